This design comes from an exercise in tuning for small area and a short achievable clock period on the open sky130 flow, not from production work. At most, simulation tests tie the RTL to the original design; equivalence was not proved. The runs stand in the order in which they began. Some may have run side by side, so a run need not build on the results above it, and the first need not be the original design. Not every run is shown, and edits may drop behaviour that the tests do not exercise. For runs 4, 5, 13, 15 to 18, 22, 23, 26 and 38, only the layout was checked, not whether the RTL still works.

==> flow/run.sh <==
#!/bin/bash
# synth_recipe.tcl (not shown) runs the flow's synth.tcl, then flattens the netlist and writes it again
# the make line also repeats each setting of config.mk as NAME=value (left out here)
make -C /OpenROAD-flow-scripts/flow DESIGN_CONFIG=/design/flow/config.mk WORK_HOME=/design/flow/orfs CLKGATE_MAP_FILE= SYNTH_SCRIPT=/design/flow/synth_recipe.tcl finish
==> flow/config.mk <==
export PLATFORM = sky130hd
export DESIGN_NAME = bitcruncher_dp
export DESIGN_NICKNAME = bitcruncher_dp
export VERILOG_FILES = /design/flow/design.v
export SDC_FILE = /design/flow/constraint.sdc
export NUM_CORES = 4
export LEC_CHECK = 0
export CAP_MARGIN = 20
export CORE_MARGIN = 2
export CORE_UTILIZATION = 40
export SLEW_MARGIN = 20
==> flow/constraint.sdc <==
create_clock -name core_clock -period 40.0 [get_ports {clk}]
set_input_delay 8.0000 -clock core_clock [delete_from_list [all_inputs] [get_ports {clk}]]
set_output_delay 8.0000 -clock core_clock [all_outputs]
set_load 0.01 [all_outputs]
==> flow/design.v <==
`timescale 1ns / 1ps
module ALU_ACC(
    input         clk,
    input         rst_n,
    input         C8,     
    input         C9,     
    input         C13,    
    input         C15,    
    input         C16,    
    input         C17,    
    input         C18,    
    input         C19,    
    input         C20,    
    input         C21,    
    input  [15:0] BR_out,
    output [15:0] ALU_out,
    output reg [3:0] ALUflags  
    );
    reg [15:0] ACC;
    assign ALU_out = ACC;
    wire signed [15:0] sACC = ACC;
    wire signed [15:0] sBR  = BR_out;
    wire signed [31:0] prod = sACC * sBR;
    wire [16:0] sum  = {1'b0, ACC} + {1'b0, BR_out};
    wire [16:0] diff = {1'b0, ACC} - {1'b0, BR_out};
    wire [15:0] quot = (BR_out == 16'b0) ? 16'hFFFF : ACC / BR_out;
    reg  [15:0] res;
    always @(*) begin
        if (C17)      res = ACC >> 1;
        else if (C18) res = ACC << 1;
        else if (C19) res = ACC & BR_out;
        else if (C20) res = ACC | BR_out;
        else          res = ~ACC;
    end
    always @(posedge clk or negedge rst_n) begin
        if (!rst_n) begin
            ACC      <= 16'b0;
            ALUflags <= 4'b0;
        end
        else begin
            if (C8) begin
                ACC      <= 16'b0;
                ALUflags <= {1'b1, 3'b0};
            end
            else if (C9) begin
                ACC <= sum[15:0];
                ALUflags[3] <= (sum[15:0] == 16'b0);
                ALUflags[2] <= sum[16];
                ALUflags[1] <= (ACC[15] == BR_out[15]) && (sum[15] != ACC[15]);
                ALUflags[0] <= sum[15];
            end
            else if (C13) begin
                ACC <= diff[15:0];
                ALUflags[3] <= (diff[15:0] == 16'b0);
                ALUflags[2] <= (ACC < BR_out);
                ALUflags[1] <= (ACC[15] != BR_out[15]) && (diff[15] != ACC[15]);
                ALUflags[0] <= diff[15];
            end
            else if (C15) begin
                ACC <= prod[15:0];
                ALUflags[3] <= (prod[15:0] == 16'b0);
                ALUflags[2] <= 1'b0;
                ALUflags[1] <= (prod[31:16] != {16{prod[15]}});
                ALUflags[0] <= prod[15];
            end
            else if (C16) begin
                ACC <= quot;
                ALUflags[3] <= (quot == 16'b0);
                ALUflags[2] <= 1'b0;
                ALUflags[1] <= 1'b0;
                ALUflags[0] <= quot[15];
            end
            else if (C17 | C18 | C19 | C20 | C21) begin
                ACC <= res;
                ALUflags[3] <= (res == 16'b0);
                ALUflags[2] <= 1'b0;
                ALUflags[1] <= 1'b0;
                ALUflags[0] <= res[15];
            end
        end
    end
endmodule
`timescale 1ns / 1ps
    module BR(
    input clk,
    input rst_n,
    input C7,
    input [15:0] MBR_out,
    output [15:0] BR_out
    );
    reg [15:0] BRr;
    assign BR_out = BRr;
    always@(posedge clk or negedge rst_n) begin
        if(!rst_n) begin
            BRr <= 16'b0;
        end
        else begin
            if(C7) begin
                BRr <= MBR_out;  
            end
            else begin
                BRr <= BRr;
            end
        end
    end
endmodule
`timescale 1ns / 1ps
module IR(
    input clk,
    input rst_n,
    input C4,
    input [15:0] MBR_out,
    output [7:0] IR_out
    );
    reg [7:0] IRr;
    assign IR_out = IRr;
    always@(posedge clk or negedge rst_n) begin
        if(!rst_n) begin
            IRr <= 8'b0;
        end
        else begin
            if(C4) begin
                IRr <= MBR_out[15:8];
            end
            else begin
                IRr <= IRr;
            end
        end
    end
endmodule
`timescale 1ns / 1ps
module MAR(
    input clk,
    input rst_n,
    input C5,
    input C10,
    input [15:0] MBR_out,
    input [7:0] PC_out,
    output [7:0] MAR_out_memory
    );
    reg [7:0] MARr;
    assign MAR_out_memory = MARr;
    always@(posedge clk or negedge rst_n) begin
        if(!rst_n) begin
            MARr <= 8'b0;
        end
        else begin
            if(C5) begin
                MARr <= MBR_out[7:0];
            end
            else if(C10) begin
                MARr <= PC_out;
            end
            else begin
                MARr <= MARr;
            end
        end
    end
endmodule
`timescale 1ns / 1ps
module MBR(
    input clk,
    input rst_n,
    input C3,
    input C11,
    input C12,
    input [15:0] ALU_out,
    input [15:0] MBR_in_memory,
    output [15:0] MBR_out,
    output reg [15:0] MBR_out_memory
    );
    reg [15:0] MBRr;
    assign MBR_out = MBRr;
    always@(posedge clk or negedge rst_n) begin
        if(!rst_n) begin
            MBRr <= 16'b0;
        end
        else begin
            if(C3) begin
                MBRr <= MBR_in_memory;
            end
            else if(C12) begin
                MBRr <= ALU_out;
            end
            else begin
                MBRr <= MBRr;
            end
            if(C11) begin
                MBR_out_memory <= MBRr;
            end
        end
    end
endmodule
`timescale 1ns / 1ps
module PC(
    input clk,
    input rst_n,
    input C6,
    input C14,
    input [15:0] MBR_out,
    output [7:0] PC_out
    );
    reg [7:0] PCr;
    assign PC_out = PCr;
    always@(posedge clk or negedge rst_n) begin
        if(!rst_n) begin
            PCr <= 8'b0;
        end
        else begin
            if(C14) begin
                PCr <= MBR_out[15:8];  
            end
            else if(C6) begin
                PCr <= PCr + 1'b1;  
            end
            else begin
                PCr <= PCr;
            end
        end
    end
endmodule
`timescale 1ns / 1ps
module bitcruncher_dp(
    input         clk,
    input         rst_n,
    input  [21:0] ctrl,             
    input  [15:0] MBR_in_memory,
    output [7:0]  MAR_out_memory,
    output [15:0] MBR_out_memory,
    output [7:0]  IR_out,
    output [3:0]  ALUflags
    );
    wire [21:0] Control_Signals = ctrl;
    wire [15:0] MBR_out;
    wire [15:0] BR_out;
    wire [15:0] ALU_out;
    wire [7:0]  PC_out;
    MAR u_MAR(
    .clk     ( clk     ),
    .rst_n   ( rst_n   ),
    .C5      ( Control_Signals[5]  ),
    .C10     ( Control_Signals[10] ),
    .MBR_out ( MBR_out ),
    .PC_out  ( PC_out  ),
    .MAR_out_memory ( MAR_out_memory )
    );
    MBR u_MBR(
    .clk           ( clk           ),
    .rst_n         ( rst_n         ),
    .C3            ( Control_Signals[3]  ),
    .C11           ( Control_Signals[11] ),
    .C12           ( Control_Signals[12] ),
    .ALU_out       ( ALU_out       ),
    .MBR_in_memory ( MBR_in_memory ),
    .MBR_out       ( MBR_out       ),
    .MBR_out_memory ( MBR_out_memory )
    );
    ALU_ACC u_ALU_ACC(
    .clk     ( clk     ),
    .rst_n   ( rst_n   ),
    .C8      ( Control_Signals[8]  ),
    .C9      ( Control_Signals[9]  ),
    .C13     ( Control_Signals[13] ),
    .C15     ( Control_Signals[15] ),
    .C16     ( Control_Signals[16] ),
    .C17     ( Control_Signals[17] ),
    .C18     ( Control_Signals[18] ),
    .C19     ( Control_Signals[19] ),
    .C20     ( Control_Signals[20] ),
    .C21     ( Control_Signals[21] ),
    .BR_out  ( BR_out  ),
    .ALU_out ( ALU_out ),
    .ALUflags ( ALUflags )
    );
    PC u_PC(
    .clk     ( clk     ),
    .rst_n   ( rst_n   ),
    .C6      ( Control_Signals[6]  ),
    .C14     ( Control_Signals[14] ),
    .MBR_out ( MBR_out ),
    .PC_out  ( PC_out  )
    );
    IR u_IR(
    .clk     ( clk     ),
    .rst_n   ( rst_n   ),
    .C4      ( Control_Signals[4] ),
    .MBR_out ( MBR_out ),
    .IR_out  ( IR_out  )
    );
    BR u_BR(
    .clk     ( clk     ),
    .rst_n   ( rst_n   ),
    .C7      ( Control_Signals[7] ),
    .MBR_out ( MBR_out ),
    .BR_out  ( BR_out  )
    );
endmodule
==> summary.md, run 1 <==
For this run, the top clock speed supported by timing is 0.02886 GHz. For the number of buffers created by CTS, the log shows 9. The layout has 5701 filler cells.

By startpoint and endpoint, the worst setup path is classified as reg -> reg. The count of maximum capacitance violations was 0; the first-pass detailed-route iteration total was 5. TritonCTS built the clock tree. The worst setup path is captured at a register.

In the final routed layout, each cell accounts on average for 22.35 µm. The run gives 125100 µm as the wire length of the first global-routing pass. Count of pins over their slew limit: 0.

At the pin with the least slew margin, the transition time is 1.230 ns. Row count: 87. Along the worst path, the maximum fanout reaches 24.

Relative to the synthesized area, the layout overhead comes to 8.239%. Headroom to the max-slew limit came out at 17.23%. After global routing the overflow that remains totals 0.

The run gives 0.02713 ns as the clock tree skew after final layout. The horizontal die dimension was 243.9 µm; the area of the placeable core was 56600 µm². Counting I/O delays and the setup requirement, the final critical path takes 34.65 ns. The via count of the first global-routing pass was 21390.

The initial antenna violation count is 1, and the mean instance size in the synthesized netlist is 8.077 µm². The number of enable-type register cells in the synthesized netlist was 16; the largest net degree at the start of global routing was 42. The CTS sink count came out at 91. For the worst-skew pair, the clock arrives at the later sink with an insertion delay of 0.37 ns. After synthesis the cells add up to 23020 µm².

Across the whole layout, storage elements account for 2357 µm². The count of input and output buffers was 72; the clock transition at the registers of the reported paths was 0.07 ns. Global router's overall resource usage: 27.20%. For the effective utilization at floorplan, the log shows 40.67%. The tools report the global placer's final weighted congestion as 0.9906.

In this run, post-CTS repair resized a total of 0 instances. The element type at the critical path start is a register. The number of nets handed over by synthesis was 3425. The tools report the count of endpoints failing hold in the final timing report as 0. For the count of yosys warnings during synthesis, the log shows 6. The logic depth of the worst register-to-register path is 122. In the layout the commonest cells are sky130_fd_sc_hd__inv_1, sky130_fd_sc_hd__nor2_1, sky130_fd_sc_hd__nand2_1, sky130_fd_sc_hd__ha_1, sky130_fd_sc_hd__fa_1.

The final standard cell count with taps included and fillers excluded is 3613. Measured along the y axis, the die boundary spans 243.9 µm. The final worst-path setup slack is 5.352 ns, and the count of antenna diodes in the layout is 0.

The final layout contains 3427 nets. The post-detailed-placement half-perimeter wirelength is 62910 µm. After detailed routing, the number of remaining DRC violations is 0.

Timing analysis after detailed placement gives a worst setup slack of 6.249 ns. Sequential elements use 10.24% of the synthesized area. The peak per-stage delay on the critical path was 1.05 ns; the fraction of registers with async set or reset after synthesis was 82.42%. Setup repair after global routing left no endpoint under its margin. The run gives 2 as the maximum number of buffers from clock root to sink. The routed layout has 21090 vias. For the worst setup path, the data arrival time is 34.94 ns. Setup violations remaining at the end of the flow were counted as 0. Once placement completed, the tool counted placed cells totaling 3597. The post-route netlist has 4.935% of its cells at a drive strength greater than 1.

The clock root buffer master is sky130_fd_sc_hd__clkbuf_16. The worst hold path cell count came out at 1. Floorplan die area: 59490 µm².

The flow ran to the end and the layout has no timing, DRC or antenna violations. Most used flip-flop cell after synthesis: sky130_fd_sc_hd__dfrtp_1. The clock tree synthesis step divided the H-tree into 3 levels.

Standard cell with the maximum stage delay on the critical path: sky130_fd_sc_hd__nor4_1. The number of violations reported at the end of detailed-routing iteration 0 came out at 1828. The number of distinct library cell variants in the gate-level netlist after synthesis was 92. The tools report the number of nets with antenna violations after routing as 0. The total detailed-routing wirelength is 80750 µm. Synthesis inferred 91 register bits.

By instance count, the cell type seen most on the critical path is sky130_fd_sc_hd__ha_1. Of the available clock period, the critical path in the final layout requires 86.62%. The instance count of the mapped netlist was 2850.

The most common cell after layout, fill and taps aside is sky130_fd_sc_hd__inv_1. The run gives 0 as the number of hold buffers added after CTS. For the number of top-level pins, the log shows 76. Dividing the detail-routed via count by the number of cells gives 5.837. The run gives 0 as the setup fix buffers added after clock tree synthesis. The post-route setup TNS was 0 ns. On the final layout, the worst hold slack is 0.5035 ns. In the final layout, the multi-input gates occupy 18710 µm².

For the worst setup path, the data required time is 40.29 ns. Class of the most critical hold timing path: reg -> reg.
## per-layer routing
layer / vias up / part of all wire (%) / track usage [%]
met4: 2 / 4.0 / 9.631
met3: 163 / 6.3 / 3.536
li1: 9695 / - / -
met5: - / 0.017 / 0
met1: 10440 / 43 / 35.93
met2: 794 / 47 / 45.61
## state kept, by name, indices dropped and copies added (netlist names)
| name | cells |
|---|---|
| u_ALU_ACC.ACC | 15 |
| u_ALU_ACC.ALUflags | 4 |
| u_BR.BRr | 16 |
| u_IR.IRr | 8 |
| u_MAR.MARr | 8 |
| u_MBR.MBR_out_memory | 16 |
| u_MBR.MBRr | 16 |
| u_PC.PCr | 8 |
## area by class of cell
class / instances / share of cell area [%]
inverter: 387 / 5.830
multi-input combinational: 2237 / 75.10
sequential: 91 / 9.460
clock buffer: 10 / 0.9189
clock inverter: 6 / 0.3816
timing repair buffer: 126 / 4.509
tap: 756 / 3.796
## worst paths after layout
check,start,to,slack (ns)
worst min-delay path,u_IR.IRr[3],u_IR.IRr[3],0.50
worst min register to register,u_IR.IRr[3],u_IR.IRr[3],0.50
max in group asynchronous,rst_n,u_ALU_ACC.ACC[10],31.41
worst max register to register,u_ALU_ACC.ACC[3],u_ALU_ACC.ALUflags[3],5.35
worst max-delay path,u_ALU_ACC.ACC[3],u_ALU_ACC.ALUflags[3],5.35
min in group asynchronous,rst_n,u_PC.PCr[6],7.61
## metrics by stage
| stage | util, % | cell area [µm²] |
|---|---|---|
| floorplan | - | 23020 |
| global placement | 43.45 | 24590 |
| detailed placement | 43.45 | 24590 |
| CTS | 44.02 | 24920 |
| global route | 44.02 | 24920 |
| finish | 44.02 | 24920 |
## worst max-delay path: cells and delay by family, from the launching register on
family          cells  cell delay, ns
mux                 6            2.53
flops               1            0.36
compound gates     68           18.58
buf+inv             2            0.49
simple gates       31            8.08
fa+ha+maj          15            4.46
## cell usage after synthesis, types with 9 or more instances
library cell	number	area [µm²]
sky130_fd_sc_hd__nor3b_1	9	67.56
sky130_fd_sc_hd__o22ai_1	11	68.82
sky130_fd_sc_hd__a211oi_1	27	202.7
sky130_fd_sc_hd__o211ai_1	19	142.6
sky130_fd_sc_hd__dfrtp_1	75	1877
sky130_fd_sc_hd__a21boi_0	10	75.07
sky130_fd_sc_hd__edfxtp_1	16	480.5
sky130_fd_sc_hd__or2_2	13	81.33
sky130_fd_sc_hd__o221ai_1	15	131.4
sky130_fd_sc_hd__fa_1	264	5285
sky130_fd_sc_hd__a31oi_1	24	150.1
sky130_fd_sc_hd__nand3_1	37	185.2
sky130_fd_sc_hd__mux2_2	28	315.3
sky130_fd_sc_hd__nand4_1	17	106.4
sky130_fd_sc_hd__and3_1	10	62.56
sky130_fd_sc_hd__ha_1	271	3391
sky130_fd_sc_hd__clkbuf_1	123	461.7
sky130_fd_sc_hd__xnor2_1	81	709.4
sky130_fd_sc_hd__inv_1	377	1415
sky130_fd_sc_hd__a21o_1	48	360.4
sky130_fd_sc_hd__nor2_1	306	1149
sky130_fd_sc_hd__mux2i_1	58	580.6
sky130_fd_sc_hd__a21oi_1	127	635.6
sky130_fd_sc_hd__nand2_1	280	1051
sky130_fd_sc_hd__and2_1	10	62.56
sky130_fd_sc_hd__o31ai_1	17	127.6
sky130_fd_sc_hd__o21a_1	47	352.8
sky130_fd_sc_hd__nor4_1	24	150.1
sky130_fd_sc_hd__or3_1	21	131.4
sky130_fd_sc_hd__nor2b_1	18	112.6
sky130_fd_sc_hd__xor2_1	34	297.8
sky130_fd_sc_hd__nor3_1	79	395.4
sky130_fd_sc_hd__nand2b_1	17	106.4
sky130_fd_sc_hd__clkinv_1	9	33.78
sky130_fd_sc_hd__o21ai_0	166	830.8
## logic make-up (layout without fill, tap and decap cells)
kind of cell | count (synthesis) | count (layout) | synth area share [%]
flip-flops | 91 | 91 | 10.24
AND/OR/NAND/NOR | 868 | 868 | 16.96
multiplexers | 86 | 86 | 3.892
buffers and inverters | 522 | 529 | 8.549
AO/OA/AOI/OAI | 633 | 633 | 18.29
adder cells (fa/ha/maj) | 535 | 535 | 37.69
XOR/XNOR | 115 | 115 | 4.375
Power of run 1 is left out: the tool's default activity adds up to more than one toggle a clock period on the data nets, which glitch-free logic cannot reach.
==> run 2: changes to the inputs <==
--- a/flow/design.v
+++ b/flow/design.v
@@ -18,68 +18,181 @@
     );
     reg [15:0] ACC;
     assign ALU_out = ACC;
-    wire signed [15:0] sACC = ACC;
-    wire signed [15:0] sBR  = BR_out;
-    wire signed [31:0] prod = sACC * sBR;
     wire [16:0] sum  = {1'b0, ACC} + {1'b0, BR_out};
     wire [16:0] diff = {1'b0, ACC} - {1'b0, BR_out};
-    wire [15:0] quot = (BR_out == 16'b0) ? 16'hFFFF : ACC / BR_out;
-    reg  [15:0] res;
-    always @(*) begin
-        if (C17)      res = ACC >> 1;
-        else if (C18) res = ACC << 1;
-        else if (C19) res = ACC & BR_out;
-        else if (C20) res = ACC | BR_out;
-        else          res = ~ACC;
-    end
+    wire add_of = (ACC[15] == BR_out[15]) && (sum[15] != ACC[15]);
+    wire sub_of = (ACC[15] != BR_out[15]) && (diff[15] != ACC[15]);
+    wire [15:0] prod;
+    wire        mul_of;
+    mul16 u_mul(.a(ACC), .b(BR_out), .p(prod), .of(mul_of));
+    wire [15:0] quot;
+    div16 u_div(.a(ACC), .d(BR_out), .q(quot));
+    wire quot_z = diff[16];
+    wire [15:0] shr = {1'b0, ACC[15:1]};
+    wire [15:0] shl = {ACC[14:0], 1'b0};
+    wire [15:0] band = ACC & BR_out;
+    wire [15:0] bor  = ACC | BR_out;
+    wire [15:0] bnot = ~ACC;
+    wire n8  = ~C8;
+    wire s9  = n8 & C9;
+    wire n9  = n8 & ~C9;
+    wire s13 = n9 & C13;
+    wire n13 = n9 & ~C13;
+    wire s15 = n13 & C15;
+    wire n15 = n13 & ~C15;
+    wire s16 = n15 & C16;
+    wire n16 = n15 & ~C16;
+    wire s17 = n16 & C17;
+    wire n17 = n16 & ~C17;
+    wire s18 = n17 & C18;
+    wire n18 = n17 & ~C18;
+    wire s19 = n18 & C19;
+    wire n19 = n18 & ~C19;
+    wire s20 = n19 & C20;
+    wire n20 = n19 & ~C20;
+    wire s21 = n20 & C21;
+    wire hold = n20 & ~C21;
+    wire [15:0] acc_n =
+          ({16{hold}} & ACC)
+        | ({16{s9}}   & sum[15:0])
+        | ({16{s13}}  & diff[15:0])
+        | ({16{s15}}  & prod)
+        | ({16{s16}}  & quot)
+        | ({16{s17}}  & shr)
+        | ({16{s18}}  & shl)
+        | ({16{s19}}  & band)
+        | ({16{s20}}  & bor)
+        | ({16{s21}}  & bnot);
+    wire zf_n = (hold & ALUflags[3]) | C8
+        | (s9  & ~|sum[15:0])
+        | (s13 & ~|diff[15:0])
+        | (s15 & ~|prod)
+        | (s16 & quot_z)
+        | (s17 & ~|ACC[15:1])
+        | (s18 & ~|ACC[14:0])
+        | (s19 & ~|band)
+        | (s20 & ~|bor)
+        | (s21 & &ACC);
+    wire cf_n = (hold & ALUflags[2]) | (s9 & sum[16]) | (s13 & diff[16]);
+    wire of_n = (hold & ALUflags[1]) | (s9 & add_of) | (s13 & sub_of) | (s15 & mul_of);
+    wire sf_n = (hold & ALUflags[0])
+        | (s9  & sum[15])
+        | (s13 & diff[15])
+        | (s15 & prod[15])
+        | (s16 & quot[15])
+        | (s18 & ACC[14])
+        | (s19 & band[15])
+        | (s20 & bor[15])
+        | (s21 & ~ACC[15]);
     always @(posedge clk or negedge rst_n) begin
         if (!rst_n) begin
             ACC      <= 16'b0;
             ALUflags <= 4'b0;
         end
         else begin
-            if (C8) begin
-                ACC      <= 16'b0;
-                ALUflags <= {1'b1, 3'b0};
-            end
-            else if (C9) begin
-                ACC <= sum[15:0];
-                ALUflags[3] <= (sum[15:0] == 16'b0);
-                ALUflags[2] <= sum[16];
-                ALUflags[1] <= (ACC[15] == BR_out[15]) && (sum[15] != ACC[15]);
-                ALUflags[0] <= sum[15];
-            end
-            else if (C13) begin
-                ACC <= diff[15:0];
-                ALUflags[3] <= (diff[15:0] == 16'b0);
-                ALUflags[2] <= (ACC < BR_out);
-                ALUflags[1] <= (ACC[15] != BR_out[15]) && (diff[15] != ACC[15]);
-                ALUflags[0] <= diff[15];
-            end
-            else if (C15) begin
-                ACC <= prod[15:0];
-                ALUflags[3] <= (prod[15:0] == 16'b0);
-                ALUflags[2] <= 1'b0;
-                ALUflags[1] <= (prod[31:16] != {16{prod[15]}});
-                ALUflags[0] <= prod[15];
-            end
-            else if (C16) begin
-                ACC <= quot;
-                ALUflags[3] <= (quot == 16'b0);
-                ALUflags[2] <= 1'b0;
-                ALUflags[1] <= 1'b0;
-                ALUflags[0] <= quot[15];
-            end
-            else if (C17 | C18 | C19 | C20 | C21) begin
-                ACC <= res;
-                ALUflags[3] <= (res == 16'b0);
-                ALUflags[2] <= 1'b0;
-                ALUflags[1] <= 1'b0;
-                ALUflags[0] <= res[15];
-            end
+            ACC      <= acc_n;
+            ALUflags <= {zf_n, cf_n, of_n, sf_n};
         end
     end
 endmodule
+module mul16(input [15:0] a, input [15:0] b, output [15:0] p, output of);
+  wire [16:0] l = {a[15], a} * {b[15], b};
+  assign p = l[15:0];
+  wire [15:1] ta, tb;
+  genvar k;
+  generate for (k = 1; k <= 15; k = k + 1) begin : th
+    assign ta[k] = |(a[15:k-1] ^ {(17-k){a[15]}});
+    assign tb[k] = |(b[15:k-1] ^ {(17-k){b[15]}});
+  end endgenerate
+  wire big = (ta[2]&tb[15]) | (ta[3]&tb[14]) | (ta[4]&tb[13]) | (ta[5]&tb[12]) | (ta[6]&tb[11]) |
+             (ta[7]&tb[10]) | (ta[8]&tb[9]) | (ta[9]&tb[8]) | (ta[10]&tb[7]) | (ta[11]&tb[6]) |
+             (ta[12]&tb[5]) | (ta[13]&tb[4]) | (ta[14]&tb[3]) | (ta[15]&tb[2]);
+  assign of = big | (l[16] ^ l[15]);
+endmodule
+module div16(input [15:0] a, input [15:0] d, output [15:0] q);
+  wire [19:0] m1 = {4'd0, d};
+  wire [19:0] m2 = {m1[18:0], 1'b0};
+  wire [19:0] m3 = m2 + m1;
+  wire [1:0] c0 = a[15:14];
+  wire [2:0] df0_1 = {1'b0, c0} - {1'b0, m1[1:0]};
+  wire ge0_1 = (~|m1[19:2]) & ~df0_1[2];
+  wire [2:0] df0_2 = {1'b0, c0} - {1'b0, m2[1:0]};
+  wire ge0_2 = (~|m2[19:2]) & ~df0_2[2];
+  wire [2:0] df0_3 = {1'b0, c0} - {1'b0, m3[1:0]};
+  wire ge0_3 = (~|m3[19:2]) & ~df0_3[2];
+  wire [1:0] r0 = ({2{~ge0_1}} & c0[1:0]) | ({2{(ge0_1 & ~ge0_2)}} & df0_1[1:0]) | ({2{(ge0_2 & ~ge0_3)}} & df0_2[1:0]) | ({2{ge0_3}} & df0_3[1:0]);
+  assign q[14] = (ge0_1 & ~ge0_2) | ge0_3;
+  assign q[15] = (ge0_2 & ~ge0_3) | ge0_3;
+  wire [3:0] c1 = {r0[1:0], a[13:12]};
+  wire [4:0] df1_1 = {1'b0, c1} - {1'b0, m1[3:0]};
+  wire ge1_1 = (~|m1[19:4]) & ~df1_1[4];
+  wire [4:0] df1_2 = {1'b0, c1} - {1'b0, m2[3:0]};
+  wire ge1_2 = (~|m2[19:4]) & ~df1_2[4];
+  wire [4:0] df1_3 = {1'b0, c1} - {1'b0, m3[3:0]};
+  wire ge1_3 = (~|m3[19:4]) & ~df1_3[4];
+  wire [3:0] r1 = ({4{~ge1_1}} & c1[3:0]) | ({4{(ge1_1 & ~ge1_2)}} & df1_1[3:0]) | ({4{(ge1_2 & ~ge1_3)}} & df1_2[3:0]) | ({4{ge1_3}} & df1_3[3:0]);
+  assign q[12] = (ge1_1 & ~ge1_2) | ge1_3;
+  assign q[13] = (ge1_2 & ~ge1_3) | ge1_3;
+  wire [5:0] c2 = {r1[3:0], a[11:10]};
+  wire [6:0] df2_1 = {1'b0, c2} - {1'b0, m1[5:0]};
+  wire ge2_1 = (~|m1[19:6]) & ~df2_1[6];
+  wire [6:0] df2_2 = {1'b0, c2} - {1'b0, m2[5:0]};
+  wire ge2_2 = (~|m2[19:6]) & ~df2_2[6];
+  wire [6:0] df2_3 = {1'b0, c2} - {1'b0, m3[5:0]};
+  wire ge2_3 = (~|m3[19:6]) & ~df2_3[6];
+  wire [5:0] r2 = ({6{~ge2_1}} & c2[5:0]) | ({6{(ge2_1 & ~ge2_2)}} & df2_1[5:0]) | ({6{(ge2_2 & ~ge2_3)}} & df2_2[5:0]) | ({6{ge2_3}} & df2_3[5:0]);
+  assign q[10] = (ge2_1 & ~ge2_2) | ge2_3;
+  assign q[11] = (ge2_2 & ~ge2_3) | ge2_3;
+  wire [7:0] c3 = {r2[5:0], a[9:8]};
+  wire [8:0] df3_1 = {1'b0, c3} - {1'b0, m1[7:0]};
+  wire ge3_1 = (~|m1[19:8]) & ~df3_1[8];
+  wire [8:0] df3_2 = {1'b0, c3} - {1'b0, m2[7:0]};
+  wire ge3_2 = (~|m2[19:8]) & ~df3_2[8];
+  wire [8:0] df3_3 = {1'b0, c3} - {1'b0, m3[7:0]};
+  wire ge3_3 = (~|m3[19:8]) & ~df3_3[8];
+  wire [7:0] r3 = ({8{~ge3_1}} & c3[7:0]) | ({8{(ge3_1 & ~ge3_2)}} & df3_1[7:0]) | ({8{(ge3_2 & ~ge3_3)}} & df3_2[7:0]) | ({8{ge3_3}} & df3_3[7:0]);
+  assign q[8] = (ge3_1 & ~ge3_2) | ge3_3;
+  assign q[9] = (ge3_2 & ~ge3_3) | ge3_3;
+  wire [9:0] c4 = {r3[7:0], a[7:6]};
+  wire [10:0] df4_1 = {1'b0, c4} - {1'b0, m1[9:0]};
+  wire ge4_1 = (~|m1[19:10]) & ~df4_1[10];
+  wire [10:0] df4_2 = {1'b0, c4} - {1'b0, m2[9:0]};
+  wire ge4_2 = (~|m2[19:10]) & ~df4_2[10];
+  wire [10:0] df4_3 = {1'b0, c4} - {1'b0, m3[9:0]};
+  wire ge4_3 = (~|m3[19:10]) & ~df4_3[10];
+  wire [9:0] r4 = ({10{~ge4_1}} & c4[9:0]) | ({10{(ge4_1 & ~ge4_2)}} & df4_1[9:0]) | ({10{(ge4_2 & ~ge4_3)}} & df4_2[9:0]) | ({10{ge4_3}} & df4_3[9:0]);
+  assign q[6] = (ge4_1 & ~ge4_2) | ge4_3;
+  assign q[7] = (ge4_2 & ~ge4_3) | ge4_3;
+  wire [11:0] c5 = {r4[9:0], a[5:4]};
+  wire [12:0] df5_1 = {1'b0, c5} - {1'b0, m1[11:0]};
+  wire ge5_1 = (~|m1[19:12]) & ~df5_1[12];
+  wire [12:0] df5_2 = {1'b0, c5} - {1'b0, m2[11:0]};
+  wire ge5_2 = (~|m2[19:12]) & ~df5_2[12];
+  wire [12:0] df5_3 = {1'b0, c5} - {1'b0, m3[11:0]};
+  wire ge5_3 = (~|m3[19:12]) & ~df5_3[12];
+  wire [11:0] r5 = ({12{~ge5_1}} & c5[11:0]) | ({12{(ge5_1 & ~ge5_2)}} & df5_1[11:0]) | ({12{(ge5_2 & ~ge5_3)}} & df5_2[11:0]) | ({12{ge5_3}} & df5_3[11:0]);
+  assign q[4] = (ge5_1 & ~ge5_2) | ge5_3;
+  assign q[5] = (ge5_2 & ~ge5_3) | ge5_3;
+  wire [13:0] c6 = {r5[11:0], a[3:2]};
+  wire [14:0] df6_1 = {1'b0, c6} - {1'b0, m1[13:0]};
+  wire ge6_1 = (~|m1[19:14]) & ~df6_1[14];
+  wire [14:0] df6_2 = {1'b0, c6} - {1'b0, m2[13:0]};
+  wire ge6_2 = (~|m2[19:14]) & ~df6_2[14];
+  wire [14:0] df6_3 = {1'b0, c6} - {1'b0, m3[13:0]};
+  wire ge6_3 = (~|m3[19:14]) & ~df6_3[14];
+  wire [13:0] r6 = ({14{~ge6_1}} & c6[13:0]) | ({14{(ge6_1 & ~ge6_2)}} & df6_1[13:0]) | ({14{(ge6_2 & ~ge6_3)}} & df6_2[13:0]) | ({14{ge6_3}} & df6_3[13:0]);
+  assign q[2] = (ge6_1 & ~ge6_2) | ge6_3;
+  assign q[3] = (ge6_2 & ~ge6_3) | ge6_3;
+  wire [15:0] c7 = {r6[13:0], a[1:0]};
+  wire [16:0] df7_1 = {1'b0, c7} - {1'b0, m1[15:0]};
+  wire ge7_1 = (~|m1[19:16]) & ~df7_1[16];
+  wire [16:0] df7_2 = {1'b0, c7} - {1'b0, m2[15:0]};
+  wire ge7_2 = (~|m2[19:16]) & ~df7_2[16];
+  wire [16:0] df7_3 = {1'b0, c7} - {1'b0, m3[15:0]};
+  wire ge7_3 = (~|m3[19:16]) & ~df7_3[16];
+  assign q[0] = (ge7_1 & ~ge7_2) | ge7_3;
+  assign q[1] = (ge7_2 & ~ge7_3) | ge7_3;
+endmodule
 `timescale 1ns / 1ps
     module BR(
     input clk,
==> summary.md, run 2 <==
The maximum number of buffers from clock root to sink was 2 (unchanged). Class of the most critical hold timing path: reg -> reg. The number of violations reported at the end of detailed-routing iteration 0 is 2040 (+12%), and the floorplan die area is 55380 µm² (-6.9%). The wire length of the first global-routing pass was 124200 µm (-0.78%); the insertion delay to the later sink of the worst-skew pair was 0.36 ns (about the same). The data arrival time at the worst-slack endpoint came out at 24.43 ns (-10.51 ns). The top cell types in the final layout, fill and taps aside, are sky130_fd_sc_hd__ha_1, sky130_fd_sc_hd__inv_1, sky130_fd_sc_hd__nand2_1, sky130_fd_sc_hd__nor2_1, sky130_fd_sc_hd__o21ai_0. The tools report the critical path required time as 40.22 ns (-0.07 ns). The effective utilization at floorplan is 40.57% (-0.099 points), and the count of input and output buffers is 72 (unchanged). The share of cell area taken by muxes after synthesis works out to 1.929% (-2.0 points). For the maximum frequency from static timing analysis, the log shows 0.04130 GHz (+43%). By count the netlist is led by sky130_fd_sc_hd__ha_1, sky130_fd_sc_hd__inv_1, sky130_fd_sc_hd__nand2_1, sky130_fd_sc_hd__nor2_1, sky130_fd_sc_hd__o21ai_0. The detailed-route wire length per cell is 24.05 µm (+7.6%). The clock period minus worst slack is 24.22 ns (-10.43 ns). The count of buffer and inverter cells on the critical path works out to 7 (+5). Residual DRC count: 0 (unchanged). The mean instance size in the synthesized netlist is 7.999 µm² (-0.97%), and the number of buffers created by CTS is 9 (unchanged). The fraction of the mapped netlist area in compound gates came out at 22.52% (+4.2 points). Tracing the worst setup path back leads to its startpoint at u_BR.BRr[2]. The height of the die was 235.3 µm (-3.5%); the via count of the first global-routing pass was 20500 (-4.1%). The area share of and/or/nand/nor cells after synthesis is 18.38% (+1.4 points), and the maximum fanout encountered on the critical timing path is 18 (-25%). For the instance count of the mapped netlist, the log shows 2676 (-6.1%). The launch instance of the worst min-delay path was u_IR.IRr[3]. The tools report the largest net degree at the start of global routing as 78 (+86%). Peak per-stage delay on the critical path: 1.00 ns (-0.05 ns). Clock transition at the registers of the reported paths: 0.09 ns (+0.02 ns).

The number of nets with antenna violations after routing is 0 (unchanged). The run gives 0 (unchanged) as the count of endpoints failing hold in the final timing report. The number of hold buffers added after CTS is 0 (unchanged). The post-synthesis sequential area ratio is 11.13% (+0.89 points), and the setup fix buffers added after clock tree synthesis is 0 (unchanged). The worst setup path is launched from a register. Area share of the largest cell type after synthesis: 20.98% (-2.0 points). The logs give 26.93% (+9.7 points) for the worst slew margin relative to its limit and 28.92% (+1.7 points) for the global router's overall resource usage. The count of pins over their slew limit came out at 0 (unchanged). The logs give 0 (unchanged) for the number of setup violations in the final report and 3192 (-6.8%) for the number of nets produced by synthesis.

The horizontal die dimension is 235.3 µm (-3.5%). The class of the most critical setup path is reg -> reg. The row count was 84 (-3.4%); the clock tree skew after final layout was 0.01219 ns (-0.01494 ns). Clock tree synthesis selected as its root buffer the cell sky130_fd_sc_hd__clkbuf_16. The final global-route overflow total was 0 (unchanged); the instance count after placement with tap cells included was 3397 (-5.6%).

By area, the combinational part of the netlist is dominated by adder cells. By area the synthesized netlist is led by sky130_fd_sc_hd__ha_1, sky130_fd_sc_hd__fa_1, sky130_fd_sc_hd__dfrtp_1. For the first-pass detailed-route iteration total, the log shows 8 (+3). The most used flip-flop cell after synthesis is sky130_fd_sc_hd__dfrtp_1. Global placer's final weighted congestion: 0.9862 (-0.44%). The standard cell with the maximum stage delay on the critical path is sky130_fd_sc_hd__o311ai_0. The initial antenna violation count is 3 (+2). The number of top-level pins was 76 (unchanged); the post-cts gate resize count was 0 (unchanged). The total detailed-routing wirelength is 82150 µm (+1.7%). The most common cell after layout, fill and taps aside was sky130_fd_sc_hd__ha_1. The layout-stage area growth over the synthesis result was 9.154%.

The CTS sink count is 92 (+1.1%). Setup repair after global routing left no endpoint under its margin. The largest total area in the synthesized netlist belongs to sky130_fd_sc_hd__ha_1. The final critical-path share of the clock period is 60.54% (-26 points). The worst setup path is captured at a register.

The logs give 21140 (+0.22%) for the total number of vias and 62570 µm (-0.54%) for the post-detailed-placement half-perimeter wirelength. The fraction of layout instances using a drive strength above 1 was 4.624% (-0.31 points). The number of distinct library cell variants in the gate-level netlist after synthesis was 95 (+3.3%).

The run gives 0 ns (unchanged) as the post-route setup TNS. Adder and majority gate portion of the synthesized area: 31.93% (-5.8 points). On the critical path the largest part of the delay comes from compound AO/OA/AOI/OAI gates. The count of yosys warnings during synthesis was 6 (unchanged); the flip-flop and latch count after synthesis was 92 (+1.1%). The most common cell in the netlist is sky130_fd_sc_hd__ha_1. The area of the placeable core was 52760 µm² (-6.8%); the transition time at the pin with the least slew margin was 1.095 ns (-0.1353 ns). The number of vias per cell after detailed routing is 6.187 (+6.0%). The number of enable-type register cells in the synthesized netlist is 16 (unchanged), and the number of nets in the final layout is 3236 (-5.6%). The cell repeated most along the worst path is sky130_fd_sc_hd__o21ai_0. The synthesized-area fraction occupied by xor and xnor cells was 8.061% (+3.7 points); the smallest hold slack was 0.5126 ns (+0.009057 ns).

The flow ran to the end and the layout has no timing, DRC or antenna violations. TritonCTS built the clock tree. The tools report the final standard cell count with taps included and fillers excluded as 3416 (-5.5%). The summed instance area of the synthesized netlist came out at 21410 µm² (-7.0%). The run gives 0 (unchanged) as the count of maximum capacitance violations. The origin of the critical flop-to-flop path is u_BR.BRr[2]. The H-tree depth was 3 (unchanged); the fraction of registers with async set or reset after synthesis was 82.61% (+0.19 points).
run 2: cells by family (layout without fill, tap and decap cells):
kind of cell	Yosys count	in the layout
other	0	3
muxes	40	40
buffers and inverters	339	388
and+or+nand+nor	811	811
AOI/OAI and AO/OA	721	721
xor gates and xnor gates	197	197
DFF	92	92
adders and majority gates	476	476
run 2: worst paths after layout:
path                       slack, ns  depth (start not counted)               end
min in group asynchronous       7.69                          1      u_BR.BRr[10]
min reg2reg                     0.51                          1       u_IR.IRr[3]
max reg2reg                    15.79                         85  u_ALU_ACC.ACC[0]
max in group asynchronous      31.82                          1       u_BR.BRr[3]
max                            15.79                         85  u_ALU_ACC.ACC[0]
min                             0.51                          1       u_IR.IRr[3]
run 2: through the flow:
step | worst slack, ns | cell area, µm² | utilization, %
2_1_floorplan | 20.75 | 21410 | -
3_3_place_gp | 16.72 | 23040 | 43.66
3_5_place_dp | 16.45 | 23040 | 43.67
4_1_cts | 16.28 | 23350 | 44.26
5_1_grt | 14.21 | 23360 | 44.27
6_report | 15.79 | 23360 | 44.28
run 2: area by class of cell:
cell class | count | area [µm²]
Fill cell | 5271 | 29400
Clock buffer | 9 | 225.2
Clock inverter | 7 | 86.33
Sequential cell | 92 | 2382
Antenna cell | 3 | 7.507
Tap cell | 688 | 860.8
Inverter | 244 | 915.9
Multi-Input combinational cell | 2245 | 17740
Timing Repair Buffer | 128 | 1142
run 2: per-layer routing:
| layer | wire, µm | vias to the layer above | track usage (%) |
|---|---|---|---|
| li1 | - | 9680 | - |
| met1 | 34540 | 10220 | 37.70 |
| met2 | 37130 | 999 | 47.45 |
| met3 | 6777 | 233 | 4.749 |
| met4 | 3714 | 0 | 12.14 |
| met5 | 0 | - | 0 |
run 2: worst register-to-register path, delay by kind of cell, from the launching register on:
| kind | cells | cell delay (ns) |
|---|---|---|
| AO/OA/AOI/OAI | 52 | 14.38 |
| AND/OR/NAND/NOR | 17 | 4.10 |
| adder cells (fa/ha/maj) | 8 | 2.68 |
| buffers and inverters | 7 | 2.12 |
| XOR/XNOR | 1 | 0.46 |
| flip-flops | 1 | 0.33 |
Power of run 2 is not shown: the default activity estimate is doubtful for this run.
==> run 3: changes to the inputs <==
--- a/flow/config.mk
+++ b/flow/config.mk
@@ -7,5 +7,5 @@
 export LEC_CHECK = 0
 export CAP_MARGIN = 20
 export CORE_MARGIN = 2
-export CORE_UTILIZATION = 40
+export CORE_UTILIZATION = 65
 export SLEW_MARGIN = 20
==> summary.md, run 3 <==
The count of buffer and inverter cells on the critical path is 6 (-1), and the number of nets in the final layout is 3227 (-0.28%). The largest net degree at the start of global routing was 76 (-2.6%). The number of nets produced by synthesis came out at 3192 (unchanged).

The logs give 45.94% (+17 points) for the global router's overall resource usage and 0 (unchanged) for the number of nets with antenna violations after routing. Initial antenna violation count: 3 (unchanged). The cell family contributing the most delay on the critical path is compound AO/OA/AOI/OAI gates. The count of yosys warnings during synthesis came out at 6 (unchanged). The critical path is of the reg -> reg type. The maximum fanout encountered on the critical timing path came out at 16 (-2). The cell repeated most along the worst path was sky130_fd_sc_hd__o21ai_0. The footprint of the multi-input gates was 17740 µm² (about the same). The most common cell in the netlist is sky130_fd_sc_hd__ha_1. Among all stages on the critical path, the largest delay is contributed by sky130_fd_sc_hd__a21oi_1. The storage element area came out at 2382 µm² (unchanged).

TritonCTS built the clock tree. The post-route setup TNS was 0 ns (unchanged). Count of input and output buffers: 72 (unchanged).

Most common cell after layout, fill and taps aside: sky130_fd_sc_hd__ha_1. For the maximum number of buffers from clock root to sink, the log shows 2 (unchanged). The first-pass detailed-route iteration total was 9 (+1); the total number of vias was 21850 (+3.4%).

The flip-flop and latch count after synthesis works out to 92 (unchanged). For the summed instance area of the synthesized netlist, the log shows 21410 µm² (unchanged). The tools report the number of top-level pins as 76 (unchanged). The cell type with the highest aggregate area in the netlist was sky130_fd_sc_hd__ha_1. Count of maximum capacitance violations: 0 (unchanged). The logs give 0 (unchanged) for the count of endpoints failing hold in the final timing report and 2676 (unchanged) for the instance count of the mapped netlist. In the layout the commonest cells are sky130_fd_sc_hd__ha_1, sky130_fd_sc_hd__inv_1, sky130_fd_sc_hd__nand2_1, sky130_fd_sc_hd__nor2_1, sky130_fd_sc_hd__o21ai_0.

The tools report the worst slew margin relative to its limit as 23.60% (-3.3 points). The CTS sink count was 92 (unchanged). Maximum frequency from static timing analysis: 0.04020 GHz (-2.7%). Post-detailed-placement half-perimeter wirelength: 58780 µm (-6.1%). The horizontal die dimension was 185.5 µm (-21%); the number of setup violations in the final report was 0 (unchanged). STA classifies the critical path startpoint as a register.

The residual DRC count was 0 (unchanged); the clock transition at the registers of the reported paths was 0.07 ns (-0.02 ns). By count the netlist is led by sky130_fd_sc_hd__ha_1, sky130_fd_sc_hd__inv_1, sky130_fd_sc_hd__nand2_1, sky130_fd_sc_hd__nor2_1, sky130_fd_sc_hd__o21ai_0. The area share of the largest cell type after synthesis is 20.98% (unchanged). The run finished with no timing, DRC or antenna violations. Setup repair after global routing left no endpoint under its margin. The tools report the row count as 66 (-21%). The logs give 25.09 ns (+0.66 ns) for the data arrival time at the worst-slack endpoint and 32450 µm² (-38%) for the area of the placeable core.

The run gives 34400 µm² (-38%) as the floorplan die area. The transition time at the pin with the least slew margin is 1.134 ns (+0.03908 ns), and the peak per-stage delay on the critical path is 0.86 ns (-0.14 ns). H-tree depth: 3 (unchanged). The clock period minus worst slack came out at 24.88 ns (+0.6635 ns). The number of vias per cell after detailed routing came out at 6.911 (+12%).

The run gives 79220 µm (-3.6%) as the total detailed-routing wirelength. The via count of the first global-routing pass was 21050 (+2.7%). The detailed-route wire length per cell is 25.06 µm (+4.2%). Clock root buffer master: sky130_fd_sc_hd__clkbuf_16. The effective utilization at floorplan is 65.96% (+25 points), and the number of hold buffers added after CTS is 0 (unchanged).

The fraction of registers with async set or reset after synthesis was 82.61% (unchanged); the fraction of layout instances using a drive strength above 1 was 4.234% (-0.39 points). The number of distinct library cell variants in the gate-level netlist after synthesis is 95 (unchanged), and the number of violations reported at the end of detailed-routing iteration 0 is 2701 (+32%). The count of pins over their slew limit came out at 0 (unchanged).

In the synthesized netlist the dominant register cell turns out to be sky130_fd_sc_hd__dfrtp_1. The global placer's final weighted congestion is 1.025 (+3.9%), and the mean instance size in the synthesized netlist is 7.999 µm² (unchanged). The post-synthesis sequential area ratio was 11.13% (unchanged); the wire length of the first global-routing pass was 119900 µm (-3.4%).

Yosys attributes the largest share of cell area to sky130_fd_sc_hd__ha_1, sky130_fd_sc_hd__fa_1, sky130_fd_sc_hd__dfrtp_1. The path class of the tightest hold or removal check is reg -> reg. Setup fix buffers added after clock tree synthesis: 0 (unchanged). The final-layout fill cell count was 2655 (-50%); the critical path required time was 40.22 ns (about the same).

Post-cts gate resize count: 0 (unchanged). Relative to the synthesized area, the layout overhead comes to 7.312%. Final critical-path share of the clock period: 62.20% (+1.7 points). The height of the die is 185.5 µm (-21%).

The tools report the endpoint type of the worst setup path as a register. The logs give 0 (unchanged) for the final global-route overflow total and 0.36 ns (about the same) for the insertion delay to the later sink of the worst-skew pair. The number of buffers created by CTS was 9 (unchanged).

The number of enable-type register cells in the synthesized netlist was 16 (unchanged). The tools report the clock tree skew after final layout as 0.006541 ns (-0.005647 ns).
run 3: per-stage QoR:
stage | cells | area, µm² | setup WS, ns | hold slack, ns | utilization, %
finish | 3161 | 22970 | 15.12 | 0.5134 | 70.78
global route | 3158 | 22960 | 14.07 | 0.5248 | 70.76
CTS | 3157 | 22960 | 16.09 | 0.5145 | 70.74
detailed placement | 3141 | 22650 | 16.22 | 0.5009 | 69.80
global placement | 3141 | 22650 | 16.80 | 0.4914 | 69.80
floorplan | 2676 | 21410 | 20.75 | 0.4673 | -
run 3: area by class of cell:
type                            count  share of cell area, %
Multi-Input combinational cell   2245                  77.23
Sequential cell                    92                  10.37
Timing Repair Buffer              119                  4.652
Inverter                          244                  3.987
Tap cell                          442                  2.408
Clock buffer                       11                  1.106
Clock inverter                      5                 0.2179
Antenna cell                        3                0.03268
run 3: kinds of logic (layout without fill, tap and decap cells):
| logic type | count (synthesis) | in the layout | synth area share (%) |
|---|---|---|---|
| adder cells (fa/ha/maj) | 476 | 476 | 31.93 |
| buffers and inverters | 339 | 379 | 6.056 |
| flip-flops | 92 | 92 | 11.13 |
| AND/OR/NAND/NOR | 811 | 811 | 18.38 |
| other | 0 | 3 | 0 |
| multiplexers | 40 | 40 | 1.929 |
| AO/OA/AOI/OAI | 721 | 721 | 22.52 |
| XOR/XNOR | 197 | 197 | 8.061 |
run 3: worst paths after layout:
check	startpoint	to	depth (start not counted)	slack (ns)
max	u_BR.BRr[5]	u_ALU_ACC.ACC[0]	86	15.12
min	u_IR.IRr[0]	u_IR.IRr[0]	1	0.51
max reg2reg	u_BR.BRr[5]	u_ALU_ACC.ACC[0]	86	15.12
min reg2reg	u_IR.IRr[0]	u_IR.IRr[0]	1	0.51
max in group asynchronous	rst_n	u_ALU_ACC.ACC[15]	2	31.41
min in group asynchronous	rst_n	u_MAR.MARr[2]	1	7.42
run 3: worst register-to-register path: cells and delay by family (launching register included):
family          cells  cell delay (ns)
compound gates     53            14.45
simple gates       18             4.51
fa+ha+maj           8             2.75
buf+inv             6             1.52
flops               1             0.81
xor+xnor            1             0.62
run 3: metal layers:
| layer | GRT usage, % | vias up | share of wire (%) |
|---|---|---|---|
| li1 | - | 9641 | - |
| met1 | 56.54 | 10300 | 37 |
| met2 | 69.33 | 1481 | 42 |
| met3 | 11.11 | 423 | 12 |
| met4 | 35.37 | 2 | 8.8 |
| met5 | 0 | - | 0.014 |
Power of run 3 is not shown: the default activity estimate is doubtful for this run.
==> run 4: too many edits to list; what changed since run 3 <==
flow/design.v: 410 -> 1007 lines; modules unchanged: 8
  div16: edited, 84 -> 681 lines, shown in part
==> module div16 as of run 4, first 37 of 681 lines <==
module div16(input [15:0] a, input [15:0] d, output [15:0] q);
  wire [19:0] m1 = {4'd0, d};
  wire [19:0] m2 = {m1[18:0], 1'b0};
  wire [19:0] m3 = m2 + m1;
  wire [19:0] nm1 = ~m1, nm2 = ~m2, nm3 = ~m3;
  wire [15:0] c0q;
  wire [1:0] c0c0 = a[15:14];
  wire [1:0] c0s0k1_g = c0c0 & nm1[1:0];
  wire [1:0] c0s0k1_t = c0c0 | nm1[1:0];
  wire c0s0k1_G0_1 = c0s0k1_g[1] | (c0s0k1_t[1] & c0s0k1_t[0]);
  wire c0s0k1_co = c0s0k1_G0_1;
  wire [1:0] c0s0k1_x = c0c0 ^ nm1[1:0];
  wire [1:0] c0s0k1_df = c0s0k1_x ^ {c0s0k1_t[0], 1'b1};
  wire c0ge0_1 = (~|m1[19:2]) & c0s0k1_co;
  wire [1:0] c0s0k2_g = c0c0 & nm2[1:0];
  wire [1:0] c0s0k2_t = c0c0 | nm2[1:0];
  wire c0s0k2_G0_1 = c0s0k2_g[1] | (c0s0k2_t[1] & c0s0k2_t[0]);
  wire c0s0k2_co = c0s0k2_G0_1;
  wire [1:0] c0s0k2_x = c0c0 ^ nm2[1:0];
  wire [1:0] c0s0k2_df = c0s0k2_x ^ {c0s0k2_t[0], 1'b1};
  wire c0ge0_2 = (~|m2[19:2]) & c0s0k2_co;
  wire [1:0] c0s0k3_g = c0c0 & nm3[1:0];
  wire [1:0] c0s0k3_t = c0c0 | nm3[1:0];
  wire c0s0k3_G0_1 = c0s0k3_g[1] | (c0s0k3_t[1] & c0s0k3_t[0]);
  wire c0s0k3_co = c0s0k3_G0_1;
  wire [1:0] c0s0k3_x = c0c0 ^ nm3[1:0];
  wire [1:0] c0s0k3_df = c0s0k3_x ^ {c0s0k3_t[0], 1'b1};
  wire c0ge0_3 = (~|m3[19:2]) & c0s0k3_co;
  wire [1:0] c0r0 = ({2{~c0ge0_1}} & c0c0[1:0]) | ({2{(c0ge0_1 & ~c0ge0_2)}} & c0s0k1_df[1:0]) | ({2{(c0ge0_2 & ~c0ge0_3)}} & c0s0k2_df[1:0]) | ({2{c0ge0_3}} & c0s0k3_df[1:0]);
  assign c0q[14] = (c0ge0_1 & ~c0ge0_2) | c0ge0_3;
  assign c0q[15] = (c0ge0_2 & ~c0ge0_3) | c0ge0_3;
  wire [3:0] c0c1 = {c0r0, a[13:12]};
  wire [3:0] c0s1k1_g = c0c1 & nm1[3:0];
  wire [3:0] c0s1k1_t = c0c1 | nm1[3:0];
  wire c0s1k1_G0_1 = c0s1k1_g[1] | (c0s1k1_t[1] & c0s1k1_t[0]);
  wire c0s1k1_G0_3 = c0s1k1_g[3] | (c0s1k1_t[3] & c0s1k1_g[2]);
  wire c0s1k1_T0_3 = c0s1k1_t[3] & c0s1k1_t[2];
--- a/flow/config.mk
+++ b/flow/config.mk
@@ -7,5 +7,5 @@
 export LEC_CHECK = 0
 export CAP_MARGIN = 20
 export CORE_MARGIN = 2
-export CORE_UTILIZATION = 65
+export CORE_UTILIZATION = 40
 export SLEW_MARGIN = 20
==> summary.md, run 4 <==
The data arrival time at the worst-slack endpoint came out at 23.53 ns (-1.56 ns). The wire length of the first global-routing pass came out at 131900 µm (+10%). The tools report the area of the placeable core as 55420 µm² (+71%). The tools report the endpoint type of the worst setup path as a register. Most common cell in the netlist: sky130_fd_sc_hd__ha_1.

The flow ran to the end and the layout has no timing, DRC or antenna violations. The transition time at the pin with the least slew margin was 1.169 ns (+0.03527 ns). The run gives 3 (unchanged) as the H-tree depth. The footprint of the multi-input gates was 18530 µm² (+4.5%). The logs give 0 (unchanged) for the final global-route overflow total and 22520 µm² (+5.2%) for the summed instance area of the synthesized netlist. By count the netlist is led by sky130_fd_sc_hd__ha_1, sky130_fd_sc_hd__inv_1, sky130_fd_sc_hd__nor2_1, sky130_fd_sc_hd__nand2_1, sky130_fd_sc_hd__a21oi_1. Number of enable-type register cells in the synthesized netlist: 16 (unchanged). In this run the worst hold path is classified as reg -> reg.

Height of the die: 241.3 µm (+30%). For the count of maximum capacitance violations, the log shows 0 (unchanged). The number of nets in the final layout is 3347 (+3.7%), and the storage element area is 2382 µm² (unchanged). The instance count of the mapped netlist was 2772 (+3.6%). The peak per-stage delay on the critical path came out at 0.92 ns (+0.06 ns). The run gives 0.36 ns (about the same) as the insertion delay to the later sink of the worst-skew pair. Yosys attributes the largest share of cell area to sky130_fd_sc_hd__ha_1, sky130_fd_sc_hd__fa_1, sky130_fd_sc_hd__dfrtp_1. The instance count after placement with tap cells included was 3545 (+13%); the CTS sink count was 92 (unchanged). The detailed-route wire length per cell was 24.58 µm (-1.9%); the critical path required time was 40.23 ns (about the same). The most common cell after layout, fill and taps aside was sky130_fd_sc_hd__ha_1. Cell repeated most along the worst path: sky130_fd_sc_hd__nor2_1.

The clock period minus worst slack was 23.30 ns (-1.576 ns); the number of vias per cell after detailed routing was 6.191 (-10%). The run gives 3311 (+3.7%) as the number of nets produced by synthesis. The count of yosys warnings during synthesis was 6 (unchanged); the count of antenna diodes in the layout was 0 (-3). The run gives 58210 µm² (+69%) as the floorplan die area. Compared with the post-synthesis result, the final layout area differs by 8.647%. The post-synthesis sequential area ratio is 10.58% (-0.55 points), and the fraction of registers with async set or reset after synthesis is 82.61% (unchanged).

The final critical-path share of the clock period was 58.26% (-3.9 points). The count of input and output buffers is 72 (unchanged). In the synthesized netlist the dominant register cell turns out to be sky130_fd_sc_hd__dfrtp_1. The tools report the number of hold buffers added after CTS as 0 (unchanged). The setup fix buffers added after clock tree synthesis was 0 (unchanged); the final standard cell count with taps included and fillers excluded was 3561 (+13%). The tools report the via count of the first global-routing pass as 21750 (+3.4%).

The residual DRC count was 0 (unchanged). The fraction of layout instances using a drive strength above 1 was 6.363% (+2.1 points); the clock transition at the registers of the reported paths was 0.07 ns (about the same). For the global placer's final weighted congestion, the log shows 1.001 (-2.3%).

The flip-flop and latch count after synthesis came out at 92 (unchanged). The final-layout fill cell count is 5502 (+110%), and the row count is 86 (+30%). The tools report the count of endpoints failing hold in the final timing report as 0 (unchanged). The cell type with the highest aggregate area in the netlist is sky130_fd_sc_hd__ha_1. The fraction of the core area covered by cells at the end of the flow is 44.15% (-27 points). In the layout the commonest cells are sky130_fd_sc_hd__ha_1, sky130_fd_sc_hd__inv_1, sky130_fd_sc_hd__nor2_1, sky130_fd_sc_hd__nand2_1, sky130_fd_sc_hd__a21oi_1.

The logs give 78 (+2.6%) for the largest net degree at the start of global routing and 0 (unchanged) for the number of setup violations in the final report. The initial antenna violation count is 0 (-3), and the first-pass detailed-route iteration total is 7 (-2). TritonCTS built the clock tree. The clock tree skew after final layout is 0.01526 ns (+0.008718 ns). The worst setup path is launched from a register.

Mean instance size in the synthesized netlist: 8.123 µm² (+1.5%). The standard cell with the maximum stage delay on the critical path was sky130_fd_sc_hd__clkinv_1. The post-route setup TNS was 0 ns (unchanged).

The count of pins over their slew limit is 0 (unchanged), and the number of top-level pins is 76 (unchanged). The tools report the number of buffers created by CTS as 9 (unchanged). By startpoint and endpoint, the worst setup path is classified as reg -> reg. The maximum fanout encountered on the critical timing path came out at 18 (+2).

The number of distinct library cell variants in the gate-level netlist after synthesis was 124 (+31%); the number of violations reported at the end of detailed-routing iteration 0 was 2331 (-14%). The run gives 0 (unchanged) as the post-cts gate resize count. The post-detailed-placement half-perimeter wirelength is 65010 µm (+11%), and the total number of vias is 22050 (+0.91%). The tools report the maximum frequency from static timing analysis as 0.04291 GHz (+6.8%). The horizontal die dimension is 241.3 µm (+30%).

Clock root buffer master: sky130_fd_sc_hd__clkbuf_16. For the maximum number of buffers from clock root to sink, the log shows 2 (unchanged). The area share of the largest cell type after synthesis is 20.84% (-0.15 points). The effective utilization at floorplan came out at 40.63% (-25 points). Setup repair after global routing left no endpoint under its margin. The logs give 29.80% (-16 points) for the global router's overall resource usage and 87520 µm (+10%) for the total detailed-routing wirelength. The tools report the worst slew margin relative to its limit as 21.45% (-2.2 points). The run gives 0 (unchanged) as the number of nets with antenna violations after routing.
-- run 4: kinds of logic after synthesis --
group | after synthesis | synth area share, %
fa+ha+maj | 508 | 32.27
compound gates | 717 | 23.29
mux | 37 | 1.695
simple gates | 793 | 16.66
xor+xnor | 214 | 8.324
flops | 92 | 10.58
buf+inv | 411 | 7.179
-- run 4: final cells by class --
type / instances / share of cell area, %
multi-input cells: 2269 / 75.75
well taps: 748 / 3.826
repair buffers: 131 / 4.762
flip-flops and latches: 92 / 9.738
inverters: 305 / 4.680
clock inverters: 5 / 0.1688
clock buffers: 11 / 1.079
-- run 4: metrics by stage --
stage	hold WS, ns	setup slack [ns]	instance area, µm²
2_1_floorplan	0.4673	22.24	22520
3_3_place_gp	0.4911	17.44	24150
3_5_place_dp	0.4939	17.27	24150
4_1_cts	0.5102	17.19	24460
5_1_grt	0.5413	15.28	24460
6_report	0.5061	16.70	24460
-- run 4: path summary, 6_finish.rpt --
check / end / cells after the start / slack [ns] / from
max in group asynchronous: u_ALU_ACC.ALUflags[3] / 1 / 31.79 / rst_n
worst max-delay path: u_ALU_ACC.ACC[0] / 86 / 16.70 / u_BR.BRr[2]
worst min register to register: u_IR.IRr[1] / 1 / 0.51 / u_IR.IRr[1]
min in group asynchronous: u_MAR.MARr[4] / 1 / 7.69 / rst_n
worst max register to register: u_ALU_ACC.ACC[0] / 86 / 16.70 / u_BR.BRr[2]
worst min-delay path: u_IR.IRr[1] / 1 / 0.51 / u_IR.IRr[1]
-- run 4: per-layer routing --
metal  wire (µm)  track usage [%]
met1       36490            39.80
met2       38900            47.95
met3        7474            3.772
met4        4655            13.67
met5           0                0
-- run 4: worst max-delay path, delay by kind of cell (launching register included) --
| family | cells | cell delay [ns] |
|---|---|---|
| flip-flops | 1 | 0.79 |
| buffers and inverters | 9 | 2.55 |
| AND/OR/NAND/NOR | 33 | 7.84 |
| AO/OA/AOI/OAI | 37 | 9.51 |
| adder cells (fa/ha/maj) | 7 | 2.39 |
Power of run 4 is not shown: the default activity estimate is doubtful for this run.
==> run 5: too many edits to list; what changed since run 4 <==
flow/design.v: 1007 -> 1398 lines; modules unchanged: 8
  div16: edited, 681 -> 1072 lines, shown in part
==> module div16 as of run 5, first 41 of 1072 lines <==
module div16(input [15:0] a, input [15:0] d, output [15:0] q);
  wire [19:0] m1 = {4'd0, d};
  wire [19:0] m2 = {m1[18:0], 1'b0};
  wire [19:0] m3 = m2 + m1;
  wire [19:0] m4 = {m2[18:0], 1'b0};
  wire [19:0] m5 = m4 + m1;
  wire [19:0] m6 = {m3[18:0], 1'b0};
  wire [19:0] m7 = m6 + m1;
  wire [19:0] nm1 = ~m1, nm2 = ~m2, nm3 = ~m3, nm4 = ~m4, nm5 = ~m5, nm6 = ~m6, nm7 = ~m7;
  wire [0:0] c0 = a[15:15];
  wire [0:0] s0k1_g = c0 & nm1[0:0];
  wire [0:0] s0k1_t = c0 | nm1[0:0];
  wire s0k1_co = s0k1_t[0];
  wire [0:0] s0k1_x = c0 ^ nm1[0:0];
  wire [0:0] s0k1_df = s0k1_x ^ {1'b1};
  wire ge0_1 = (~|m1[19:1]) & s0k1_co;
  wire [0:0] r0 = ({1{~ge0_1}} & c0[0:0]) | ({1{ge0_1}} & s0k1_df[0:0]);
  assign q[15] = ge0_1;
  wire [3:0] c1 = {r0[0:0], a[14:12]};
  wire [3:0] s1k1_g = c1 & nm1[3:0];
  wire [3:0] s1k1_t = c1 | nm1[3:0];
  wire s1k1_G0_1 = s1k1_g[1] | (s1k1_t[1] & s1k1_t[0]);
  wire s1k1_G0_3 = s1k1_g[3] | (s1k1_t[3] & s1k1_g[2]);
  wire s1k1_T0_3 = s1k1_t[3] & s1k1_t[2];
  wire s1k1_G1_2 = s1k1_g[2] | (s1k1_t[2] & s1k1_G0_1);
  wire s1k1_G1_3 = s1k1_G0_3 | (s1k1_T0_3 & s1k1_G0_1);
  wire s1k1_co = s1k1_G1_3;
  wire [3:0] s1k1_x = c1 ^ nm1[3:0];
  wire [3:0] s1k1_df = s1k1_x ^ {s1k1_G1_2, s1k1_G0_1, s1k1_t[0], 1'b1};
  wire ge1_1 = (~|m1[19:4]) & s1k1_co;
  wire [3:0] s1k2_g = c1 & nm2[3:0];
  wire [3:0] s1k2_t = c1 | nm2[3:0];
  wire s1k2_G0_1 = s1k2_g[1] | (s1k2_t[1] & s1k2_t[0]);
  wire s1k2_G0_3 = s1k2_g[3] | (s1k2_t[3] & s1k2_g[2]);
  wire s1k2_T0_3 = s1k2_t[3] & s1k2_t[2];
  wire s1k2_G1_2 = s1k2_g[2] | (s1k2_t[2] & s1k2_G0_1);
  wire s1k2_G1_3 = s1k2_G0_3 | (s1k2_T0_3 & s1k2_G0_1);
  wire s1k2_co = s1k2_G1_3;
  wire [3:0] s1k2_x = c1 ^ nm2[3:0];
  wire [3:0] s1k2_df = s1k2_x ^ {s1k2_G1_2, s1k2_G0_1, s1k2_t[0], 1'b1};
  wire ge1_2 = (~|m2[19:4]) & s1k2_co;
==> summary.md, run 5 <==
The CTS sink count came out at 92 (unchanged). The horizontal die dimension came out at 268.5 µm (+11%). The count of input and output buffers works out to 72 (unchanged). Layout-stage area growth over the synthesis result: 9.093%. Leaving out fill and tap cells, the most frequent cell in the layout is sky130_fd_sc_hd__ha_1. The final critical-path share of the clock period came out at 49.69% (-8.6 points). Sorting the synthesized cells by how often they occur yields sky130_fd_sc_hd__ha_1, sky130_fd_sc_hd__nor2_1, sky130_fd_sc_hd__inv_1, sky130_fd_sc_hd__nand2_1, sky130_fd_sc_hd__a21oi_1. The most crowded layer after global routing was met2. After synthesis, the cell types taking the most area are sky130_fd_sc_hd__ha_1, sky130_fd_sc_hd__fa_1, sky130_fd_sc_hd__dfrtp_1. The class of the most critical hold timing path was reg -> reg.

TritonCTS built the clock tree. Height of the die: 268.5 µm (+11%). The area share of the largest cell type after synthesis was 23.07% (+2.2 points). The run finished with no timing, DRC or antenna violations. The cell repeated most along the worst path was sky130_fd_sc_hd__nor2_1. For the number of hold buffers added after CTS, the log shows 0 (unchanged). The number of nets in the final layout is 4260 (+27%), and the setup fix buffers added after clock tree synthesis is 0 (unchanged). Insertion delay to the later sink of the worst-skew pair: 0.38 ns (+0.02 ns).

The endpoint type of the worst setup path was a register. The run gives 89520 µm (+38%) as the post-detailed-placement half-perimeter wirelength. The maximum number of buffers from clock root to sink came out at 2 (unchanged). The detailed-route wire length per cell is 26.09 µm (+6.2%), and the worst slew margin relative to its limit is 24.48% (+3.0 points). The number of enable-type register cells in the synthesized netlist is 16 (unchanged).

The wire length of the first global-routing pass is 173000 µm (+31%), and the flip-flop and latch count after synthesis is 92 (unchanged). Setup repair after global routing left no endpoint under its margin. The final global-route overflow total is 0 (unchanged), and the global placer's final weighted congestion is 1.029 (+2.8%). The via count of the first global-routing pass is 26200 (+20%), and the met2 track demand over resource is 49.67% (+1.7 points).

The tools report the element type at the critical path start as a register. For the post-synthesis sequential area ratio, the log shows 8.512% (-2.1 points). The peak per-stage delay on the critical path is 0.87 ns (-0.05 ns).

The tools report the total number of vias as 27870 (+26%). For this design, the slowest cell found on the critical path is sky130_fd_sc_hd__dfrtp_1. The number of buffers created by CTS is 9 (unchanged), and the clock transition at the registers of the reported paths is 0.09 ns (+0.02 ns).

The number of vias per cell after detailed routing works out to 6.199 (+0.13%). The floorplan die area was 72100 µm² (+24%). The most used flip-flop cell after synthesis is sky130_fd_sc_hd__dfrtp_1. The worst setup path is of the reg -> reg kind. The H-tree depth was 3 (unchanged); the row count was 96 (+12%). In this run the clock root is driven by a sky130_fd_sc_hd__clkbuf_16.

The global router's overall resource usage was 32.06% (+2.3 points). The cell type with the highest aggregate area in the netlist was sky130_fd_sc_hd__ha_1. The run gives 0 (unchanged) as the count of pins over their slew limit.

The tools report the global routing usage on met3 as 5.991% (+2.2 points). The post-route setup TNS was 0 ns (unchanged); the total detailed-routing wirelength was 117300 µm (+34%). The run gives 0 (unchanged) as the number of nets with antenna violations after routing.

For the initial antenna violation count, the log shows 3 (+3). The summed instance area of the synthesized netlist is 27990 µm² (+24%), and the count of endpoints failing hold in the final timing report is 0 (unchanged). The residual DRC count is 0 (unchanged).

The post-cts gate resize count is 0 (unchanged). The effective utilization at floorplan was 40.59% (about the same); the largest net degree at the start of global routing was 65 (-17%). The number of distinct library cell variants in the gate-level netlist after synthesis was 120 (-3.2%). The met1 track demand over resource in global routing was 44.38% (+4.6 points); the mean instance size in the synthesized netlist was 8.008 µm² (-1.4%). The most common cell in the netlist was sky130_fd_sc_hd__ha_1. The fraction of registers with async set or reset after synthesis is 82.61% (unchanged). Instance count of the mapped netlist: 3495 (+26%). For the maximum frequency from static timing analysis, the log shows 0.05031 GHz (+17%). The data arrival time at the worst-slack endpoint was 20.10 ns (-3.43 ns). The fraction of layout instances using a drive strength above 1 came out at 6.792% (+0.43 points). The transition time at the pin with the least slew margin came out at 1.127 ns (-0.04260 ns). The final-layout fill cell count is 7041 (+28%).

The tools report the number of setup violations in the final report as 0 (unchanged). The number of violations reported at the end of detailed-routing iteration 0 is 3362 (+44%). The first-pass detailed-route iteration total was 8 (+1); the area of the placeable core was 68950 µm² (+24%). Number of top-level pins: 76 (unchanged). The run gives 40.22 ns (about the same) as the critical path required time. The count of yosys warnings during synthesis is 6 (unchanged), and the clock period minus worst slack is 19.88 ns (-3.426 ns). The maximum fanout encountered on the critical timing path is 12 (-6), and the number of nets produced by synthesis is 4197 (+27%).

The run gives 0 (unchanged) as the count of maximum capacitance violations. The clock tree skew after final layout is 0.02629 ns (+0.01103 ns). The top cell types in the final layout, fill and taps aside, are sky130_fd_sc_hd__ha_1, sky130_fd_sc_hd__nor2_1, sky130_fd_sc_hd__inv_1, sky130_fd_sc_hd__nand2_1, sky130_fd_sc_hd__a21oi_1.
run 5: worst paths after layout:
| path | start | to | slack, ns | cells past startpoint |
|---|---|---|---|---|
| min in group asynchronous | rst_n | u_IR.IRr[0] | 7.47 | 1 |
| max | u_BR.BRr[6] | u_ALU_ACC.ACC[0] | 20.12 | 60 |
| max reg2reg | u_BR.BRr[6] | u_ALU_ACC.ACC[0] | 20.12 | 60 |
| min reg2reg | u_ALU_ACC.ALUflags[0] | u_ALU_ACC.ALUflags[0] | 0.49 | 1 |
| min | u_ALU_ACC.ALUflags[0] | u_ALU_ACC.ALUflags[0] | 0.49 | 1 |
| max in group asynchronous | rst_n | u_BR.BRr[1] | 31.28 | 2 |
run 5: critical path: cells and delay by family, from the launching register on:
kind / cells / cell delay (ns)
buffers and inverters: 5 / 2.09
adder cells (fa/ha/maj): 5 / 1.94
AO/OA/AOI/OAI: 27 / 6.97
flip-flops: 1 / 0.87
AND/OR/NAND/NOR: 23 / 7.80
run 5: per-layer routing:
metal,vias to the layer above,wire length (µm)
met4,4,5048
met2,1512,50470
li1,12590,-
met3,281,11700
met1,13480,50050
met5,-,23
run 5: metrics by stage:
step | instances | util (%) | cell area (µm²) | hold WS (ns) | setup slack [ns]
after floorplan | 3495 | - | 27990 | 0.4673 | 24.36
after global placement | 4477 | 43.79 | 30190 | 0.4687 | 20.65
after detailed placement | 4477 | 43.79 | 30190 | 0.4729 | 20.41
after CTS | 4493 | 44.27 | 30520 | 0.4931 | 20.36
after global routing | 4494 | 44.28 | 30530 | 0.5040 | 19.42
final | 4495 | 44.28 | 30530 | 0.4894 | 20.12
run 5: cell families after synthesis:
kind of cell | count (synthesis) | synth area share, %
muxes | 40 | 1.480
adders and majority gates | 680 | 34.17
buffers and inverters | 470 | 6.442
AOI/OAI and AO/OA | 897 | 23.15
DFF | 92 | 8.512
xor gates and xnor gates | 252 | 7.886
and+or+nand+nor | 1064 | 18.36
run 5: final cells by class:
class | instances | area, µm² | area share [%]
well taps | 931 | 1165 | 3.815
inverters | 346 | 1299 | 4.254
multi-input cells | 2933 | 23850 | 78.11
flip-flops and latches | 92 | 2385 | 7.811
diodes | 1 | 2.502 | 0.008196
clock buffers | 9 | 225.2 | 0.7376
clock inverters | 7 | 107.6 | 0.3524
repair buffers | 176 | 1499 | 4.909
Power of run 5 is not shown: the default activity estimate is doubtful for this run.
==> run 6: too many edits to list; what changed since run 5 <==
flow/design.v: 1398 -> 986 lines; modules unchanged: 7
  ALU_ACC: edited, 96 -> 75 lines
  div16: edited, 1072 -> 681 lines, shown in part
==> module ALU_ACC as of run 6 <==
module ALU_ACC(
    input         clk,
    input         rst_n,
    input         C8,     
    input         C9,     
    input         C13,    
    input         C15,    
    input         C16,    
    input         C17,    
    input         C18,    
    input         C19,    
    input         C20,    
    input         C21,    
    input  [15:0] BR_out,
    output [15:0] ALU_out,
    output reg [3:0] ALUflags  
    );
    reg [15:0] ACC;
    assign ALU_out = ACC;
    wire n8  = ~C8;
    wire s9  = n8 & C9;
    wire n9  = n8 & ~C9;
    wire s13 = n9 & C13;
    wire n13 = n9 & ~C13;
    wire s15 = n13 & C15;
    wire n15 = n13 & ~C15;
    wire s16 = n15 & C16;
    wire n16 = n15 & ~C16;
    wire s17 = n16 & C17;
    wire n17 = n16 & ~C17;
    wire s18 = n17 & C18;
    wire n18 = n17 & ~C18;
    wire s19 = n18 & C19;
    wire n19 = n18 & ~C19;
    wire s20 = n19 & C20;
    wire n20 = n19 & ~C20;
    wire s21 = n20 & C21;
    wire hold = n20 & ~C21;
    wire sas = s9 | s13;
    wire        sub = ~C9;
    wire [15:0] bx  = BR_out ^ {16{sub}};
    wire [16:0] as  = {1'b0, ACC} + {1'b0, bx} + {16'd0, sub};
    wire as_cf = as[16] ^ sub;                  
    wire as_of = (ACC[15] == bx[15]) && (as[15] != ACC[15]);
    wire [15:0] prod;
    wire        mul_of;
    mul16 u_mul(.a(ACC), .b(BR_out), .p(prod), .of(mul_of));
    wire [15:0] quot;
    div16 u_div(.a(ACC), .d(BR_out), .q(quot));
    wire quot_z = as_cf;
    wire [15:0] acc_nd =
          ({16{hold}} & ACC)
        | ({16{sas}}  & as[15:0])
        | ({16{s15}}  & prod)
        | ({16{s17}}  & {1'b0, ACC[15:1]})
        | ({16{s18}}  & {ACC[14:0], 1'b0})
        | ({16{s19}}  & (ACC & BR_out))
        | ({16{s20}}  & (ACC | BR_out))
        | ({16{s21}}  & ~ACC);
    wire [15:0] acc_n = acc_nd | ({16{s16}} & quot);
    wire zf_n = hold ? ALUflags[3] : (s16 ? quot_z : ~|acc_nd);
    wire cf_n = hold ? ALUflags[2] : (sas & as_cf);
    wire of_n = hold ? ALUflags[1] : ((sas & as_of) | (s15 & mul_of));
    wire sf_n = hold ? ALUflags[0] : acc_n[15];
    always @(posedge clk or negedge rst_n) begin
        if (!rst_n) begin
            ACC      <= 16'b0;
            ALUflags <= 4'b0;
        end
        else begin
            ACC      <= acc_n;
            ALUflags <= {zf_n, cf_n, of_n, sf_n};
        end
    end
endmodule
==> module div16 as of run 6, first 37 of 681 lines <==
module div16(input [15:0] a, input [15:0] d, output [15:0] q);
  wire [19:0] m1 = {4'd0, d};
  wire [19:0] m2 = {m1[18:0], 1'b0};
  wire [19:0] m3 = m2 + m1;
  wire [19:0] nm1 = ~m1, nm2 = ~m2, nm3 = ~m3;
  wire [15:0] c0q;
  wire [1:0] c0c0 = a[15:14];
  wire [1:0] c0s0k1_g = c0c0 & nm1[1:0];
  wire [1:0] c0s0k1_t = c0c0 | nm1[1:0];
  wire c0s0k1_G0_1 = c0s0k1_g[1] | (c0s0k1_t[1] & c0s0k1_t[0]);
  wire c0s0k1_co = c0s0k1_G0_1;
  wire [1:0] c0s0k1_x = c0c0 ^ nm1[1:0];
  wire [1:0] c0s0k1_df = c0s0k1_x ^ {c0s0k1_t[0], 1'b1};
  wire c0ge0_1 = (~|m1[19:2]) & c0s0k1_co;
  wire [1:0] c0s0k2_g = c0c0 & nm2[1:0];
  wire [1:0] c0s0k2_t = c0c0 | nm2[1:0];
  wire c0s0k2_G0_1 = c0s0k2_g[1] | (c0s0k2_t[1] & c0s0k2_t[0]);
  wire c0s0k2_co = c0s0k2_G0_1;
  wire [1:0] c0s0k2_x = c0c0 ^ nm2[1:0];
  wire [1:0] c0s0k2_df = c0s0k2_x ^ {c0s0k2_t[0], 1'b1};
  wire c0ge0_2 = (~|m2[19:2]) & c0s0k2_co;
  wire [1:0] c0s0k3_g = c0c0 & nm3[1:0];
  wire [1:0] c0s0k3_t = c0c0 | nm3[1:0];
  wire c0s0k3_G0_1 = c0s0k3_g[1] | (c0s0k3_t[1] & c0s0k3_t[0]);
  wire c0s0k3_co = c0s0k3_G0_1;
  wire [1:0] c0s0k3_x = c0c0 ^ nm3[1:0];
  wire [1:0] c0s0k3_df = c0s0k3_x ^ {c0s0k3_t[0], 1'b1};
  wire c0ge0_3 = (d <= 16'd1) & c0s0k3_co;
  wire [1:0] c0r0 = ({2{~c0ge0_1}} & c0c0[1:0]) | ({2{(c0ge0_1 & ~c0ge0_2)}} & c0s0k1_df[1:0]) | ({2{(c0ge0_2 & ~c0ge0_3)}} & c0s0k2_df[1:0]) | ({2{c0ge0_3}} & c0s0k3_df[1:0]);
  assign c0q[14] = (c0ge0_1 & ~c0ge0_2) | c0ge0_3;
  assign c0q[15] = (c0ge0_2 & ~c0ge0_3) | c0ge0_3;
  wire [3:0] c0c1 = {c0r0, a[13:12]};
  wire [3:0] c0s1k1_g = c0c1 & nm1[3:0];
  wire [3:0] c0s1k1_t = c0c1 | nm1[3:0];
  wire c0s1k1_G0_1 = c0s1k1_g[1] | (c0s1k1_t[1] & c0s1k1_t[0]);
  wire c0s1k1_G0_3 = c0s1k1_g[3] | (c0s1k1_t[3] & c0s1k1_g[2]);
  wire c0s1k1_T0_3 = c0s1k1_t[3] & c0s1k1_t[2];
removed: flow/run.sh
==> flow/flow/run.sh (new file) <==
#!/bin/bash
# The standard layout, with the standard synthesis, but with timing repair
# aiming for 18 ns of setup slack instead of 0 (the clock period and the
# constraints are the design's own). Each step's output goes to its own log.
set -euo pipefail
bash standard.sh synth > synth.log 2>&1
bash standard.sh SETUP_SLACK_MARGIN=18 finish > layout.log 2>&1
==> flow/standard.sh (new file) <==
#!/bin/bash
# synth_recipe.tcl (not shown) runs the flow's synth.tcl, then flattens the netlist and writes it again
# the make line also repeats each setting of config.mk as NAME=value (left out here)
make -C /OpenROAD-flow-scripts/flow DESIGN_CONFIG=/design/flow/config.mk WORK_HOME=/design/flow/orfs CLKGATE_MAP_FILE= SYNTH_SCRIPT=/design/flow/synth_recipe.tcl "${@:-finish}"
==> summary.md, run 6 <==
Final global-route overflow total: 0 (unchanged). For the via count of the first global-routing pass, the log shows 20800 (-21%). The CTS sink count is 92 (unchanged), and the global router's overall resource usage is 28.56% (-3.5 points).

The number of top-level pins is 76 (unchanged). The logic depth of the worst register-to-register path works out to 76 (+27%). The effective utilization at floorplan was 40.52% (-0.074 points); the number of enable-type register cells in the synthesized netlist was 16 (unchanged).

The H-tree depth was 3 (unchanged); the count of endpoints failing hold in the final timing report was 0 (unchanged). Clock period minus worst slack: 20.76 ns (+0.8835 ns). Leaving out fill and tap cells, the most frequent cell in the layout is sky130_fd_sc_hd__ha_1. The number of nets with antenna violations after routing was 0 (unchanged); the fraction of layout instances using a drive strength above 1 was 6.511% (-0.28 points). For the fraction of the core area covered by cells at the end of the flow, the log shows 44.29% (about the same). The fraction of registers with async set or reset after synthesis is 82.61% (unchanged), and the worst slew margin relative to its limit is 25.58% (+1.1 points). The synthesized-area fraction occupied by xor and xnor cells is 8.074% (+0.19 points).

The critical path ends at u_ALU_ACC.ACC[0]. Number of nets in the final layout: 3266 (-23%). Origin of the critical flop-to-flop path: u_BR.BRr[10].

The path length in cells of the critical path is 76 (+27%). STA classifies the critical path startpoint as a register. The peak per-stage delay on the critical path came out at 0.69 ns (-0.18 ns).

Ranked by instance count, the synthesized netlist is headed by sky130_fd_sc_hd__ha_1, sky130_fd_sc_hd__inv_1, sky130_fd_sc_hd__nand2_1, sky130_fd_sc_hd__nor2_1, sky130_fd_sc_hd__a21oi_1. The flip-flop and latch count after synthesis came out at 92 (unchanged). The worst register-to-register path ends at u_ALU_ACC.ACC[0]. The tools report the area of the placeable core as 53810 µm² (-22%).

For the global placer's final weighted congestion, the log shows 0.9628 (-6.4%). Transition time at the pin with the least slew margin: 1.112 ns (-0.01444 ns). For the data arrival time at the worst-slack endpoint, the log shows 20.98 ns (+0.88 ns).

The post-synthesis sequential area ratio is 10.93% (+2.4 points). The setup path with the least slack is of type reg -> reg. Relative to the synthesized area, the layout overhead comes to 9.307%. The mean instance size in the synthesized netlist was 8.088 µm² (+1.0%). The register-to-register setup slack was 19.24 ns (-0.88 ns). The critical path starts at u_BR.BRr[10].

The detailed-route wire length per cell is 23.48 µm (-10%). The number of distinct library cell variants in the gate-level netlist after synthesis was 120 (unchanged). Count of yosys warnings during synthesis: 6 (unchanged).

The number of setup violations in the final report is 0 (unchanged), and the count of buffer and inverter cells on the critical path is 9 (+4). The adder and majority gate portion of the synthesized area works out to 32.25% (-1.9 points). The share of cell area taken by muxes after synthesis works out to 1.853% (+0.37 points). The setup fix buffers added after clock tree synthesis was 0 (unchanged). Clock root buffer master: sky130_fd_sc_hd__clkbuf_16. The logs give 56390 µm² (-22%) for the floorplan die area and 124500 µm (-28%) for the wire length of the first global-routing pass.

For the post-detailed-placement half-perimeter wirelength, the log shows 60500 µm (-32%). The total detailed-routing wirelength was 80920 µm (-31%). sky130_fd_sc_hd__ha_1 takes more of the synthesized area than any other cell. The area share of and/or/nand/nor cells after synthesis works out to 17.34% (-1.0 points). The row count was 85 (-11%). Among all cell types in the netlist, the one instantiated most often is sky130_fd_sc_hd__ha_1.

The tools report the summed instance area of the synthesized netlist as 21800 µm² (-22%). The fraction of the mapped netlist area in compound gates came out at 22.03% (-1.1 points). The flow ran to the end and the layout has no timing, DRC or antenna violations.

The maximum fanout encountered on the critical timing path is 21 (+9), and the count of maximum capacitance violations is 0 (unchanged). Most used flip-flop cell after synthesis: sky130_fd_sc_hd__dfrtp_1. The first-pass detailed-route iteration total was 6 (-2); the final critical-path share of the clock period was 51.90% (+2.2 points).

The largest net degree at the start of global routing is 78 (+20%), and the number of nets produced by synthesis is 3218 (-23%). Family with the most delay on the worst path: compound AO/OA/AOI/OAI gates. Main combinational cell family by area after synthesis: adder cells. The count of input and output buffers works out to 72 (unchanged). The clock tree skew after final layout is 0.01611 ns (-0.01017 ns).

Horizontal die dimension: 237.5 µm (-12%). The residual DRC count is 0 (unchanged). TritonCTS built the clock tree.

The run gives 2022 (-40%) as the number of violations reported at the end of detailed-routing iteration 0. Number of vias per cell after detailed routing: 6.104 (-1.5%). The number of buffers created by CTS was 9 (unchanged); the area share of the largest cell type after synthesis was 20.49% (-2.6 points). Setup repair after global routing left no endpoint under its margin. The height of the die was 237.5 µm (-12%). The path class of the tightest hold or removal check is reg -> reg. Leaving out fill and tap cells, the most frequent cells in the layout are sky130_fd_sc_hd__ha_1, sky130_fd_sc_hd__inv_1, sky130_fd_sc_hd__nand2_1, sky130_fd_sc_hd__nor2_1, sky130_fd_sc_hd__a21oi_1.

The tools report the instance count of the mapped netlist as 2696 (-23%). The worst setup path is captured at a register. The initial antenna violation count is 1 (-2). The maximum frequency from static timing analysis came out at 0.04817 GHz (-4.3%). The standard cell with the maximum stage delay on the critical path was sky130_fd_sc_hd__a221oi_1. The post-route setup TNS is 0 ns (unchanged).

The insertion delay to the later sink of the worst-skew pair is 0.37 ns (about the same), and the critical path required time is 40.23 ns (about the same). The logs give 0 (unchanged) for the count of pins over their slew limit and 21040 (-24%) for the total number of vias. By area the synthesized netlist is led by sky130_fd_sc_hd__ha_1, sky130_fd_sc_hd__fa_1, sky130_fd_sc_hd__dfrtp_1. The clock transition at the registers of the reported paths is 0.09 ns (about the same), and the maximum number of buffers from clock root to sink is 2 (unchanged).
-- run 6: cell count changes after synthesis, moves of 21 or more --
| cell | delta |
|---|---|
| sky130_fd_sc_hd__ha_1 | -159 |
| sky130_fd_sc_hd__nor2_1 | -131 |
| sky130_fd_sc_hd__nand2_1 | -36 |
| sky130_fd_sc_hd__xor2_1 | -33 |
| sky130_fd_sc_hd__a21oi_1 | -28 |
| sky130_fd_sc_hd__clkbuf_1 | -22 |
| sky130_fd_sc_hd__nand3_1 | -22 |
| sky130_fd_sc_hd__nor3_1 | -22 |
| sky130_fd_sc_hd__fa_1 | -21 |
-- run 6: final cells by class --
| class | instances | area, µm² |
|---|---|---|
| Sequential cell | 92 | 2384 |
| Clock inverter | 7 | 80.08 |
| Clock buffer | 9 | 225.2 |
| Tap cell | 696 | 870.8 |
| Inverter | 324 | 1220 |
| Timing Repair Buffer | 138 | 1212 |
| Fill cell | 5413 | 29980 |
| Antenna cell | 2 | 5.005 |
| Multi-Input combinational cell | 2179 | 17840 |
-- run 6: kinds of logic after synthesis --
logic type	after synthesis
compound gates	673
xor+xnor	201
fa+ha+maj	488
buf+inv	425
flops	92
mux	38
simple gates	779
-- run 6: stage by stage --
| step | worst slack [ns] | hold WS [ns] | cell area (µm²) | instances |
|---|---|---|---|---|
| final | 19.24 | 0.5149 | 23830 | 3447 |
| after global routing | 18.07 | 0.5354 | 23830 | 3445 |
| after CTS | 18.68 | 0.5145 | 23770 | 3444 |
| after detailed placement | 18.76 | 0.4969 | 23470 | 3428 |
| after global placement | 18.88 | 0.4920 | 23470 | 3428 |
| after floorplan | 22.77 | 0.4673 | 21800 | 2696 |
-- run 6: layer usage --
layer | track usage [%] | wire length (µm) | part of all wire (%) | vias up
met5 | 0 | 0 | 0 | -
met1 | 38.85 | 34400 | 43 | 10370
li1 | - | - | - | 9519
met3 | 3.345 | 6629 | 8.2 | 170
met2 | 46.84 | 36990 | 46 | 977
met4 | 9.968 | 2905 | 3.6 | 0
-- run 6: worst min path at each step --
| stage | end | slack (ns) | cells past startpoint | start |
|---|---|---|---|---|
| 3_3_place_gp | u_IR.IRr[1] | 0.49 | 1 | u_IR.IRr[1] |
| 5_1_grt | u_IR.IRr[3] | 0.54 | 1 | u_IR.IRr[3] |
| 4_1_cts | u_IR.IRr[3] | 0.51 | 1 | u_IR.IRr[3] |
| 3_5_place_dp | u_IR.IRr[3] | 0.50 | 1 | u_IR.IRr[3] |
| 6_report | u_IR.IRr[7] | 0.51 | 1 | u_IR.IRr[7] |
| 2_1_floorplan | u_MBR.MBR_out_memory[6] | 0.47 | 0 | u_MBR.MBRr[6] |
-- run 6: worst register-to-register path, delay by kind of cell, from the launching register on --
family / cells / cell delay (ns)
and+or+nand+nor: 29 / 7.89
DFF: 1 / 0.33
adders and majority gates: 7 / 1.98
AOI/OAI and AO/OA: 31 / 8.09
buffers and inverters: 9 / 2.32
-- run 6: timing repair --
action	in CTS	in global routing
setup endpoints to repair	0	2
gates resized for setup	0	7
endpoints found under the hold margin	0	0
hold buffers	0	0
Power of run 6 is left out: the tool's default activity adds up to more than one toggle a clock period on the data nets, which glitch-free logic cannot reach.
==> run 7: changes to the inputs <==
==> flow/run.sh (new file) <==
#!/bin/bash
# synth_recipe.tcl (not shown) runs the flow's synth.tcl, then flattens the netlist and writes it again
# the make line also repeats each setting of config.mk as NAME=value (left out here)
make -C /OpenROAD-flow-scripts/flow DESIGN_CONFIG=/design/flow/config.mk WORK_HOME=/design/flow/orfs CLKGATE_MAP_FILE= SYNTH_SCRIPT=/design/flow/synth_recipe.tcl finish
removed: flow/flow/run.sh
removed: flow/standard.sh
==> summary.md, run 7 <==
The tools report the count of endpoints failing hold in the final timing report as 0 (unchanged). The flow ran to the end and the layout has no timing, DRC or antenna violations. The area share of and/or/nand/nor cells after synthesis was 17.34% (unchanged); the fraction of registers with async set or reset after synthesis was 82.61% (unchanged).

The final critical-path share of the clock period was 54.45% (+2.6 points); the post-detailed-placement half-perimeter wirelength was 60500 µm (unchanged). The fraction of layout instances using a drive strength above 1 came out at 6.330% (-0.18 points). sky130_fd_sc_hd__ha_1 is the most common cell in the netlist.

The launch instance of the worst min-delay path was u_IR.IRr[7]. The number of vias per cell after detailed routing came out at 6.084 (-0.33%). The maximum frequency from static timing analysis is 0.04591 GHz (-4.7%). Most used flip-flop cell after synthesis: sky130_fd_sc_hd__dfrtp_1. The run gives 0.37 ns (about the same) as the insertion delay to the later sink of the worst-skew pair. The logs give 6 (unchanged) for the first-pass detailed-route iteration total and 76 (unchanged) for the number of top-level pins.

Ranked by total cell area, the synthesized netlist is headed by sky130_fd_sc_hd__ha_1, sky130_fd_sc_hd__fa_1, sky130_fd_sc_hd__dfrtp_1. The total number of vias was 20960 (-0.38%); the synthesized-area fraction occupied by xor and xnor cells was 8.074% (unchanged). The run gives 2696 (unchanged) as the instance count of the mapped netlist. The clock period minus worst slack was 21.78 ns (+1.022 ns); the final global-route overflow total was 0 (unchanged). For the critical path required time, the log shows 40.29 ns (+0.06 ns). The clock root buffer master is sky130_fd_sc_hd__clkbuf_16. The run gives 53810 µm² (unchanged) as the area of the placeable core. Leaving out fill and tap cells, the most frequent cells in the layout are sky130_fd_sc_hd__ha_1, sky130_fd_sc_hd__inv_1, sky130_fd_sc_hd__nand2_1, sky130_fd_sc_hd__nor2_1, sky130_fd_sc_hd__a21oi_1.

Counting instances in the post-synthesis netlist gives the leading cell types as sky130_fd_sc_hd__ha_1, sky130_fd_sc_hd__inv_1, sky130_fd_sc_hd__nand2_1, sky130_fd_sc_hd__nor2_1, sky130_fd_sc_hd__a21oi_1. Post-synthesis sequential area ratio: 10.93% (unchanged). The final worst-path setup slack was 18.22 ns (-1.022 ns). The register-to-register setup slack is 18.22 ns (-1.02 ns), and the number of enable-type register cells in the synthesized netlist is 16 (unchanged). The run gives 0 (unchanged) as the post-cts gate resize count. Worst slew margin relative to its limit: 26.54% (+0.96 points). The global router's overall resource usage was 28.56% (unchanged); the number of hold buffers added after CTS was 0 (unchanged). The clock tree skew after final layout came out at 0.01900 ns (+0.002885 ns). The row count was 85 (unchanged); the adder and majority gate portion of the synthesized area was 32.25% (unchanged). The class of the most critical setup path was reg -> reg. For the initial antenna violation count, the log shows 1 (unchanged). The effective utilization at floorplan was 40.52% (unchanged); the maximum number of buffers from clock root to sink was 2 (unchanged). TritonCTS built the clock tree. The peak per-stage delay on the critical path was 0.88 ns (+0.19 ns).

For the count of yosys warnings during synthesis, the log shows 6 (unchanged). The element type at the critical path start was a register. Count of maximum capacitance violations: 0 (unchanged). The endpoint identified for the worst register-to-register timing path is u_ALU_ACC.ACC[0]. The number of setup violations in the final report was 0 (unchanged); the mean instance size in the synthesized netlist was 8.088 µm² (unchanged).

Among the stages of the critical path, the cell type that occurs most often is sky130_fd_sc_hd__inv_1. The transition time at the pin with the least slew margin was 1.098 ns (-0.01439 ns). The tools report the global placer's final weighted congestion as 0.9628 (unchanged). The path with the worst hold slack has its endpoint at u_IR.IRr[7]. Setup repair after global routing left no endpoint under its margin. For the residual DRC count, the log shows 0 (unchanged). The layout-stage area growth over the synthesis result was 9.112%. Number of distinct library cell variants in the gate-level netlist after synthesis: 120 (unchanged). The share of cell area taken by muxes after synthesis came out at 1.853% (unchanged). The logs give 3 (unchanged) for the H-tree depth and 0.5149 ns (-0.00001800 ns) for the smallest hold slack. The maximum fanout encountered on the critical timing path was 21 (unchanged); the post-route setup TNS was 0 ns (unchanged).

The height of the die is 237.5 µm (unchanged). Wire length of the first global-routing pass: 124500 µm (unchanged). The largest net degree at the start of global routing came out at 78 (unchanged).

Of all cell types, the one taking the most synthesized area is sky130_fd_sc_hd__ha_1. The count of pins over their slew limit came out at 0 (unchanged). Worst hold path cell count: 1 (unchanged). The detailed-route wire length per cell is 23.51 µm (+0.14%). The path class of the tightest hold or removal check is reg -> reg.

The logs give 56390 µm² (unchanged) for the floorplan die area and 5414 (+0.018%) for the final-layout fill cell count. Fraction of the mapped netlist area in compound gates: 22.03% (unchanged). The clock transition at the registers of the reported paths was 0.09 ns (about the same). Leaving out fill and tap cells, the most frequent cell in the layout is sky130_fd_sc_hd__ha_1. The endpoint type of the worst setup path was a register.

The number of nets in the final layout came out at 3266 (unchanged). By area, the combinational part of the netlist is dominated by adder cells. The slowest stage of the critical path belongs to the cell sky130_fd_sc_hd__clkinv_1. The fraction of the core area covered by cells at the end of the flow is 44.21% (-0.079 points), and the area share of the largest cell type after synthesis is 20.49% (unchanged).

The CTS sink count came out at 92 (unchanged). The count of input and output buffers was 72 (unchanged). The setup fix buffers added after clock tree synthesis was 0 (unchanged); the horizontal die dimension was 237.5 µm (unchanged). The count of antenna diodes in the layout was 0 (-2). The worst register-to-register path begins at u_BR.BRr[10].

The flip-flop and latch count after synthesis is 92 (unchanged). For the summed instance area of the synthesized netlist, the log shows 21800 µm² (unchanged). The logs give 3218 (unchanged) for the number of nets produced by synthesis and 0 (unchanged) for the number of nets with antenna violations after routing. The tools report the number of violations reported at the end of detailed-routing iteration 0 as 2196 (+8.6%). The logic depth of the worst register-to-register path is 74 (-2.6%), and the total detailed-routing wirelength is 80990 µm (about the same). The number of buffers created by CTS is 9 (unchanged), and the via count of the first global-routing pass is 20800 (unchanged).

The worst setup slack before clock tree synthesis was 18.76 ns (unchanged); the data arrival time at the worst-slack endpoint was 22.07 ns (+1.09 ns).
## run 7: worst max path at each step
stage,startpoint,to,cells after the start
after floorplan,u_BR.BRr[1],u_ALU_ACC.ACC[0],78
after global placement,u_BR.BRr[10],u_ALU_ACC.ACC[0],74
after detailed placement,u_BR.BRr[10],u_ALU_ACC.ACC[0],74
after CTS,u_BR.BRr[10],u_ALU_ACC.ACC[0],74
after global routing,u_BR.BRr[10],u_ALU_ACC.ACC[0],74
final,u_BR.BRr[10],u_ALU_ACC.ACC[0],74
## run 7: layout make-up
| type | count | area, µm² | area share (%) |
|---|---|---|---|
| tap | 696 | 870.8 | 3.660 |
| multi-input combinational | 2179 | 17800 | 74.84 |
| clock buffer | 9 | 225.2 | 0.9466 |
| inverter | 324 | 1216 | 5.112 |
| sequential | 92 | 2382 | 10.01 |
| timing repair buffer | 138 | 1212 | 5.096 |
| clock inverter | 7 | 80.08 | 0.3366 |
## run 7: per-layer routing
layer / track usage [%] / up-vias / share of wire (%)
li1: - / 9512 / -
met1: 38.85 / 10280 / 43
met2: 46.84 / 975 / 45
met3: 3.345 / 188 / 7.9
met4: 9.968 / 0 / 3.9
met5: 0 / - / 0
## run 7: critical path, delay by kind of cell, from the launching register on
family                   cells  cell delay (ns)
buffers and inverters       10             2.76
flip-flops                   1             0.33
adder cells (fa/ha/maj)      7             2.20
AO/OA/AOI/OAI               31             8.98
AND/OR/NAND/NOR             26             7.39
## run 7: cells by family after synthesis
kind of cell	count (synthesis)
xor gates and xnor gates	201
buffers and inverters	425
DFF	92
adders and majority gates	488
and+or+nand+nor	779
muxes	38
AOI/OAI and AO/OA	673
## run 7: metrics by stage
| stage | std cells | instance area (µm²) |
|---|---|---|
| floorplan | 2696 | 21800 |
| global placement | 3428 | 23470 |
| detailed placement | 3428 | 23470 |
| CTS | 3444 | 23770 |
| global route | 3445 | 23790 |
| finish | 3445 | 23790 |
Power of run 7 is left out for the same reason.
==> run 8: changes to the inputs <==
==> flow/flow/run.sh (new file) <==
#!/bin/bash
# The standard layout, with the standard synthesis, but with timing repair
# aiming for 24 ns of setup slack instead of 0 (the clock period and the
# constraints are the design's own). Each step's output goes to its own log.
set -euo pipefail
bash standard.sh synth > synth.log 2>&1
bash standard.sh SETUP_SLACK_MARGIN=24 finish > layout.log 2>&1
==> flow/standard.sh (new file) <==
#!/bin/bash
# synth_recipe.tcl (not shown) runs the flow's synth.tcl, then flattens the netlist and writes it again
# the make line also repeats each setting of config.mk as NAME=value (left out here)
make -C /OpenROAD-flow-scripts/flow DESIGN_CONFIG=/design/flow/config.mk WORK_HOME=/design/flow/orfs CLKGATE_MAP_FILE= SYNTH_SCRIPT=/design/flow/synth_recipe.tcl "${@:-finish}"
removed: flow/run.sh
==> summary.md, run 8 <==
The run finished with no timing, DRC or antenna violations. The mean instance size in the synthesized netlist was 8.088 µm² (unchanged). The initial antenna violation count is 1 (unchanged), and the insertion delay to the later sink of the worst-skew pair is 0.38 ns (about the same). CTS placed an instance of sky130_fd_sc_hd__clkbuf_16 at the clock tree root. The number of hold buffers added after CTS is 0 (unchanged). The met2 track demand over resource came out at 48.79% (+1.9 points).

The detailed-route wire length per cell is 23.89 µm (+1.6%), and the number of nets with antenna violations after routing is 0 (unchanged). The logs give 0 (unchanged) for the final global-route overflow total and 2201 (+0.23%) for the number of violations reported at the end of detailed-routing iteration 0. The post-synthesis sequential area ratio was 10.93% (unchanged).

The run gives 40.52% (unchanged) as the effective utilization at floorplan. The count of endpoints failing hold in the final timing report is 0 (unchanged). The number of buffers created by CTS is 9 (unchanged). The run gives 3 (unchanged) as the H-tree depth. The post-detailed-placement half-perimeter wirelength is 60810 µm (+0.53%). The global router's overall resource usage is 29.77% (+1.2 points). Leaving out fill and tap cells, the most frequent cells in the layout are sky130_fd_sc_hd__ha_1, sky130_fd_sc_hd__inv_1, sky130_fd_sc_hd__buf_4, sky130_fd_sc_hd__nand2_1, sky130_fd_sc_hd__nor2_1. The global routing stage identified its most utilized layer as met2. The run gives 0.9633 (about the same) as the global placer's final weighted congestion.

The fraction of registers with async set or reset after synthesis was 82.61% (unchanged). The layout-stage area growth over the synthesis result works out to 25.76%. Sorting the synthesized cells by how often they occur yields sky130_fd_sc_hd__ha_1, sky130_fd_sc_hd__inv_1, sky130_fd_sc_hd__nand2_1, sky130_fd_sc_hd__nor2_1, sky130_fd_sc_hd__a21oi_1.

The total number of vias is 22340 (+6.6%). The count of pins over their slew limit is 0 (unchanged). Horizontal die dimension: 237.5 µm (unchanged). For the global routing usage on met3, the log shows 4.599% (+1.3 points). The most common cell after layout, fill and taps aside was sky130_fd_sc_hd__ha_1. The count of maximum capacitance violations was 0 (unchanged). TritonCTS built the clock tree.

The run gives 0.06281 GHz (+37%) as the maximum frequency from static timing analysis. The cell type with the highest aggregate area in the netlist is sky130_fd_sc_hd__ha_1. The worst hold path belongs to the class reg -> reg. The number of nets produced by synthesis is 3218 (unchanged). The worst setup path is captured at a register. The area share of the largest cell type after synthesis is 20.49% (unchanged), and the height of the die is 237.5 µm (unchanged). The fraction of layout instances using a drive strength above 1 was 22.16% (+16 points); the maximum number of buffers from clock root to sink was 2 (unchanged). Yosys attributes the largest share of cell area to sky130_fd_sc_hd__ha_1, sky130_fd_sc_hd__fa_1, sky130_fd_sc_hd__dfrtp_1.

For the largest net degree at the start of global routing, the log shows 78 (unchanged). The instance count after placement with tap cells included is 3424 (-0.12%). The peak per-stage delay on the critical path came out at 0.55 ns (-0.33 ns). The number of vias per cell after detailed routing was 6.109 (+0.41%).

The worst setup path is launched from a register. The maximum fanout encountered on the critical timing path works out to 7 (-67%). The worst slew margin relative to its limit is 29.30% (+2.8 points), and the first-pass detailed-route iteration total is 9 (+3).

The number of distinct library cell variants in the gate-level netlist after synthesis came out at 120 (unchanged). The number of nets in the final layout was 3477 (+6.5%); the count of input and output buffers was 72 (unchanged). For the critical path required time, the log shows 40.29 ns (about the same). The final critical-path share of the clock period works out to 39.80% (-15 points). The standard cell with the maximum stage delay on the critical path was sky130_fd_sc_hd__or4_4. The total detailed-routing wirelength was 87360 µm (+7.9%). The setup path with the least slack is of type reg -> reg. For the met1 track demand over resource in global routing, the log shows 38.76% (-0.085 points).

The clock transition at the registers of the reported paths was 0.08 ns (about the same); the number of setup violations in the final report was 0 (unchanged). Residual DRC count: 0 (unchanged). Setup repair after global routing could not meet its margin everywhere. The number of enable-type register cells in the synthesized netlist was 16 (unchanged).

For the CTS sink count, the log shows 92 (unchanged). The clock period minus worst slack is 15.92 ns (-5.862 ns), and the post-route setup TNS is 0 ns (unchanged). The most used flip-flop cell after synthesis was sky130_fd_sc_hd__dfrtp_1.

The clock tree skew after final layout was 0.01665 ns (-0.002353 ns); the area of the placeable core was 53810 µm² (unchanged). The transition time at the pin with the least slew margin works out to 1.057 ns (-0.04129 ns). For the wire length of the first global-routing pass, the log shows 129700 µm (+4.2%). The count of antenna diodes in the layout was 0 (unchanged).

The floorplan die area was 56390 µm² (unchanged); the final standard cell count with taps included and fillers excluded was 3656 (+6.1%). The logs give 6 (unchanged) for the count of yosys warnings during synthesis and 21800 µm² (unchanged) for the summed instance area of the synthesized netlist. The smallest hold slack came out at 0.5139 ns (-0.001027 ns).

The tools report the number of top-level pins as 76 (unchanged). The run gives 5024 (-7.2%) as the final-layout fill cell count. The logs give 16.21 ns (-5.86 ns) for the data arrival time at the worst-slack endpoint and 85 (unchanged) for the row count. Flip-flop and latch count after synthesis: 92 (unchanged). sky130_fd_sc_hd__ha_1 is the most common cell in the netlist. The logs give 21690 (+4.3%) for the via count of the first global-routing pass and 2696 (unchanged) for the instance count of the mapped netlist.
-- run 8: cell counts after synthesis --
Identical to the previous run, type by type.
-- run 8: worst paths after layout --
| path | start | to | slack (ns) | cells after the start |
|---|---|---|---|---|
| min | u_IR.IRr[0] | u_IR.IRr[0] | 0.51 | 1 |
| min reg2reg | u_IR.IRr[0] | u_IR.IRr[0] | 0.51 | 1 |
| max reg2reg | u_BR.BRr[12] | u_ALU_ACC.ACC[0] | 24.08 | 77 |
| min in group asynchronous | rst_n | u_IR.IRr[0] | 7.68 | 1 |
| max | u_BR.BRr[12] | u_ALU_ACC.ACC[0] | 24.08 | 77 |
| max in group asynchronous | rst_n | u_BR.BRr[12] | 31.73 | 1 |
-- run 8: kinds of logic (layout without fill, tap and decap cells) --
| logic type | count (synthesis) | count (layout) | share of synthesized area (%) |
|---|---|---|---|
| buffers and inverters | 425 | 687 | 7.529 |
| DFF | 92 | 92 | 10.93 |
| and+or+nand+nor | 779 | 779 | 17.34 |
| muxes | 38 | 38 | 1.853 |
| AOI/OAI and AO/OA | 673 | 675 | 22.03 |
| xor gates and xnor gates | 201 | 201 | 8.074 |
| adders and majority gates | 488 | 488 | 32.25 |
-- run 8: cell type report --
class                   count  area [µm²]  share of cell area [%]
clock buffers               9       225.2                  0.8213
clock inverters             7       86.33                  0.3148
inverters                 324        1285                   4.686
multi-input cells        2181       19500                   71.11
flip-flops and latches     92        2397                   8.742
well taps                 696       870.8                   3.176
repair buffers            347        3057                   11.15
-- run 8: stage by stage --
| step | setup WS, ns | utilization (%) | instance area, µm² |
|---|---|---|---|
| after floorplan | 24.07 | - | 21860 |
| after global placement | 19.49 | 43.62 | 23470 |
| after detailed placement | 19.11 | 43.62 | 23470 |
| after CTS | 24.00 | 47.92 | 25790 |
| after global routing | 23.44 | 50.96 | 27420 |
| final | 24.08 | 50.96 | 27420 |
-- run 8: repair_timing --
action,4_1_cts,5_1_grt
setup endpoints to repair,4,2
setup buffers,107,104
gates resized for setup,265,175
gates cloned,1,4
pin swaps,71,117
-- run 8: layer usage --
| layer | wire length, µm | share of wire [%] | up-vias |
|---|---|---|---|
| li1 | - | - | 9940 |
| met1 | 34690 | 40 | 10910 |
| met2 | 39630 | 45 | 1190 |
| met3 | 8029 | 9.2 | 297 |
| met4 | 5009 | 5.7 | 0 |
| met5 | 0 | 0 | - |
-- run 8: critical path: cells and delay by family, from the launching register on --
kind	cells	cell delay, ns
AOI/OAI and AO/OA	30	6.16
adders and majority gates	8	1.75
buffers and inverters	9	0.95
DFF	1	0.52
and+or+nand+nor	30	6.45
Power of run 8 is left out for the same reason.
==> run 9: changes to the inputs <==
==> flow/flow/run.sh (replaced) <==
#!/bin/bash
# The standard layout, with the standard synthesis, but with timing repair
# aiming for 21 ns of setup slack instead of 0 (the clock period and the
# constraints are the design's own). Each step's output goes to its own log.
set -euo pipefail
bash standard.sh synth > synth.log 2>&1
bash standard.sh SETUP_SLACK_MARGIN=21 finish > layout.log 2>&1
==> summary.md, run 9 <==
The fraction of layout instances using a drive strength above 1 works out to 9.591% (-13 points). The worst slew margin relative to its limit is 27.16% (-2.1 points), and the residual DRC count is 0 (unchanged). Relative to the synthesized area, the layout overhead comes to 12.13%. Class of the most critical hold timing path: reg -> reg. The most used flip-flop cell after synthesis is sky130_fd_sc_hd__dfrtp_1. The instance count of the mapped netlist is 2696 (unchanged), and the count of antenna diodes in the layout is 0 (unchanged). The logs give 2 (unchanged) for the maximum number of buffers from clock root to sink and 85 (unchanged) for the row count. The worst hold path cell count works out to 1 (unchanged).

Global router's overall resource usage: 28.65% (-1.1 points). Setup repair after global routing left no endpoint under its margin. The via count of the first global-routing pass is 20890 (-3.7%), and the fraction of the core area covered by cells at the end of the flow is 45.43% (-5.5 points). The tools report the total number of vias as 21110 (-5.5%). The class of the most critical setup path was reg -> reg. The number of buffers created by CTS was 9 (unchanged). The library cell used most frequently in the layout, excluding fill and tap cells, is sky130_fd_sc_hd__ha_1. The summed instance area of the synthesized netlist was 21800 µm² (unchanged). The flow ran to the end and the layout has no timing, DRC or antenna violations. The run gives 0 (unchanged) as the count of pins over their slew limit.

The standard cell with the maximum stage delay on the critical path is sky130_fd_sc_hd__or4_1. The count of input and output buffers is 72 (unchanged), and the number of nets in the final layout is 3301 (-5.1%). The effective utilization at floorplan is 40.52% (unchanged), and the logic depth of the worst register-to-register path is 80 (+3.9%). The smallest hold slack was 0.5149 ns (+0.0009790 ns).

The tools report the number of distinct library cell variants in the gate-level netlist after synthesis as 120 (unchanged). The run gives 92 (unchanged) as the CTS sink count. The number of violations reported at the end of detailed-routing iteration 0 was 2043 (-7.2%); the first-pass detailed-route iteration total was 5 (-4). The mean instance size in the synthesized netlist was 8.088 µm² (unchanged); the number of nets produced by synthesis was 3218 (unchanged). For the data arrival time at the worst-slack endpoint, the log shows 18.41 ns (+2.20 ns).

The number of vias per cell after detailed routing was 6.067 (-0.69%); the number of enable-type register cells in the synthesized netlist was 16 (unchanged). The maximum frequency from static timing analysis was 0.05519 GHz (-12%). Post-synthesis sequential area ratio: 10.93% (unchanged). The count of yosys warnings during synthesis is 6 (unchanged), and the area share of the largest cell type after synthesis is 20.49% (unchanged). Sorting the synthesized cells by how often they occur yields sky130_fd_sc_hd__ha_1, sky130_fd_sc_hd__inv_1, sky130_fd_sc_hd__nand2_1, sky130_fd_sc_hd__nor2_1, sky130_fd_sc_hd__a21oi_1. The total detailed-routing wirelength came out at 81840 µm (-6.3%). The number of hold buffers added after CTS was 0 (unchanged).

In the post-synthesis netlist, the biggest area contributors are sky130_fd_sc_hd__ha_1, sky130_fd_sc_hd__fa_1, sky130_fd_sc_hd__dfrtp_1. The logs give 0 (unchanged) for the count of endpoints failing hold in the final timing report and 124800 µm (-3.7%) for the wire length of the first global-routing pass. Final worst-path setup slack: 21.88 ns (-2.198 ns).

The endpoint type of the worst setup path is a register. The clock transition at the registers of the reported paths was 0.08 ns (about the same). The fraction of registers with async set or reset after synthesis is 82.61% (unchanged), and the critical path required time is 40.29 ns (about the same). The detailed-route wire length per cell is 23.52 µm (-1.6%), and the peak per-stage delay on the critical path is 0.58 ns (+0.03 ns).

The transition time at the pin with the least slew margin works out to 1.089 ns (+0.03203 ns). The height of the die came out at 237.5 µm (unchanged). sky130_fd_sc_hd__ha_1 is the most common cell in the netlist. Number of nets with antenna violations after routing: 0 (unchanged).

The run gives 56390 µm² (unchanged) as the floorplan die area. The logs give 0 (unchanged) for the final global-route overflow total and 53810 µm² (unchanged) for the area of the placeable core. The tools report the H-tree depth as 3 (unchanged). For the insertion delay to the later sink of the worst-skew pair, the log shows 0.37 ns (about the same). The tools report the count of maximum capacitance violations as 0 (unchanged).

In this run the clock root is driven by a sky130_fd_sc_hd__clkbuf_16. The maximum fanout encountered on the critical timing path works out to 14 (+7). For the initial antenna violation count, the log shows 1 (unchanged).

sky130_fd_sc_hd__ha_1 takes more of the synthesized area than any other cell. The final critical-path share of the clock period was 45.30% (+5.5 points). The flip-flop and latch count after synthesis works out to 92 (unchanged). The top cell types in the final layout, fill and taps aside, are sky130_fd_sc_hd__ha_1, sky130_fd_sc_hd__inv_1, sky130_fd_sc_hd__nand2_1, sky130_fd_sc_hd__nor2_1, sky130_fd_sc_hd__a21oi_1. The run gives 0.01511 ns (-0.001537 ns) as the clock tree skew after final layout. The post-detailed-placement half-perimeter wirelength is 60500 µm (-0.52%). The post-route setup TNS is 0 ns (unchanged). The clock period minus worst slack is 18.12 ns (+2.198 ns), and the number of setup violations in the final report is 0 (unchanged). The run gives 78 (unchanged) as the largest net degree at the start of global routing. TritonCTS built the clock tree. The global placer's final weighted congestion is 0.9628 (about the same). The worst setup path is launched from a register. Horizontal die dimension: 237.5 µm (unchanged). For the worst setup slack before clock tree synthesis, the log shows 18.76 ns (-0.3501 ns).

The number of top-level pins is 76 (unchanged).
[run 9: final timing paths]
check | from | to | slack [ns]
max | u_BR.BRr[11] | u_ALU_ACC.ACC[0] | 21.88
min | u_IR.IRr[7] | u_IR.IRr[7] | 0.51
max reg2reg | u_BR.BRr[11] | u_ALU_ACC.ACC[0] | 21.88
min reg2reg | u_IR.IRr[7] | u_IR.IRr[7] | 0.51
max in group asynchronous | rst_n | u_BR.BRr[13] | 31.74
min in group asynchronous | rst_n | u_PC.PCr[0] | 7.69
[run 9: stage by stage]
step	area [µm²]	instances
2_1_floorplan	21800	2696
3_3_place_gp	23470	3428
3_5_place_dp	23470	3428
4_1_cts	23980	3453
5_1_grt	24450	3480
6_report	24450	3480
[run 9: what timing repair did]
item / 4_1_cts / 5_1_grt
cloned: 0 / 0
buffers inserted: 9 / 26
pin swaps: 3 / 5
endpoints found under the setup margin: 2 / 2
resized for setup: 28 / 55
[run 9: logic make-up (layout without fill, tap and decap cells)]
kind of cell / after synthesis / after routing / share of synthesized area, %
flops: 92 / 92 / 10.93
simple gates: 779 / 779 / 17.34
compound gates: 673 / 673 / 22.03
fa+ha+maj: 488 / 488 / 32.25
xor+xnor: 201 / 201 / 8.074
mux: 38 / 38 / 1.853
buf+inv: 425 / 513 / 7.529
[run 9: layout make-up]
cell class                 count  area (µm²)
tap                          696       870.8
clock inverter                 7       80.08
timing repair buffer         173        1515
fill                        5372       29360
sequential                    92        2390
inverter                     324        1230
clock buffer                   9       225.2
multi-input combinational   2179       18140
[run 9: critical path: cells and delay by family (launching register included)]
family,cells,cell delay [ns]
compound gates,32,6.81
buf+inv,11,1.83
flops,1,0.38
fa+ha+maj,8,2.07
simple gates,28,6.67
xor+xnor,1,0.20
[run 9: routing by layer]
metal | wire length [µm] | GRT usage (%)
met3 | 6719 | 3.391
met1 | 34760 | 38.89
met4 | 3436 | 10.33
met2 | 36930 | 46.89
met5 | 0 | 0
Power of run 9 is left out for the same reason.
==> run 10: changes to the inputs <==
==> flow/flow/run.sh (replaced) <==
#!/bin/bash
# The standard layout, with the standard synthesis, but with timing repair
# aiming for 27 ns of setup slack instead of 0 (the clock period and the
# constraints are the design's own). Each step's output goes to its own log.
set -euo pipefail
bash standard.sh synth > synth.log 2>&1
bash standard.sh SETUP_SLACK_MARGIN=27 finish > layout.log 2>&1
==> summary.md, run 10 <==
The run finished with no timing, DRC or antenna violations. Class of the most critical hold timing path: reg -> reg. The horizontal die dimension came out at 237.5 µm (unchanged). Endpoint of the most critical register-to-register path: u_ALU_ACC.ACC[1].

Peak per-stage delay on the critical path: 0.52 ns (-0.06 ns). The logs give 21800 µm² (unchanged) for the summed instance area of the synthesized netlist and 10.93% (unchanged) for the post-synthesis sequential area ratio. The logic depth of the worst register-to-register path is 95 (+19%), and the critical path required time is 40.17 ns (-0.12 ns).

TritonCTS built the clock tree. For the total number of vias, the log shows 22970 (+8.8%). The detailed-route wire length per cell is 24.35 µm (+3.5%). The top cell types in the final layout, fill and taps aside, are sky130_fd_sc_hd__ha_1, sky130_fd_sc_hd__buf_4, sky130_fd_sc_hd__inv_1, sky130_fd_sc_hd__nand2_1, sky130_fd_sc_hd__nor2_1. For the number of nets in the final layout, the log shows 3545 (+7.4%).

The most common cell in the synthesized netlist is sky130_fd_sc_hd__ha_1. Count of input and output buffers: 72 (unchanged). By count the netlist is led by sky130_fd_sc_hd__ha_1, sky130_fd_sc_hd__inv_1, sky130_fd_sc_hd__nand2_1, sky130_fd_sc_hd__nor2_1, sky130_fd_sc_hd__a21oi_1. The maximum frequency from static timing analysis was 0.06322 GHz (+15%); the worst hold path cell count was 1 (unchanged). CTS sink count: 92 (unchanged). The number of setup violations in the final report was 0 (unchanged); the floorplan die area was 56390 µm² (unchanged).

The row count was 85 (unchanged); the height of the die was 237.5 µm (unchanged). The first-pass detailed-route iteration total is 6 (+1). The path with the worst hold slack has its endpoint at u_IR.IRr[6]. The launch instance of the worst min-delay path was u_IR.IRr[6]. Cell type with the highest aggregate area in the netlist: sky130_fd_sc_hd__ha_1.

The number of top-level pins was 76 (unchanged). In this design, the critical path's most frequently occurring cell is sky130_fd_sc_hd__buf_6. The data arrival time at the worst-slack endpoint is 15.99 ns (-2.42 ns), and the post-detailed-placement half-perimeter wirelength is 60970 µm (+0.78%).

The run gives 6 (unchanged) as the count of yosys warnings during synthesis. By area, the combinational part of the netlist is dominated by adder cells. Ranked by total cell area, the synthesized netlist is headed by sky130_fd_sc_hd__ha_1, sky130_fd_sc_hd__fa_1, sky130_fd_sc_hd__dfrtp_1. The count of pins over their slew limit was 0 (unchanged); the count of maximum capacitance violations was 0 (unchanged). The endpoint type of the worst setup path was a register.

Setup repair after global routing could not meet its margin everywhere. The tools report the total detailed-routing wirelength as 90710 µm (+11%). The via count of the first global-routing pass is 23020 (+10%).

Maximum fanout encountered on the critical timing path: 7 (-7). The number of enable-type register cells in the synthesized netlist works out to 16 (unchanged). The fraction of the mapped netlist area in compound gates is 22.03% (unchanged), and the number of violations reported at the end of detailed-routing iteration 0 is 2372 (+16%). Fraction of registers with async set or reset after synthesis: 82.61% (unchanged).

The run gives 3 (unchanged) as the H-tree depth. The final critical-path share of the clock period came out at 39.55% (-5.7 points). The tools report the effective utilization at floorplan as 40.52% (unchanged).

Clock tree synthesis selected as its root buffer the cell sky130_fd_sc_hd__clkbuf_16. The transition time at the pin with the least slew margin was 1.107 ns (+0.01805 ns); the worst slew margin relative to its limit was 25.69% (-1.5 points). The count of endpoints failing hold in the final timing report is 0 (unchanged).

The class of the most critical setup path is reg -> reg. The number of nets with antenna violations after routing was 0 (unchanged); the flip-flop and latch count after synthesis was 92 (unchanged). The tools report the number of buffers created by CTS as 9 (unchanged). The clock period minus worst slack is 15.82 ns (-2.299 ns), and the register-to-register setup slack is 24.18 ns (+2.30 ns).

The area share of and/or/nand/nor cells after synthesis is 17.34% (unchanged), and the global router's overall resource usage is 31.12% (+2.5 points). The clock transition at the registers of the reported paths was 0.09 ns (about the same); the maximum number of buffers from clock root to sink was 2 (unchanged). For the instance count of the mapped netlist, the log shows 2696 (unchanged). The number of hold buffers added after CTS was 0 (unchanged); the area share of the largest cell type after synthesis was 20.49% (unchanged). The final global-route overflow total is 0 (unchanged), and the layout-stage area growth over the synthesis result is 32.23%. The worst setup path is launched from a register. The synthesized-area fraction occupied by xor and xnor cells works out to 8.074% (unchanged). Number of nets produced by synthesis: 3218 (unchanged). Number of distinct library cell variants in the gate-level netlist after synthesis: 120 (unchanged). Leaving out fill and tap cells, the most frequent cell in the layout is sky130_fd_sc_hd__ha_1. The wire length of the first global-routing pass was 135200 µm (+8.3%); the clock tree skew after final layout was 0.02078 ns (+0.005668 ns).

For the initial antenna violation count, the log shows 1 (unchanged). For this design, the slowest cell found on the critical path is sky130_fd_sc_hd__or4_4. The post-route setup TNS is 0 ns (unchanged), and the share of cell area taken by muxes after synthesis is 1.853% (unchanged). The fraction of layout instances using a drive strength above 1 was 26.65% (+17 points).

The number of vias per cell after detailed routing came out at 6.167 (+1.6%). The most used flip-flop cell after synthesis was sky130_fd_sc_hd__dfrtp_1. Global placer's final weighted congestion: 0.9520 (-1.1%). The adder and majority gate portion of the synthesized area was 32.25% (unchanged); the mean instance size in the synthesized netlist was 8.088 µm² (unchanged). The run gives 53810 µm² (unchanged) as the area of the placeable core.

The insertion delay to the later sink of the worst-skew pair was 0.38 ns (about the same); the residual DRC count was 0 (unchanged). The largest net degree at the start of global routing is 78 (unchanged). The tools report the origin of the critical flop-to-flop path as u_BR.BRr[7].
## run 10: cell counts after synthesis
No cell type changed its count.
## run 10: how the worst max path moves through the flow
| stage | start | end | cells past startpoint |
|---|---|---|---|
| finish | u_BR.BRr[7] | u_ALU_ACC.ACC[1] | 95 |
| global route | u_BR.BRr[12] | u_ALU_ACC.ACC[0] | 92 |
| CTS | u_BR.BRr[0] | u_ALU_ACC.ACC[1] | 83 |
| detailed placement | u_BR.BRr[14] | u_ALU_ACC.ACC[0] | 79 |
| global placement | u_BR.BRr[12] | u_ALU_ACC.ACC[0] | 80 |
| floorplan | u_BR.BRr[12] | u_ALU_ACC.ACC[0] | 85 |
## run 10: worst max-delay path, delay by kind of cell, from the launching register on
family	cells	cell delay, ns
adder cells (fa/ha/maj)	9	1.65
flip-flops	1	0.46
AND/OR/NAND/NOR	31	4.82
buffers and inverters	22	2.80
AO/OA/AOI/OAI	33	5.87
## run 10: area by class of cell
cell class,instances,area (µm²)
diodes,1,2.502
clock buffers,9,225.2
clock inverters,7,91.34
fillers,4843,24980
inverters,324,1349
multi-input cells,2180,20110
flip-flops and latches,92,2401
well taps,696,870.8
repair buffers,416,3785
## run 10: layer usage
layer  vias to the layer above  track usage, %  share of wire, %
li1                      10090               -                 -
met1                     11230           39.69                39
met5                         -               0                 0
met3                       342           4.378               9.1
met4                         0           14.98               5.8
met2                      1314           51.80                46
## run 10: metrics by stage
stage	util (%)	setup WS (ns)	hold WS (ns)	area [µm²]	instances
3_3_place_gp	44.04	20.69	0.4930	23700	3414
5_1_grt	53.58	23.58	0.5356	28830	3725
3_5_place_dp	44.04	20.53	0.4949	23700	3414
6_report	53.58	24.18	0.5101	28830	3725
4_1_cts	51.13	24.57	0.5139	27520	3644
2_1_floorplan	-	25.29	0.4673	22220	2696
## run 10: repair_timing
action	in CTS	in global routing
endpoints found under the setup margin	6	4
cloned	4	1
pin swaps	149	98
buffers inserted	210	79
resized for setup	374	138
## run 10: kinds of logic after synthesis
| group | count (synthesis) |
|---|---|
| buffers and inverters | 425 |
| DFF | 92 |
| adders and majority gates | 488 |
| muxes | 38 |
| xor gates and xnor gates | 201 |
| AOI/OAI and AO/OA | 673 |
| and+or+nand+nor | 779 |
Power of run 10 is left out for the same reason.
==> run 11: changes to the inputs <==
--- a/flow/design.v
+++ b/flow/design.v
@@ -75,7 +75,298 @@
     end
 endmodule
 module mul16(input [15:0] a, input [15:0] b, output [15:0] p, output of);
-  wire [16:0] l = {a[15], a} * {b[15], b};
+  wire [17:0] ax = {a[15], a[15], a};       
+  wire [16:0] bx = {b, 1'b0};               
+  wire one0 = bx[1] ^ bx[0];
+  wire two0 = (bx[2] & ~bx[1] & ~bx[0]) | (~bx[2] & bx[1] & bx[0]);
+  wire neg0 = bx[2];
+  wire [16:0] pp0;
+  assign pp0[0] = (one0 & ax[0]) ^ neg0;
+  assign pp0[1] = ((one0 & ax[1]) | (two0 & ax[0])) ^ neg0;
+  assign pp0[2] = ((one0 & ax[2]) | (two0 & ax[1])) ^ neg0;
+  assign pp0[3] = ((one0 & ax[3]) | (two0 & ax[2])) ^ neg0;
+  assign pp0[4] = ((one0 & ax[4]) | (two0 & ax[3])) ^ neg0;
+  assign pp0[5] = ((one0 & ax[5]) | (two0 & ax[4])) ^ neg0;
+  assign pp0[6] = ((one0 & ax[6]) | (two0 & ax[5])) ^ neg0;
+  assign pp0[7] = ((one0 & ax[7]) | (two0 & ax[6])) ^ neg0;
+  assign pp0[8] = ((one0 & ax[8]) | (two0 & ax[7])) ^ neg0;
+  assign pp0[9] = ((one0 & ax[9]) | (two0 & ax[8])) ^ neg0;
+  assign pp0[10] = ((one0 & ax[10]) | (two0 & ax[9])) ^ neg0;
+  assign pp0[11] = ((one0 & ax[11]) | (two0 & ax[10])) ^ neg0;
+  assign pp0[12] = ((one0 & ax[12]) | (two0 & ax[11])) ^ neg0;
+  assign pp0[13] = ((one0 & ax[13]) | (two0 & ax[12])) ^ neg0;
+  assign pp0[14] = ((one0 & ax[14]) | (two0 & ax[13])) ^ neg0;
+  assign pp0[15] = ((one0 & ax[15]) | (two0 & ax[14])) ^ neg0;
+  assign pp0[16] = ((one0 & ax[16]) | (two0 & ax[15])) ^ neg0;
+  wire one1 = bx[3] ^ bx[2];
+  wire two1 = (bx[4] & ~bx[3] & ~bx[2]) | (~bx[4] & bx[3] & bx[2]);
+  wire neg1 = bx[4];
+  wire [14:0] pp1;
+  assign pp1[0] = (one1 & ax[0]) ^ neg1;
+  assign pp1[1] = ((one1 & ax[1]) | (two1 & ax[0])) ^ neg1;
+  assign pp1[2] = ((one1 & ax[2]) | (two1 & ax[1])) ^ neg1;
+  assign pp1[3] = ((one1 & ax[3]) | (two1 & ax[2])) ^ neg1;
+  assign pp1[4] = ((one1 & ax[4]) | (two1 & ax[3])) ^ neg1;
+  assign pp1[5] = ((one1 & ax[5]) | (two1 & ax[4])) ^ neg1;
+  assign pp1[6] = ((one1 & ax[6]) | (two1 & ax[5])) ^ neg1;
+  assign pp1[7] = ((one1 & ax[7]) | (two1 & ax[6])) ^ neg1;
+  assign pp1[8] = ((one1 & ax[8]) | (two1 & ax[7])) ^ neg1;
+  assign pp1[9] = ((one1 & ax[9]) | (two1 & ax[8])) ^ neg1;
+  assign pp1[10] = ((one1 & ax[10]) | (two1 & ax[9])) ^ neg1;
+  assign pp1[11] = ((one1 & ax[11]) | (two1 & ax[10])) ^ neg1;
+  assign pp1[12] = ((one1 & ax[12]) | (two1 & ax[11])) ^ neg1;
+  assign pp1[13] = ((one1 & ax[13]) | (two1 & ax[12])) ^ neg1;
+  assign pp1[14] = ((one1 & ax[14]) | (two1 & ax[13])) ^ neg1;
+  wire one2 = bx[5] ^ bx[4];
+  wire two2 = (bx[6] & ~bx[5] & ~bx[4]) | (~bx[6] & bx[5] & bx[4]);
+  wire neg2 = bx[6];
+  wire [12:0] pp2;
+  assign pp2[0] = (one2 & ax[0]) ^ neg2;
+  assign pp2[1] = ((one2 & ax[1]) | (two2 & ax[0])) ^ neg2;
+  assign pp2[2] = ((one2 & ax[2]) | (two2 & ax[1])) ^ neg2;
+  assign pp2[3] = ((one2 & ax[3]) | (two2 & ax[2])) ^ neg2;
+  assign pp2[4] = ((one2 & ax[4]) | (two2 & ax[3])) ^ neg2;
+  assign pp2[5] = ((one2 & ax[5]) | (two2 & ax[4])) ^ neg2;
+  assign pp2[6] = ((one2 & ax[6]) | (two2 & ax[5])) ^ neg2;
+  assign pp2[7] = ((one2 & ax[7]) | (two2 & ax[6])) ^ neg2;
+  assign pp2[8] = ((one2 & ax[8]) | (two2 & ax[7])) ^ neg2;
+  assign pp2[9] = ((one2 & ax[9]) | (two2 & ax[8])) ^ neg2;
+  assign pp2[10] = ((one2 & ax[10]) | (two2 & ax[9])) ^ neg2;
+  assign pp2[11] = ((one2 & ax[11]) | (two2 & ax[10])) ^ neg2;
+  assign pp2[12] = ((one2 & ax[12]) | (two2 & ax[11])) ^ neg2;
+  wire one3 = bx[7] ^ bx[6];
+  wire two3 = (bx[8] & ~bx[7] & ~bx[6]) | (~bx[8] & bx[7] & bx[6]);
+  wire neg3 = bx[8];
+  wire [10:0] pp3;
+  assign pp3[0] = (one3 & ax[0]) ^ neg3;
+  assign pp3[1] = ((one3 & ax[1]) | (two3 & ax[0])) ^ neg3;
+  assign pp3[2] = ((one3 & ax[2]) | (two3 & ax[1])) ^ neg3;
+  assign pp3[3] = ((one3 & ax[3]) | (two3 & ax[2])) ^ neg3;
+  assign pp3[4] = ((one3 & ax[4]) | (two3 & ax[3])) ^ neg3;
+  assign pp3[5] = ((one3 & ax[5]) | (two3 & ax[4])) ^ neg3;
+  assign pp3[6] = ((one3 & ax[6]) | (two3 & ax[5])) ^ neg3;
+  assign pp3[7] = ((one3 & ax[7]) | (two3 & ax[6])) ^ neg3;
+  assign pp3[8] = ((one3 & ax[8]) | (two3 & ax[7])) ^ neg3;
+  assign pp3[9] = ((one3 & ax[9]) | (two3 & ax[8])) ^ neg3;
+  assign pp3[10] = ((one3 & ax[10]) | (two3 & ax[9])) ^ neg3;
+  wire one4 = bx[9] ^ bx[8];
+  wire two4 = (bx[10] & ~bx[9] & ~bx[8]) | (~bx[10] & bx[9] & bx[8]);
+  wire neg4 = bx[10];
+  wire [8:0] pp4;
+  assign pp4[0] = (one4 & ax[0]) ^ neg4;
+  assign pp4[1] = ((one4 & ax[1]) | (two4 & ax[0])) ^ neg4;
+  assign pp4[2] = ((one4 & ax[2]) | (two4 & ax[1])) ^ neg4;
+  assign pp4[3] = ((one4 & ax[3]) | (two4 & ax[2])) ^ neg4;
+  assign pp4[4] = ((one4 & ax[4]) | (two4 & ax[3])) ^ neg4;
+  assign pp4[5] = ((one4 & ax[5]) | (two4 & ax[4])) ^ neg4;
+  assign pp4[6] = ((one4 & ax[6]) | (two4 & ax[5])) ^ neg4;
+  assign pp4[7] = ((one4 & ax[7]) | (two4 & ax[6])) ^ neg4;
+  assign pp4[8] = ((one4 & ax[8]) | (two4 & ax[7])) ^ neg4;
+  wire one5 = bx[11] ^ bx[10];
+  wire two5 = (bx[12] & ~bx[11] & ~bx[10]) | (~bx[12] & bx[11] & bx[10]);
+  wire neg5 = bx[12];
+  wire [6:0] pp5;
+  assign pp5[0] = (one5 & ax[0]) ^ neg5;
+  assign pp5[1] = ((one5 & ax[1]) | (two5 & ax[0])) ^ neg5;
+  assign pp5[2] = ((one5 & ax[2]) | (two5 & ax[1])) ^ neg5;
+  assign pp5[3] = ((one5 & ax[3]) | (two5 & ax[2])) ^ neg5;
+  assign pp5[4] = ((one5 & ax[4]) | (two5 & ax[3])) ^ neg5;
+  assign pp5[5] = ((one5 & ax[5]) | (two5 & ax[4])) ^ neg5;
+  assign pp5[6] = ((one5 & ax[6]) | (two5 & ax[5])) ^ neg5;
+  wire one6 = bx[13] ^ bx[12];
+  wire two6 = (bx[14] & ~bx[13] & ~bx[12]) | (~bx[14] & bx[13] & bx[12]);
+  wire neg6 = bx[14];
+  wire [4:0] pp6;
+  assign pp6[0] = (one6 & ax[0]) ^ neg6;
+  assign pp6[1] = ((one6 & ax[1]) | (two6 & ax[0])) ^ neg6;
+  assign pp6[2] = ((one6 & ax[2]) | (two6 & ax[1])) ^ neg6;
+  assign pp6[3] = ((one6 & ax[3]) | (two6 & ax[2])) ^ neg6;
+  assign pp6[4] = ((one6 & ax[4]) | (two6 & ax[3])) ^ neg6;
+  wire one7 = bx[15] ^ bx[14];
+  wire two7 = (bx[16] & ~bx[15] & ~bx[14]) | (~bx[16] & bx[15] & bx[14]);
+  wire neg7 = bx[16];
+  wire [2:0] pp7;
+  assign pp7[0] = (one7 & ax[0]) ^ neg7;
+  assign pp7[1] = ((one7 & ax[1]) | (two7 & ax[0])) ^ neg7;
+  assign pp7[2] = ((one7 & ax[2]) | (two7 & ax[1])) ^ neg7;
+  wire hs1 = pp0[10] ^ pp1[8];
+  wire hc1 = pp0[10] & pp1[8];
+  wire hs2 = pp0[11] ^ pp1[9];
+  wire hc2 = pp0[11] & pp1[9];
+  wire fs3 = pp0[12] ^ pp1[10] ^ pp2[8];
+  wire fc3 = (pp0[12] & pp1[10]) | (pp0[12] & pp2[8]) | (pp1[10] & pp2[8]);
+  wire hs4 = pp3[6] ^ pp4[4];
+  wire hc4 = pp3[6] & pp4[4];
+  wire fs5 = pp0[13] ^ pp1[11] ^ pp2[9];
+  wire fc5 = (pp0[13] & pp1[11]) | (pp0[13] & pp2[9]) | (pp1[11] & pp2[9]);
+  wire hs6 = pp3[7] ^ pp4[5];
+  wire hc6 = pp3[7] & pp4[5];
+  wire fs7 = pp0[14] ^ pp1[12] ^ pp2[10];
+  wire fc7 = (pp0[14] & pp1[12]) | (pp0[14] & pp2[10]) | (pp1[12] & pp2[10]);
+  wire fs8 = pp3[8] ^ pp4[6] ^ pp5[4];
+  wire fc8 = (pp3[8] & pp4[6]) | (pp3[8] & pp5[4]) | (pp4[6] & pp5[4]);
+  wire hs9 = pp6[2] ^ pp7[0];
+  wire hc9 = pp6[2] & pp7[0];
+  wire fs10 = pp0[15] ^ pp1[13] ^ pp2[11];
+  wire fc10 = (pp0[15] & pp1[13]) | (pp0[15] & pp2[11]) | (pp1[13] & pp2[11]);
+  wire fs11 = pp3[9] ^ pp4[7] ^ pp5[5];
+  wire fc11 = (pp3[9] & pp4[7]) | (pp3[9] & pp5[5]) | (pp4[7] & pp5[5]);
+  wire hs12 = pp6[3] ^ pp7[1];
+  wire hc12 = pp6[3] & pp7[1];
+  wire fs13 = pp0[16] ^ pp1[14] ^ pp2[12];
+  wire fc13 = (pp0[16] & pp1[14]) | (pp0[16] & pp2[12]) | (pp1[14] & pp2[12]);
+  wire fs14 = pp3[10] ^ pp4[8] ^ pp5[6];
+  wire fc14 = (pp3[10] & pp4[8]) | (pp3[10] & pp5[6]) | (pp4[8] & pp5[6]);
+  wire hs15 = pp6[4] ^ pp7[2];
+  wire hc15 = pp6[4] & pp7[2];
+  wire hs16 = pp0[6] ^ pp1[4];
+  wire hc16 = pp0[6] & pp1[4];
+  wire hs17 = pp0[7] ^ pp1[5];
+  wire hc17 = pp0[7] & pp1[5];
+  wire fs18 = pp0[8] ^ pp1[6] ^ pp2[4];
+  wire fc18 = (pp0[8] & pp1[6]) | (pp0[8] & pp2[4]) | (pp1[6] & pp2[4]);
+  wire hs19 = pp3[2] ^ pp4[0];
+  wire hc19 = pp3[2] & pp4[0];
+  wire fs20 = pp0[9] ^ pp1[7] ^ pp2[5];
+  wire fc20 = (pp0[9] & pp1[7]) | (pp0[9] & pp2[5]) | (pp1[7] & pp2[5]);
+  wire hs21 = pp3[3] ^ pp4[1];
+  wire hc21 = pp3[3] & pp4[1];
+  wire fs22 = pp2[6] ^ pp3[4] ^ pp4[2];
+  wire fc22 = (pp2[6] & pp3[4]) | (pp2[6] & pp4[2]) | (pp3[4] & pp4[2]);
+  wire fs23 = pp5[0] ^ neg5 ^ hs1;
+  wire fc23 = (pp5[0] & neg5) | (pp5[0] & hs1) | (neg5 & hs1);
+  wire fs24 = pp2[7] ^ pp3[5] ^ pp4[3];
+  wire fc24 = (pp2[7] & pp3[5]) | (pp2[7] & pp4[3]) | (pp3[5] & pp4[3]);
+  wire fs25 = pp5[1] ^ hc1 ^ hs2;
+  wire fc25 = (pp5[1] & hc1) | (pp5[1] & hs2) | (hc1 & hs2);
+  wire fs26 = pp5[2] ^ pp6[0] ^ neg6;
+  wire fc26 = (pp5[2] & pp6[0]) | (pp5[2] & neg6) | (pp6[0] & neg6);
+  wire fs27 = hc2 ^ fs3 ^ hs4;
+  wire fc27 = (hc2 & fs3) | (hc2 & hs4) | (fs3 & hs4);
+  wire fs28 = pp5[3] ^ pp6[1] ^ fc3;
+  wire fc28 = (pp5[3] & pp6[1]) | (pp5[3] & fc3) | (pp6[1] & fc3);
+  wire fs29 = hc4 ^ fs5 ^ hs6;
+  wire fc29 = (hc4 & fs5) | (hc4 & hs6) | (fs5 & hs6);
+  wire fs30 = neg7 ^ fc5 ^ hc6;
+  wire fc30 = (neg7 & fc5) | (neg7 & hc6) | (fc5 & hc6);
+  wire fs31 = fs7 ^ fs8 ^ hs9;
+  wire fc31 = (fs7 & fs8) | (fs7 & hs9) | (fs8 & hs9);
+  wire fs32 = fc7 ^ fc8 ^ hc9;
+  wire fc32 = (fc7 & fc8) | (fc7 & hc9) | (fc8 & hc9);
+  wire fs33 = fs10 ^ fs11 ^ hs12;
+  wire fc33 = (fs10 & fs11) | (fs10 & hs12) | (fs11 & hs12);
+  wire fs34 = fc10 ^ fc11 ^ hc12;
+  wire fc34 = (fc10 & fc11) | (fc10 & hc12) | (fc11 & hc12);
+  wire fs35 = fs13 ^ fs14 ^ hs15;
+  wire fc35 = (fs13 & fs14) | (fs13 & hs15) | (fs14 & hs15);
+  wire hs36 = pp0[4] ^ pp1[2];
+  wire hc36 = pp0[4] & pp1[2];
+  wire hs37 = pp0[5] ^ pp1[3];
+  wire hc37 = pp0[5] & pp1[3];
+  wire fs38 = pp2[2] ^ pp3[0] ^ neg3;
+  wire fc38 = (pp2[2] & pp3[0]) | (pp2[2] & neg3) | (pp3[0] & neg3);
+  wire fs39 = pp2[3] ^ pp3[1] ^ hc16;
+  wire fc39 = (pp2[3] & pp3[1]) | (pp2[3] & hc16) | (pp3[1] & hc16);
+  wire fs40 = neg4 ^ hc17 ^ fs18;
+  wire fc40 = (neg4 & hc17) | (neg4 & fs18) | (hc17 & fs18);
+  wire fs41 = fc18 ^ hc19 ^ fs20;
+  wire fc41 = (fc18 & hc19) | (fc18 & fs20) | (hc19 & fs20);
+  wire fs42 = fc20 ^ hc21 ^ fs22;
+  wire fc42 = (fc20 & hc21) | (fc20 & fs22) | (hc21 & fs22);
+  wire fs43 = fc22 ^ fc23 ^ fs24;
+  wire fc43 = (fc22 & fc23) | (fc22 & fs24) | (fc23 & fs24);
+  wire fs44 = fc24 ^ fc25 ^ fs26;
+  wire fc44 = (fc24 & fc25) | (fc24 & fs26) | (fc25 & fs26);
+  wire fs45 = fc26 ^ fc27 ^ fs28;
+  wire fc45 = (fc26 & fc27) | (fc26 & fs28) | (fc27 & fs28);
+  wire fs46 = fc28 ^ fc29 ^ fs30;
+  wire fc46 = (fc28 & fc29) | (fc28 & fs30) | (fc29 & fs30);
+  wire fs47 = fc30 ^ fc31 ^ fs32;
+  wire fc47 = (fc30 & fc31) | (fc30 & fs32) | (fc31 & fs32);
+  wire fs48 = fc32 ^ fc33 ^ fs34;
+  wire fc48 = (fc32 & fc33) | (fc32 & fs34) | (fc33 & fs34);
+  wire hs49 = pp0[2] ^ pp1[0];
+  wire hc49 = pp0[2] & pp1[0];
+  wire hs50 = pp0[3] ^ pp1[1];
+  wire hc50 = pp0[3] & pp1[1];
+  wire fs51 = pp2[0] ^ neg2 ^ hs36;
+  wire fc51 = (pp2[0] & neg2) | (pp2[0] & hs36) | (neg2 & hs36);
+  wire fs52 = pp2[1] ^ hc36 ^ hs37;
+  wire fc52 = (pp2[1] & hc36) | (pp2[1] & hs37) | (hc36 & hs37);
+  wire fs53 = hs16 ^ hc37 ^ fs38;
+  wire fc53 = (hs16 & hc37) | (hs16 & fs38) | (hc37 & fs38);
+  wire fs54 = hs17 ^ fc38 ^ fs39;
+  wire fc54 = (hs17 & fc38) | (hs17 & fs39) | (fc38 & fs39);
+  wire fs55 = hs19 ^ fc39 ^ fs40;
+  wire fc55 = (hs19 & fc39) | (hs19 & fs40) | (fc39 & fs40);
+  wire fs56 = hs21 ^ fc40 ^ fs41;
+  wire fc56 = (hs21 & fc40) | (hs21 & fs41) | (fc40 & fs41);
+  wire fs57 = fs23 ^ fc41 ^ fs42;
+  wire fc57 = (fs23 & fc41) | (fs23 & fs42) | (fc41 & fs42);
+  wire fs58 = fs25 ^ fc42 ^ fs43;
+  wire fc58 = (fs25 & fc42) | (fs25 & fs43) | (fc42 & fs43);
+  wire fs59 = fs27 ^ fc43 ^ fs44;
+  wire fc59 = (fs27 & fc43) | (fs27 & fs44) | (fc43 & fs44);
+  wire fs60 = fs29 ^ fc44 ^ fs45;
+  wire fc60 = (fs29 & fc44) | (fs29 & fs45) | (fc44 & fs45);
+  wire fs61 = fs31 ^ fc45 ^ fs46;
+  wire fc61 = (fs31 & fc45) | (fs31 & fs46) | (fc45 & fs46);
+  wire fs62 = fs33 ^ fc46 ^ fs47;
+  wire fc62 = (fs33 & fc46) | (fs33 & fs47) | (fc46 & fs47);
+  wire fs63 = fs35 ^ fc47 ^ fs48;
+  wire fc63 = (fs35 & fc47) | (fs35 & fs48) | (fc47 & fs48);
+  wire [16:0] l;
+  wire hs64 = pp0[0] ^ neg0;
+  wire hc64 = pp0[0] & neg0;
+  assign l[0] = hs64;
+  wire hs65 = pp0[1] ^ hc64;
+  wire hc65 = pp0[1] & hc64;
+  assign l[1] = hs65;
+  wire fs66 = neg1 ^ hs49 ^ hc65;
+  wire fc66 = (neg1 & hs49) | (neg1 & hc65) | (hs49 & hc65);
+  assign l[2] = fs66;
+  wire fs67 = hc49 ^ hs50 ^ fc66;
+  wire fc67 = (hc49 & hs50) | (hc49 & fc66) | (hs50 & fc66);
+  assign l[3] = fs67;
+  wire fs68 = hc50 ^ fs51 ^ fc67;
+  wire fc68 = (hc50 & fs51) | (hc50 & fc67) | (fs51 & fc67);
+  assign l[4] = fs68;
+  wire fs69 = fc51 ^ fs52 ^ fc68;
+  wire fc69 = (fc51 & fs52) | (fc51 & fc68) | (fs52 & fc68);
+  assign l[5] = fs69;
+  wire fs70 = fc52 ^ fs53 ^ fc69;
+  wire fc70 = (fc52 & fs53) | (fc52 & fc69) | (fs53 & fc69);
+  assign l[6] = fs70;
+  wire fs71 = fc53 ^ fs54 ^ fc70;
+  wire fc71 = (fc53 & fs54) | (fc53 & fc70) | (fs54 & fc70);
+  assign l[7] = fs71;
+  wire fs72 = fc54 ^ fs55 ^ fc71;
+  wire fc72 = (fc54 & fs55) | (fc54 & fc71) | (fs55 & fc71);
+  assign l[8] = fs72;
+  wire fs73 = fc55 ^ fs56 ^ fc72;
+  wire fc73 = (fc55 & fs56) | (fc55 & fc72) | (fs56 & fc72);
+  assign l[9] = fs73;
+  wire fs74 = fc56 ^ fs57 ^ fc73;
+  wire fc74 = (fc56 & fs57) | (fc56 & fc73) | (fs57 & fc73);
+  assign l[10] = fs74;
+  wire fs75 = fc57 ^ fs58 ^ fc74;
+  wire fc75 = (fc57 & fs58) | (fc57 & fc74) | (fs58 & fc74);
+  assign l[11] = fs75;
+  wire fs76 = fc58 ^ fs59 ^ fc75;
+  wire fc76 = (fc58 & fs59) | (fc58 & fc75) | (fs59 & fc75);
+  assign l[12] = fs76;
+  wire fs77 = fc59 ^ fs60 ^ fc76;
+  wire fc77 = (fc59 & fs60) | (fc59 & fc76) | (fs60 & fc76);
+  assign l[13] = fs77;
+  wire fs78 = fc60 ^ fs61 ^ fc77;
+  wire fc78 = (fc60 & fs61) | (fc60 & fc77) | (fs61 & fc77);
+  assign l[14] = fs78;
+  wire fs79 = fc61 ^ fs62 ^ fc78;
+  wire fc79 = (fc61 & fs62) | (fc61 & fc78) | (fs62 & fc78);
+  assign l[15] = fs79;
+  wire fs80 = fc62 ^ fs63 ^ fc79;
+  wire fc80 = (fc62 & fs63) | (fc62 & fc79) | (fs63 & fc79);
+  assign l[16] = fs80;
   assign p = l[15:0];
   wire [15:1] ta, tb;
   genvar k;
==> flow/flow/run.sh (replaced) <==
#!/bin/bash
# The standard layout, with the standard synthesis, but with timing repair
# aiming for 24 ns of setup slack instead of 0 (the clock period and the
# constraints are the design's own). Each step's output goes to its own log.
set -euo pipefail
bash standard.sh synth > synth.log 2>&1
bash standard.sh SETUP_SLACK_MARGIN=24 finish > layout.log 2>&1
==> summary.md, run 11 <==
The flow ran to the end and the layout has no timing, DRC or antenna violations. The height of the die was 231.6 µm (-2.5%); the detailed-route wire length per cell was 24.85 µm (+2.0%). TritonCTS built the clock tree. For the H-tree depth, the log shows 3 (unchanged). The floorplan die area is 53630 µm² (-4.9%).

The most common cell after layout, fill and taps aside was sky130_fd_sc_hd__ha_1. The tools report the largest net degree at the start of global routing as 60 (-23%). For the total number of vias, the log shows 21670 (-5.6%). Worst slew margin relative to its limit: 17.47% (-8.2 points). The tools report the number of buffers created by CTS as 9 (unchanged). The clock tree skew after final layout is 0.03540 ns (+0.01462 ns). The number of vias per cell after detailed routing is 6.291 (+2.0%), and the global router's overall resource usage is 30.00% (-1.1 points). The register-to-register setup slack came out at 24.34 ns (+0.16 ns). The worst setup path is captured at a register. Compared with the post-synthesis result, the final layout area differs by 25.62%. The clock transition at the registers of the reported paths came out at 0.08 ns (about the same). The tightest min-delay check is of the reg -> reg type. The tools report the insertion delay to the later sink of the worst-skew pair as 0.38 ns (about the same). The mean instance size in the synthesized netlist is 8.182 µm² (+1.2%). The post-synthesis sequential area ratio was 11.50% (+0.57 points). The worst setup path is launched from a register. The area share of the largest cell type after synthesis came out at 18.84% (-1.6 points). The final critical-path share of the clock period is 39.14% (-0.41 points). The number of hold buffers added after CTS was 0 (unchanged). The post-detailed-placement half-perimeter wirelength is 59220 µm (-2.9%), and the number of enable-type register cells in the synthesized netlist is 16 (unchanged). The area share of and/or/nand/nor cells after synthesis is 14.81% (-2.5 points), and the fraction of the mapped netlist area in compound gates is 26.40% (+4.4 points). The logs give 3 (+2) for the initial antenna violation count and 0 (unchanged) for the residual DRC count. The share of cell area taken by muxes after synthesis works out to 2.700% (+0.85 points). The cell type with the highest aggregate area in the netlist is sky130_fd_sc_hd__ha_1.

The total detailed-routing wirelength came out at 85600 µm (-5.6%). The clock period minus worst slack was 15.66 ns (-0.1625 ns). The run gives 22240 µm² (-6.1%) as the post-detailed-placement cell area. The run gives 26030 µm² (-9.7%) as the summed area of non-filler cells in the final layout. The run gives 0 ns (unchanged) as the post-route setup TNS. The count of endpoints failing hold in the final timing report came out at 0 (unchanged). The logs give 0.9534 (+0.15%) for the global placer's final weighted congestion and 0 (unchanged) for the count of maximum capacitance violations. For the first-pass detailed-route iteration total, the log shows 7 (+1). Sorting the synthesized cells by how often they occur yields sky130_fd_sc_hd__ha_1, sky130_fd_sc_hd__inv_1, sky130_fd_sc_hd__xnor2_1, sky130_fd_sc_hd__nand2_1, sky130_fd_sc_hd__a21oi_1. The row count is 83 (-2.4%). The number of setup violations in the final report is 0 (unchanged).

For the number of distinct library cell variants in the gate-level netlist after synthesis, the log shows 120 (unchanged). Flip-flop and latch count after synthesis: 92 (unchanged). In the post-synthesis netlist, the cell with the most instances is sky130_fd_sc_hd__ha_1.

The data arrival time at the worst-slack endpoint is 15.78 ns (-0.21 ns), and the maximum number of buffers from clock root to sink is 2 (unchanged). After synthesis, the largest family of logic cells by area is adder cells. The maximum frequency from static timing analysis is 0.06387 GHz (+1.0%), and the critical path required time is 40.13 ns (-0.04 ns).

The CTS sink count was 92 (unchanged); the fraction of layout instances using a drive strength above 1 was 22.11% (-4.5 points). The count of pins over their slew limit was 0 (unchanged); the wire length of the first global-routing pass was 124300 µm (-8.1%). The transition time at the pin with the least slew margin was 1.235 ns (+0.1283 ns); the synthesized-area fraction occupied by xor and xnor cells was 10.48% (+2.4 points). The number of violations reported at the end of detailed-routing iteration 0 was 2388 (+0.67%); the fraction of registers with async set or reset after synthesis was 82.61% (unchanged). Among all flip-flop cells after synthesis, the most frequent one is sky130_fd_sc_hd__dfrtp_1. The summed instance area of the synthesized netlist is 20720 µm² (-5.0%), and the peak per-stage delay on the critical path is 0.56 ns (+0.04 ns).

Final global-route overflow total: 0 (unchanged). The count of input and output buffers is 72 (unchanged). The run gives 3189 (-10%) as the number of nets in the final layout.

For the area of the placeable core, the log shows 51300 µm² (-4.7%). The most numerous cell type found on the critical path is sky130_fd_sc_hd__nor2_1. The number of nets with antenna violations after routing was 0 (unchanged); the number of nets produced by synthesis was 2967 (-7.8%).

The run gives 20760 (-9.8%) as the via count of the first global-routing pass. The library cells used most frequently in the layout, excluding fill and tap cells, are sky130_fd_sc_hd__ha_1, sky130_fd_sc_hd__buf_4, sky130_fd_sc_hd__inv_1, sky130_fd_sc_hd__xnor2_1, sky130_fd_sc_hd__nand2_1. The logs give 2532 (-6.1%) for the instance count of the mapped netlist and 6 (unchanged) for the count of yosys warnings during synthesis. Number of top-level pins: 76 (unchanged). The horizontal die dimension is 231.6 µm (-2.5%).

The tree is rooted in a sky130_fd_sc_hd__clkbuf_16. The adder and majority gate portion of the synthesized area works out to 27.30% (-5.0 points). The maximum fanout encountered on the critical timing path came out at 25 (+18). Sorting the synthesized cells by area gives the leading types as sky130_fd_sc_hd__ha_1, sky130_fd_sc_hd__dfrtp_1, sky130_fd_sc_hd__xnor2_1. The standard cell with the maximum stage delay on the critical path is sky130_fd_sc_hd__or4_4.

For the effective utilization at floorplan, the log shows 40.38% (-0.14 points). The class of the most critical setup path is reg -> reg. The fraction of the core area covered by cells at the end of the flow was 50.73% (-2.8 points). Setup repair after global routing left no endpoint under its margin.
==> run 11: changes by cell type in the layout (fill, tap and decap cells not counted), sizes merged, moves of 45 or more <==
cell and delta:
nor2 -76, buf -91, inv -73, xnor2 +53
ha -45, a22oi +71, nand2 -53
==> run 11: timing repair <==
action,4_1_cts,5_1_grt
setup endpoints to repair,4,2
pin swaps,35,121
gates resized for setup,182,241
buffers inserted,64,128
gates cloned,2,3
==> run 11: path summary, 6_finish.rpt <==
check / start / end / cells past startpoint
setup / recovery: u_BR.BRr[5] / u_ALU_ACC.ACC[1] / 77
hold / removal: u_ALU_ACC.ALUflags[3] / u_ALU_ACC.ALUflags[3] / 2
setup reg to reg: u_BR.BRr[5] / u_ALU_ACC.ACC[1] / 77
hold reg to reg: u_ALU_ACC.ALUflags[3] / u_ALU_ACC.ALUflags[3] / 2
max in group asynchronous: rst_n / u_BR.BRr[3] / 2
min in group asynchronous: rst_n / u_ALU_ACC.ACC[4] / 1
==> run 11: cell type report <==
class                   count  area (µm²)
inverters                 245        1015
clock inverters             7       81.33
multi-input cells        2081       18530
diodes                      6       15.01
fillers                  4849       25280
flip-flops and latches     92        2390
well taps                 680       850.8
repair buffers            325        2923
clock buffers               9       225.2
==> run 11: cells by family after synthesis <==
family,Yosys count
fa+ha+maj,404
buf+inv,360
xor+xnor,248
compound gates,756
simple gates,619
flops,92
mux,53
==> run 11: per-stage QoR <==
stage	hold WS, ns	cells	setup slack, ns
after floorplan	0.4673	2532	24.07
after global placement	0.4673	3225	19.94
after detailed placement	0.4707	3225	20.00
after CTS	0.4940	3307	24.01
after global routing	0.5383	3439	23.81
final	0.5008	3445	24.34
==> run 11: per-layer routing <==
| metal | GRT usage, % | part of all wire [%] | vias to the layer above |
|---|---|---|---|
| met3 | 4.441 | 9.6 | 289 |
| met2 | 49.20 | 46 | 1177 |
| li1 | - | - | 9623 |
| met4 | 13.28 | 4.9 | 2 |
| met5 | 0 | 0.015 | - |
| met1 | 39.04 | 40 | 10580 |
==> run 11: critical path, delay by kind of cell (launching register included) <==
family | cells | cell delay, ns
AOI/OAI and AO/OA | 29 | 6.05
adders and majority gates | 8 | 1.84
buffers and inverters | 13 | 1.78
DFF | 1 | 0.48
muxes | 1 | 0.13
and+or+nand+nor | 26 | 5.07
Power of run 11 is left out for the same reason.
==> run 12: changes to the inputs <==
==> flow/flow/run.sh (replaced) <==
#!/bin/bash
# The standard layout, with the standard synthesis, but with timing repair
# aiming for 22 ns of setup slack instead of 0 (the clock period and the
# constraints are the design's own). Each step's output goes to its own log.
set -euo pipefail
bash standard.sh synth > synth.log 2>&1
bash standard.sh SETUP_SLACK_MARGIN=22 finish > layout.log 2>&1
==> summary.md, run 12 <==
The run finished with no timing, DRC or antenna violations. The clock tree skew after final layout was 0.02873 ns (-0.006666 ns). Class of the most critical hold timing path: reg -> reg. The library cell used most frequently in the layout, excluding fill and tap cells, is sky130_fd_sc_hd__ha_1. Family with the most delay on the worst path: compound AO/OA/AOI/OAI gates. The most used flip-flop cell after synthesis is sky130_fd_sc_hd__dfrtp_1. The count of endpoints failing hold in the final timing report was 0 (unchanged); the instance count of the mapped netlist was 2532 (unchanged).

In the layout the commonest cells are sky130_fd_sc_hd__ha_1, sky130_fd_sc_hd__inv_1, sky130_fd_sc_hd__xnor2_1, sky130_fd_sc_hd__nand2_1, sky130_fd_sc_hd__a21oi_1. The area share of the largest cell type after synthesis came out at 18.84% (unchanged). The number of nets in the final layout was 3033 (-4.9%); the area of the placeable core was 51300 µm² (unchanged). The count of pins over their slew limit is 0 (unchanged), and the clock period minus worst slack is 17.33 ns (+1.670 ns). Element type at the critical path start: a register. The commonest cells after synthesis are sky130_fd_sc_hd__ha_1, sky130_fd_sc_hd__inv_1, sky130_fd_sc_hd__xnor2_1, sky130_fd_sc_hd__nand2_1, sky130_fd_sc_hd__a21oi_1. The tools report the post-route setup TNS as 0 ns (unchanged). The data arrival time at the worst-slack endpoint is 17.52 ns (+1.74 ns), and the detailed-route wire length per cell is 24.94 µm (+0.38%). TritonCTS built the clock tree. The tools report the initial antenna violation count as 0 (-3). Final global-route overflow total: 0 (unchanged). The total detailed-routing wirelength is 81910 µm (-4.3%), and the layout-stage area growth over the synthesis result is 12.42%.

Maximum number of buffers from clock root to sink: 2 (unchanged). The run gives 76 (unchanged) as the number of top-level pins. sky130_fd_sc_hd__ha_1 is the most common cell in the netlist. The logic depth of the worst register-to-register path was 69 (-10%); the height of the die was 231.6 µm (unchanged).

The insertion delay to the later sink of the worst-skew pair was 0.37 ns (about the same); the global placer's final weighted congestion was 0.9451 (-0.87%). The run gives 0 (unchanged) as the number of nets with antenna violations after routing. The worst slew margin relative to its limit was 25.82% (+8.3 points). The count of yosys warnings during synthesis is 6 (unchanged), and the number of setup violations in the final report is 0 (unchanged). The effective utilization at floorplan is 40.38% (unchanged), and the post-detailed-placement half-perimeter wirelength is 59470 µm (+0.42%). For the summed instance area of the synthesized netlist, the log shows 20720 µm² (unchanged). The clock root buffer master was sky130_fd_sc_hd__clkbuf_16. The via count of the first global-routing pass is 20350 (-2.0%). The run gives 2385 µm² (-0.21%) as the storage element area. The fraction of registers with async set or reset after synthesis was 82.61% (unchanged); the number of buffers created by CTS was 9 (unchanged). Floorplan die area: 53630 µm² (unchanged). The number of hold buffers added after CTS is 0 (unchanged), and the number of nets produced by synthesis is 2967 (unchanged). The transition time at the pin with the least slew margin is 1.110 ns (-0.1249 ns).

The number of violations reported at the end of detailed-routing iteration 0 was 2426 (+1.6%). For the critical path required time, the log shows 40.19 ns (+0.06 ns). STA classifies the critical path endpoint as a register. The H-tree depth is 3 (unchanged), and the wire length of the first global-routing pass is 123600 µm (-0.59%). The peak per-stage delay on the critical path was 0.60 ns (+0.04 ns). The number of distinct library cell variants in the gate-level netlist after synthesis is 120 (unchanged), and the mean instance size in the synthesized netlist is 8.182 µm² (unchanged). In the post-synthesis netlist, the biggest area contributors are sky130_fd_sc_hd__ha_1, sky130_fd_sc_hd__dfrtp_1, sky130_fd_sc_hd__xnor2_1. The final critical-path share of the clock period is 43.32% (+4.2 points), and the CTS sink count is 92 (unchanged).

The horizontal die dimension works out to 231.6 µm (unchanged). The footprint of the multi-input gates is 17350 µm² (-6.3%), and the worst hold path cell count is 2 (unchanged). The first-pass detailed-route iteration total is 6 (-1). The flip-flop and latch count after synthesis was 92 (unchanged); the clock transition at the registers of the reported paths was 0.07 ns (about the same). The fraction of layout instances using a drive strength above 1 works out to 10.83% (-11 points).

The count of input and output buffers is 72 (unchanged). The number of vias per cell after detailed routing works out to 6.335 (+0.69%). By startpoint and endpoint, the worst setup path is classified as reg -> reg. Path length in cells of the critical path: 69 (-10%). The tools report the global router's overall resource usage as 29.93% (-0.075 points). Largest net degree at the start of global routing: 60 (unchanged). The biggest area contributor in the post-synthesis netlist is sky130_fd_sc_hd__ha_1. Count of buffer and inverter cells on the critical path: 11 (-2).

Setup repair after global routing left no endpoint under its margin. The post-synthesis sequential area ratio came out at 11.50% (unchanged). The residual DRC count was 0 (unchanged); the total number of vias was 20800 (-4.0%).

For the count of maximum capacitance violations, the log shows 0 (unchanged). The final-layout fill cell count was 5142 (+6.0%). The row count was 83 (unchanged). The maximum fanout encountered on the critical timing path was 17 (-32%); the maximum frequency from static timing analysis was 0.05771 GHz (-9.6%). The slowest stage of the critical path is the sky130_fd_sc_hd__or4_1 cell. The number of enable-type register cells in the synthesized netlist was 16 (unchanged).
-- run 12: cell counts after synthesis --
Identical to the previous run, type by type.
-- run 12: path summary, 6_finish.rpt --
kind | from | end | slack [ns]
setup / recovery | u_BR.BRr[10] | u_ALU_ACC.ACC[1] | 22.67
hold / removal | u_ALU_ACC.ALUflags[3] | u_ALU_ACC.ALUflags[3] | 0.49
setup reg to reg | u_BR.BRr[10] | u_ALU_ACC.ACC[1] | 22.67
hold reg to reg | u_ALU_ACC.ALUflags[3] | u_ALU_ACC.ALUflags[3] | 0.49
max in group asynchronous | rst_n | u_BR.BRr[3] | 31.23
min in group asynchronous | rst_n | u_ALU_ACC.ACC[7] | 7.55
-- run 12: per-stage QoR --
| step | hold slack, ns | cell area (µm²) | setup WS (ns) | instances | util, % |
|---|---|---|---|---|---|
| final | 0.4913 | 23290 | 22.67 | 3284 | 45.40 |
| after floorplan | 0.4673 | 20720 | 23.08 | 2532 | - |
| after global placement | 0.4686 | 22250 | 19.59 | 3228 | 43.36 |
| after detailed placement | 0.4736 | 22250 | 19.43 | 3228 | 43.36 |
| after global routing | 0.5085 | 23290 | 22.00 | 3283 | 45.40 |
| after CTS | 0.4890 | 22830 | 22.02 | 3260 | 44.49 |
-- run 12: timing repair --
| item | CTS | global route |
|---|---|---|
| pin swaps | 5 | 10 |
| endpoints found under the setup margin | 4 | 3 |
| setup buffers | 16 | 22 |
| gates cloned | 0 | 1 |
| endpoints found under the hold margin | 0 | 0 |
| gates resized for setup | 40 | 71 |
-- run 12: cell families (layout without fill, tap and decap cells) --
kind of cell    Yosys count  count (layout)  synth area share [%]
compound gates          756             756                 26.40
buf+inv                 360             430                 6.806
xor+xnor                248             248                 10.48
fa+ha+maj               404             404                 27.30
mux                      53              53                 2.700
other cells               0               1                     0
flops                    92              92                 11.50
simple gates            619             620                 14.81
-- run 12: per-layer routing --
| layer | track usage [%] | up-vias | part of all wire, % |
|---|---|---|---|
| li1 | - | 9295 | - |
| met1 | 39.41 | 10220 | 41 |
| met2 | 48.63 | 1056 | 45 |
| met3 | 4.183 | 232 | 8.7 |
| met4 | 13.32 | 0 | 4.5 |
| met5 | 0 | - | 0 |
-- run 12: layout make-up --
type,instances,area share [%]
clock buffer,10,0.9831
clock inverter,6,0.2041
inverter,245,4.072
timing repair buffer,169,6.334
sequential,92,10.24
multi-input combinational,2081,74.50
antenna,1,0.01074
tap,680,3.653
-- run 12: tightest hold or removal path, cell delays in order, from the launching register on --
cell and delay (ns):
sky130_fd_sc_hd__dfrtp_1 0.35, sky130_fd_sc_hd__nand2_1 0.05, sky130_fd_sc_hd__o21ai_0 0.06
Power of run 12 is left out for the same reason.
==> run 13: too many edits to list; what changed since run 12 <==
flow/design.v: 1277 -> 1670 lines; modules unchanged: 8
  div16: edited, 681 -> 1074 lines, shown in part
==> module div16, changes in run 13, first 38 of 1425 lines <==
@@ -2,34 +2,22 @@
   wire [19:0] m1 = {4'd0, d};
   wire [19:0] m2 = {m1[18:0], 1'b0};
   wire [19:0] m3 = m2 + m1;
-  wire [19:0] nm1 = ~m1, nm2 = ~m2, nm3 = ~m3;
+  wire [19:0] m4 = {m2[18:0], 1'b0};
+  wire [19:0] m5 = m4 + m1;
+  wire [19:0] m6 = {m3[18:0], 1'b0};
+  wire [19:0] m7 = m6 + m1;
+  wire [19:0] nm1 = ~m1, nm2 = ~m2, nm3 = ~m3, nm4 = ~m4, nm5 = ~m5, nm6 = ~m6, nm7 = ~m7;
   wire [15:0] c0q;
-  wire [1:0] c0c0 = a[15:14];
-  wire [1:0] c0s0k1_g = c0c0 & nm1[1:0];
-  wire [1:0] c0s0k1_t = c0c0 | nm1[1:0];
-  wire c0s0k1_G0_1 = c0s0k1_g[1] | (c0s0k1_t[1] & c0s0k1_t[0]);
-  wire c0s0k1_co = c0s0k1_G0_1;
-  wire [1:0] c0s0k1_x = c0c0 ^ nm1[1:0];
-  wire [1:0] c0s0k1_df = c0s0k1_x ^ {c0s0k1_t[0], 1'b1};
-  wire c0ge0_1 = (~|m1[19:2]) & c0s0k1_co;
-  wire [1:0] c0s0k2_g = c0c0 & nm2[1:0];
-  wire [1:0] c0s0k2_t = c0c0 | nm2[1:0];
-  wire c0s0k2_G0_1 = c0s0k2_g[1] | (c0s0k2_t[1] & c0s0k2_t[0]);
-  wire c0s0k2_co = c0s0k2_G0_1;
-  wire [1:0] c0s0k2_x = c0c0 ^ nm2[1:0];
-  wire [1:0] c0s0k2_df = c0s0k2_x ^ {c0s0k2_t[0], 1'b1};
-  wire c0ge0_2 = (~|m2[19:2]) & c0s0k2_co;
-  wire [1:0] c0s0k3_g = c0c0 & nm3[1:0];
-  wire [1:0] c0s0k3_t = c0c0 | nm3[1:0];
-  wire c0s0k3_G0_1 = c0s0k3_g[1] | (c0s0k3_t[1] & c0s0k3_t[0]);
-  wire c0s0k3_co = c0s0k3_G0_1;
-  wire [1:0] c0s0k3_x = c0c0 ^ nm3[1:0];
-  wire [1:0] c0s0k3_df = c0s0k3_x ^ {c0s0k3_t[0], 1'b1};
-  wire c0ge0_3 = (d <= 16'd1) & c0s0k3_co;
-  wire [1:0] c0r0 = ({2{~c0ge0_1}} & c0c0[1:0]) | ({2{(c0ge0_1 & ~c0ge0_2)}} & c0s0k1_df[1:0]) | ({2{(c0ge0_2 & ~c0ge0_3)}} & c0s0k2_df[1:0]) | ({2{c0ge0_3}} & c0s0k3_df[1:0]);
-  assign c0q[14] = (c0ge0_1 & ~c0ge0_2) | c0ge0_3;
-  assign c0q[15] = (c0ge0_2 & ~c0ge0_3) | c0ge0_3;
-  wire [3:0] c0c1 = {c0r0, a[13:12]};
+  wire [0:0] c0c0 = a[15:15];
==> flow/flow/run.sh (replaced) <==
#!/bin/bash
# The standard layout, with the standard synthesis, but with timing repair
# aiming for 26 ns of setup slack instead of 0 (the clock period and the
# constraints are the design's own). Each step's output goes to its own log.
set -euo pipefail
bash standard.sh synth > synth.log 2>&1
bash standard.sh SETUP_SLACK_MARGIN=26 finish > layout.log 2>&1
==> summary.md, run 13 <==
The flow ran to the end and the layout has no timing, DRC or antenna violations. For the instance count of the mapped netlist, the log shows 3161 (+25%). The number of enable-type register cells in the synthesized netlist is 16 (unchanged), and the post-synthesis sequential area ratio is 9.215% (-2.3 points). The run gives 26.37 ns (+3.69 ns) as the register-to-register setup slack. Number of setup violations in the final report: 0 (unchanged).

The initial antenna violation count was 6 (+6); the logic depth of the worst register-to-register path was 61 (-12%). The height of the die is 258.2 µm (+12%). The number of nets with antenna violations after routing is 0 (unchanged). The horizontal die dimension works out to 258.2 µm (+12%). The tools report the global router's overall resource usage as 31.17% (+1.2 points). The run gives 0 (unchanged) as the residual DRC count. The largest net degree at the start of global routing was 61 (+1.7%). The final-layout fill cell count is 6466 (+26%). The tools report the via count of the first global-routing pass as 24400 (+20%). The standard cell with the maximum stage delay on the critical path was sky130_fd_sc_hd__or4_4. The critical path required time is 40.24 ns (+0.05 ns). The footprint of the multi-input gates was 22410 µm² (+29%). The endpoint of the most critical register-to-register path was u_ALU_ACC.ACC[1]. The number of hold buffers added after CTS was 0 (unchanged); the row count was 93 (+12%). The count of maximum capacitance violations is 0 (unchanged), and the maximum fanout encountered on the critical timing path is 18 (+1).

For the number of buffers created by CTS, the log shows 9 (unchanged). The element type at the critical path start is a register. The cell repeated most along the worst path was sky130_fd_sc_hd__nor2_1. The fraction of layout instances using a drive strength above 1 was 13.38% (+2.5 points).

The synthesized design spends more area on one cell type than any other, namely sky130_fd_sc_hd__ha_1. The detailed-route wire length per cell was 25.71 µm (+3.1%). The fraction of registers with async set or reset after synthesis came out at 82.61% (unchanged). Ranked by total cell area, the synthesized netlist is headed by sky130_fd_sc_hd__ha_1, sky130_fd_sc_hd__fa_1, sky130_fd_sc_hd__dfrtp_1. The tools report the number of top-level pins as 76 (unchanged).

H-tree depth: 3 (unchanged). The mean instance size in the synthesized netlist is 8.178 µm² (about the same). The number of nets in the final layout is 3913 (+29%). The post-route setup TNS is 0 ns (unchanged). The final critical-path share of the clock period works out to 34.08% (-9.2 points).

The worst hold path cell count works out to 2 (unchanged). Endpoint type of the worst setup path: a register. In the layout the commonest cells are sky130_fd_sc_hd__ha_1, sky130_fd_sc_hd__inv_1, sky130_fd_sc_hd__nor2_1, sky130_fd_sc_hd__xnor2_1, sky130_fd_sc_hd__a21oi_1.

The class of the most critical setup path was reg -> reg. The floorplan die area is 66680 µm² (+24%). The most used flip-flop cell after synthesis is sky130_fd_sc_hd__dfrtp_1.

The clock period minus worst slack works out to 13.63 ns (-3.693 ns). The insertion delay to the later sink of the worst-skew pair is 0.37 ns (about the same), and the number of nets produced by synthesis is 3761 (+27%). The area share of the largest cell type after synthesis was 21.83% (+3.0 points). The clock tree skew after final layout was 0.01120 ns (-0.01753 ns). The storage element area came out at 2391 µm² (+0.26%). The library cell used most frequently in the layout, excluding fill and tap cells, is sky130_fd_sc_hd__ha_1. The path with the worst hold slack has its endpoint at u_ALU_ACC.ALUflags[3]. The count of endpoints failing hold in the final timing report was 0 (unchanged). The final global-route overflow total was 0 (unchanged); the data arrival time at the worst-slack endpoint was 13.88 ns (-3.64 ns). Setup repair after global routing left no endpoint under its margin. Compared with the post-synthesis result, the final layout area differs by 14.77%.

For the wire length of the first global-routing pass, the log shows 157700 µm (+28%). The number of vias per cell after detailed routing is 6.251 (-1.3%), and the peak per-stage delay on the critical path is 0.58 ns (-0.02 ns). The number of distinct library cell variants in the gate-level netlist after synthesis came out at 127 (+5.8%). The run gives 40.25% (-0.14 points) as the effective utilization at floorplan. The maximum frequency from static timing analysis was 0.07335 GHz (+27%); the total detailed-routing wirelength was 107300 µm (+31%). The flip-flop and latch count after synthesis was 92 (unchanged). The count of input and output buffers works out to 72 (unchanged).

The CTS sink count came out at 92 (unchanged). The number of violations reported at the end of detailed-routing iteration 0 came out at 3008 (+24%). The tools report the area of the placeable core as 64230 µm² (+25%).

The count of pins over their slew limit came out at 0 (unchanged). The count of yosys warnings during synthesis is 6 (unchanged), and the maximum number of buffers from clock root to sink is 2 (unchanged). The total number of vias is 26100 (+25%), and the clock transition at the registers of the reported paths is 0.07 ns (about the same). The tools report the clock root buffer master as sky130_fd_sc_hd__clkbuf_16. The most common cell in the netlist was sky130_fd_sc_hd__ha_1.

The tools report the origin of the critical flop-to-flop path as u_BR.BRr[6]. TritonCTS built the clock tree. The worst hold path belongs to the class reg -> reg.

For the post-detailed-placement half-perimeter wirelength, the log shows 78570 µm (+32%). The run gives 1.010 (+6.8%) as the global placer's final weighted congestion. For the worst slew margin relative to its limit, the log shows 13.65% (-12 points). The launch instance of the worst min-delay path was u_ALU_ACC.ALUflags[3]. In the synthesized netlist, the cells that appear most often are sky130_fd_sc_hd__ha_1, sky130_fd_sc_hd__inv_1, sky130_fd_sc_hd__nor2_1, sky130_fd_sc_hd__a21oi_1, sky130_fd_sc_hd__xnor2_1. The transition time at the pin with the least slew margin was 1.277 ns (+0.1674 ns). Summed instance area of the synthesized netlist: 25850 µm² (+25%).

The first-pass detailed-route iteration total came out at 7 (+1).
## run 13: area by class of cell
class                           instances  share of cell area [%]
Antenna cell                            2                 0.01687
Clock inverter                          7                  0.2109
Timing Repair Buffer                  275                   7.950
Timing Repair inverter                  1                 0.01687
Sequential cell                        92                   8.059
Inverter                              283                   3.833
Tap cell                              855                   3.606
Clock buffer                            9                  0.7591
Multi-Input combinational cell       2651                   75.55
## run 13: cell families (layout without fill, tap and decap cells)
family	Yosys count	in the layout	share of synthesized area, %
buffers and inverters	418	575	6.428
XOR/XNOR	300	300	10.19
AND/OR/NAND/NOR	770	770	14.81
adder cells (fa/ha/maj)	579	579	31.03
other	0	2	0
flip-flops	92	92	9.215
AO/OA/AOI/OAI	952	952	26.31
multiplexers	50	50	2.023
## run 13: critical path: cells and delay by family (launching register included)
kind                       cells  cell delay [ns]
buffers and inverters         11             2.08
adders and majority gates      7             1.62
and+or+nand+nor               21             4.36
DFF                            1             0.37
AOI/OAI and AO/OA             22             5.04
## run 13: per-stage QoR
step / utilization [%] / hold slack (ns) / cell area, µm² / instances / worst slack [ns]
detailed placement: 43.42 / 0.4827 / 27890 / 4059 / 22.77
global placement: 43.42 / 0.4739 / 27890 / 4059 / 22.84
finish: 46.19 / 0.4877 / 29670 / 4175 / 26.37
floorplan: - / 0.4673 / 25880 / 3161 / 26.01
CTS: 44.86 / 0.4983 / 28820 / 4108 / 26.00
global route: 46.18 / 0.5317 / 29660 / 4173 / 25.94
## run 13: routing by layer
layer	GRT usage [%]	up-vias	wire (µm)	part of all wire (%)
met3	5.468	297	11280	11
met1	41.58	12630	43530	41
li1	-	11700	-	-
met2	49.40	1468	47600	44
met5	0	-	47	0.044
met4	13.55	8	4864	4.5
## run 13: how the worst max path moves through the flow
stage | depth (start not counted) | end | slack (ns) | from
after floorplan | 55 | u_ALU_ACC.ACC[0] | 26.01 | u_BR.BRr[2]
after global placement | 45 | u_ALU_ACC.ACC[1] | 22.84 | u_BR.BRr[1]
after detailed placement | 45 | u_ALU_ACC.ACC[1] | 22.77 | u_BR.BRr[1]
after CTS | 57 | u_ALU_ACC.ACC[1] | 26.00 | u_BR.BRr[2]
after global routing | 59 | u_ALU_ACC.ACC[1] | 25.94 | u_BR.BRr[6]
final | 61 | u_ALU_ACC.ACC[1] | 26.37 | u_BR.BRr[6]
## run 13: timing repair
item,in CTS,in global routing
pin swaps,9,20
buffers inserted,33,63
endpoints found under the setup margin,6,3
gates resized for setup,87,83
gates cloned,0,2
endpoints found under the hold margin,0,0
Power of run 13 is left out for the same reason.
==> run 14: changes to the inputs <==
==> flow/design.v: back to that of run 11 <==
==> flow/flow/run.sh (replaced) <==
#!/bin/bash
# The standard layout, with the standard synthesis, but with timing repair
# aiming for 22 ns of setup slack instead of 0 (the clock period and the
# constraints are the design's own), then gates off the critical paths
# downsized again (power recovery). Each step's output goes to its own log.
set -euo pipefail
bash standard.sh synth > synth.log 2>&1
bash standard.sh SETUP_SLACK_MARGIN=22 RECOVER_POWER=100 finish > layout.log 2>&1
==> summary.md, run 14 <==
The height of the die works out to 231.6 µm (-10%). The logs give 0 (unchanged) for the residual DRC count and 83 (-11%) for the row count. The most used flip-flop cell after synthesis is sky130_fd_sc_hd__dfrtp_1.

The insertion delay to the later sink of the worst-skew pair is 0.37 ns (about the same), and the total number of vias is 20870 (-20%). The count of input and output buffers came out at 72 (unchanged). The endpoint of the most critical register-to-register path is u_ALU_ACC.ACC[1].

Compared with the post-synthesis result, the final layout area differs by 12.27%. The number of enable-type register cells in the synthesized netlist came out at 16 (unchanged). The post-route setup TNS is 0 ns (unchanged), and the critical path required time is 40.19 ns (-0.05 ns). The tools report the effective utilization at floorplan as 40.38% (+0.14 points). The tools report the count of pins over their slew limit as 97 (+97). The via count of the first global-routing pass is 20350 (-17%), and the instance count of the mapped netlist is 2532 (-20%).

For the final global-route overflow total, the log shows 0 (unchanged). The transition time at the pin with the least slew margin was 3.360 ns (+2.083 ns). Among the stages of the critical path, the cell type that occurs most often is sky130_fd_sc_hd__nor2_1.

For the final-layout fill cell count, the log shows 5145 (-20%). The library cells used most frequently in the layout, excluding fill and tap cells, are sky130_fd_sc_hd__ha_1, sky130_fd_sc_hd__inv_1, sky130_fd_sc_hd__xnor2_1, sky130_fd_sc_hd__nand2_1, sky130_fd_sc_hd__a21oi_1. The clock period minus worst slack was 19.11 ns (+5.472 ns). For the total detailed-routing wirelength, the log shows 82110 µm (-23%). Ranked by total cell area, the synthesized netlist is headed by sky130_fd_sc_hd__ha_1, sky130_fd_sc_hd__dfrtp_1, sky130_fd_sc_hd__xnor2_1.

The count of buffer and inverter cells on the critical path is 11 (unchanged). The root buffer cell chosen for the clock tree is sky130_fd_sc_hd__clkbuf_16. The summed instance area of the synthesized netlist came out at 20720 µm² (-20%).

The area of the placeable core is 51300 µm² (-20%). The tools report the instance count after placement with tap cells included as 3228 (-20%). For the routed metal-1 wire length, the log shows 34020 µm (-22%). The post-detailed-placement half-perimeter wirelength is 59470 µm (-24%). The logic depth of the worst register-to-register path was 72 (+18%); the register-to-register setup slack was 20.89 ns (-5.47 ns). The data arrival time at the worst-slack endpoint came out at 19.30 ns (+5.42 ns). The detailed-route wire length per cell works out to 24.99 µm (-2.8%). The CTS sink count came out at 92 (unchanged). The global placer's final weighted congestion is 0.9451 (-6.4%). The library cell used most frequently in the layout, excluding fill and tap cells, is sky130_fd_sc_hd__ha_1.

For the clock tree skew after final layout, the log shows 0.02767 ns (+0.01647 ns). The logs give 123600 µm (-22%) for the wire length of the first global-routing pass and 3 (unchanged) for the H-tree depth. The setup path with the least slack is of type reg -> reg. Setup repair after global routing left no endpoint under its margin.

The logs give 60 (-1.6%) for the largest net degree at the start of global routing and 37470 µm (-21%) for the wire length on met2. Maximum fanout encountered on the critical timing path: 33 (+15). The run gives 2967 (-21%) as the number of nets produced by synthesis. The run finished, with violations left. The fraction of layout instances using a drive strength above 1 was 10.53% (-2.9 points). TritonCTS built the clock tree. The number of vias per cell after detailed routing is 6.351 (+1.6%).

The number of nets in the final layout was 3033 (-22%); the final critical-path share of the clock period was 47.76% (+14 points). For the maximum frequency from static timing analysis, the log shows 0.05234 GHz (-29%). The layout checks failed on max-capacitance violations, max-slew violations. Cell type with the highest aggregate area in the netlist: sky130_fd_sc_hd__ha_1. The number of distinct library cell variants in the gate-level netlist after synthesis was 120 (-5.5%). The tools report the origin of the critical flop-to-flop path as u_BR.BRr[1]. The worst setup path is captured at a register. The slowest stage of the critical path is the sky130_fd_sc_hd__clkbuf_1 cell. The tools report the post-synthesis sequential area ratio as 11.50% (+2.3 points). The worst setup path is launched from a register. The clock transition at the registers of the reported paths was 0.07 ns (about the same). The tools report the worst setup path startpoint as u_BR.BRr[1]. Peak per-stage delay on the critical path: 1.09 ns (+0.51 ns).

The horizontal die dimension is 231.6 µm (-10%), and the wire length on met3 is 6961 µm (-38%). Flip-flop and latch count after synthesis: 92 (unchanged). The cell family contributing the most delay on the critical path is compound AO/OA/AOI/OAI gates. The number of top-level pins was 76 (unchanged); the fraction of registers with async set or reset after synthesis was 82.61% (unchanged). The count of maximum capacitance violations was 3 (+3).

The tools report the smallest hold slack as 0.4890 ns (+0.001255 ns). The most critical setup path has its endpoint at u_ALU_ACC.ACC[1]. The mean instance size in the synthesized netlist was 8.182 µm² (about the same). The tools report the first-pass detailed-route iteration total as 8 (+1). After synthesis, the most frequently instantiated cells are sky130_fd_sc_hd__ha_1, sky130_fd_sc_hd__inv_1, sky130_fd_sc_hd__xnor2_1, sky130_fd_sc_hd__nand2_1, sky130_fd_sc_hd__a21oi_1. The area share of the largest cell type after synthesis is 18.84% (-3.0 points), and the maximum number of buffers from clock root to sink is 2 (unchanged).

The path length in cells of the critical path was 72 (+18%). For the initial antenna violation count, the log shows 1 (-5). The run gives 3286 (-21%) as the final standard cell count with taps included and fillers excluded. The logs give 29.93% (-1.2 points) for the global router's overall resource usage and 0 (unchanged) for the number of nets with antenna violations after routing.

The logs give 6 (unchanged) for the count of yosys warnings during synthesis and 0 (unchanged) for the number of setup violations in the final report. The floorplan die area was 53630 µm² (-20%); the count of endpoints failing hold in the final timing report was 0 (unchanged). The highest layer touched by signal routing is met4. Most common cell in the netlist: sky130_fd_sc_hd__ha_1. The number of buffers created by CTS came out at 9 (unchanged). The class of the most critical hold timing path was reg -> reg.

The number of violations reported at the end of detailed-routing iteration 0 is 2306 (-23%), and the worst slew margin relative to its limit is -124.0% (-140 points).
[run 14: final cells by class]
cell class              count  area [µm²]  share of cell area [%]
well taps                 680       850.8                   3.658
clock buffers              10       229.0                  0.9844
clock inverters             6       47.55                  0.2044
repair buffers            169        1456                   6.261
inverters                 245       948.4                   4.077
flip-flops and latches     92        2385                   10.25
diodes                      3       7.507                 0.03228
multi-input cells        2081       17340                   74.53
[run 14: stage by stage]
stage                     instance area (µm²)  setup slack (ns)  utilization (%)
after floorplan                         20720             23.08                -
after global placement                  22250             19.59            43.36
after detailed placement                22250             19.43            43.36
after CTS                               22830             22.02            44.49
after global routing                    23250             20.25            45.32
final                                   23260             20.89            45.34
[run 14: what timing repair did]
item | CTS | global route
hold buffers | 0 | 0
endpoints found under the setup margin | 4 | 3
pin swaps | 5 | 10
gates cloned | 0 | 1
gates resized for setup | 40 | 71
buffers inserted | 16 | 22
[run 14: cell families (layout without fill, tap and decap cells)]
logic type / count (synthesis) / in the layout / synth area share (%)
AOI/OAI and AO/OA: 756 / 756 / 26.40
and+or+nand+nor: 619 / 620 / 14.81
adders and majority gates: 404 / 404 / 27.30
other: 0 / 3 / 0
xor gates and xnor gates: 248 / 248 / 10.48
DFF: 92 / 92 / 11.50
muxes: 53 / 53 / 2.700
buffers and inverters: 360 / 430 / 6.806
[run 14: worst reg2reg max path, delay by kind of cell, from the launching register on]
family / cells / cell delay (ns)
AND/OR/NAND/NOR: 24 / 5.58
buffers and inverters: 11 / 2.76
flip-flops: 1 / 0.33
AO/OA/AOI/OAI: 26 / 7.00
adder cells (fa/ha/maj): 10 / 3.10
multiplexers: 1 / 0.20
[run 14: layer usage]
layer	vias to the layer above	GRT usage, %
met2	1058	48.63
met1	10270	39.41
met4	0	13.32
li1	9300	-
met5	-	0
met3	236	4.183
[run 14: how the worst min path moves through the flow]
stage                          startpoint                      end  cells past startpoint
floorplan                   u_MBR.MBRr[6]  u_MBR.MBR_out_memory[6]                      0
global placement    u_ALU_ACC.ALUflags[3]    u_ALU_ACC.ALUflags[3]                      2
detailed placement  u_ALU_ACC.ALUflags[3]    u_ALU_ACC.ALUflags[3]                      2
CTS                 u_ALU_ACC.ALUflags[3]    u_ALU_ACC.ALUflags[3]                      2
global route        u_ALU_ACC.ALUflags[3]    u_ALU_ACC.ALUflags[3]                      2
finish              u_ALU_ACC.ALUflags[2]    u_ALU_ACC.ALUflags[2]                      2
Power of run 14 is left out for the same reason.
==> run 15: too many edits to list; what changed since run 14 <==
flow/design.v: 1277 -> 1673 lines; modules unchanged: 8
  div16: edited, 681 -> 1077 lines, shown in part
==> module div16, changes in run 15, first 35 of 1225 lines <==
@@ -33,9 +33,11 @@
   wire [3:0] c0s1k1_g = c0c1 & nm1[3:0];
   wire [3:0] c0s1k1_t = c0c1 | nm1[3:0];
   wire c0s1k1_G0_1 = c0s1k1_g[1] | (c0s1k1_t[1] & c0s1k1_t[0]);
+  wire c0s1k1_G0_2 = c0s1k1_g[2] | (c0s1k1_t[2] & c0s1k1_g[1]);
+  wire c0s1k1_T0_2 = c0s1k1_t[2] & c0s1k1_t[1];
   wire c0s1k1_G0_3 = c0s1k1_g[3] | (c0s1k1_t[3] & c0s1k1_g[2]);
   wire c0s1k1_T0_3 = c0s1k1_t[3] & c0s1k1_t[2];
-  wire c0s1k1_G1_2 = c0s1k1_g[2] | (c0s1k1_t[2] & c0s1k1_G0_1);
+  wire c0s1k1_G1_2 = c0s1k1_G0_2 | (c0s1k1_T0_2 & c0s1k1_t[0]);
   wire c0s1k1_G1_3 = c0s1k1_G0_3 | (c0s1k1_T0_3 & c0s1k1_G0_1);
   wire c0s1k1_co = c0s1k1_G1_3;
   wire [3:0] c0s1k1_x = c0c1 ^ nm1[3:0];
@@ -44,9 +46,11 @@
   wire [3:0] c0s1k2_g = c0c1 & nm2[3:0];
   wire [3:0] c0s1k2_t = c0c1 | nm2[3:0];
   wire c0s1k2_G0_1 = c0s1k2_g[1] | (c0s1k2_t[1] & c0s1k2_t[0]);
+  wire c0s1k2_G0_2 = c0s1k2_g[2] | (c0s1k2_t[2] & c0s1k2_g[1]);
+  wire c0s1k2_T0_2 = c0s1k2_t[2] & c0s1k2_t[1];
   wire c0s1k2_G0_3 = c0s1k2_g[3] | (c0s1k2_t[3] & c0s1k2_g[2]);
   wire c0s1k2_T0_3 = c0s1k2_t[3] & c0s1k2_t[2];
-  wire c0s1k2_G1_2 = c0s1k2_g[2] | (c0s1k2_t[2] & c0s1k2_G0_1);
+  wire c0s1k2_G1_2 = c0s1k2_G0_2 | (c0s1k2_T0_2 & c0s1k2_t[0]);
   wire c0s1k2_G1_3 = c0s1k2_G0_3 | (c0s1k2_T0_3 & c0s1k2_G0_1);
   wire c0s1k2_co = c0s1k2_G1_3;
   wire [3:0] c0s1k2_x = c0c1 ^ nm2[3:0];
@@ -55,9 +59,11 @@
   wire [3:0] c0s1k3_g = c0c1 & nm3[3:0];
   wire [3:0] c0s1k3_t = c0c1 | nm3[3:0];
   wire c0s1k3_G0_1 = c0s1k3_g[1] | (c0s1k3_t[1] & c0s1k3_t[0]);
+  wire c0s1k3_G0_2 = c0s1k3_g[2] | (c0s1k3_t[2] & c0s1k3_g[1]);
+  wire c0s1k3_T0_2 = c0s1k3_t[2] & c0s1k3_t[1];
   wire c0s1k3_G0_3 = c0s1k3_g[3] | (c0s1k3_t[3] & c0s1k3_g[2]);
   wire c0s1k3_T0_3 = c0s1k3_t[3] & c0s1k3_t[2];
-  wire c0s1k3_G1_2 = c0s1k3_g[2] | (c0s1k3_t[2] & c0s1k3_G0_1);
==> flow/flow/run.sh (replaced) <==
#!/bin/bash
# The standard layout, with the standard synthesis, but with timing repair
# aiming for 22 ns of setup slack instead of 0 (the clock period and the
# constraints are the design's own). Each step's output goes to its own log.
set -euo pipefail
bash standard.sh synth > synth.log 2>&1
bash standard.sh SETUP_SLACK_MARGIN=22 finish > layout.log 2>&1
==> summary.md, run 15 <==
Leaving out fill and tap cells, the most frequent cells in the layout are sky130_fd_sc_hd__ha_1, sky130_fd_sc_hd__inv_1, sky130_fd_sc_hd__nor2_1, sky130_fd_sc_hd__xnor2_1, sky130_fd_sc_hd__a21oi_1. The mean instance size in the synthesized netlist was 8.042 µm² (-1.7%). The worst hold path begins at u_ALU_ACC.ALUflags[3].

The horizontal die dimension is 233.2 µm (+0.68%), and the number of nets produced by synthesis is 3079 (+3.8%). The endpoint type of the worst setup path is a register. The run gives 2020 (-12%) as the number of violations reported at the end of detailed-routing iteration 0. The count of yosys warnings during synthesis came out at 6 (unchanged). The tools report the number of nets with antenna violations after routing as 0 (unchanged).

The fraction of layout instances using a drive strength above 1 is 10.77% (+0.24 points), and the number of vias per cell after detailed routing is 6.157 (-3.0%). The run gives 0 ns (unchanged) as the post-route setup TNS. The most common cell in the synthesized netlist is sky130_fd_sc_hd__ha_1. Number of buffers created by CTS: 9 (unchanged). For the H-tree depth, the log shows 3 (unchanged). The tools report the global router's overall resource usage as 28.60% (-1.3 points).

The clock tree skew after final layout is 0.01114 ns (-0.01654 ns), and the global placer's final weighted congestion is 0.9537 (+0.91%). The post-synthesis sequential area ratio is 11.34% (-0.16 points). The total number of vias came out at 20880 (+0.058%). The detailed-route wire length per cell is 23.60 µm (-5.5%). Setup repair after global routing left no endpoint under its margin. The run gives 32.45% (+160 points) as the worst slew margin relative to its limit. TritonCTS built the clock tree. Worst setup path startpoint: u_BR.BRr[14]. The critical path required time was 40.23 ns (+0.04 ns); the post-detailed-placement half-perimeter wirelength was 57700 µm (-3.0%).

The floorplan die area is 54360 µm² (+1.4%), and the maximum fanout encountered on the critical timing path is 14 (-58%). The logs give 40.70% (+0.31 points) for the effective utilization at floorplan and 107 (-11%) for the number of distinct library cell variants in the gate-level netlist after synthesis. The count of input and output buffers was 72 (unchanged); the via count of the first global-routing pass was 20400 (+0.24%). The final critical-path share of the clock period was 43.31% (-4.5 points).

The worst hold path belongs to the class reg -> reg. On the critical path, the stage with the largest delay is an instance of sky130_fd_sc_hd__dfrtp_1. The number of enable-type register cells in the synthesized netlist is 16 (unchanged).

The class of the most critical setup path was reg -> reg. Summed instance area of the synthesized netlist: 21010 µm² (+1.4%). The largest net degree at the start of global routing is 61 (+1.7%).

Clock root buffer master: sky130_fd_sc_hd__clkbuf_16. The run gives 2392 µm² (+0.31%) as the storage element area. The height of the die is 233.2 µm (+0.68%). The wire length of the first global-routing pass was 120000 µm (-2.9%); the area share of the largest cell type after synthesis was 21.38% (+2.5 points). Final-layout fill cell count: 5008 (-2.7%). The maximum number of buffers from clock root to sink came out at 2 (unchanged). The commonest cells after synthesis are sky130_fd_sc_hd__ha_1, sky130_fd_sc_hd__inv_1, sky130_fd_sc_hd__nor2_1, sky130_fd_sc_hd__a21oi_1, sky130_fd_sc_hd__xnor2_1. The clock transition at the registers of the reported paths is 0.08 ns (about the same), and the data arrival time at the worst-slack endpoint is 17.55 ns (-1.75 ns). The tools report the CTS sink count as 92 (unchanged). The smallest hold slack was 0.4950 ns (+0.005987 ns). The run gives 0.37 ns (about the same) as the insertion delay to the later sink of the worst-skew pair. Clock period minus worst slack: 17.33 ns (-1.780 ns). The initial antenna violation count came out at 0 (-1). The fraction of registers with async set or reset after synthesis came out at 82.61% (unchanged).

Sorting the synthesized cells by area gives the leading types as sky130_fd_sc_hd__ha_1, sky130_fd_sc_hd__dfrtp_1, sky130_fd_sc_hd__xnor2_1. The maximum frequency from static timing analysis was 0.05772 GHz (+10%). The transition time at the pin with the least slew margin is 1.013 ns (-2.347 ns), and the number of nets in the final layout is 3173 (+4.6%). Final global-route overflow total: 0 (unchanged). The cell repeated most along the worst path was sky130_fd_sc_hd__inv_1. The count of maximum capacitance violations came out at 0 (-3). The tools report the total detailed-routing wirelength as 80040 µm (-2.5%). The synthesized design spends more area on one cell type than any other, namely sky130_fd_sc_hd__ha_1. The residual DRC count was 0 (unchanged); the area of the placeable core was 51610 µm² (+0.61%). Number of top-level pins: 76 (unchanged). The first-pass detailed-route iteration total is 6 (-2), and the number of setup violations in the final report is 0 (unchanged). Instance count of the mapped netlist: 2612 (+3.2%). The tools report the element type at the critical path start as a register.

The count of pins over their slew limit is 0 (-100%). The flow ran to the end and the layout has no timing, DRC or antenna violations. The worst register-to-register path begins at u_BR.BRr[14]. For the footprint of the multi-input gates, the log shows 17820 µm² (+2.8%).

The flip-flop and latch count after synthesis was 92 (unchanged); the row count was 83 (unchanged). The peak per-stage delay on the critical path is 0.62 ns (-0.47 ns). For this run, the leading register cell type out of synthesis is sky130_fd_sc_hd__dfrtp_1. Leaving out fill and tap cells, the most frequent cell in the layout is sky130_fd_sc_hd__ha_1.

The tools report the count of endpoints failing hold in the final timing report as 0 (unchanged). The tools report the count of antenna diodes in the layout as 0 (-3). The layout-stage area growth over the synthesis result came out at 14.30%.
## run 15: changes by cell type in the layout (fill, tap and decap cells not counted), moves of 10 or more
| cell | before | now |
|---|---|---|
| sky130_fd_sc_hd__o21bai_1 | 40 | 57 |
| sky130_fd_sc_hd__a22oi_1 | 84 | 73 |
| sky130_fd_sc_hd__buf_4 | 90 | 114 |
| sky130_fd_sc_hd__clkdlybuf4s50_1 | 28 | 71 |
| sky130_fd_sc_hd__a21oi_1 | 160 | 184 |
| sky130_fd_sc_hd__nor2_1 | 137 | 208 |
| sky130_fd_sc_hd__dlygate4sd3_1 | 43 | 0 |
| sky130_fd_sc_hd__nand2_1 | 179 | 166 |
| sky130_fd_sc_hd__xor2_1 | 57 | 69 |
| sky130_fd_sc_hd__fa_1 | 83 | 68 |
| sky130_fd_sc_hd__o21ai_0 | 118 | 134 |
| sky130_fd_sc_hd__ha_1 | 309 | 354 |
| sky130_fd_sc_hd__a31oi_1 | 21 | 11 |
## run 15: layout make-up
class	count	area share [%]
multi-input combinational	2167	74.21
sequential	92	9.965
timing repair buffer	192	7.051
inverter	244	3.888
tap	680	3.544
clock buffer	10	1.042
clock inverter	6	0.3023
## run 15: per-stage QoR
step / worst slack [ns] / util [%] / std cells / cell area (µm²)
after global routing: 21.85 / 46.52 / 3391 / 24010
after CTS: 22.02 / 45.22 / 3348 / 23340
after floorplan: 22.76 / - / 2612 / 21010
final: 22.68 / 46.52 / 3391 / 24010
after detailed placement: 17.75 / 43.70 / 3310 / 22550
after global placement: 17.87 / 43.70 / 3310 / 22550
## run 15: timing repair
action / in CTS / in global routing
cloned: 0 / 1
setup buffers: 22 / 42
resized for setup: 62 / 68
pin swaps: 10 / 18
setup endpoints to repair: 4 / 2
hold buffers: 0 / 0
## run 15: cell families (layout without fill, tap and decap cells)
group	after synthesis	in the layout	share of synthesized area [%]
compound gates	777	777	25.89
xor+xnor	260	260	10.84
fa+ha+maj	439	439	28.45
buf+inv	353	452	6.511
flops	92	92	11.34
mux	49	49	2.448
simple gates	642	642	14.52
## run 15: path summary, 6_finish.rpt
check	end	slack, ns	cells after the start
worst max-delay path	u_ALU_ACC.ACC[0]	22.68	78
worst min-delay path	u_ALU_ACC.ALUflags[3]	0.49	2
worst max register to register	u_ALU_ACC.ACC[0]	22.68	78
worst min register to register	u_ALU_ACC.ALUflags[3]	0.49	2
max in group asynchronous	u_BR.BRr[1]	31.35	2
min in group asynchronous	u_PC.PCr[1]	7.48	1
## run 15: layer usage
layer | up-vias | part of all wire, % | global-route usage, %
met5 | - | 0 | 0
met4 | 0 | 4.3 | 11.82
met3 | 207 | 8.5 | 3.406
met2 | 1018 | 45 | 46.49
met1 | 10110 | 42 | 38.29
li1 | 9546 | - | -
## run 15: critical path, delay by kind of cell (launching register included)
family          cells  cell delay, ns
flops               1            0.62
fa+ha+maj          10            2.83
compound gates     33            8.26
simple gates       23            3.46
buf+inv            12            1.93
Power of run 15 is left out for the same reason.
==> run 16: changes to the inputs <==
==> flow/design.v: back to that of run 13 <==
==> flow/flow/run.sh (replaced) <==
#!/bin/bash
# The standard layout, with the standard synthesis, but with timing repair
# aiming for 28 ns of setup slack instead of 0 (the clock period and the
# constraints are the design's own). Each step's output goes to its own log.
set -euo pipefail
bash standard.sh synth > synth.log 2>&1
bash standard.sh SETUP_SLACK_MARGIN=28 finish > layout.log 2>&1
==> summary.md, run 16 <==
Most used flip-flop cell after synthesis: sky130_fd_sc_hd__dfrtp_1. The maximum number of buffers from clock root to sink came out at 2 (unchanged). The tools report the count of pins over their slew limit as 0 (unchanged).

Ranked by instance count, the synthesized netlist is headed by sky130_fd_sc_hd__ha_1, sky130_fd_sc_hd__inv_1, sky130_fd_sc_hd__nor2_1, sky130_fd_sc_hd__a21oi_1, sky130_fd_sc_hd__xnor2_1. The detailed-route wire length per cell is 26.24 µm (+11%). The logs give 7 (+1) for the first-pass detailed-route iteration total and 3761 (+22%) for the number of nets produced by synthesis.

Peak per-stage delay on the critical path: 0.58 ns (-0.04 ns). The number of distinct library cell variants in the gate-level netlist after synthesis is 127 (+19%). The total number of vias came out at 27580 (+32%). The clock transition at the registers of the reported paths was 0.08 ns (about the same); the flip-flop and latch count after synthesis was 92 (unchanged).

For the met2 track demand over resource, the log shows 51.48% (+5.0 points). The run gives 0 (unchanged) as the final global-route overflow total. The maximum frequency from static timing analysis is 0.08091 GHz (+40%). Wire length of the first global-routing pass: 168600 µm (+41%). The final critical-path share of the clock period was 30.90% (-12 points); the met1 track demand over resource in global routing was 42.59% (+4.3 points). The standard cell with the maximum stage delay on the critical path was sky130_fd_sc_hd__fa_2. The post-synthesis sequential area ratio is 9.215% (-2.1 points), and the synthesized-area fraction occupied by xor and xnor cells is 10.19% (-0.65 points). The run gives 40.29 ns (+0.06 ns) as the critical path required time.

Main combinational cell family by area after synthesis: adder cells. The height of the die is 258.2 µm (+11%), and the clock period minus worst slack is 12.36 ns (-4.965 ns). The library cells used most frequently in the layout, excluding fill and tap cells, are sky130_fd_sc_hd__ha_1, sky130_fd_sc_hd__buf_4, sky130_fd_sc_hd__inv_1, sky130_fd_sc_hd__xnor2_1, sky130_fd_sc_hd__nand2_1.

The run gives 40.25% (-0.45 points) as the effective utilization at floorplan. The mean instance size in the synthesized netlist works out to 8.178 µm² (+1.7%). The root buffer cell chosen for the clock tree is sky130_fd_sc_hd__clkbuf_16. The tools report the worst slew margin relative to its limit as 7.938% (-25 points).

The register-to-register setup slack is 27.64 ns (+4.96 ns). The most crowded layer after global routing was met2. The layout-stage area growth over the synthesis result is 27.19%, and the via count of the first global-routing pass is 26570 (+30%). The number of violations reported at the end of detailed-routing iteration 0 was 3165 (+57%); the area share of the largest cell type after synthesis was 21.83% (+0.44 points). The global placer's final weighted congestion was 1.008 (+5.7%). The run gives 2402 µm² (+0.42%) as the storage element area.

For the clock tree skew after final layout, the log shows 0.01069 ns (-0.0004424 ns). The total detailed-routing wirelength was 114800 µm (+43%). The fraction of layout instances using a drive strength above 1 is 24.62% (+14 points). By startpoint and endpoint, the worst setup path is classified as reg -> reg. The area share of and/or/nand/nor cells after synthesis was 14.81% (+0.29 points); the residual DRC count was 0 (unchanged). Global router's overall resource usage: 33.19% (+4.6 points). TritonCTS built the clock tree. The count of endpoints failing hold in the final timing report was 0 (unchanged); the logic depth of the worst register-to-register path was 56 (-28%). The run gives 78360 µm (+36%) as the post-detailed-placement half-perimeter wirelength. Global routing usage on met3: 6.847% (+3.4 points).

The tightest min-delay check is of the reg -> reg type. The H-tree depth was 3 (unchanged). The transition time at the pin with the least slew margin is 1.368 ns (+0.3551 ns), and the worst hold path cell count is 2 (unchanged).

The count of maximum capacitance violations was 0 (unchanged); the summed instance area of the synthesized netlist was 25850 µm² (+23%). In this design, the critical path's most frequently occurring cell is sky130_fd_sc_hd__buf_4. The footprint of the multi-input gates came out at 23720 µm² (+33%). Setup repair after global routing could not meet its margin everywhere. The data arrival time at the worst-slack endpoint is 12.65 ns (-4.90 ns). The tools report the number of buffers created by CTS as 9 (unchanged). The most common cell in the netlist is sky130_fd_sc_hd__ha_1. The run finished with no timing, DRC or antenna violations. For the count of yosys warnings during synthesis, the log shows 6 (unchanged). The fraction of registers with async set or reset after synthesis came out at 82.61% (unchanged). Cell type with the highest aggregate area in the netlist: sky130_fd_sc_hd__ha_1.

The initial antenna violation count was 7 (+7); the CTS sink count was 92 (unchanged). Number of nets in the final layout: 4112 (+30%). The number of setup violations in the final report was 0 (unchanged). Number of nets with antenna violations after routing: 0 (unchanged).

The row count is 93 (+12%). STA classifies the critical path startpoint as a register. The insertion delay to the later sink of the worst-skew pair is 0.36 ns (about the same).

STA classifies the critical path endpoint as a register. Number of enable-type register cells in the synthesized netlist: 16 (unchanged). Most common cell after layout, fill and taps aside: sky130_fd_sc_hd__ha_1. The tools report the post-route setup TNS as 0 ns (unchanged).

In the post-synthesis netlist, the biggest area contributors are sky130_fd_sc_hd__ha_1, sky130_fd_sc_hd__fa_1, sky130_fd_sc_hd__dfrtp_1. The number of vias per cell after detailed routing is 6.308 (+2.4%). For the number of top-level pins, the log shows 76 (unchanged). The adder and majority gate portion of the synthesized area was 31.03% (+2.6 points). Final-layout fill cell count: 6059 (+21%). For the instance count of the mapped netlist, the log shows 3161 (+21%). The share of cell area taken by muxes after synthesis works out to 2.023% (-0.43 points).

The horizontal die dimension works out to 258.2 µm (+11%). The area of the placeable core was 64230 µm² (+24%); the maximum fanout encountered on the critical timing path was 7 (-7). The count of input and output buffers is 72 (unchanged). Fraction of the mapped netlist area in compound gates: 26.31% (+0.42 points). Largest net degree at the start of global routing: 55 (-9.8%). For the floorplan die area, the log shows 66680 µm² (+23%).
[run 16: cell types whose count changed in the layout (fill, tap and decap cells not counted), sizes merged, moves of 18 or more]
cell and delta:
a211oi +21, a21oi +30, buf +276, clkinvlp +24, fa +41, ha +92, inv +18, nand2 +41
nor3 +23, o22ai +19, xnor2 +26
[run 16: logic make-up (layout without fill, tap and decap cells)]
family | count (synthesis) | after routing
other | 0 | 1
buffers and inverters | 418 | 772
AOI/OAI and AO/OA | 952 | 952
and+or+nand+nor | 770 | 772
DFF | 92 | 92
xor gates and xnor gates | 300 | 300
muxes | 50 | 50
adders and majority gates | 579 | 579
[run 16: path summary, 6_finish.rpt]
check / from / endpoint
min in group asynchronous: rst_n / u_MAR.MARr[0]
hold reg to reg: u_ALU_ACC.ALUflags[3] / u_ALU_ACC.ALUflags[3]
setup reg to reg: u_BR.BRr[1] / u_ALU_ACC.ACC[0]
setup / recovery: u_BR.BRr[1] / u_ALU_ACC.ACC[0]
max in group asynchronous: rst_n / u_BR.BRr[14]
hold / removal: u_ALU_ACC.ALUflags[3] / u_ALU_ACC.ALUflags[3]
[run 16: worst max-delay path: cells and delay by family (launching register included)]
family,cells,cell delay (ns)
AND/OR/NAND/NOR,11,2.41
buffers and inverters,17,2.64
adder cells (fa/ha/maj),10,2.81
AO/OA/AOI/OAI,17,3.66
flip-flops,1,0.51
XOR/XNOR,1,0.20
[run 16: final cells by class]
cell class,count,area share (%)
sequential,92,7.306
clock buffer,9,0.6850
tap,855,3.254
multi-input combinational,2653,72.15
inverter,283,3.615
clock inverter,7,0.2093
timing repair buffer,473,12.78
antenna,1,0.007611
[run 16: stage by stage]
stage                     hold WS, ns  area (µm²)  worst slack (ns)  utilization [%]  std cells
after floorplan                0.4673       26170             27.39                -       3161
after global placement         0.4671       28040             23.65            43.65       4046
after detailed placement       0.4818       28040             23.55            43.65       4046
after CTS                      0.4978       31440             28.00            48.95       4287
after global routing           0.5274       32880             27.37            51.19       4372
final                          0.4928       32880             27.64            51.19       4373
[run 16: routing by layer]
layer	wire length (µm)	share of wire [%]
met1	44430	39
met2	49430	43
met3	12650	11
met4	8220	7.2
met5	30	0.026
[run 16: timing repair]
item	4_1_cts	5_1_grt
resized for setup	304	171
gates cloned	6	3
setup endpoints to repair	7	5
pin swaps	95	105
buffers inserted	219	82
hold buffers	0	0
Power of run 16 is left out for the same reason.
## Run 17: large edit since run 16, in outline
flow/design.v: 1670 -> 1428 lines; modules unchanged: 8
  div16: edited, 1074 -> 832 lines, shown in part
==> module div16 as of run 17, first 38 of 832 lines <==
module div16(input [15:0] a, input [15:0] d, output [15:0] q);
  wire [19:0] m1 = {4'd0, d};
  wire [19:0] m2 = {m1[18:0], 1'b0};
  wire [19:0] m3 = m2 + m1;
  wire [19:0] m4 = {m2[18:0], 1'b0};
  wire [19:0] m5 = m4 + m1;
  wire [19:0] m6 = {m3[18:0], 1'b0};
  wire [19:0] m7 = m6 + m1;
  wire [19:0] nm1 = ~m1, nm2 = ~m2, nm3 = ~m3, nm4 = ~m4, nm5 = ~m5, nm6 = ~m6, nm7 = ~m7;
  wire [15:0] c0q;
  wire [0:0] c0c0 = a[15:15];
  wire [0:0] c0s0k1_g = c0c0 & nm1[0:0];
  wire [0:0] c0s0k1_t = c0c0 | nm1[0:0];
  wire c0s0k1_co = c0s0k1_t[0];
  wire [0:0] c0s0k1_x = c0c0 ^ nm1[0:0];
  wire [0:0] c0s0k1_df = c0s0k1_x ^ {1'b1};
  wire c0ge0_1 = (~|m1[19:1]) & c0s0k1_co;
  wire [0:0] c0r0 = ({1{~c0ge0_1}} & c0c0[0:0]) | ({1{c0ge0_1}} & c0s0k1_df[0:0]);
  assign c0q[15] = c0ge0_1;
  wire [3:0] c0c1 = {c0r0, a[14:12]};
  wire [3:0] c0s1k1_g = c0c1 & nm1[3:0];
  wire [3:0] c0s1k1_t = c0c1 | nm1[3:0];
  wire c0s1k1_G0_1 = c0s1k1_g[1] | (c0s1k1_t[1] & c0s1k1_t[0]);
  wire c0s1k1_G0_3 = c0s1k1_g[3] | (c0s1k1_t[3] & c0s1k1_g[2]);
  wire c0s1k1_T0_3 = c0s1k1_t[3] & c0s1k1_t[2];
  wire c0s1k1_G1_2 = c0s1k1_g[2] | (c0s1k1_t[2] & c0s1k1_G0_1);
  wire c0s1k1_G1_3 = c0s1k1_G0_3 | (c0s1k1_T0_3 & c0s1k1_G0_1);
  wire c0s1k1_co = c0s1k1_G1_3;
  wire [3:0] c0s1k1_x = c0c1 ^ nm1[3:0];
  wire [3:0] c0s1k1_df = c0s1k1_x ^ {c0s1k1_G1_2, c0s1k1_G0_1, c0s1k1_t[0], 1'b1};
  wire c0ge1_1 = (~|m1[19:4]) & c0s1k1_co;
  wire [3:0] c0s1k2_g = c0c1 & nm2[3:0];
  wire [3:0] c0s1k2_t = c0c1 | nm2[3:0];
  wire c0s1k2_G0_1 = c0s1k2_g[1] | (c0s1k2_t[1] & c0s1k2_t[0]);
  wire c0s1k2_G0_3 = c0s1k2_g[3] | (c0s1k2_t[3] & c0s1k2_g[2]);
  wire c0s1k2_T0_3 = c0s1k2_t[3] & c0s1k2_t[2];
  wire c0s1k2_G1_2 = c0s1k2_g[2] | (c0s1k2_t[2] & c0s1k2_G0_1);
  wire c0s1k2_G1_3 = c0s1k2_G0_3 | (c0s1k2_T0_3 & c0s1k2_G0_1);
==> flow/flow/run.sh (replaced) <==
#!/bin/bash
# The standard layout, with the standard synthesis, but with timing repair
# aiming for 25 ns of setup slack instead of 0 (the clock period and the
# constraints are the design's own). Each step's output goes to its own log.
set -euo pipefail
bash standard.sh synth > synth.log 2>&1
bash standard.sh SETUP_SLACK_MARGIN=25 finish > layout.log 2>&1
==> summary.md, run 17 <==
Most common cell in the netlist: sky130_fd_sc_hd__ha_1. The global placer's final weighted congestion is 0.9687 (-3.9%). For the first-pass detailed-route iteration total, the log shows 6 (-1).

The mean instance size in the synthesized netlist works out to 8.338 µm² (+2.0%). The CTS sink count came out at 92 (unchanged). The run finished with no timing, DRC or antenna violations. The logs give 0 (unchanged) for the count of endpoints failing hold in the final timing report and 3377 (-10%) for the number of nets produced by synthesis. The peak per-stage delay on the critical path was 0.58 ns (about the same); the effective utilization at floorplan was 40.66% (+0.41 points). The total detailed-routing wirelength came out at 94990 µm (-17%). In this design, the critical path's most frequently occurring cell is sky130_fd_sc_hd__ha_1. The count of antenna diodes in the layout is 0 (-1). Setup repair after global routing left no endpoint under its margin. Compared with the post-synthesis result, the final layout area differs by 16.53%. For the number of setup violations in the final report, the log shows 0 (unchanged). The largest net degree at the start of global routing was 78 (+42%). The tools report the fraction of the core area covered by cells at the end of the flow as 47.38% (-3.8 points). The commonest cells after synthesis are sky130_fd_sc_hd__ha_1, sky130_fd_sc_hd__inv_1, sky130_fd_sc_hd__xnor2_1, sky130_fd_sc_hd__nand2_1, sky130_fd_sc_hd__nor2_1.

The insertion delay to the later sink of the worst-skew pair was 0.36 ns (about the same); the fraction of the mapped netlist area in compound gates was 24.33% (-2.0 points). The clock transition at the registers of the reported paths came out at 0.08 ns (about the same). The largest total area in the synthesized netlist belongs to sky130_fd_sc_hd__ha_1.

The maximum frequency from static timing analysis came out at 0.06836 GHz (-16%). The tools report the H-tree depth as 3 (unchanged). The endpoint type of the worst setup path is a register. The logs give 14.92 ns (+2.27 ns) for the data arrival time at the worst-slack endpoint and 2 (unchanged) for the maximum number of buffers from clock root to sink. The cell sitting at the root of the clock tree is a sky130_fd_sc_hd__clkbuf_16. The number of vias per cell after detailed routing works out to 6.210 (-1.6%). The class of the most critical hold timing path was reg -> reg.

Count of input and output buffers: 72 (unchanged). The adder and majority gate portion of the synthesized area was 30.86% (-0.17 points); the number of enable-type register cells in the synthesized netlist was 16 (unchanged). Worst slew margin relative to its limit: 29.27% (+21 points). The fraction of layout instances using a drive strength above 1 was 15.24% (-9.4 points); the count of pins over their slew limit was 0 (unchanged). The most common cell after layout, fill and taps aside is sky130_fd_sc_hd__ha_1. For the count of maximum capacitance violations, the log shows 0 (unchanged). The synthesized-area fraction occupied by xor and xnor cells was 11.12% (+0.93 points); the global router's overall resource usage was 30.38% (-2.8 points). For the initial antenna violation count, the log shows 0 (-7). The tools report the instance count of the mapped netlist as 2824 (-11%). The via count of the first global-routing pass is 22690 (-15%). For the final global-route overflow total, the log shows 0 (unchanged). The critical path in this run is classified as reg -> reg. The run gives 88 (-5.4%) as the row count.

The count of yosys warnings during synthesis is 6 (unchanged), and the area share of the largest cell type after synthesis is 21.89% (+0.063 points). The maximum fanout encountered on the critical timing path came out at 30 (+23). Post-detailed-placement half-perimeter wirelength: 68770 µm (-12%). The share of cell area taken by muxes after synthesis works out to 2.184% (+0.16 points). The logs give 2524 (-20%) for the number of violations reported at the end of detailed-routing iteration 0 and 23210 (-16%) for the total number of vias. Height of the die: 246.6 µm (-4.5%). The tools report the residual DRC count as 0 (unchanged).

The tools report the post-route setup TNS as 0 ns (unchanged). The main combinational cell family by area after synthesis is adder cells. The worst setup path is launched from a register. The transition time at the pin with the least slew margin is 1.034 ns (-0.3341 ns), and the wire length of the first global-routing pass is 140700 µm (-17%). The standard cell with the maximum stage delay on the critical path is sky130_fd_sc_hd__or4_1.

For the number of nets with antenna violations after routing, the log shows 0 (unchanged). The library cells used most frequently in the layout, excluding fill and tap cells, are sky130_fd_sc_hd__ha_1, sky130_fd_sc_hd__inv_1, sky130_fd_sc_hd__xnor2_1, sky130_fd_sc_hd__nand2_1, sky130_fd_sc_hd__nor2_1. The clock period minus worst slack is 14.63 ns (+2.269 ns), and the flip-flop and latch count after synthesis is 92 (unchanged). The final critical-path share of the clock period came out at 36.57% (+5.7 points). The summed instance area of the synthesized netlist was 23550 µm² (-8.9%). The number of nets in the final layout came out at 3520 (-14%). For the number of buffers created by CTS, the log shows 9 (unchanged).

TritonCTS built the clock tree. The number of top-level pins is 76 (unchanged). By area the synthesized netlist is led by sky130_fd_sc_hd__ha_1, sky130_fd_sc_hd__fa_1, sky130_fd_sc_hd__dfrtp_1.

The fraction of registers with async set or reset after synthesis was 82.61% (unchanged). The area of the placeable core was 57920 µm² (-9.8%). The detailed-route wire length per cell came out at 25.42 µm (-3.1%).

The area share of and/or/nand/nor cells after synthesis was 14.98% (+0.17 points). The clock tree skew after final layout was 0.01193 ns (+0.001240 ns); the floorplan die area was 60830 µm² (-8.8%). The number of distinct library cell variants in the gate-level netlist after synthesis was 133 (+4.7%). The horizontal die dimension was 246.6 µm (-4.5%). The tools report the post-synthesis sequential area ratio as 10.12% (+0.90 points).

For the critical path required time, the log shows 40.29 ns (about the same). The most used flip-flop cell after synthesis is sky130_fd_sc_hd__dfrtp_1.
-- run 17: worst paths after layout --
kind	startpoint	end	slack (ns)	cells after the start
max in group asynchronous	rst_n	u_BR.BRr[1]	31.73	1
setup / recovery	u_BR.BRr[4]	u_ALU_ACC.ACC[0]	25.37	64
min in group asynchronous	rst_n	u_IR.IRr[1]	7.67	1
hold reg to reg	u_ALU_ACC.ALUflags[3]	u_ALU_ACC.ALUflags[3]	0.50	2
hold / removal	u_ALU_ACC.ALUflags[3]	u_ALU_ACC.ALUflags[3]	0.50	2
setup reg to reg	u_BR.BRr[4]	u_ALU_ACC.ACC[0]	25.37	64
-- run 17: critical path, delay by kind of cell (launching register included) --
kind / cells / cell delay [ns]
and+or+nand+nor: 24 / 5.69
AOI/OAI and AO/OA: 22 / 4.82
buffers and inverters: 10 / 1.73
adders and majority gates: 7 / 1.72
DFF: 1 / 0.39
xor gates and xnor gates: 1 / 0.14
-- run 17: per-layer routing --
layer | wire, µm | track usage [%] | vias up
li1 | - | - | 10360
met1 | 38850 | 39.82 | 11350
met2 | 42760 | 48.74 | 1200
met3 | 8042 | 4.630 | 299
met4 | 5348 | 14.58 | 0
met5 | 0 | 0 | -
-- run 17: timing repair --
item | CTS | global route
gates resized for setup | 134 | 78
setup endpoints to repair | 4 | 2
pin swaps | 24 | 30
cloned | 2 | 2
hold buffers | 0 | 0
buffers inserted | 44 | 64
-- run 17: final cells by class --
cell class                      count  area [µm²]
Clock inverter                      7       92.59
Sequential cell                    92        2392
Fill cell                        5633       30480
Tap cell                          765       957.2
Timing Repair inverter              1       5.005
Multi-Input combinational cell   2352       20540
Clock buffer                        9       225.2
Inverter                          261        1028
Timing Repair Buffer              250        2195
-- run 17: kinds of logic (layout without fill, tap and decap cells) --
kind of cell    Yosys count  in the layout
fa+ha+maj               522            522
flops                    92             92
simple gates            697            698
xor+xnor                299            299
compound gates          784            784
buf+inv                 381            528
mux                      49             49
-- run 17: through the flow --
step                area, µm²  std cells  hold WS [ns]  setup WS (ns)
floorplan               23600       2824        0.4673          25.02
global placement        25250       3609        0.4838          20.70
detailed placement      25250       3609        0.4899          20.47
CTS                     26530       3671        0.5055          25.02
global route            27440       3737        0.5354          24.94
finish                  27440       3737        0.4956          25.37
Power of run 17 is left out for the same reason.
## Run 18: large edit since run 17, in outline
flow/design.v: 1428 -> 1430 lines; modules unchanged: 8
  div16: edited, 832 -> 834 lines, shown in part
==> module div16, changes in run 18, first 38 of 939 lines <==
@@ -8,98 +8,108 @@
   wire [19:0] m7 = m6 + m1;
   wire [19:0] nm1 = ~m1, nm2 = ~m2, nm3 = ~m3, nm4 = ~m4, nm5 = ~m5, nm6 = ~m6, nm7 = ~m7;
   wire [15:0] c0q;
-  wire [0:0] c0c0 = a[15:15];
-  wire [0:0] c0s0k1_g = c0c0 & nm1[0:0];
-  wire [0:0] c0s0k1_t = c0c0 | nm1[0:0];
-  wire c0s0k1_co = c0s0k1_t[0];
-  wire [0:0] c0s0k1_x = c0c0 ^ nm1[0:0];
-  wire [0:0] c0s0k1_df = c0s0k1_x ^ {1'b1};
-  wire c0ge0_1 = (~|m1[19:1]) & c0s0k1_co;
-  wire [0:0] c0r0 = ({1{~c0ge0_1}} & c0c0[0:0]) | ({1{c0ge0_1}} & c0s0k1_df[0:0]);
-  assign c0q[15] = c0ge0_1;
-  wire [3:0] c0c1 = {c0r0, a[14:12]};
-  wire [3:0] c0s1k1_g = c0c1 & nm1[3:0];
-  wire [3:0] c0s1k1_t = c0c1 | nm1[3:0];
+  wire [2:0] c0c0 = a[15:13];
+  wire [2:0] c0s0k1_g = c0c0 & nm1[2:0];
+  wire [2:0] c0s0k1_t = c0c0 | nm1[2:0];
+  wire c0s0k1_G0_1 = c0s0k1_g[1] | (c0s0k1_t[1] & c0s0k1_t[0]);
+  wire c0s0k1_G1_2 = c0s0k1_g[2] | (c0s0k1_t[2] & c0s0k1_G0_1);
+  wire c0s0k1_co = c0s0k1_G1_2;
+  wire [2:0] c0s0k1_x = c0c0 ^ nm1[2:0];
+  wire [2:0] c0s0k1_df = c0s0k1_x ^ {c0s0k1_G0_1, c0s0k1_t[0], 1'b1};
+  wire c0ge0_1 = (~|m1[19:3]) & c0s0k1_co;
+  wire [2:0] c0s0k2_g = c0c0 & nm2[2:0];
+  wire [2:0] c0s0k2_t = c0c0 | nm2[2:0];
+  wire c0s0k2_G0_1 = c0s0k2_g[1] | (c0s0k2_t[1] & c0s0k2_t[0]);
+  wire c0s0k2_G1_2 = c0s0k2_g[2] | (c0s0k2_t[2] & c0s0k2_G0_1);
+  wire c0s0k2_co = c0s0k2_G1_2;
+  wire [2:0] c0s0k2_x = c0c0 ^ nm2[2:0];
+  wire [2:0] c0s0k2_df = c0s0k2_x ^ {c0s0k2_G0_1, c0s0k2_t[0], 1'b1};
+  wire c0ge0_2 = (~|m2[19:3]) & c0s0k2_co;
+  wire [2:0] c0s0k3_g = c0c0 & nm3[2:0];
+  wire [2:0] c0s0k3_t = c0c0 | nm3[2:0];
+  wire c0s0k3_G0_1 = c0s0k3_g[1] | (c0s0k3_t[1] & c0s0k3_t[0]);
+  wire c0s0k3_G1_2 = c0s0k3_g[2] | (c0s0k3_t[2] & c0s0k3_G0_1);
+  wire c0s0k3_co = c0s0k3_G1_2;
==> flow/flow/run.sh (replaced) <==
#!/bin/bash
# The standard layout, with the standard synthesis, but with timing repair
# aiming for 24 ns of setup slack instead of 0 (the clock period and the
# constraints are the design's own). Each step's output goes to its own log.
set -euo pipefail
bash standard.sh synth > synth.log 2>&1
bash standard.sh SETUP_SLACK_MARGIN=24 finish > layout.log 2>&1
==> summary.md, run 18 <==
The run finished with no timing, DRC or antenna violations. The layout-stage area growth over the synthesis result was 30.41%; the count of antenna diodes in the layout was 0 (unchanged). The number of nets in the final layout was 3439 (-2.3%). For the area of the placeable core, the log shows 53500 µm² (-7.6%). TritonCTS built the clock tree. The transition time at the pin with the least slew margin was 1.135 ns (+0.1011 ns). The logs give 0.06204 GHz (-9.2%) for the maximum frequency from static timing analysis and 76 (unchanged) for the number of top-level pins. The instance count of the mapped netlist is 2719 (-3.7%), and the global placer's final weighted congestion is 0.9594 (-0.96%). The clock root buffer master is sky130_fd_sc_hd__clkbuf_16. The clock transition at the registers of the reported paths works out to 0.07 ns (about the same).

The class of the most critical setup path is reg -> reg. The count of maximum capacitance violations is 0 (unchanged), and the clock period minus worst slack is 16.12 ns (+1.489 ns). The height of the die is 235.9 µm (-4.3%), and the final critical-path share of the clock period is 40.30% (+3.7 points). By area, the combinational part of the netlist is dominated by compound AO/OA/AOI/OAI gates. The most critical setup path has its startpoint at u_BR.BRr[1]. In the post-synthesis netlist, the biggest area contributors are sky130_fd_sc_hd__ha_1, sky130_fd_sc_hd__dfrtp_1, sky130_fd_sc_hd__xnor2_1. The initial antenna violation count was 1 (+1). The library cells used most frequently in the layout, excluding fill and tap cells, are sky130_fd_sc_hd__buf_4, sky130_fd_sc_hd__ha_1, sky130_fd_sc_hd__inv_1, sky130_fd_sc_hd__xnor2_1, sky130_fd_sc_hd__nand2_1. STA classifies the critical path startpoint as a register. The count of buffer and inverter cells on the critical path is 17 (+7), and the logic depth of the worst register-to-register path is 89 (+39%). The horizontal die dimension is 235.9 µm (-4.3%). The detailed-route wire length per cell was 25.35 µm (-0.29%); the fraction of the mapped netlist area in compound gates was 27.52% (+3.2 points). The peak per-stage delay on the critical path is 0.55 ns (-0.03 ns).

The share of cell area taken by muxes after synthesis is 2.890% (+0.71 points), and the first-pass detailed-route iteration total is 7 (+1). The endpoint type of the worst setup path was a register. The tools report the CTS sink count as 92 (unchanged). The synthesized-area fraction occupied by xor and xnor cells is 10.50% (-0.62 points).

The total detailed-routing wirelength was 94420 µm (-0.61%). The run gives 0 (unchanged) as the count of endpoints failing hold in the final timing report. The worst hold path belongs to the class reg -> reg. Row count: 85 (-3.4%). The post-synthesis sequential area ratio was 11.07% (+0.96 points). The cell repeated most along the worst path is sky130_fd_sc_hd__buf_4. Grouping stages by cell kind, the critical path spends the most delay in compound AO/OA/AOI/OAI gates. The residual DRC count came out at 0 (unchanged).

The maximum fanout encountered on the critical timing path is 5 (-83%). The area share of and/or/nand/nor cells after synthesis was 15.34% (+0.36 points); the number of vias per cell after detailed routing was 6.378 (+2.7%). The most used flip-flop cell after synthesis is sky130_fd_sc_hd__dfrtp_1. The tools report the critical path required time as 40.21 ns (-0.08 ns). The path length in cells of the critical path was 89 (+39%); the mean instance size in the synthesized netlist was 7.913 µm² (-5.1%).

The run gives 63060 µm (-8.3%) as the post-detailed-placement half-perimeter wirelength. The tools report the number of hold buffers added after CTS as 0 (unchanged). The adder and majority gate portion of the synthesized area is 25.70% (-5.2 points).

Standard cell with the maximum stage delay on the critical path: sky130_fd_sc_hd__fa_1. The number of setup violations in the final report was 0 (unchanged); the count of input and output buffers was 72 (unchanged). The most common cell in the synthesized netlist is sky130_fd_sc_hd__ha_1. Effective utilization at floorplan: 40.22% (-0.44 points). The launch instance of the worst min-delay path is u_ALU_ACC.ALUflags[3].

The number of buffers created by CTS came out at 9 (unchanged). The most common cell after layout, fill and taps aside is sky130_fd_sc_hd__buf_4. The via count of the first global-routing pass is 22480 (-0.92%), and the fraction of layout instances using a drive strength above 1 is 26.31% (+11 points). The tools report the summed instance area of the synthesized netlist as 21520 µm² (-8.6%). The number of nets with antenna violations after routing was 0 (unchanged).

For the maximum number of buffers from clock root to sink, the log shows 2 (unchanged). The flip-flop and latch count after synthesis was 92 (unchanged). The number of distinct library cell variants in the gate-level netlist after synthesis is 119 (-11%). Setup repair after global routing could not meet its margin everywhere. The tools report the floorplan die area as 55660 µm² (-8.5%). The post-route setup TNS was 0 ns (unchanged); the insertion delay to the later sink of the worst-skew pair was 0.37 ns (about the same). For the largest net degree at the start of global routing, the log shows 56 (-28%). The commonest cells after synthesis are sky130_fd_sc_hd__ha_1, sky130_fd_sc_hd__inv_1, sky130_fd_sc_hd__nand2_1, sky130_fd_sc_hd__xnor2_1, sky130_fd_sc_hd__a21oi_1.

The area share of the largest cell type after synthesis works out to 16.98% (-4.9 points). The number of enable-type register cells in the synthesized netlist came out at 16 (unchanged). The synthesized design spends more area on one cell type than any other, namely sky130_fd_sc_hd__ha_1. The count of pins over their slew limit is 0 (unchanged), and the number of violations reported at the end of detailed-routing iteration 0 is 2957 (+17%). The worst slew margin relative to its limit came out at 23.77% (-5.5 points). Clock tree skew after final layout: 0.01141 ns (-0.0005200 ns). For the total number of vias, the log shows 23760 (+2.4%). The count of yosys warnings during synthesis came out at 6 (unchanged). In this run the worst setup path terminates at u_ALU_ACC.ACC[2]. Wire length of the first global-routing pass: 136200 µm (-3.3%). H-tree depth: 3 (unchanged). Final global-route overflow total: 0 (unchanged). The global router's overall resource usage is 31.52% (+1.1 points), and the number of nets produced by synthesis is 3134 (-7.2%). The data arrival time at the worst-slack endpoint came out at 16.33 ns (+1.41 ns). The endpoint of the most critical register-to-register path is u_ALU_ACC.ACC[2]. The fraction of registers with async set or reset after synthesis came out at 82.61% (unchanged). Origin of the critical flop-to-flop path: u_BR.BRr[1].

The tools report the register-to-register setup slack as 23.88 ns (-1.49 ns).
run 18: changes by cell type after synthesis, sizes merged, moves of 15 or more:
cell and delta:
ha -120, o21ai +37, nor2 -31, xor2 -29, a21oi +23, and2 -19
fa -18, nand2 +15
run 18: worst min-delay path: stages (launching register included):
cell	delay, ns
sky130_fd_sc_hd__dfrtp_1	0.35
sky130_fd_sc_hd__nand2_1	0.05
sky130_fd_sc_hd__o21ai_0	0.06
run 18: logic make-up after synthesis:
| group | after synthesis |
|---|---|
| AND/OR/NAND/NOR | 673 |
| flip-flops | 92 |
| XOR/XNOR | 258 |
| adder cells (fa/ha/maj) | 396 |
| AO/OA/AOI/OAI | 855 |
| buffers and inverters | 386 |
| multiplexers | 59 |
run 18: stage by stage:
step	instances	util [%]	cell area (µm²)	hold slack (ns)	setup WS, ns
after floorplan	2719	-	21560	0.4673	24.05
after global placement	3423	43.23	23130	0.4679	19.78
after detailed placement	3423	43.23	23130	0.4854	19.68
after CTS	3573	47.19	25240	0.5058	24.02
after global routing	3725	52.45	28060	0.5266	23.39
final	3725	52.45	28060	0.4969	23.88
run 18: area by class of cell:
class,instances,area (µm²)
Fill cell,4904,25440
Multi-Input combinational cell,2242,19860
Timing Repair Buffer,425,3632
Sequential cell,92,2394
Inverter,254,1018
Tap cell,696,870.8
Clock buffer,10,239.0
Clock inverter,6,50.05
run 18: worst min-delay path by stage:
stage	cells past startpoint	to	slack, ns
finish	2	u_ALU_ACC.ALUflags[3]	0.50
global route	2	u_ALU_ACC.ALUflags[2]	0.53
CTS	2	u_ALU_ACC.ALUflags[3]	0.51
detailed placement	2	u_ALU_ACC.ALUflags[3]	0.49
global placement	2	u_ALU_ACC.ALUflags[3]	0.47
floorplan	0	u_MBR.MBR_out_memory[6]	0.47
run 18: metal layers:
metal	share of wire (%)	GRT usage [%]
met3	9.9	4.716
met5	0	0
met2	45	50.46
met1	39	41.44
met4	6.1	15.50
run 18: repair_timing:
item / CTS / global route
pin swaps: 65 / 164
cloned: 2 / 2
setup endpoints to repair: 5 / 3
resized for setup: 182 / 368
buffers inserted: 132 / 150
hold endpoints to repair: 0 / 0
Power of run 18 is left out for the same reason.
==> run 19: changes to the inputs <==
==> flow/design.v: back to that of run 11 <==
==> flow/flow/run.sh (replaced) <==
#!/bin/bash
# The standard layout, with the standard synthesis, but with timing repair
# aiming for 22 ns of setup slack instead of 0 (the clock period and the
# constraints are the design's own). Each step's output goes to its own log.
set -euo pipefail
bash standard.sh synth > synth.log 2>&1
bash standard.sh SETUP_SLACK_MARGIN=22 finish > layout.log 2>&1
--- a/flow/config.mk
+++ b/flow/config.mk
@@ -5,6 +5,7 @@
 export SDC_FILE = /design/flow/constraint.sdc
 export NUM_CORES = 4
 export LEC_CHECK = 0
+export ABC_AREA = 1
 export CAP_MARGIN = 20
 export CORE_MARGIN = 2
 export CORE_UTILIZATION = 40
==> summary.md, run 19 <==
The H-tree depth was 3 (unchanged); the count of antenna diodes in the layout was 0 (unchanged). By area the synthesized netlist is led by sky130_fd_sc_hd__ha_1, sky130_fd_sc_hd__nand2_1, sky130_fd_sc_hd__dfrtp_1. For the floorplan die area, the log shows 52390 µm² (-5.9%). Compared with the post-synthesis result, the final layout area differs by 9.240%. The smallest hold slack was 0.4930 ns (-0.003859 ns). The global router's overall resource usage was 27.78% (-3.7 points); the critical path required time was 40.21 ns (about the same).

The tools report the global placer's final weighted congestion as 0.9762 (+1.8%). The maximum fanout encountered on the critical timing path was 23 (+18); the routed metal-1 wire length was 31680 µm (-15%). The summed instance area of the synthesized netlist came out at 20230 µm² (-6.0%).

The insertion delay to the later sink of the worst-skew pair was 0.36 ns (about the same); the residual DRC count was 0 (unchanged). The wire length of the first global-routing pass is 113500 µm (-17%), and the count of maximum capacitance violations is 0 (unchanged). The cell type with the highest aggregate area in the netlist is sky130_fd_sc_hd__ha_1. The number of nets with antenna violations after routing was 0 (unchanged); the number of buffers created by CTS was 9 (unchanged). The run gives 5107 µm (-45%) as the wire length on met3.

The min-delay analysis places its worst path in the category reg -> reg. The CTS sink count is 92 (unchanged), and the via count of the first global-routing pass is 19460 (-13%). Effective utilization at floorplan: 40.41% (+0.19 points). Number of nets in the final layout: 3359 (-2.3%). The worst setup path is captured at a register.

STA classifies the critical path startpoint as a register. Maximum number of buffers from clock root to sink: 2 (unchanged). The fraction of layout instances using a drive strength above 1 is 8.330% (-18 points). Post-synthesis sequential area ratio: 11.78% (+0.70 points). The run gives 0 (unchanged) as the number of hold buffers added after CTS.

In the synthesized netlist the dominant register cell turns out to be sky130_fd_sc_hd__dfrtp_1. The height of the die was 228.9 µm (-3.0%); the count of pins over their slew limit was 0 (unchanged). The number of enable-type register cells in the synthesized netlist is 16 (unchanged).

The clock period minus worst slack is 16.20 ns (+0.08510 ns), and the peak per-stage delay on the critical path is 0.64 ns (+0.09 ns). The run finished with no timing, DRC or antenna violations. The row count was 82 (-3.5%).

The detailed-route wire length per cell works out to 20.45 µm (-19%). The total detailed-routing wirelength is 73660 µm (-22%), and the wire length on met2 is 33620 µm (-20%). The area of the placeable core was 50070 µm² (-6.4%); the clock transition at the registers of the reported paths was 0.07 ns (about the same). The commonest cells after synthesis are sky130_fd_sc_hd__nand2_1, sky130_fd_sc_hd__inv_1, sky130_fd_sc_hd__ha_1, sky130_fd_sc_hd__nor2_1, sky130_fd_sc_hd__a21oi_1. For the total number of vias, the log shows 20060 (-16%). The maximum frequency from static timing analysis was 0.06172 GHz (-0.53%).

The number of distinct library cell variants in the gate-level netlist after synthesis was 64 (-46%); the number of violations reported at the end of detailed-routing iteration 0 was 1737 (-41%). The final global-route overflow total came out at 0 (unchanged). The tools report the number of top-level pins as 76 (unchanged). The first-pass detailed-route iteration total came out at 7 (unchanged). The top routing layer in use was met4. TritonCTS built the clock tree. Flip-flop and latch count after synthesis: 92 (unchanged).

The count of yosys warnings during synthesis was 6 (unchanged); the number of setup violations in the final report was 0 (unchanged). The mean instance size in the synthesized netlist is 7.042 µm² (-11%). The top cell types in the final layout, fill and taps aside, are sky130_fd_sc_hd__nand2_1, sky130_fd_sc_hd__inv_1, sky130_fd_sc_hd__ha_1, sky130_fd_sc_hd__nor2_1, sky130_fd_sc_hd__a21oi_1. The run gives 78 (+39%) as the largest net degree at the start of global routing.

In this run the clock root is driven by a sky130_fd_sc_hd__clkbuf_16. The number of vias per cell after detailed routing is 5.571 (-13%), and the final critical-path share of the clock period is 40.51% (+0.21 points). The worst slew margin relative to its limit was 20.62% (-3.2 points); the number of nets produced by synthesis was 3308 (+5.6%).

The post-route setup TNS came out at 0 ns (unchanged). The transition time at the pin with the least slew margin came out at 1.158 ns (+0.02237 ns). The count of input and output buffers came out at 72 (unchanged). The setup path with the least slack is of type reg -> reg. The tools report the post-detailed-placement half-perimeter wirelength as 56210 µm (-11%). The most numerous cell type found on the critical path is sky130_fd_sc_hd__nand2_1. The horizontal die dimension is 228.9 µm (-3.0%).

Among all stages on the critical path, the largest delay is contributed by sky130_fd_sc_hd__a21oi_2. Leaving out fill and tap cells, the most frequent cell in the layout is sky130_fd_sc_hd__nand2_1. The fraction of registers with async set or reset after synthesis is 82.61% (unchanged), and the area share of the largest cell type after synthesis is 19.30% (+2.3 points). Data arrival time at the worst-slack endpoint: 16.41 ns (+0.08 ns).

The most common cell in the netlist is sky130_fd_sc_hd__nand2_1. Setup repair after global routing left no endpoint under its margin. The tools report the initial antenna violation count as 0 (-1). The run gives 2873 (+5.7%) as the instance count of the mapped netlist. The run gives 0 (unchanged) as the count of endpoints failing hold in the final timing report. Clock tree skew after final layout: 0.01072 ns (-0.0006900 ns).
[run 19: cell types whose count changed after synthesis, moves of 34 or more]
| cell | change |
|---|---|
| sky130_fd_sc_hd__o21ai_0 | -50 |
| sky130_fd_sc_hd__xnor2_1 | -136 |
| sky130_fd_sc_hd__nand2_2 | +49 |
| sky130_fd_sc_hd__nand4_1 | +42 |
| sky130_fd_sc_hd__nor3_1 | -41 |
| sky130_fd_sc_hd__a22oi_1 | -79 |
| sky130_fd_sc_hd__o22ai_1 | +42 |
| sky130_fd_sc_hd__clkbuf_1 | -39 |
| sky130_fd_sc_hd__nand2_1 | +331 |
| sky130_fd_sc_hd__inv_1 | +171 |
| sky130_fd_sc_hd__o21bai_1 | -34 |
| sky130_fd_sc_hd__nor2_1 | +46 |
| sky130_fd_sc_hd__xor2_1 | +87 |
| sky130_fd_sc_hd__nand3_1 | +95 |
[run 19: final timing paths]
path,cells after the start,slack (ns),to,start
max,82,23.80,u_ALU_ACC.ACC[1],u_BR.BRr[7]
min,2,0.49,u_ALU_ACC.ALUflags[0],u_ALU_ACC.ALUflags[0]
max reg2reg,82,23.80,u_ALU_ACC.ACC[1],u_BR.BRr[7]
min reg2reg,2,0.49,u_ALU_ACC.ALUflags[0],u_ALU_ACC.ALUflags[0]
max in group asynchronous,1,31.75,u_BR.BRr[3],rst_n
min in group asynchronous,1,7.66,u_IR.IRr[1],rst_n
[run 19: worst max-delay path: cells and delay by family, from the launching register on]
kind            cells  cell delay, ns
flops               1            0.32
simple gates       47            7.10
buf+inv            17            3.66
fa+ha+maj           7            1.73
compound gates     11            3.15
[run 19: layer usage]
metal | vias to the layer above | GRT usage [%]
met4 | 0 | 11.63
met1 | 9501 | 36.61
met3 | 201 | 3.505
met2 | 823 | 45.87
li1 | 9535 | -
met5 | - | 0
[run 19: per-stage QoR]
stage	worst slack, ns	instances	utilization (%)	area (µm²)
floorplan	26.78	2873	-	20230
global placement	23.92	3585	43.52	21790
finish	23.80	3601	44.14	22100
global route	22.19	3601	44.14	22100
CTS	23.72	3601	44.11	22080
detailed placement	23.80	3585	43.53	21790
[run 19: final cells by class]
type	count	area, µm²
fillers	5264	27970
multi-input cells	2246	15810
flip-flops and latches	92	2384
clock buffers	9	225.2
clock inverters	7	67.56
repair buffers	115	1045
well taps	672	840.8
inverters	460	1730
[run 19: logic make-up after synthesis]
family	after synthesis	share of synthesized area [%]
and+or+nand+nor	1134	26.09
buffers and inverters	535	10.14
AOI/OAI and AO/OA	494	14.68
adders and majority gates	395	27.51
xor gates and xnor gates	209	9.048
DFF	92	11.78
muxes	14	0.7545
[run 19: what timing repair did]
item | CTS | global route
gates resized for setup | 0 | 2
endpoints found under the setup margin | 0 | 2
setup buffers | 0 | 0
Power of run 19 is left out for the same reason.
==> run 20: changes to the inputs <==
==> flow/flow/run.sh (replaced) <==
#!/bin/bash
# The standard layout, with the standard synthesis, but with timing repair
# aiming for 28 ns of setup slack instead of 0 (the clock period and the
# constraints are the design's own). Each step's output goes to its own log.
set -euo pipefail
bash standard.sh synth > synth.log 2>&1
bash standard.sh SETUP_SLACK_MARGIN=28 finish > layout.log 2>&1
==> summary.md, run 20 <==
Number of nets in the final layout: 3587 (+6.8%). The instance count after placement with tap cells included was 3584 (-0.028%). The total detailed-routing wirelength came out at 80980 µm (+9.9%).

The run gives 25.04% (+4.4 points) as the worst slew margin relative to its limit. The flow ran to the end and the layout has no timing, DRC or antenna violations. The routed metal-1 wire length is 33060 µm (+4.4%), and the flip-flop and latch count after synthesis is 92 (unchanged). The number of distinct library cell variants in the gate-level netlist after synthesis is 64 (unchanged). Global router's overall resource usage: 29.29% (+1.5 points). Leaving out fill and tap cells, the most frequent cells in the layout are sky130_fd_sc_hd__nand2_1, sky130_fd_sc_hd__inv_1, sky130_fd_sc_hd__ha_1, sky130_fd_sc_hd__buf_4, sky130_fd_sc_hd__nor2_1.

Yosys attributes the largest share of cell area to sky130_fd_sc_hd__ha_1, sky130_fd_sc_hd__nand2_1, sky130_fd_sc_hd__dfrtp_1. The launch instance of the worst min-delay path was u_ALU_ACC.ALUflags[0]. The most critical setup path has its startpoint at u_BR.BRr[0]. The logs give 20230 µm² (unchanged) for the summed instance area of the synthesized netlist and 0 (unchanged) for the initial antenna violation count.

The layout-stage area growth over the synthesis result works out to 31.31%. Number of hold buffers added after CTS: 0 (unchanged). The tools report the wire length on met3 as 6280 µm (+23%). The class of the most critical setup path was reg -> reg. Standard cell with the maximum stage delay on the critical path: sky130_fd_sc_hd__dfrtp_1. The wire length on met2 was 37000 µm (+10%). The run gives 0 (unchanged) as the count of antenna diodes in the layout.

The run gives 11.78% (unchanged) as the post-synthesis sequential area ratio. Fraction of layout instances using a drive strength above 1: 26.83% (+18 points). The tools report the via count of the first global-routing pass as 20730 (+6.5%). The number of buffers created by CTS came out at 9 (unchanged). The run gives 0.4913 ns (-0.001691 ns) as the smallest hold slack. The horizontal die dimension is 228.9 µm (unchanged), and the final standard cell count with taps included and fillers excluded is 3829 (+6.3%).

Setup repair after global routing could not meet its margin everywhere. Area of the placeable core: 50070 µm² (unchanged). The cell that appears most often on the critical path is sky130_fd_sc_hd__nand2_2.

The library cell used most frequently in the layout, excluding fill and tap cells, is sky130_fd_sc_hd__nand2_1. The count of input and output buffers is 72 (unchanged), and the number of setup violations in the final report is 0 (unchanged). The residual DRC count came out at 0 (unchanged). The run gives 52390 µm² (unchanged) as the floorplan die area.

The summed area of non-filler cells in the final layout was 26570 µm² (+20%). The count of pins over their slew limit was 0 (unchanged); the detailed-route wire length per cell was 21.15 µm (+3.4%). Top routing layer in use: met4. The logic depth of the worst register-to-register path works out to 84 (+2.4%). The data arrival time at the worst-slack endpoint is 11.96 ns (-4.45 ns). The post-route setup TNS is 0 ns (unchanged), and the number of enable-type register cells in the synthesized netlist is 16 (unchanged).

CTS sink count: 92 (unchanged). The height of the die came out at 228.9 µm (unchanged). The peak per-stage delay on the critical path was 0.40 ns (-0.24 ns); the clock transition at the registers of the reported paths was 0.08 ns (about the same). The logs give 0 (unchanged) for the final global-route overflow total and 3308 (unchanged) for the number of nets produced by synthesis.

CTS placed an instance of sky130_fd_sc_hd__clkbuf_16 at the clock tree root. The tools report the row count as 82 (unchanged). The origin of the critical flop-to-flop path is u_BR.BRr[0].

The final-layout fill cell count is 4775 (-9.3%). The wire length of the first global-routing pass is 119900 µm (+5.6%), and the post-detailed-placement half-perimeter wirelength is 55710 µm (-0.88%). The instance count of the mapped netlist is 2873 (unchanged). The worst setup path is launched from a register. The count of endpoints failing hold in the final timing report was 0 (unchanged); the number of violations reported at the end of detailed-routing iteration 0 was 1851 (+6.6%). The number of vias per cell after detailed routing was 5.664 (+1.7%); the total number of vias was 21690 (+8.1%). The maximum frequency from static timing analysis came out at 0.08510 GHz (+38%). The count of yosys warnings during synthesis was 6 (unchanged). The first-pass detailed-route iteration total came out at 6 (-1). In the synthesized netlist, the cells that appear most often are sky130_fd_sc_hd__nand2_1, sky130_fd_sc_hd__inv_1, sky130_fd_sc_hd__ha_1, sky130_fd_sc_hd__nor2_1, sky130_fd_sc_hd__a21oi_1. The tools report the number of top-level pins as 76 (unchanged).

The critical path required time is 40.21 ns (about the same), and the worst hold path cell count is 2 (unchanged). The endpoint type of the worst setup path is a register. The count of maximum capacitance violations is 0 (unchanged), and the clock tree skew after final layout is 0.01158 ns (+0.0008544 ns). The maximum number of buffers from clock root to sink was 2 (unchanged). The clock period minus worst slack works out to 11.75 ns (-4.452 ns).

The final critical-path share of the clock period was 29.38% (-11 points). The most used flip-flop cell after synthesis is sky130_fd_sc_hd__dfrtp_1. Area share of the largest cell type after synthesis: 19.30% (unchanged). For the H-tree depth, the log shows 3 (unchanged). The transition time at the pin with the least slew margin is 1.121 ns (-0.03679 ns). The maximum fanout encountered on the critical timing path is 7 (-70%).

The post-detailed-placement cell area was 21810 µm² (about the same); the number of nets with antenna violations after routing was 0 (unchanged). The run gives 40.41% (unchanged) as the effective utilization at floorplan. TritonCTS built the clock tree. Cell type with the highest aggregate area in the netlist: sky130_fd_sc_hd__ha_1. The mean instance size in the synthesized netlist came out at 7.042 µm² (unchanged). The min-delay analysis places its worst path in the category reg -> reg. sky130_fd_sc_hd__nand2_1 is the most common cell in the netlist.

Fraction of registers with async set or reset after synthesis: 82.61% (unchanged). The tools report the insertion delay to the later sink of the worst-skew pair as 0.37 ns (about the same). The logs give 0.9754 (about the same) for the global placer's final weighted congestion and 78 (unchanged) for the largest net degree at the start of global routing.
## run 20: cell families (layout without fill, tap and decap cells)
| kind of cell | Yosys count | count (layout) | synth area share [%] |
|---|---|---|---|
| and+or+nand+nor | 1134 | 1136 | 26.09 |
| xor gates and xnor gates | 209 | 209 | 9.048 |
| AOI/OAI and AO/OA | 494 | 494 | 14.68 |
| DFF | 92 | 92 | 11.78 |
| buffers and inverters | 535 | 817 | 10.14 |
| adders and majority gates | 395 | 395 | 27.51 |
| muxes | 14 | 14 | 0.7545 |
## run 20: final cells by class
class                      count  area [µm²]  share of cell area (%)
multi-input combinational   2248       17850                   67.20
inverter                     460        1847                   6.952
clock buffer                   9       225.2                  0.8478
clock inverter                 7       93.84                  0.3532
tap                          672       840.8                   3.165
sequential                    92        2387                   8.986
timing repair buffer         341        3319                   12.50
## run 20: path summary, 6_finish.rpt
path / to / slack, ns
worst max-delay path: u_ALU_ACC.ACC[0] / 28.25
worst min-delay path: u_ALU_ACC.ALUflags[0] / 0.49
worst max register to register: u_ALU_ACC.ACC[0] / 28.25
worst min register to register: u_ALU_ACC.ALUflags[0] / 0.49
max in group asynchronous: u_ALU_ACC.ACC[14] / 31.73
min in group asynchronous: u_IR.IRr[1] / 7.64
## run 20: repair_timing
action	4_1_cts	5_1_grt
resized for setup	215	435
gates cloned	5	5
setup endpoints to repair	7	6
setup buffers	86	133
pin swaps	57	186
## run 20: worst max-delay path, delay by kind of cell, from the launching register on
| kind | cells | cell delay [ns] |
|---|---|---|
| buffers and inverters | 17 | 1.69 |
| DFF | 1 | 0.40 |
| AOI/OAI and AO/OA | 16 | 2.25 |
| adders and majority gates | 9 | 2.37 |
| xor gates and xnor gates | 2 | 0.37 |
| and+or+nand+nor | 40 | 4.49 |
## run 20: routing by layer
metal / GRT usage, % / vias up
met1: 37.62 / 10470
met5: 0 / -
li1: - / 10030
met2: 48.01 / 939
met3: 4.117 / 244
met4: 14.91 / 0
## run 20: through the flow
step,util (%),setup WS [ns]
after floorplan,-,28.02
after global placement,43.56,24.47
after detailed placement,43.56,24.30
after CTS,47.62,27.97
after global routing,53.06,27.66
final,53.06,28.25
Power of run 20 is left out for the same reason.
==> run 21: changes to the inputs <==
==> flow/flow/run.sh (replaced) <==
#!/bin/bash
# The standard layout, with the standard synthesis, but with timing repair
# aiming for 26 ns of setup slack instead of 0 (the clock period and the
# constraints are the design's own). Each step's output goes to its own log.
set -euo pipefail
bash standard.sh synth > synth.log 2>&1
bash standard.sh SETUP_SLACK_MARGIN=26 finish > layout.log 2>&1
==> summary.md, run 21 <==
The number of hold buffers added after CTS was 0 (unchanged); the count of endpoints failing hold in the final timing report was 0 (unchanged). The fraction of layout instances using a drive strength above 1 is 11.47% (-15 points). The detailed-route wire length per cell is 20.51 µm (-3.0%), and the worst slew margin relative to its limit is 22.68% (-2.4 points).

The logs give 56210 µm (+0.89%) for the post-detailed-placement half-perimeter wirelength and 2 (unchanged) for the maximum number of buffers from clock root to sink. The initial antenna violation count is 0 (unchanged), and the largest net degree at the start of global routing is 78 (unchanged). The horizontal die dimension was 228.9 µm (unchanged). The global router's overall resource usage is 27.90% (-1.4 points). The number of distinct library cell variants in the gate-level netlist after synthesis is 64 (unchanged). The logs give 74790 µm (-7.7%) for the total detailed-routing wirelength and 3404 (-5.1%) for the number of nets in the final layout. The mean instance size in the synthesized netlist is 7.042 µm² (unchanged). The worst setup path is launched from a primary input. The cell type with the highest aggregate area in the netlist is sky130_fd_sc_hd__ha_1. Final critical-path share of the clock period: 32.50% (+3.1 points).

By area the synthesized netlist is led by sky130_fd_sc_hd__ha_1, sky130_fd_sc_hd__nand2_1, sky130_fd_sc_hd__dfrtp_1. TritonCTS built the clock tree. The clock tree skew after final layout was 0.01257 ns (+0.0009928 ns); the area share of the largest cell type after synthesis was 19.30% (unchanged).

The maximum fanout encountered on the critical timing path works out to 18 (+11). The most common cell after layout, fill and taps aside was sky130_fd_sc_hd__nand2_1. The post-detailed-placement cell area came out at 21790 µm² (about the same).

Number of enable-type register cells in the synthesized netlist: 16 (unchanged). The tools report the count of yosys warnings during synthesis as 6 (unchanged). The logs give 0 (unchanged) for the count of pins over their slew limit and 113900 µm (-5.0%) for the wire length of the first global-routing pass. The run gives 5232 (+9.6%) as the final-layout fill cell count.

Standard cell with the maximum stage delay on the critical path: sky130_fd_sc_hd__nor4b_1. Among all cell types in the netlist, the one instantiated most often is sky130_fd_sc_hd__nand2_1. The worst setup path is captured at a register. The logs give 0.36 ns (about the same) for the insertion delay to the later sink of the worst-skew pair and 0 (unchanged) for the number of setup violations in the final report.

The number of vias per cell after detailed routing is 5.583 (-1.4%), and the number of nets produced by synthesis is 3308 (unchanged). The clock root buffer master was sky130_fd_sc_hd__clkbuf_16. The tools report the count of antenna diodes in the layout as 0 (unchanged).

By count the netlist is led by sky130_fd_sc_hd__nand2_1, sky130_fd_sc_hd__inv_1, sky130_fd_sc_hd__ha_1, sky130_fd_sc_hd__nor2_1, sky130_fd_sc_hd__a21oi_1. The min-delay analysis places its worst path in the category reg -> reg. Leaving out fill and tap cells, the most frequent cells in the layout are sky130_fd_sc_hd__nand2_1, sky130_fd_sc_hd__inv_1, sky130_fd_sc_hd__ha_1, sky130_fd_sc_hd__nor2_1, sky130_fd_sc_hd__a21oi_1. The flow ran to the end and the layout has no timing, DRC or antenna violations. The logs give 52390 µm² (unchanged) for the floorplan die area and 2873 (unchanged) for the instance count of the mapped netlist. The number of buffers created by CTS was 9 (unchanged); the first-pass detailed-route iteration total was 7 (+1). The run gives 50070 µm² (unchanged) as the area of the placeable core. The tools report the data arrival time at the worst-slack endpoint as 13.28 ns (+1.32 ns).

The clock transition at the registers of the reported paths works out to 0.08 ns (about the same). The logs give 76 (unchanged) for the number of top-level pins and 0 (unchanged) for the number of nets with antenna violations after routing. The tools report the post-route setup TNS as 0 ns (unchanged). The number of violations reported at the end of detailed-routing iteration 0 is 1907 (+3.0%), and the count of buffer and inverter cells on the critical path is 5 (-12). The family with the most delay on the worst path was simple AND/OR/NAND/NOR gates.

For the count of maximum capacitance violations, the log shows 0 (unchanged). The effective utilization at floorplan is 40.41% (unchanged), and the maximum frequency from static timing analysis is 0.07692 GHz (-9.6%). The H-tree depth is 3 (unchanged). Storage element area: 2386 µm² (about the same). The via count of the first global-routing pass came out at 19580 (-5.6%). The footprint of the multi-input gates was 16080 µm² (-10%). For the smallest hold slack, the log shows 0.4932 ns (+0.001903 ns). Residual DRC count: 0 (unchanged). The clock period minus worst slack is 13.00 ns (+1.250 ns), and the height of the die is 228.9 µm (unchanged). The layout-stage area growth over the synthesis result works out to 12.99%.

In the synthesized netlist the dominant register cell turns out to be sky130_fd_sc_hd__dfrtp_1. For the final global-route overflow total, the log shows 0 (unchanged). The transition time at the pin with the least slew margin was 1.128 ns (+0.006683 ns); the fraction of registers with async set or reset after synthesis was 82.61% (unchanged). Setup repair after global routing left no endpoint under its margin. The count of input and output buffers was 72 (unchanged).

The summed area of non-filler cells in the final layout is 22860 µm² (-14%), and the CTS sink count is 92 (unchanged). For the summed instance area of the synthesized netlist, the log shows 20230 µm² (unchanged). The row count is 82 (unchanged), and the global placer's final weighted congestion is 0.9762 (about the same). Post-synthesis sequential area ratio: 11.78% (unchanged).

For the total number of vias, the log shows 20360 (-6.1%). The flip-flop and latch count after synthesis was 92 (unchanged); the critical path required time was 40.28 ns (+0.07 ns). The cell that appears most often on the critical path is sky130_fd_sc_hd__nor2_1. The class of the most critical setup path is in -> reg.

The peak per-stage delay on the critical path came out at 0.75 ns (+0.35 ns).
-- run 21: layout make-up --
cell class,instances,share of cell area (%)
Inverter,460,7.734
Clock buffer,9,0.9853
Clock inverter,7,0.2956
Timing Repair Buffer,160,6.541
Sequential cell,92,10.44
Tap cell,672,3.678
Multi-Input combinational cell,2246,70.33
-- run 21: path summary, 6_finish.rpt --
path / to / cells after the start / from / slack [ns]
setup / recovery: u_ALU_ACC.ALUflags[3] / 28 / ctrl[9] / 27.00
hold / removal: u_ALU_ACC.ALUflags[0] / 2 / u_ALU_ACC.ALUflags[0] / 0.49
setup reg to reg: u_ALU_ACC.ACC[1] / 90 / u_BR.BRr[0] / 27.04
hold reg to reg: u_ALU_ACC.ALUflags[0] / 2 / u_ALU_ACC.ALUflags[0] / 0.49
max in group asynchronous: u_BR.BRr[0] / 1 / rst_n / 31.74
min in group asynchronous: u_IR.IRr[1] / 1 / rst_n / 7.65
-- run 21: repair_timing --
item | CTS | global route
cloned | 0 | 1
pin swaps | 4 | 12
endpoints found under the setup margin | 4 | 4
resized for setup | 29 | 73
buffers inserted | 14 | 30
-- run 21: tightest hold or removal path, delay by kind of cell (launching register included) --
kind | cells | cell delay, ns
flops | 1 | 0.35
simple gates | 2 | 0.11
-- run 21: cell families after synthesis --
| kind of cell | share of synthesized area, % |
|---|---|
| xor+xnor | 9.048 |
| mux | 0.7545 |
| simple gates | 26.09 |
| buf+inv | 10.14 |
| compound gates | 14.68 |
| flops | 11.78 |
| fa+ha+maj | 27.51 |
-- run 21: metal layers --
metal  GRT usage [%]  wire length (µm)  up-vias  part of all wire (%)
li1                -                 -     9645                     -
met1           36.59             31570     9656                    42
met2           46.22             34430      848                    46
met3           3.568              5377      206                   7.2
met4           11.69              3405        0                   4.6
met5               0                 0        -                     0
-- run 21: metrics by stage --
stage               worst slack [ns]  util [%]  std cells
floorplan                      26.78         -       2873
global placement               23.92     43.52       3585
detailed placement             23.80     43.53       3585
CTS                            26.01     44.58       3615
global route                   25.94     45.65       3646
finish                         27.00     45.65       3646
Power of run 21 is left out for the same reason.
## Run 22: large edit since run 21, in outline
flow/design.v: 1277 -> 1271 lines; modules unchanged: 8
  div16: edited, 681 -> 675 lines, shown in part
==> module div16, changes in run 22, first 38 of 913 lines <==
@@ -4,193 +4,114 @@
   wire [19:0] m3 = m2 + m1;
   wire [19:0] nm1 = ~m1, nm2 = ~m2, nm3 = ~m3;
   wire [15:0] c0q;
-  wire [1:0] c0c0 = a[15:14];
-  wire [1:0] c0s0k1_g = c0c0 & nm1[1:0];
-  wire [1:0] c0s0k1_t = c0c0 | nm1[1:0];
-  wire c0s0k1_G0_1 = c0s0k1_g[1] | (c0s0k1_t[1] & c0s0k1_t[0]);
-  wire c0s0k1_co = c0s0k1_G0_1;
-  wire [1:0] c0s0k1_x = c0c0 ^ nm1[1:0];
-  wire [1:0] c0s0k1_df = c0s0k1_x ^ {c0s0k1_t[0], 1'b1};
-  wire c0ge0_1 = (~|m1[19:2]) & c0s0k1_co;
-  wire [1:0] c0s0k2_g = c0c0 & nm2[1:0];
-  wire [1:0] c0s0k2_t = c0c0 | nm2[1:0];
-  wire c0s0k2_G0_1 = c0s0k2_g[1] | (c0s0k2_t[1] & c0s0k2_t[0]);
-  wire c0s0k2_co = c0s0k2_G0_1;
-  wire [1:0] c0s0k2_x = c0c0 ^ nm2[1:0];
-  wire [1:0] c0s0k2_df = c0s0k2_x ^ {c0s0k2_t[0], 1'b1};
-  wire c0ge0_2 = (~|m2[19:2]) & c0s0k2_co;
-  wire [1:0] c0s0k3_g = c0c0 & nm3[1:0];
-  wire [1:0] c0s0k3_t = c0c0 | nm3[1:0];
-  wire c0s0k3_G0_1 = c0s0k3_g[1] | (c0s0k3_t[1] & c0s0k3_t[0]);
-  wire c0s0k3_co = c0s0k3_G0_1;
-  wire [1:0] c0s0k3_x = c0c0 ^ nm3[1:0];
-  wire [1:0] c0s0k3_df = c0s0k3_x ^ {c0s0k3_t[0], 1'b1};
-  wire c0ge0_3 = (d <= 16'd1) & c0s0k3_co;
-  wire [1:0] c0r0 = ({2{~c0ge0_1}} & c0c0[1:0]) | ({2{(c0ge0_1 & ~c0ge0_2)}} & c0s0k1_df[1:0]) | ({2{(c0ge0_2 & ~c0ge0_3)}} & c0s0k2_df[1:0]) | ({2{c0ge0_3}} & c0s0k3_df[1:0]);
-  assign c0q[14] = (c0ge0_1 & ~c0ge0_2) | c0ge0_3;
-  assign c0q[15] = (c0ge0_2 & ~c0ge0_3) | c0ge0_3;
-  wire [3:0] c0c1 = {c0r0, a[13:12]};
-  wire [3:0] c0s1k1_g = c0c1 & nm1[3:0];
-  wire [3:0] c0s1k1_t = c0c1 | nm1[3:0];
+  wire [0:0] c0c0 = a[15:15];
+  wire [0:0] c0s0k1_g = c0c0 & nm1[0:0];
+  wire [0:0] c0s0k1_t = c0c0 | nm1[0:0];
+  wire c0s0k1_co = c0s0k1_t[0];
+  wire [0:0] c0s0k1_x = c0c0 ^ nm1[0:0];
+  wire [0:0] c0s0k1_df = c0s0k1_x ^ {1'b1};
==> summary.md, run 22 <==
The area share of the largest cell type after synthesis was 18.90% (-0.40 points). The instance count of the mapped netlist is 2880 (+0.24%), and the number of top-level pins is 76 (unchanged). The data arrival time at the worst-slack endpoint is 13.42 ns (+0.14 ns).

Ranked by total cell area, the synthesized netlist is headed by sky130_fd_sc_hd__ha_1, sky130_fd_sc_hd__nand2_1, sky130_fd_sc_hd__dfrtp_1. The logs give 1815 (-4.8%) for the number of violations reported at the end of detailed-routing iteration 0 and 57 (-27%) for the largest net degree at the start of global routing. The global routing usage on met3 came out at 2.567% (-1.0 points). The clock transition at the registers of the reported paths is 0.09 ns (about the same). The horizontal die dimension came out at 230.1 µm (+0.55%).

The library cells used most frequently in the layout, excluding fill and tap cells, are sky130_fd_sc_hd__nand2_1, sky130_fd_sc_hd__inv_1, sky130_fd_sc_hd__ha_1, sky130_fd_sc_hd__nor2_1, sky130_fd_sc_hd__a21oi_1. The number of setup violations in the final report was 0 (unchanged); the mean instance size in the synthesized netlist was 7.103 µm² (+0.87%). The total detailed-routing wirelength came out at 75520 µm (+0.99%). The tools report the post-detailed-placement half-perimeter wirelength as 56710 µm (+0.89%). The most used flip-flop cell after synthesis was sky130_fd_sc_hd__dfrtp_1.

The logs give 0 (unchanged) for the residual DRC count and 0.07605 GHz (-1.1%) for the maximum frequency from static timing analysis. Path length in cells of the critical path: 87 (+210%). The detailed-route wire length per cell is 20.72 µm (+1.0%). TritonCTS built the clock tree. The count of pins over their slew limit is 0 (unchanged).

The worst hold path cell count was 2 (unchanged). After global routing, the most crowded layer is met2. The setup path with the least slack is of type reg -> reg. The most common cell in the netlist is sky130_fd_sc_hd__nand2_1. For the final global-route overflow total, the log shows 0 (unchanged).

The tools report the insertion delay to the later sink of the worst-skew pair as 0.37 ns (about the same). The final-layout fill cell count is 5110 (-2.3%). Met1 track demand over resource in global routing: 37.26% (+0.67 points). The number of buffers created by CTS was 9 (unchanged); the critical path required time was 40.27 ns (about the same).

The post-route setup TNS was 0 ns (unchanged); the count of input and output buffers was 72 (unchanged). The first-pass detailed-route iteration total was 6 (-1). The root buffer cell chosen for the clock tree is sky130_fd_sc_hd__clkbuf_16. The count of maximum capacitance violations was 0 (unchanged); the number of enable-type register cells in the synthesized netlist was 16 (unchanged). The clock period minus worst slack came out at 13.15 ns (+0.1473 ns). The run gives 28.05% (+0.16 points) as the global router's overall resource usage.

The maximum fanout encountered on the critical timing path is 21 (+3), and the initial antenna violation count is 0 (unchanged). Setup repair after global routing left no endpoint under its margin. Among all stages on the critical path, the largest delay is contributed by sky130_fd_sc_hd__fa_1. For the final worst-path setup slack, the log shows 26.85 ns (-0.1473 ns).

The peak per-stage delay on the critical path was 0.37 ns (-0.38 ns); the count of endpoints failing hold in the final timing report was 0 (unchanged). The instance count after placement with tap cells included was 3595 (+0.28%). The run gives 50270 µm² (+0.41%) as the area of the placeable core. The final critical-path share of the clock period works out to 32.87% (+0.37 points). The worst slew margin relative to its limit is 17.67% (-5.0 points), and the wire length of the first global-routing pass is 115600 µm (+1.4%). The height of the die works out to 230.1 µm (+0.55%).

The tools report the effective utilization at floorplan as 40.69% (+0.28 points). The summed area of non-filler cells in the final layout was 22840 µm² (about the same). The fraction of registers with async set or reset after synthesis is 82.61% (unchanged). Grouping stages by cell kind, the critical path spends the most delay in simple AND/OR/NAND/NOR gates. The run gives 0.01771 ns (+0.005140 ns) as the clock tree skew after final layout. For the number of distinct library cell variants in the gate-level netlist after synthesis, the log shows 69 (+7.8%).

The number of nets in the final layout is 3396 (-0.24%). The logs give 52960 µm² (+1.1%) for the floorplan die area and 0 (unchanged) for the number of nets with antenna violations after routing. For the met2 track demand over resource, the log shows 46.64% (+0.42 points). The logs give 0.9779 (+0.17%) for the global placer's final weighted congestion and 3 (unchanged) for the H-tree depth.

The min-delay analysis places its worst path in the category reg -> reg. The CTS sink count was 92 (unchanged). For the total number of vias, the log shows 20400 (+0.24%).

The summed instance area of the synthesized netlist is 20460 µm² (+1.1%), and the row count is 82 (unchanged). The run gives 3308 (unchanged) as the number of nets produced by synthesis. In this design, the critical path's most frequently occurring cell is sky130_fd_sc_hd__nand2_1.

Counting instances in the post-synthesis netlist gives the leading cell types as sky130_fd_sc_hd__nand2_1, sky130_fd_sc_hd__inv_1, sky130_fd_sc_hd__ha_1, sky130_fd_sc_hd__nor2_1, sky130_fd_sc_hd__a21oi_1. The fraction of layout instances using a drive strength above 1 came out at 11.84% (+0.37 points). The tools report the post-synthesis sequential area ratio as 11.65% (-0.13 points). The count of antenna diodes in the layout is 0 (unchanged), and the count of yosys warnings during synthesis is 6 (unchanged).

The layout-stage area growth over the synthesis result was 11.68%; the worst setup slack before clock tree synthesis was 24.55 ns (+0.7557 ns). The logic depth of the worst register-to-register path works out to 87 (-3.3%). The endpoint type of the worst setup path is a register. The post-detailed-placement cell area came out at 21990 µm² (+0.92%). The flow ran to the end and the layout has no timing, DRC or antenna violations.

The maximum number of buffers from clock root to sink is 2 (unchanged), and the number of vias per cell after detailed routing is 5.598 (+0.27%). sky130_fd_sc_hd__ha_1 takes more of the synthesized area than any other cell. The final standard cell count with taps included and fillers excluded came out at 3645 (-0.027%).

The transition time at the pin with the least slew margin came out at 1.204 ns (+0.07631 ns). The via count of the first global-routing pass is 19880 (+1.5%). The most common cell after layout, fill and taps aside is sky130_fd_sc_hd__nand2_1. The flip-flop and latch count after synthesis is 92 (unchanged). The worst setup path is launched from a register. Count of buffer and inverter cells on the critical path: 18 (+13).
run 22: changes by cell type after synthesis, moves of 10 or more:
cell	before	now
sky130_fd_sc_hd__inv_1	415	429
sky130_fd_sc_hd__nor2_2	7	17
sky130_fd_sc_hd__nor2_1	204	189
sky130_fd_sc_hd__inv_2	28	12
sky130_fd_sc_hd__nand2_2	50	64
sky130_fd_sc_hd__o21ai_0	111	98
sky130_fd_sc_hd__nand3_1	145	133
sky130_fd_sc_hd__nand4_1	71	58
run 22: cells by family after synthesis:
| group | Yosys count | share of synthesized area [%] |
|---|---|---|
| DFF | 92 | 11.65 |
| AOI/OAI and AO/OA | 497 | 14.82 |
| and+or+nand+nor | 1138 | 26.63 |
| muxes | 12 | 0.6484 |
| buffers and inverters | 535 | 10.29 |
| xor gates and xnor gates | 218 | 9.334 |
| adders and majority gates | 388 | 26.63 |
run 22: area by class of cell:
type                            count  area (µm²)  area share (%)
Multi-Input combinational cell   2253       16160           70.75
Clock buffer                        9       225.2          0.9859
Timing Repair Buffer              154        1381           6.047
Sequential cell                    92        2386           10.44
Clock inverter                      7       91.34          0.3998
Inverter                          458        1758           7.695
Tap cell                          672       840.8           3.681
run 22: final timing paths:
path / end / from / slack, ns
worst max-delay path: u_ALU_ACC.ACC[0] / u_BR.BRr[4] / 26.85
worst min-delay path: u_ALU_ACC.ALUflags[0] / u_ALU_ACC.ALUflags[0] / 0.50
worst max register to register: u_ALU_ACC.ACC[0] / u_BR.BRr[4] / 26.85
worst min register to register: u_ALU_ACC.ALUflags[0] / u_ALU_ACC.ALUflags[0] / 0.50
max in group asynchronous: u_BR.BRr[7] / rst_n / 31.34
min in group asynchronous: u_ALU_ACC.ACC[0] / rst_n / 7.55
run 22: metrics by stage:
step / hold WS [ns] / util [%]
3_3_place_gp: 0.4644 / 43.74
2_1_floorplan: 0.4688 / -
5_1_grt: 0.5201 / 45.44
6_report: 0.4996 / 45.44
3_5_place_dp: 0.4834 / 43.75
4_1_cts: 0.5017 / 44.76
run 22: what timing repair did:
action                     CTS  global route
hold endpoints to repair     0             0
pin swaps                    4            11
setup endpoints to repair    4             4
resized for setup           26            45
setup buffers               10            24
hold buffers                 0             0
run 22: worst min-delay path, stage by stage, from the launching register on:
cell,delay [ns]
sky130_fd_sc_hd__dfrtp_1,0.35
sky130_fd_sc_hd__nand2_1,0.05
sky130_fd_sc_hd__nand2_1,0.06
run 22: metal layers:
metal  vias to the layer above  wire length, µm  share of wire (%)
met5                         -                0                  0
met2                       845            34880                 46
met4                         0             3032                4.0
met3                       174             5069                6.7
met1                      9762            32540                 43
li1                       9623                -                  -
Power of run 22 is left out for the same reason.
--- run 23: outline of the changes from run 22 ---
flow/design.v: 1271 -> 1276 lines; modules unchanged: 7
  ALU_ACC: edited, 75 -> 74 lines
  div16: edited, 675 -> 681 lines, shown in part
==> module ALU_ACC as of run 23 <==
module ALU_ACC(
    input         clk,
    input         rst_n,
    input         C8,     
    input         C9,     
    input         C13,    
    input         C15,    
    input         C16,    
    input         C17,    
    input         C18,    
    input         C19,    
    input         C20,    
    input         C21,    
    input  [15:0] BR_out,
    output [15:0] ALU_out,
    output reg [3:0] ALUflags  
    );
    reg [15:0] ACC;
    assign ALU_out = ACC;
    wire n8  = ~C8;
    wire s9  = n8 & C9;
    wire n9  = n8 & ~C9;
    wire s13 = n9 & C13;
    wire n13 = n9 & ~C13;
    wire s15 = n13 & C15;
    wire n15 = n13 & ~C15;
    wire s16 = n15 & C16;
    wire n16 = n15 & ~C16;
    wire s17 = n16 & C17;
    wire n17 = n16 & ~C17;
    wire s18 = n17 & C18;
    wire n18 = n17 & ~C18;
    wire s19 = n18 & C19;
    wire n19 = n18 & ~C19;
    wire s20 = n19 & C20;
    wire n20 = n19 & ~C20;
    wire s21 = n20 & C21;
    wire hold = n20 & ~C21;
    wire [16:0] sum  = {1'b0, ACC} + {1'b0, BR_out};
    wire [16:0] diff = {1'b0, ACC} - {1'b0, BR_out};
    wire add_of = (ACC[15] == BR_out[15]) && (sum[15] != ACC[15]);
    wire sub_of = (ACC[15] != BR_out[15]) && (diff[15] != ACC[15]);
    wire [15:0] prod;
    wire        mul_of;
    mul16 u_mul(.a(ACC), .b(BR_out), .p(prod), .of(mul_of));
    wire [15:0] quot;
    div16 u_div(.a(ACC), .d(BR_out), .q(quot));
    wire quot_z = diff[16];
    wire [15:0] acc_nd =
          ({16{hold}} & ACC)
        | ({16{s9}}   & sum[15:0])
        | ({16{s13}}  & diff[15:0])
        | ({16{s15}}  & prod)
        | ({16{s17}}  & {1'b0, ACC[15:1]})
        | ({16{s18}}  & {ACC[14:0], 1'b0})
        | ({16{s19}}  & (ACC & BR_out))
        | ({16{s20}}  & (ACC | BR_out))
        | ({16{s21}}  & ~ACC);
    wire [15:0] acc_n = acc_nd | ({16{s16}} & quot);
    wire zf_n = hold ? ALUflags[3] : (s16 ? quot_z : ~|acc_nd);
    wire cf_n = hold ? ALUflags[2] : ((s9 & sum[16]) | (s13 & diff[16]));
    wire of_n = hold ? ALUflags[1] : ((s9 & add_of) | (s13 & sub_of) | (s15 & mul_of));
    wire sf_n = hold ? ALUflags[0] : acc_n[15];
    always @(posedge clk or negedge rst_n) begin
        if (!rst_n) begin
            ACC      <= 16'b0;
            ALUflags <= 4'b0;
        end
        else begin
            ACC      <= acc_n;
            ALUflags <= {zf_n, cf_n, of_n, sf_n};
        end
    end
endmodule
==> module div16, changes in run 23, first 38 of 913 lines <==
@@ -4,114 +4,193 @@
   wire [19:0] m3 = m2 + m1;
   wire [19:0] nm1 = ~m1, nm2 = ~m2, nm3 = ~m3;
   wire [15:0] c0q;
-  wire [0:0] c0c0 = a[15:15];
-  wire [0:0] c0s0k1_g = c0c0 & nm1[0:0];
-  wire [0:0] c0s0k1_t = c0c0 | nm1[0:0];
-  wire c0s0k1_co = c0s0k1_t[0];
-  wire [0:0] c0s0k1_x = c0c0 ^ nm1[0:0];
-  wire [0:0] c0s0k1_df = c0s0k1_x ^ {1'b1};
-  wire c0ge0_1 = (~|m1[19:1]) & c0s0k1_co;
-  wire [0:0] c0r0 = ({1{~c0ge0_1}} & c0c0[0:0]) | ({1{c0ge0_1}} & c0s0k1_df[0:0]);
-  assign c0q[15] = c0ge0_1;
-  wire [1:0] c0c1 = {c0r0, a[14:14]};
-  wire [1:0] c0s1k1_g = c0c1 & nm1[1:0];
-  wire [1:0] c0s1k1_t = c0c1 | nm1[1:0];
+  wire [1:0] c0c0 = a[15:14];
+  wire [1:0] c0s0k1_g = c0c0 & nm1[1:0];
+  wire [1:0] c0s0k1_t = c0c0 | nm1[1:0];
+  wire c0s0k1_G0_1 = c0s0k1_g[1] | (c0s0k1_t[1] & c0s0k1_t[0]);
+  wire c0s0k1_co = c0s0k1_G0_1;
+  wire [1:0] c0s0k1_x = c0c0 ^ nm1[1:0];
+  wire [1:0] c0s0k1_df = c0s0k1_x ^ {c0s0k1_t[0], 1'b1};
+  wire c0ge0_1 = (~|m1[19:2]) & c0s0k1_co;
+  wire [1:0] c0s0k2_g = c0c0 & nm2[1:0];
+  wire [1:0] c0s0k2_t = c0c0 | nm2[1:0];
+  wire c0s0k2_G0_1 = c0s0k2_g[1] | (c0s0k2_t[1] & c0s0k2_t[0]);
+  wire c0s0k2_co = c0s0k2_G0_1;
+  wire [1:0] c0s0k2_x = c0c0 ^ nm2[1:0];
+  wire [1:0] c0s0k2_df = c0s0k2_x ^ {c0s0k2_t[0], 1'b1};
+  wire c0ge0_2 = (~|m2[19:2]) & c0s0k2_co;
+  wire [1:0] c0s0k3_g = c0c0 & nm3[1:0];
+  wire [1:0] c0s0k3_t = c0c0 | nm3[1:0];
+  wire c0s0k3_G0_1 = c0s0k3_g[1] | (c0s0k3_t[1] & c0s0k3_t[0]);
+  wire c0s0k3_co = c0s0k3_G0_1;
+  wire [1:0] c0s0k3_x = c0c0 ^ nm3[1:0];
+  wire [1:0] c0s0k3_df = c0s0k3_x ^ {c0s0k3_t[0], 1'b1};
+  wire c0ge0_3 = (d <= 16'd1) & c0s0k3_co;
==> summary.md, run 23 <==
The run finished with no timing, DRC or antenna violations. The detailed-route wire length per cell is 21.32 µm (+2.9%), and the count of yosys warnings during synthesis is 6 (unchanged). In this run the worst setup path begins at u_BR.BRr[4]. The flip-flop and latch count after synthesis is 92 (unchanged). The element type at the critical path start is a register. Via count of the first global-routing pass: 20380 (+2.5%). The residual DRC count was 0 (unchanged); the area share of the largest cell type after synthesis was 20.14% (+1.2 points).

The largest net degree at the start of global routing came out at 58 (+1.8%). Number of nets in the final layout: 3542 (+4.3%). The mean instance size in the synthesized netlist works out to 7.167 µm² (+0.91%).

The top routing layer in use is met4. The height of the die is 234.5 µm (+1.9%). The layout-stage area growth over the synthesis result was 12.26%; the count of endpoints failing hold in the final timing report was 0 (unchanged). In the layout the commonest cells are sky130_fd_sc_hd__nand2_1, sky130_fd_sc_hd__inv_1, sky130_fd_sc_hd__ha_1, sky130_fd_sc_hd__nor2_1, sky130_fd_sc_hd__a21oi_1. The maximum fanout encountered on the critical timing path was 19 (-9.5%); the instance count after placement with tap cells included was 3711 (+3.2%). H-tree depth: 3 (unchanged).

The worst hold path belongs to the class reg -> reg. The routed metal-1 wire length was 34780 µm (+6.9%). The cell repeated most along the worst path is sky130_fd_sc_hd__nand2_1. The run gives 2 (unchanged) as the maximum number of buffers from clock root to sink. The summed instance area of the synthesized netlist is 21240 µm² (+3.9%), and the total detailed-routing wirelength is 80370 µm (+6.4%). The register-to-register setup slack is 26.78 ns (-0.07 ns).

The final worst-path setup slack came out at 26.78 ns (-0.06690 ns). The logs give 92 (unchanged) for the CTS sink count and 5206 µm (+2.7%) for the wire length on met3. The number of setup violations in the final report is 0 (unchanged). The wire length of the first global-routing pass is 120800 µm (+4.6%). The number of top-level pins was 76 (unchanged).

For the row count, the log shows 84 (+2.4%). The origin of the critical flop-to-flop path was u_BR.BRr[4]. The transition time at the pin with the least slew margin was 0.9545 ns (-0.2493 ns). Setup repair after global routing left no endpoint under its margin. For the number of buffers created by CTS, the log shows 9 (unchanged).

The area share of and/or/nand/nor cells after synthesis came out at 26.65% (about the same). The peak per-stage delay on the critical path is 0.40 ns (+0.03 ns). Final critical-path share of the clock period: 33.04% (+0.17 points). The worst setup path is captured at a register. The logs give 5383 (+5.3%) for the final-layout fill cell count and 1938 (+6.8%) for the number of violations reported at the end of detailed-routing iteration 0. Among all flip-flop cells after synthesis, the most frequent one is sky130_fd_sc_hd__dfrtp_1. The global router's overall resource usage is 28.81% (+0.76 points).

The number of nets produced by synthesis was 3430 (+3.7%); the count of antenna diodes in the layout was 0 (unchanged). The cell type with the highest aggregate area in the netlist is sky130_fd_sc_hd__ha_1. The critical path is of the reg -> reg type. The wire length on met2 was 36600 µm (+4.9%). The most common cell after layout, fill and taps aside was sky130_fd_sc_hd__nand2_1. The first-pass detailed-route iteration total is 10 (+4), and the final standard cell count with taps included and fillers excluded is 3769 (+3.4%). By area, the combinational part of the netlist is dominated by adder cells.

The most common cell in the netlist was sky130_fd_sc_hd__nand2_1. The fraction of layout instances using a drive strength above 1 is 13.08% (+1.2 points), and the clock period minus worst slack is 13.22 ns (+0.06690 ns). The number of distinct library cell variants in the gate-level netlist after synthesis was 71 (+2.9%). The fraction of registers with async set or reset after synthesis is 82.61% (unchanged), and the worst slew margin relative to its limit is 36.30% (+19 points). Adder and majority gate portion of the synthesized area: 28.06% (+1.4 points).

The global placer's final weighted congestion is 1.000 (+2.3%), and the number of enable-type register cells in the synthesized netlist is 16 (unchanged). The post-detailed-placement half-perimeter wirelength is 60110 µm (+6.0%), and the fraction of the core area covered by cells at the end of the flow is 45.38% (-0.057 points). The tools report the area of the placeable core as 52550 µm² (+4.5%). Horizontal die dimension: 234.5 µm (+1.9%). Number of nets with antenna violations after routing: 0 (unchanged). The number of vias per cell after detailed routing was 5.631 (+0.60%); the maximum frequency from static timing analysis was 0.07567 GHz (-0.51%). The run gives 0 (unchanged) as the final global-route overflow total. The tools report the count of pins over their slew limit as 0 (unchanged). The worst hold path begins at u_ALU_ACC.ALUflags[0]. The floorplan die area came out at 54970 µm² (+3.8%). Initial antenna violation count: 0 (unchanged).

The fraction of the mapped netlist area in compound gates came out at 15.17% (+0.35 points). The count of input and output buffers came out at 72 (unchanged). The data arrival time at the worst-slack endpoint is 13.53 ns (+0.11 ns), and the synthesized-area fraction occupied by xor and xnor cells is 8.039% (-1.3 points).

The logs give 40.32 ns (+0.05 ns) for the critical path required time and 11.21% (-0.43 points) for the post-synthesis sequential area ratio. The tools report the total number of vias as 21220 (+4.0%). The number of hold buffers added after CTS came out at 0 (unchanged). The standard cell with the maximum stage delay on the critical path is sky130_fd_sc_hd__nor3_2. The cell sitting at the root of the clock tree is a sky130_fd_sc_hd__clkbuf_16. The post-route setup TNS was 0 ns (unchanged). TritonCTS built the clock tree.

Counting instances in the post-synthesis netlist gives the leading cell types as sky130_fd_sc_hd__nand2_1, sky130_fd_sc_hd__inv_1, sky130_fd_sc_hd__ha_1, sky130_fd_sc_hd__nor2_1, sky130_fd_sc_hd__a21oi_1. The instance count of the mapped netlist was 2964 (+2.9%); the clock transition at the registers of the reported paths was 0.08 ns (about the same). The count of maximum capacitance violations was 0 (unchanged); the share of cell area taken by muxes after synthesis was 0.6243% (-0.024 points). The effective utilization at floorplan is 40.43% (-0.26 points), and the insertion delay to the later sink of the worst-skew pair is 0.38 ns (about the same). The clock tree skew after final layout is 0.01779 ns (+0.00007980 ns), and the worst setup slack before clock tree synthesis is 24.22 ns (-0.3297 ns). In the post-synthesis netlist, the biggest area contributors are sky130_fd_sc_hd__ha_1, sky130_fd_sc_hd__nand2_1, sky130_fd_sc_hd__dfrtp_1.
## run 23: cell types whose count changed in the layout (fill, tap and decap cells not counted), sizes merged, moves of 6 or more
cell,change
ha,+33
inv,+30
xor2,-15
nand2,+14
buf,+13
clkinv,-8
xnor2,-8
o21ai,+7
nor2,+6
o31ai,+6
## run 23: cell families after synthesis
| family | Yosys count |
|---|---|
| fa+ha+maj | 426 |
| mux | 12 |
| xor+xnor | 195 |
| simple gates | 1164 |
| buf+inv | 551 |
| compound gates | 524 |
| flops | 92 |
## run 23: critical path: cells and delay by family, from the launching register on
kind,cells,cell delay (ns)
and+or+nand+nor,53,6.53
buffers and inverters,17,2.63
adders and majority gates,8,1.87
AOI/OAI and AO/OA,8,1.54
DFF,1,0.37
xor gates and xnor gates,1,0.14
## run 23: final cells by class
cell class | count | area, µm² | area share (%)
Tap cell | 688 | 860.8 | 3.609
Clock inverter | 6 | 72.57 | 0.3043
Clock buffer | 10 | 229.0 | 0.9601
Multi-Input combinational cell | 2321 | 16850 | 70.64
Inverter | 485 | 1873 | 7.854
Timing Repair Buffer | 167 | 1572 | 6.589
Sequential cell | 92 | 2395 | 10.04
## run 23: what timing repair did
| action | in CTS | in global routing |
|---|---|---|
| setup endpoints to repair | 4 | 4 |
| pin swaps | 4 | 9 |
| resized for setup | 31 | 63 |
| cloned | 0 | 1 |
| setup buffers | 12 | 29 |
## run 23: final timing paths
path	end	depth (start not counted)
max	u_ALU_ACC.ACC[0]	87
min reg2reg	u_ALU_ACC.ALUflags[0]	2
min	u_ALU_ACC.ALUflags[0]	2
max in group asynchronous	u_BR.BRr[15]	2
max reg2reg	u_ALU_ACC.ACC[0]	87
min in group asynchronous	u_ALU_ACC.ALUflags[0]	1
## run 23: per-layer routing
layer	up-vias	global-route usage [%]
met2	839	47.51
li1	9967	-
met3	208	3.464
met4	0	13.07
met5	-	0
met1	10210	37.66
## run 23: stage by stage
| step | area (µm²) | hold WS (ns) |
|---|---|---|
| after floorplan | 21240 | 0.4688 |
| after global placement | 22870 | 0.4702 |
| after detailed placement | 22880 | 0.4784 |
| after CTS | 23380 | 0.4979 |
| after global routing | 23850 | 0.5349 |
| final | 23850 | 0.4949 |
Power of run 23 is left out for the same reason.
==> run 24: changes to the inputs <==
--- a/flow/design.v
+++ b/flow/design.v
@@ -37,20 +37,21 @@
     wire n20 = n19 & ~C20;
     wire s21 = n20 & C21;
     wire hold = n20 & ~C21;
-    wire [16:0] sum  = {1'b0, ACC} + {1'b0, BR_out};
-    wire [16:0] diff = {1'b0, ACC} - {1'b0, BR_out};
-    wire add_of = (ACC[15] == BR_out[15]) && (sum[15] != ACC[15]);
-    wire sub_of = (ACC[15] != BR_out[15]) && (diff[15] != ACC[15]);
+    wire sas = s9 | s13;
+    wire        sub = ~C9;
+    wire [15:0] bx  = BR_out ^ {16{sub}};
+    wire [16:0] as  = {1'b0, ACC} + {1'b0, bx} + {16'd0, sub};
+    wire as_cf = as[16] ^ sub;                  
+    wire as_of = (ACC[15] == bx[15]) && (as[15] != ACC[15]);
     wire [15:0] prod;
     wire        mul_of;
     mul16 u_mul(.a(ACC), .b(BR_out), .p(prod), .of(mul_of));
     wire [15:0] quot;
     div16 u_div(.a(ACC), .d(BR_out), .q(quot));
-    wire quot_z = diff[16];
+    wire quot_z = as_cf;
     wire [15:0] acc_nd =
           ({16{hold}} & ACC)
-        | ({16{s9}}   & sum[15:0])
-        | ({16{s13}}  & diff[15:0])
+        | ({16{sas}}  & as[15:0])
         | ({16{s15}}  & prod)
         | ({16{s17}}  & {1'b0, ACC[15:1]})
         | ({16{s18}}  & {ACC[14:0], 1'b0})
@@ -59,8 +60,8 @@
         | ({16{s21}}  & ~ACC);
     wire [15:0] acc_n = acc_nd | ({16{s16}} & quot);
     wire zf_n = hold ? ALUflags[3] : (s16 ? quot_z : ~|acc_nd);
-    wire cf_n = hold ? ALUflags[2] : ((s9 & sum[16]) | (s13 & diff[16]));
-    wire of_n = hold ? ALUflags[1] : ((s9 & add_of) | (s13 & sub_of) | (s15 & mul_of));
+    wire cf_n = hold ? ALUflags[2] : (sas & as_cf);
+    wire of_n = hold ? ALUflags[1] : ((sas & as_of) | (s15 & mul_of));
     wire sf_n = hold ? ALUflags[0] : acc_n[15];
     always @(posedge clk or negedge rst_n) begin
         if (!rst_n) begin
--- a/flow/config.mk
+++ b/flow/config.mk
@@ -8,5 +8,5 @@
 export ABC_AREA = 1
 export CAP_MARGIN = 20
 export CORE_MARGIN = 2
-export CORE_UTILIZATION = 40
+export CORE_UTILIZATION = 55
 export SLEW_MARGIN = 20
==> summary.md, run 24 <==
The run finished with no timing, DRC or antenna violations. For the final worst-path setup slack, the log shows 26.75 ns (-0.03800 ns). The final global-route overflow total was 0 (unchanged).

For the number of buffers created by CTS, the log shows 9 (unchanged). Most common cell after layout, fill and taps aside: sky130_fd_sc_hd__nand2_1. The clock transition at the registers of the reported paths is 0.08 ns (about the same). Final standard cell count with taps included and fillers excluded: 3470 (-7.9%).

By area the synthesized netlist is led by sky130_fd_sc_hd__ha_1, sky130_fd_sc_hd__nand2_1, sky130_fd_sc_hd__dfrtp_1. The maximum number of buffers from clock root to sink was 2 (unchanged). The standard cell with the maximum stage delay on the critical path was sky130_fd_sc_hd__clkdlybuf4s50_1. The fraction of registers with async set or reset after synthesis came out at 82.61% (unchanged). The tools report the number of nets produced by synthesis as 3308 (-3.6%).

The worst slew margin relative to its limit came out at 17.06% (-19 points). The H-tree depth is 3 (unchanged). The number of vias per cell after detailed routing was 6.002 (+6.6%).

The data arrival time at the worst-slack endpoint came out at 13.54 ns (about the same). TritonCTS built the clock tree. The CTS sink count is 92 (unchanged).

The total number of vias is 20830 (-1.9%), and the effective utilization at floorplan is 55.53% (+15 points). The clock period minus worst slack is 13.25 ns (+0.03800 ns). The area share of the largest cell type after synthesis came out at 19.30% (-0.85 points). The via count of the first global-routing pass is 20310 (-0.32%).

The class of the most critical setup path is in -> reg. The tools report the worst setup slack before clock tree synthesis as 22.79 ns (-1.427 ns). For the instance count after placement with tap cells included, the log shows 3374 (-9.1%). The min-delay analysis places its worst path in the category reg -> reg. In the layout the commonest cells are sky130_fd_sc_hd__nand2_1, sky130_fd_sc_hd__inv_1, sky130_fd_sc_hd__ha_1, sky130_fd_sc_hd__nor2_1, sky130_fd_sc_hd__a21oi_1.

Counting stages on the worst path, the most repeated cell is sky130_fd_sc_hd__nor2_1. Total detailed-routing wirelength: 75840 µm (-5.6%). The run gives 0.07545 GHz (-0.29%) as the maximum frequency from static timing analysis.

Setup repair after global routing left no endpoint under its margin. Number of enable-type register cells in the synthesized netlist: 16 (unchanged). The run gives 38330 µm² (-30%) as the floorplan die area. The flip-flop and latch count after synthesis is 92 (unchanged). The detailed-route wire length per cell was 21.85 µm (+2.5%); the count of endpoints failing hold in the final timing report was 0 (unchanged). The tools report the count of antenna diodes in the layout as 0 (unchanged). The height of the die was 195.8 µm (-16%).

The post-detailed-placement half-perimeter wirelength is 55240 µm (-8.1%). The run gives 3432 (-3.1%) as the number of nets in the final layout. The transition time at the pin with the least slew margin was 1.213 ns (+0.2583 ns). The summed instance area of the synthesized netlist came out at 20230 µm² (-4.8%). The final critical-path share of the clock period is 33.13% (+0.095 points). Insertion delay to the later sink of the worst-skew pair: 0.37 ns (about the same).

The logs give 8 (-2) for the first-pass detailed-route iteration total and 0 (unchanged) for the count of pins over their slew limit. The number of distinct library cell variants in the gate-level netlist after synthesis is 64 (-9.9%), and the initial antenna violation count is 1 (+1). The commonest cells after synthesis are sky130_fd_sc_hd__nand2_1, sky130_fd_sc_hd__inv_1, sky130_fd_sc_hd__ha_1, sky130_fd_sc_hd__nor2_1, sky130_fd_sc_hd__a21oi_1. The number of nets with antenna violations after routing is 0 (unchanged). Cell type with the highest aggregate area in the netlist: sky130_fd_sc_hd__ha_1. The logs give 40.29 ns (-0.03 ns) for the critical path required time and 0 (unchanged) for the count of maximum capacitance violations. The worst hold path cell count is 2 (unchanged), and the residual DRC count is 0 (unchanged).

The fraction of the core area covered by cells at the end of the flow is 63.16% (+18 points). Mean instance size in the synthesized netlist: 7.042 µm² (-1.8%). The peak per-stage delay on the critical path works out to 0.94 ns (+0.54 ns). The count of yosys warnings during synthesis is 6 (unchanged), and the wire length of the first global-routing pass is 115900 µm (-4.1%).

In the synthesized netlist the dominant register cell turns out to be sky130_fd_sc_hd__dfrtp_1. The tools report the endpoint type of the worst setup path as a register. The logs give 11.78% (+0.56 points) for the post-synthesis sequential area ratio and 36430 µm² (-31%) for the area of the placeable core. The count of input and output buffers was 72 (unchanged); the fraction of layout instances using a drive strength above 1 was 13.02% (-0.056 points). The clock root buffer master was sky130_fd_sc_hd__clkbuf_16.

The horizontal die dimension is 195.8 µm (-16%), and the final-layout fill cell count is 3395 (-37%). The tools report the largest net degree at the start of global routing as 41 (-29%). Logic depth of the worst register-to-register path: 91 (+4.6%). The maximum fanout encountered on the critical timing path was 18 (-1). The global router's overall resource usage came out at 39.22% (+10 points).

The global placer's final weighted congestion was 0.9871 (-1.3%). By instance count, the leading cell after synthesis is sky130_fd_sc_hd__nand2_1. The row count was 70 (-17%). The element type at the critical path start is a primary input. The tools report the instance count of the mapped netlist as 2873 (-3.1%).

The number of setup violations in the final report was 0 (unchanged); the post-route setup TNS was 0 ns (unchanged). The area growth from synthesis to layout is 13.75%. The clock tree skew after final layout is 0.01516 ns (-0.002630 ns), and the number of violations reported at the end of detailed-routing iteration 0 is 2014 (+3.9%).

Number of top-level pins: 76 (unchanged).
==> run 24: cell count changes after synthesis, moves of 8 or more <==
cell	change
sky130_fd_sc_hd__ha_1	-30
sky130_fd_sc_hd__inv_1	-29
sky130_fd_sc_hd__nand2_2	-24
sky130_fd_sc_hd__nand3_1	+14
sky130_fd_sc_hd__nand2_4	-11
sky130_fd_sc_hd__nand4_1	+11
sky130_fd_sc_hd__o21ai_0	+11
sky130_fd_sc_hd__nand3_2	-9
sky130_fd_sc_hd__a21oi_1	-8
sky130_fd_sc_hd__xnor2_1	+8
==> run 24: worst paths after layout <==
path,end,from,slack [ns]
max,u_ALU_ACC.ALUflags[3],ctrl[9],26.75
max in group asynchronous,u_BR.BRr[13],rst_n,31.41
min,u_ALU_ACC.ALUflags[2],u_ALU_ACC.ALUflags[2],0.50
min in group asynchronous,u_MAR.MARr[2],rst_n,7.59
max reg2reg,u_ALU_ACC.ACC[0],u_BR.BRr[5],26.84
min reg2reg,u_ALU_ACC.ALUflags[2],u_ALU_ACC.ALUflags[2],0.50
==> run 24: cell families (layout without fill, tap and decap cells) <==
kind of cell / after synthesis / in the layout / synth area share (%)
and+or+nand+nor: 1134 / 1136 / 26.09
buffers and inverters: 535 / 662 / 10.14
AOI/OAI and AO/OA: 494 / 494 / 14.68
adders and majority gates: 395 / 395 / 27.51
xor gates and xnor gates: 209 / 209 / 9.048
DFF: 92 / 92 / 11.78
muxes: 14 / 14 / 0.7545
==> run 24: what timing repair did <==
action                                  CTS  global route
endpoints found under the setup margin    4             4
endpoints found under the hold margin     0             0
hold buffers                              0             0
resized for setup                        49           107
setup buffers                            13            65
cloned                                    0             2
pin swaps                                 4            22
==> run 24: through the flow <==
step                      hold WS (ns)  cell area [µm²]
after global routing            0.5362            23010
after detailed placement        0.4748            21480
after CTS                       0.4994            22070
after floorplan                 0.4688            20230
final                           0.4954            23010
after global placement          0.4767            21480
==> run 24: area by class of cell <==
| class | instances | area (µm²) | share of cell area, % |
|---|---|---|---|
| clock inverter | 5 | 41.29 | 0.1794 |
| clock buffer | 11 | 254.0 | 1.104 |
| timing repair buffer | 186 | 1719 | 7.471 |
| inverter | 460 | 1799 | 7.819 |
| tap | 468 | 585.6 | 2.545 |
| multi-input combinational | 2248 | 16210 | 70.45 |
| sequential | 92 | 2401 | 10.43 |
==> run 24: metal layers <==
layer / track usage (%) / wire, µm
met4: 23.06 / 5359
met2: 63.78 / 33440
met3: 5.278 / 6278
met1: 50.03 / 30740
met5: 0 / 13
==> run 24: critical path: cells and delay by family <==
| family | cells | cell delay, ns |
|---|---|---|
| buffers and inverters | 4 | 1.13 |
| AND/OR/NAND/NOR | 13 | 1.64 |
| adder cells (fa/ha/maj) | 1 | 0.29 |
| AO/OA/AOI/OAI | 8 | 1.91 |
| XOR/XNOR | 1 | 0.54 |
Power of run 24 is left out for the same reason.
==> run 25: changes to the inputs <==
==> flow/flow/run.sh (replaced) <==
#!/bin/bash
# The standard layout, with the standard synthesis, but with timing repair
# aiming for 25 ns of setup slack instead of 0 (the clock period and the
# constraints are the design's own). Each step's output goes to its own log.
set -euo pipefail
bash standard.sh synth > synth.log 2>&1
bash standard.sh SETUP_SLACK_MARGIN=25 finish > layout.log 2>&1
--- a/flow/config.mk
+++ b/flow/config.mk
@@ -8,5 +8,5 @@
 export ABC_AREA = 1
 export CAP_MARGIN = 20
 export CORE_MARGIN = 2
-export CORE_UTILIZATION = 55
+export CORE_UTILIZATION = 40
 export SLEW_MARGIN = 20
==> summary.md, run 25 <==
The tools report the via count of the first global-routing pass as 19490 (-4.0%). Fraction of registers with async set or reset after synthesis: 82.61% (unchanged). Cell repeated most along the worst path: sky130_fd_sc_hd__nand2_1.

The fraction of layout instances using a drive strength above 1 works out to 9.949% (-3.1 points). The number of distinct library cell variants in the gate-level netlist after synthesis was 64 (unchanged). The global router's overall resource usage is 27.80% (-11 points), and the CTS sink count is 92 (unchanged). The summed instance area of the synthesized netlist is 20230 µm² (unchanged). The logs give 3 (unchanged) for the H-tree depth and 0.4914 ns (-0.003988 ns) for the smallest hold slack.

Global placer's final weighted congestion: 0.9762 (-1.1%). In this run the clock root is driven by a sky130_fd_sc_hd__clkbuf_16. The top cell types in the final layout, fill and taps aside, are sky130_fd_sc_hd__nand2_1, sky130_fd_sc_hd__inv_1, sky130_fd_sc_hd__ha_1, sky130_fd_sc_hd__nor2_1, sky130_fd_sc_hd__a21oi_1. The run gives 0 (-1) as the initial antenna violation count.

The count of input and output buffers works out to 72 (unchanged). The flow ran to the end and the layout has no timing, DRC or antenna violations. The critical path required time was 40.21 ns (-0.08 ns); the number of buffers created by CTS was 9 (unchanged).

The footprint of the multi-input gates is 15930 µm² (-1.7%), and the total number of vias is 20190 (-3.1%). The number of nets with antenna violations after routing came out at 0 (unchanged). Ranked by instance count, the synthesized netlist is headed by sky130_fd_sc_hd__nand2_1, sky130_fd_sc_hd__inv_1, sky130_fd_sc_hd__ha_1, sky130_fd_sc_hd__nor2_1, sky130_fd_sc_hd__a21oi_1.

The run gives 0 (unchanged) as the residual DRC count. TritonCTS built the clock tree. The clock tree skew after final layout was 0.01076 ns (-0.004405 ns); the transition time at the pin with the least slew margin was 1.145 ns (-0.06742 ns).

The logs give 73950 µm (-2.5%) for the total detailed-routing wirelength and 52390 µm² (+37%) for the floorplan die area. Number of violations reported at the end of detailed-routing iteration 0: 1926 (-4.4%). The count of antenna diodes in the layout came out at 0 (unchanged). For the final standard cell count with taps included and fillers excluded, the log shows 3627 (+4.5%). The logs give 78 (+90%) for the largest net degree at the start of global routing and 5255 (+55%) for the final-layout fill cell count. The run gives 0.07234 GHz (-4.1%) as the maximum frequency from static timing analysis.

Count of maximum capacitance violations: 0 (unchanged). Count of pins over their slew limit: 0 (unchanged). The library cell used most frequently in the layout, excluding fill and tap cells, is sky130_fd_sc_hd__nand2_1. The area share of the largest cell type after synthesis works out to 19.30% (unchanged). After synthesis, the cell types taking the most area are sky130_fd_sc_hd__ha_1, sky130_fd_sc_hd__nand2_1, sky130_fd_sc_hd__dfrtp_1. The tools report the count of endpoints failing hold in the final timing report as 0 (unchanged).

For the post-route setup TNS, the log shows 0 ns (unchanged). The endpoint type of the worst setup path is a register. Peak per-stage delay on the critical path: 0.64 ns (-0.30 ns).

The tools report the final worst-path setup slack as 26.18 ns (-0.5699 ns). The wire length of the first global-routing pass was 113500 µm (-2.0%). The worst setup path is of the reg -> reg kind. The number of enable-type register cells in the synthesized netlist is 16 (unchanged), and the flip-flop and latch count after synthesis is 92 (unchanged). The detailed-route wire length per cell works out to 20.39 µm (-6.7%). Class of the most critical hold timing path: reg -> reg. STA classifies the critical path startpoint as a register. The row count is 82 (+17%).

Number of vias per cell after detailed routing: 5.566 (-7.3%). The worst setup slack before clock tree synthesis came out at 23.80 ns (+1.001 ns). First-pass detailed-route iteration total: 6 (-2). From synthesis to final layout, the design area changed by 11.08%. The cell type with the highest aggregate area in the netlist was sky130_fd_sc_hd__ha_1. The insertion delay to the later sink of the worst-skew pair was 0.36 ns (about the same); the final critical-path share of the clock period was 34.56% (+1.4 points). The number of nets produced by synthesis is 3308 (unchanged), and the maximum fanout encountered on the critical timing path is 21 (+3). Number of top-level pins: 76 (unchanged). The clock period minus worst slack came out at 13.82 ns (+0.5699 ns). The most used flip-flop cell after synthesis is sky130_fd_sc_hd__dfrtp_1.

The clock transition at the registers of the reported paths was 0.08 ns (about the same); the storage element area was 2385 µm² (-0.68%). The post-detailed-placement half-perimeter wirelength was 56210 µm (+1.8%); the number of setup violations in the final report was 0 (unchanged). The run gives 0 (unchanged) as the final global-route overflow total. The logs give 11.78% (unchanged) for the post-synthesis sequential area ratio and 21.46% (+4.4 points) for the worst slew margin relative to its limit. Data arrival time at the worst-slack endpoint: 14.04 ns (+0.50 ns). The tools report the instance count after placement with tap cells included as 3585 (+6.3%). The height of the die is 228.9 µm (+17%), and the horizontal die dimension is 228.9 µm (+17%). On the critical path, the stage with the largest delay is an instance of sky130_fd_sc_hd__nor3_1.

Among all cell types in the netlist, the one instantiated most often is sky130_fd_sc_hd__nand2_1. For the effective utilization at floorplan, the log shows 40.41% (-15 points). The logs give 2873 (unchanged) for the instance count of the mapped netlist and 3385 (-1.4%) for the number of nets in the final layout. The count of yosys warnings during synthesis is 6 (unchanged), and the maximum number of buffers from clock root to sink is 2 (unchanged). The area of the placeable core was 50070 µm² (+37%); the mean instance size in the synthesized netlist was 7.042 µm² (unchanged).

Setup repair after global routing left no endpoint under its margin.
-- run 25: per-stage QoR --
stage	util, %	cell area (µm²)
3_5_place_dp	43.53	21790
6_report	44.88	22470
5_1_grt	44.88	22470
3_3_place_gp	43.52	21790
4_1_cts	44.25	22160
2_1_floorplan	-	20230
-- run 25: metal layers --
| layer | GRT usage [%] | wire length, µm |
|---|---|---|
| met3 | 3.431 | 5140 |
| met5 | 0 | 0 |
| met2 | 45.94 | 33550 |
| met4 | 11.40 | 3471 |
| met1 | 36.72 | 31790 |
-- run 25: final timing paths --
kind | start | to | slack [ns] | cells past startpoint
max | u_BR.BRr[3] | u_ALU_ACC.ACC[1] | 26.18 | 82
min | u_ALU_ACC.ALUflags[0] | u_ALU_ACC.ALUflags[0] | 0.49 | 2
max reg2reg | u_BR.BRr[3] | u_ALU_ACC.ACC[1] | 26.18 | 82
min reg2reg | u_ALU_ACC.ALUflags[0] | u_ALU_ACC.ALUflags[0] | 0.49 | 2
max in group asynchronous | rst_n | u_BR.BRr[3] | 31.74 | 1
min in group asynchronous | rst_n | u_IR.IRr[1] | 7.66 | 1
-- run 25: repair_timing --
item,CTS,global route
hold buffers,0,0
resized for setup,13,31
pin swaps,0,7
setup endpoints to repair,4,4
setup buffers,1,25
-- run 25: worst max-delay path: cells and delay by family (launching register included) --
family                     cells  cell delay [ns]
DFF                            1             0.47
and+or+nand+nor               49             7.11
AOI/OAI and AO/OA              7             1.37
adders and majority gates      8             1.85
buffers and inverters         17             2.65
xor gates and xnor gates       1             0.17
-- run 25: area by class of cell --
type                       instances  area share [%]
multi-input combinational       2246           70.89
sequential                        92           10.61
inverter                         460           7.800
timing repair buffer             141           5.651
tap                              672           3.741
clock buffer                       9           1.002
clock inverter                     7          0.3007
-- run 25: cells by family after synthesis --
family | share of synthesized area (%)
mux | 0.7545
simple gates | 26.09
buf+inv | 10.14
fa+ha+maj | 27.51
flops | 11.78
compound gates | 14.68
xor+xnor | 9.048
Power of run 25 is left out for the same reason.
==> run 26: changes to the inputs <==
--- a/flow/design.v
+++ b/flow/design.v
@@ -43,23 +43,26 @@
     wire [16:0] as  = {1'b0, ACC} + {1'b0, bx} + {16'd0, sub};
     wire as_cf = as[16] ^ sub;                  
     wire as_of = (ACC[15] == bx[15]) && (as[15] != ACC[15]);
+    wire add_z = ((ACC ^ BR_out) == {ACC[14:0] | BR_out[14:0], 1'b0});
+    wire sub_z = (ACC == BR_out);
     wire [15:0] prod;
     wire        mul_of;
     mul16 u_mul(.a(ACC), .b(BR_out), .p(prod), .of(mul_of));
     wire [15:0] quot;
     div16 u_div(.a(ACC), .d(BR_out), .q(quot));
     wire quot_z = as_cf;
-    wire [15:0] acc_nd =
+    wire [15:0] acc_nl =
           ({16{hold}} & ACC)
-        | ({16{sas}}  & as[15:0])
         | ({16{s15}}  & prod)
         | ({16{s17}}  & {1'b0, ACC[15:1]})
         | ({16{s18}}  & {ACC[14:0], 1'b0})
         | ({16{s19}}  & (ACC & BR_out))
         | ({16{s20}}  & (ACC | BR_out))
         | ({16{s21}}  & ~ACC);
-    wire [15:0] acc_n = acc_nd | ({16{s16}} & quot);
-    wire zf_n = hold ? ALUflags[3] : (s16 ? quot_z : ~|acc_nd);
+    wire [15:0] acc_n = acc_nl | ({16{sas}} & as[15:0]) | ({16{s16}} & quot);
+    wire zf_n = hold ? ALUflags[3] :
+                s16  ? quot_z :
+                sas  ? (C9 ? add_z : sub_z) : ~|acc_nl;
     wire cf_n = hold ? ALUflags[2] : (sas & as_cf);
     wire of_n = hold ? ALUflags[1] : ((sas & as_of) | (s15 & mul_of));
     wire sf_n = hold ? ALUflags[0] : acc_n[15];
==> flow/flow/run.sh (replaced) <==
#!/bin/bash
# The standard layout, with the standard synthesis, but with timing repair
# aiming for 26 ns of setup slack instead of 0 (the clock period and the
# constraints are the design's own). Each step's output goes to its own log.
set -euo pipefail
bash standard.sh synth > synth.log 2>&1
bash standard.sh SETUP_SLACK_MARGIN=26 finish > layout.log 2>&1
==> summary.md, run 26 <==
Leaving out fill and tap cells, the most frequent cell in the layout is sky130_fd_sc_hd__nand2_1. The number of vias per cell after detailed routing was 5.623 (+1.0%); the count of yosys warnings during synthesis was 6 (unchanged). The CTS sink count came out at 92 (unchanged).

The run gives 20670 (+6.0%) as the via count of the first global-routing pass. The run gives 1705 (-11%) as the number of violations reported at the end of detailed-routing iteration 0. For the largest net degree at the start of global routing, the log shows 50 (-36%). The residual DRC count is 0 (unchanged). The endpoint identified for the worst register-to-register timing path is u_ALU_ACC.ACC[1].

The flip-flop and latch count after synthesis came out at 92 (unchanged). In the layout the commonest cells are sky130_fd_sc_hd__nand2_1, sky130_fd_sc_hd__inv_1, sky130_fd_sc_hd__ha_1, sky130_fd_sc_hd__nor2_1, sky130_fd_sc_hd__a21oi_1. For this run, the leading register cell type out of synthesis is sky130_fd_sc_hd__dfrtp_1. The path with the worst hold slack has its endpoint at u_ALU_ACC.ALUflags[3]. The number of hold buffers added after CTS was 0 (unchanged). The global placer's final weighted congestion is 0.9488 (-2.8%), and the summed instance area of the synthesized netlist is 21060 µm² (+4.1%). The clock period minus worst slack came out at 13.11 ns (-0.7095 ns).

The initial antenna violation count is 0 (unchanged), and the worst slew margin relative to its limit is 22.35% (+0.90 points). The height of the die was 233.5 µm (+2.0%); the count of antenna diodes in the layout was 0 (unchanged). Total detailed-routing wirelength: 79290 µm (+7.2%). The count of maximum capacitance violations came out at 0 (unchanged).

The cell type with the highest aggregate area in the netlist is sky130_fd_sc_hd__ha_1. The logic depth of the worst register-to-register path is 88 (+7.3%). The logs give 0.07625 GHz (+5.4%) for the maximum frequency from static timing analysis and 67 (+4.7%) for the number of distinct library cell variants in the gate-level netlist after synthesis. Class of the most critical setup path: reg -> reg. Count of endpoints failing hold in the final timing report: 0 (unchanged). For the first-pass detailed-route iteration total, the log shows 8 (+2). The fraction of registers with async set or reset after synthesis works out to 82.61% (unchanged). The instance count of the mapped netlist is 2934 (+2.1%). The worst hold path begins at u_ALU_ACC.ALUflags[3].

The horizontal die dimension works out to 233.5 µm (+2.0%). Global router's overall resource usage: 28.96% (+1.2 points). The storage element area came out at 2387 µm² (+0.10%).

The number of nets in the final layout came out at 3526 (+4.2%). The tools report the number of setup violations in the final report as 0 (unchanged). H-tree depth: 3 (unchanged). The class of the most critical hold timing path is reg -> reg. The effective utilization at floorplan was 40.23% (-0.17 points); the post-synthesis sequential area ratio was 11.31% (-0.46 points). The peak per-stage delay on the critical path was 0.40 ns (-0.24 ns). The worst setup path is launched from a register. The area share of the largest cell type after synthesis is 20.44% (+1.1 points). The area of the placeable core came out at 52340 µm² (+4.5%).

By count the netlist is led by sky130_fd_sc_hd__nand2_1, sky130_fd_sc_hd__inv_1, sky130_fd_sc_hd__ha_1, sky130_fd_sc_hd__nor2_1, sky130_fd_sc_hd__a21oi_1. The tree is rooted in a sky130_fd_sc_hd__clkbuf_16. The clock transition at the registers of the reported paths is 0.08 ns (about the same), and the mean instance size in the synthesized netlist is 7.178 µm² (+1.9%).

Register-to-register setup slack: 26.89 ns (+0.71 ns). The tools report the number of top-level pins as 76 (unchanged). The clock tree skew after final layout was 0.01447 ns (+0.003717 ns); the layout-stage area growth over the synthesis result was 13.53%. The fraction of the core area covered by cells at the end of the flow came out at 45.68% (+0.79 points). For the floorplan die area, the log shows 54500 µm² (+4.0%). The critical path required time is 40.26 ns (+0.05 ns), and the row count is 84 (+2.4%). Number of nets with antenna violations after routing: 0 (unchanged). Wire length of the first global-routing pass: 120700 µm (+6.3%). The maximum fanout encountered on the critical timing path is 36 (+71%), and the maximum number of buffers from clock root to sink is 2 (unchanged). The final critical-path share of the clock period was 32.78% (-1.8 points); the worst hold path cell count was 2 (unchanged). Post-route setup TNS: 0 ns (unchanged). The most common cell in the netlist was sky130_fd_sc_hd__nand2_1. The instance count after placement with tap cells included is 3660 (+2.1%). The tools report the insertion delay to the later sink of the worst-skew pair as 0.36 ns (about the same). By area the synthesized netlist is led by sky130_fd_sc_hd__ha_1, sky130_fd_sc_hd__nand2_1, sky130_fd_sc_hd__dfrtp_1. Among all stages on the critical path, the largest delay is contributed by sky130_fd_sc_hd__nor2_1. In this run the critical register-to-register path is launched from u_BR.BRr[0]. By instance count, the cell type seen most on the critical path is sky130_fd_sc_hd__nand2_1. The number of nets produced by synthesis was 3401 (+2.8%); the number of buffers created by CTS was 9 (unchanged). TritonCTS built the clock tree. The fraction of layout instances using a drive strength above 1 was 12.76% (+2.8 points). Setup repair after global routing could not meet its margin everywhere. Count of input and output buffers: 72 (unchanged). STA classifies the critical path endpoint as a register. The detailed-route wire length per cell came out at 21.13 µm (+3.6%).

The total number of vias came out at 21100 (+4.5%). The final standard cell count with taps included and fillers excluded was 3752 (+3.4%); the data arrival time at the worst-slack endpoint was 13.37 ns (-0.67 ns). The transition time at the pin with the least slew margin was 1.161 ns (+0.01538 ns).

The post-detailed-placement half-perimeter wirelength is 59130 µm (+5.2%), and the footprint of the multi-input gates is 16800 µm² (+5.5%). For the final global-route overflow total, the log shows 0 (unchanged). For the final-layout fill cell count, the log shows 5305 (+0.95%). For the smallest hold slack, the log shows 0.4894 ns (-0.001958 ns). The flow ran to the end and the layout has no timing, DRC or antenna violations.

The number of enable-type register cells in the synthesized netlist came out at 16 (unchanged). The count of pins over their slew limit was 0 (unchanged).
[run 26: cells by family after synthesis]
logic type / synth area share (%)
AOI/OAI and AO/OA: 14.60
buffers and inverters: 10.52
adders and majority gates: 28.33
DFF: 11.31
and+or+nand+nor: 25.53
muxes: 0.7249
xor gates and xnor gates: 8.983
[run 26: layout make-up]
class                   instances  area share (%)
repair buffers                189           7.159
inverters                     474           7.704
flip-flops and latches         92           9.985
multi-input cells            2293           70.27
well taps                     688           3.601
clock inverters                 7          0.3349
clock buffers                   9          0.9420
[run 26: critical path, delay by kind of cell, from the launching register on]
| kind | cells | cell delay [ns] |
|---|---|---|
| compound gates | 14 | 2.34 |
| flops | 1 | 0.37 |
| simple gates | 42 | 5.16 |
| buf+inv | 22 | 2.69 |
| fa+ha+maj | 9 | 2.25 |
| xor+xnor | 1 | 0.17 |
[run 26: per-layer routing]
metal	global-route usage [%]	wire length, µm	up-vias
li1	-	-	9910
met1	38.08	33680	10110
met2	46.94	35600	859
met3	3.748	5788	220
met4	13.81	4226	0
met5	0	0	-
[run 26: through the flow]
| step | cell area, µm² | setup slack, ns |
|---|---|---|
| finish | 23910 | 26.89 |
| global route | 23910 | 25.90 |
| CTS | 23050 | 26.01 |
| detailed placement | 22520 | 23.90 |
| global placement | 22520 | 24.07 |
| floorplan | 21060 | 27.01 |
[run 26: repair_timing]
item / in CTS / in global routing
setup buffers: 13 / 62
pin swaps: 4 / 18
endpoints found under the setup margin: 4 / 4
endpoints found under the hold margin: 0 / 0
gates resized for setup: 31 / 95
[run 26: worst max path at each step]
stage / start / cells past startpoint / to / slack (ns)
floorplan: u_BR.BRr[1] / 86 / u_ALU_ACC.ACC[0] / 27.01
global placement: u_BR.BRr[0] / 75 / u_ALU_ACC.ACC[1] / 24.07
detailed placement: u_BR.BRr[0] / 75 / u_ALU_ACC.ACC[1] / 23.90
CTS: u_BR.BRr[5] / 96 / u_ALU_ACC.ACC[1] / 26.01
global route: u_BR.BRr[14] / 94 / u_ALU_ACC.ACC[1] / 25.90
finish: u_BR.BRr[0] / 88 / u_ALU_ACC.ACC[1] / 26.89
Power of run 26 is left out for the same reason.
==> run 27: changes to the inputs <==
--- a/flow/design.v
+++ b/flow/design.v
@@ -43,26 +43,23 @@
     wire [16:0] as  = {1'b0, ACC} + {1'b0, bx} + {16'd0, sub};
     wire as_cf = as[16] ^ sub;                  
     wire as_of = (ACC[15] == bx[15]) && (as[15] != ACC[15]);
-    wire add_z = ((ACC ^ BR_out) == {ACC[14:0] | BR_out[14:0], 1'b0});
-    wire sub_z = (ACC == BR_out);
     wire [15:0] prod;
     wire        mul_of;
     mul16 u_mul(.a(ACC), .b(BR_out), .p(prod), .of(mul_of));
     wire [15:0] quot;
     div16 u_div(.a(ACC), .d(BR_out), .q(quot));
     wire quot_z = as_cf;
-    wire [15:0] acc_nl =
+    wire [15:0] acc_nd =
           ({16{hold}} & ACC)
+        | ({16{sas}}  & as[15:0])
         | ({16{s15}}  & prod)
         | ({16{s17}}  & {1'b0, ACC[15:1]})
         | ({16{s18}}  & {ACC[14:0], 1'b0})
         | ({16{s19}}  & (ACC & BR_out))
         | ({16{s20}}  & (ACC | BR_out))
         | ({16{s21}}  & ~ACC);
-    wire [15:0] acc_n = acc_nl | ({16{sas}} & as[15:0]) | ({16{s16}} & quot);
-    wire zf_n = hold ? ALUflags[3] :
-                s16  ? quot_z :
-                sas  ? (C9 ? add_z : sub_z) : ~|acc_nl;
+    wire [15:0] acc_n = acc_nd | ({16{s16}} & quot);
+    wire zf_n = hold ? ALUflags[3] : (s16 ? quot_z : ~|acc_nd);
     wire cf_n = hold ? ALUflags[2] : (sas & as_cf);
     wire of_n = hold ? ALUflags[1] : ((sas & as_of) | (s15 & mul_of));
     wire sf_n = hold ? ALUflags[0] : acc_n[15];
==> flow/flow/run.sh (replaced) <==
#!/bin/bash
# The standard layout, with the standard synthesis, but with timing repair
# aiming for 27 ns of setup slack instead of 0 (the clock period and the
# constraints are the design's own). Each step's output goes to its own log.
set -euo pipefail
bash standard.sh synth > synth.log 2>&1
bash standard.sh SETUP_SLACK_MARGIN=27 finish > layout.log 2>&1
==> summary.md, run 27 <==
Compared with the post-synthesis result, the final layout area differs by 19.20%. The area share of the largest cell type after synthesis is 19.30% (-1.1 points), and the transition time at the pin with the least slew margin is 1.263 ns (+0.1023 ns). The total number of vias was 20860 (-1.1%); the number of buffers created by CTS was 9 (unchanged). The area share of and/or/nand/nor cells after synthesis is 26.09% (+0.56 points). Class of the most critical setup path: in -> reg. The run gives 0 ns (unchanged) as the post-route setup TNS. The run finished with no timing, DRC or antenna violations.

The worst setup slack before clock tree synthesis came out at 23.68 ns (-0.2266 ns). The clock root buffer master is sky130_fd_sc_hd__clkbuf_16. The logs give 0 (unchanged) for the number of nets with antenna violations after routing and 28.03% (-0.94 points) for the global router's overall resource usage. The library cells used most frequently in the layout, excluding fill and tap cells, are sky130_fd_sc_hd__nand2_1, sky130_fd_sc_hd__inv_1, sky130_fd_sc_hd__ha_1, sky130_fd_sc_hd__nor2_1, sky130_fd_sc_hd__a21oi_1. The worst setup path is captured at a register.

TritonCTS built the clock tree. The number of enable-type register cells in the synthesized netlist is 16 (unchanged), and the maximum number of buffers from clock root to sink is 2 (unchanged). The logs give 0.08025 GHz (+5.2%) for the maximum frequency from static timing analysis and 3 (unchanged) for the H-tree depth.

Fraction of registers with async set or reset after synthesis: 82.61% (unchanged). The most common cell in the netlist is sky130_fd_sc_hd__nand2_1. The wire length of the first global-routing pass is 115000 µm (-4.7%), and the height of the die is 228.9 µm (-2.0%). Final worst-path setup slack: 27.54 ns (+0.6534 ns). The footprint of the multi-input gates came out at 16580 µm² (-1.3%). The clock transition at the registers of the reported paths is 0.08 ns (about the same). The tools report the row count as 82 (-2.4%). The maximum fanout encountered on the critical timing path was 18 (-50%); the CTS sink count was 92 (unchanged). The tools report the worst slew margin relative to its limit as 13.39% (-9.0 points).

Setup repair after global routing could not meet its margin everywhere. The fraction of the mapped netlist area in compound gates was 14.68% (+0.072 points); the synthesized-area fraction occupied by xor and xnor cells was 9.048% (+0.065 points). The logs give 1709 (+0.23%) for the number of violations reported at the end of detailed-routing iteration 0 and 52390 µm² (-3.9%) for the floorplan die area. For the count of yosys warnings during synthesis, the log shows 6 (unchanged).

The detailed-route wire length per cell came out at 20.49 µm (-3.0%). Summed over all instances, the cell type with the most area after synthesis is sky130_fd_sc_hd__ha_1. The tools report the storage element area as 2391 µm² (+0.16%).

The fraction of layout instances using a drive strength above 1 was 16.80% (+4.0 points); the number of hold buffers added after CTS was 0 (unchanged). The area of the placeable core was 50070 µm² (-4.3%); the insertion delay to the later sink of the worst-skew pair was 0.36 ns (about the same). The data arrival time at the worst-slack endpoint was 12.74 ns (-0.63 ns); the share of cell area taken by muxes after synthesis was 0.7545% (+0.030 points).

Number of vias per cell after detailed routing: 5.606 (-0.29%). The logs give 11.78% (+0.46 points) for the post-synthesis sequential area ratio and 0 (unchanged) for the number of setup violations in the final report. The first-pass detailed-route iteration total came out at 7 (-1). The mean instance size in the synthesized netlist is 7.042 µm² (-1.9%). The tools report the global placer's final weighted congestion as 0.9805 (+3.3%).

The run gives 78 (+56%) as the largest net degree at the start of global routing. The total detailed-routing wirelength came out at 76240 µm (-3.9%). Flip-flop and latch count after synthesis: 92 (unchanged). For the number of top-level pins, the log shows 76 (unchanged). Post-detailed-placement half-perimeter wirelength: 55790 µm (-5.7%). The clock period minus worst slack came out at 12.46 ns (-0.6534 ns).

The count of input and output buffers was 72 (unchanged); the clock tree skew after final layout was 0.01093 ns (-0.003549 ns). The run gives 0 (unchanged) as the count of endpoints failing hold in the final timing report. By area the synthesized netlist is led by sky130_fd_sc_hd__ha_1, sky130_fd_sc_hd__nand2_1, sky130_fd_sc_hd__dfrtp_1.

The tools report the number of nets produced by synthesis as 3308 (-2.7%). The min-delay analysis places its worst path in the category reg -> reg. The element type at the critical path start was a primary input. The horizontal die dimension is 228.9 µm (-2.0%). The effective utilization at floorplan is 40.41% (+0.17 points). The run gives 0 (unchanged) as the count of maximum capacitance violations. The number of nets in the final layout is 3479 (-1.3%), and the initial antenna violation count is 2 (+2). The final critical-path share of the clock period was 31.15% (-1.6 points).

For the count of pins over their slew limit, the log shows 0 (unchanged). The tools report the final global-route overflow total as 0 (unchanged). The library cell used most frequently in the layout, excluding fill and tap cells, is sky130_fd_sc_hd__nand2_1. The final-layout fill cell count is 5033 (-5.1%), and the number of distinct library cell variants in the gate-level netlist after synthesis is 64 (-4.5%).

Critical path required time: 40.28 ns (+0.02 ns). The tools report the residual DRC count as 0 (unchanged). By count the netlist is led by sky130_fd_sc_hd__nand2_1, sky130_fd_sc_hd__inv_1, sky130_fd_sc_hd__ha_1, sky130_fd_sc_hd__nor2_1, sky130_fd_sc_hd__a21oi_1.

After synthesis, the largest family of logic cells by area is adder cells. The via count of the first global-routing pass was 19990 (-3.3%); the summed instance area of the synthesized netlist was 20230 µm² (-3.9%). In the synthesized netlist the dominant register cell turns out to be sky130_fd_sc_hd__dfrtp_1. The instance count of the mapped netlist was 2873 (-2.1%). The adder and majority gate portion of the synthesized area came out at 27.51% (-0.82 points).
-- run 27: metrics by stage --
| step | instance area [µm²] | instances | hold WS, ns | utilization (%) |
|---|---|---|---|---|
| after detailed placement | 21770 | 3583 | 0.4740 | 43.49 |
| final | 24120 | 3721 | 0.4952 | 48.17 |
| after global routing | 24110 | 3720 | 0.5244 | 48.16 |
| after global placement | 21770 | 3583 | 0.4678 | 43.49 |
| after floorplan | 20240 | 2873 | 0.4688 | - |
| after CTS | 22610 | 3628 | 0.4978 | 45.16 |
-- run 27: cells by family after synthesis --
group	Yosys count
and+or+nand+nor	1134
buffers and inverters	535
AOI/OAI and AO/OA	494
adders and majority gates	395
xor gates and xnor gates	209
DFF	92
muxes	14
-- run 27: worst max-delay path: stages --
cell and delay (ns):
sky130_fd_sc_hd__clkdlybuf4s50_1 0.45, sky130_fd_sc_hd__buf_4 0.29, sky130_fd_sc_hd__xnor2_1 0.22, sky130_fd_sc_hd__fa_1 0.27
sky130_fd_sc_hd__nand3_1 0.08, sky130_fd_sc_hd__nand2_1 0.08, sky130_fd_sc_hd__nand2_1 0.05, sky130_fd_sc_hd__inv_1 0.07
sky130_fd_sc_hd__nor2_1 0.04, sky130_fd_sc_hd__o21ai_0 0.20, sky130_fd_sc_hd__inv_1 0.07, sky130_fd_sc_hd__nor2_1 0.13
sky130_fd_sc_hd__nor2_1 0.05, sky130_fd_sc_hd__o21ai_0 0.21, sky130_fd_sc_hd__inv_1 0.07, sky130_fd_sc_hd__nor2_1 0.12
sky130_fd_sc_hd__nor2_1 0.05, sky130_fd_sc_hd__o21ai_0 0.08, sky130_fd_sc_hd__o21ai_0 0.15, sky130_fd_sc_hd__a21oi_1 0.16
sky130_fd_sc_hd__o221ai_1 0.15, sky130_fd_sc_hd__a2111oi_2 0.51, sky130_fd_sc_hd__nand4_1 0.20, sky130_fd_sc_hd__nor4b_2 0.47
sky130_fd_sc_hd__nand4_1 0.16, sky130_fd_sc_hd__nor2_1 0.14, sky130_fd_sc_hd__nand4_1 0.09, sky130_fd_sc_hd__a31oi_1 0.18
-- run 27: worst paths after layout --
check                                      start               endpoint  slack (ns)  cells past startpoint
max                                      ctrl[9]  u_ALU_ACC.ALUflags[3]       27.54                     28
min                        u_ALU_ACC.ALUflags[0]  u_ALU_ACC.ALUflags[0]        0.50                      2
max reg2reg                          u_BR.BRr[7]       u_ALU_ACC.ACC[0]       27.59                     85
min reg2reg                u_ALU_ACC.ALUflags[0]  u_ALU_ACC.ALUflags[0]        0.50                      2
max in group asynchronous                  rst_n            u_BR.BRr[0]       31.74                      1
min in group asynchronous                  rst_n            u_IR.IRr[2]        7.66                      1
-- run 27: layout make-up --
cell class	count	share of cell area [%]
Inverter	460	7.419
Tap cell	672	3.487
Clock inverter	6	0.3061
Sequential cell	92	9.915
Timing Repair Buffer	233	9.173
Multi-Input combinational cell	2248	68.76
Antenna cell	1	0.01038
Clock buffer	9	0.9339
-- run 27: timing repair --
item / CTS / global route
buffers inserted: 30 / 85
cloned: 0 / 6
pin swaps: 11 / 73
endpoints found under the setup margin: 6 / 5
resized for setup: 74 / 199
-- run 27: routing by layer --
layer / routed length (µm) / GRT usage (%) / part of all wire (%) / vias to the layer above
met5: 31 / 0 / 0.041 / -
met4: 4408 / 13.90 / 5.8 / 2
met3: 5712 / 4.029 / 7.5 / 264
met2: 34390 / 45.75 / 45 / 858
met1: 31690 / 36.22 / 42 / 9950
li1: - / - / - / 9787
Power of run 27 is left out for the same reason.
==> run 28: changes to the inputs <==
==> flow/flow/run.sh (replaced) <==
#!/bin/bash
# The standard layout, with the standard synthesis, but with timing repair
# aiming for 26 ns of setup slack instead of 0 (the clock period and the
# constraints are the design's own). Each step's output goes to its own log.
set -euo pipefail
bash standard.sh synth > synth.log 2>&1
bash standard.sh SETUP_SLACK_MARGIN=26 finish > layout.log 2>&1
--- a/flow/config.mk
+++ b/flow/config.mk
@@ -10,3 +10,4 @@
 export CORE_MARGIN = 2
 export CORE_UTILIZATION = 40
 export SLEW_MARGIN = 20
+export SYNTH_HIERARCHICAL = 1
==> summary.md, run 28 <==
The flow ran to the end and the layout has no timing, DRC or antenna violations. Global placer's final weighted congestion: 0.9024 (-8.0%). Height of the die: 236.9 µm (+3.5%). The summed instance area of the synthesized netlist is 21700 µm² (+7.3%), and the number of nets with antenna violations after routing is 0 (unchanged).

Yosys attributes the largest share of cell area to sky130_fd_sc_hd__ha_1, sky130_fd_sc_hd__nand2_1, sky130_fd_sc_hd__dfrtp_1. Ranked by instance count, the synthesized netlist is headed by sky130_fd_sc_hd__nand2_1, sky130_fd_sc_hd__inv_1, sky130_fd_sc_hd__ha_1, sky130_fd_sc_hd__nand3_1, sky130_fd_sc_hd__nor2_1. The number of violations reported at the end of detailed-routing iteration 0 was 1803 (+5.5%); the logic depth of the worst register-to-register path was 88 (+3.5%). The effective utilization at floorplan was 40.41% (about the same); the clock tree skew after final layout was 0.01563 ns (+0.004705 ns). The clock transition at the registers of the reported paths is 0.09 ns (about the same).

Setup repair after global routing left no endpoint under its margin. From synthesis to final layout, the design area changed by 10.75%. The transition time at the pin with the least slew margin works out to 0.8244 ns (-0.4387 ns). The initial antenna violation count came out at 0 (-2).

The number of nets produced by synthesis was 3693 (+12%). The worst slew margin relative to its limit was 44.57% (+31 points). Row count: 85 (+3.7%). Fraction of layout instances using a drive strength above 1: 11.16% (-5.6 points). The run gives 9 (unchanged) as the number of buffers created by CTS. The maximum fanout encountered on the critical timing path works out to 26 (+8). The number of vias per cell after detailed routing was 5.260 (-6.2%). The critical path in this run is classified as reg -> reg.

The worst register-to-register path begins at u_BR.BRr[5]. The first-pass detailed-route iteration total was 6 (-1). The mean instance size in the synthesized netlist was 6.625 µm² (-5.9%). Top routing layer in use: met4. Clock period minus worst slack: 12.98 ns (+0.5237 ns). The capture endpoint of the worst hold path was u_IR.IRr[3]. The largest total area in the synthesized netlist belongs to sky130_fd_sc_hd__ha_1. The worst hold path cell count works out to 2 (unchanged). The global router's overall resource usage is 25.27% (-2.8 points). The total detailed-routing wirelength is 72000 µm (-5.6%), and the number of top-level pins is 76 (unchanged).

The insertion delay to the later sink of the worst-skew pair was 0.36 ns (about the same). Count of endpoints failing hold in the final timing report: 0 (unchanged). The fraction of registers with async set or reset after synthesis came out at 82.61% (unchanged).

The path class of the tightest hold or removal check is reg -> reg. Endpoint type of the worst setup path: a register. The logs give 13.23 ns (+0.49 ns) for the data arrival time at the worst-slack endpoint and 12 (+6) for the count of yosys warnings during synthesis. The peak per-stage delay on the critical path is 0.51 ns (about the same), and the flip-flop and latch count after synthesis is 92 (unchanged). The maximum number of buffers from clock root to sink was 2 (unchanged). The number of nets in the final layout is 3791 (+9.0%). Wire length of the first global-routing pass: 112000 µm (-2.6%).

The horizontal die dimension was 236.9 µm (+3.5%). The tools report the count of antenna diodes in the layout as 0 (-1). The CTS sink count is 92 (unchanged).

The number of enable-type register cells in the synthesized netlist was 16 (unchanged). The final-layout fill cell count was 5609 (+11%). The worst register-to-register path ends at u_ALU_ACC.ACC[0]. In the synthesized netlist the dominant register cell turns out to be sky130_fd_sc_hd__dfrtp_1. The number of hold buffers added after CTS was 0 (unchanged); the largest net degree at the start of global routing was 53 (-32%). The routed metal-1 wire length is 33560 µm (+5.9%), and the total number of vias is 21430 (+2.7%). The residual DRC count is 0 (unchanged).

The run gives 19990 (+0.025%) as the via count of the first global-routing pass. For the maximum frequency from static timing analysis, the log shows 0.07702 GHz (-4.0%). The count of maximum capacitance violations came out at 0 (unchanged). Standard cell with the maximum stage delay on the critical path: sky130_fd_sc_hd__nor3_1. For the number of distinct library cell variants in the gate-level netlist after synthesis, the log shows 65 (+1.6%). The storage element area is 2389 µm² (-0.10%). The count of pins over their slew limit is 0 (unchanged). Counting stages on the worst path, the most repeated cell is sky130_fd_sc_hd__nand2_1. The clock root buffer master was sky130_fd_sc_hd__clkbuf_16.

The H-tree depth came out at 3 (unchanged). The run gives 3276 (+14%) as the instance count of the mapped netlist. The register-to-register setup slack was 27.02 ns (-0.57 ns). The area share of the largest cell type after synthesis was 16.95% (-2.3 points); the footprint of the multi-input gates was 17010 µm² (+2.6%). The post-synthesis sequential area ratio was 10.98% (-0.80 points); the final critical-path share of the clock period was 32.46% (+1.3 points). The library cells used most frequently in the layout, excluding fill and tap cells, are sky130_fd_sc_hd__nand2_1, sky130_fd_sc_hd__inv_1, sky130_fd_sc_hd__ha_1, sky130_fd_sc_hd__nand3_1, sky130_fd_sc_hd__nor2_1. sky130_fd_sc_hd__nand2_1 is the most common cell in the netlist.

The library cell used most frequently in the layout, excluding fill and tap cells, is sky130_fd_sc_hd__nand2_1. The count of input and output buffers came out at 72 (unchanged). TritonCTS built the clock tree.

The number of setup violations in the final report was 0 (unchanged). The launch instance of the worst min-delay path was u_IR.IRr[3]. Floorplan die area: 56140 µm² (+7.2%). The area of the placeable core came out at 53710 µm² (+7.3%). The run gives 4348 µm (-24%) as the wire length on met3. The final global-route overflow total was 0 (unchanged). The tools report the critical path required time as 40.24 ns (-0.04 ns). The worst setup path is launched from a register. The post-detailed-placement half-perimeter wirelength was 54160 µm (-2.9%); the detailed-route wire length per cell was 17.67 µm (-14%).

For the post-route setup TNS, the log shows 0 ns (unchanged). The wire length on met2 came out at 31760 µm (-7.7%).
## run 28: stage by stage
step | worst slack, ns | instance area, µm² | util (%) | hold WS [ns] | instances
2_1_floorplan | 27.98 | 21700 | - | 0.4688 | 3276
3_3_place_gp | 24.31 | 23100 | 43.02 | 0.4663 | 4017
3_5_place_dp | 24.37 | 23100 | 43.02 | 0.4621 | 4017
4_1_cts | 26.03 | 23540 | 43.82 | 0.4884 | 4039
5_1_grt | 26.00 | 24040 | 44.75 | 0.5028 | 4075
6_report | 27.02 | 24040 | 44.75 | 0.4849 | 4075
## run 28: final cells by class
type / count / share of cell area (%)
multi-input cells: 2576 / 70.76
well taps: 696 / 3.623
clock buffers: 9 / 0.9370
flip-flops and latches: 92 / 9.937
repair buffers: 159 / 5.830
clock inverters: 7 / 0.3331
inverters: 536 / 8.584
## run 28: what timing repair did
| action | in CTS | in global routing |
|---|---|---|
| pin swaps | 2 | 15 |
| endpoints found under the setup margin | 4 | 4 |
| setup buffers | 6 | 35 |
| gates resized for setup | 21 | 59 |
| gates cloned | 0 | 1 |
## run 28: critical path, delay by kind of cell, from the launching register on
kind	cells	cell delay, ns
AND/OR/NAND/NOR	53	6.79
buffers and inverters	16	2.35
XOR/XNOR	1	0.16
adder cells (fa/ha/maj)	8	1.86
AO/OA/AOI/OAI	10	1.31
flip-flops	1	0.33
## run 28: layer usage
layer,global-route usage (%),up-vias
li1,-,10710
met1,35.48,9939
met2,40.58,673
met3,2.588,110
met4,8.170,0
met5,0,-
## run 28: kinds of logic (layout without fill, tap and decap cells)
group | count (synthesis) | count (layout) | synth area share [%]
muxes | 2 | 2 | 0.09224
AOI/OAI and AO/OA | 369 | 369 | 10.23
DFF | 92 | 92 | 10.98
xor gates and xnor gates | 193 | 193 | 7.892
and+or+nand+nor | 1634 | 1635 | 34.38
buffers and inverters | 609 | 711 | 11.82
adders and majority gates | 377 | 377 | 24.61
## run 28: Yosys stat by module (local to each module, per instance), a selection
| module | area (µm²) | flip-flops and latches | times used |
|---|---|---|---|
| div16 | 11340 | 0 | 1 |
| ALU_ACC | 3080 | 20 | 1 |
| MBR | 1252 | 32 | 1 |
| IR | 305.3 | 8 | 1 |
| mul16 | 4210 | 0 | 1 |
| MAR | 374.1 | 8 | 1 |
## run 28: worst max path at each step
stage / from / endpoint / slack (ns) / cells past startpoint
final: u_BR.BRr[5] / u_ALU_ACC.ACC[0] / 27.02 / 88
after CTS: u_BR.BRr[15] / u_ALU_ACC.ACC[0] / 26.03 / 97
after global routing: u_BR.BRr[12] / u_ALU_ACC.ACC[0] / 26.00 / 90
after detailed placement: u_BR.BRr[5] / u_ALU_ACC.ACC[0] / 24.37 / 81
after global placement: u_BR.BRr[5] / u_ALU_ACC.ACC[0] / 24.31 / 81
after floorplan: u_BR.BRr[1] / u_ALU_ACC.ACC[0] / 27.98 / 78
Power of run 28 is left out for the same reason.
==> run 29: changes to the inputs <==
--- a/flow/config.mk
+++ b/flow/config.mk
@@ -9,5 +9,5 @@
 export CAP_MARGIN = 20
 export CORE_MARGIN = 2
 export CORE_UTILIZATION = 40
+export PLACE_DENSITY = 0.75
 export SLEW_MARGIN = 20
-export SYNTH_HIERARCHICAL = 1
==> summary.md, run 29 <==
The run finished with no timing, DRC or antenna violations. Compared with the post-synthesis result, the final layout area differs by 12.38%. The run gives 2873 (-12%) as the instance count of the mapped netlist. For the global router's overall resource usage, the log shows 26.04% (+0.77 points). The tools report the post-detailed-placement half-perimeter wirelength as 51700 µm (-4.5%).

The logic depth of the worst register-to-register path is 81 (-8.0%). Count of input and output buffers: 72 (unchanged). The logs give 3389 (-11%) for the number of nets in the final layout and 20360 (-5.0%) for the total number of vias. The H-tree depth is 3 (unchanged), and the clock tree skew after final layout is 0.02049 ns (+0.004856 ns). The setup path with the least slack is of type reg -> reg. Via count of the first global-routing pass: 19060 (-4.7%).

TritonCTS built the clock tree. STA classifies the critical path endpoint as a register. The number of enable-type register cells in the synthesized netlist was 16 (unchanged); the maximum frequency from static timing analysis was 0.07432 GHz (-3.5%). The most crowded layer after global routing is met2. The most common cell after layout, fill and taps aside is sky130_fd_sc_hd__nand2_1. By count the netlist is led by sky130_fd_sc_hd__nand2_1, sky130_fd_sc_hd__inv_1, sky130_fd_sc_hd__ha_1, sky130_fd_sc_hd__nor2_1, sky130_fd_sc_hd__a21oi_1. For the number of nets produced by synthesis, the log shows 3308 (-10%).

The detailed-route wire length per cell works out to 19.31 µm (+9.3%). In this run the critical register-to-register path is launched from u_BR.BRr[3]. The worst register-to-register path ends at u_ALU_ACC.ACC[0]. The tools report the count of pins over their slew limit as 0 (unchanged).

The transition time at the pin with the least slew margin was 1.119 ns (+0.2943 ns); the maximum number of buffers from clock root to sink was 2 (unchanged). The number of distinct library cell variants in the gate-level netlist after synthesis was 64 (-1.5%); the maximum fanout encountered on the critical timing path was 11 (-58%). The clock transition at the registers of the reported paths came out at 0.09 ns (about the same). The fraction of registers with async set or reset after synthesis came out at 82.61% (unchanged). The CTS sink count was 92 (unchanged); the horizontal die dimension was 228.9 µm (-3.4%). The tools report the count of antenna diodes in the layout as 0 (unchanged). Setup repair after global routing left no endpoint under its margin. For the critical path required time, the log shows 40.23 ns (about the same). Yosys instantiated no cell more often than sky130_fd_sc_hd__nand2_1.

In the layout the commonest cells are sky130_fd_sc_hd__nand2_1, sky130_fd_sc_hd__inv_1, sky130_fd_sc_hd__ha_1, sky130_fd_sc_hd__nor2_1, sky130_fd_sc_hd__a21oi_1. The peak per-stage delay on the critical path works out to 0.79 ns (+0.28 ns). The global placer's final weighted congestion was 1.002 (+11%); the count of endpoints failing hold in the final timing report was 0 (unchanged). The height of the die came out at 228.9 µm (-3.4%).

The mean instance size in the synthesized netlist works out to 7.042 µm² (+6.3%). The tools report the met2 track demand over resource as 41.37% (+0.79 points). The worst setup path is launched from a register. Cell repeated most along the worst path: sky130_fd_sc_hd__nand2_1.

The run gives 26.54 ns (-0.47 ns) as the register-to-register setup slack. The effective utilization at floorplan came out at 40.41% (about the same). For the initial antenna violation count, the log shows 0 (unchanged). By area the synthesized netlist is led by sky130_fd_sc_hd__ha_1, sky130_fd_sc_hd__nand2_1, sky130_fd_sc_hd__dfrtp_1. For the final-layout fill cell count, the log shows 5115 (-8.8%). The count of yosys warnings during synthesis is 6 (-6), and the area share of the largest cell type after synthesis is 19.30% (+2.3 points). The logs give 52390 µm² (-6.7%) for the floorplan die area and 20230 µm² (-6.8%) for the summed instance area of the synthesized netlist. The worst setup path startpoint was u_BR.BRr[3].

For this design, the slowest cell found on the critical path is sky130_fd_sc_hd__xor2_1. The number of buffers created by CTS is 9 (unchanged), and the number of vias per cell after detailed routing is 5.606 (+6.6%). The logs give 0 (unchanged) for the number of setup violations in the final report and 33.58% (-1.9 points) for the met1 track demand over resource in global routing.

The row count was 82 (-3.5%); the final global-route overflow total was 0 (unchanged). The clock period minus worst slack is 13.46 ns (+0.4717 ns). The post-route setup TNS was 0 ns (unchanged).

Count of maximum capacitance violations: 0 (unchanged). The logs give 70110 µm (-2.6%) for the total detailed-routing wirelength and 16080 µm² (-5.5%) for the footprint of the multi-input gates. The flip-flop and latch count after synthesis was 92 (unchanged); the insertion delay to the later sink of the worst-skew pair was 0.38 ns (+0.02 ns). For the storage element area, the log shows 2392 µm² (+0.16%). The number of top-level pins was 76 (unchanged). The min-delay analysis places its worst path in the category reg -> reg.

The first-pass detailed-route iteration total came out at 6 (unchanged). The data arrival time at the worst-slack endpoint came out at 13.68 ns (+0.45 ns). The run gives 2066 (+15%) as the number of violations reported at the end of detailed-routing iteration 0. In the synthesized netlist the dominant register cell turns out to be sky130_fd_sc_hd__dfrtp_1. The worst slew margin relative to its limit is 25.14% (-19 points).

The final critical-path share of the clock period was 33.64% (+1.2 points); the global routing usage on met3 was 4.117% (+1.5 points). The residual DRC count was 0 (unchanged). Area of the placeable core: 50070 µm² (-6.8%). The tools report the end of the critical path as u_ALU_ACC.ACC[0].

The logs give 60 (+13%) for the largest net degree at the start of global routing and 11.78% (+0.80 points) for the post-synthesis sequential area ratio. The fraction of layout instances using a drive strength above 1 is 10.88% (-0.28 points), and the number of nets with antenna violations after routing is 0 (unchanged). sky130_fd_sc_hd__ha_1 takes more of the synthesized area than any other cell. For the wire length of the first global-routing pass, the log shows 107800 µm (-3.7%).

The tools report the clock root buffer master as sky130_fd_sc_hd__clkbuf_16.
run 29: cell count changes in the layout (fill, tap and decap cells not counted), sizes merged, moves of 14 or more:
cell	change
a21oi	+34
a31oi	+14
buf	-14
ha	+18
inv	-87
nand2	-330
nand3	-133
nor2	-46
o211ai	+19
o21ai	+36
xor2	+22
run 29: cells by family after synthesis:
group                      synth area share, %
DFF                                      11.78
and+or+nand+nor                          26.09
adders and majority gates                27.51
buffers and inverters                    10.14
xor gates and xnor gates                 9.048
muxes                                   0.7545
AOI/OAI and AO/OA                        14.68
run 29: stage by stage:
stage	util, %	std cells	hold slack, ns	setup slack (ns)	cell area (µm²)
detailed placement	43.45	3580	0.4823	23.52	21750
CTS	44.45	3605	0.4995	26.04	22260
global placement	43.45	3580	0.4734	23.67	21750
floorplan	-	2873	0.4688	26.78	20230
finish	45.41	3631	0.5079	26.54	22730
global route	45.41	3631	0.5246	25.94	22730
run 29: final cells by class:
class | instances | share of cell area, %
Clock buffer | 9 | 0.9906
Tap cell | 672 | 3.698
Inverter | 460 | 7.744
Clock inverter | 7 | 0.2972
Multi-Input combinational cell | 2246 | 70.71
Timing Repair Buffer | 145 | 6.037
Sequential cell | 92 | 10.52
run 29: timing repair:
action	CTS	global route
cloned	0	1
resized for setup	35	61
pin swaps	3	12
endpoints found under the setup margin	4	4
setup buffers	9	25
hold buffers	0	0
endpoints found under the hold margin	0	0
run 29: worst min-delay path by stage:
stage / cells past startpoint / startpoint / to / slack, ns
floorplan: 0 / u_MBR.MBRr[0] / u_MBR.MBR_out_memory[0] / 0.47
global placement: 2 / u_ALU_ACC.ALUflags[0] / u_ALU_ACC.ALUflags[0] / 0.47
detailed placement: 2 / u_ALU_ACC.ALUflags[0] / u_ALU_ACC.ALUflags[0] / 0.48
CTS: 2 / u_ALU_ACC.ALUflags[0] / u_ALU_ACC.ALUflags[0] / 0.50
global route: 2 / u_ALU_ACC.ALUflags[0] / u_ALU_ACC.ALUflags[0] / 0.52
finish: 2 / u_ALU_ACC.ALUflags[2] / u_ALU_ACC.ALUflags[2] / 0.51
run 29: routing by layer:
| metal | up-vias | routed length (µm) |
|---|---|---|
| met5 | - | 0 |
| met4 | 0 | 4698 |
| met3 | 292 | 6806 |
| met2 | 1071 | 30490 |
| met1 | 9380 | 28110 |
| li1 | 9613 | - |
run 29: critical path, delay by kind of cell, from the launching register on:
| family | cells | cell delay [ns] |
|---|---|---|
| buf+inv | 19 | 2.58 |
| simple gates | 43 | 5.67 |
| compound gates | 10 | 1.64 |
| xor+xnor | 1 | 0.79 |
| fa+ha+maj | 8 | 1.99 |
| flops | 1 | 0.57 |
Power of run 29 is left out for the same reason.
==> run 30: changes to the inputs <==
==> flow/flow/run.sh (replaced) <==
#!/bin/bash
# The standard layout with two changes in how it is made (the clock period and
# the constraints are the design's own):
#  - synthesis is the standard one, except that ABC maps for area with
#    "map -a" (a copy of ORFS's scripts folder with only abc_area.script
#    changed; registers are mapped before ABC, so they are the standard ones);
#  - timing repair aims for 26 ns of setup slack instead of 0.
# Each step's output goes to its own log.
set -euo pipefail
cp -r "$FLOW_HOME/scripts" ./scripts_abc
printf 'strash\ndch\nmap -a\ntopo\nstime -c\nbuffer -c\nupsize -c\ndnsize -c\n' > ./scripts_abc/abc_area.script
bash standard.sh SCRIPTS_DIR="$PWD/scripts_abc" synth > synth.log 2>&1
bash standard.sh SETUP_SLACK_MARGIN=26 finish > layout.log 2>&1
--- a/flow/config.mk
+++ b/flow/config.mk
@@ -9,5 +9,4 @@
 export CAP_MARGIN = 20
 export CORE_MARGIN = 2
 export CORE_UTILIZATION = 40
-export PLACE_DENSITY = 0.75
 export SLEW_MARGIN = 20
==> summary.md, run 30 <==
The run finished with no timing, DRC or antenna violations. The worst slew margin relative to its limit is 26.58% (+1.4 points). Total detailed-routing wirelength: 74550 µm (+6.3%). The tools report the count of maximum capacitance violations as 0 (unchanged). The post-synthesis sequential area ratio is 12.60% (+0.82 points).

The post-detailed-placement half-perimeter wirelength was 51030 µm (-1.3%). The total number of vias was 19680 (-3.3%); the count of endpoints failing hold in the final timing report was 0 (unchanged). The logs give 1850 (-10%) for the number of violations reported at the end of detailed-routing iteration 0 and 0 (unchanged) for the number of nets with antenna violations after routing. The post-detailed-placement cell area came out at 20420 µm² (-6.1%). The final global-route overflow total is 0 (unchanged), and the number of distinct library cell variants in the gate-level netlist after synthesis is 74 (+16%).

The adder and majority gate portion of the synthesized area was 29.49% (+2.0 points); the fraction of the mapped netlist area in compound gates was 20.96% (+6.3 points). Setup repair after global routing could not meet its margin everywhere. The fraction of registers with async set or reset after synthesis came out at 82.61% (unchanged). For the floorplan die area, the log shows 49020 µm² (-6.4%).

The number of nets produced by synthesis is 2955 (-11%). The number of enable-type register cells in the synthesized netlist came out at 16 (unchanged). The initial antenna violation count was 0 (unchanged). Peak per-stage delay on the critical path: 0.44 ns (-0.35 ns). The most common cell in the netlist is sky130_fd_sc_hd__inv_1. The wire length of the first global-routing pass was 110500 µm (+2.5%); the number of hold buffers added after CTS was 0 (unchanged).

For the final-layout fill cell count, the log shows 4234 (-17%). The row count was 79 (-3.7%); the number of vias per cell after detailed routing was 5.804 (+3.5%). Instance count of the mapped netlist: 2520 (-12%). The number of buffers created by CTS was 9 (unchanged). The path class of the tightest hold or removal check is reg -> reg. The transition time at the pin with the least slew margin came out at 1.091 ns (-0.02748 ns).

By count the netlist is led by sky130_fd_sc_hd__inv_1, sky130_fd_sc_hd__ha_1, sky130_fd_sc_hd__nor2_1, sky130_fd_sc_hd__nand2_1, sky130_fd_sc_hd__a21oi_1. For the effective utilization at floorplan, the log shows 40.61% (+0.20 points). After synthesis, the largest family of logic cells by area is adder cells. Among all stages on the critical path, the largest delay is contributed by sky130_fd_sc_hd__dfrtp_2. The area share of the largest cell type after synthesis works out to 20.65% (+1.4 points).

The mean instance size in the synthesized netlist is 7.503 µm² (+6.5%), and the count of yosys warnings during synthesis is 6 (unchanged). The share of cell area taken by muxes after synthesis was 0.1059% (-0.65 points). The cell repeated most along the worst path is sky130_fd_sc_hd__nor2_4. The number of nets in the final layout is 3214 (-5.2%), and the summed area of non-filler cells in the final layout is 24190 µm² (+6.4%). Maximum fanout encountered on the critical timing path: 19 (+8).

The cell type with the highest aggregate area in the netlist was sky130_fd_sc_hd__ha_1. The global placer's final weighted congestion is 0.9196 (-8.3%), and the area of the placeable core is 46560 µm² (-7.0%). The flip-flop and latch count after synthesis is 92 (unchanged). Post-route setup TNS: 0 ns (unchanged).

In the layout the commonest cells are sky130_fd_sc_hd__inv_1, sky130_fd_sc_hd__ha_1, sky130_fd_sc_hd__nand2_1, sky130_fd_sc_hd__nor2_1, sky130_fd_sc_hd__buf_4. The class of the most critical setup path was reg -> reg. The count of antenna diodes in the layout is 0 (unchanged). The layout-stage area growth over the synthesis result was 27.96%.

The clock period minus worst slack is 13.79 ns (+0.3380 ns). Critical path required time: 40.23 ns (about the same). For the number of top-level pins, the log shows 76 (unchanged). The final critical-path share of the clock period was 34.48% (+0.85 points); the maximum number of buffers from clock root to sink was 2 (unchanged). The residual DRC count was 0 (unchanged). The run gives 0.37 ns (about the same) as the insertion delay to the later sink of the worst-skew pair. The horizontal die dimension works out to 221.4 µm (-3.3%). The synthesized-area fraction occupied by xor and xnor cells was 10.33% (+1.3 points). The first-pass detailed-route iteration total was 6 (unchanged). The count of input and output buffers works out to 72 (unchanged). The tools report the clock root buffer master as sky130_fd_sc_hd__clkbuf_16.

The CTS sink count is 92 (unchanged). The maximum frequency from static timing analysis was 0.07250 GHz (-2.5%). The detailed-route wire length per cell was 21.99 µm (+14%).

The fraction of layout instances using a drive strength above 1 came out at 23.89% (+13 points). The logs give 0 (unchanged) for the count of pins over their slew limit and 18910 µm² (-6.5%) for the summed instance area of the synthesized netlist. Endpoint type of the worst setup path: a register. The area share of and/or/nand/nor cells after synthesis is 17.03% (-9.1 points). The worst setup path is launched from a register.

By area the synthesized netlist is led by sky130_fd_sc_hd__ha_1, sky130_fd_sc_hd__dfrtp_1, sky130_fd_sc_hd__fa_1. Data arrival time at the worst-slack endpoint: 14.03 ns (+0.35 ns). The logs give 3 (unchanged) for the H-tree depth and 0.006872 ns (-0.01361 ns) for the clock tree skew after final layout. The most used flip-flop cell after synthesis was sky130_fd_sc_hd__dfrtp_1.

TritonCTS built the clock tree. The clock transition at the registers of the reported paths works out to 0.08 ns (about the same). Global router's overall resource usage: 28.71% (+2.7 points).

The most common cell after layout, fill and taps aside is sky130_fd_sc_hd__inv_1. The largest net degree at the start of global routing is 44 (-27%). The number of setup violations in the final report is 0 (unchanged). The height of the die is 221.4 µm (-3.3%), and the via count of the first global-routing pass is 18970 (-0.46%).
-- run 30: path summary, 6_finish.rpt --
path | slack, ns | start | cells after the start | endpoint
min reg2reg | 0.50 | u_MAR.MARr[0] | 2 | u_MAR.MARr[0]
min in group asynchronous | 7.57 | rst_n | 1 | u_PC.PCr[0]
max in group asynchronous | 31.38 | rst_n | 2 | u_BR.BRr[0]
max | 26.21 | u_BR.BRr[0] | 89 | u_ALU_ACC.ACC[0]
min | 0.50 | u_MAR.MARr[0] | 2 | u_MAR.MARr[0]
max reg2reg | 26.21 | u_BR.BRr[0] | 89 | u_ALU_ACC.ACC[0]
-- run 30: per-layer routing --
metal  up-vias  track usage [%]  part of all wire [%]
li1       8991                -                     -
met1      9454            37.95                    41
met2       981            46.77                    45
met3       256            5.112                   8.8
met4         0            10.65                   4.8
met5         -                0                     0
-- run 30: logic make-up after synthesis --
logic type,after synthesis
mux,2
fa+ha+maj,396
flops,92
buf+inv,467
xor+xnor,223
simple gates,730
compound gates,610
-- run 30: repair_timing --
action | CTS | global route
endpoints found under the setup margin | 6 | 3
resized for setup | 168 | 286
gates cloned | 1 | 3
buffers inserted | 78 | 123
pin swaps | 65 | 140
-- run 30: final cells by class --
class | count | area, µm² | share of cell area (%)
Clock inverter | 7 | 81.33 | 0.3362
Timing Repair inverter | 1 | 5.005 | 0.02069
Timing Repair Buffer | 322 | 2885 | 11.93
Sequential cell | 92 | 2394 | 9.893
Clock buffer | 9 | 225.2 | 0.9309
Multi-Input combinational cell | 1962 | 16260 | 67.21
Inverter | 391 | 1584 | 6.547
Tap cell | 607 | 759.5 | 3.139
-- run 30: stage by stage --
stage / instances / hold slack, ns / utilization [%] / setup slack [ns]
floorplan: 2520 / 0.4464 / - / 26.02
global placement: 3170 / 0.4646 / 43.87 / 21.55
detailed placement: 3170 / 0.4644 / 43.87 / 21.27
CTS: 3265 / 0.4962 / 47.35 / 26.01
global route: 3391 / 0.5121 / 51.97 / 25.69
finish: 3391 / 0.4960 / 51.97 / 26.21
-- run 30: worst max-delay path, delay by kind of cell (launching register included) --
family	cells	cell delay [ns]
compound gates	26	5.05
simple gates	30	3.28
buf+inv	25	3.09
fa+ha+maj	8	1.81
flops	1	0.44
Power of run 30 is left out for the same reason.
==> run 31: changes to the inputs <==
--- a/flow/flow/run.sh
+++ b/flow/flow/run.sh
@@ -8,6 +8,6 @@
 # Each step's output goes to its own log.
 set -euo pipefail
 cp -r "$FLOW_HOME/scripts" ./scripts_abc
-printf 'strash\ndch\nmap -a\ntopo\nstime -c\nbuffer -c\nupsize -c\ndnsize -c\n' > ./scripts_abc/abc_area.script
+printf 'strash\ndch -f\nmap -a\ntopo\nstime -c\nbuffer -c\nupsize -c\ndnsize -c\n' > ./scripts_abc/abc_area.script
 bash standard.sh SCRIPTS_DIR="$PWD/scripts_abc" synth > synth.log 2>&1
 bash standard.sh SETUP_SLACK_MARGIN=26 finish > layout.log 2>&1
==> summary.md, run 31 <==
The flow ran to the end and the layout has no timing, DRC or antenna violations. For the critical path required time, the log shows 40.26 ns (+0.03 ns). The fraction of the core area covered by cells at the end of the flow is 50.73% (-1.2 points), and the final-layout fill cell count is 4425 (+4.5%).

The post-detailed-placement half-perimeter wirelength was 53600 µm (+5.0%); the global placer's final weighted congestion was 0.9763 (+6.2%). The wire length of the first global-routing pass was 111600 µm (+0.97%); the horizontal die dimension was 223.2 µm (+0.79%). The floorplan die area came out at 49800 µm² (+1.6%). In the layout the commonest cells are sky130_fd_sc_hd__inv_1, sky130_fd_sc_hd__ha_1, sky130_fd_sc_hd__nand2_1, sky130_fd_sc_hd__nor2_1, sky130_fd_sc_hd__buf_4.

The number of nets produced by synthesis is 2981 (+0.88%). Relative to the synthesized area, the layout overhead comes to 25.56%. The logs give 3225 (+0.34%) for the number of nets in the final layout and 0 (unchanged) for the number of nets with antenna violations after routing. Setup repair after global routing could not meet its margin everywhere. For the largest net degree at the start of global routing, the log shows 64 (+45%).

The cell family contributing the most delay on the critical path is simple AND/OR/NAND/NOR gates. For the clock tree skew after final layout, the log shows 0.01484 ns (+0.007968 ns). The number of top-level pins is 76 (unchanged), and the post-route setup TNS is 0 ns (unchanged). Effective utilization at floorplan: 40.41% (-0.20 points). Most used flip-flop cell after synthesis: sky130_fd_sc_hd__dfrtp_1. The final critical-path share of the clock period is 34.52% (+0.037 points). The total detailed-routing wirelength is 76330 µm (+2.4%), and the count of endpoints failing hold in the final timing report is 0 (unchanged). The total number of vias was 19740 (+0.27%); the count of input and output buffers was 72 (unchanged). The logs give 2 (unchanged) for the maximum number of buffers from clock root to sink and 9 (unchanged) for the number of buffers created by CTS.

The cell type with the highest aggregate area in the netlist was sky130_fd_sc_hd__ha_1. The number of enable-type register cells in the synthesized netlist came out at 16 (unchanged). The number of violations reported at the end of detailed-routing iteration 0 was 1889 (+2.1%). Area share of the largest cell type after synthesis: 20.32% (-0.33 points). The worst slew margin relative to its limit is 21.86% (-4.7 points), and the number of setup violations in the final report is 0 (unchanged). Number of distinct library cell variants in the gate-level netlist after synthesis: 79 (+6.8%). The count of antenna diodes in the layout is 0 (unchanged), and the count of maximum capacitance violations is 0 (unchanged). The run gives 18680 (-1.5%) as the via count of the first global-routing pass. The most common cell in the synthesized netlist is sky130_fd_sc_hd__inv_1. The height of the die works out to 223.2 µm (+0.79%). The class of the most critical setup path was reg -> reg.

The tools report the instance count of the mapped netlist as 2546 (+1.0%). The tools report the count of yosys warnings during synthesis as 6 (unchanged). For the post-synthesis sequential area ratio, the log shows 12.40% (-0.20 points).

The tools report the endpoint type of the worst setup path as a register. The insertion delay to the later sink of the worst-skew pair was 0.38 ns (about the same). TritonCTS built the clock tree. Smallest hold slack: 0.4725 ns (-0.02354 ns). The peak per-stage delay on the critical path is 0.39 ns (-0.05 ns), and the data arrival time at the worst-slack endpoint is 14.06 ns (+0.03 ns).

The count of pins over their slew limit came out at 0 (unchanged). The most common cell after layout, fill and taps aside is sky130_fd_sc_hd__inv_1. The H-tree depth is 3 (unchanged).

The count of buffer and inverter cells on the critical path works out to 21 (-16%). The maximum fanout encountered on the critical timing path is 7 (-12). The commonest cells after synthesis are sky130_fd_sc_hd__inv_1, sky130_fd_sc_hd__ha_1, sky130_fd_sc_hd__nand2_1, sky130_fd_sc_hd__nor2_1, sky130_fd_sc_hd__a21oi_1.

The cell repeated most along the worst path is sky130_fd_sc_hd__nor2_2. The fraction of layout instances using a drive strength above 1 was 23.08% (-0.81 points); the final global-route overflow total was 0 (unchanged). The number of vias per cell after detailed routing was 5.788 (-0.28%). The flip-flop and latch count after synthesis is 92 (unchanged). Clock root buffer master: sky130_fd_sc_hd__clkbuf_16.

The clock period minus worst slack works out to 13.81 ns (+0.01480 ns). The fraction of registers with async set or reset after synthesis was 82.61% (unchanged); the number of hold buffers added after CTS was 0 (unchanged). The residual DRC count is 0 (unchanged), and the global router's overall resource usage is 29.24% (+0.53 points). By area the synthesized netlist is led by sky130_fd_sc_hd__ha_1, sky130_fd_sc_hd__dfrtp_1, sky130_fd_sc_hd__fa_1. Row count: 80 (+1.3%). The mean instance size in the synthesized netlist came out at 7.546 µm² (+0.58%). The tools report the CTS sink count as 92 (unchanged).

The initial antenna violation count came out at 2 (+2). Detailed-route wire length per cell: 22.38 µm (+1.8%). The class of the most critical hold timing path was reg -> reg. Standard cell with the maximum stage delay on the critical path: sky130_fd_sc_hd__dfrtp_1. The clock transition at the registers of the reported paths was 0.08 ns (about the same); the transition time at the pin with the least slew margin was 1.164 ns (+0.07304 ns). The area of the placeable core was 47550 µm² (+2.1%); the maximum frequency from static timing analysis was 0.07242 GHz (-0.11%). First-pass detailed-route iteration total: 6 (unchanged). STA classifies the critical path startpoint as a register. The summed instance area of the synthesized netlist was 19210 µm² (+1.6%).
[run 31: cells by family after synthesis]
family	synth area share [%]
xor gates and xnor gates	10.35
AOI/OAI and AO/OA	20.74
adders and majority gates	29.02
and+or+nand+nor	17.56
buffers and inverters	9.932
DFF	12.40
[run 31: worst paths after layout]
check | startpoint | endpoint | slack, ns | depth (start not counted)
max in group asynchronous | rst_n | u_BR.BRr[13] | 31.27 | 2
min in group asynchronous | rst_n | u_IR.IRr[3] | 7.49 | 1
worst min register to register | u_MBR.MBRr[5] | u_MBR.MBR_out_memory[5] | 0.47 | 0
worst max register to register | u_BR.BRr[14] | u_ALU_ACC.ACC[1] | 26.19 | 101
worst min-delay path | u_MBR.MBRr[5] | u_MBR.MBR_out_memory[5] | 0.47 | 0
worst max-delay path | u_BR.BRr[14] | u_ALU_ACC.ACC[1] | 26.19 | 101
[run 31: area by class of cell]
type	count	area (µm²)	area share (%)
flip-flops and latches	92	2387	9.897
repair buffers	304	2760	11.44
inverters	415	1677	6.951
clock inverters	7	78.83	0.3268
multi-input cells	1968	16220	67.26
well taps	615	769.5	3.190
clock buffers	9	225.2	0.9337
[run 31: what timing repair did]
| action | in CTS | in global routing |
|---|---|---|
| setup buffers | 54 | 136 |
| pin swaps | 33 | 158 |
| resized for setup | 93 | 284 |
| cloned | 1 | 1 |
| endpoints found under the hold margin | 0 | 0 |
| setup endpoints to repair | 5 | 5 |
[run 31: metal layers]
metal  share of wire, %  up-vias  track usage (%)
met5              0.035        -                0
met4                5.1        4            11.97
met3                8.7      237            4.438
met2                 45      957            47.45
met1                 41     9494            38.89
li1                   -     9044                -
[run 31: worst register-to-register path, delay by kind of cell, from the launching register on]
family	cells	cell delay (ns)
flip-flops	1	0.39
adder cells (fa/ha/maj)	7	1.37
buffers and inverters	21	2.07
AND/OR/NAND/NOR	53	6.14
AO/OA/AOI/OAI	20	3.75
[run 31: per-stage QoR]
stage	area [µm²]	cells	setup WS (ns)
finish	24120	3410	26.19
global route	24120	3410	25.60
CTS	21810	3273	26.01
detailed placement	20680	3202	22.17
global placement	20670	3202	22.47
floorplan	19210	2546	26.23
Power of run 31 is left out for the same reason.
==> run 32: changes to the inputs <==
==> flow/flow/run.sh (replaced) <==
#!/bin/bash
# The standard layout, with the standard synthesis, changed in two ways (the
# clock period and the constraints are the design's own):
#  - timing repair aims for 26 ns of setup slack instead of 0;
#  - after synthesis the delay cells (clkdlybuf4s*, dlygate*, dlymetal*) are
#    added to the platform's don't-use list, so the port buffers that
#    placement inserts are plain buffers instead of delay buffers.
# Each step's output goes to its own log.
set -euo pipefail
bash standard.sh synth > synth.log 2>&1
DONT_USE="sky130_fd_sc_hd__lpflow_bleeder_1 sky130_fd_sc_hd__lpflow_clkbufkapwr_1 sky130_fd_sc_hd__lpflow_clkbufkapwr_16 sky130_fd_sc_hd__lpflow_clkbufkapwr_2 sky130_fd_sc_hd__lpflow_clkbufkapwr_4 sky130_fd_sc_hd__lpflow_clkbufkapwr_8 sky130_fd_sc_hd__lpflow_clkinvkapwr_1 sky130_fd_sc_hd__lpflow_clkinvkapwr_16 sky130_fd_sc_hd__lpflow_clkinvkapwr_2 sky130_fd_sc_hd__lpflow_clkinvkapwr_4 sky130_fd_sc_hd__lpflow_clkinvkapwr_8 sky130_fd_sc_hd__lpflow_decapkapwr_12 sky130_fd_sc_hd__lpflow_decapkapwr_3 sky130_fd_sc_hd__lpflow_decapkapwr_4 sky130_fd_sc_hd__lpflow_decapkapwr_6 sky130_fd_sc_hd__lpflow_decapkapwr_8 sky130_fd_sc_hd__lpflow_inputiso0n_1 sky130_fd_sc_hd__lpflow_inputiso0p_1 sky130_fd_sc_hd__lpflow_inputiso1n_1 sky130_fd_sc_hd__lpflow_inputiso1p_1 sky130_fd_sc_hd__lpflow_inputisolatch_1 sky130_fd_sc_hd__lpflow_isobufsrc_1 sky130_fd_sc_hd__lpflow_isobufsrc_16 sky130_fd_sc_hd__lpflow_isobufsrc_2 sky130_fd_sc_hd__lpflow_isobufsrc_4 sky130_fd_sc_hd__lpflow_isobufsrc_8 sky130_fd_sc_hd__lpflow_isobufsrckapwr_16 sky130_fd_sc_hd__lpflow_lsbuf_lh_hl_isowell_tap_1 sky130_fd_sc_hd__lpflow_lsbuf_lh_hl_isowell_tap_2 sky130_fd_sc_hd__lpflow_lsbuf_lh_hl_isowell_tap_4 sky130_fd_sc_hd__lpflow_lsbuf_lh_isowell_4 sky130_fd_sc_hd__lpflow_lsbuf_lh_isowell_tap_1 sky130_fd_sc_hd__lpflow_lsbuf_lh_isowell_tap_2 sky130_fd_sc_hd__lpflow_lsbuf_lh_isowell_tap_4 sky130_fd_sc_hd__probe_p_8 sky130_fd_sc_hd__probec_p_8 sky130_fd_sc_hd__clkdlybuf4s15_1 sky130_fd_sc_hd__clkdlybuf4s15_2 sky130_fd_sc_hd__clkdlybuf4s18_1 sky130_fd_sc_hd__clkdlybuf4s18_2 sky130_fd_sc_hd__clkdlybuf4s25_1 sky130_fd_sc_hd__clkdlybuf4s25_2 sky130_fd_sc_hd__clkdlybuf4s50_1 sky130_fd_sc_hd__clkdlybuf4s50_2 sky130_fd_sc_hd__dlygate4sd1_1 sky130_fd_sc_hd__dlygate4sd2_1 sky130_fd_sc_hd__dlygate4sd3_1 sky130_fd_sc_hd__dlymetal6s2s_1 sky130_fd_sc_hd__dlymetal6s4s_1 sky130_fd_sc_hd__dlymetal6s6s_1 "
bash standard.sh SETUP_SLACK_MARGIN=26 "DONT_USE_CELLS=$DONT_USE" finish > layout.log 2>&1
==> summary.md, run 32 <==
The post-synthesis sequential area ratio was 11.78% (-0.62 points). The standard cell with the maximum stage delay on the critical path was sky130_fd_sc_hd__dfrtp_2. The clock tree skew after final layout is 0.01504 ns (+0.0001972 ns), and the via count of the first global-routing pass is 19290 (+3.3%).

The largest net degree at the start of global routing was 52 (-19%). The cell repeated most along the worst path is sky130_fd_sc_hd__nand2_1. The run gives 58900 µm (+9.9%) as the post-detailed-placement half-perimeter wirelength. Maximum fanout encountered on the critical timing path: 18 (+11). The maximum number of buffers from clock root to sink was 2 (unchanged). The count of antenna diodes in the layout was 0 (unchanged); the height of the die was 228.9 µm (+2.6%).

The worst hold path cell count came out at 2 (+2). Endpoint type of the worst setup path: a register. The fraction of registers with async set or reset after synthesis was 82.61% (unchanged). The biggest area contributor in the post-synthesis netlist is sky130_fd_sc_hd__ha_1. The clock period minus worst slack works out to 13.02 ns (-0.7855 ns).

The count of pins over their slew limit came out at 0 (unchanged). Setup repair after global routing left no endpoint under its margin. Final critical-path share of the clock period: 32.56% (-2.0 points). The run gives 3308 (+11%) as the number of nets produced by synthesis. Data arrival time at the worst-slack endpoint: 13.24 ns (-0.82 ns). The run gives 0.07679 GHz (+6.0%) as the maximum frequency from static timing analysis. The number of enable-type register cells in the synthesized netlist was 16 (unchanged). The critical path required time is 40.22 ns (-0.04 ns), and the number of top-level pins is 76 (unchanged). For the final worst-path setup slack, the log shows 26.98 ns (+0.7855 ns).

The clock transition at the registers of the reported paths works out to 0.08 ns (about the same). The adder and majority gate portion of the synthesized area is 27.51% (-1.5 points), and the floorplan die area is 52390 µm² (+5.2%). Compared with the post-synthesis result, the final layout area differs by 9.648%.

The final global-route overflow total is 0 (unchanged). The logs give 0 ns (unchanged) for the post-route setup TNS and 64 (-19%) for the number of distinct library cell variants in the gate-level netlist after synthesis. The run gives 34390 µm (-0.52%) as the wire length on met2. Yosys instantiated no cell more often than sky130_fd_sc_hd__nand2_1. Horizontal die dimension: 228.9 µm (+2.6%). The routed metal-1 wire length came out at 32240 µm (+3.4%). The share of cell area taken by muxes after synthesis came out at 0.7545% (+0.75 points). Yosys attributes the largest share of cell area to sky130_fd_sc_hd__ha_1, sky130_fd_sc_hd__nand2_1, sky130_fd_sc_hd__dfrtp_1.

The count of input and output buffers was 72 (unchanged). The first-pass detailed-route iteration total came out at 6 (unchanged). Sorting the synthesized cells by how often they occur yields sky130_fd_sc_hd__nand2_1, sky130_fd_sc_hd__inv_1, sky130_fd_sc_hd__ha_1, sky130_fd_sc_hd__nor2_1, sky130_fd_sc_hd__a21oi_1. For the row count, the log shows 82 (+2.5%).

Leaving out fill and tap cells, the most frequent cell in the layout is sky130_fd_sc_hd__nand2_1. Number of hold buffers added after CTS: 0 (unchanged). The fraction of the mapped netlist area in compound gates works out to 14.68% (-6.1 points).

For the number of nets in the final layout, the log shows 3414 (+5.9%). The area share of and/or/nand/nor cells after synthesis came out at 26.09% (+8.5 points). The number of violations reported at the end of detailed-routing iteration 0 is 1940 (+2.7%).

The worst slew margin relative to its limit came out at 28.44% (+6.6 points). The number of vias per cell after detailed routing is 5.610 (-3.1%). Peak per-stage delay on the critical path: 0.50 ns (+0.11 ns).

For the total number of vias, the log shows 20510 (+3.9%). The transition time at the pin with the least slew margin is 1.070 ns (-0.09476 ns), and the wire length on met3 is 5845 µm (-12%). The run gives 115200 µm (+3.2%) as the wire length of the first global-routing pass. The run gives 3 (unchanged) as the H-tree depth. The global placer's final weighted congestion was 0.9610 (-1.6%). TritonCTS built the clock tree.

In the layout the commonest cells are sky130_fd_sc_hd__nand2_1, sky130_fd_sc_hd__inv_1, sky130_fd_sc_hd__ha_1, sky130_fd_sc_hd__nor2_1, sky130_fd_sc_hd__a21oi_1. The summed instance area of the synthesized netlist is 20230 µm² (+5.3%). For the number of setup violations in the final report, the log shows 0 (unchanged). For the effective utilization at floorplan, the log shows 40.41% (about the same).

Main combinational cell family by area after synthesis: adder cells. The tools report the count of maximum capacitance violations as 0 (unchanged). The flip-flop and latch count after synthesis was 92 (unchanged); the initial antenna violation count was 1 (-1). Number of buffers created by CTS: 9 (unchanged). The cell sitting at the root of the clock tree is a sky130_fd_sc_hd__clkbuf_16. The count of endpoints failing hold in the final timing report is 0 (unchanged).

STA classifies the critical path startpoint as a register. The run gives 0 (unchanged) as the residual DRC count. The global router's overall resource usage came out at 28.36% (-0.88 points).

The mean instance size in the synthesized netlist works out to 7.042 µm² (-6.7%). Instance count of the mapped netlist: 2873 (+13%). The critical path is of the reg -> reg type. The fraction of layout instances using a drive strength above 1 was 10.59% (-12 points). The detailed-route wire length per cell is 20.80 µm (-7.1%). For this run, the leading register cell type out of synthesis is sky130_fd_sc_hd__dfrtp_1.

For the worst setup slack before clock tree synthesis, the log shows 23.65 ns (+1.479 ns). Logic depth of the worst register-to-register path: 89 (-12%). The insertion delay to the later sink of the worst-skew pair is 0.37 ns (about the same).

The top routing layer in use is met5. The area share of the largest cell type after synthesis works out to 19.30% (-1.0 points). In this run the worst hold path is classified as reg -> reg. The run gives 92 (unchanged) as the CTS sink count.

The number of nets with antenna violations after routing is 0 (unchanged). The area of the placeable core was 50070 µm² (+5.3%). The run finished with no timing, DRC or antenna violations. The total detailed-routing wirelength is 76060 µm (-0.35%), and the synthesized-area fraction occupied by xor and xnor cells is 9.048% (-1.3 points). The count of yosys warnings during synthesis is 6 (unchanged).
run 32: logic make-up (layout without fill, tap and decap cells):
kind of cell,Yosys count,count (layout)
flops,92,92
mux,14,14
compound gates,494,494
xor+xnor,209,209
buf+inv,535,646
fa+ha+maj,395,395
simple gates,1134,1134
run 32: layout make-up:
class	instances	area (µm²)
multi-input combinational	2246	16070
tap	672	840.8
clock buffer	9	225.2
inverter	460	1780
clock inverter	7	67.56
fill	5250	27890
sequential	92	2397
timing repair buffer	170	803.3
run 32: final timing paths:
| path | from | to | slack [ns] |
|---|---|---|---|
| min reg2reg | u_ALU_ACC.ALUflags[0] | u_ALU_ACC.ALUflags[0] | 0.49 |
| min | u_ALU_ACC.ALUflags[0] | u_ALU_ACC.ALUflags[0] | 0.49 |
| max | u_BR.BRr[11] | u_ALU_ACC.ACC[1] | 26.98 |
| min in group asynchronous | rst_n | u_IR.IRr[1] | 7.69 |
| max reg2reg | u_BR.BRr[11] | u_ALU_ACC.ACC[1] | 26.98 |
| max in group asynchronous | rst_n | u_BR.BRr[3] | 31.00 |
run 32: stage by stage:
step,instance area [µm²],std cells,hold slack (ns),util (%)
after detailed placement,21230,3589,0.4680,42.40
after global placement,21230,3589,0.4664,42.40
after CTS,21800,3622,0.4930,43.53
after floorplan,20230,2873,0.4688,-
final,22180,3656,0.4877,44.30
after global routing,22180,3656,0.5372,44.30
run 32: what timing repair did:
action / CTS / global route
pin swaps: 4 / 13
hold endpoints to repair: 0 / 0
gates resized for setup: 44 / 62
endpoints found under the setup margin: 4 / 4
buffers inserted: 17 / 34
run 32: critical path, delay by kind of cell (launching register included):
family,cells,cell delay [ns]
simple gates,50,6.14
buf+inv,18,2.25
compound gates,13,2.14
fa+ha+maj,8,1.81
flops,1,0.50
run 32: metal layers:
metal / GRT usage, % / vias up
met5: 0 / -
met4: 12.13 / 2
met3: 2.632 / 185
met2: 46.49 / 902
met1: 38.14 / 9762
li1: - / 9659
Power of run 32 is left out for the same reason.
==> run 33: changes to the inputs <==
==> flow/flow/run.sh (replaced) <==
#!/bin/bash
# The standard layout, with the standard synthesis, changed in two ways (the
# clock period and the constraints are the design's own):
#  - timing repair aims for 27 ns of setup slack instead of 0;
#  - after synthesis the delay cells (clkdlybuf4s*, dlygate*, dlymetal*) are
#    added to the platform's don't-use list, so the port buffers that
#    placement inserts are plain buffers instead of delay buffers.
# Each step's output goes to its own log.
set -euo pipefail
bash standard.sh synth > synth.log 2>&1
DONT_USE="sky130_fd_sc_hd__lpflow_bleeder_1 sky130_fd_sc_hd__lpflow_clkbufkapwr_1 sky130_fd_sc_hd__lpflow_clkbufkapwr_16 sky130_fd_sc_hd__lpflow_clkbufkapwr_2 sky130_fd_sc_hd__lpflow_clkbufkapwr_4 sky130_fd_sc_hd__lpflow_clkbufkapwr_8 sky130_fd_sc_hd__lpflow_clkinvkapwr_1 sky130_fd_sc_hd__lpflow_clkinvkapwr_16 sky130_fd_sc_hd__lpflow_clkinvkapwr_2 sky130_fd_sc_hd__lpflow_clkinvkapwr_4 sky130_fd_sc_hd__lpflow_clkinvkapwr_8 sky130_fd_sc_hd__lpflow_decapkapwr_12 sky130_fd_sc_hd__lpflow_decapkapwr_3 sky130_fd_sc_hd__lpflow_decapkapwr_4 sky130_fd_sc_hd__lpflow_decapkapwr_6 sky130_fd_sc_hd__lpflow_decapkapwr_8 sky130_fd_sc_hd__lpflow_inputiso0n_1 sky130_fd_sc_hd__lpflow_inputiso0p_1 sky130_fd_sc_hd__lpflow_inputiso1n_1 sky130_fd_sc_hd__lpflow_inputiso1p_1 sky130_fd_sc_hd__lpflow_inputisolatch_1 sky130_fd_sc_hd__lpflow_isobufsrc_1 sky130_fd_sc_hd__lpflow_isobufsrc_16 sky130_fd_sc_hd__lpflow_isobufsrc_2 sky130_fd_sc_hd__lpflow_isobufsrc_4 sky130_fd_sc_hd__lpflow_isobufsrc_8 sky130_fd_sc_hd__lpflow_isobufsrckapwr_16 sky130_fd_sc_hd__lpflow_lsbuf_lh_hl_isowell_tap_1 sky130_fd_sc_hd__lpflow_lsbuf_lh_hl_isowell_tap_2 sky130_fd_sc_hd__lpflow_lsbuf_lh_hl_isowell_tap_4 sky130_fd_sc_hd__lpflow_lsbuf_lh_isowell_4 sky130_fd_sc_hd__lpflow_lsbuf_lh_isowell_tap_1 sky130_fd_sc_hd__lpflow_lsbuf_lh_isowell_tap_2 sky130_fd_sc_hd__lpflow_lsbuf_lh_isowell_tap_4 sky130_fd_sc_hd__probe_p_8 sky130_fd_sc_hd__probec_p_8 sky130_fd_sc_hd__clkdlybuf4s15_1 sky130_fd_sc_hd__clkdlybuf4s15_2 sky130_fd_sc_hd__clkdlybuf4s18_1 sky130_fd_sc_hd__clkdlybuf4s18_2 sky130_fd_sc_hd__clkdlybuf4s25_1 sky130_fd_sc_hd__clkdlybuf4s25_2 sky130_fd_sc_hd__clkdlybuf4s50_1 sky130_fd_sc_hd__clkdlybuf4s50_2 sky130_fd_sc_hd__dlygate4sd1_1 sky130_fd_sc_hd__dlygate4sd2_1 sky130_fd_sc_hd__dlygate4sd3_1 sky130_fd_sc_hd__dlymetal6s2s_1 sky130_fd_sc_hd__dlymetal6s4s_1 sky130_fd_sc_hd__dlymetal6s6s_1 "
bash standard.sh SETUP_SLACK_MARGIN=27 "DONT_USE_CELLS=$DONT_USE" finish > layout.log 2>&1
==> summary.md, run 33 <==
The number of violations reported at the end of detailed-routing iteration 0 came out at 1775 (-8.5%). The cell sitting at the root of the clock tree is a sky130_fd_sc_hd__clkbuf_16. The post-synthesis sequential area ratio was 11.78% (unchanged); the transition time at the pin with the least slew margin was 1.202 ns (+0.1329 ns).

The summed instance area of the synthesized netlist was 20230 µm² (unchanged); the flip-flop and latch count after synthesis was 92 (unchanged). The final global-route overflow total is 0 (unchanged), and the area share of the largest cell type after synthesis is 19.30% (unchanged). The height of the die is 228.9 µm (unchanged). The first-pass detailed-route iteration total was 6 (unchanged); the number of nets produced by synthesis was 3308 (unchanged).

The total number of vias came out at 21080 (+2.8%). The final critical-path share of the clock period is 30.84% (-1.7 points). The register-to-register setup slack is 27.66 ns (+0.69 ns), and the largest net degree at the start of global routing is 47 (-9.6%). The logs give 76 (unchanged) for the number of top-level pins and 40.20 ns (-0.02 ns) for the critical path required time. The worst setup path startpoint is u_BR.BRr[9].

The count of pins over their slew limit is 0 (unchanged), and the residual DRC count is 0 (unchanged). The fraction of registers with async set or reset after synthesis came out at 82.61% (unchanged). The CTS sink count is 92 (unchanged).

The logic depth of the worst register-to-register path is 92 (+3.4%). The end of the critical path was u_ALU_ACC.ACC[0]. The row count is 82 (unchanged). The number of buffers created by CTS came out at 9 (unchanged). Number of nets in the final layout: 3493 (+2.3%).

The count of yosys warnings during synthesis came out at 6 (unchanged). For the count of antenna diodes in the layout, the log shows 0 (unchanged). The standard cell with the maximum stage delay on the critical path was sky130_fd_sc_hd__dfrtp_1.

The maximum frequency from static timing analysis is 0.08106 GHz (+5.6%), and the mean instance size in the synthesized netlist is 7.042 µm² (unchanged). Number of vias per cell after detailed routing: 5.643 (+0.58%). The largest total area in the synthesized netlist belongs to sky130_fd_sc_hd__ha_1. The initial antenna violation count is 1 (unchanged), and the global placer's final weighted congestion is 0.9771 (+1.7%).

The total detailed-routing wirelength was 77270 µm (+1.6%); the post-route setup TNS was 0 ns (unchanged). Count of input and output buffers: 72 (unchanged). Peak per-stage delay on the critical path: 0.40 ns (-0.10 ns). The data arrival time at the worst-slack endpoint is 12.54 ns (-0.70 ns).

The path length in cells of the critical path is 92 (+3.4%), and the count of maximum capacitance violations is 0 (unchanged). The run gives 0.36 ns (about the same) as the insertion delay to the later sink of the worst-skew pair. The final-layout fill cell count came out at 5237 (-0.25%). Horizontal die dimension: 228.9 µm (unchanged).

The logs give 0 (unchanged) for the count of endpoints failing hold in the final timing report and 19.30% (-9.1 points) for the worst slew margin relative to its limit. The family with the most delay on the worst path is simple AND/OR/NAND/NOR gates. TritonCTS built the clock tree.

The worst setup path is captured at a register. The number of enable-type register cells in the synthesized netlist works out to 16 (unchanged). The tools report the origin of the critical flop-to-flop path as u_BR.BRr[9]. The most common cell in the netlist is sky130_fd_sc_hd__nand2_1.

The logs give 3 (unchanged) for the H-tree depth and 50070 µm² (unchanged) for the area of the placeable core. Maximum number of buffers from clock root to sink: 2 (unchanged). STA classifies the critical path startpoint as a register. The floorplan die area is 52390 µm² (unchanged). The clock transition at the registers of the reported paths is 0.08 ns (about the same). For the instance count of the mapped netlist, the log shows 2873 (unchanged).

The clock tree skew after final layout is 0.01311 ns (-0.001924 ns). Among all flip-flop cells after synthesis, the most frequent one is sky130_fd_sc_hd__dfrtp_1. The number of setup violations in the final report is 0 (unchanged). The worst hold path cell count works out to 2 (unchanged). The class of the most critical setup path is reg -> reg.

Endpoint of the most critical register-to-register path: u_ALU_ACC.ACC[0]. Class of the most critical hold timing path: reg -> reg. The cell repeated most along the worst path is sky130_fd_sc_hd__nand2_1. Most common cell after layout, fill and taps aside: sky130_fd_sc_hd__nand2_1.

The maximum fanout encountered on the critical timing path was 20 (+2); the clock period minus worst slack was 12.34 ns (-0.6872 ns). The via count of the first global-routing pass came out at 20150 (+4.5%). The count of buffer and inverter cells on the critical path works out to 17 (-1). Number of nets with antenna violations after routing: 0 (unchanged).

The tools report the effective utilization at floorplan as 40.41% (unchanged). The number of distinct library cell variants in the gate-level netlist after synthesis was 64 (unchanged). By area the synthesized netlist is led by sky130_fd_sc_hd__ha_1, sky130_fd_sc_hd__nand2_1, sky130_fd_sc_hd__dfrtp_1. The flow ran to the end and the layout has no timing, DRC or antenna violations. The layout-stage area growth over the synthesis result works out to 13.67%.

Setup repair after global routing left no endpoint under its margin. The fraction of layout instances using a drive strength above 1 works out to 13.68% (+3.1 points). After synthesis, the most frequently instantiated cells are sky130_fd_sc_hd__nand2_1, sky130_fd_sc_hd__inv_1, sky130_fd_sc_hd__ha_1, sky130_fd_sc_hd__nor2_1, sky130_fd_sc_hd__a21oi_1.

The post-detailed-placement half-perimeter wirelength was 57620 µm (-2.2%). The tools report the wire length of the first global-routing pass as 116600 µm (+1.3%). The global router's overall resource usage came out at 28.53% (+0.17 points). The detailed-route wire length per cell is 20.69 µm (-0.56%). The top cell types in the final layout, fill and taps aside, are sky130_fd_sc_hd__nand2_1, sky130_fd_sc_hd__inv_1, sky130_fd_sc_hd__ha_1, sky130_fd_sc_hd__nor2_1, sky130_fd_sc_hd__a21oi_1.
-- run 33: cell counts after synthesis --
No cell type changed its count.
-- run 33: worst min path at each step --
stage	startpoint	end
4_1_cts	u_ALU_ACC.ALUflags[0]	u_ALU_ACC.ALUflags[0]
6_report	u_ALU_ACC.ALUflags[0]	u_ALU_ACC.ALUflags[0]
3_5_place_dp	u_ALU_ACC.ALUflags[0]	u_ALU_ACC.ALUflags[0]
2_1_floorplan	u_MBR.MBRr[0]	u_MBR.MBR_out_memory[0]
3_3_place_gp	u_ALU_ACC.ALUflags[0]	u_ALU_ACC.ALUflags[0]
5_1_grt	u_IR.IRr[1]	u_IR.IRr[1]
-- run 33: repair_timing --
action / CTS / global route
pin swaps: 11 / 43
cloned: 0 / 1
buffers inserted: 39 / 94
resized for setup: 81 / 141
endpoints found under the setup margin: 6 / 5
hold buffers: 0 / 0
-- run 33: cell type report --
| class | count | area (µm²) | area share [%] |
|---|---|---|---|
| Clock buffer | 9 | 225.2 | 0.9794 |
| Sequential cell | 92 | 2402 | 10.45 |
| Clock inverter | 7 | 67.56 | 0.2938 |
| Tap cell | 672 | 840.8 | 3.656 |
| Timing Repair Buffer | 249 | 1251 | 5.441 |
| Multi-Input combinational cell | 2246 | 16390 | 71.28 |
| Inverter | 460 | 1817 | 7.900 |
-- run 33: layer usage --
metal / vias to the layer above / share of wire [%] / global-route usage [%]
met5: - / 0 / 0
met4: 0 / 4.9 / 12.24
met3: 224 / 7.7 / 3.481
met2: 942 / 46 / 47.53
met1: 10100 / 42 / 37.22
li1: 9809 / - / -
-- run 33: worst min-delay path: cells and delay by family (launching register included) --
family | cells | cell delay (ns)
AND/OR/NAND/NOR | 2 | 0.10
flip-flops | 1 | 0.35
-- run 33: kinds of logic (layout without fill, tap and decap cells) --
family | after synthesis | after routing | synth area share [%]
compound gates | 494 | 494 | 14.68
xor+xnor | 209 | 209 | 9.048
fa+ha+maj | 395 | 395 | 27.51
buf+inv | 535 | 725 | 10.14
flops | 92 | 92 | 11.78
mux | 14 | 14 | 0.7545
simple gates | 1134 | 1134 | 26.09
-- run 33: stage by stage --
step	hold slack, ns	util [%]	setup slack [ns]	std cells	instance area [µm²]
2_1_floorplan	0.4688	-	27.18	2873	20230
3_3_place_gp	0.4653	42.37	23.15	3584	21210
3_5_place_dp	0.4675	42.41	23.36	3585	21230
4_1_cts	0.4939	43.96	27.01	3640	22010
5_1_grt	0.5267	45.93	26.77	3735	23000
6_report	0.4867	45.93	27.66	3735	23000
Power of run 33 is left out for the same reason.
==> run 34: changes to the inputs <==
==> flow/flow/run.sh (replaced) <==
#!/bin/bash
# The standard layout, with the standard synthesis, changed in two ways (the
# clock period and the constraints are the design's own):
#  - timing repair aims for 28 ns of setup slack instead of 0;
#  - after synthesis the delay cells (clkdlybuf4s*, dlygate*, dlymetal*) are
#    added to the platform's don't-use list, so the port buffers that
#    placement inserts are plain buffers instead of delay buffers.
# Each step's output goes to its own log.
set -euo pipefail
bash standard.sh synth > synth.log 2>&1
DONT_USE="sky130_fd_sc_hd__lpflow_bleeder_1 sky130_fd_sc_hd__lpflow_clkbufkapwr_1 sky130_fd_sc_hd__lpflow_clkbufkapwr_16 sky130_fd_sc_hd__lpflow_clkbufkapwr_2 sky130_fd_sc_hd__lpflow_clkbufkapwr_4 sky130_fd_sc_hd__lpflow_clkbufkapwr_8 sky130_fd_sc_hd__lpflow_clkinvkapwr_1 sky130_fd_sc_hd__lpflow_clkinvkapwr_16 sky130_fd_sc_hd__lpflow_clkinvkapwr_2 sky130_fd_sc_hd__lpflow_clkinvkapwr_4 sky130_fd_sc_hd__lpflow_clkinvkapwr_8 sky130_fd_sc_hd__lpflow_decapkapwr_12 sky130_fd_sc_hd__lpflow_decapkapwr_3 sky130_fd_sc_hd__lpflow_decapkapwr_4 sky130_fd_sc_hd__lpflow_decapkapwr_6 sky130_fd_sc_hd__lpflow_decapkapwr_8 sky130_fd_sc_hd__lpflow_inputiso0n_1 sky130_fd_sc_hd__lpflow_inputiso0p_1 sky130_fd_sc_hd__lpflow_inputiso1n_1 sky130_fd_sc_hd__lpflow_inputiso1p_1 sky130_fd_sc_hd__lpflow_inputisolatch_1 sky130_fd_sc_hd__lpflow_isobufsrc_1 sky130_fd_sc_hd__lpflow_isobufsrc_16 sky130_fd_sc_hd__lpflow_isobufsrc_2 sky130_fd_sc_hd__lpflow_isobufsrc_4 sky130_fd_sc_hd__lpflow_isobufsrc_8 sky130_fd_sc_hd__lpflow_isobufsrckapwr_16 sky130_fd_sc_hd__lpflow_lsbuf_lh_hl_isowell_tap_1 sky130_fd_sc_hd__lpflow_lsbuf_lh_hl_isowell_tap_2 sky130_fd_sc_hd__lpflow_lsbuf_lh_hl_isowell_tap_4 sky130_fd_sc_hd__lpflow_lsbuf_lh_isowell_4 sky130_fd_sc_hd__lpflow_lsbuf_lh_isowell_tap_1 sky130_fd_sc_hd__lpflow_lsbuf_lh_isowell_tap_2 sky130_fd_sc_hd__lpflow_lsbuf_lh_isowell_tap_4 sky130_fd_sc_hd__probe_p_8 sky130_fd_sc_hd__probec_p_8 sky130_fd_sc_hd__clkdlybuf4s15_1 sky130_fd_sc_hd__clkdlybuf4s15_2 sky130_fd_sc_hd__clkdlybuf4s18_1 sky130_fd_sc_hd__clkdlybuf4s18_2 sky130_fd_sc_hd__clkdlybuf4s25_1 sky130_fd_sc_hd__clkdlybuf4s25_2 sky130_fd_sc_hd__clkdlybuf4s50_1 sky130_fd_sc_hd__clkdlybuf4s50_2 sky130_fd_sc_hd__dlygate4sd1_1 sky130_fd_sc_hd__dlygate4sd2_1 sky130_fd_sc_hd__dlygate4sd3_1 sky130_fd_sc_hd__dlymetal6s2s_1 sky130_fd_sc_hd__dlymetal6s4s_1 sky130_fd_sc_hd__dlymetal6s6s_1 "
bash standard.sh SETUP_SLACK_MARGIN=28 "DONT_USE_CELLS=$DONT_USE" finish > layout.log 2>&1
==> summary.md, run 34 <==
The number of enable-type register cells in the synthesized netlist works out to 16 (unchanged). Count of yosys warnings during synthesis: 6 (unchanged). The tools report the register-to-register setup slack as 27.76 ns (+0.10 ns).

Post-synthesis sequential area ratio: 11.78% (unchanged). The fraction of layout instances using a drive strength above 1 was 19.36% (+5.7 points). The clock period minus worst slack was 12.24 ns (-0.09630 ns). The instance count of the mapped netlist is 2873 (unchanged).

The tools report the floorplan die area as 52390 µm² (unchanged). The run gives 80080 µm (+3.6%) as the total detailed-routing wirelength. The worst hold path cell count was 2 (unchanged). The logs give 12.46 ns (-0.08 ns) for the data arrival time at the worst-slack endpoint and 2406 µm² (+0.16%) for the storage element area.

Leaving out fill and tap cells, the most frequent cell in the layout is sky130_fd_sc_hd__nand2_1. The logs give 0.08170 GHz (+0.79%) for the maximum frequency from static timing analysis and 40.41% (unchanged) for the effective utilization at floorplan. The tools report the clock root buffer master as sky130_fd_sc_hd__clkbuf_16. The final global-route overflow total was 0 (unchanged). The most used flip-flop cell after synthesis was sky130_fd_sc_hd__dfrtp_1. The run gives 50070 µm² (unchanged) as the area of the placeable core. The clock transition at the registers of the reported paths is 0.07 ns (about the same).

The logic depth of the worst register-to-register path is 91 (-1.1%), and the first-pass detailed-route iteration total is 8 (+2). The largest net degree at the start of global routing came out at 48 (+2.1%). The flow ran to the end and the layout has no timing, DRC or antenna violations.

The detailed-route wire length per cell works out to 20.62 µm (-0.34%). After synthesis, the most frequently instantiated cells are sky130_fd_sc_hd__nand2_1, sky130_fd_sc_hd__inv_1, sky130_fd_sc_hd__ha_1, sky130_fd_sc_hd__nor2_1, sky130_fd_sc_hd__a21oi_1. Origin of the critical flop-to-flop path: u_BR.BRr[9]. The count of buffer and inverter cells on the critical path was 25 (+8).

On the critical path, the stage with the largest delay is an instance of sky130_fd_sc_hd__dfrtp_1. The run gives 0 (unchanged) as the count of maximum capacitance violations. For the insertion delay to the later sink of the worst-skew pair, the log shows 0.37 ns (about the same).

In the post-synthesis netlist, the cell with the most instances is sky130_fd_sc_hd__nand2_1. The endpoint of the most critical register-to-register path is u_ALU_ACC.ACC[0]. The peak per-stage delay on the critical path was 0.41 ns (about the same). The footprint of the multi-input gates was 17090 µm² (+4.2%). The tightest min-delay check is of the reg -> reg type. The run gives 76 (unchanged) as the number of top-level pins. Setup repair after global routing could not meet its margin everywhere. The fraction of registers with async set or reset after synthesis is 82.61% (unchanged), and the flip-flop and latch count after synthesis is 92 (unchanged). The number of distinct library cell variants in the gate-level netlist after synthesis is 64 (unchanged).

The area share of the largest cell type after synthesis was 19.30% (unchanged). For the number of nets with antenna violations after routing, the log shows 0 (unchanged). The path with the worst hold slack has its endpoint at u_ALU_ACC.ALUflags[0]. The run gives 0.007027 ns (-0.006086 ns) as the clock tree skew after final layout.

The run gives 2 (unchanged) as the maximum number of buffers from clock root to sink. The maximum fanout encountered on the critical timing path came out at 7 (-65%). Launch instance of the worst min-delay path: u_ALU_ACC.ALUflags[0]. The worst setup path is captured at a register. For the count of pins over their slew limit, the log shows 0 (unchanged).

The transition time at the pin with the least slew margin came out at 1.046 ns (-0.1563 ns). TritonCTS built the clock tree. The class of the most critical setup path was reg -> reg. The run gives 0 (unchanged) as the count of antenna diodes in the layout. The worst slew margin relative to its limit was 28.46% (+9.2 points). The tools report the post-detailed-placement half-perimeter wirelength as 57460 µm (-0.28%). Summed instance area of the synthesized netlist: 20230 µm² (unchanged). After synthesis, the cell types taking the most area are sky130_fd_sc_hd__ha_1, sky130_fd_sc_hd__nand2_1, sky130_fd_sc_hd__dfrtp_1. The cell type with the highest aggregate area in the netlist is sky130_fd_sc_hd__ha_1. The post-route setup TNS was 0 ns (unchanged); the number of violations reported at the end of detailed-routing iteration 0 was 1800 (+1.4%).

The tools report the H-tree depth as 3 (unchanged). Height of the die: 228.9 µm (unchanged). The run gives 0 (unchanged) as the count of endpoints failing hold in the final timing report. The element type at the critical path start is a register.

The tools report the row count as 82 (unchanged). The top cell types in the final layout, fill and taps aside, are sky130_fd_sc_hd__nand2_1, sky130_fd_sc_hd__inv_1, sky130_fd_sc_hd__ha_1, sky130_fd_sc_hd__buf_1, sky130_fd_sc_hd__nor2_1. Cell repeated most along the worst path: sky130_fd_sc_hd__nand2_1. Mean instance size in the synthesized netlist: 7.042 µm² (unchanged). The global router's overall resource usage was 29.13% (+0.60 points). The residual DRC count is 0 (unchanged), and the number of setup violations in the final report is 0 (unchanged).

The run gives 21760 (+3.3%) as the total number of vias. The logs give 3642 (+4.3%) for the number of nets in the final layout and 40.22 ns (+0.02 ns) for the critical path required time. The count of input and output buffers was 72 (unchanged). The via count of the first global-routing pass is 20950 (+3.9%), and the horizontal die dimension is 228.9 µm (unchanged). The global placer's final weighted congestion is 0.9464 (-3.1%), and the layout-stage area growth over the synthesis result is 20.91%. Broken down by cell family, the worst path's largest delay share belongs to simple AND/OR/NAND/NOR gates. The number of buffers created by CTS was 9 (unchanged). The wire length of the first global-routing pass was 119900 µm (+2.8%); the final critical-path share of the clock period was 30.60% (-0.24 points). For the initial antenna violation count, the log shows 0 (-1).

The logs give 3308 (unchanged) for the number of nets produced by synthesis and 92 (unchanged) for the CTS sink count. The final-layout fill cell count was 5091 (-2.8%). The number of vias per cell after detailed routing is 5.604 (-0.69%), and the number of hold buffers added after CTS is 0 (unchanged).
-- run 34: cell count changes in the layout (fill, tap and decap cells not counted), sizes merged --
cell      change
nand2         +1
buf         +143
clkbuf        +5
clkinv        -1
clkinvlp      +1
-- run 34: kinds of logic after synthesis --
family / share of synthesized area (%)
and+or+nand+nor: 26.09
muxes: 0.7545
buffers and inverters: 10.14
DFF: 11.78
AOI/OAI and AO/OA: 14.68
xor gates and xnor gates: 9.048
adders and majority gates: 27.51
-- run 34: worst reg2reg max path, delay by kind of cell, from the launching register on --
family | cells | cell delay (ns)
AO/OA/AOI/OAI | 9 | 1.10
flip-flops | 1 | 0.41
AND/OR/NAND/NOR | 49 | 5.89
buffers and inverters | 25 | 2.90
adder cells (fa/ha/maj) | 8 | 1.76
-- run 34: what timing repair did --
item / CTS / global route
pin swaps: 50 / 113
resized for setup: 158 / 289
cloned: 0 / 2
buffers inserted: 136 / 146
endpoints found under the setup margin: 7 / 5
hold endpoints to repair: 0 / 0
-- run 34: how the worst max path moves through the flow --
stage,startpoint,to,slack [ns],cells past startpoint
2_1_floorplan,u_BR.BRr[1],u_ALU_ACC.ACC[0],28.02,89
3_3_place_gp,u_BR.BRr[15],u_ALU_ACC.ACC[0],23.52,82
3_5_place_dp,u_BR.BRr[15],u_ALU_ACC.ACC[0],23.45,80
4_1_cts,u_BR.BRr[11],u_ALU_ACC.ACC[0],27.86,96
5_1_grt,u_BR.BRr[6],u_ALU_ACC.ACC[0],27.24,94
6_report,u_BR.BRr[9],u_ALU_ACC.ACC[0],27.76,91
-- run 34: stage by stage --
stage | setup slack [ns] | hold WS (ns) | utilization [%] | cell area (µm²) | cells
finish | 27.76 | 0.4883 | 48.86 | 24460 | 3884
global route | 27.24 | 0.5322 | 48.86 | 24460 | 3884
CTS | 27.86 | 0.4961 | 45.45 | 22750 | 3736
detailed placement | 23.45 | 0.4724 | 42.44 | 21250 | 3584
global placement | 23.52 | 0.4640 | 42.43 | 21240 | 3584
floorplan | 28.02 | 0.4688 | - | 20260 | 2873
-- run 34: layout make-up --
cell class	count	share of cell area, %
timing repair buffer	397	8.230
sequential	92	9.836
tap	672	3.437
clock buffer	9	0.9207
multi-input combinational	2247	69.85
clock inverter	7	0.2558
inverter	460	7.468
-- run 34: routing by layer --
metal	wire length, µm	part of all wire [%]	vias to the layer above	global-route usage [%]
li1	-	-	10130	-
met4	4370	5.5	0	14.10
met5	0	0	-	0
met3	6248	7.8	260	4.167
met1	32480	41	10380	37.39
met2	36980	46	998	48.05
Power of run 34 is left out for the same reason.
==> run 35: changes to the inputs <==
==> flow/flow/run.sh: back to that of run 33 <==
--- a/flow/config.mk
+++ b/flow/config.mk
@@ -9,4 +9,5 @@
 export CAP_MARGIN = 20
 export CORE_MARGIN = 2
 export CORE_UTILIZATION = 40
+export CTS_BUF_LIST = sky130_fd_sc_hd__clkbuf_4 sky130_fd_sc_hd__clkbuf_8
 export SLEW_MARGIN = 20
==> summary.md, run 35 <==
The tools report the number of setup violations in the final report as 0 (unchanged). CTS placed an instance of sky130_fd_sc_hd__clkbuf_8 at the clock tree root. Worst slew margin relative to its limit: 17.05% (-11 points). The run gives 92 (unchanged) as the CTS sink count. The met2 track demand over resource came out at 47.68% (-0.37 points). The wire length of the first global-routing pass is 116600 µm (-2.8%). The run gives 6 (unchanged) as the count of yosys warnings during synthesis.

The worst hold path terminates at u_ALU_ACC.ALUflags[0]. The maximum frequency from static timing analysis is 0.08068 GHz (-1.3%). The fraction of registers with async set or reset after synthesis was 82.61% (unchanged); the mean instance size in the synthesized netlist was 7.042 µm² (unchanged). By count the netlist is led by sky130_fd_sc_hd__nand2_1, sky130_fd_sc_hd__inv_1, sky130_fd_sc_hd__ha_1, sky130_fd_sc_hd__nor2_1, sky130_fd_sc_hd__a21oi_1.

Number of enable-type register cells in the synthesized netlist: 16 (unchanged). The count of input and output buffers is 72 (unchanged), and the number of nets in the final layout is 3489 (-4.2%). Fraction of layout instances using a drive strength above 1: 13.60% (-5.8 points). The largest individual stage delay along the critical path comes from the cell sky130_fd_sc_hd__dfrtp_2. The peak per-stage delay on the critical path works out to 0.44 ns (+0.03 ns). The critical path is of the reg -> reg type. TritonCTS built the clock tree.

The run finished with no timing, DRC or antenna violations. The clock tree skew after final layout is 0.01574 ns (+0.008713 ns). Setup repair after global routing left no endpoint under its margin. The area of the placeable core is 50070 µm² (unchanged), and the insertion delay to the later sink of the worst-skew pair is 0.40 ns (+0.03 ns). The post-synthesis sequential area ratio is 11.78% (unchanged).

The worst hold path cell count was 2 (unchanged); the area share of the largest cell type after synthesis was 19.30% (unchanged). The height of the die works out to 228.9 µm (unchanged). The floorplan die area was 52390 µm² (unchanged); the residual DRC count was 0 (unchanged). The met1 track demand over resource in global routing is 36.99% (-0.40 points), and the global routing usage on met3 is 3.830% (-0.34 points). The row count was 82 (unchanged). The post-detailed-placement half-perimeter wirelength was 57620 µm (+0.28%); the maximum fanout encountered on the critical timing path was 12 (+5). The run gives 76 (unchanged) as the number of top-level pins. The global routing stage identified its most utilized layer as met2. The run gives 47 (-2.1%) as the largest net degree at the start of global routing.

The register-to-register setup slack was 27.60 ns (-0.16 ns). The number of vias per cell after detailed routing is 5.639 (+0.63%), and the count of buffer and inverter cells on the critical path is 21 (-16%). The number of buffers created by CTS came out at 9 (unchanged). The count of endpoints failing hold in the final timing report was 0 (unchanged); the share of cell area taken by muxes after synthesis was 0.7545% (unchanged).

Clock transition at the registers of the reported paths: 0.11 ns (+0.04 ns). The effective utilization at floorplan was 40.41% (unchanged); the total detailed-routing wirelength was 77110 µm (-3.7%). The number of hold buffers added after CTS came out at 0 (unchanged). The synthesized-area fraction occupied by xor and xnor cells was 9.048% (unchanged). The logic depth of the worst register-to-register path was 93 (+2.2%). The cell family contributing the most delay on the critical path is simple AND/OR/NAND/NOR gates. Sorting the synthesized cells by area gives the leading types as sky130_fd_sc_hd__ha_1, sky130_fd_sc_hd__nand2_1, sky130_fd_sc_hd__dfrtp_1. The fraction of the mapped netlist area in compound gates works out to 14.68% (unchanged).

Total number of vias: 21050 (-3.3%). By area, the combinational part of the netlist is dominated by adder cells. From synthesis to final layout, the design area changed by 13.12%. The most common cell in the netlist was sky130_fd_sc_hd__nand2_1. The worst setup path is captured at a register.

The logs give 0.9771 (+3.2%) for the global placer's final weighted congestion and 12.65 ns (+0.19 ns) for the data arrival time at the worst-slack endpoint. Most common cell after layout, fill and taps aside: sky130_fd_sc_hd__nand2_1. The number of nets with antenna violations after routing is 0 (unchanged), and the initial antenna violation count is 1 (+1). The final critical-path share of the clock period works out to 30.99% (+0.39 points). The global router's overall resource usage was 28.54% (-0.59 points). The worst register-to-register path begins at u_BR.BRr[7]. The number of distinct library cell variants in the gate-level netlist after synthesis was 64 (unchanged). The area share of and/or/nand/nor cells after synthesis is 26.09% (unchanged).

Among the stages of the critical path, the cell type that occurs most often is sky130_fd_sc_hd__nand2_1. The tools report the final global-route overflow total as 0 (unchanged). The post-route setup TNS was 0 ns (unchanged); the critical path required time was 40.25 ns (+0.03 ns). The flip-flop and latch count after synthesis works out to 92 (unchanged). The synthesized design spends more area on one cell type than any other, namely sky130_fd_sc_hd__ha_1.

The summed instance area of the synthesized netlist was 20230 µm² (unchanged). The first-pass detailed-route iteration total is 6 (-2), and the detailed-route wire length per cell is 20.66 µm (+0.21%). The min-delay analysis places its worst path in the category reg -> reg.

The tools report the maximum number of buffers from clock root to sink as 2 (unchanged). Via count of the first global-routing pass: 20150 (-3.8%). The most used flip-flop cell after synthesis is sky130_fd_sc_hd__dfrtp_1. Number of violations reported at the end of detailed-routing iteration 0: 1954 (+8.6%). Adder and majority gate portion of the synthesized area: 27.51% (unchanged).

In the layout the commonest cells are sky130_fd_sc_hd__nand2_1, sky130_fd_sc_hd__inv_1, sky130_fd_sc_hd__ha_1, sky130_fd_sc_hd__nor2_1, sky130_fd_sc_hd__a21oi_1. The horizontal die dimension is 228.9 µm (unchanged). Transition time at the pin with the least slew margin: 1.236 ns (+0.1900 ns). The worst setup path is launched from a register. The clock period minus worst slack is 12.40 ns (+0.1556 ns). The H-tree depth came out at 3 (unchanged).

The tools report the count of maximum capacitance violations as 0 (unchanged). The startpoint identified for the worst hold timing path is u_ALU_ACC.ALUflags[0]. Endpoint of the most critical register-to-register path: u_ALU_ACC.ACC[0]. The logs give 2873 (unchanged) for the instance count of the mapped netlist and 0 (unchanged) for the count of pins over their slew limit.

The logs give 3308 (unchanged) for the number of nets produced by synthesis and 5249 (+3.1%) for the final-layout fill cell count.
==> run 35: cell counts after synthesis <==
No cell type changed its count.
==> run 35: per-stage QoR <==
| stage | utilization [%] | cell area, µm² | hold WS, ns | std cells | worst slack, ns |
|---|---|---|---|---|---|
| finish | 45.71 | 22880 | 0.4952 | 3732 | 27.60 |
| detailed placement | 42.41 | 21230 | 0.4675 | 3585 | 23.36 |
| CTS | 43.76 | 21910 | 0.5024 | 3640 | 27.01 |
| global placement | 42.37 | 21210 | 0.4653 | 3584 | 23.15 |
| floorplan | - | 20230 | 0.4688 | 2873 | 27.18 |
| global route | 45.70 | 22880 | 0.5354 | 3731 | 26.77 |
==> run 35: tightest hold or removal path: cells and delay by family, from the launching register on <==
kind             cells  cell delay (ns)
DFF                  1             0.36
and+or+nand+nor      2             0.10
==> run 35: logic make-up after synthesis <==
kind of cell	after synthesis
flops	92
xor+xnor	209
fa+ha+maj	395
simple gates	1134
mux	14
buf+inv	535
compound gates	494
==> run 35: cell type report <==
type | instances | area [µm²] | area share, %
flip-flops and latches | 92 | 2402 | 10.50
multi-input cells | 2246 | 16400 | 71.67
diodes | 1 | 2.502 | 0.01093
repair buffers | 245 | 1230 | 5.375
clock inverters | 7 | 67.56 | 0.2952
well taps | 672 | 840.8 | 3.674
inverters | 460 | 1817 | 7.939
clock buffers | 9 | 123.9 | 0.5413
==> run 35: how the worst max path moves through the flow <==
| stage | startpoint | endpoint | depth (start not counted) |
|---|---|---|---|
| detailed placement | u_BR.BRr[7] | u_ALU_ACC.ACC[0] | 85 |
| finish | u_BR.BRr[7] | u_ALU_ACC.ACC[0] | 93 |
| floorplan | u_BR.BRr[1] | u_ALU_ACC.ACC[0] | 85 |
| CTS | u_BR.BRr[7] | u_ALU_ACC.ACC[0] | 90 |
| global placement | u_BR.BRr[7] | u_ALU_ACC.ACC[0] | 83 |
| global route | u_BR.BRr[7] | u_ALU_ACC.ACC[0] | 93 |
==> run 35: timing repair <==
item,4_1_cts,5_1_grt
buffers inserted,39,90
pin swaps,11,43
gates resized for setup,81,143
gates cloned,0,1
endpoints found under the setup margin,6,5
==> run 35: per-layer routing <==
layer,wire (µm),up-vias,share of wire (%)
li1,-,9820,-
met1,32260,10050,42
met2,35520,955,46
met3,5727,222,7.4
met4,3599,0,4.7
met5,0,-,0
Power of run 35 is left out for the same reason.
==> run 36: changes to the inputs <==
--- a/flow/config.mk
+++ b/flow/config.mk
@@ -8,6 +8,5 @@
 export ABC_AREA = 1
 export CAP_MARGIN = 20
 export CORE_MARGIN = 2
-export CORE_UTILIZATION = 40
-export CTS_BUF_LIST = sky130_fd_sc_hd__clkbuf_4 sky130_fd_sc_hd__clkbuf_8
+export CORE_UTILIZATION = 33
 export SLEW_MARGIN = 20
==> summary.md, run 36 <==
The count of input and output buffers was 72 (unchanged). The clock period minus worst slack was 12.45 ns (+0.04980 ns); the peak per-stage delay on the critical path was 0.91 ns (+0.47 ns). The run gives 92 (unchanged) as the CTS sink count.

The run gives 1913 (-2.1%) as the number of violations reported at the end of detailed-routing iteration 0. The tools report the insertion delay to the later sink of the worst-skew pair as 0.38 ns (-0.02 ns). The run gives 3308 (unchanged) as the number of nets produced by synthesis. The logs give 0 (unchanged) for the count of pins over their slew limit and 90 (+9.8%) for the row count. The share of cell area taken by muxes after synthesis is 0.7545% (unchanged), and the count of endpoints failing hold in the final timing report is 0 (unchanged). The horizontal die dimension was 251.6 µm (+9.9%); the fraction of registers with async set or reset after synthesis was 82.61% (unchanged). STA classifies the critical path endpoint as a register.

The fraction of the mapped netlist area in compound gates came out at 14.68% (unchanged). Setup repair after global routing left no endpoint under its margin. The tools report the number of setup violations in the final report as 0 (unchanged). Most used flip-flop cell after synthesis: sky130_fd_sc_hd__dfrtp_1. The synthesized-area fraction occupied by xor and xnor cells was 9.048% (unchanged); the number of nets in the final layout was 3472 (-0.49%). Mean instance size in the synthesized netlist: 7.042 µm² (unchanged). The run finished with no timing, DRC or antenna violations. The logs give 64 (unchanged) for the number of distinct library cell variants in the gate-level netlist after synthesis and 2873 (unchanged) for the instance count of the mapped netlist. The tools report the initial antenna violation count as 1 (unchanged). CTS placed an instance of sky130_fd_sc_hd__clkbuf_16 at the clock tree root. The count of yosys warnings during synthesis came out at 6 (unchanged).

The cell type with the highest aggregate area in the netlist was sky130_fd_sc_hd__ha_1. The final critical-path share of the clock period is 31.11% (+0.12 points), and the maximum number of buffers from clock root to sink is 2 (unchanged). The clock transition at the registers of the reported paths is 0.08 ns (-0.03 ns).

Cell repeated most along the worst path: sky130_fd_sc_hd__nand2_1. The detailed-route wire length per cell is 19.99 µm (-3.2%). The tools report the H-tree depth as 3 (unchanged). The area share of and/or/nand/nor cells after synthesis is 26.09% (unchanged).

The run gives 25.54% (+8.5 points) as the worst slew margin relative to its limit. The post-detailed-placement half-perimeter wirelength is 57620 µm (about the same). The global router's overall resource usage was 23.43% (-5.1 points); the summed area of non-filler cells in the final layout was 23030 µm² (+0.62%).

The largest net degree at the start of global routing came out at 59 (+26%). Standard cell with the maximum stage delay on the critical path: sky130_fd_sc_hd__fa_1. The wire length of the first global-routing pass was 114200 µm (-2.1%); the count of maximum capacitance violations was 0 (unchanged).

The total number of vias was 20600 (-2.1%); the summed instance area of the synthesized netlist was 20230 µm² (unchanged). The tools report the final-layout fill cell count as 6373 (+21%). The residual DRC count was 0 (unchanged); the storage element area was 2409 µm² (+0.26%). The class of the most critical setup path was reg -> reg. The most common cell in the netlist was sky130_fd_sc_hd__nand2_1.

For the number of buffers created by CTS, the log shows 9 (unchanged). In the layout the commonest cells are sky130_fd_sc_hd__nand2_1, sky130_fd_sc_hd__inv_1, sky130_fd_sc_hd__ha_1, sky130_fd_sc_hd__nor2_1, sky130_fd_sc_hd__a21oi_1. The number of hold buffers added after CTS was 0 (unchanged); the total detailed-routing wirelength was 76460 µm (-0.85%). The post-route setup TNS is 0 ns (unchanged). The tools report the effective utilization at floorplan as 33.46% (-7.0 points). Height of the die: 251.6 µm (+9.9%). The element type at the critical path start is a register. The area share of the largest cell type after synthesis was 19.30% (unchanged); the maximum fanout encountered on the critical timing path was 10 (-2).

For the via count of the first global-routing pass, the log shows 18990 (-5.8%). The min-delay analysis places its worst path in the category reg -> reg. The flip-flop and latch count after synthesis came out at 92 (unchanged). The logs give 0.08035 GHz (-0.40%) for the maximum frequency from static timing analysis and 6 (unchanged) for the first-pass detailed-route iteration total. The data arrival time at the worst-slack endpoint was 12.68 ns (+0.03 ns). TritonCTS built the clock tree. By area the synthesized netlist is led by sky130_fd_sc_hd__ha_1, sky130_fd_sc_hd__nand2_1, sky130_fd_sc_hd__dfrtp_1.

The count of antenna diodes in the layout was 0 (-1); the fraction of layout instances using a drive strength above 1 was 13.58% (-0.023 points). The run gives 0 (unchanged) as the number of nets with antenna violations after routing. The final worst-path setup slack was 27.55 ns (-0.04980 ns); the floorplan die area was 63300 µm² (+21%). The transition time at the pin with the least slew margin was 1.117 ns (-0.1191 ns); the critical path required time was 40.24 ns (about the same). Compared with the post-synthesis result, the final layout area differs by 13.82%. The logs give 21340 µm² (+0.53%) for the post-detailed-placement cell area and 23.14 ns (-0.2184 ns) for the worst setup slack before clock tree synthesis.

The logs give 0 (unchanged) for the final global-route overflow total and 0.01440 ns (-0.001335 ns) for the clock tree skew after final layout. The run gives 16420 µm² (+0.11%) as the footprint of the multi-input gates. For the post-synthesis sequential area ratio, the log shows 11.78% (unchanged).

The number of enable-type register cells in the synthesized netlist is 16 (unchanged), and the global placer's final weighted congestion is 0.9785 (+0.14%). The area of the placeable core is 60470 µm² (+21%), and the number of vias per cell after detailed routing is 5.388 (-4.5%). In the synthesized netlist, the cells that appear most often are sky130_fd_sc_hd__nand2_1, sky130_fd_sc_hd__inv_1, sky130_fd_sc_hd__ha_1, sky130_fd_sc_hd__nor2_1, sky130_fd_sc_hd__a21oi_1.

After synthesis, the largest family of logic cells by area is adder cells. The tools report the number of top-level pins as 76 (unchanged). The adder and majority gate portion of the synthesized area came out at 27.51% (unchanged). The library cell used most frequently in the layout, excluding fill and tap cells, is sky130_fd_sc_hd__nand2_1.
## run 36: cell counts after synthesis
Identical to the previous run, type by type.
## run 36: worst max-delay path: cells and delay by family, from the launching register on
family	cells	cell delay, ns
fa+ha+maj	10	3.16
buf+inv	17	2.15
compound gates	5	0.72
flops	1	0.42
simple gates	46	5.84
## run 36: cell type report
class,instances,area share [%]
timing repair buffer,228,4.814
sequential,92,10.46
clock inverter,7,0.2989
multi-input combinational,2246,71.31
clock buffer,9,0.9781
tap,782,4.249
inverter,460,7.890
## run 36: logic make-up after synthesis
group / count (synthesis)
AOI/OAI and AO/OA: 494
xor gates and xnor gates: 209
adders and majority gates: 395
buffers and inverters: 535
DFF: 92
muxes: 14
and+or+nand+nor: 1134
## run 36: per-stage QoR
step | cells | hold WS [ns] | util, %
finish | 3824 | 0.4862 | 38.08
detailed placement | 3693 | 0.4720 | 35.30
global placement | 3693 | 0.4652 | 35.30
floorplan | 2873 | 0.4688 | -
global route | 3824 | 0.5258 | 38.08
CTS | 3760 | 0.4898 | 36.68
## run 36: final timing paths
path,start,to,slack (ns),cells past startpoint
worst min register to register,u_ALU_ACC.ALUflags[0],u_ALU_ACC.ALUflags[0],0.49,2
worst max-delay path,u_BR.BRr[0],u_ALU_ACC.ACC[0],27.55,78
worst min-delay path,u_ALU_ACC.ALUflags[0],u_ALU_ACC.ALUflags[0],0.49,2
max in group asynchronous,rst_n,u_ALU_ACC.ACC[10],31.16,2
min in group asynchronous,rst_n,u_MAR.MARr[0],7.77,1
worst max register to register,u_BR.BRr[0],u_ALU_ACC.ACC[0],27.55,78
## run 36: per-layer routing
metal  global-route usage [%]  up-vias  part of all wire [%]
met5                        0        -                 0.014
met3                    2.022      189                   6.9
met4                    9.711        2                   4.9
met2                    38.94      833                    46
li1                         -     9786                     -
met1                    31.22     9792                    42
## run 36: repair_timing
item / in CTS / in global routing
setup buffers: 51 / 64
endpoints found under the setup margin: 6 / 5
pin swaps: 13 / 43
endpoints found under the hold margin: 0 / 0
gates resized for setup: 86 / 143
Power of run 36 is left out for the same reason.
==> run 37: changes to the inputs <==
==> flow/design.v: back to that of run 6 <==
--- a/flow/config.mk
+++ b/flow/config.mk
@@ -8,5 +8,5 @@
 export ABC_AREA = 1
 export CAP_MARGIN = 20
 export CORE_MARGIN = 2
-export CORE_UTILIZATION = 33
+export CORE_UTILIZATION = 40
 export SLEW_MARGIN = 20
==> summary.md, run 37 <==
The wire length of the first global-routing pass came out at 119300 µm (+4.5%). The number of vias per cell after detailed routing is 5.384 (about the same). The number of nets in the final layout came out at 3837 (+11%).

For the instance count after placement with tap cells included, the log shows 3841 (+4.0%). The horizontal die dimension was 236.5 µm (-6.0%). The logs give 0.07841 GHz (-2.4%) for the maximum frequency from static timing analysis and 0 (unchanged) for the count of antenna diodes in the layout. The count of yosys warnings during synthesis is 6 (unchanged). For the number of setup violations in the final report, the log shows 0 (unchanged). The tree is rooted in a sky130_fd_sc_hd__clkbuf_16. The clock transition at the registers of the reported paths is 0.09 ns (about the same). The via count of the first global-routing pass came out at 20310 (+7.0%). Standard cell with the maximum stage delay on the critical path: sky130_fd_sc_hd__a31oi_1.

In the synthesized netlist the dominant register cell turns out to be sky130_fd_sc_hd__dfrtp_1. The area of the placeable core came out at 53600 µm² (-11%). The worst slew margin relative to its limit is 17.22% (-8.3 points). The transition time at the pin with the least slew margin was 1.231 ns (+0.1143 ns); the number of violations reported at the end of detailed-routing iteration 0 was 1994 (+4.2%). Summed over all instances, the cell type with the most area after synthesis is sky130_fd_sc_hd__ha_1. The count of maximum capacitance violations was 0 (unchanged); the count of endpoints failing hold in the final timing report was 0 (unchanged).

The residual DRC count was 0 (unchanged); the count of input and output buffers was 72 (unchanged). The post-synthesis sequential area ratio was 11.01% (-0.76 points). The maximum number of buffers from clock root to sink is 2 (unchanged), and the floorplan die area is 55950 µm² (-12%).

The clock tree skew after final layout is 0.01149 ns (-0.002916 ns), and the total detailed-routing wirelength is 78890 µm (+3.2%). The tools report the data arrival time at the worst-slack endpoint as 13.04 ns (+0.36 ns). The mean instance size in the synthesized netlist works out to 6.993 µm² (-0.70%). Row count: 85 (-5.6%). Leaving out fill and tap cells, the most frequent cells in the layout are sky130_fd_sc_hd__nand2_1, sky130_fd_sc_hd__inv_1, sky130_fd_sc_hd__ha_1, sky130_fd_sc_hd__nor2_1, sky130_fd_sc_hd__buf_1. The layout-stage area growth over the synthesis result was 14.60%; the final critical-path share of the clock period was 31.88% (+0.77 points). The logs give 40.29 ns (+0.05 ns) for the critical path required time and 24790 µm² (+7.6%) for the summed area of non-filler cells in the final layout. The logs give 0 (-1) for the initial antenna violation count and 0.37 ns (about the same) for the insertion delay to the later sink of the worst-skew pair. The number of nets produced by synthesis was 3615 (+9.3%). The logs give 46.24% (+8.2 points) for the fraction of the core area covered by cells at the end of the flow and 76 (unchanged) for the number of top-level pins. The final standard cell count with taps included and fillers excluded is 4016 (+5.0%), and the global router's overall resource usage is 27.37% (+3.9 points).

The min-delay analysis places its worst path in the category reg -> reg. The instance count of the mapped netlist was 3093 (+7.7%). By instance count, the leading cell after synthesis is sky130_fd_sc_hd__nand2_1. The summed instance area of the synthesized netlist was 21630 µm² (+6.9%).

The element type at the critical path start was a primary input. The global placer's final weighted congestion came out at 0.9462 (-3.3%). The area share of the largest cell type after synthesis works out to 20.65% (+1.4 points).

By startpoint and endpoint, the worst setup path is classified as in -> reg. The number of nets with antenna violations after routing came out at 0 (unchanged). The post-detailed-placement cell area was 22700 µm² (+6.4%); the post-detailed-placement half-perimeter wirelength was 58070 µm (+0.78%). Yosys attributes the largest share of cell area to sky130_fd_sc_hd__ha_1, sky130_fd_sc_hd__fa_1, sky130_fd_sc_hd__nand2_1.

The fraction of layout instances using a drive strength above 1 was 13.13% (-0.44 points); the largest net degree at the start of global routing was 65 (+10%). Setup repair after global routing left no endpoint under its margin. Count of pins over their slew limit: 0 (unchanged).

The number of distinct library cell variants in the gate-level netlist after synthesis was 62 (-3.1%); the maximum fanout encountered on the critical timing path was 6 (-4). The H-tree depth is 3 (unchanged), and the clock period minus worst slack is 12.75 ns (+0.3086 ns). Cell repeated most along the worst path: sky130_fd_sc_hd__nor2_1. The flip-flop and latch count after synthesis works out to 92 (unchanged). The final global-route overflow total was 0 (unchanged). The number of buffers created by CTS was 9 (unchanged); the effective utilization at floorplan was 40.35% (+6.9 points). The tools report the total number of vias as 21620 (+5.0%). The peak per-stage delay on the critical path was 0.50 ns (-0.41 ns); the height of the die was 236.5 µm (-6.0%). The fraction of registers with async set or reset after synthesis is 82.61% (unchanged). By count the netlist is led by sky130_fd_sc_hd__nand2_1, sky130_fd_sc_hd__inv_1, sky130_fd_sc_hd__ha_1, sky130_fd_sc_hd__nor2_1, sky130_fd_sc_hd__a21oi_1.

The detailed-route wire length per cell came out at 19.64 µm (-1.8%). The flow ran to the end and the layout has no timing, DRC or antenna violations. First-pass detailed-route iteration total: 5 (-1). TritonCTS built the clock tree. The tools report the CTS sink count as 92 (unchanged). Post-route setup TNS: 0 ns (unchanged). The endpoint type of the worst setup path was a register. The number of enable-type register cells in the synthesized netlist was 16 (unchanged). The library cell used most frequently in the layout, excluding fill and tap cells, is sky130_fd_sc_hd__nand2_1.
[run 37: final cells by class]
class                   count  area (µm²)
clock buffers               9       225.2
inverters                 600        2345
flip-flops and latches     92        2409
repair buffers            279        1465
well taps                 696       870.8
fillers                  5592       28820
clock inverters             7       93.84
multi-input cells        2333       17380
[run 37: worst max-delay path: cells and delay by family]
family          cells  cell delay, ns
compound gates      7            1.50
fa+ha+maj           1            0.32
simple gates       19            2.11
buf+inv             6            0.94
xor+xnor            1            0.15
[run 37: cell families after synthesis]
family | Yosys count | synth area share (%)
compound gates | 438 | 12.25
mux | 8 | 0.4165
simple gates | 1255 | 26.31
flops | 92 | 11.01
xor+xnor | 149 | 6.034
buf+inv | 669 | 11.75
fa+ha+maj | 482 | 32.22
[run 37: final timing paths]
path                                  start               endpoint  slack (ns)  depth (start not counted)
max in group asynchronous             rst_n      u_ALU_ACC.ACC[15]       30.86                          2
min in group asynchronous             rst_n            u_PC.PCr[5]        7.81                          1
worst max-delay path                ctrl[9]  u_ALU_ACC.ALUflags[3]       27.25                         34
worst min register to register  u_IR.IRr[3]            u_IR.IRr[3]        0.51                          1
worst min-delay path            u_IR.IRr[3]            u_IR.IRr[3]        0.51                          1
worst max register to register  u_BR.BRr[0]       u_ALU_ACC.ACC[1]       27.55                         88
[run 37: layer usage]
metal  global-route usage (%)  wire length (µm)
met1                    37.49             34340
met2                    44.33             34740
met3                    3.276              6466
met4                    9.935              3340
met5                        0                 0
[run 37: through the flow]
step                hold WS [ns]  setup WS [ns]
finish                    0.5066          27.25
global route              0.5165          26.83
CTS                       0.5110          27.01
detailed placement        0.4940          23.33
global placement          0.4897          23.28
floorplan                 0.4688          27.54
[run 37: what timing repair did]
action | in CTS | in global routing
resized for setup | 97 | 151
setup buffers | 51 | 101
gates cloned | 2 | 3
setup endpoints to repair | 6 | 4
pin swaps | 15 | 49
hold buffers | 0 | 0
endpoints found under the hold margin | 0 | 0
Power of run 37 is left out for the same reason.
==> run 38: changes to the inputs <==
==> flow/design.v: back to that of run 22 <==
==> summary.md, run 38 <==
The global router's overall resource usage is 29.13% (+1.8 points). The count of maximum capacitance violations was 0 (unchanged); the flip-flop and latch count after synthesis was 92 (unchanged). Setup repair after global routing left no endpoint under its margin. The number of setup violations in the final report was 0 (unchanged).

For the floorplan die area, the log shows 52960 µm² (-5.3%). STA classifies the critical path startpoint as a register. From synthesis to final layout, the design area changed by 13.71%. The count of buffer and inverter cells on the critical path was 14 (+8).

For the count of endpoints failing hold in the final timing report, the log shows 0 (unchanged). The CTS sink count is 92 (unchanged), and the clock transition at the registers of the reported paths is 0.10 ns (about the same). Area share of the largest cell type after synthesis: 18.90% (-1.8 points).

The effective utilization at floorplan is 40.69% (+0.34 points). The run gives 53 (-18%) as the largest net degree at the start of global routing. The class of the most critical setup path is reg -> reg.

TritonCTS built the clock tree. Leaving out fill and tap cells, the most frequent cell in the layout is sky130_fd_sc_hd__nand2_1. STA classifies the critical path endpoint as a register.

The maximum fanout encountered on the critical timing path works out to 14 (+8). The count of pins over their slew limit was 0 (unchanged); the fraction of layout instances using a drive strength above 1 was 14.60% (+1.5 points). The number of enable-type register cells in the synthesized netlist works out to 16 (unchanged).

Ranked by total cell area, the synthesized netlist is headed by sky130_fd_sc_hd__ha_1, sky130_fd_sc_hd__nand2_1, sky130_fd_sc_hd__dfrtp_1. The clock tree skew after final layout is 0.03028 ns (+0.01879 ns). The via count of the first global-routing pass was 20170 (-0.71%); the area share of and/or/nand/nor cells after synthesis was 26.63% (+0.32 points). The run gives 40.32 ns (+0.03 ns) as the critical path required time. The cell type with the highest aggregate area in the netlist is sky130_fd_sc_hd__ha_1. The summed instance area of the synthesized netlist was 20460 µm² (-5.4%); the worst slew margin relative to its limit was 12.90% (-4.3 points). The wire length of the first global-routing pass was 119500 µm (+0.20%); the count of antenna diodes in the layout was 0 (unchanged). The flow ran to the end and the layout has no timing, DRC or antenna violations.

The slowest stage of the critical path belongs to the cell sky130_fd_sc_hd__fa_2. The fraction of registers with async set or reset after synthesis is 82.61% (unchanged), and the total detailed-routing wirelength is 79940 µm (+1.3%). The tools report the number of distinct library cell variants in the gate-level netlist after synthesis as 69 (+11%). The horizontal die dimension came out at 230.1 µm (-2.7%). The count of yosys warnings during synthesis was 6 (unchanged). The root buffer cell chosen for the clock tree is sky130_fd_sc_hd__clkbuf_16. The number of nets produced by synthesis was 3308 (-8.5%). The total number of vias was 21170 (-2.1%). The adder and majority gate portion of the synthesized area is 26.63% (-5.6 points), and the peak per-stage delay on the critical path is 0.57 ns (+0.07 ns). The number of vias per cell after detailed routing works out to 5.628 (+4.5%).

The share of cell area taken by muxes after synthesis was 0.6484% (+0.23 points); the data arrival time at the worst-slack endpoint was 12.67 ns (-0.37 ns). Family with the most delay on the worst path: simple AND/OR/NAND/NOR gates. The area of the placeable core is 50270 µm² (-6.2%), and the height of the die is 230.1 µm (-2.7%).

The fraction of the mapped netlist area in compound gates was 14.82% (+2.6 points). The final global-route overflow total is 0 (unchanged), and the H-tree depth is 3 (unchanged). The global placer's final weighted congestion was 1.019 (+7.7%); the synthesized-area fraction occupied by xor and xnor cells was 9.334% (+3.3 points). The detailed-route wire length per cell was 21.25 µm (+8.2%); the instance count of the mapped netlist was 2880 (-6.9%). For the post-route setup TNS, the log shows 0 ns (unchanged).

The worst hold path belongs to the class reg -> reg. The first-pass detailed-route iteration total is 8 (+3). The maximum frequency from static timing analysis came out at 0.08098 GHz (+3.3%).

The tools report the number of buffers created by CTS as 9 (unchanged). In the synthesized netlist, the cells that appear most often are sky130_fd_sc_hd__nand2_1, sky130_fd_sc_hd__inv_1, sky130_fd_sc_hd__ha_1, sky130_fd_sc_hd__nor2_1, sky130_fd_sc_hd__a21oi_1. The row count is 82 (-3.5%). Most used flip-flop cell after synthesis: sky130_fd_sc_hd__dfrtp_1. Number of nets in the final layout: 3513 (-8.4%). For the residual DRC count, the log shows 0 (unchanged). The final critical-path share of the clock period is 30.87% (-1.0 points).

The post-synthesis sequential area ratio was 11.65% (+0.63 points); the number of violations reported at the end of detailed-routing iteration 0 was 2048 (+2.7%). The number of top-level pins was 76 (unchanged). The count of input and output buffers is 72 (unchanged), and the number of nets with antenna violations after routing is 0 (unchanged). The transition time at the pin with the least slew margin works out to 1.293 ns (+0.06172 ns). The clock period minus worst slack is 12.35 ns (-0.4046 ns). sky130_fd_sc_hd__nand2_1 is the most common cell in the netlist. The tools report the initial antenna violation count as 1 (+1). Among the stages of the critical path, the cell type that occurs most often is sky130_fd_sc_hd__nand2_1. By area, the combinational part of the netlist is dominated by adder cells. The maximum number of buffers from clock root to sink is 2 (unchanged), and the number of hold buffers added after CTS is 0 (unchanged). In the layout the commonest cells are sky130_fd_sc_hd__nand2_1, sky130_fd_sc_hd__inv_1, sky130_fd_sc_hd__ha_1, sky130_fd_sc_hd__nor2_1, sky130_fd_sc_hd__a21oi_1. The insertion delay to the later sink of the worst-skew pair is 0.39 ns (+0.02 ns).

The post-detailed-placement half-perimeter wirelength was 58970 µm (+1.5%); the mean instance size in the synthesized netlist was 7.103 µm² (+1.6%).
## run 38: stage by stage
step | cell area [µm²] | hold slack, ns | instances | util (%) | worst slack [ns]
3_5_place_dp | 21400 | 0.4780 | 3591 | 42.57 | 24.38
2_1_floorplan | 20460 | 0.4688 | 2880 | - | 27.65
6_report | 23260 | 0.5002 | 3762 | 46.27 | 27.65
5_1_grt | 23260 | 0.5366 | 3762 | 46.27 | 26.89
3_3_place_gp | 21400 | 0.4615 | 3591 | 42.57 | 24.57
4_1_cts | 22190 | 0.4996 | 3645 | 44.15 | 27.03
## run 38: worst min-delay path: cells and delay by family (launching register included)
family / cells / cell delay, ns
flops: 1 / 0.36
simple gates: 2 / 0.11
## run 38: cells by family after synthesis
group,count (synthesis)
muxes,12
xor gates and xnor gates,218
adders and majority gates,388
DFF,92
buffers and inverters,535
and+or+nand+nor,1138
AOI/OAI and AO/OA,497
## run 38: final timing paths
check                                       from                     to  slack [ns]  cells past startpoint
max                                  u_BR.BRr[0]       u_ALU_ACC.ACC[1]       27.65                     73
min                        u_ALU_ACC.ALUflags[0]  u_ALU_ACC.ALUflags[0]        0.50                      2
max reg2reg                          u_BR.BRr[0]       u_ALU_ACC.ACC[1]       27.65                     73
min reg2reg                u_ALU_ACC.ALUflags[0]  u_ALU_ACC.ALUflags[0]        0.50                      2
max in group asynchronous                  rst_n            u_IR.IRr[2]       31.10                      2
min in group asynchronous                  rst_n  u_ALU_ACC.ALUflags[0]        7.68                      1
## run 38: routing by layer
metal  share of wire (%)  track usage [%]
met2                  46            48.92
met4                 4.6            11.43
met1                  42            37.67
met3                 7.8            4.030
met5                   0                0
## run 38: cell type report
class	count	area [µm²]
fill	5122	27010
multi-input combinational	2255	16570
sequential	92	2414
inverter	458	1782
timing repair buffer	269	1356
tap	672	840.8
clock buffer	9	225.2
clock inverter	7	75.07
## run 38: what timing repair did
action | CTS | global route
setup buffers | 37 | 114
resized for setup | 76 | 137
hold endpoints to repair | 0 | 0
pin swaps | 9 | 40
setup endpoints to repair | 4 | 4
gates cloned | 1 | 3
Power of run 38 is left out for the same reason.
==> run 39: changes to the inputs <==
==> flow/design.v: back to that of run 11 <==
==> flow/flow/run.sh (replaced) <==
#!/bin/bash
# The standard layout, with the standard synthesis, changed in two ways (the
# clock period and the constraints are the design's own):
#  - timing repair aims for 27 ns of setup slack instead of 0 (29 ns in the
#    repair before placement, which sees no wires yet);
#  - after synthesis the delay cells (clkdlybuf4s*, dlygate*, dlymetal*) are
#    added to the platform's don't-use list, so the port buffers that
#    placement inserts are plain buffers instead of delay buffers.
# Each step's output goes to its own log.
set -euo pipefail
bash standard.sh synth > synth.log 2>&1
DONT_USE="sky130_fd_sc_hd__lpflow_bleeder_1 sky130_fd_sc_hd__lpflow_clkbufkapwr_1 sky130_fd_sc_hd__lpflow_clkbufkapwr_16 sky130_fd_sc_hd__lpflow_clkbufkapwr_2 sky130_fd_sc_hd__lpflow_clkbufkapwr_4 sky130_fd_sc_hd__lpflow_clkbufkapwr_8 sky130_fd_sc_hd__lpflow_clkinvkapwr_1 sky130_fd_sc_hd__lpflow_clkinvkapwr_16 sky130_fd_sc_hd__lpflow_clkinvkapwr_2 sky130_fd_sc_hd__lpflow_clkinvkapwr_4 sky130_fd_sc_hd__lpflow_clkinvkapwr_8 sky130_fd_sc_hd__lpflow_decapkapwr_12 sky130_fd_sc_hd__lpflow_decapkapwr_3 sky130_fd_sc_hd__lpflow_decapkapwr_4 sky130_fd_sc_hd__lpflow_decapkapwr_6 sky130_fd_sc_hd__lpflow_decapkapwr_8 sky130_fd_sc_hd__lpflow_inputiso0n_1 sky130_fd_sc_hd__lpflow_inputiso0p_1 sky130_fd_sc_hd__lpflow_inputiso1n_1 sky130_fd_sc_hd__lpflow_inputiso1p_1 sky130_fd_sc_hd__lpflow_inputisolatch_1 sky130_fd_sc_hd__lpflow_isobufsrc_1 sky130_fd_sc_hd__lpflow_isobufsrc_16 sky130_fd_sc_hd__lpflow_isobufsrc_2 sky130_fd_sc_hd__lpflow_isobufsrc_4 sky130_fd_sc_hd__lpflow_isobufsrc_8 sky130_fd_sc_hd__lpflow_isobufsrckapwr_16 sky130_fd_sc_hd__lpflow_lsbuf_lh_hl_isowell_tap_1 sky130_fd_sc_hd__lpflow_lsbuf_lh_hl_isowell_tap_2 sky130_fd_sc_hd__lpflow_lsbuf_lh_hl_isowell_tap_4 sky130_fd_sc_hd__lpflow_lsbuf_lh_isowell_4 sky130_fd_sc_hd__lpflow_lsbuf_lh_isowell_tap_1 sky130_fd_sc_hd__lpflow_lsbuf_lh_isowell_tap_2 sky130_fd_sc_hd__lpflow_lsbuf_lh_isowell_tap_4 sky130_fd_sc_hd__probe_p_8 sky130_fd_sc_hd__probec_p_8 sky130_fd_sc_hd__clkdlybuf4s15_1 sky130_fd_sc_hd__clkdlybuf4s15_2 sky130_fd_sc_hd__clkdlybuf4s18_1 sky130_fd_sc_hd__clkdlybuf4s18_2 sky130_fd_sc_hd__clkdlybuf4s25_1 sky130_fd_sc_hd__clkdlybuf4s25_2 sky130_fd_sc_hd__clkdlybuf4s50_1 sky130_fd_sc_hd__clkdlybuf4s50_2 sky130_fd_sc_hd__dlygate4sd1_1 sky130_fd_sc_hd__dlygate4sd2_1 sky130_fd_sc_hd__dlygate4sd3_1 sky130_fd_sc_hd__dlymetal6s2s_1 sky130_fd_sc_hd__dlymetal6s4s_1 sky130_fd_sc_hd__dlymetal6s6s_1 "
bash standard.sh SETUP_SLACK_MARGIN=29 "DONT_USE_CELLS=$DONT_USE" floorplan > floorplan.log 2>&1
bash standard.sh SETUP_SLACK_MARGIN=27 "DONT_USE_CELLS=$DONT_USE" finish > layout.log 2>&1
==> summary.md, run 39 <==
The flow ran to the end and the layout has no timing, DRC or antenna violations. The insertion delay to the later sink of the worst-skew pair was 0.37 ns (-0.02 ns). The tools report the instance count of the mapped netlist as 2873 (-0.24%). sky130_fd_sc_hd__nand2_1 is the most common cell in the netlist. Flip-flop and latch count after synthesis: 92 (unchanged). The tools report the number of nets produced by synthesis as 3308 (unchanged).

The row count was 82 (unchanged). The worst setup path is captured at a register. The mean instance size in the synthesized netlist is 7.042 µm² (-0.86%), and the number of vias per cell after detailed routing is 5.690 (+1.1%). The effective utilization at floorplan was 40.41% (-0.28 points); the number of violations reported at the end of detailed-routing iteration 0 was 2066 (+0.88%). Count of maximum capacitance violations: 0 (unchanged). The commonest cells after synthesis are sky130_fd_sc_hd__nand2_1, sky130_fd_sc_hd__inv_1, sky130_fd_sc_hd__ha_1, sky130_fd_sc_hd__nor2_1, sky130_fd_sc_hd__a21oi_1. The worst hold path cell count came out at 2 (unchanged). In the synthesized netlist the dominant register cell turns out to be sky130_fd_sc_hd__dfrtp_1. The final-layout fill cell count was 5179 (+1.1%). The via count of the first global-routing pass is 20060 (-0.54%). The tools report the clock root buffer master as sky130_fd_sc_hd__clkbuf_16. The maximum fanout encountered on the critical timing path came out at 6 (-8).

The post-synthesis sequential area ratio came out at 11.78% (+0.13 points). The total detailed-routing wirelength is 80030 µm (+0.11%). The count of antenna diodes in the layout is 0 (unchanged). The number of enable-type register cells in the synthesized netlist works out to 16 (unchanged). For the worst slew margin relative to its limit, the log shows 21.51% (+8.6 points).

On the critical path the largest part of the delay comes from simple AND/OR/NAND/NOR gates. The top cell types in the final layout, fill and taps aside, are sky130_fd_sc_hd__nand2_1, sky130_fd_sc_hd__inv_1, sky130_fd_sc_hd__ha_1, sky130_fd_sc_hd__nor2_1, sky130_fd_sc_hd__buf_1. The tools report the final global-route overflow total as 0 (unchanged).

The run gives 27.51 ns (-0.14 ns) as the register-to-register setup slack. The library cell used most frequently in the layout, excluding fill and tap cells, is sky130_fd_sc_hd__nand2_1. The number of distinct library cell variants in the gate-level netlist after synthesis was 64 (-7.2%); the peak per-stage delay on the critical path was 0.53 ns (-0.04 ns). The logic depth of the worst register-to-register path came out at 87 (+19%). The post-detailed-placement half-perimeter wirelength was 59000 µm (about the same).

The initial antenna violation count was 0 (-1); the number of top-level pins was 76 (unchanged). The final critical-path share of the clock period was 31.22% (+0.35 points); the clock period minus worst slack was 12.49 ns (+0.1382 ns). The number of buffers created by CTS came out at 9 (unchanged). Compared with the post-synthesis result, the final layout area differs by 15.44%. The floorplan die area is 52390 µm² (-1.1%). Clock tree skew after final layout: 0.01507 ns (-0.01520 ns). The count of pins over their slew limit was 0 (unchanged).

On the critical path, the stage with the largest delay is an instance of sky130_fd_sc_hd__dfrtp_2. Setup repair after global routing left no endpoint under its margin. The logs give 6 (unchanged) for the count of yosys warnings during synthesis and 0.9686 (-5.0%) for the global placer's final weighted congestion.

The count of buffer and inverter cells on the critical path is 23 (+9), and the fraction of registers with async set or reset after synthesis is 82.61% (unchanged). The detailed-route wire length per cell works out to 21.22 µm (-0.16%). The tools report the residual DRC count as 0 (unchanged). For the post-route setup TNS, the log shows 0 ns (unchanged).

The fraction of layout instances using a drive strength above 1 is 15.29% (+0.69 points). The number of setup violations in the final report is 0 (unchanged). The count of endpoints failing hold in the final timing report was 0 (unchanged); the number of nets with antenna violations after routing was 0 (unchanged). The endpoint identified for the worst register-to-register timing path is u_ALU_ACC.ACC[0]. The wire length of the first global-routing pass is 119300 µm (-0.18%), and the first-pass detailed-route iteration total is 6 (-2). By area the synthesized netlist is led by sky130_fd_sc_hd__ha_1, sky130_fd_sc_hd__nand2_1, sky130_fd_sc_hd__dfrtp_1.

The global router's overall resource usage was 29.38% (+0.25 points). The summed instance area of the synthesized netlist was 20230 µm² (-1.1%). The run gives 50070 µm² (-0.41%) as the area of the placeable core. The CTS sink count was 92 (unchanged); the maximum number of buffers from clock root to sink was 2 (unchanged).

The clock transition at the registers of the reported paths came out at 0.08 ns (-0.02 ns). The tools report the footprint of the multi-input gates as 16620 µm² (+0.31%). The origin of the critical flop-to-flop path is u_BR.BRr[9]. Class of the most critical hold timing path: reg -> reg. The class of the most critical setup path was reg -> reg.

Among the stages of the critical path, the cell type that occurs most often is sky130_fd_sc_hd__nand2_1. The run gives 0.08008 GHz (-1.1%) as the maximum frequency from static timing analysis. The synthesized design spends more area on one cell type than any other, namely sky130_fd_sc_hd__ha_1.

The worst hold path begins at u_ALU_ACC.ALUflags[0]. The count of input and output buffers is 72 (unchanged), and the height of the die is 228.9 µm (-0.54%). The run gives 45 (-15%) as the largest net degree at the start of global routing. For the number of nets in the final layout, the log shows 3530 (+0.48%). The element type at the critical path start was a register.

The total number of vias is 21460 (+1.4%). The horizontal die dimension is 228.9 µm (-0.54%). The data arrival time at the worst-slack endpoint is 12.71 ns (+0.04 ns). Storage element area: 2417 µm² (+0.16%).

The transition time at the pin with the least slew margin was 1.167 ns (-0.1255 ns); the H-tree depth was 3 (unchanged). The critical path required time is 40.22 ns (-0.10 ns), and the area share of the largest cell type after synthesis is 19.30% (+0.40 points). Capture endpoint of the worst hold path: u_ALU_ACC.ALUflags[0]. TritonCTS built the clock tree.
run 39: logic make-up (layout without fill, tap and decap cells):
group	after synthesis	count (layout)	synth area share (%)
AOI/OAI and AO/OA	494	494	14.68
buffers and inverters	535	761	10.14
DFF	92	92	11.78
muxes	14	14	0.7545
adders and majority gates	395	395	27.51
and+or+nand+nor	1134	1135	26.09
xor gates and xnor gates	209	209	9.048
run 39: layout make-up:
class	count	area share, %
flip-flops and latches	92	10.35
inverters	460	7.929
repair buffers	284	5.701
clock inverters	7	0.2411
repair inverters	1	0.04822
well taps	672	3.600
clock buffers	9	0.9644
multi-input cells	2247	71.17
run 39: repair_timing:
item                                    4_1_cts  5_1_grt
hold buffers                                  0        0
setup buffers                                43      128
endpoints found under the setup margin        4        4
gates resized for setup                      64      163
cloned                                        0        2
pin swaps                                    14       57
run 39: how the worst max path moves through the flow:
stage | end | slack (ns) | cells past startpoint | from
2_1_floorplan | u_ALU_ACC.ACC[0] | 28.94 | 89 | u_BR.BRr[1]
3_3_place_gp | u_ALU_ACC.ACC[0] | 24.91 | 82 | u_BR.BRr[13]
3_5_place_dp | u_ALU_ACC.ACC[0] | 24.78 | 84 | u_BR.BRr[13]
4_1_cts | u_ALU_ACC.ACC[0] | 27.02 | 87 | u_BR.BRr[13]
5_1_grt | u_ALU_ACC.ACC[0] | 26.78 | 92 | u_BR.BRr[9]
6_report | u_ALU_ACC.ACC[0] | 27.51 | 87 | u_BR.BRr[9]
run 39: worst reg2reg max path: cells and delay by family (launching register included):
| kind | cells | cell delay, ns |
|---|---|---|
| xor gates and xnor gates | 1 | 0.14 |
| buffers and inverters | 23 | 2.83 |
| AOI/OAI and AO/OA | 9 | 1.43 |
| DFF | 1 | 0.53 |
| adders and majority gates | 9 | 2.22 |
| and+or+nand+nor | 45 | 5.19 |
run 39: stage by stage:
stage | hold WS (ns) | util (%) | instance area (µm²) | cells | setup slack [ns]
6_report | 0.5093 | 46.64 | 23350 | 3772 | 27.51
5_1_grt | 0.5360 | 46.64 | 23350 | 3772 | 26.78
3_5_place_dp | 0.4800 | 42.70 | 21380 | 3583 | 24.78
3_3_place_gp | 0.4761 | 42.70 | 21380 | 3583 | 24.91
4_1_cts | 0.5029 | 44.15 | 22110 | 3642 | 27.02
2_1_floorplan | 0.4688 | - | 20480 | 2873 | 28.94
run 39: layer usage:
layer  up-vias  wire [µm]  global-route usage, %
met5         -          0                      0
met4         0       3870                  13.43
met3       210       6054                  3.381
met2      1031      36880                  48.43
met1     10340      33220                  38.54
li1       9885          -                      -
Power of run 39 is left out for the same reason.
==> run 40: changes to the inputs <==
==> flow/flow/run.sh (replaced) <==
#!/bin/bash
# The standard layout, with the standard synthesis, changed in two ways (the
# clock period and the constraints are the design's own):
#  - timing repair aims for 27 ns of setup slack instead of 0 (31 ns in the
#    repair before placement, which sees no wires yet);
#  - after synthesis the delay cells (clkdlybuf4s*, dlygate*, dlymetal*) are
#    added to the platform's don't-use list, so the port buffers that
#    placement inserts are plain buffers instead of delay buffers.
# Each step's output goes to its own log.
set -euo pipefail
bash standard.sh synth > synth.log 2>&1
DONT_USE="sky130_fd_sc_hd__lpflow_bleeder_1 sky130_fd_sc_hd__lpflow_clkbufkapwr_1 sky130_fd_sc_hd__lpflow_clkbufkapwr_16 sky130_fd_sc_hd__lpflow_clkbufkapwr_2 sky130_fd_sc_hd__lpflow_clkbufkapwr_4 sky130_fd_sc_hd__lpflow_clkbufkapwr_8 sky130_fd_sc_hd__lpflow_clkinvkapwr_1 sky130_fd_sc_hd__lpflow_clkinvkapwr_16 sky130_fd_sc_hd__lpflow_clkinvkapwr_2 sky130_fd_sc_hd__lpflow_clkinvkapwr_4 sky130_fd_sc_hd__lpflow_clkinvkapwr_8 sky130_fd_sc_hd__lpflow_decapkapwr_12 sky130_fd_sc_hd__lpflow_decapkapwr_3 sky130_fd_sc_hd__lpflow_decapkapwr_4 sky130_fd_sc_hd__lpflow_decapkapwr_6 sky130_fd_sc_hd__lpflow_decapkapwr_8 sky130_fd_sc_hd__lpflow_inputiso0n_1 sky130_fd_sc_hd__lpflow_inputiso0p_1 sky130_fd_sc_hd__lpflow_inputiso1n_1 sky130_fd_sc_hd__lpflow_inputiso1p_1 sky130_fd_sc_hd__lpflow_inputisolatch_1 sky130_fd_sc_hd__lpflow_isobufsrc_1 sky130_fd_sc_hd__lpflow_isobufsrc_16 sky130_fd_sc_hd__lpflow_isobufsrc_2 sky130_fd_sc_hd__lpflow_isobufsrc_4 sky130_fd_sc_hd__lpflow_isobufsrc_8 sky130_fd_sc_hd__lpflow_isobufsrckapwr_16 sky130_fd_sc_hd__lpflow_lsbuf_lh_hl_isowell_tap_1 sky130_fd_sc_hd__lpflow_lsbuf_lh_hl_isowell_tap_2 sky130_fd_sc_hd__lpflow_lsbuf_lh_hl_isowell_tap_4 sky130_fd_sc_hd__lpflow_lsbuf_lh_isowell_4 sky130_fd_sc_hd__lpflow_lsbuf_lh_isowell_tap_1 sky130_fd_sc_hd__lpflow_lsbuf_lh_isowell_tap_2 sky130_fd_sc_hd__lpflow_lsbuf_lh_isowell_tap_4 sky130_fd_sc_hd__probe_p_8 sky130_fd_sc_hd__probec_p_8 sky130_fd_sc_hd__clkdlybuf4s15_1 sky130_fd_sc_hd__clkdlybuf4s15_2 sky130_fd_sc_hd__clkdlybuf4s18_1 sky130_fd_sc_hd__clkdlybuf4s18_2 sky130_fd_sc_hd__clkdlybuf4s25_1 sky130_fd_sc_hd__clkdlybuf4s25_2 sky130_fd_sc_hd__clkdlybuf4s50_1 sky130_fd_sc_hd__clkdlybuf4s50_2 sky130_fd_sc_hd__dlygate4sd1_1 sky130_fd_sc_hd__dlygate4sd2_1 sky130_fd_sc_hd__dlygate4sd3_1 sky130_fd_sc_hd__dlymetal6s2s_1 sky130_fd_sc_hd__dlymetal6s4s_1 sky130_fd_sc_hd__dlymetal6s6s_1 "
bash standard.sh SETUP_SLACK_MARGIN=31 "DONT_USE_CELLS=$DONT_USE" floorplan > floorplan.log 2>&1
bash standard.sh SETUP_SLACK_MARGIN=27 "DONT_USE_CELLS=$DONT_USE" finish > layout.log 2>&1
==> summary.md, run 40 <==
The run finished with no timing, DRC or antenna violations. The number of setup violations in the final report is 0 (unchanged), and the worst setup slack before clock tree synthesis is 24.76 ns (-0.01080 ns). The transition time at the pin with the least slew margin came out at 1.155 ns (-0.01221 ns).

By instance count, the cell type seen most on the critical path is sky130_fd_sc_hd__nand2_1. The tools report the clock root buffer master as sky130_fd_sc_hd__clkbuf_16. The first-pass detailed-route iteration total came out at 6 (unchanged). The run gives 46.20% (-0.44 points) as the fraction of the core area covered by cells at the end of the flow. The count of input and output buffers was 72 (unchanged). Wire length of the first global-routing pass: 117800 µm (-1.2%). The number of violations reported at the end of detailed-routing iteration 0 came out at 1772 (-14%). The effective utilization at floorplan is 40.41% (unchanged). Height of the die: 228.9 µm (unchanged). Leaving out fill and tap cells, the most frequent cell in the layout is sky130_fd_sc_hd__nand2_1.

The fraction of layout instances using a drive strength above 1 is 15.20% (-0.092 points), and the maximum frequency from static timing analysis is 0.08074 GHz (+0.82%). The final critical-path share of the clock period came out at 30.96% (-0.25 points). The floorplan die area came out at 52390 µm² (unchanged).

STA classifies the critical path startpoint as a register. The critical path required time is 40.24 ns (+0.02 ns). The run gives 36380 µm (-1.4%) as the wire length on met2.

For this run, the leading register cell type out of synthesis is sky130_fd_sc_hd__dfrtp_1. The register-to-register setup slack is 27.61 ns (+0.10 ns). After synthesis, the most frequently instantiated cells are sky130_fd_sc_hd__nand2_1, sky130_fd_sc_hd__inv_1, sky130_fd_sc_hd__ha_1, sky130_fd_sc_hd__nor2_1, sky130_fd_sc_hd__a21oi_1.

The run gives 0 (unchanged) as the initial antenna violation count. The tools report the H-tree depth as 3 (unchanged). The kind of cell with the highest combined delay along the critical path is simple AND/OR/NAND/NOR gates. TritonCTS built the clock tree. The flip-flop and latch count after synthesis was 92 (unchanged); the count of maximum capacitance violations was 0 (unchanged). The data arrival time at the worst-slack endpoint came out at 12.62 ns (-0.09 ns). The cell type with the highest aggregate area in the netlist is sky130_fd_sc_hd__ha_1. The area share of the largest cell type after synthesis was 19.30% (unchanged).

The tools report the via count of the first global-routing pass as 19670 (-1.9%). The maximum number of buffers from clock root to sink was 2 (unchanged); the area of the placeable core was 50070 µm² (unchanged). The residual DRC count was 0 (unchanged). The maximum fanout encountered on the critical timing path works out to 13 (+7).

Leaving out fill and tap cells, the most frequent cells in the layout are sky130_fd_sc_hd__nand2_1, sky130_fd_sc_hd__inv_1, sky130_fd_sc_hd__ha_1, sky130_fd_sc_hd__nor2_1, sky130_fd_sc_hd__xor2_1. The post-detailed-placement cell area came out at 21660 µm² (+1.3%). The run gives 79360 µm (-0.83%) as the total detailed-routing wirelength. The tools report the endpoint type of the worst setup path as a register. The summed area of non-filler cells in the final layout came out at 23130 µm² (-0.94%).

The origin of the critical flop-to-flop path was u_BR.BRr[1]. The routed metal-1 wire length was 33290 µm (+0.22%). Standard cell with the maximum stage delay on the critical path: sky130_fd_sc_hd__fa_1. For the instance count of the mapped netlist, the log shows 2873 (unchanged). The logs give 0.39 ns (+0.02 ns) for the insertion delay to the later sink of the worst-skew pair and 0 ns (unchanged) for the post-route setup TNS. The global router's overall resource usage was 29.13% (-0.26 points).

The number of distinct library cell variants in the gate-level netlist after synthesis was 64 (unchanged). The count of buffer and inverter cells on the critical path was 22 (-4.3%). Number of buffers created by CTS: 9 (unchanged). The number of enable-type register cells in the synthesized netlist was 16 (unchanged). Count of endpoints failing hold in the final timing report: 0 (unchanged). Class of the most critical setup path: reg -> reg.

The worst hold path cell count came out at 2 (unchanged). For the post-detailed-placement half-perimeter wirelength, the log shows 59180 µm (+0.29%). Setup repair after global routing could not meet its margin everywhere. In this run the critical register-to-register path is captured at u_ALU_ACC.ACC[0]. The tools report the total number of vias as 21100 (-1.7%). The run gives 3483 (-1.3%) as the number of nets in the final layout. The worst hold path begins at u_ALU_ACC.ALUflags[2].

The logs give 76 (unchanged) for the number of top-level pins and 82 (unchanged) for the row count. For the wire length on met3, the log shows 5995 µm (-0.97%). Sorting the synthesized cells by area gives the leading types as sky130_fd_sc_hd__ha_1, sky130_fd_sc_hd__nand2_1, sky130_fd_sc_hd__dfrtp_1. The final worst-path setup slack was 27.61 ns (+0.1018 ns).

The logs give 0.9693 (about the same) for the global placer's final weighted congestion and 11.78% (unchanged) for the post-synthesis sequential area ratio. The mean instance size in the synthesized netlist is 7.042 µm² (unchanged), and the number of nets with antenna violations after routing is 0 (unchanged). The CTS sink count is 92 (unchanged), and the final global-route overflow total is 0 (unchanged).

Class of the most critical hold timing path: reg -> reg. The clock period minus worst slack works out to 12.39 ns (-0.1018 ns). The fraction of registers with async set or reset after synthesis was 82.61% (unchanged).

The horizontal die dimension works out to 228.9 µm (unchanged). The number of vias per cell after detailed routing was 5.663 (-0.48%). For the clock tree skew after final layout, the log shows 0.01951 ns (+0.004439 ns). The most common cell in the netlist is sky130_fd_sc_hd__nand2_1. The largest net degree at the start of global routing came out at 60 (+33%). The run gives 0 (unchanged) as the number of hold buffers added after CTS.

The detailed-route wire length per cell was 21.30 µm (+0.39%). The top routing layer in use was met4. The clock transition at the registers of the reported paths is 0.09 ns (about the same).

The count of pins over their slew limit is 0 (unchanged). The capture endpoint of the worst hold path was u_ALU_ACC.ALUflags[2]. The summed instance area of the synthesized netlist came out at 20230 µm² (unchanged).

From synthesis to final layout, the design area changed by 14.35%. Logic depth of the worst register-to-register path: 87 (unchanged). The logs give 3308 (unchanged) for the number of nets produced by synthesis and 22.99% (+1.5 points) for the worst slew margin relative to its limit. The count of yosys warnings during synthesis is 6 (unchanged), and the peak per-stage delay on the critical path is 0.85 ns (+0.32 ns).
## run 40: cell counts after synthesis
No cell type changed its count.
## run 40: cells by family (layout without fill, tap and decap cells)
group	count (synthesis)	in the layout	synth area share, %
buf+inv	535	713	10.14
simple gates	1134	1135	26.09
fa+ha+maj	395	395	27.51
compound gates	494	495	14.68
other cells	0	1	0
flops	92	92	11.78
xor+xnor	209	209	9.048
mux	14	14	0.7545
## run 40: through the flow
step	cells	hold slack (ns)
after floorplan	2873	0.4688
after global placement	3577	0.4726
after detailed placement	3577	0.4678
after CTS	3617	0.4913
after global routing	3725	0.5221
final	3726	0.4936
## run 40: area by class of cell
class	count	area, µm²
sequential	92	2417
timing repair buffer	237	1096
tap	672	840.8
fill	5214	26930
multi-input combinational	2248	16640
antenna	1	2.502
clock inverter	7	86.33
inverter	460	1826
clock buffer	9	225.2
## run 40: tightest hold or removal path, stage by stage, from the launching register on
cell	delay, ns
sky130_fd_sc_hd__dfrtp_1	0.35
sky130_fd_sc_hd__nand2_1	0.05
sky130_fd_sc_hd__o21ai_0	0.06
## run 40: how the worst max path moves through the flow
stage / slack [ns] / cells past startpoint / to / from
floorplan: 29.05 / 30 / u_ALU_ACC.ALUflags[0] / ctrl[9]
global placement: 24.93 / 78 / u_ALU_ACC.ACC[0] / u_BR.BRr[15]
detailed placement: 24.76 / 78 / u_ALU_ACC.ACC[0] / u_BR.BRr[15]
CTS: 27.00 / 87 / u_ALU_ACC.ACC[0] / u_BR.BRr[11]
global route: 26.83 / 99 / u_ALU_ACC.ACC[0] / u_BR.BRr[11]
finish: 27.61 / 87 / u_ALU_ACC.ACC[0] / u_BR.BRr[1]
## run 40: metal layers
layer | global-route usage [%] | vias up
met5 | 0 | -
met4 | 12.82 | 0
met3 | 3.431 | 192
met2 | 48.13 | 922
met1 | 38.26 | 10180
li1 | - | 9803
## run 40: repair_timing
action / 4_1_cts / 5_1_grt
gates resized for setup: 43 / 87
cloned: 0 / 2
setup buffers: 24 / 106
endpoints found under the setup margin: 4 / 4
pin swaps: 7 / 42
Power of run 40 is left out for the same reason.
==> run 41: changes to the inputs <==
==> flow/flow/run.sh: back to that of run 33 <==
--- a/flow/config.mk
+++ b/flow/config.mk
@@ -9,4 +9,5 @@
 export CAP_MARGIN = 20
 export CORE_MARGIN = 2
 export CORE_UTILIZATION = 40
+export GPL_ROUTABILITY_DRIVEN = 0
 export SLEW_MARGIN = 20
==> summary.md, run 41 <==
The most common cell after layout, fill and taps aside is sky130_fd_sc_hd__nand2_1. The global router's overall resource usage was 28.64% (-0.49 points); the critical path required time was 40.29 ns (+0.05 ns). The count of input and output buffers was 72 (unchanged). The tools report the worst setup path startpoint as ctrl[9]. The final critical-path share of the clock period is 31.30% (+0.34 points), and the layout-stage area growth over the synthesis result is 13.76%.

The run finished with no timing, DRC or antenna violations. Fraction of registers with async set or reset after synthesis: 82.61% (unchanged). The logs give 2873 (unchanged) for the instance count of the mapped netlist and 0 (unchanged) for the number of nets with antenna violations after routing. Insertion delay to the later sink of the worst-skew pair: 0.37 ns (-0.02 ns).

The launch instance of the worst min-delay path was u_ALU_ACC.ALUflags[0]. The height of the die was 228.9 µm (unchanged). The H-tree depth was 3 (unchanged); the final-layout fill cell count was 5215 (+0.019%). For the total detailed-routing wirelength, the log shows 77280 µm (-2.6%). The clock period minus worst slack works out to 12.52 ns (+0.1362 ns). Total number of vias: 21150 (+0.23%).

The number of hold buffers added after CTS came out at 0 (unchanged). For the worst slew margin relative to its limit, the log shows 19.98% (-3.0 points). The transition time at the pin with the least slew margin is 1.190 ns (+0.03495 ns), and the first-pass detailed-route iteration total is 7 (+1).

Yosys instantiated no cell more often than sky130_fd_sc_hd__nand2_1. The largest net degree at the start of global routing was 41 (-32%); the flip-flop and latch count after synthesis was 92 (unchanged). In the synthesized netlist, the cells that appear most often are sky130_fd_sc_hd__nand2_1, sky130_fd_sc_hd__inv_1, sky130_fd_sc_hd__ha_1, sky130_fd_sc_hd__nor2_1, sky130_fd_sc_hd__a21oi_1. The fraction of layout instances using a drive strength above 1 came out at 13.75% (-1.4 points).

The count of pins over their slew limit was 0 (unchanged); the number of distinct library cell variants in the gate-level netlist after synthesis was 64 (unchanged). In this run the worst hold path is classified as reg -> reg. The run gives 2 (unchanged) as the maximum number of buffers from clock root to sink. The number of violations reported at the end of detailed-routing iteration 0 is 2045 (+15%), and the number of nets produced by synthesis is 3308 (unchanged).

For the residual DRC count, the log shows 0 (unchanged). The worst register-to-register path begins at u_BR.BRr[11]. For the number of nets in the final layout, the log shows 3491 (+0.23%). The count of endpoints failing hold in the final timing report came out at 0 (unchanged). The number of enable-type register cells in the synthesized netlist is 16 (unchanged). TritonCTS built the clock tree. The most used flip-flop cell after synthesis is sky130_fd_sc_hd__dfrtp_1. The effective utilization at floorplan was 40.41% (unchanged).

The tree is rooted in a sky130_fd_sc_hd__clkbuf_16. The number of setup violations in the final report is 0 (unchanged). The logs give 50070 µm² (unchanged) for the area of the placeable core and 20230 µm² (unchanged) for the summed instance area of the synthesized netlist. The run gives 117100 µm (-0.66%) as the wire length of the first global-routing pass. The post-detailed-placement half-perimeter wirelength was 57420 µm (-3.0%); the detailed-route wire length per cell was 20.69 µm (-2.9%). Post-synthesis sequential area ratio: 11.78% (unchanged). The number of buffers created by CTS is 9 (unchanged), and the final global-route overflow total is 0 (unchanged).

For the count of maximum capacitance violations, the log shows 0 (unchanged). The CTS sink count is 92 (unchanged). For the number of top-level pins, the log shows 76 (unchanged). Sorting the synthesized cells by area gives the leading types as sky130_fd_sc_hd__ha_1, sky130_fd_sc_hd__nand2_1, sky130_fd_sc_hd__dfrtp_1. Area share of the largest cell type after synthesis: 19.30% (unchanged). The clock transition at the registers of the reported paths was 0.08 ns (about the same). Initial antenna violation count: 1 (+1). The tools report the floorplan die area as 52390 µm² (unchanged). The mean instance size in the synthesized netlist is 7.042 µm² (unchanged), and the row count is 82 (unchanged). The maximum fanout encountered on the critical timing path was 11 (-2). Maximum frequency from static timing analysis: 0.07986 GHz (-1.1%). The horizontal die dimension was 228.9 µm (unchanged). For the count of yosys warnings during synthesis, the log shows 6 (unchanged).

The cell type with the highest aggregate area in the netlist was sky130_fd_sc_hd__ha_1. The worst setup path is launched from a primary input. Leaving out fill and tap cells, the most frequent cells in the layout are sky130_fd_sc_hd__nand2_1, sky130_fd_sc_hd__inv_1, sky130_fd_sc_hd__ha_1, sky130_fd_sc_hd__nor2_1, sky130_fd_sc_hd__buf_1. The post-route setup TNS came out at 0 ns (unchanged). The clock tree skew after final layout is 0.009238 ns (-0.01027 ns), and the number of vias per cell after detailed routing is 5.662 (about the same). The logs give 12.81 ns (+0.19 ns) for the data arrival time at the worst-slack endpoint and 20200 (+2.7%) for the via count of the first global-routing pass. Setup repair after global routing could not meet its margin everywhere. The endpoint type of the worst setup path was a register. The class of the most critical setup path is in -> reg.
## run 41: final cells by class
| class | instances | area (µm²) | share of cell area [%] |
|---|---|---|---|
| diodes | 2 | 5.005 | 0.02175 |
| clock buffers | 9 | 225.2 | 0.9786 |
| clock inverters | 7 | 80.08 | 0.3479 |
| inverters | 460 | 1803 | 7.834 |
| multi-input cells | 2246 | 16430 | 71.40 |
| flip-flops and latches | 92 | 2415 | 10.49 |
| well taps | 672 | 840.8 | 3.653 |
| repair buffers | 247 | 1214 | 5.273 |
## run 41: critical path, cell delays in order
cell and delay, ns:
sky130_fd_sc_hd__buf_1 0.42, sky130_fd_sc_hd__clkbuf_2 0.44, sky130_fd_sc_hd__xnor2_1 0.12, sky130_fd_sc_hd__ha_1 0.28
sky130_fd_sc_hd__inv_1 0.06, sky130_fd_sc_hd__o21ai_0 0.21, sky130_fd_sc_hd__inv_1 0.07, sky130_fd_sc_hd__nor2_1 0.12
sky130_fd_sc_hd__nor2_1 0.05, sky130_fd_sc_hd__o21ai_0 0.23, sky130_fd_sc_hd__inv_1 0.06, sky130_fd_sc_hd__nor2_1 0.12
sky130_fd_sc_hd__nor2_1 0.05, sky130_fd_sc_hd__o21ai_0 0.07, sky130_fd_sc_hd__o21ai_0 0.13, sky130_fd_sc_hd__a21oi_1 0.18
sky130_fd_sc_hd__o221ai_1 0.21, sky130_fd_sc_hd__a2111oi_1 0.59, sky130_fd_sc_hd__nand4_1 0.20, sky130_fd_sc_hd__nor4b_1 0.61
sky130_fd_sc_hd__nand4_1 0.17, sky130_fd_sc_hd__nor2_1 0.14, sky130_fd_sc_hd__nand4_1 0.09, sky130_fd_sc_hd__a31oi_1 0.17
## run 41: final timing paths
path                                    endpoint  slack, ns  depth (start not counted)
min                        u_ALU_ACC.ALUflags[0]       0.49                          2
max                        u_ALU_ACC.ALUflags[3]      27.48                         24
min in group asynchronous            u_IR.IRr[0]       7.64                          1
min reg2reg                u_ALU_ACC.ALUflags[0]       0.49                          2
max reg2reg                     u_ALU_ACC.ACC[0]      27.59                         90
max in group asynchronous            u_BR.BRr[6]      30.86                          2
## run 41: metal layers
| layer | global-route usage [%] | part of all wire, % |
|---|---|---|
| met1 | 37.38 | 42 |
| met2 | 46.61 | 45 |
| met3 | 3.855 | 7.6 |
| met4 | 13.94 | 5.4 |
| met5 | 0 | 0 |
## run 41: timing repair
item | 4_1_cts | 5_1_grt
buffers inserted | 35 | 93
pin swaps | 9 | 48
gates cloned | 1 | 0
hold endpoints to repair | 0 | 0
setup endpoints to repair | 6 | 5
gates resized for setup | 75 | 150
## run 41: cells by family (layout without fill, tap and decap cells)
logic type               after synthesis  count (layout)  share of synthesized area [%]
flip-flops                            92              92                          11.78
AO/OA/AOI/OAI                        494             494                          14.68
XOR/XNOR                             209             209                          9.048
buffers and inverters                535             723                          10.14
multiplexers                          14              14                         0.7545
other                                  0               2                              0
AND/OR/NAND/NOR                     1134            1134                          26.09
adder cells (fa/ha/maj)              395             395                          27.51
## run 41: through the flow
step	hold WS (ns)	area, µm²	worst slack, ns	cells	utilization [%]
after floorplan	0.4688	20230	27.18	2873	-
after global placement	0.4628	21220	23.52	3588	42.38
after detailed placement	0.4637	21220	23.32	3588	42.38
after CTS	0.4913	21990	27.00	3640	43.93
after global routing	0.5255	23010	26.84	3733	45.96
final	0.4879	23010	27.48	3735	45.97
Power of run 41 is left out for the same reason.
==> run 42: changes to the inputs <==
--- a/flow/config.mk
+++ b/flow/config.mk
@@ -9,5 +9,5 @@
 export CAP_MARGIN = 20
 export CORE_MARGIN = 2
 export CORE_UTILIZATION = 40
-export GPL_ROUTABILITY_DRIVEN = 0
+export PLACE_DENSITY = 0.5
 export SLEW_MARGIN = 20
==> summary.md, run 42 <==
The run finished with no timing, DRC or antenna violations. The clock tree skew after final layout came out at 0.01668 ns (+0.007443 ns). The most common cell after layout, fill and taps aside is sky130_fd_sc_hd__nand2_1. The adder and majority gate portion of the synthesized area works out to 27.51% (unchanged). The detailed-route wire length per cell came out at 22.43 µm (+8.4%). For the largest net degree at the start of global routing, the log shows 45 (+9.8%). The share of cell area taken by muxes after synthesis is 0.7545% (unchanged). The run gives 0 ns (unchanged) as the post-route setup TNS.

The area share of and/or/nand/nor cells after synthesis was 26.09% (unchanged); the horizontal die dimension was 228.9 µm (unchanged). The class of the most critical hold timing path is reg -> reg. Global placer's final weighted congestion: 0.9731. The tools report the maximum frequency from static timing analysis as 0.07974 GHz (-0.15%). The most used flip-flop cell after synthesis is sky130_fd_sc_hd__dfrtp_1.

The number of buffers created by CTS came out at 9 (unchanged). The run gives 31.48% (+2.8 points) as the global router's overall resource usage. The number of enable-type register cells in the synthesized netlist was 16 (unchanged); the final global-route overflow total was 0 (unchanged). The fraction of the mapped netlist area in compound gates was 14.68% (unchanged).

The most common cell in the netlist is sky130_fd_sc_hd__nand2_1. Flip-flop and latch count after synthesis: 92 (unchanged). By area, the combinational part of the netlist is dominated by adder cells. The tools report the clock root buffer master as sky130_fd_sc_hd__clkbuf_16.

Clock transition at the registers of the reported paths: 0.08 ns (about the same). The number of nets with antenna violations after routing is 0 (unchanged), and the clock period minus worst slack is 12.54 ns (+0.01920 ns). The critical path required time was 40.24 ns (-0.05 ns).

By instance count, the cell type seen most on the critical path is sky130_fd_sc_hd__nand2_1. Data arrival time at the worst-slack endpoint: 12.78 ns (-0.03 ns). The footprint of the multi-input gates was 16660 µm² (+1.4%). Class of the most critical setup path: reg -> reg. The final critical-path share of the clock period was 31.35% (+0.048 points).

The tools report the total number of vias as 21050 (-0.44%). STA classifies the critical path startpoint as a register. The tools report the via count of the first global-routing pass as 19680 (-2.6%).

The logs give 92 (unchanged) for the CTS sink count and 84900 µm (+9.9%) for the total detailed-routing wirelength. The maximum number of buffers from clock root to sink was 2 (unchanged). The maximum fanout encountered on the critical timing path was 10 (-1); the number of nets in the final layout was 3543 (+1.5%). The cell type with the highest aggregate area in the netlist is sky130_fd_sc_hd__ha_1. For the count of endpoints failing hold in the final timing report, the log shows 0 (unchanged). The logs give 6 (-1) for the first-pass detailed-route iteration total and 2412 µm² (-0.10%) for the storage element area. The run gives 20230 µm² (unchanged) as the summed instance area of the synthesized netlist. Count of antenna diodes in the layout: 0 (-2). The fraction of layout instances using a drive strength above 1 is 15.55% (+1.8 points). The initial antenna violation count came out at 0 (-1). For the worst slew margin relative to its limit, the log shows 5.554% (-14 points).

Ranked by instance count, the synthesized netlist is headed by sky130_fd_sc_hd__nand2_1, sky130_fd_sc_hd__inv_1, sky130_fd_sc_hd__ha_1, sky130_fd_sc_hd__nor2_1, sky130_fd_sc_hd__a21oi_1. The tools report the number of setup violations in the final report as 0 (unchanged). The smallest hold slack is 0.4948 ns (+0.006816 ns). The residual DRC count is 0 (unchanged), and the effective utilization at floorplan is 40.41% (unchanged). TritonCTS built the clock tree. The peak per-stage delay on the critical path was 0.44 ns (-0.17 ns). Compared with the post-synthesis result, the final layout area differs by 16.46%. The number of top-level pins is 76 (unchanged), and the post-synthesis sequential area ratio is 11.78% (unchanged). The count of pins over their slew limit was 0 (unchanged). The number of distinct library cell variants in the gate-level netlist after synthesis came out at 64 (unchanged).

The synthesized-area fraction occupied by xor and xnor cells works out to 9.048% (unchanged). The tools report the final-layout fill cell count as 5276 (+1.2%). STA classifies the critical path endpoint as a register.

The count of yosys warnings during synthesis was 6 (unchanged). The mean instance size in the synthesized netlist is 7.042 µm² (unchanged). The tools report the instance count of the mapped netlist as 2873 (unchanged). The height of the die works out to 228.9 µm (unchanged).

The count of maximum capacitance violations was 0 (unchanged). The post-detailed-placement half-perimeter wirelength was 62740 µm (+9.3%); the fraction of registers with async set or reset after synthesis was 82.61% (unchanged). The row count is 82 (unchanged). The tools report the wire length of the first global-routing pass as 125000 µm (+6.8%). Count of input and output buffers: 72 (unchanged). The tools report the number of violations reported at the end of detailed-routing iteration 0 as 1918 (-6.2%).

In the layout the commonest cells are sky130_fd_sc_hd__nand2_1, sky130_fd_sc_hd__inv_1, sky130_fd_sc_hd__ha_1, sky130_fd_sc_hd__nor2_1, sky130_fd_sc_hd__buf_1. The standard cell with the maximum stage delay on the critical path was sky130_fd_sc_hd__fa_1. The run gives 21240 µm² (about the same) as the post-detailed-placement cell area. The run gives 0 (unchanged) as the number of hold buffers added after CTS. The number of vias per cell after detailed routing works out to 5.562 (-1.8%). The area of the placeable core came out at 50070 µm² (unchanged). The tools report the number of nets produced by synthesis as 3308 (unchanged). Insertion delay to the later sink of the worst-skew pair: 0.38 ns (about the same).

Sorting the synthesized cells by area gives the leading types as sky130_fd_sc_hd__ha_1, sky130_fd_sc_hd__nand2_1, sky130_fd_sc_hd__dfrtp_1. Setup repair after global routing could not meet its margin everywhere. The floorplan die area came out at 52390 µm² (unchanged). The tools report the summed area of non-filler cells in the final layout as 23560 µm² (+2.4%). The area share of the largest cell type after synthesis is 19.30% (unchanged). The transition time at the pin with the least slew margin is 1.405 ns (+0.2145 ns), and the H-tree depth is 3 (unchanged).
==> run 42: cell counts after synthesis <==
Identical to the previous run, type by type.
==> run 42: path summary, 6_finish.rpt <==
check / startpoint / to / slack (ns) / cells after the start
worst min register to register: u_ALU_ACC.ALUflags[0] / u_ALU_ACC.ALUflags[0] / 0.49 / 2
max in group asynchronous: rst_n / u_BR.BRr[2] / 30.89 / 2
min in group asynchronous: rst_n / u_IR.IRr[4] / 7.68 / 1
worst max register to register: u_BR.BRr[0] / u_ALU_ACC.ACC[1] / 27.46 / 89
worst max-delay path: u_BR.BRr[0] / u_ALU_ACC.ACC[1] / 27.46 / 89
worst min-delay path: u_ALU_ACC.ALUflags[0] / u_ALU_ACC.ALUflags[0] / 0.49 / 2
==> run 42: cell families after synthesis <==
group | count (synthesis)
xor+xnor | 209
fa+ha+maj | 395
simple gates | 1134
flops | 92
buf+inv | 535
mux | 14
compound gates | 494
==> run 42: cell type report <==
class | count | area share [%]
Inverter | 460 | 7.790
Clock buffer | 9 | 0.9559
Clock inverter | 7 | 0.3292
Timing Repair Buffer | 299 | 6.404
Sequential cell | 92 | 10.24
Multi-Input combinational cell | 2246 | 70.71
Tap cell | 672 | 3.569
==> run 42: worst max-delay path: cells and delay by family (launching register included) <==
kind                       cells  cell delay [ns]
and+or+nand+nor               48             5.97
buffers and inverters         23             2.51
adders and majority gates      9             2.27
AOI/OAI and AO/OA              9             1.18
DFF                            1             0.41
==> run 42: what timing repair did <==
action                     4_1_cts  5_1_grt
pin swaps                       11       69
setup endpoints to repair        6        5
gates cloned                     2        0
resized for setup               91      195
setup buffers                   41      135
==> run 42: metrics by stage <==
step | utilization [%] | worst slack (ns) | instances
3_5_place_dp | 42.42 | 22.93 | 3591
3_3_place_gp | 42.42 | 22.92 | 3591
2_1_floorplan | - | 27.18 | 2873
4_1_cts | 44.20 | 26.59 | 3650
6_report | 47.06 | 27.46 | 3785
5_1_grt | 47.06 | 26.84 | 3785
==> run 42: per-layer routing <==
layer | track usage, % | wire [µm] | up-vias
met5 | 0 | 0 | -
met4 | 12.95 | 4204 | 0
met3 | 3.106 | 5495 | 206
met2 | 50.98 | 38350 | 835
met1 | 42.92 | 36850 | 10090
li1 | - | - | 9922
Power of run 42 is left out for the same reason.

==> port drivers added, routing unchanged <==
No port has a modelled driver above. Below, the same layouts with a new extraction and two added sets of constraints. Step 1 sets driving cells, clkbuf_16 on the clock port and buf_2 on the other inputs (assumed; they add their load-dependent delay and slew). Step 2 also shifts input and output timing later by t, the mid clock arrival at the registers, as if the neighbouring blocks saw the same clock. a / b / c = no drivers / after step 1 / after step 2; a / b = the first two.
run | t (ns) | setup slack, ns | worst register clock-pin slew, ns
run 1 | 0.390 | 5.352 / 5.352 / 5.352 | 0.09 / 0.09
run 2 | 0.400 | 15.785 / 15.785 / 15.785 | 0.09 / 0.09
run 3 | 0.401 | 15.121 / 15.121 / 15.121 | 0.07 / 0.07
run 4 | 0.394 | 16.697 / 16.697 / 16.697 | 0.08 / 0.08
run 5 | 0.412 | 20.124 / 20.124 / 20.124 | 0.09 / 0.09
run 6 | 0.412 | 19.240 / 19.240 / 19.240 | 0.09 / 0.09
run 7 | 0.414 | 18.219 / 18.219 / 18.219 | 0.09 / 0.09
run 8 | 0.422 | 24.080 / 24.080 / 24.080 | 0.10 / 0.10
run 9 | 0.415 | 21.882 / 21.882 / 21.882 | 0.09 / 0.09
run 10 | 0.416 | 24.181 / 24.181 / 24.181 | 0.10 / 0.10
run 11 | 0.414 | 24.344 / 24.344 / 24.344 | 0.11 / 0.11
run 12 | 0.404 | 22.673 / 22.673 / 22.673 | 0.09 / 0.09
run 13 | 0.407 | 26.366 / 26.366 / 26.366 | 0.08 / 0.08
run 14 | 0.405 | 20.895 / 20.895 / 20.895 | 0.09 / 0.09
run 15 | 0.412 | 22.675 / 22.675 / 22.675 | 0.08 / 0.08
run 16 | 0.403 | 27.640 / 27.640 / 27.640 | 0.08 / 0.08
run 17 | 0.402 | 25.371 / 25.371 / 25.371 | 0.08 / 0.08
run 18 | 0.413 | 23.882 / 23.882 / 23.882 | 0.08 / 0.08
run 19 | 0.399 | 23.797 / 23.797 / 23.797 | 0.07 / 0.07
run 20 | 0.414 | 28.248 / 28.248 / 27.961 | 0.08 / 0.08
run 21 | 0.402 | 26.999 / 27.019 / 26.617 | 0.08 / 0.08
run 22 | 0.414 | 26.851 / 26.851 / 26.851 | 0.09 / 0.09
run 23 | 0.425 | 26.784 / 26.784 / 26.784 | 0.08 / 0.08
run 24 | 0.408 | 26.747 / 26.772 / 26.364 | 0.08 / 0.08
run 25 | 0.402 | 26.177 / 26.177 / 26.177 | 0.08 / 0.08
run 26 | 0.398 | 26.886 / 26.886 / 26.886 | 0.08 / 0.08
run 27 | 0.406 | 27.539 / 27.562 / 27.156 | 0.08 / 0.08
run 28 | 0.397 | 27.016 / 27.016 / 27.016 | 0.09 / 0.09
run 29 | 0.405 | 26.544 / 26.544 / 26.544 | 0.09 / 0.09
run 30 | 0.414 | 26.206 / 26.206 / 26.206 | 0.08 / 0.08
run 31 | 0.410 | 26.191 / 26.191 / 26.191 | 0.08 / 0.08
run 32 | 0.406 | 26.977 / 26.977 / 26.977 | 0.08 / 0.08
run 33 | 0.408 | 27.664 / 27.664 / 27.385 | 0.08 / 0.08
run 34 | 0.411 | 27.760 / 27.760 / 27.760 | 0.08 / 0.08
run 35 | 0.444 | 27.605 / 27.605 / 27.282 | 0.11 / 0.11
run 36 | 0.418 | 27.555 / 27.555 / 27.540 | 0.08 / 0.08
run 37 | 0.396 | 27.246 / 27.254 / 26.858 | 0.09 / 0.09
run 38 | 0.430 | 27.651 / 27.651 / 27.607 | 0.10 / 0.10
run 39 | 0.414 | 27.513 / 27.513 / 27.137 | 0.08 / 0.08
run 40 | 0.428 | 27.615 / 27.615 / 27.283 | 0.09 / 0.09
run 41 | 0.413 | 27.478 / 27.503 / 27.090 | 0.08 / 0.08
run 42 | 0.424 | 27.459 / 27.459 / 27.314 | 0.08 / 0.08
